Context: an optimization exercise on an open-source flow, tuned for small area and a short achievable clock period. The choices shown serve that exercise and are no tape-out recipe. At most, simulation tests tie the RTL to the original design; equivalence was not proved. Order is by start time. A run may have started before the one above it ended, and the first run may already hold edits. Some runs may be left out. An edit can pass the tests and still lose a function that they never use. Function not checked in runs 5, 8, 11, 13, 14, 16, 24, 25, 27 and 42: the RTL went through the layout flow alone.

### flow/run.sh
#!/bin/bash
# synth_recipe.tcl (not shown) runs the flow's synth.tcl, then flattens the netlist and writes it again
# the make line also repeats each setting of config.mk as NAME=value (left out here)
make -C /OpenROAD-flow-scripts/flow DESIGN_CONFIG=/design/flow/config.mk WORK_HOME=/design/flow/orfs CLKGATE_MAP_FILE= SYNTH_SCRIPT=/design/flow/synth_recipe.tcl finish
### flow/config.mk
export PLATFORM = sky130hd
export DESIGN_NAME = alu
export DESIGN_NICKNAME = alu
export VERILOG_FILES = /design/flow/design.v
export SDC_FILE = /design/flow/constraint.sdc
export NUM_CORES = 4
export LEC_CHECK = 0
export CAP_MARGIN = 20
export CORE_MARGIN = 2
export CORE_UTILIZATION = 40
export SLEW_MARGIN = 20
### flow/constraint.sdc
create_clock -name core_clock -period 9.0 [get_ports {clk}]
set_input_delay 1.8000 -clock core_clock [delete_from_list [all_inputs] [get_ports {clk}]]
set_output_delay 1.8000 -clock core_clock [all_outputs]
set_load 0.01 [all_outputs]
### flow/design.v
module alu # ( parameter WIDTH = 16, CMD_WIDTH = 4 ) (
	input clk, rst,
	input CE,
	input CIN,
	input mode,
	input [1:0] INP_INVALID,
	input [ CMD_WIDTH-1 :0] CMD,
	input [ WIDTH-1 :0] opa,
	input [ WIDTH-1 :0] opb,
	output reg ERR, OFLOW, g , l, e, cout,
	output reg [ 2 * WIDTH :0] RES
);
    localparam ADD = 4'd0,		 
	             SUB = 4'd1,
	             ADD_CIN = 4'd2,
	             SUB_CIN = 4'd3,
	             INC_A = 4'd4,
	             INC_B = 4'd5,
      	       DEC_A = 4'd6,
	             DEC_B = 4'd7,
      	       CMP = 4'd8,
	             ADD_MUL = 4'd9,
	             SHFTL_MUL = 4'd10,
	             ADD_SIG = 4'd11,
	             SUB_SIG = 4'd12;
    localparam AND = 4'd0,		 
               NAND = 4'd1,
               OR = 4'd2,
               NOR = 4'd3,
               XOR = 4'd4,
               XNOR = 4'd5,
               NOT_A = 4'd6,
               NOT_B = 4'd7,
               SHR1_A = 4'd8,
               SHL1_A = 4'd9,
               SHR1_B = 4'd10,
               SHL1_B = 4'd11,
	             ROL_A_B = 4'd12,
	             ROR_A_B = 4'd13;
    reg [ 2 * WIDTH :0] res;
    reg oflow,G,L,E,COUT,err;
    localparam POW_2_N = $clog2(WIDTH);  
    wire [POW_2_N - 1:0] SH_AMT = opb[POW_2_N - 1:0];
    wire [ 2 * WIDTH :0] sum      = opa + opb;
    wire [ 2 * WIDTH :0] sum_cin  = opa + opb + CIN;
    wire [ 2 * WIDTH :0] diff_cin = opa - opb - CIN;
    wire [ 2 * WIDTH :0] inc_a    = opa + 1;
    wire [ 2 * WIDTH :0] dec_a    = opa - 1;
    wire [ 2 * WIDTH :0] inc_b    = opb + 1;
    wire [ 2 * WIDTH :0] dec_b    = opb - 1;
    wire [ 2 * WIDTH :0] sum_sig  = $signed(opa) + $signed(opb);
    wire [ 2 * WIDTH :0] diff_sig = $signed(opa) - $signed(opb);
    wire sig_zero = ~|sum_sig;
    wire dif_zero = ~|diff_sig;
    wire sum_ovf  = (opa[WIDTH-1] == opb[WIDTH-1]) && (sum_sig[WIDTH-1] != opa[WIDTH-1]);
    wire dif_ovf  = (opa[WIDTH-1] != opb[WIDTH-1]) && (diff_sig[WIDTH-1] != opa[WIDTH-1]);
    wire [ WIDTH-1 :0] rot_l = (opa << SH_AMT) | (opa >> (WIDTH - SH_AMT));
    wire [ WIDTH-1 :0] rot_r = (opa >> SH_AMT) | (opa << (WIDTH - SH_AMT));
    wire rot_err = |opb[WIDTH - 1 : POW_2_N];
    always@( posedge clk or posedge rst ) begin
      if(rst) begin
            res <= {(2*WIDTH+1){1'b0}};
            {G, L, E, err, COUT, oflow} <= 6'b0;
      end
      else if( CE ) begin
		    if( mode ) begin  
		      if( INP_INVALID == 2'b11 ) begin
		          case( CMD )
		              ADD       : begin
		                              res   <= sum;
		                              {G, L, E, err, COUT, oflow} <= {5'b0, 1'b0};
		                              COUT  <= sum[WIDTH];
		                          end
		              SUB       : begin 
		                              res   <= opa - opb;
		                              {G, L, E, err, COUT, oflow} <= 6'b0;
		                              COUT  <= ( opa < opb ) ? 1'b1 : 1'b0;
		                          end
		              ADD_CIN   : begin
		                              res   <= sum_cin;
		                              {G, L, E, err} <= 4'b0;
		                              COUT  <= sum_cin[WIDTH];
		                              oflow <= sum_cin[WIDTH];
		                          end
		              SUB_CIN   : begin
		                              res   <= diff_cin;
		                              {G, L, E, err} <= 4'b0;
		                              COUT  <= diff_cin[WIDTH];
		                              oflow <= diff_cin[WIDTH];
		                          end
		              ADD_MUL   : begin
		                              res   <= ({{WIDTH{1'b0}},opa} + 1 ) * ({{WIDTH{1'b0}},opb} + 1 );
		                              {G, L, E, err, COUT, oflow} <= 6'b0;
		                          end
		              CMP       : begin
		                              res   <= 0;
		                              {err, COUT, oflow} <= 3'b0;
		                              {G,L,E} <= (opa > opb) ? 3'b100 : (opa < opb) ? 3'b010 : 3'b001;
		                          end
		              SHFTL_MUL : begin
		                              res   <= {{WIDTH{1'b0}},opa << 1} * opb;
		                              {G, L, E, err, COUT, oflow} <= 6'b0;
		                          end
		              ADD_SIG   : begin
		                              res   <= sum_sig;
		                              err   <= 1'b0;
		                              COUT  <= sum_sig[WIDTH];
		                              oflow <= sum_ovf;
		                              {G,L,E} <= sig_zero ? 3'b001 : sum_sig[2*WIDTH] ? 3'b010 : 3'b100;
		                          end
		              SUB_SIG   : begin
		                              res   <= diff_sig;
		                              err   <= 1'b0;
		                              COUT  <= diff_sig[WIDTH];
		                              oflow <= dif_ovf;
		                              {G,L,E} <= dif_zero ? 3'b001 : diff_sig[2*WIDTH] ? 3'b010 : 3'b100;
		                          end
		              default   : begin
		                              res <= {(2*WIDTH+1){1'b0}};
                                  {G, L, E, err, COUT, oflow} <= 6'b000100;
		                          end
		          endcase
		      end
		      else if( INP_INVALID == 2'b10 ) begin
		          case( CMD )
		              INC_A     : begin
		                              res   <= inc_a;
		                              {G, L, E, err} <= 4'b0;
		                              COUT  <= inc_a[WIDTH];
		                              oflow <= inc_a[WIDTH];
		                          end
		              DEC_A     : begin
		                              res   <= dec_a;
		                              {G, L, E, err, oflow} <= 5'b0;
		                              COUT  <= dec_a[WIDTH];
		                          end
		              default   : begin
		                              res <= {(2*WIDTH+1){1'b0}};
                                  {G, L, E, err, COUT, oflow} <= 6'b000100;
		                          end
		          endcase
		      end
		      else if( INP_INVALID == 2'b01 ) begin
		          case( CMD )
		              INC_B     : begin
		                              res   <= inc_b;
		                              {G, L, E, err} <= 4'b0;
		                              COUT  <= inc_b[WIDTH];
		                              oflow <= inc_b[WIDTH];
		                          end
		              DEC_B     : begin
		                              res   <= dec_b;
		                              {G, L, E, err, oflow} <= 5'b0;
		                              COUT  <= dec_b[WIDTH];
		                          end
		              default   : begin
		                              res <= {(2*WIDTH+1){1'b0}};
                                  {G, L, E, err, COUT, oflow} <= 6'b000100;
		                          end
		          endcase
		      end
		      else 
                res <= {(2*WIDTH+1){1'b0}};             
          end  
          else begin  
              if( INP_INVALID == 2'b11 ) begin
                  {G, L, E, err, COUT, oflow} <= 6'b0;
		          case( CMD )
		              AND       : res <= {{(WIDTH+1){1'b0}},(opa & opb)};
		              OR        : res <= {{(WIDTH+1){1'b0}},(opa | opb)};
		              NAND      : res <= {{(WIDTH+1){1'b0}},(~(opa & opb))};
		              XOR       : res <= {{(WIDTH+1){1'b0}},(opa ^ opb)};
		              NOR       : res <= {{(WIDTH+1){1'b0}},(~(opa | opb))};
		              XNOR      : res <= {{(WIDTH+1){1'b0}},(~(opa ^ opb))};
		              ROL_A_B   : begin
		                              res <= {{(WIDTH+1){1'b0}},rot_l};
		                              err <= rot_err;
		                          end 
		              ROR_A_B   : begin
		                              res <= {{(WIDTH+1){1'b0}},rot_r};
		                              err <= rot_err;
		                          end
		              default   : begin
		                              res <= {(2*WIDTH+1){1'b0}};
                                  {G, L, E, err, COUT, oflow} <= 6'b000100;
		                          end
		          endcase
		      end
		      else if( INP_INVALID == 2'b10 ) begin                    
		          {G, L, E, err, COUT, oflow} <= 6'b0;
		          case( CMD )
		              NOT_A     : res <= {{(WIDTH+1){1'b0}},(~opa)};
		              SHR1_A    : res <= {{(WIDTH+1){1'b0}},(opa >> 1)};
		              SHL1_A    : res <= {{(WIDTH+1){1'b0}},(opa << 1)};
		              default   : begin
		                              res <= {(2*WIDTH+1){1'b0}};
                                  {G, L, E, err, COUT, oflow} <= 6'b000100;
		                          end
		          endcase
		      end
		      else if( INP_INVALID == 2'b01 ) begin
		          {G, L, E, err, COUT, oflow} <= 6'b0;
		          case( CMD )
		              NOT_B     : res <= {{(WIDTH+1){1'b0}},(~opb)};
		              SHR1_B    : res <= {{(WIDTH+1){1'b0}},(opb >> 1)};
		              SHL1_B    : res <= {{(WIDTH+1){1'b0}},(opb << 1)};
		              default   : begin
		                              res <= {(2*WIDTH+1){1'b0}};
                                  {G, L, E, err, COUT, oflow} <= 6'b000100;
		                          end
		          endcase
		      end
		      else begin
                res <= {(2*WIDTH+1){1'b0}};
                {G, L, E, err, COUT, oflow} <= 6'b000100;
              end  
          end
       end
       end
       always@( * ) begin
          RES = res;
		      cout = COUT;
	        {g,l,e} = {G,L,E};
		      OFLOW = oflow;
		      ERR = err;
       end
endmodule
==> impl_metrics.toml, run 1 <==
[clock_tree]
clock_sinks = 39
root_buffer = "clkbuf_16"
cts_tree = "yes"
htreeDepth = 2
hold_buffers = 0
cts.path.max_buffers = 2
clk_pin_slew_ns = 0.07
clkLatencyLatePin_ns = 0.30
cts_buffers = 5

[synthesis]
synth_cell_type_count = 85
netlist_instances = 3580
avgSynthCellArea_um2 = 7.705
yosysSeqAreaShare = 0.03538
synth_edf_count = 0
synthArstFlopShare = 1.000
synth_flop_cell = "dfrtp_1"
synth_fp_nets = 4285
ys_warn_count = 1
syn_area_um2 = 27590
synth_seq_cells = 39

[grt]
track_usage = 0.3559
first_global_vias = 28370
grt_max_degree = 57
grt_pass1_wl_um = 186700
gr-total-overflow = 0
grt_antenna_before_repair = 2

[timing]
skew_ns = 0
fin_crit_sh = 0.9661
fin_ws_ns = 0.3051
final-setup-viol-count = 0
hold_ws_ns = 0.4887
final_hold_viol_count = 0
fmax_mhz = 115.0
finalSetupTns_ns = 0
maxSlewViolCount = 0
slew_headroom = 0.2333
period_needed_ns = 8.695
worst_pin_slew_ns = 1.147

[final_layout]
drive_gt1_frac = 0.1352
fin_nets = 4558
layout_common_cells = "inv_1, nand2_1, fa_1"
area_growth_pct = 16.72
final_common_cell = "inv_1"
fin_cells = 4739
fill_cells = 7017

[drt]
first_iter_violations = 3133
drt_pass1_iterations = 8
vias_per_cell = 5.987
wl_um = 125800
wire_per_inst_um = 26.55
drc = 0
final_antenna_net_count = 0
vias = 28370

[floorplanning]
die_x_um = 266.6
die_h_um = 266.6
core_area_um2 = 68470
ios = 82
dieArea_um2 = 71080
start_util = 0.4029
rows = 96

[worst_setup_path]
critical_path.top_delay_family = "adder cells"
crit_required_ns = 9.17
cp_common_cell = "fa_1"
slowest_stage = "fa_1"
cp_max_fo = 3
end_kind = "flop"
worst-path-buf-inv = 8
arrival_ns = 8.86
crit_type = "in2reg"
worst_setup_path_start_kind = "input pin"
cp_slowest_stage_delay_ns = 0.55

[place]
dp.cells = 4718
globalplace.congestion = 1.027
dpl.hpwl_um = 102600
preCtsSetupSlack_ns = -0.6662
port-buffer-count = 81

[hold_path]
min_path_type = "reg2reg"

[job]
maxCapViolCount = 0

[status]
status = "complete, no violations"
-- path summary, 6_finish.rpt --
check	from	to	slack, ns	cells after the start
max reg2reg	res[14]	res[14]	6.81	6
max	opa[12]	res[27]	0.31	25
min	res[22]	res[22]	0.49	1
min reg2reg	res[22]	res[22]	0.49	1
min in group asynchronous	rst	res[24]	2.04	2
max in group asynchronous	rst	res[6]	6.30	2
-- Yosys cell counts (40+ instances only) --
master | count | share of area
xor2_1 | 47 | 0.015
mux2i_1 | 43 | 0.016
fa_1 | 405 | 0.29
o21ai_0 | 108 | 0.020
buf_1 | 40 | 0.0054
o22ai_1 | 73 | 0.017
clkbuf_1 | 159 | 0.022
a21oi_1 | 149 | 0.027
nand3_1 | 53 | 0.0096
xnor2_1 | 152 | 0.048
ha_1 | 257 | 0.12
inv_1 | 505 | 0.069
nor3_1 | 58 | 0.011
nand2_1 | 475 | 0.065
nor2_1 | 379 | 0.052
-- worst reg2reg max path: cells and delay by family, from the launching register on --
family	cells	cell delay (ns)
AO/OA/AOI/OAI	4	1.37
AND/OR/NAND/NOR	2	0.24
flip-flops	1	0.47
-- layer usage --
metal / global-route usage / wire length, um / vias up
li1: - / - / 12420
met3: 0.08811 / 14290 / 407
met2: 0.5349 / 52690 / 1632
met4: 0.1918 / 8863 / 4
met5: 0 / 28 / -
met1: 0.4702 / 49930 / 13900
-- through the flow --
step	util	cell area (um^2)
floorplan	-	27610
global placement	0.4626	31680
detailed placement	0.4627	31680
CTS	0.4667	31950
global route	0.4702	32190
finish	0.4703	32200
-- layout make-up --
class                           count  area [um^2]  area share
Multi-Input combinational cell   2802        24090      0.7483
Timing Repair Buffer              477         3866      0.1201
Inverter                          528         1982     0.06155
Tap cell                          882         1104     0.03427
Sequential cell                    39        975.9     0.03031
Clock buffer                        5        125.1    0.003886
Clock inverter                      3        43.79    0.001360
Antenna cell                        3        7.507   0.0002332
-- kinds of logic after synthesis --
| family | share of synthesized area |
|---|---|
| AO/OA/AOI/OAI | 0.1776 |
| multiplexers | 0.02662 |
| AND/OR/NAND/NOR | 0.1852 |
| flip-flops | 0.03538 |
| adder cells (fa/ha/maj) | 0.4105 |
| buffers and inverters | 0.1016 |
| XOR/XNOR | 0.06318 |
-- what timing repair did --
item                       CTS  global route
setup buffers                4             6
resized for setup           25            60
setup endpoints to repair   16            16
pin swaps                    6            22
-- state kept, by name, summed over array words and instances (netlist names) --
signal	flops
G	1
E	1
L	1
COUT	1
res	33
err	1
oflow	1
Power of run 1 is not shown: the default activity estimate is doubtful for this run.
--- run 2: outline of the changes from run 1 ---
flow/design.v: 227 -> 823 lines; modules unchanged: 0
  alu: edited, 227 -> 823 lines, shown in part
==> module alu as of run 2, first 47 of 823 lines <==
module alu # ( parameter WIDTH = 16, CMD_WIDTH = 4 ) (
	input clk, rst,
	input CE,
	input CIN,
	input mode,
	input [1:0] INP_INVALID,
	input [ CMD_WIDTH-1 :0] CMD,
	input [ WIDTH-1 :0] opa,
	input [ WIDTH-1 :0] opb,
	output reg ERR, OFLOW, g , l, e, cout,
	output reg [ 2 * WIDTH :0] RES
);
    wire [15:0] a = opa;
    wire [15:0] b = opb;
    wire v11 = INP_INVALID == 2'b11;
    wire v10 = INP_INVALID == 2'b10;
    wire v01 = INP_INVALID == 2'b01;
    wire v00 = INP_INVALID == 2'b00;
    wire ar  = mode;
    wire lo  = ~mode;
    wire op_add  = ar & v11 & (CMD == 4'd0);
    wire op_sub  = ar & v11 & (CMD == 4'd1);
    wire op_addc = ar & v11 & (CMD == 4'd2);
    wire op_subc = ar & v11 & (CMD == 4'd3);
    wire op_cmp  = ar & v11 & (CMD == 4'd8);
    wire op_amul = ar & v11 & (CMD == 4'd9);
    wire op_smul = ar & v11 & (CMD == 4'd10);
    wire op_adds = ar & v11 & (CMD == 4'd11);
    wire op_subs = ar & v11 & (CMD == 4'd12);
    wire op_inca = ar & v10 & (CMD == 4'd4);
    wire op_deca = ar & v10 & (CMD == 4'd6);
    wire op_incb = ar & v01 & (CMD == 4'd5);
    wire op_decb = ar & v01 & (CMD == 4'd7);
    wire op_nop  = ar & v00;                
    wire op_and  = lo & v11 & (CMD == 4'd0);
    wire op_nand = lo & v11 & (CMD == 4'd1);
    wire op_or   = lo & v11 & (CMD == 4'd2);
    wire op_nor  = lo & v11 & (CMD == 4'd3);
    wire op_xor  = lo & v11 & (CMD == 4'd4);
    wire op_xnor = lo & v11 & (CMD == 4'd5);
    wire op_rol  = lo & v11 & (CMD == 4'd12);
    wire op_ror  = lo & v11 & (CMD == 4'd13);
    wire op_nota = lo & v10 & (CMD == 4'd6);
    wire op_shra = lo & v10 & (CMD == 4'd8);
    wire op_shla = lo & v10 & (CMD == 4'd9);
    wire op_notb = lo & v01 & (CMD == 4'd7);
    wire op_shrb = lo & v01 & (CMD == 4'd10);
==> run 2 against run 1 <==
Setup slack got worse by 0.14 ns. Non-clock buffer count fell by 37. Register-to-register slack improved by 1.4 ns. Worst hold slack got worse by 0.0084 ns. First-iteration DRC count fell by 52%. Critical path depth rose by 8. Die area fell by 50%. Sequential share of layout area rose by 2.5 points. Sequential cell count did not move. Maximum frequency fell by 1.6%. Critical endpoint is now RES[27]. Highest routed layer is now met4. Global-route usage fell by 6.3 points. Critical path type unchanged. Largest cell class unchanged.
==> impl_metrics.toml, run 2 <==
[worst_setup_path]
cp_max_fo = 6
critical_path.top_delay_family = "adder cells"
end_kind = "flop"
worst_setup_path_start_kind = "input pin"
crit_required_ns = 9.17
slowest_stage = "fa_1"
crit_type = "in2reg"
arrival_ns = 9.00
cp_slowest_stage_delay_ns = 0.55
cp_common_cell = "buf_4"
worst-path-buf-inv = 10

[synthesis]
netlist_instances = 1806
synthArstFlopShare = 1.000
synth.largest_area_cell = "fa_1"
synthTopCellsByArea = "fa_1, ha_1, dfrtp_1, inv_1, o21ai_0"
syn_area_um2 = 13690
synth_flop_cell = "dfrtp_1"
synth_cell_type_count = 90
synth_seq_cells = 39
yosys-top-cells-count = "inv_1, nor2_1, nand2_1"
yosysMostFrequentCell = "inv_1"
synth_top_cell_area_share = 0.2106
avgSynthCellArea_um2 = 7.580
yosysSeqAreaShare = 0.07129
synth_fp_nets = 2073
ys_warn_count = 1
synth_edf_count = 0

[grt]
grt_pass1_wl_um = 81610
first_global_vias = 14100
grt_antenna_before_repair = 3
grt_busiest_layer = "met2"
use_met2 = 0.4749
grt_max_degree = 40
track_usage = 0.2927
gr-total-overflow = 0
met3_usage = 0.04096
gr-usage-met1 = 0.3934

[clock_tree]
cts.path.max_buffers = 2
cts_buffers = 5
clock_sinks = 39
root_buffer = "clkbuf_16"
clk_pin_slew_ns = 0.06
clkLatencyLatePin_ns = 0.28
hold_buffers = 0
htreeDepth = 2
cts_tree = "yes"

[floorplanning]
rows = 67
start_util = 0.4072
dieArea_um2 = 35720
core_area_um2 = 33620
die_h_um = 189.0
die_x_um = 189.0
ios = 82

[timing]
period_needed_ns = 8.835
fin_crit_sh = 0.9817
final_hold_viol_count = 0
finalSetupTns_ns = 0
slew_headroom = 0.2525
skew_ns = 0
fmax_mhz = 113.2
final-setup-viol-count = 0
maxSlewViolCount = 0
hold_ws_ns = 0.4803
fin_ws_ns = 0.1646
worst_pin_slew_ns = 1.117

[job]
maxCapViolCount = 0

[final_layout]
utilization = 0.5219
regMostFlops = "RES"
drive_gt1_frac = 0.2310
area_growth_pct = 28.15
largest_reg_flops = 33
layout_common_cells = "buf_4, inv_1, nor2_1"
fin_nets = 2344
final_common_cell = "buf_4"

[drt]
drt_pass1_iterations = 7
wl_um = 53600
drc = 0
final_antenna_net_count = 0
wire_per_inst_um = 21.19
vias = 14540
first_iter_violations = 1512
vias_per_cell = 5.749

[hold_path]
min_path_type = "reg2reg"

[place]
preCtsSetupSlack_ns = -0.3448
globalplace.congestion = 0.9444
dpl.hpwl_um = 43530
port-buffer-count = 81

[status]
status = "complete, no violations"
==> run 2: through the flow <==
stage,instances,cell area [um^2]
floorplan,1806,13690
global placement,2507,16970
detailed placement,2507,16970
CTS,2515,17140
global route,2526,17540
finish,2529,17540
==> run 2: repair_timing <==
action,4_1_cts,5_1_grt
gates resized for setup,2,60
setup buffers,0,11
endpoints found under the setup margin,5,36
pin swaps,0,23
==> run 2: final cells by class <==
| cell class | instances | area [um^2] |
|---|---|---|
| fillers | 3247 | 16070 |
| multi-input cells | 1399 | 11490 |
| repair buffers | 440 | 3621 |
| flip-flops and latches | 39 | 975.9 |
| inverters | 192 | 720.7 |
| well taps | 448 | 560.5 |
| clock buffers | 5 | 125.1 |
| clock inverters | 3 | 43.79 |
| diodes | 3 | 7.507 |
==> run 2: final timing paths <==
| kind | from | endpoint | slack [ns] | cells after the start |
|---|---|---|---|---|
| min in group asynchronous | rst | RES[16] | 1.95 | 3 |
| min reg2reg | e | e | 0.48 | 2 |
| max reg2reg | RES[32] | RES[32] | 8.20 | 2 |
| max | opb[0] | RES[27] | 0.16 | 33 |
| max in group asynchronous | rst | RES[4] | 6.69 | 3 |
| min | e | e | 0.48 | 2 |
==> run 2: kinds of logic (layout without fill, tap and decap cells) <==
group | Yosys count | in the layout | synth area share
buf+inv | 368 | 640 | 0.1109
flops | 39 | 39 | 0.07129
simple gates | 472 | 472 | 0.1560
xor+xnor | 75 | 75 | 0.04853
compound gates | 588 | 588 | 0.2977
fa+ha+maj | 224 | 224 | 0.2837
other cells | 0 | 3 | 0
mux | 40 | 40 | 0.03190
==> run 2: worst min-delay path: cells and delay by family (launching register included) <==
| family | cells | cell delay [ns] |
|---|---|---|
| AO/OA/AOI/OAI | 1 | 0.06 |
| AND/OR/NAND/NOR | 1 | 0.05 |
| flip-flops | 1 | 0.34 |
==> run 2: per-layer routing <==
layer | up-vias | share of wire
li1 | 6775 | -
met1 | 7064 | 0.43
met2 | 597 | 0.46
met3 | 103 | 0.075
met4 | 0 | 0.043
met5 | - | 0
Power of run 2 is not shown: the default activity estimate is doubtful for this run.
--- run 3: outline of the changes from run 2 ---
flow/design.v: 823 -> 1077 lines; modules unchanged: 0
  alu: edited, 823 -> 1077 lines, shown in part
==> module alu as of run 3, first 47 of 1077 lines <==
module alu # ( parameter WIDTH = 16, CMD_WIDTH = 4 ) (
	input clk, rst,
	input CE,
	input CIN,
	input mode,
	input [1:0] INP_INVALID,
	input [ CMD_WIDTH-1 :0] CMD,
	input [ WIDTH-1 :0] opa,
	input [ WIDTH-1 :0] opb,
	output reg ERR, OFLOW, g , l, e, cout,
	output reg [ 2 * WIDTH :0] RES
);
    wire [15:0] a = opa;
    wire [15:0] b = opb;
    wire v11 = INP_INVALID == 2'b11;
    wire v10 = INP_INVALID == 2'b10;
    wire v01 = INP_INVALID == 2'b01;
    wire v00 = INP_INVALID == 2'b00;
    wire ar  = mode;
    wire lo  = ~mode;
    wire op_add  = ar & v11 & (CMD == 4'd0);
    wire op_sub  = ar & v11 & (CMD == 4'd1);
    wire op_addc = ar & v11 & (CMD == 4'd2);
    wire op_subc = ar & v11 & (CMD == 4'd3);
    wire op_cmp  = ar & v11 & (CMD == 4'd8);
    wire op_amul = ar & v11 & (CMD == 4'd9);
    wire op_smul = ar & v11 & (CMD == 4'd10);
    wire op_adds = ar & v11 & (CMD == 4'd11);
    wire op_subs = ar & v11 & (CMD == 4'd12);
    wire op_inca = ar & v10 & (CMD == 4'd4);
    wire op_deca = ar & v10 & (CMD == 4'd6);
    wire op_incb = ar & v01 & (CMD == 4'd5);
    wire op_decb = ar & v01 & (CMD == 4'd7);
    wire op_nop  = ar & v00;                
    wire op_and  = lo & v11 & (CMD == 4'd0);
    wire op_nand = lo & v11 & (CMD == 4'd1);
    wire op_or   = lo & v11 & (CMD == 4'd2);
    wire op_nor  = lo & v11 & (CMD == 4'd3);
    wire op_xor  = lo & v11 & (CMD == 4'd4);
    wire op_xnor = lo & v11 & (CMD == 4'd5);
    wire op_rol  = lo & v11 & (CMD == 4'd12);
    wire op_ror  = lo & v11 & (CMD == 4'd13);
    wire op_nota = lo & v10 & (CMD == 4'd6);
    wire op_shra = lo & v10 & (CMD == 4'd8);
    wire op_shla = lo & v10 & (CMD == 4'd9);
    wire op_notb = lo & v01 & (CMD == 4'd7);
    wire op_shrb = lo & v01 & (CMD == 4'd10);
==> run 3 against run 2 <==
Non-clock buffer count down 124. Worst hold slack worse by 0.00067 ns. Die area is 3.3% lower. Synthesized cell count is 13% lower. Register-to-register slack gained 0.04 ns. Clock-buffer cell count rose by 1. Setup slack better by 0.027 ns. Largest cell class unchanged. Cell count down 12%. Design area fell by 4.7%. Still clean on timing, DRC and antenna.
==> impl_metrics.toml, run 3 <==
[floorplanning]
start_util = 0.4065
die_h_um = 185.8
rows = 66
dieArea_um2 = 34530
die_x_um = 185.8
core_area_um2 = 32540
ios = 82

[synthesis]
ys_warn_count = 1
synthTopCellsByArea = "fa_1, ha_1, inv_1, and2_1, dfrtp_1"
synth_cell_type_count = 79
synth.largest_area_cell = "fa_1"
yosys-top-cells-count = "inv_1, fa_1, nand2_1"
synth_flop_cell = "dfrtp_1"
yosysSeqAreaShare = 0.07379
syn_area_um2 = 13230
synth_top_cell_area_share = 0.3482
synth_fp_nets = 1925
synth_seq_cells = 39
avgSynthCellArea_um2 = 8.445
yosysMostFrequentCell = "inv_1"
netlist_instances = 1566
synthArstFlopShare = 1.000
synth_edf_count = 0

[place]
dp.cells = 2208
dpl.hpwl_um = 36170
globalplace.congestion = 0.9609
port-buffer-count = 81

[worst_setup_path]
crit_required_ns = 9.16
arrival_ns = 8.97
end_kind = "flop"
worst_setup_path_start_kind = "input pin"
cp_max_fo = 8
crit_type = "in2reg"

[drt]
drc = 0
wire_per_inst_um = 20.04
final_antenna_net_count = 0
wl_um = 44650
vias_per_cell = 5.254
drt_pass1_iterations = 5
vias = 11710
first_iter_violations = 739

[clock_tree]
clock_sinks = 39
cts_tree = "yes"
htreeDepth = 2
clk_pin_slew_ns = 0.05
root_buffer = "clkbuf_16"
cts_buffers = 5
cts.path.max_buffers = 2
clkLatencyLatePin_ns = 0.28

[grt]
track_usage = 0.2663
grt_antenna_before_repair = 0
first_global_vias = 12270
grt_max_degree = 53
grt_pass1_wl_um = 69570
gr-total-overflow = 0

[final_layout]
utilization = 0.5137
fin_cells = 2228
fin_nets = 2144
antenna_cells = 0
layout_common_cells = "inv_1, fa_1, buf_4"
drive_gt1_frac = 0.2004
regMostFlops = "RES"
largest_reg_flops = 33
final_common_cell = "inv_1"
area_growth_pct = 26.38

[timing]
final-setup-viol-count = 0
final_hold_viol_count = 0
fmax_mhz = 113.5
hold_ws_ns = 0.4796
fin_crit_sh = 0.9787
worst_pin_slew_ns = 1.239
skew_ns = 0
period_needed_ns = 8.809
slew_headroom = 0.1709
finalSetupTns_ns = 0
maxSlewViolCount = 0

[job]
maxCapViolCount = 0

[status]
status = "complete, no violations"

[hold_path]
min_path_type = "reg2reg"
[run 3: cell types whose count changed after synthesis, sizes merged, moves of 47 or more]
cell	previous run	this run
a21oi	132	68
a221oi	68	21
a22oi	76	3
and2	17	163
fa	144	230
inv	192	275
nor2	196	82
o21ai	159	56
[run 3: path summary, 6_finish.rpt]
check / from / end / slack [ns] / cells past startpoint
max in group asynchronous: rst / RES[12] / 6.70 / 3
hold / removal: RES[9] / RES[9] / 0.48 / 1
setup / recovery: opb[2] / RES[21] / 0.19 / 28
min in group asynchronous: rst / RES[4] / 1.94 / 3
hold reg to reg: RES[9] / RES[9] / 0.48 / 1
setup reg to reg: RES[1] / RES[1] / 8.24 / 1
[run 3: cells by family after synthesis]
family          share of synthesized area
simple gates                       0.1927
buf+inv                            0.1116
fa+ha+maj                          0.4295
compound gates                     0.1389
xor+xnor                          0.03974
flops                             0.07379
mux                               0.01372
[run 3: worst max-delay path, stage by stage]
cell	delay [ns]
clkdlybuf4s50_1	0.47
o31ai_2	0.28
xnor2_1	0.12
a21oi_2	0.23
or2_4	0.22
nor2_2	0.05
a22o_1	0.23
and2_1	0.19
fa_1	0.53
inv_1	0.05
fa_1	0.49
inv_2	0.05
fa_1	0.53
inv_2	0.05
fa_2	0.37
inv_2	0.06
fa_1	0.40
fa_1	0.49
ha_1	0.32
and4_4	0.16
a221oi_2	0.26
nand2_1	0.13
fa_1	0.48
buf_6	0.16
nand3b_1	0.14
o211ai_4	0.15
buf_12	0.20
o32a_1	0.34
[run 3: final cells by class]
type,instances,area (um^2)
tap,442,553.0
clock inverter,2,35.03
clock buffer,6,138.9
multi-input combinational,1148,11280
sequential,39,975.9
inverter,275,1032
fill,3135,15820
timing repair buffer,316,2701
[run 3: routing by layer]
layer	wire length, um	track usage	vias up
li1	-	-	5355
met1	18580	0.3487	5924
met2	21610	0.4470	340
met3	2230	0.02504	88
met4	2228	0.1216	0
met5	0	0	-
[run 3: repair_timing]
item,4_1_cts,5_1_grt
buffers inserted,7,5
gates cloned,1,0
hold buffers,0,0
setup endpoints to repair,31,38
pin swaps,15,59
resized for setup,30,89
[run 3: metrics by stage]
| step | instance area, um^2 | setup WS (ns) |
|---|---|---|
| after global routing | 16710 | -0.06568 |
| final | 16710 | 0.1914 |
| after detailed placement | 15870 | -0.4699 |
| after floorplan | 13240 | 0.02785 |
| after CTS | 16250 | -0.02403 |
| after global placement | 15870 | -0.3833 |
Power of run 3 is not shown: the default activity estimate is doubtful for this run.
==> run 4: changes to the inputs <==
--- a/flow/config.mk
+++ b/flow/config.mk
@@ -8,4 +8,5 @@
 export CAP_MARGIN = 20
 export CORE_MARGIN = 2
 export CORE_UTILIZATION = 40
+export SETUP_SLACK_MARGIN = 2.0
 export SLEW_MARGIN = 20
==> run 4 against run 3 <==
Sequential share of layout area shrank 0.27 points. Synthesized cell count is the same. Cell count grew 1.2%. Critical path type unchanged.
==> impl_metrics.toml, run 4 <==
[status]
status = "complete, no violations"

[final_layout]
drive_gt1_frac = 0.2599
layout_common_cells = "inv_1, buf_4, fa_1"
fin_nets = 2170
area_growth_pct = 32.50
fin_cells = 2254
final_common_cell = "inv_1"
utilization = 0.5386
antenna_cells = 0
regMostFlops = "RES"
fin_area_um2 = 17520
largest_reg_flops = 33

[timing]
period_needed_ns = 8.507
rsz0062_at_grt = "true"
worst_pin_slew_ns = 1.258
skew_ns = 0
slew_headroom = 0.1584
maxSlewViolCount = 0
final_hold_viol_count = 0
final-setup-viol-count = 0
fin_crit_sh = 0.9452
fmax_mhz = 117.5
hold_ws_ns = 0.4808

[worst_setup_path]
cp_slowest_stage_delay_ns = 0.52
slowest_stage = "fa_1"
arrival_ns = 8.67
worst_setup_path_start_kind = "input pin"
crit_required_ns = 9.16
cp_max_fo = 7
crit_type = "in2reg"
end_kind = "flop"
reg2reg_depth = 1
cp_common_cell = "fa_1"

[place]
port-buffer-count = 81
dp.cells = 2198
place_area_um2 = 16110
globalplace.congestion = 0.9807
dpl.hpwl_um = 36450

[grt]
grt_pass1_wl_um = 69820
first_global_vias = 12380
grt_max_degree = 54
gr-total-overflow = 0
track_usage = 0.2660
grt_antenna_before_repair = 0

[synthesis]
synth_edf_count = 0
yosys-top-cells-count = "inv_1, fa_1, nand2_1"
synth_top_cell_area_share = 0.3482
netlist_instances = 1566
yosysSeqAreaShare = 0.07379
avgSynthCellArea_um2 = 8.445
synth.largest_area_cell = "fa_1"
synth_seq_cells = 39
synthTopCellsByArea = "fa_1, ha_1, inv_1, and2_1, dfrtp_1"
synth_cell_type_count = 79
synth_fp_nets = 1925
yosysMostFrequentCell = "inv_1"
synth_flop_cell = "dfrtp_1"
ys_warn_count = 1
syn_area_um2 = 13230
synthArstFlopShare = 1.000

[clock_tree]
clk_pin_slew_ns = 0.06
clkLatencyLatePin_ns = 0.28
root_buffer = "clkbuf_16"
cts_buffers = 5
clock_sinks = 39
htreeDepth = 2
cts_tree = "yes"
cts.path.max_buffers = 2

[drt]
vias_per_cell = 5.268
wl_um = 44720
final_antenna_net_count = 0
drc = 0
drt_pass1_iterations = 7
wire_per_inst_um = 19.84
first_iter_violations = 729
vias = 11870

[floorplanning]
rows = 66
die_h_um = 185.8
die_x_um = 185.8
start_util = 0.4065
core_area_um2 = 32540
ios = 82
dieArea_um2 = 34530

[hold_path]
hold_path_depth = 1
min_path_type = "reg2reg"

[job]
maxCapViolCount = 0
[run 4: metal layers]
layer | track usage | up-vias | part of all wire | routed length [um]
li1 | - | 5404 | - | -
met1 | 0.3579 | 5952 | 0.42 | 18940
met2 | 0.4459 | 435 | 0.48 | 21300
met5 | 0 | - | 0 | 0
met4 | 0.09953 | 0 | 0.042 | 1890
met3 | 0.02387 | 83 | 0.058 | 2591
[run 4: worst paths after layout]
kind / start / end / slack, ns
min in group asynchronous: rst / l / 1.95
hold / removal: RES[14] / RES[14] / 0.48
hold reg to reg: RES[14] / RES[14] / 0.48
max in group asynchronous: rst / RES[30] / 6.70
setup / recovery: INP_INVALID[0] / RES[29] / 0.49
setup reg to reg: l / l / 8.24
[run 4: area by class of cell]
| class | instances | area, um^2 |
|---|---|---|
| Clock inverter | 1 | 5.005 |
| Clock buffer | 7 | 132.6 |
| Sequential cell | 39 | 975.9 |
| Timing Repair Buffer | 341 | 2948 |
| Multi-Input combinational cell | 1149 | 11870 |
| Tap cell | 442 | 553.0 |
| Inverter | 275 | 1042 |
| Fill cell | 3004 | 15010 |
[run 4: timing repair]
action                                  CTS  global route
pin swaps                                71            76
resized for setup                       146            71
endpoints found under the setup margin   38            38
cloned                                    1             0
hold endpoints to repair                  0             0
hold buffers                              0             0
setup buffers                            34            13
[run 4: cell families (layout without fill, tap and decap cells)]
kind of cell / Yosys count / after routing / synth area share
buf+inv: 379 / 624 / 0.1116
compound gates: 257 / 258 / 0.1389
xor+xnor: 60 / 60 / 0.03974
simple gates: 497 / 497 / 0.1927
mux: 18 / 18 / 0.01372
fa+ha+maj: 316 / 316 / 0.4295
flops: 39 / 39 / 0.07379
[run 4: critical path, delay by kind of cell]
| family | cells | cell delay [ns] |
|---|---|---|
| compound gates | 4 | 0.55 |
| fa+ha+maj | 8 | 3.48 |
| buf+inv | 11 | 1.16 |
| simple gates | 9 | 1.67 |
[run 4: metrics by stage]
step	setup slack (ns)	setup TNS, ns
floorplan	0.6573	0
global placement	-0.2963	-4.306
detailed placement	-0.3491	-5.274
CTS	0.5296	0
global route	0.2502	0
finish	0.4929	0
Power of run 4 is not shown: the default activity estimate is doubtful for this run.
--- run 5: outline of the changes from run 4 ---
flow/design.v: 1077 -> 825 lines; modules unchanged: 0
  alu: edited, 1077 -> 825 lines, shown in part
==> module alu, changes in run 5, first 27 of 1757 lines <==
@@ -55,1014 +55,762 @@
     wire op_lut  = op_and | op_nand | op_or | op_nor | op_xor | op_xnor | op_nota | op_notb;
     wire op_ok   = op_addt | op_cmp | op_mul | op_nop | op_lut | op_shq | op_shrb | op_shlb;
     wire op_err  = ~op_ok;
-    wire [3:0] sh   = b[3:0];
-    wire [3:0] kk   = ({4{op_rol}} & sh) | ({4{op_ror}} & (4'd0 - sh)) |
-                      ({4{op_shla}} & 4'd1) | ({4{op_shra}} & 4'd15);
-    wire [15:0] onehot = {15'd0, op_shq} << kk;
-    wire [15:0] m  = {a[15] & ~op_smul, a[14:0]};
-    wire [15:0] q  = ({16{op_mul}} & b) | onehot;
-    wire ena  = op_add | op_sub | op_addc | op_subc | op_cmp | op_amul | op_sig | op_inca | op_deca;
-    wire enb1 = op_incb | op_decb;
-    wire enb2 = op_add | op_sub | op_addc | op_subc | op_cmp | op_amul | op_sig;
-    wire inv  = op_sub | op_subc | op_cmp | op_subs | op_deca | op_decb;
-    wire [15:0] r1 = ({16{ena}} & a) | ({16{enb1}} & b);
-    wire [15:0] r2 = ({16{enb2}} & b) ^ {16{inv}};
+    wire [15:0] m  = (op_smul ? {a[14:0], 1'b0} : a) | {16{op_decb}};
+    wire [15:0] q  = b;
+    wire ben   = op_mul;
+    wire ym1   = op_amul;
+    wire one0f = (op_addt & ~op_incb) | op_cmp;
+    wire enb  = op_add | op_sub | op_addc | op_subc | op_cmp | op_amul | op_sig | op_incb | op_decb;
+    wire inv  = op_sub | op_subc | op_cmp | op_subs | op_deca;
+    wire [15:0] r1 = ({16{enb}} & b) ^ {16{inv}};
     wire cin = op_sub | op_cmp | op_subs | op_amul | op_inca | op_incb |
                (op_addc & CIN) | (op_subc & ~CIN);
+    wire op_neg = op_sub | op_subc | op_cmp | op_deca | op_decb;
--- a/flow/config.mk
+++ b/flow/config.mk
@@ -8,5 +8,4 @@
 export CAP_MARGIN = 20
 export CORE_MARGIN = 2
 export CORE_UTILIZATION = 40
-export SETUP_SLACK_MARGIN = 2.0
 export SLEW_MARGIN = 20
==> run 5 against run 4 <==
Wire length up 39%. First-iteration DRC count increased to 2.8 times the previous value. Largest cell class unchanged. Sequential cell count unchanged. Worst hold slack worse by 0.0062 ns. Still clean on timing, DRC and antenna. Maximum frequency down 0.80%. Register-to-register slack got worse by 0.30 ns. Sequential share of layout area is 0.13 points higher. Critical path type unchanged.
==> impl_metrics.toml, run 5 <==
[clock_tree]
cts_resized = 0
cts_buffers = 5
clk_pin_slew_ns = 0.06
clock_sinks = 39
htreeDepth = 2
cts_tree = "yes"
clkLatencyLatePin_ns = 0.29
root_buffer = "clkbuf_16"
cts.path.max_buffers = 2
hold_buffers = 0
cts_setup_buffers = 0

[floorplanning]
die_h_um = 198.8
ios = 82
core_area_um2 = 37490
start_util = 0.4050
rows = 71
dieArea_um2 = 39530
die_x_um = 198.8

[timing]
rsz0062_at_grt = "false"
worst_pin_slew_ns = 1.079
maxSlewViolCount = 0
fin_crit_sh = 0.9528
slew_headroom = 0.2765
period_needed_ns = 8.575
final_hold_viol_count = 0
skew_ns = 0
hold_ws_ns = 0.4746
fmax_mhz = 116.6
final-setup-viol-count = 0

[final_layout]
regMostFlops = "RES"
fin_nets = 2296
largest_reg_flops = 33
fin_cells = 2555
drive_gt1_frac = 0.1228
final_common_cell = "nand2_1"
layout_common_cells = "nand2_1, inv_1, buf_4"
antenna_cells = 0
fill_cells = 3794
area_growth_pct = 12.76

[synthesis]
synth_flop_cell = "dfrtp_1"
ys_warn_count = 1
synth_cell_type_count = 78
synth.largest_area_cell = "fa_1"
netlist_instances = 2017
synth_fp_nets = 2270
yosysMostFrequentCell = "nand2_1"
synth_top_cell_area_share = 0.1806
synthArstFlopShare = 1.000
synth_edf_count = 0
avgSynthCellArea_um2 = 7.528
yosys-top-cells-count = "nand2_1, inv_1, clkbuf_1"
synth_seq_cells = 39
yosysSeqAreaShare = 0.06428
syn_area_um2 = 15180
synthTopCellsByArea = "fa_1, dfrtp_1, ha_1, nand2_1, o21ai_0"

[grt]
grt_antenna_before_repair = 0
grt_max_degree = 55
gr-total-overflow = 0
track_usage = 0.3169
first_global_vias = 15190
grt_pass1_wl_um = 96010

[drt]
vias = 16010
wl_um = 62200
wl_met3_um = 5743
wire_per_inst_um = 24.34
m1WireLength_um = 27070
drt_pass1_iterations = 10
wl_met2_um = 27340
final_antenna_net_count = 0
drc = 0
top_layer = "met4"
vias_per_cell = 6.266
first_iter_violations = 2037

[worst_setup_path]
crit_required_ns = 9.18
r2r_start = "RES[13]"
end_kind = "flop"
cp_max_fo = 18
crit_type = "in2reg"
reg2reg_to = "RES[13]"
worst_setup_path_start_kind = "input pin"
reg2reg_setup_slack_ns = 7.94
reg2reg_depth = 3
arrival_ns = 8.76
cp_common_cell = "fa_1"
slowest_stage = "fa_1"
cp_slowest_stage_delay_ns = 0.55

[place]
dp.cells = 2547
dpl.hpwl_um = 48010
globalplace.congestion = 0.9655
port-buffer-count = 81

[status]
status = "complete, no violations"

[hold_path]
hp-start = "RES[5]"
hold_path_depth = 1
min_path_type = "reg2reg"
min_to = "RES[5]"

[job]
maxCapViolCount = 0
## run 5: cell type report
class                      count  area, um^2  area share
multi-input combinational   1580       12630      0.7378
timing repair buffer         238        2021      0.1180
sequential                    39       975.9     0.05700
inverter                     179       684.4     0.03998
tap                          511       639.4     0.03735
clock buffer                   5       125.1    0.007308
clock inverter                 3       43.79    0.002558
## run 5: routing by layer
layer	GRT usage	vias to the layer above
li1	-	7214
met1	0.4544	7745
met2	0.4982	931
met3	0.03662	120
met4	0.09701	0
met5	0	-
## run 5: stage by stage
step / utilization / cell area (um^2) / TNS (ns) / worst slack (ns)
final: 0.4567 / 17120 / 0 / 0.4245
after global routing: 0.4567 / 17120 / 0 / 0.06090
after CTS: 0.4556 / 17080 / 0 / 0.2121
after detailed placement: 0.4511 / 16910 / -0.1166 / -0.08085
after global placement: 0.4511 / 16910 / -0.007432 / -0.007432
after floorplan: - / 15190 / 0 / 0.1785
## run 5: cell families after synthesis
logic type | after synthesis | synth area share
flops | 39 | 0.06428
fa+ha+maj | 255 | 0.2705
buf+inv | 398 | 0.1079
mux | 75 | 0.06757
simple gates | 476 | 0.1405
compound gates | 678 | 0.2915
xor+xnor | 96 | 0.05785
## run 5: worst max-delay path by stage
| stage | startpoint | endpoint | cells past startpoint |
|---|---|---|---|
| floorplan | CMD[2] | RES[30] | 31 |
| global placement | mode | OFLOW | 26 |
| detailed placement | mode | e | 25 |
| CTS | mode | e | 25 |
| global route | CMD[2] | OFLOW | 29 |
| finish | CMD[3] | e | 25 |
## run 5: worst max-delay path, delay by kind of cell
kind,cells,cell delay [ns]
compound gates,6,1.39
simple gates,5,1.19
buf+inv,8,1.47
fa+ha+maj,6,2.88
Power of run 5 is not shown: the default activity estimate is doubtful for this run.
==> run 6: changes to the inputs <==
==> flow/design.v: back to that of run 3 <==
--- a/flow/config.mk
+++ b/flow/config.mk
@@ -8,4 +8,5 @@
 export CAP_MARGIN = 20
 export CORE_MARGIN = 2
 export CORE_UTILIZATION = 40
+export GPL_TIMING_DRIVEN = 0
 export SLEW_MARGIN = 20
==> run 6 against run 5 <==
Worst hold slack better by 0.0040 ns. Synthesized cell count is 22% lower. Critical path depth is 8 higher. Cell count is 17% lower. Highest routed layer unchanged. Still clean. Critical path type unchanged.
==> impl_metrics.toml, run 6 <==
[synthesis]
yosys-top-cells-count = "inv_1, fa_1, nand2_1"
yosysSeqAreaShare = 0.07379
avgSynthCellArea_um2 = 8.445
synth_cell_type_count = 79
synth_seq_cells = 39
synth_edf_count = 0
synth.largest_area_cell = "fa_1"
synth_flop_cell = "dfrtp_1"
netlist_instances = 1566
synth_fp_nets = 1925
synthArstFlopShare = 1.000
ys_warn_count = 1
yosysMostFrequentCell = "inv_1"
syn_area_um2 = 13230
synth_top_cell_area_share = 0.3482
synthTopCellsByArea = "fa_1, ha_1, inv_1, and2_1, dfrtp_1"

[floorplanning]
ios = 82
dieArea_um2 = 34530
die_x_um = 185.8
rows = 66
start_util = 0.4065
die_h_um = 185.8
core_area_um2 = 32540

[final_layout]
final_common_cell = "inv_1"
largest_reg_flops = 33
area_growth_pct = 19.74
fin_area_um2 = 15840
layout_common_cells = "inv_1, fa_1, nand2_1"
fin_nets = 2044
fill_cells = 3131
regMostFlops = "RES"
drive_gt1_frac = 0.1489

[status]
status = "complete, no violations"

[worst_setup_path]
crit_end = "RES[23]"
reg2reg_to = "l"
setup.worst_path.start = "opb[1]"
cp_slowest_stage_delay_ns = 0.61
reg2reg_setup_slack_ns = 8.25
arrival_ns = 8.99
r2r_start = "l"
cp_max_fo = 7
cp_common_cell = "fa_1"
end_kind = "flop"
reg2reg_depth = 1
crit_type = "in2reg"
slowest_stage = "fa_1"
worst_setup_path_start_kind = "input pin"
crit_required_ns = 9.16

[timing]
final_hold_viol_count = 0
maxSlewViolCount = 0
rsz0062_at_grt = "true"
final-setup-viol-count = 0
period_needed_ns = 8.835
worst_pin_slew_ns = 1.077
slew_headroom = 0.2819
fin_crit_sh = 0.9816
fmax_mhz = 113.2
skew_ns = 0

[place]
place_area_um2 = 14330
globalplace.congestion = 0.9388
port-buffer-count = 52
dpl.hpwl_um = 36370

[clock_tree]
clock_sinks = 39
root_buffer = "clkbuf_16"
clk_pin_slew_ns = 0.06
hold_buffers = 0
clkLatencyLatePin_ns = 0.28
cts_tree = "yes"
cts.path.max_buffers = 2
htreeDepth = 2
cts_buffers = 5

[grt]
grt_pass1_wl_um = 71910
grt_max_degree = 34
grt_antenna_before_repair = 3
gr-total-overflow = 0
track_usage = 0.2803
first_global_vias = 11980

[drt]
wl_um = 47100
vias_per_cell = 5.531
wire_per_inst_um = 22.11
final_antenna_net_count = 0
drc = 0
first_iter_violations = 996
vias = 11780
drt_pass1_iterations = 6

[job]
maxCapViolCount = 0

[hold_path]
min_path_type = "reg2reg"
## run 6: cell types whose count changed in the layout (fill, tap and decap cells not counted), sizes merged, moves of 66 or more
cell,change
clkbuf,+69
a22oi,-66
inv,+98
and2,+155
nand2,-83
o21ai,-136
o22ai,-81
fa,+93
## run 6: repair_timing
item                       CTS  global route
resized for setup          157            92
pin swaps                   34            53
setup endpoints to repair   38            38
buffers inserted            32            29
cloned                       1             1
## run 6: final cells by class
class	instances	area (um^2)	area share
multi-input combinational	1148	11430	0.7217
inverter	275	1032	0.06519
timing repair buffer	116	1025	0.06471
sequential	39	975.9	0.06163
buffer	100	626.9	0.03959
tap	442	553.0	0.03492
clock buffer	6	128.9	0.008138
clock inverter	2	60.06	0.003793
antenna	2	5.005	0.0003161
## run 6: logic make-up after synthesis
group / after synthesis / share of synthesized area
mux: 18 / 0.01372
simple gates: 497 / 0.1927
flops: 39 / 0.07379
buf+inv: 379 / 0.1116
xor+xnor: 60 / 0.03974
compound gates: 257 / 0.1389
fa+ha+maj: 316 / 0.4295
## run 6: worst min path at each step
stage               startpoint       to  slack, ns  cells past startpoint
CTS                    RES[27]  RES[27]       0.48                      1
detailed placement     RES[27]  RES[27]       0.47                      1
global route           RES[14]  RES[14]       0.50                      1
global placement         OFLOW    OFLOW       0.47                      2
floorplan                  ERR      ERR       0.52                      2
finish                     ERR      ERR       0.48                      2
## run 6: layer usage
metal | GRT usage | share of wire | up-vias
met3 | 0.03444 | 0.079 | 121
met2 | 0.4614 | 0.46 | 565
met1 | 0.3746 | 0.41 | 5929
met4 | 0.1146 | 0.051 | 0
li1 | - | - | 5165
met5 | 0 | 0 | -
## run 6: stage by stage
stage / setup slack, ns / utilization / setup TNS (ns) / hold WS, ns / cells
2_1_floorplan: 0.02785 / - / 0 / 0.5162 / 1566
3_3_place_gp: -1.981 / 0.4399 / -63.83 / 0.4701 / 2060
3_5_place_dp: -2.045 / 0.4405 / -65.49 / 0.4703 / 2061
4_1_cts: 0.002516 / 0.4714 / 0 / 0.4833 / 2099
5_1_grt: -0.03658 / 0.4867 / -0.1713 / 0.5011 / 2130
6_report: 0.1654 / 0.4867 / 0 / 0.4786 / 2130
## run 6: critical path: cells and delay by family
family | cells | cell delay, ns
AO/OA/AOI/OAI | 5 | 0.94
buffers and inverters | 11 | 1.15
AND/OR/NAND/NOR | 8 | 1.25
adder cells (fa/ha/maj) | 9 | 3.85
Power of run 6 is not shown: the default activity estimate is doubtful for this run.
==> run 7: changes to the inputs <==
--- a/flow/config.mk
+++ b/flow/config.mk
@@ -5,8 +5,8 @@
 export SDC_FILE = /design/flow/constraint.sdc
 export NUM_CORES = 4
 export LEC_CHECK = 0
-export CAP_MARGIN = 20
+export CAP_MARGIN = 0
 export CORE_MARGIN = 2
 export CORE_UTILIZATION = 40
 export GPL_TIMING_DRIVEN = 0
-export SLEW_MARGIN = 20
+export SLEW_MARGIN = 0
==> run 7 against run 6 <==
Synthesized cell count is the same. Die area stayed put. Global-route usage rose by 0.30 points. Sequential share of layout area about the same. Sequential cell count unchanged. Design area is 0.62% higher. Worst hold slack about the same. First-iteration DRC count rose by 12%. Synthesized area stayed put. Wire length up 0.94%. Highest routed layer unchanged.
==> impl_metrics.toml, run 7 <==
[status]
status = "complete, no violations"

[floorplanning]
die_x_um = 185.8
dieArea_um2 = 34530
ios = 82
rows = 66
die_h_um = 185.8
start_util = 0.4065
core_area_um2 = 32540

[final_layout]
final_common_cell = "inv_1"
drive_gt1_frac = 0.1555
largest_reg_flops = 33
fin_nets = 2043
fin_area_um2 = 15930
area_growth_pct = 20.47
fin_cells = 2131
layout_common_cells = "inv_1, fa_1, nand2_1"
regMostFlops = "RES"

[drt]
drc = 0
drt_pass1_iterations = 5
vias_per_cell = 5.554
vias = 11840
first_iter_violations = 1114
final_antenna_net_count = 0
wl_um = 47540
wire_per_inst_um = 22.31

[hold_path]
hold_path_depth = 2
min_path_type = "reg2reg"

[synthesis]
synth_edf_count = 0
avgSynthCellArea_um2 = 8.445
yosys-top-cells-count = "inv_1, fa_1, nand2_1"
ys_warn_count = 1
syn_area_um2 = 13230
synth_seq_cells = 39
synth.largest_area_cell = "fa_1"
synthTopCellsByArea = "fa_1, ha_1, inv_1, and2_1, dfrtp_1"
synth_fp_nets = 1925
synthArstFlopShare = 1.000
synth_flop_cell = "dfrtp_1"
netlist_instances = 1566
synth_cell_type_count = 79
yosysMostFrequentCell = "inv_1"
yosysSeqAreaShare = 0.07379
synth_top_cell_area_share = 0.3482

[timing]
skew_ns = 0
maxSlewViolCount = 0
final-setup-viol-count = 0
fin_ws_ns = 0.1060
slew_headroom = 0.2598
fmax_mhz = 112.4
worst_pin_slew_ns = 1.102
period_needed_ns = 8.894
final_hold_viol_count = 0
rsz0062_at_grt = "true"
fin_crit_sh = 0.9882

[clock_tree]
cts.path.max_buffers = 2
clkLatencyLatePin_ns = 0.28
htreeDepth = 2
cts_tree = "yes"
clk_pin_slew_ns = 0.06
cts_buffers = 5
clock_sinks = 39
root_buffer = "clkbuf_16"

[place]
globalplace.congestion = 0.9388
dp.cells = 2060
place_area_um2 = 14310
dpl.hpwl_um = 36340
port-buffer-count = 52
preCtsSetupSlack_ns = -2.017

[grt]
grt_pass1_wl_um = 72550
first_global_vias = 11970
track_usage = 0.2833
grt_antenna_before_repair = 4
gr-total-overflow = 0
grt_max_degree = 40

[worst_setup_path]
crit_type = "in2reg"
end_kind = "flop"
arrival_ns = 9.03
cp_slowest_stage_delay_ns = 0.61
worst_setup_path_start_kind = "input pin"
reg2reg_depth = 1
cp_common_cell = "fa_1"
cp_max_fo = 6
crit_required_ns = 9.14
slowest_stage = "fa_1"

[job]
maxCapViolCount = 0
## run 7: cell count changes in the layout (fill, tap and decap cells not counted), moves of 2 or more
cell and change:
a21oi_4 +3, a221oi_2 +2, nand3_4 +2, buf_6 +5
ha_1 -2, diode_2 +2, a21oi_1 -2, clkbuf_4 -2
a221oi_1 -2, buf_8 -3
## run 7: final cells by class
cell class | count | area (um^2)
fillers | 3205 | 16600
multi-input cells | 1148 | 11540
inverters | 275 | 1032
repair buffers | 115 | 992.2
flip-flops and latches | 39 | 975.9
plain buffers | 100 | 643.1
well taps | 442 | 553.0
clock buffers | 6 | 128.9
clock inverters | 2 | 60.06
diodes | 4 | 10.01
## run 7: layer usage
| layer | share of wire | global-route usage |
|---|---|---|
| met3 | 0.087 | 0.04148 |
| met4 | 0.048 | 0.1228 |
| met2 | 0.47 | 0.4578 |
| met1 | 0.40 | 0.3789 |
| met5 | 0 | 0 |
## run 7: kinds of logic after synthesis
family | count (synthesis) | synth area share
compound gates | 257 | 0.1389
xor+xnor | 60 | 0.03974
fa+ha+maj | 316 | 0.4295
buf+inv | 379 | 0.1116
flops | 39 | 0.07379
mux | 18 | 0.01372
simple gates | 497 | 0.1927
## run 7: timing repair
action,in CTS,in global routing
buffers inserted,33,30
pin swaps,32,57
hold buffers,0,0
gates resized for setup,152,117
gates cloned,1,0
endpoints found under the setup margin,38,38
## run 7: worst paths after layout
kind / startpoint / endpoint / slack [ns]
max in group asynchronous: rst / RES[27] / 6.47
worst min-delay path: ERR / ERR / 0.48
min in group asynchronous: rst / e / 2.01
worst max register to register: l / l / 8.25
worst min register to register: ERR / ERR / 0.48
worst max-delay path: opb[0] / RES[16] / 0.11
## run 7: critical path: cells and delay by family
kind	cells	cell delay, ns
adder cells (fa/ha/maj)	8	3.52
AND/OR/NAND/NOR	7	1.27
AO/OA/AOI/OAI	5	1.24
buffers and inverters	8	0.92
XOR/XNOR	1	0.26
## run 7: per-stage QoR
step	hold WS, ns	TNS (ns)	utilization
after global routing	0.5007	-0.5921	0.4895
final	0.4784	0	0.4897
after global placement	0.4701	-63.83	0.4399
after floorplan	0.5162	0	-
after CTS	0.4865	0	0.4699
after detailed placement	0.4703	-64.14	0.4399
Power of run 7 is not shown: the default activity estimate is doubtful for this run.
==> run 8: too many edits to list; what changed since run 7 <==
flow/design.v: 1077 -> 1085 lines; modules unchanged: 0
  alu: edited, 1077 -> 1085 lines, shown in part
==> module alu, changes in run 8, first 26 of 930 lines <==
@@ -55,20 +55,28 @@
     wire op_lut  = op_and | op_nand | op_or | op_nor | op_xor | op_xnor | op_nota | op_notb;
     wire op_ok   = op_addt | op_cmp | op_mul | op_nop | op_lut | op_shq | op_shrb | op_shlb;
     wire op_err  = ~op_ok;
-    wire [3:0] sh   = b[3:0];
-    wire [3:0] kk   = ({4{op_rol}} & sh) | ({4{op_ror}} & (4'd0 - sh)) |
-                      ({4{op_shla}} & 4'd1) | ({4{op_shra}} & 4'd15);
-    wire [15:0] onehot = {15'd0, op_shq} << kk;
     wire [15:0] m  = {a[15] & ~op_smul, a[14:0]};
-    wire [15:0] q  = ({16{op_mul}} & b) | onehot;
-    wire ena  = op_add | op_sub | op_addc | op_subc | op_cmp | op_amul | op_sig | op_inca | op_deca;
-    wire enb1 = op_incb | op_decb;
-    wire enb2 = op_add | op_sub | op_addc | op_subc | op_cmp | op_amul | op_sig;
-    wire inv  = op_sub | op_subc | op_cmp | op_subs | op_deca | op_decb;
-    wire [15:0] r1 = ({16{ena}} & a) | ({16{enb1}} & b);
-    wire [15:0] r2 = ({16{enb2}} & b) ^ {16{inv}};
-    wire cin = op_sub | op_cmp | op_subs | op_amul | op_inca | op_incb |
-               (op_addc & CIN) | (op_subc & ~CIN);
+    wire [15:0] q  = b;
+    wire [15:0] r1 = {16{op_amul}} & a;
+    wire [15:0] r2 = {16{op_amul}} & b;
+    wire cin = op_amul;
+    wire sel_xb = op_incb | op_decb;
+    wire eny = op_add | op_sub | op_addc | op_subc | op_cmp | op_sig;
+    wire inv = op_sub | op_subc | op_cmp | op_subs | op_deca | op_decb;
+    wire [15:0] x = sel_xb ? b : a;
--- a/flow/config.mk
+++ b/flow/config.mk
@@ -5,8 +5,8 @@
 export SDC_FILE = /design/flow/constraint.sdc
 export NUM_CORES = 4
 export LEC_CHECK = 0
-export CAP_MARGIN = 0
+export CAP_MARGIN = 20
 export CORE_MARGIN = 2
 export CORE_UTILIZATION = 40
 export GPL_TIMING_DRIVEN = 0
-export SLEW_MARGIN = 0
+export SLEW_MARGIN = 20
==> run 8 against run 7 <==
Still clean. Register-to-register slack lost 0.38 ns. Clock-buffer cell count is the same. First-iteration DRC count grew 15%. Cell count grew 6.7%. Setup slack gained 0.054 ns. Design area grew 1.9%. Critical path depth shrank 9. Critical endpoint is now RES[30]. Largest cell class unchanged. Highest routed layer unchanged.
==> impl_metrics.toml, run 8 <==
[final_layout]
antenna_cells = 0
fin_nets = 2164
final_common_cell = "inv_1"
regMostFlops = "RES"
drive_gt1_frac = 0.07064
fin_area_um2 = 16240
fin_cells = 2273
largest_reg_flops = 33
layout_common_cells = "inv_1, fa_1, and2_1"
area_growth_pct = 11.44

[clock_tree]
cts.path.max_buffers = 2
htreeDepth = 2
root_buffer = "clkbuf_16"
clock_sinks = 39
cts_buffers = 5
cts_tree = "yes"
hold_buffers = 0
clkLatencyLatePin_ns = 0.31
clk_pin_slew_ns = 0.06

[synthesis]
yosys-top-cells-count = "inv_1, fa_1, and2_1"
synth_fp_nets = 2077
yosysSeqAreaShare = 0.06698
synthTopCellsByArea = "fa_1, and2_1, dfrtp_1, ha_1, inv_1"
yosysMostFrequentCell = "inv_1"
ys_warn_count = 1
synthArstFlopShare = 1.000
synth_flop_cell = "dfrtp_1"
synth_seq_cells = 39
synth_top_cell_area_share = 0.3201
synth_cell_type_count = 93
synth.largest_area_cell = "fa_1"
synth_edf_count = 0
avgSynthCellArea_um2 = 8.447
netlist_instances = 1725
syn_area_um2 = 14570

[place]
dpl.hpwl_um = 42570
dp.cells = 2265
globalplace.congestion = 0.9578
place_area_um2 = 15950
port-buffer-count = 78

[worst_setup_path]
worst_setup_path_start_kind = "input pin"
r2r_start = "RES[32]"
reg2reg_to = "RES[32]"
reg2reg_setup_slack_ns = 7.87
crit_type = "in2reg"
end_kind = "flop"
crit_required_ns = 9.22
reg2reg_depth = 5
arrival_ns = 9.06
cp_max_fo = 10

[drt]
first_iter_violations = 1276
vias_per_cell = 5.885
vias = 13380
final_antenna_net_count = 0
wire_per_inst_um = 23.53
drc = 0
drt_pass1_iterations = 11
wl_um = 53480

[floorplanning]
rows = 69
dieArea_um2 = 37970
core_area_um2 = 35740
ios = 82
die_h_um = 194.9
die_x_um = 194.9
start_util = 0.4077

[timing]
final-setup-viol-count = 0
skew_ns = 0
period_needed_ns = 8.840
worst_pin_slew_ns = 0.9469
hold_ws_ns = 0.4862
final_hold_viol_count = 0
fin_crit_sh = 0.9823
maxSlewViolCount = 0
slew_headroom = 0.3687
rsz0062_at_grt = "false"
fmax_mhz = 113.1

[hold_path]
hp-start = "cout"
hold_path_depth = 2
min_to = "cout"
min_path_type = "reg2reg"

[job]
maxCapViolCount = 0

[grt]
grt_max_degree = 26
first_global_vias = 13620
grt_pass1_wl_um = 82850
track_usage = 0.2887
gr-total-overflow = 0
grt_antenna_before_repair = 0

[status]
status = "complete, no violations"
==> run 8: changes by cell type in the layout (fill, tap and decap cells not counted), moves of 20 or more <==
cell | before | now
clkdlybuf4s50_1 | 44 | 78
mux2_2 | 1 | 22
inv_1 | 263 | 239
nor2_1 | 69 | 96
xor2_1 | 35 | 15
and2_1 | 159 | 199
buf_4 | 67 | 6
xnor2_1 | 18 | 40
==> run 8: per-stage QoR <==
| stage | util | TNS, ns | worst slack [ns] |
|---|---|---|---|
| final | 0.4543 | 0 | 0.1595 |
| after global routing | 0.4543 | 0 | 0.008389 |
| after CTS | 0.4523 | 0 | 0.03224 |
| after detailed placement | 0.4462 | -28.65 | -1.582 |
| after global placement | 0.4457 | -27.59 | -1.514 |
| after floorplan | - | 0 | 1.154 |
==> run 8: logic make-up after synthesis <==
logic type / Yosys count / synth area share
compound gates: 281 / 0.1332
xor+xnor: 58 / 0.03667
fa+ha+maj: 309 / 0.3854
buf+inv: 359 / 0.09574
flops: 39 / 0.06698
mux: 58 / 0.06054
simple gates: 621 / 0.2215
==> run 8: how the worst max path moves through the flow <==
| stage | from | to | slack, ns |
|---|---|---|---|
| 6_report | opa[5] | RES[30] | 0.16 |
| 5_1_grt | INP_INVALID[0] | RES[26] | 0.008 |
| 3_5_place_dp | INP_INVALID[0] | RES[30] | -1.58 |
| 3_3_place_gp | INP_INVALID[0] | RES[30] | -1.51 |
| 2_1_floorplan | INP_INVALID[1] | RES[21] | 1.15 |
| 4_1_cts | opa[5] | RES[30] | 0.03 |
==> run 8: layout make-up <==
cell class	count	area (um^2)
fill	3580	19500
multi-input combinational	1327	12270
sequential	39	975.9
inverter	241	907.1
timing repair buffer	81	815.8
tap	461	576.8
buffer	117	534.3
clock buffer	6	128.9
clock inverter	1	30.03
==> run 8: critical path, cell delays in order <==
cell	delay [ns]
clkdlybuf4s50_1	0.61
clkbuf_2	0.42
clkbuf_1	0.54
and2_1	0.24
fa_1	0.44
fa_1	0.53
inv_1	0.06
fa_1	0.53
fa_1	0.45
inv_1	0.09
fa_1	0.41
fa_1	0.50
ha_1	0.37
and4_1	0.29
nand3_1	0.20
o31ai_4	0.54
a21oi_1	0.19
o21ba_2	0.26
or4_1	0.47
o211ai_1	0.10
==> run 8: repair_timing <==
item	in CTS	in global routing
endpoints found under the setup margin	25	23
buffers inserted	2	0
gates resized for setup	18	49
pin swaps	1	1
==> run 8: per-layer routing <==
metal | global-route usage | routed length (um) | up-vias
li1 | - | - | 5843
met1 | 0.3911 | 22270 | 6683
met2 | 0.4559 | 24110 | 706
met3 | 0.05691 | 4666 | 144
met4 | 0.1134 | 2440 | 0
met5 | 0 | 0 | -
Power of run 8 is not shown: the default activity estimate is doubtful for this run.
==> run 9: changes to the inputs <==
==> flow/design.v: back to that of run 3 <==
--- a/flow/config.mk
+++ b/flow/config.mk
@@ -5,6 +5,7 @@
 export SDC_FILE = /design/flow/constraint.sdc
 export NUM_CORES = 4
 export LEC_CHECK = 0
+export ABC_AREA = 1
 export CAP_MARGIN = 20
 export CORE_MARGIN = 2
 export CORE_UTILIZATION = 40
==> run 9 against run 8 <==
Synthesized cell count is 9.3% higher. Maximum frequency decreased by 0.14%. Global-route usage is 0.49 points higher. Setup slack got worse by 0.013 ns. Synthesized area shrank 7.6%. Register-to-register slack better by 0.26 ns. Critical path type unchanged.
==> impl_metrics.toml, run 9 <==
[clock_tree]
cts_buffers = 5
cts.path.max_buffers = 2
clkLatencyLatePin_ns = 0.29
clock_sinks = 39
cts_tree = "yes"
clk_pin_slew_ns = 0.06
htreeDepth = 2
root_buffer = "clkbuf_16"

[final_layout]
regMostFlops = "RES"
utilization = 0.4709
final_common_cell = "inv_1"
area_growth_pct = 16.63
drive_gt1_frac = 0.1124
fin_nets = 2369
antenna_cells = 0
layout_common_cells = "inv_1, nand2_1, fa_1"
largest_reg_flops = 33

[status]
status = "complete, no violations"

[floorplanning]
core_area_um2 = 33360
die_h_um = 187.5
ios = 82
rows = 67
dieArea_um2 = 35160
die_x_um = 187.5
start_util = 0.4037

[synthesis]
synth_fp_nets = 2244
synth_cell_type_count = 46
syn_area_um2 = 13470
synth_seq_cells = 39
yosys-top-cells-count = "inv_1, nand2_1, nor2_1"
netlist_instances = 1885
yosysMostFrequentCell = "inv_1"
synth_top_cell_area_share = 0.3418
synth.largest_area_cell = "fa_1"
yosysSeqAreaShare = 0.07245
synth_edf_count = 0
ys_warn_count = 1
avgSynthCellArea_um2 = 7.146
synthArstFlopShare = 1.000
synth_flop_cell = "dfrtp_1"
synthTopCellsByArea = "fa_1, inv_1, nand2_1, ha_1, dfrtp_1"

[grt]
gr-total-overflow = 0
grt_max_degree = 22
track_usage = 0.2936
grt_pass1_wl_um = 77710
grt_antenna_before_repair = 1
first_global_vias = 13490

[worst_setup_path]
r2r_start = "RES[30]"
crit_end = "RES[20]"
arrival_ns = 9.03
cp_max_fo = 6
crit_cells = 37
end_kind = "flop"
worst_setup_path_start_kind = "input pin"
slowest_stage = "fa_2"
crit_required_ns = 9.18
critical_path.top_delay_family = "adder cells"
worst-path-buf-inv = 11
reg2reg_setup_slack_ns = 8.13
cp_slowest_stage_delay_ns = 0.67
crit_type = "in2reg"
reg2reg_depth = 3
reg2reg_to = "RES[30]"
setup.worst_path.start = "mode"

[drt]
drt_pass1_iterations = 6
final_antenna_net_count = 0
drc = 0
wl_um = 50810
vias_per_cell = 5.346
wire_per_inst_um = 20.66
first_iter_violations = 1154
vias = 13150

[timing]
maxSlewViolCount = 0
fin_crit_sh = 0.9837
final-setup-viol-count = 0
worst_pin_slew_ns = 0.9991
slew_headroom = 0.3340
final_hold_viol_count = 0
skew_ns = 0
period_needed_ns = 8.853
fmax_mhz = 113.0

[hold_path]
min_path_type = "reg2reg"

[place]
dpl.hpwl_um = 40620
globalplace.congestion = 0.9689
port-buffer-count = 70

[job]
maxCapViolCount = 0
[run 9: cell count changes after synthesis, sizes merged, moves of 16 or more]
cell / change
nor2: +147
nand3: +107
xnor2: -34
mux2: -23
mux4: -20
nand2: +206
a221oi: -16
a21oi: +25
inv: +160
clkbuf: -55
and2: -177
[run 9: worst min path at each step]
stage	start	end	slack, ns	cells past startpoint
2_1_floorplan	g	g	0.51	2
3_3_place_gp	e	e	0.48	2
3_5_place_dp	e	e	0.48	2
4_1_cts	e	e	0.50	2
5_1_grt	e	e	0.52	2
6_report	e	e	0.49	2
[run 9: logic make-up after synthesis]
family / after synthesis / share of synthesized area
adder cells (fa/ha/maj): 316 / 0.4217
buffers and inverters: 469 / 0.1342
flip-flops: 39 / 0.07245
AO/OA/AOI/OAI: 196 / 0.08387
XOR/XNOR: 33 / 0.02146
AND/OR/NAND/NOR: 832 / 0.2663
[run 9: worst reg2reg max path, cell delays in order (launching register included)]
cell	delay [ns]
dfrtp_1	0.38
or2_2	0.28
nand2_1	0.07
inv_1	0.04
[run 9: repair_timing]
action	in CTS	in global routing
hold buffers	0	0
endpoints found under the setup margin	38	30
pin swaps	23	35
gates cloned	0	1
resized for setup	87	58
setup buffers	32	19
[run 9: metal layers]
metal / vias up / routed length, um / track usage
li1: 5963 / - / -
met1: 6378 / 19990 / 0.3686
met2: 667 / 22950 / 0.4725
met3: 137 / 5148 / 0.08235
met4: 2 / 2712 / 0.1320
met5: - / 10 / 0
[run 9: cell type report]
| class | count | area [um^2] |
|---|---|---|
| clock buffer | 6 | 128.9 |
| clock inverter | 2 | 60.06 |
| buffer | 59 | 296.5 |
| fill | 3510 | 17650 |
| inverter | 405 | 1548 |
| sequential | 39 | 975.9 |
| timing repair buffer | 123 | 1095 |
| tap | 448 | 560.5 |
| multi-input combinational | 1377 | 11050 |
[run 9: per-stage QoR]
step	setup TNS, ns	hold WS [ns]	std cells	instance area, um^2	worst slack, ns
floorplan	0	0.5149	1885	13470	0.3266
global placement	-48.02	0.4778	2403	14730	-1.827
detailed placement	-48.67	0.4816	2404	14760	-1.857
CTS	0	0.4992	2439	15430	0.004325
global route	-0.5145	0.5162	2459	15710	-0.06693
finish	0	0.4940	2459	15710	0.1469
Power of run 9 is not shown: the default activity estimate is doubtful for this run.
==> run 10: changes to the inputs <==
==> flow/flow/run.sh (new file) <==
#!/bin/bash
# The standard layout, with the port buffers made of sky130_fd_sc_hd__buf_4
# instead of the delay cell buffer_ports picks by default.
bash standard.sh BUFFER_PORTS_ARGS="-buffer_cell sky130_fd_sc_hd__buf_4" finish > standard.log 2>&1
==> flow/standard.sh (new file) <==
#!/bin/bash
# synth_recipe.tcl (not shown) runs the flow's synth.tcl, then flattens the netlist and writes it again
# the make line also repeats each setting of config.mk as NAME=value (left out here)
make -C /OpenROAD-flow-scripts/flow DESIGN_CONFIG=/design/flow/config.mk WORK_HOME=/design/flow/orfs CLKGATE_MAP_FILE= SYNTH_SCRIPT=/design/flow/synth_recipe.tcl "${@:-finish}"
--- a/flow/config.mk
+++ b/flow/config.mk
@@ -5,7 +5,6 @@
 export SDC_FILE = /design/flow/constraint.sdc
 export NUM_CORES = 4
 export LEC_CHECK = 0
-export ABC_AREA = 1
 export CAP_MARGIN = 20
 export CORE_MARGIN = 2
 export CORE_UTILIZATION = 40
removed: flow/run.sh
==> run 10 against run 9 <==
Synthesized cell count decreased by 17%. Clock skew is the same. Design area is 0.49% higher. Sequential share of layout area about the same. Via count shrank 10%. Wire length is 5.9% lower. Cell count is 13% lower. Die area decreased by 1.8%.
==> impl_metrics.toml, run 10 <==
[status]
status = "complete, no violations"

[clock_tree]
cts_tree = "yes"
hold_buffers = 0
cts_buffers = 5
cts.path.max_buffers = 2
root_buffer = "clkbuf_16"
clkLatencyLatePin_ns = 0.28
htreeDepth = 2
clk_pin_slew_ns = 0.06
clock_sinks = 39

[job]
maxCapViolCount = 0

[synthesis]
yosysMostFrequentCell = "inv_1"
synth_fp_nets = 1925
synthArstFlopShare = 1.000
synth_cell_type_count = 79
netlist_instances = 1566
synth_xor_area_frac = 0.03974
synth_flop_cell = "dfrtp_1"
synth_top_family_by_area = "adder cells"
synth_seq_cells = 39
synth_top_cell_area_share = 0.3482
yosysSeqAreaShare = 0.07379
synth.largest_area_cell = "fa_1"
synth_fa_ha_area_frac = 0.4295
yosys-top-cells-count = "inv_1, fa_1, nand2_1"
syn_area_um2 = 13230
avgSynthCellArea_um2 = 8.445
synthTopCellsByArea = "fa_1, ha_1, inv_1, and2_1, dfrtp_1"
synth_compound_area_frac = 0.1389
yosys.area_share.simple = 0.1927
ys_warn_count = 1
synth_mux_area_frac = 0.01372
synth_edf_count = 0

[floorplanning]
die_h_um = 185.8
dieArea_um2 = 34530
die_x_um = 185.8
start_util = 0.4065
core_area_um2 = 32540
ios = 82
rows = 66

[timing]
final-setup-viol-count = 0
skew_ns = 0
fin_ws_ns = 0.09871
fmax_mhz = 112.3
maxSlewViolCount = 0
slew_headroom = 0.2627
period_needed_ns = 8.901
worst_pin_slew_ns = 1.106
fin_crit_sh = 0.9890
final_hold_viol_count = 0

[worst_setup_path]
cp_slowest_stage_delay_ns = 0.55
cp_common_cell = "fa_1"
arrival_ns = 9.08
worst_setup_path_start_kind = "input pin"
cp_max_fo = 7
end_kind = "flop"
crit_required_ns = 9.18
slowest_stage = "fa_1"
crit_type = "in2reg"

[grt]
grt_antenna_before_repair = 5
first_global_vias = 12000
gr-total-overflow = 0
track_usage = 0.2817
grt_max_degree = 34
grt_pass1_wl_um = 72350

[drt]
drc = 0
vias_per_cell = 5.529
wire_per_inst_um = 22.40
final_antenna_net_count = 0
wl_um = 47820
drt_pass1_iterations = 12
vias = 11810
first_iter_violations = 1008

[final_layout]
fill_cells = 3232
drive_gt1_frac = 0.1763
area_growth_pct = 19.38
layout_common_cells = "inv_1, fa_1, nand2_1"
fin_nets = 2048
largest_reg_flops = 33
regMostFlops = "RES"
final_common_cell = "inv_1"

[place]
preCtsSetupSlack_ns = -1.547
port-buffer-count = 52
dpl.hpwl_um = 36260
globalplace.congestion = 0.9468

[hold_path]
min_path_type = "reg2reg"
==> run 10: cells by family after synthesis <==
logic type | Yosys count
mux | 18
buf+inv | 379
flops | 39
compound gates | 257
xor+xnor | 60
simple gates | 497
fa+ha+maj | 316
==> run 10: final cells by class <==
type	count	area, um^2	share of cell area
timing repair buffer	117	940.9	0.05960
tap	442	553.0	0.03503
clock inverter	1	5.005	0.0003170
clock buffer	7	132.6	0.008401
inverter	275	1032	0.06538
multi-input combinational	1148	11530	0.7305
antenna	3	7.507	0.0004755
buffer	103	606.8	0.03844
sequential	39	975.9	0.06182
==> run 10: worst max-delay path, delay by kind of cell <==
family / cells / cell delay, ns
buffers and inverters: 8 / 1.06
AO/OA/AOI/OAI: 6 / 1.43
adder cells (fa/ha/maj): 8 / 3.37
AND/OR/NAND/NOR: 7 / 1.40
==> run 10: metal layers <==
metal,vias up,track usage,part of all wire
li1,5159,-,-
met1,5960,0.3785,0.41
met2,559,0.4638,0.46
met3,127,0.03111,0.075
met4,0,0.1159,0.050
met5,-,0,0
==> run 10: through the flow <==
step | hold WS [ns] | cells | area [um^2] | setup TNS [ns] | utilization
finish | 0.4731 | 2135 | 15790 | 0 | 0.4852
detailed placement | 0.4680 | 2061 | 14200 | -46.86 | 0.4365
global route | 0.5079 | 2135 | 15790 | -0.4635 | 0.4852
CTS | 0.4804 | 2086 | 14990 | -0.002999 | 0.4606
global placement | 0.4704 | 2060 | 14180 | -43.86 | 0.4359
floorplan | 0.5162 | 1566 | 13240 | 0 | -
==> run 10: final timing paths <==
check,start,to,slack [ns],cells after the start
setup / recovery,opb[0],RES[27],0.1,29
hold / removal,cout,cout,0.47,2
setup reg to reg,l,l,8.25,1
hold reg to reg,cout,cout,0.47,2
max in group asynchronous,rst,RES[24],7.18,3
min in group asynchronous,rst,OFLOW,1.41,2
==> run 10: repair_timing <==
| action | CTS | global route |
|---|---|---|
| pin swaps | 23 | 67 |
| gates resized for setup | 108 | 102 |
| gates cloned | 1 | 0 |
| buffers inserted | 17 | 46 |
| endpoints found under the setup margin | 38 | 38 |
Power of run 10 is not shown: the default activity estimate is doubtful for this run.
==> run 11: too many edits to list; what changed since run 10 <==
flow/design.v: 1077 -> 1083 lines; modules unchanged: 0
  alu: edited, 1077 -> 1083 lines, shown in part
==> module alu, changes in run 11, first 25 of 928 lines <==
@@ -55,20 +55,25 @@
     wire op_lut  = op_and | op_nand | op_or | op_nor | op_xor | op_xnor | op_nota | op_notb;
     wire op_ok   = op_addt | op_cmp | op_mul | op_nop | op_lut | op_shq | op_shrb | op_shlb;
     wire op_err  = ~op_ok;
-    wire [3:0] sh   = b[3:0];
-    wire [3:0] kk   = ({4{op_rol}} & sh) | ({4{op_ror}} & (4'd0 - sh)) |
-                      ({4{op_shla}} & 4'd1) | ({4{op_shra}} & 4'd15);
-    wire [15:0] onehot = {15'd0, op_shq} << kk;
+    wire [15:0] dec = 16'd1 << b[3:0];
+    wire [15:0] dec_r = {dec[1], dec[2], dec[3], dec[4], dec[5], dec[6], dec[7], dec[8],
+                         dec[9], dec[10], dec[11], dec[12], dec[13], dec[14], dec[15], dec[0]};
     wire [15:0] m  = {a[15] & ~op_smul, a[14:0]};
-    wire [15:0] q  = ({16{op_mul}} & b) | onehot;
-    wire ena  = op_add | op_sub | op_addc | op_subc | op_cmp | op_amul | op_sig | op_inca | op_deca;
-    wire enb1 = op_incb | op_decb;
-    wire enb2 = op_add | op_sub | op_addc | op_subc | op_cmp | op_amul | op_sig;
-    wire inv  = op_sub | op_subc | op_cmp | op_subs | op_deca | op_decb;
-    wire [15:0] r1 = ({16{ena}} & a) | ({16{enb1}} & b);
-    wire [15:0] r2 = ({16{enb2}} & b) ^ {16{inv}};
-    wire cin = op_sub | op_cmp | op_subs | op_amul | op_inca | op_incb |
-               (op_addc & CIN) | (op_subc & ~CIN);
+    wire [15:0] q  = mode ? b : (CMD[0] ? dec_r : dec);
+    wire [15:0] r1 = {16{op_amul}} & a;
+    wire [15:0] r2 = {16{op_amul}} & b;
+    wire cin = op_amul;
removed: flow/flow/run.sh
removed: flow/standard.sh
==> flow/run.sh (new file) <==
#!/bin/bash
# synth_recipe.tcl (not shown) runs the flow's synth.tcl, then flattens the netlist and writes it again
# the make line also repeats each setting of config.mk as NAME=value (left out here)
make -C /OpenROAD-flow-scripts/flow DESIGN_CONFIG=/design/flow/config.mk WORK_HOME=/design/flow/orfs CLKGATE_MAP_FILE= SYNTH_SCRIPT=/design/flow/synth_recipe.tcl finish
==> run 11 against run 10 <==
Critical endpoint is now RES[5]. Via count is 7.6% higher. Register-to-register slack got worse by 0.03 ns. Still clean. Synthesized area is 3.8% higher. Maximum frequency rose by 0.85%. Clock skew is the same. Critical path type unchanged. First-iteration DRC count is 40% higher. Die area up 3.7%. Utilization decreased by 1.1 points.
==> impl_metrics.toml, run 11 <==
[drt]
drc = 0
vias = 12710
wl_um = 52520
final_antenna_net_count = 0
drt_pass1_iterations = 5
wire_per_inst_um = 23.86
first_iter_violations = 1410
vias_per_cell = 5.772

[synthesis]
syn_area_um2 = 13730
avgSynthCellArea_um2 = 8.299
yosysMostFrequentCell = "inv_1"
netlist_instances = 1654
yosysSeqAreaShare = 0.07110
synth_cell_type_count = 80
synth_edf_count = 0
yosys-top-cells-count = "inv_1, fa_1, nand2_1"
synthArstFlopShare = 1.000
synth_fp_nets = 2006
synthTopCellsByArea = "fa_1, and2_1, dfrtp_1, ha_1, inv_1"
synth_top_cell_area_share = 0.3398
ys_warn_count = 1
synth_seq_cells = 39
synth.largest_area_cell = "fa_1"
synth_flop_cell = "dfrtp_1"

[grt]
first_global_vias = 12970
grt_antenna_before_repair = 2
grt_max_degree = 33
gr-total-overflow = 0
track_usage = 0.2972
grt_pass1_wl_um = 79180

[job]
maxCapViolCount = 0

[worst_setup_path]
crit_required_ns = 9.18
slowest_stage = "fa_2"
arrival_ns = 9.00
critical_path.top_delay_family = "adder cells"
worst_setup_path_start_kind = "input pin"
cp_common_cell = "fa_1"
end_kind = "flop"
crit_type = "in2reg"
crit_cells = 28
worst-path-buf-inv = 8
reg2reg_depth = 2
cp_slowest_stage_delay_ns = 0.58
cp_max_fo = 10

[floorplanning]
core_area_um2 = 33700
die_h_um = 189.3
dieArea_um2 = 35820
ios = 82
start_util = 0.4073
die_x_um = 189.3
rows = 67

[place]
port-buffer-count = 74
dpl.hpwl_um = 42570
globalplace.congestion = 0.9998

[timing]
maxSlewViolCount = 0
finalSetupTns_ns = 0
rsz0062_at_grt = "false"
final-setup-viol-count = 0
fmax_mhz = 113.3
period_needed_ns = 8.826
skew_ns = 0
slew_headroom = 0.2831
final_hold_viol_count = 0
worst_pin_slew_ns = 1.061
fin_crit_sh = 0.9807

[clock_tree]
hold_buffers = 0
htreeDepth = 2
cts_tree = "yes"
clk_pin_slew_ns = 0.06
clkLatencyLatePin_ns = 0.28
root_buffer = "clkbuf_16"
clock_sinks = 39
cts_buffers = 5
cts.path.max_buffers = 2

[final_layout]
regMostFlops = "RES"
fin_nets = 2104
layout_common_cells = "inv_1, fa_1, nand2_1"
final_common_cell = "inv_1"
drive_gt1_frac = 0.1005
area_growth_pct = 16.50
largest_reg_flops = 33

[hold_path]
min_path_type = "reg2reg"
hold_path_depth = 1

[status]
status = "complete, no violations"
run 11: cell count changes after synthesis, moves of 16 or more:
cell / previous run / this run
and2_1: 163 / 182
buf_2: 28 / 10
clkbuf_1: 68 / 91
inv_1: 272 / 238
mux2_2: 1 / 18
nand2_1: 169 / 185
nor2b_1: 9 / 31
o21ai_0: 37 / 66
run 11: what timing repair did:
action,in CTS,in global routing
endpoints found under the hold margin,0,0
pin swaps,11,17
gates resized for setup,116,49
buffers inserted,8,8
endpoints found under the setup margin,33,33
run 11: stage by stage:
step	instance area (um^2)	worst slack (ns)	hold slack [ns]	utilization	instances
after floorplan	13730	0.7113	0.5162	-	1654
after global placement	15030	-2.254	0.4661	0.4459	2176
after detailed placement	15090	-2.317	0.4745	0.4478	2179
after CTS	15730	-0.002078	0.4872	0.4669	2193
after global routing	15990	0.00006573	0.4981	0.4745	2200
final	15990	0.1740	0.4822	0.4745	2201
run 11: final timing paths:
kind,from,to,slack (ns)
max in group asynchronous,rst,l,6.84
min in group asynchronous,rst,RES[0],1.73
min reg2reg,RES[5],RES[5],0.48
min,RES[5],RES[5],0.48
max reg2reg,RES[6],RES[6],8.22
max,opb[3],RES[5],0.17
run 11: cell type report:
class | count | area [um^2]
fillers | 3363 | 17710
multi-input cells | 1266 | 11940
flip-flops and latches | 39 | 975.9
inverters | 239 | 905.9
repair buffers | 93 | 903.4
well taps | 448 | 560.5
plain buffers | 108 | 558.0
clock buffers | 6 | 138.9
clock inverters | 1 | 5.005
diodes | 1 | 2.502
run 11: logic make-up (layout without fill, tap and decap cells):
family / count (synthesis) / after routing / synth area share
compound gates: 305 / 305 / 0.1516
xor+xnor: 60 / 60 / 0.03883
fa+ha+maj: 309 / 309 / 0.4091
buf+inv: 349 / 447 / 0.09671
flops: 39 / 39 / 0.07110
mux: 25 / 25 / 0.01987
other cells: 0 / 1 / 0
simple gates: 567 / 567 / 0.2128
run 11: worst reg2reg max path, cell delays in order (launching register included):
cell     delay (ns)
dfrtp_1        0.37
nor2_1         0.17
a31oi_1        0.09
run 11: metal layers:
layer	vias up	part of all wire	track usage	routed length, um
li1	5555	-	-	-
met4	2	0.045	0.1196	2338
met2	610	0.43	0.4438	22700
met3	107	0.10	0.07192	5290
met1	6431	0.42	0.4143	22180
met5	-	0.00025	0	13
Power of run 11 is not shown: the default activity estimate is doubtful for this run.
--- run 12: outline of the changes from run 11 ---
flow/design.v: 1083 -> 1080 lines; modules unchanged: 0
  alu: edited, 1083 -> 1080 lines, shown in part
==> module alu, changes in run 12, first 27 of 933 lines <==
@@ -58,22 +58,21 @@
     wire [15:0] dec = 16'd1 << b[3:0];
     wire [15:0] dec_r = {dec[1], dec[2], dec[3], dec[4], dec[5], dec[6], dec[7], dec[8],
                          dec[9], dec[10], dec[11], dec[12], dec[13], dec[14], dec[15], dec[0]};
-    wire [15:0] m  = {a[15] & ~op_smul, a[14:0]};
-    wire [15:0] q  = mode ? b : (CMD[0] ? dec_r : dec);
-    wire [15:0] r1 = {16{op_amul}} & a;
-    wire [15:0] r2 = {16{op_amul}} & b;
-    wire cin = op_amul;
-    wire sel_xb = op_incb | op_decb;
-    wire eny = op_add | op_sub | op_addc | op_subc | op_cmp | op_sig;
-    wire inv = op_sub | op_subc | op_cmp | op_subs | op_deca | op_decb;
-    wire [15:0] x = sel_xb ? b : a;
-    wire [15:0] y = ({16{eny}} & b) ^ {16{inv}};
-    wire ci = op_sub | op_cmp | op_subs | op_inca | op_incb |
-              (op_addc & CIN) | (op_subc & ~CIN);
-    wire [16:0] s = {1'b0, x} + {1'b0, y} + {16'd0, ci};
-    wire kinv = op_sub | op_subc | op_cmp | op_deca | op_decb | (op_sig & (x[15] ^ y[15]));
-    wire hb = s[16] ^ kinv;
-    wire z = ~|s[15:0];
+    wire [15:0] onehot = ({16{op_rol}} & dec) | ({16{op_ror}} & dec_r) |
+                         {op_shra, 13'd0, op_shla, 1'b0};
+    wire [15:0] m  = op_smul ? {a[14:0], 1'b0} : a;
+    wire [15:0] q  = ({16{op_mul}} & b) | onehot;
+    wire ena  = op_add | op_sub | op_addc | op_subc | op_cmp | op_amul | op_sig | op_inca | op_deca;
+    wire enb1 = op_incb | op_decb;
+    wire enb2 = op_add | op_sub | op_addc | op_subc | op_cmp | op_amul | op_sig;
--- a/flow/config.mk
+++ b/flow/config.mk
@@ -5,6 +5,7 @@
 export SDC_FILE = /design/flow/constraint.sdc
 export NUM_CORES = 4
 export LEC_CHECK = 0
+export ABC_AREA = 1
 export CAP_MARGIN = 20
 export CORE_MARGIN = 2
 export CORE_UTILIZATION = 40
==> run 12 against run 11 <==
Still clean. Register-to-register slack improved by 0.03 ns. Worst hold slack better by 0.0032 ns. Setup slack gained 0.011 ns. Clock skew unchanged. Largest cell class unchanged. Synthesized area is 2.0% lower. Highest routed layer is now met4. Utilization shrank 1.5 points.
==> impl_metrics.toml, run 12 <==
[status]
status = "complete, no violations"

[floorplanning]
die_x_um = 187.4
start_util = 0.4041
dieArea_um2 = 35110
rows = 67
die_h_um = 187.4
ios = 82
core_area_um2 = 33280

[synthesis]
ys_warn_count = 1
synth_mux_area_frac = 0
synth_xor_area_frac = 0.02019
yosysSeqAreaShare = 0.07256
synth_compound_area_frac = 0.09759
synth_fa_ha_area_frac = 0.4317
synth_flop_cell = "dfrtp_1"
synth_seq_cells = 39
netlist_instances = 1806
synth_edf_count = 0
yosys-top-cells-count = "nand2_1, inv_1, nor2_1"
synth.largest_area_cell = "fa_1"
synthTopCellsByArea = "fa_1, nand2_1, inv_1, dfrtp_1, nor2_1"
synth_fp_nets = 2166
synth_cell_type_count = 53
syn_area_um2 = 13450
synth_top_family_by_area = "adder cells"
yosysMostFrequentCell = "nand2_1"
avgSynthCellArea_um2 = 7.447
synthArstFlopShare = 1.000
synth_top_cell_area_share = 0.3647
yosys.area_share.simple = 0.2467

[final_layout]
final_common_cell = "nand2_1"
fin_nets = 2268
area_growth_pct = 13.61
drive_gt1_frac = 0.09534
fin_area_um2 = 15280
fin_cells = 2358
layout_common_cells = "nand2_1, inv_1, nor2_1"
regMostFlops = "RES"
largest_reg_flops = 33

[grt]
track_usage = 0.2725
grt_max_degree = 27
grt_pass1_wl_um = 72590
gr-total-overflow = 0
grt_antenna_before_repair = 1
first_global_vias = 12650

[timing]
fmax_mhz = 113.4
maxSlewViolCount = 0
worst_pin_slew_ns = 0.5858
final-setup-viol-count = 0
skew_ns = 0
period_needed_ns = 8.815
final_hold_viol_count = 0
rsz0062_at_grt = "true"
fin_crit_sh = 0.9794
slew_headroom = 0.6054

[drt]
vias_per_cell = 5.364
drt_pass1_iterations = 6
vias = 12650
drc = 0
first_iter_violations = 1103
wl_um = 47040
final_antenna_net_count = 0
wire_per_inst_um = 19.95

[clock_tree]
htreeDepth = 2
clk_pin_slew_ns = 0.06
cts_buffers = 5
clock_sinks = 39
clkLatencyLatePin_ns = 0.29
cts_tree = "yes"
hold_buffers = 0
cts.path.max_buffers = 2
root_buffer = "clkbuf_16"

[place]
globalplace.congestion = 0.9230
dpl.hpwl_um = 38680
port-buffer-count = 77
dp.cells = 2332
place_area_um2 = 14800

[worst_setup_path]
reg2reg_setup_slack_ns = 8.25
crit_required_ns = 9.17
cp_max_fo = 10
reg2reg_to = "OFLOW"
crit_type = "in2reg"
arrival_ns = 8.98
slowest_stage = "fa_1"
cp_slowest_stage_delay_ns = 0.58
setup.worst_path.start = "opb[2]"
r2r_start = "OFLOW"
end_kind = "flop"
worst_setup_path_start_kind = "input pin"
cp_common_cell = "fa_1"
reg2reg_depth = 2

[job]
maxCapViolCount = 0

[hold_path]
min_to = "RES[31]"
hold_path_depth = 2
min_path_type = "reg2reg"
hp-start = "RES[31]"
[run 12: cell families (layout without fill, tap and decap cells)]
logic type	Yosys count	count (layout)
and+or+nand+nor	786	786
adders and majority gates	317	317
other	0	1
AOI/OAI and AO/OA	184	184
xor gates and xnor gates	31	31
buffers and inverters	449	552
DFF	39	39
[run 12: worst max path at each step]
stage / endpoint / slack [ns]
after detailed placement: RES[1] / -1.20
final: RES[1] / 0.19
after CTS: RES[1] / -0.12
after global routing: RES[1] / -0.11
after floorplan: RES[1] / 0.73
after global placement: RES[1] / -1.16
[run 12: metal layers]
layer | up-vias | global-route usage | part of all wire
met5 | - | 0 | 0
met4 | 0 | 0.1435 | 0.063
met3 | 134 | 0.04803 | 0.086
met2 | 606 | 0.4291 | 0.45
met1 | 6233 | 0.3595 | 0.40
li1 | 5675 | - | -
[run 12: per-stage QoR]
stage / hold slack [ns] / utilization / TNS [ns] / worst slack [ns]
after floorplan: 0.5155 / - / 0 / 0.7274
after global placement: 0.4690 / 0.4441 / -15.88 / -1.163
after detailed placement: 0.4725 / 0.4447 / -16.13 / -1.201
after CTS: 0.4889 / 0.4548 / -0.1220 / -0.1220
after global routing: 0.5029 / 0.4591 / -0.1117 / -0.1117
final: 0.4854 / 0.4591 / 0 / 0.1850
[run 12: timing repair]
action / in CTS / in global routing
endpoints found under the setup margin: 28 / 27
buffers inserted: 10 / 10
resized for setup: 44 / 45
pin swaps: 6 / 8
[run 12: critical path: cells and delay by family]
family | cells | cell delay, ns
AOI/OAI and AO/OA | 3 | 0.51
adders and majority gates | 8 | 3.79
buffers and inverters | 10 | 1.42
and+or+nand+nor | 11 | 1.28
xor gates and xnor gates | 1 | 0.20
[run 12: layout make-up]
class | instances | area, um^2
Tap cell | 448 | 560.5
Sequential cell | 39 | 975.9
Timing Repair Buffer | 98 | 915.9
Clock buffer | 6 | 128.9
Clock inverter | 2 | 12.51
Antenna cell | 1 | 2.502
Multi-Input combinational cell | 1318 | 10860
Buffer | 47 | 294.0
Fill cell | 3433 | 18000
Inverter | 399 | 1534
Power of run 12 is not shown: the default activity estimate is doubtful for this run.
==> run 13: too many edits to list; what changed since run 12 <==
flow/design.v: 1080 -> 1080 lines; modules unchanged: 0
  alu: edited, 1080 -> 1080 lines, shown in part
==> module alu as of run 13, first 42 of 1080 lines <==
module alu # ( parameter WIDTH = 16, CMD_WIDTH = 4 ) (
	input clk, rst,
	input CE,
	input CIN,
	input mode,
	input [1:0] INP_INVALID,
	input [ CMD_WIDTH-1 :0] CMD,
	input [ WIDTH-1 :0] opa,
	input [ WIDTH-1 :0] opb,
	output reg ERR, OFLOW, g , l, e, cout,
	output reg [ 2 * WIDTH :0] RES
);
    wire [15:0] a = opa;
    wire [15:0] b = opb;
    wire v11 = INP_INVALID == 2'b11;
    wire v10 = INP_INVALID == 2'b10;
    wire v01 = INP_INVALID == 2'b01;
    wire v00 = INP_INVALID == 2'b00;
    wire ar  = mode;
    wire lo  = ~mode;
    wire op_add  = ar & v11 & (CMD == 4'd0);
    wire op_sub  = ar & v11 & (CMD == 4'd1);
    wire op_addc = ar & v11 & (CMD == 4'd2);
    wire op_subc = ar & v11 & (CMD == 4'd3);
    wire op_cmp  = ar & v11 & (CMD == 4'd8);
    wire op_amul = ar & v11 & (CMD == 4'd9);
    wire op_smul = ar & v11 & (CMD == 4'd10);
    wire op_adds = ar & v11 & (CMD == 4'd11);
    wire op_subs = ar & v11 & (CMD == 4'd12);
    wire op_inca = ar & v10 & (CMD == 4'd4);
    wire op_deca = ar & v10 & (CMD == 4'd6);
    wire op_incb = ar & v01 & (CMD == 4'd5);
    wire op_decb = ar & v01 & (CMD == 4'd7);
    wire op_nop  = ar & v00;                
    wire op_and  = lo & v11 & (CMD == 4'd0);
    wire op_nand = lo & v11 & (CMD == 4'd1);
    wire op_or   = lo & v11 & (CMD == 4'd2);
    wire op_nor  = lo & v11 & (CMD == 4'd3);
    wire op_xor  = lo & v11 & (CMD == 4'd4);
    wire op_xnor = lo & v11 & (CMD == 4'd5);
    wire op_rol  = lo & v11 & (CMD == 4'd12);
    wire op_ror  = lo & v11 & (CMD == 4'd13);
--- a/flow/config.mk
+++ b/flow/config.mk
@@ -5,7 +5,6 @@
 export SDC_FILE = /design/flow/constraint.sdc
 export NUM_CORES = 4
 export LEC_CHECK = 0
-export ABC_AREA = 1
 export CAP_MARGIN = 20
 export CORE_MARGIN = 2
 export CORE_UTILIZATION = 40
==> run 13 against run 12 <==
Setup slack worse by 0.048 ns. Register-to-register slack worse by 0.05 ns. Cell count is 10% lower. Non-clock buffer count is 74 higher. Die area is 1.1% lower. Sequential share of layout area is 0.33 points lower. Maximum frequency is 0.54% lower. Synthesized cell count is 15% lower. Global-route usage is 2.2 points higher. Sequential cell count stayed put. Critical path depth is 9 lower. Utilization is 3.5 points higher. Highest routed layer unchanged.
==> impl_metrics.toml, run 13 <==
[clock_tree]
cts_tree = "yes"
root_buffer = "clkbuf_16"
htreeDepth = 2
hold_buffers = 0
clk_pin_slew_ns = 0.07
clkLatencyLatePin_ns = 0.28
clock_sinks = 39
cts.path.max_buffers = 2
cts_buffers = 5

[timing]
skew_ns = 0
fmax_mhz = 112.8
fin_crit_sh = 0.9848
final_hold_viol_count = 0
worst_pin_slew_ns = 0.8979
final-setup-viol-count = 0
fin_ws_ns = 0.1369
maxSlewViolCount = 0
period_needed_ns = 8.863
slew_headroom = 0.3960

[place]
globalplace.congestion = 0.9657
place_area_um2 = 14680
dp.cells = 2050
dpl.hpwl_um = 39360
preCtsSetupSlack_ns = -1.983
port-buffer-count = 65

[worst_setup_path]
end_kind = "flop"
worst_setup_path_start_kind = "input pin"
crit_required_ns = 9.17
crit_type = "in2reg"
cp_max_fo = 10
arrival_ns = 9.03
reg2reg_depth = 2

[hold_path]
hold_path_depth = 2
min_path_type = "reg2reg"

[synthesis]
synth.largest_area_cell = "fa_1"
syn_area_um2 = 13300
synth_top_cell_area_share = 0.3537
synth_edf_count = 0
synth_cell_type_count = 82
synthTopCellsByArea = "fa_1, ha_1, inv_1, dfrtp_1, nor2_1"
yosys.area_share.simple = 0.1766
synth_compound_area_frac = 0.1330
netlist_instances = 1540
synth_seq_cells = 39
yosys-top-cells-count = "inv_1, fa_1, nor2_1"
yosysSeqAreaShare = 0.07338
synth_fa_ha_area_frac = 0.4324
synth_top_family_by_area = "adder cells"
synth_mux_area_frac = 0.04234
synth_xor_area_frac = 0.03951
ys_warn_count = 1
avgSynthCellArea_um2 = 8.636
synth_flop_cell = "dfrtp_1"
synthArstFlopShare = 1.000
yosysMostFrequentCell = "inv_1"
synth_fp_nets = 1900

[final_layout]
area_growth_pct = 21.24
fin_nets = 2034
utilization = 0.4943
seq_area_um2 = 975.9
largest_reg_flops = 33
drive_gt1_frac = 0.1899
fin_area_um2 = 16120
fill_cells = 3150
layout_common_cells = "inv_1, fa_1, nor2_1"
final_common_cell = "inv_1"
regMostFlops = "RES"
fin_cells = 2118
multi_input_comb_area_um2 = 11590

[drt]
first_iter_violations = 1029
wl_um = 51100
vias = 12250
vias_per_cell = 5.782
drc = 0
final_antenna_net_count = 0
drt_pass1_iterations = 5
wire_per_inst_um = 24.12

[floorplanning]
ios = 82
start_util = 0.4077
die_x_um = 186.3
rows = 66
die_h_um = 186.3
dieArea_um2 = 34720
core_area_um2 = 32620

[grt]
gr-total-overflow = 0
grt_max_degree = 31
first_global_vias = 12720
grt_pass1_wl_um = 76980
track_usage = 0.2944
grt_antenna_before_repair = 1

[job]
maxCapViolCount = 0

[status]
status = "complete, no violations"
==> run 13: cells by family (layout without fill, tap and decap cells) <==
logic type | Yosys count | count (layout)
and+or+nand+nor | 491 | 491
DFF | 39 | 39
buffers and inverters | 355 | 490
adders and majority gates | 319 | 319
AOI/OAI and AO/OA | 240 | 240
muxes | 36 | 36
xor gates and xnor gates | 60 | 60
other | 0 | 1
==> run 13: final timing paths <==
path	from	end	slack, ns
setup / recovery	opb[2]	RES[12]	0.14
hold / removal	RES[27]	RES[27]	0.48
setup reg to reg	RES[32]	RES[32]	8.20
hold reg to reg	RES[27]	RES[27]	0.48
max in group asynchronous	rst	RES[0]	6.81
min in group asynchronous	rst	RES[10]	1.75
==> run 13: timing repair <==
action	4_1_cts	5_1_grt
setup endpoints to repair	38	26
setup buffers	39	23
gates cloned	1	1
resized for setup	134	101
pin swaps	39	42
==> run 13: final cells by class <==
type	count	share of cell area
diodes	1	0.0001552
plain buffers	87	0.03849
clock buffers	5	0.007760
clock inverters	3	0.002949
inverters	263	0.06200
multi-input cells	1146	0.7190
flip-flops and latches	39	0.06053
well taps	442	0.03430
repair buffers	132	0.07480
==> run 13: through the flow <==
stage	hold slack, ns	setup TNS [ns]
after floorplan	0.5115	0
after global placement	0.4688	-58.82
after detailed placement	0.4690	-58.17
after CTS	0.4908	0
after global routing	0.5081	-0.008218
final	0.4806	0
==> run 13: metal layers <==
metal | vias up | share of wire | global-route usage
met5 | - | 0 | 0
met4 | 0 | 0.040 | 0.1052
met3 | 138 | 0.099 | 0.07391
met2 | 618 | 0.46 | 0.4601
met1 | 6220 | 0.40 | 0.3971
li1 | 5271 | - | -
==> run 13: worst max-delay path, cell delays in order <==
cell             delay [ns]
clkdlybuf4s50_1        0.54
buf_6                  0.17
nand2b_1               0.22
o22ai_2                0.09
a22oi_2                0.35
clkbuf_8               0.28
nor2_1                 0.07
fa_2                   0.36
fa_1                   0.56
inv_2                  0.04
fa_1                   0.49
fa_1                   0.56
inv_2                  0.04
fa_1                   0.50
fa_2                   0.58
ha_4                   0.22
and2_1                 0.14
a311o_1                0.32
a21o_1                 0.21
a221oi_4               0.40
a211oi_2               0.15
or3_1                  0.38
and3_4                 0.19
o32a_1                 0.33
Power of run 13 is not shown: the default activity estimate is doubtful for this run.
==> run 14: changes to the inputs <==
--- a/flow/config.mk
+++ b/flow/config.mk
@@ -5,6 +5,7 @@
 export SDC_FILE = /design/flow/constraint.sdc
 export NUM_CORES = 4
 export LEC_CHECK = 0
+export ABC_AREA = 1
 export CAP_MARGIN = 20
 export CORE_MARGIN = 2
 export CORE_UTILIZATION = 40
==> run 14 against run 13 <==
Still clean on timing, DRC and antenna. Via count rose by 7.1%. Clock skew did not move. Clock-buffer cell count rose by 1. Synthesized cell count rose by 22%. Maximum frequency rose by 0.26%. Critical endpoint is now RES[0].
==> impl_metrics.toml, run 14 <==
[final_layout]
fill_cells = 3501
regMostFlops = "RES"
area_growth_pct = 13.57
multi_input_comb_area_um2 = 10960
largest_reg_flops = 33
drive_gt1_frac = 0.06939
layout_common_cells = "inv_1, nand2_1, nor2_1"
final_common_cell = "inv_1"
seq_area_um2 = 975.9
fin_nets = 2321
utilization = 0.4583
fin_cells = 2409
fin_area_um2 = 15290

[drt]
first_iter_violations = 1349
drc = 0
final_antenna_net_count = 0
drt_pass1_iterations = 6
vias_per_cell = 5.447
vias = 13120
wire_per_inst_um = 21.61
wl_um = 52060

[timing]
rsz0062_at_grt = "true"
final-setup-viol-count = 0
maxSlewViolCount = 0
fin_ws_ns = 0.1601
final_hold_viol_count = 0
skew_ns = 0
fin_crit_sh = 0.9822
slew_headroom = 0.2447
period_needed_ns = 8.840
fmax_mhz = 113.1
worst_pin_slew_ns = 1.123

[floorplanning]
die_x_um = 187.5
rows = 67
start_util = 0.4035
core_area_um2 = 33360
dieArea_um2 = 35140
die_h_um = 187.5
ios = 82

[hold_path]
min_path_type = "reg2reg"
hp-start = "cout"
min_to = "cout"
hold_path_depth = 2

[place]
globalplace.congestion = 1.042
preCtsSetupSlack_ns = -2.537
dp.cells = 2398
dpl.hpwl_um = 43380
port-buffer-count = 76
place_area_um2 = 14810

[grt]
gr-total-overflow = 0
grt_pass1_wl_um = 79540
grt_antenna_before_repair = 1
track_usage = 0.2998
grt_max_degree = 33
first_global_vias = 13260

[clock_tree]
cts_buffers = 5
htreeDepth = 2
clkLatencyLatePin_ns = 0.28
clock_sinks = 39
cts_tree = "yes"
clk_pin_slew_ns = 0.05
cts.path.max_buffers = 2
hold_buffers = 0
root_buffer = "clkbuf_16"

[synthesis]
synth_edf_count = 0
synthTopCellsByArea = "fa_1, inv_1, nand2_1, ha_1, nor2_1"
synth_xor_area_frac = 0.02900
synth.largest_area_cell = "fa_1"
synth_fp_nets = 2233
ys_warn_count = 1
synth_seq_cells = 39
synth_flop_cell = "dfrtp_1"
synthArstFlopShare = 1.000
yosys.area_share.simple = 0.2401
synth_fa_ha_area_frac = 0.4257
synth_compound_area_frac = 0.1046
yosysSeqAreaShare = 0.07249
yosysMostFrequentCell = "inv_1"
synth_mux_area_frac = 0
synth_cell_type_count = 50
avgSynthCellArea_um2 = 7.188
syn_area_um2 = 13460
yosys-top-cells-count = "inv_1, nand2_1, nor2_1"
synth_top_cell_area_share = 0.3494
synth_top_family_by_area = "adder cells"
netlist_instances = 1873

[worst_setup_path]
crit_required_ns = 9.14
crit_type = "in2reg"
r2r_start = "RES[6]"
end_kind = "flop"
cp_max_fo = 11
reg2reg_to = "RES[6]"
worst_setup_path_start_kind = "input pin"
arrival_ns = 8.98
reg2reg_depth = 3
reg2reg_setup_slack_ns = 8.15

[status]
status = "complete, no violations"

[job]
maxCapViolCount = 0
==> run 14: worst max-delay path by stage <==
stage                         to    from  cells after the start  slack [ns]
after floorplan           RES[0]  CMD[1]                     34        0.12
after global placement    RES[0]  CMD[1]                     35       -2.38
after detailed placement  RES[0]  CMD[1]                     35       -2.54
after CTS                 RES[0]  opb[1]                     30       0.004
after global routing      RES[0]  CMD[1]                     35       -0.02
final                     RES[0]  opa[9]                     26        0.16
==> run 14: kinds of logic after synthesis <==
logic type / count (synthesis)
and+or+nand+nor: 780
buffers and inverters: 454
adders and majority gates: 317
AOI/OAI and AO/OA: 241
xor gates and xnor gates: 42
DFF: 39
==> run 14: worst max-delay path, cell delays in order <==
cell             delay [ns]
clkdlybuf4s50_1        0.62
inv_1                  0.19
o21ai_1                0.76
inv_1                  0.49
nor2_1                 0.24
ha_1                   0.28
fa_1                   0.49
fa_1                   0.51
inv_1                  0.05
fa_1                   0.40
inv_1                  0.08
fa_1                   0.41
fa_2                   0.48
ha_4                   0.31
inv_1                  0.07
nor3_4                 0.20
and2_1                 0.14
nand2_1                0.08
nand2_4                0.14
fa_2                   0.50
inv_2                  0.13
o22ai_1                0.09
a21oi_1                0.13
nand3_1                0.10
a21oi_1                0.16
o21ai_0                0.09
==> run 14: repair_timing <==
| action | 4_1_cts | 5_1_grt |
|---|---|---|
| resized for setup | 86 | 47 |
| pin swaps | 4 | 5 |
| cloned | 1 | 0 |
| setup endpoints to repair | 38 | 28 |
| setup buffers | 7 | 4 |
==> run 14: final cells by class <==
type / instances / area share
Multi-Input combinational cell: 1380 / 0.7166
Inverter: 391 / 0.09705
Sequential cell: 39 / 0.06383
Timing Repair Buffer: 88 / 0.05638
Tap cell: 448 / 0.03666
Buffer: 55 / 0.02054
Clock buffer: 6 / 0.008429
Timing Repair inverter: 1 / 0.0003273
Antenna cell: 1 / 0.0001637
==> run 14: routing by layer <==
metal  vias to the layer above  track usage  part of all wire
met5                         -            0                 0
met4                         0       0.1266             0.048
li1                       5917            -                 -
met2                       637       0.4847              0.46
met1                      6459       0.4032              0.42
met3                       109      0.04390             0.080
==> run 14: stage by stage <==
step / setup TNS, ns / hold slack (ns)
4_1_cts: 0 / 0.4813
5_1_grt: -0.01859 / 0.5195
6_report: 0 / 0.4742
3_5_place_dp: -68.32 / 0.4665
3_3_place_gp: -62.67 / 0.4658
2_1_floorplan: 0 / 0.5155
Power of run 14 is not shown: the default activity estimate is doubtful for this run.
--- run 15: outline of the changes from run 14 ---
flow/design.v: 1080 -> 1076 lines; modules unchanged: 0
  alu: edited, 1080 -> 1076 lines, not shown
==> run 15 against run 14 <==
Still clean. Via count fell by 5.0%. Die area shrank 5.0%. Register-to-register slack barely moved. Synthesized cell count fell by 6.9%. Critical path depth is 2 higher. Wire length shrank 11%. Design area decreased by 2.7%. Clock skew unchanged. Maximum frequency is 2.0% higher. Critical path type unchanged.
==> impl_metrics.toml, run 15 <==
[status]
status = "complete, no violations"

[clock_tree]
clk_pin_slew_ns = 0.06
cts_buffers = 5
clkLatencyLatePin_ns = 0.28
root_buffer = "clkbuf_16"
htreeDepth = 2
clock_sinks = 39
hold_buffers = 0
cts.path.max_buffers = 2
cts_tree = "yes"

[final_layout]
layout_common_cells = "inv_1, nand2_1, nor2_1"
fin_cells = 2271
fill_cells = 3211
multi_input_comb_area_um2 = 10410
fin_nets = 2203
drive_gt1_frac = 0.09898
regMostFlops = "RES"
area_growth_pct = 16.54
largest_reg_flops = 33
antenna_cells = 0
seq_area_um2 = 975.9

[floorplanning]
ios = 82
die_x_um = 182.7
start_util = 0.4058
die_h_um = 182.7
core_area_um2 = 31470
dieArea_um2 = 33370
rows = 65

[worst_setup_path]
end_kind = "flop"
crit_type = "in2reg"
cp_slowest_stage_delay_ns = 0.50
r2r_start = "OFLOW"
cp_common_cell = "fa_1"
worst_setup_path_start_kind = "input pin"
reg2reg_setup_slack_ns = 8.14
crit_end = "OFLOW"
reg2reg_to = "OFLOW"
setup.worst_path.start = "INP_INVALID[0]"
cp_max_fo = 10
reg2reg_depth = 2
arrival_ns = 8.81
crit_required_ns = 9.15
slowest_stage = "fa_1"

[place]
globalplace.congestion = 0.9724
dpl.hpwl_um = 37730
port-buffer-count = 79
dp.cells = 2226

[drt]
wire_per_inst_um = 20.36
wl_um = 46250
final_antenna_net_count = 0
drt_pass1_iterations = 5
drc = 0
vias = 12460
first_iter_violations = 1241
vias_per_cell = 5.488

[synthesis]
avgSynthCellArea_um2 = 7.323
synth.largest_area_cell = "fa_1"
synthTopCellsByArea = "fa_1, nand2_1, inv_1, nor2_1, dfrtp_1"
synth_edf_count = 0
netlist_instances = 1744
yosys-top-cells-count = "nand2_1, inv_1, nor2_1"
yosysSeqAreaShare = 0.07642
synth_cell_type_count = 44
synth_fp_nets = 2079
synth_top_cell_area_share = 0.3841
synth_seq_cells = 39
ys_warn_count = 1
syn_area_um2 = 12770
yosysMostFrequentCell = "nand2_1"
synth_flop_cell = "dfrtp_1"
synthArstFlopShare = 1.000

[timing]
fin_crit_sh = 0.9626
hold_ws_ns = 0.4769
final-setup-viol-count = 0
skew_ns = 0
period_needed_ns = 8.663
fmax_mhz = 115.4
rsz0062_at_grt = "true"
worst_pin_slew_ns = 0.8064
finalSetupTns_ns = 0
slew_headroom = 0.4623
maxSlewViolCount = 0
final_hold_viol_count = 0

[job]
maxCapViolCount = 0

[hold_path]
min_path_type = "reg2reg"
hold_path_depth = 2

[grt]
gr-total-overflow = 0
track_usage = 0.2818
grt_max_degree = 24
grt_antenna_before_repair = 0
grt_pass1_wl_um = 70880
first_global_vias = 12550
run 15: cell count changes after synthesis, sizes merged, moves of 20 or more:
cell | previous run | this run
clkbuf | 53 | 14
ha | 82 | 47
o211ai | 28 | 6
o22ai | 27 | 7
xor2 | 36 | 3
run 15: how the worst min path moves through the flow:
stage,from,slack [ns],endpoint
after global placement,RES[26],0.47,RES[26]
after global routing,RES[24],0.51,RES[24]
after detailed placement,RES[26],0.47,RES[26]
final,RES[26],0.48,RES[26]
after floorplan,g,0.52,g
after CTS,RES[26],0.48,RES[26]
run 15: stage by stage:
| step | instance area (um^2) | util | setup slack, ns |
|---|---|---|---|
| after floorplan | 12770 | - | 0.8993 |
| after global placement | 14060 | 0.4469 | -1.146 |
| after detailed placement | 14090 | 0.4477 | -1.142 |
| after CTS | 14480 | 0.4601 | 0.004502 |
| after global routing | 14880 | 0.4729 | -0.02571 |
| final | 14880 | 0.4729 | 0.3368 |
run 15: area by class of cell:
| class | instances | area share |
|---|---|---|
| multi-input cells | 1285 | 0.6993 |
| inverters | 381 | 0.09836 |
| repair buffers | 119 | 0.07558 |
| flip-flops and latches | 39 | 0.06557 |
| well taps | 402 | 0.03380 |
| plain buffers | 37 | 0.01606 |
| clock buffers | 5 | 0.008407 |
| clock inverters | 3 | 0.002942 |
run 15: cell families (layout without fill, tap and decap cells):
family,after synthesis,in the layout,share of synthesized area
AOI/OAI and AO/OA,212,212,0.1046
xor gates and xnor gates,22,22,0.01568
adders and majority gates,292,292,0.4301
buffers and inverters,421,545,0.1272
DFF,39,39,0.07642
and+or+nand+nor,758,759,0.2460
run 15: layer usage:
layer / GRT usage / routed length (um) / vias up / share of wire
met5: 0 / 0 / - / 0
met1: 0.3671 / 17600 / 6199 / 0.38
met3: 0.04271 / 4439 / 115 / 0.096
met2: 0.4713 / 21860 / 608 / 0.47
met4: 0.1139 / 2346 / 0 / 0.051
li1: - / - / 5542 / -
run 15: repair_timing:
| item | 4_1_cts | 5_1_grt |
|---|---|---|
| gates cloned | 0 | 1 |
| pin swaps | 7 | 11 |
| endpoints found under the setup margin | 31 | 27 |
| resized for setup | 37 | 67 |
| buffers inserted | 15 | 24 |
run 15: critical path, delay by kind of cell:
kind / cells / cell delay, ns
AND/OR/NAND/NOR: 10 / 1.54
buffers and inverters: 8 / 1.61
adder cells (fa/ha/maj): 7 / 3.08
AO/OA/AOI/OAI: 3 / 0.76
Power of run 15 is not shown: the default activity estimate is doubtful for this run.
--- run 16: outline of the changes from run 15 ---
flow/design.v: 1076 -> 1074 lines; modules unchanged: 0
  alu: edited, 1076 -> 1074 lines, shown in part
==> module alu as of run 16, first 47 of 1074 lines <==
module alu # ( parameter WIDTH = 16, CMD_WIDTH = 4 ) (
	input clk, rst,
	input CE,
	input CIN,
	input mode,
	input [1:0] INP_INVALID,
	input [ CMD_WIDTH-1 :0] CMD,
	input [ WIDTH-1 :0] opa,
	input [ WIDTH-1 :0] opb,
	output reg ERR, OFLOW, g , l, e, cout,
	output reg [ 2 * WIDTH :0] RES
);
    wire [15:0] a = opa;
    wire [15:0] b = opb;
    wire v11 = INP_INVALID == 2'b11;
    wire v10 = INP_INVALID == 2'b10;
    wire v01 = INP_INVALID == 2'b01;
    wire v00 = INP_INVALID == 2'b00;
    wire ar  = mode;
    wire lo  = ~mode;
    wire op_add  = ar & v11 & (CMD == 4'd0);
    wire op_sub  = ar & v11 & (CMD == 4'd1);
    wire op_addc = ar & v11 & (CMD == 4'd2);
    wire op_subc = ar & v11 & (CMD == 4'd3);
    wire op_cmp  = ar & v11 & (CMD == 4'd8);
    wire op_amul = ar & v11 & (CMD == 4'd9);
    wire op_smul = ar & v11 & (CMD == 4'd10);
    wire op_adds = ar & v11 & (CMD == 4'd11);
    wire op_subs = ar & v11 & (CMD == 4'd12);
    wire op_inca = ar & v10 & (CMD == 4'd4);
    wire op_deca = ar & v10 & (CMD == 4'd6);
    wire op_incb = ar & v01 & (CMD == 4'd5);
    wire op_decb = ar & v01 & (CMD == 4'd7);
    wire op_nop  = ar & v00;                
    wire op_and  = lo & v11 & (CMD == 4'd0);
    wire op_nand = lo & v11 & (CMD == 4'd1);
    wire op_or   = lo & v11 & (CMD == 4'd2);
    wire op_nor  = lo & v11 & (CMD == 4'd3);
    wire op_xor  = lo & v11 & (CMD == 4'd4);
    wire op_xnor = lo & v11 & (CMD == 4'd5);
    wire op_rol  = lo & v11 & (CMD == 4'd12);
    wire op_ror  = lo & v11 & (CMD == 4'd13);
    wire op_nota = lo & v10 & (CMD == 4'd6);
    wire op_shra = lo & v10 & (CMD == 4'd8);
    wire op_shla = lo & v10 & (CMD == 4'd9);
    wire op_notb = lo & v01 & (CMD == 4'd7);
    wire op_shrb = lo & v01 & (CMD == 4'd10);
==> run 16 against run 15 <==
Wire length up 3.1%. Non-clock buffer count fell by 4. Maximum frequency is 2.0% lower. Critical path depth increased by 2. Via count up 0.43%. Worst hold slack better by 0.0017 ns. Cell count up 0.18%. Highest routed layer unchanged. Register-to-register slack better by 0.06 ns. Global-route usage rose by 1.2 points. Still clean. Sequential share of layout area barely moved.
==> impl_metrics.toml, run 16 <==
[worst_setup_path]
worst-path-buf-inv = 10
cp_max_fo = 10
cp_slowest_stage_delay_ns = 0.66
r2r_start = "RES[0]"
slowest_stage = "fa_2"
arrival_ns = 9.06
crit_type = "in2reg"
reg2reg_depth = 2
end_kind = "flop"
worst_setup_path_start_kind = "input pin"
cp_common_cell = "fa_1"
crit_required_ns = 9.22
critical_path.top_delay_family = "adder cells"
reg2reg_to = "RES[0]"
reg2reg_setup_slack_ns = 8.20

[timing]
slew_headroom = 0.5007
hold_ws_ns = 0.4785
fin_crit_sh = 0.9826
skew_ns = 0
maxSlewViolCount = 0
period_needed_ns = 8.844
final-setup-viol-count = 0
fmax_mhz = 113.1
final_hold_viol_count = 0
worst_pin_slew_ns = 0.7489

[synthesis]
synth_top_cell_area_share = 0.3856
synth_compound_area_frac = 0.1026
synth_mux_area_frac = 0
yosysSeqAreaShare = 0.07673
synth_edf_count = 0
synth_xor_area_frac = 0.01308
synth_fa_ha_area_frac = 0.4308
avgSynthCellArea_um2 = 7.277
synth.largest_area_cell = "fa_1"
synth_cell_type_count = 47
yosys.area_share.simple = 0.2429
netlist_instances = 1748
synth_top_family_by_area = "adder cells"
yosys-top-cells-count = "inv_1, nand2_1, nor2_1"
synth_fp_nets = 2082
yosysMostFrequentCell = "inv_1"
syn_area_um2 = 12720
synthTopCellsByArea = "fa_1, inv_1, nand2_1, dfrtp_1, nor2_1"
ys_warn_count = 1
synth_flop_cell = "dfrtp_1"
synth_seq_cells = 39
synthArstFlopShare = 1.000

[drt]
drt_pass1_iterations = 6
drc = 0
first_iter_violations = 1151
vias_per_cell = 5.502
vias = 12520
final_antenna_net_count = 0
wire_per_inst_um = 20.97
wl_um = 47700

[floorplanning]
start_util = 0.4041
die_h_um = 182.3
core_area_um2 = 31470
die_x_um = 182.3
ios = 82
rows = 65
dieArea_um2 = 33240

[status]
status = "complete, no violations"

[grt]
first_global_vias = 12930
gr-total-overflow = 0
track_usage = 0.2942
grt_pass1_wl_um = 73760
grt_antenna_before_repair = 0
grt_max_degree = 32

[place]
globalplace.congestion = 0.9778
port-buffer-count = 80
dpl.hpwl_um = 37610

[hold_path]
hold_path_depth = 2
min_to = "RES[28]"
hp-start = "RES[28]"
min_path_type = "reg2reg"

[final_layout]
antenna_cells = 0
multi_input_comb_area_um2 = 10370
seq_area_um2 = 975.9
fill_cells = 3172
layout_common_cells = "inv_1, nand2_1, fa_1"
drive_gt1_frac = 0.09717
regMostFlops = "RES"
area_growth_pct = 17.65
fin_nets = 2206
final_common_cell = "inv_1"
largest_reg_flops = 33

[clock_tree]
root_buffer = "clkbuf_16"
clk_pin_slew_ns = 0.06
clock_sinks = 39
cts_tree = "yes"
clkLatencyLatePin_ns = 0.28
htreeDepth = 2
cts_buffers = 5
cts.path.max_buffers = 2

[job]
maxCapViolCount = 0
run 16: changes by cell type after synthesis, moves of 5 or more:
cell      previous run  this run
xor2_1               3        18
xnor2_1             18         1
nand4_1             10        17
nand2_1            349       372
o21ai_0             50        43
nor2_1             275       249
clkinv_1             2        12
a221oi_1             0        13
a31oi_1             19         5
nand2_2              7         2
inv_2               33        18
buf_2               23        12
inv_1              346       379
clkbuf_1            14        20
run 16: area by class of cell:
class                   count  area share
multi-input cells        1264      0.6929
inverters                 410      0.1070
well taps                 402     0.03361
flip-flops and latches     39     0.06522
clock buffers               6    0.009281
clock inverters             2    0.002341
plain buffers              32     0.01338
repair buffers            120     0.07625
run 16: worst register-to-register path: stages, from the launching register on:
cell and delay [ns]:
dfrtp_1 0.38, nor2_1 0.07, a31oi_1 0.25
run 16: kinds of logic after synthesis:
kind of cell / count (synthesis)
buf+inv: 445
compound gates: 200
simple gates: 754
xor+xnor: 19
fa+ha+maj: 291
flops: 39
run 16: stage by stage:
stage / instances / area (um^2) / util / setup WS (ns) / TNS, ns
3_3_place_gp: 2230 / 14020 / 0.4456 / -1.669 / -32.15
6_report: 2275 / 14960 / 0.4755 / 0.1563 / 0
5_1_grt: 2275 / 14960 / 0.4755 / -0.03072 / -0.04641
4_1_cts: 2271 / 14830 / 0.4710 / -0.007976 / -0.007976
2_1_floorplan: 1748 / 12720 / - / 0.7235 / 0
3_5_place_dp: 2231 / 14040 / 0.4462 / -1.661 / -34.19
run 16: worst max-delay path by stage:
stage                         from  to  slack, ns  cells past startpoint
floorplan                   CMD[0]   e       0.72                     31
global placement            CMD[1]   e      -1.67                     32
detailed placement          CMD[1]   e      -1.66                     32
CTS                           mode   e     -0.008                     29
global route                CMD[3]   e      -0.03                     35
finish              INP_INVALID[1]   e       0.16                     30
run 16: layer usage:
metal	GRT usage	routed length, um
met1	0.3727	18330
met2	0.4994	22630
met3	0.04889	4157
met4	0.1245	2574
met5	0	0
run 16: what timing repair did:
| action | in CTS | in global routing |
|---|---|---|
| endpoints found under the setup margin | 38 | 32 |
| pin swaps | 20 | 5 |
| setup buffers | 34 | 5 |
| hold buffers | 0 | 0 |
| gates resized for setup | 90 | 58 |
Power of run 16 is not shown: the default activity estimate is doubtful for this run.
==> run 17: changes to the inputs <==
==> flow/design.v: back to that of run 12 <==
==> flow/flow/run.sh (new file) <==
#!/bin/bash
# The standard layout (standard.sh, all of its steps), except that the
# port buffers that buffer_ports inserts at placement are sky130_fd_sc_hd__buf_1
# instead of the delay cell it picks by default.  Every input and output port
# still gets its own buffer.  The make output is kept in standard.log.
bash standard.sh BUFFER_PORTS_ARGS="-buffer_cell sky130_fd_sc_hd__buf_1" finish > standard.log 2>&1
==> flow/standard.sh (new file) <==
#!/bin/bash
# synth_recipe.tcl (not shown) runs the flow's synth.tcl, then flattens the netlist and writes it again
# the make line also repeats each setting of config.mk as NAME=value (left out here)
make -C /OpenROAD-flow-scripts/flow DESIGN_CONFIG=/design/flow/config.mk WORK_HOME=/design/flow/orfs CLKGATE_MAP_FILE= SYNTH_SCRIPT=/design/flow/synth_recipe.tcl "${@:-finish}"
removed: flow/run.sh
==> run 17 against run 16 <==
Via count rose by 0.79%. Critical path depth increased by 1. Wire length decreased by 2.1%. Global-route usage is 2.1 points lower. Register-to-register slack gained 0.05 ns. Sequential share of layout area grew 0.087 points. Non-clock buffer count down 17. Die area up 5.6%. First-iteration DRC count down 12%. Synthesized cell count grew 3.3%. Clock-buffer cell count fell by 1. Synthesized area increased by 5.7%.
==> impl_metrics.toml, run 17 <==
[drt]
wire_per_inst_um = 19.89
drt_pass1_iterations = 5
final_antenna_net_count = 0
drc = 0
wl_um = 46690
vias_per_cell = 5.374
first_iter_violations = 1009
vias = 12620

[place]
preCtsSetupSlack_ns = -0.9193
place_area_um2 = 14320
port-buffer-count = 77
globalplace.congestion = 0.9253
dpl.hpwl_um = 38790

[synthesis]
synthArstFlopShare = 1.000
yosysSeqAreaShare = 0.07256
netlist_instances = 1806
ys_warn_count = 1
synth_seq_cells = 39
synth_top_cell_area_share = 0.3647
yosys-top-cells-count = "nand2_1, inv_1, nor2_1"
synth_edf_count = 0
synth.largest_area_cell = "fa_1"
synth_cell_type_count = 53
synth_flop_cell = "dfrtp_1"
avgSynthCellArea_um2 = 7.447
synth_fp_nets = 2166
yosysMostFrequentCell = "nand2_1"
synthTopCellsByArea = "fa_1, nand2_1, inv_1, dfrtp_1, nor2_1"
syn_area_um2 = 13450

[worst_setup_path]
end_kind = "flop"
cp_common_cell = "fa_1"
crit_required_ns = 9.18
slowest_stage = "fa_1"
cp_slowest_stage_delay_ns = 0.60
cp_max_fo = 10
arrival_ns = 8.95
worst_setup_path_start_kind = "input pin"
crit_type = "in2reg"

[clock_tree]
clock_sinks = 39
cts_buffers = 5
clk_pin_slew_ns = 0.07
cts.path.max_buffers = 2
htreeDepth = 2
cts_tree = "yes"
hold_buffers = 0
clkLatencyLatePin_ns = 0.29
root_buffer = "clkbuf_16"

[floorplanning]
ios = 82
die_x_um = 187.4
rows = 67
die_h_um = 187.4
core_area_um2 = 33280
start_util = 0.4041
dieArea_um2 = 35110

[timing]
slew_headroom = 0.4141
worst_pin_slew_ns = 0.8730
finalSetupTns_ns = 0
fin_ws_ns = 0.2267
final-setup-viol-count = 0
fmax_mhz = 114.0
final_hold_viol_count = 0
fin_crit_sh = 0.9748
skew_ns = 0
maxSlewViolCount = 0
period_needed_ns = 8.773

[hold_path]
min_path_type = "reg2reg"

[grt]
first_global_vias = 12830
grt_max_degree = 29
grt_antenna_before_repair = 0
gr-total-overflow = 0
track_usage = 0.2735
grt_pass1_wl_um = 73320

[final_layout]
area_growth_pct = 9.797
regMostFlops = "RES"
layout_common_cells = "nand2_1, inv_1, nor2_1"
fill_cells = 3494
utilization = 0.4437
drive_gt1_frac = 0.09005
final_common_cell = "nand2_1"
fin_area_um2 = 14770
fin_nets = 2258
largest_reg_flops = 33

[job]
maxCapViolCount = 0

[status]
status = "complete, no violations"
[run 17: cell families (layout without fill, tap and decap cells)]
| group | Yosys count | count (layout) | synth area share |
|---|---|---|---|
| compound gates | 184 | 184 | 0.09759 |
| xor+xnor | 31 | 31 | 0.02019 |
| fa+ha+maj | 317 | 317 | 0.4317 |
| buf+inv | 449 | 542 | 0.1313 |
| flops | 39 | 39 | 0.07257 |
| other cells | 0 | 1 | 0 |
| simple gates | 786 | 786 | 0.2467 |
[run 17: stage by stage]
stage,hold slack (ns),cells
2_1_floorplan,0.5155,1806
3_3_place_gp,0.4659,2331
3_5_place_dp,0.4651,2332
4_1_cts,0.4811,2347
5_1_grt,0.4978,2347
6_report,0.4783,2348
[run 17: final timing paths]
path | startpoint | end | slack, ns | cells after the start
hold / removal | RES[31] | RES[31] | 0.48 | 2
setup reg to reg | OFLOW | OFLOW | 8.25 | 2
max in group asynchronous | rst | RES[9] | 7.13 | 3
min in group asynchronous | rst | RES[24] | 1.42 | 2
setup / recovery | opb[3] | RES[1] | 0.23 | 31
hold reg to reg | RES[31] | RES[31] | 0.48 | 2
[run 17: per-layer routing]
metal / wire length (um) / share of wire / track usage
met4: 2210 / 0.047 / 0.1129
met1: 18890 / 0.40 / 0.3693
met5: 0 / 0 / 0
met3: 3791 / 0.081 / 0.03340
met2: 21810 / 0.47 / 0.4467
[run 17: worst max-delay path, delay by kind of cell]
| kind | cells | cell delay, ns |
|---|---|---|
| fa+ha+maj | 8 | 3.63 |
| compound gates | 4 | 0.80 |
| buf+inv | 7 | 1.31 |
| simple gates | 11 | 1.23 |
| xor+xnor | 1 | 0.19 |
[run 17: timing repair]
action | in CTS | in global routing
setup endpoints to repair | 9 | 27
hold endpoints to repair | 0 | 0
pin swaps | 5 | 5
buffers inserted | 11 | 0
gates resized for setup | 19 | 57
[run 17: layout make-up]
type                    instances  area (um^2)  area share
flip-flops and latches         39        975.9     0.06609
plain buffers                  46        282.8     0.01915
multi-input cells            1318        10850      0.7346
clock inverters                 3        43.79    0.002966
diodes                          1        2.502   0.0001695
well taps                     448        560.5     0.03796
clock buffers                   5        125.1    0.008473
repair buffers                 89        400.4     0.02711
inverters                     399         1528      0.1035
Power of run 17 is not shown: the default activity estimate is doubtful for this run.
==> run 18: changes to the inputs <==
--- a/flow/design.v
+++ b/flow/design.v
@@ -1043,17 +1043,13 @@
   assign p[30] = pp0[30] ^ g669;
   assign p[31] = pp0[31] ^ g671;
   assign p[32] = pp0[32] ^ g673;
-    wire [15:0] zt = {r1[14:0] | r2[14:0], cin};
-    wire z = &(~(r1 ^ r2 ^ zt));
+    wire z = ~|p[15:0];
     wire t00 = op_nand | op_nor | op_xnor | op_nota | op_notb;
     wire t01 = op_nand | op_or  | op_xor  | op_nota;
     wire t10 = op_nand | op_or  | op_xor  | op_notb;
     wire t11 = op_and  | op_or  | op_xnor;
-    wire [15:0] lut;
-    genvar gi;
-    generate for (gi = 0; gi < 16; gi = gi + 1) begin : g_lut
-        assign lut[gi] = a[gi] ? (b[gi] ? t11 : t10) : (b[gi] ? t01 : t00);
-    end endgenerate
+    wire [15:0] lut = ({16{t00}} & ~a & ~b) | ({16{t01}} & ~a & b) |
+                      ({16{t10}} & a & ~b) | ({16{t11}} & a & b);
     wire sel_p  = op_addt | op_mul;
     wire sel_lo = sel_p | op_rol | op_ror | op_shla;
     wire sel_hi = op_rol | op_ror | op_shra;
==> flow/flow/run.sh (replaced) <==
#!/bin/bash
# The standard layout (standard.sh, all of its steps), with one change
# to synthesis: Yosys's synth command is run with -noabc as well, so its quick
# generic ABC pass does not rewrite the full adders before extract_fa maps them
# (that pass leaves an inverter between most pairs of adder cells).  The rest
# of the synthesis script is synth_recipe.tcl unchanged (-nofsm -noshare,
# flatten, renames), and ORFS's own ABC mapping still runs afterwards.
set -euo pipefail
{
  echo 'proc synth {args} { yosys synth -nofsm -noshare -noabc {*}$args }'
  tail -n +2 synth_recipe.tcl
} > synth_noabc.tcl
head -1 synth_recipe.tcl > synth_noabc.orig_first_line.txt
bash standard.sh SYNTH_SCRIPT="$PWD/synth_noabc.tcl" finish > standard.log 2>&1
==> run 18 against run 17 <==
Via count decreased by 9.2%. Worst hold slack worse by 0.0040 ns. First-iteration DRC count increased by 0.99%. Register-to-register slack got worse by 0.02 ns. Sequential cell count unchanged. Wire length is 6.2% lower. Cell count fell by 13%. Utilization up 2.4 points. Global-route usage grew 1.1 points. Maximum frequency about the same. Clock skew did not move. Critical path depth is 2 lower. Critical path type unchanged. Critical endpoint is now e. Largest cell class unchanged.
==> impl_metrics.toml, run 18 <==
[status]
status = "complete, no violations"

[drt]
vias_per_cell = 5.635
first_iter_violations = 1019
wl_um = 43790
drc = 0
drt_pass1_iterations = 5
final_antenna_net_count = 0
wire_per_inst_um = 21.54
vias = 11460

[final_layout]
largest_reg_flops = 33
seq_area_um2 = 975.9
multi_input_comb_area_um2 = 10430
fill_cells = 2958
drive_gt1_frac = 0.09982
layout_common_cells = "nor2_1, nand2_1, fa_1"
antenna_cells = 0
area_growth_pct = 14.63
final_common_cell = "nor2_1"
regMostFlops = "RES"
fin_nets = 1979

[synthesis]
synth_seq_cells = 39
yosys-top-cells-count = "nor2_1, nand2_1, fa_1"
synth_flop_cell = "dfrtp_1"
yosysSeqAreaShare = 0.08032
netlist_instances = 1543
yosysMostFrequentCell = "nor2_1"
syn_area_um2 = 12150
synth_fp_nets = 1880
ys_warn_count = 1
synth_cell_type_count = 50
synth_top_cell_area_share = 0.4053
synth.largest_area_cell = "fa_1"
synthArstFlopShare = 1.000
synth_edf_count = 0
synthTopCellsByArea = "fa_1, nor2_1, nand2_1, dfrtp_1, ha_1"
avgSynthCellArea_um2 = 7.875

[hold_path]
hp-start = "g"
min_to = "g"
min_path_type = "reg2reg"
hold_path_depth = 2

[worst_setup_path]
crit_type = "in2reg"
cp_common_cell = "fa_1"
reg2reg_setup_slack_ns = 8.23
cp_max_fo = 10
arrival_ns = 8.98
reg2reg_depth = 3
slowest_stage = "fa_1"
end_kind = "flop"
cp_slowest_stage_delay_ns = 0.56
worst_setup_path_start_kind = "input pin"
crit_required_ns = 9.22
reg2reg_to = "RES[0]"
r2r_start = "RES[0]"

[place]
port-buffer-count = 76
dpl.hpwl_um = 35710
globalplace.congestion = 0.9932

[clock_tree]
clk_pin_slew_ns = 0.06
cts_tree = "yes"
clkLatencyLatePin_ns = 0.27
cts_buffers = 5
htreeDepth = 2
cts.path.max_buffers = 2
clock_sinks = 39
root_buffer = "clkbuf_16"
hold_buffers = 0

[job]
maxCapViolCount = 0

[timing]
slew_headroom = 0.3962
worst_pin_slew_ns = 0.9057
final-setup-viol-count = 0
hold_ws_ns = 0.4743
fin_crit_sh = 0.9742
fmax_mhz = 114.1
finalSetupTns_ns = 0
maxSlewViolCount = 0
skew_ns = 0
period_needed_ns = 8.767
final_hold_viol_count = 0

[floorplanning]
core_area_um2 = 29800
rows = 63
dieArea_um2 = 31790
start_util = 0.4078
ios = 82
die_x_um = 178.3
die_h_um = 178.3

[grt]
grt_antenna_before_repair = 0
grt_pass1_wl_um = 67880
gr-total-overflow = 0
track_usage = 0.2850
first_global_vias = 11770
grt_max_degree = 30
==> run 18: cell families after synthesis <==
family	Yosys count	share of synthesized area
xor gates and xnor gates	18	0.01297
and+or+nand+nor	811	0.2799
AOI/OAI and AO/OA	174	0.09906
adders and majority gates	294	0.4547
buffers and inverters	207	0.07301
DFF	39	0.08032
==> run 18: how the worst max path moves through the flow <==
stage                              start  cells past startpoint      end
final                             CMD[1]                     29        e
after global routing              CMD[1]                     31   RES[1]
after CTS                         CMD[1]                     30   RES[1]
after detailed placement          CMD[1]                     30   RES[1]
after global placement            CMD[2]                     31  RES[11]
after floorplan           INP_INVALID[0]                     28  RES[10]
==> run 18: area by class of cell <==
cell class / instances / share of cell area
multi-input cells: 1297 / 0.7488
flip-flops and latches: 39 / 0.07007
repair buffers: 94 / 0.06719
inverters: 149 / 0.04042
well taps: 390 / 0.03503
plain buffers: 56 / 0.02632
clock buffers: 5 / 0.008983
clock inverters: 3 / 0.003144
==> run 18: stage by stage <==
| step | utilization | setup WS, ns | cell area (um^2) | instances |
|---|---|---|---|---|
| after floorplan | - | 0.09457 | 12150 | 1543 |
| after global placement | 0.4497 | -2.063 | 13400 | 2009 |
| final | 0.4675 | 0.2326 | 13930 | 2033 |
| after CTS | 0.4601 | 0.0008322 | 13710 | 2023 |
| after detailed placement | 0.4517 | -0.7205 | 13460 | 2011 |
| after global routing | 0.4675 | -0.01440 | 13930 | 2033 |
==> run 18: repair_timing <==
action | 4_1_cts | 5_1_grt
endpoints found under the setup margin | 19 | 26
endpoints found under the hold margin | 0 | 0
buffers inserted | 4 | 12
pin swaps | 2 | 8
gates resized for setup | 14 | 32
==> run 18: per-layer routing <==
layer / part of all wire / global-route usage / vias to the layer above
met5: 0 / 0 / -
met4: 0.042 / 0.1043 / 0
met3: 0.085 / 0.05861 / 114
met2: 0.48 / 0.4677 / 578
met1: 0.39 / 0.3735 / 5667
li1: - / - / 5096
==> run 18: critical path: cells and delay by family <==
kind,cells,cell delay [ns]
compound gates,1,0.39
fa+ha+maj,8,3.62
simple gates,13,1.50
buf+inv,7,1.65
Power of run 18 is not shown: the default activity estimate is doubtful for this run.
==> run 19: changes to the inputs <==
==> flow/flow/run.sh (replaced) <==
#!/bin/bash
# The standard layout (standard.sh, all of its steps), with two changes:
#  - synthesis: Yosys's synth command also gets -noabc, so its quick generic
#    ABC pass does not rewrite the full adders before extract_fa maps them (that
#    pass leaves an inverter between most pairs of adder cells).  The rest of
#    the synthesis script is synth_recipe.tcl unchanged (-nofsm -noshare,
#    flatten, renames), and ORFS's own ABC mapping still runs afterwards.
#  - placement: buffer_ports uses sky130_fd_sc_hd__buf_1 for the port buffers
#    instead of the delay cell it picks by default; every input and output port
#    still gets its own buffer.
# The make output is kept in standard.log.
set -euo pipefail
{
  echo 'proc synth {args} { yosys synth -nofsm -noshare -noabc {*}$args }'
  tail -n +2 synth_recipe.tcl
} > synth_noabc.tcl
bash standard.sh SYNTH_SCRIPT="$PWD/synth_noabc.tcl" \
  BUFFER_PORTS_ARGS="-buffer_cell sky130_fd_sc_hd__buf_1" finish > standard.log 2>&1
==> run 19 against run 18 <==
Sequential share of layout area up 0.36 points. Clock skew unchanged. Setup slack gained 0.060 ns. Maximum frequency increased by 0.68%. Register-to-register slack about the same. Utilization shrank 2.3 points.
==> impl_metrics.toml, run 19 <==
[status]
status = "complete, no violations"

[drt]
vias = 11380
wire_per_inst_um = 21.55
final_antenna_net_count = 0
wl_um = 43570
drt_pass1_iterations = 6
first_iter_violations = 1047
vias_per_cell = 5.628
drc = 0

[synthesis]
synth_seq_cells = 39
synthArstFlopShare = 1.000
yosys-top-cells-count = "nor2_1, nand2_1, fa_1"
synthTopCellsByArea = "fa_1, nor2_1, nand2_1, dfrtp_1, ha_1"
yosysMostFrequentCell = "nor2_1"
synth_fp_nets = 1880
synth.largest_area_cell = "fa_1"
avgSynthCellArea_um2 = 7.875
synth_top_cell_area_share = 0.4053
syn_area_um2 = 12150
yosysSeqAreaShare = 0.08032
ys_warn_count = 1
synth_edf_count = 0
synth_cell_type_count = 50
netlist_instances = 1543
synth_flop_cell = "dfrtp_1"

[worst_setup_path]
cp_max_fo = 10
end_kind = "flop"
reg2reg_setup_slack_ns = 8.23
crit_required_ns = 9.17
r2r_start = "RES[0]"
reg2reg_depth = 3
reg2reg_to = "RES[0]"
crit_type = "in2reg"
cp_common_cell = "fa_1"
cp_slowest_stage_delay_ns = 0.55
arrival_ns = 8.88
worst_setup_path_start_kind = "input pin"
slowest_stage = "fa_1"

[hold_path]
hp-start = "RES[30]"
min_to = "RES[30]"
min_path_type = "reg2reg"
hold_path_depth = 2

[grt]
grt_antenna_before_repair = 1
grt_max_degree = 30
track_usage = 0.2809
first_global_vias = 11700
grt_pass1_wl_um = 66790
gr-total-overflow = 0

[final_layout]
area_growth_pct = 9.042
largest_reg_flops = 33
fin_cells = 2022
multi_input_comb_area_um2 = 10340
antenna_cells = 0
final_common_cell = "nor2_1"
regMostFlops = "RES"
seq_area_um2 = 975.9
fin_nets = 1968
layout_common_cells = "nor2_1, nand2_1, fa_1"
drive_gt1_frac = 0.08701
fill_cells = 3060

[timing]
slew_headroom = 0.3483
period_needed_ns = 8.708
maxSlewViolCount = 0
skew_ns = 0
fin_crit_sh = 0.9675
fmax_mhz = 114.8
final-setup-viol-count = 0
worst_pin_slew_ns = 0.9710
final_hold_viol_count = 0
fin_ws_ns = 0.2922
rsz0062_at_grt = "false"
hold_ws_ns = 0.4783

[place]
dp.cells = 2011
port-buffer-count = 76
globalplace.congestion = 0.9902
dpl.hpwl_um = 35710
preCtsSetupSlack_ns = -0.4348

[clock_tree]
hold_buffers = 0
root_buffer = "clkbuf_16"
cts_tree = "yes"
cts.path.max_buffers = 2
clock_sinks = 39
htreeDepth = 2
clk_pin_slew_ns = 0.06
clkLatencyLatePin_ns = 0.28
cts_buffers = 5

[floorplanning]
start_util = 0.4078
dieArea_um2 = 31790
core_area_um2 = 29800
rows = 63
ios = 82
die_x_um = 178.3
die_h_um = 178.3

[job]
maxCapViolCount = 0
## run 19: cell count changes in the layout (fill, tap and decap cells not counted), moves of 3 or more
| cell | before | now |
|---|---|---|
| buf_4 | 31 | 18 |
| nand2_1 | 289 | 293 |
| nand2_2 | 12 | 8 |
| clkdlybuf4s50_1 | 73 | 0 |
| o21ai_4 | 6 | 3 |
| dlymetal6s2s_1 | 3 | 0 |
| buf_2 | 23 | 26 |
| a21oi_1 | 56 | 59 |
| buf_1 | 1 | 75 |
## run 19: what timing repair did
item / in CTS / in global routing
gates cloned: 0 / 0
endpoints found under the setup margin: 1 / 7
pin swaps: 1 / 2
hold endpoints to repair: 0 / 0
buffers inserted: 2 / 1
resized for setup: 4 / 15
## run 19: per-stage QoR
stage	util	cell area, um^2	setup TNS (ns)
after global routing	0.4447	13250	0
after detailed placement	0.4357	12980	-1.481
after CTS	0.4424	13180	0
after global placement	0.4337	12920	-42.21
after floorplan	-	12150	0
final	0.4447	13250	0
## run 19: routing by layer
layer	up-vias	wire length (um)	global-route usage
li1	5068	-	-
met1	5650	17230	0.3622
met2	536	20240	0.4559
met3	123	3600	0.05797
met4	2	2487	0.1277
met5	-	11	0
## run 19: worst max-delay path by stage
stage	from	endpoint	slack (ns)	cells past startpoint
final	CMD[1]	RES[1]	0.29	31
after global routing	CMD[1]	RES[1]	0.01	30
after CTS	CMD[1]	RES[1]	0.06	30
after detailed placement	CMD[1]	RES[1]	-0.43	30
after global placement	CMD[2]	RES[11]	-1.69	31
after floorplan	INP_INVALID[0]	RES[10]	0.09	28
## run 19: worst max-delay path, delay by kind of cell
| kind | cells | cell delay (ns) |
|---|---|---|
| AOI/OAI and AO/OA | 6 | 1.16 |
| buffers and inverters | 7 | 1.08 |
| adders and majority gates | 8 | 3.44 |
| xor gates and xnor gates | 1 | 0.19 |
| and+or+nand+nor | 9 | 1.18 |
## run 19: final cells by class
class	count	area share
multi-input combinational	1297	0.7803
inverter	149	0.04250
buffer	58	0.02654
clock buffer	6	0.01048
clock inverter	2	0.002644
tap	390	0.03683
timing repair buffer	81	0.02701
sequential	39	0.07366
## run 19: cells by family (layout without fill, tap and decap cells)
family,after synthesis,after routing,share of synthesized area
simple gates,811,811,0.2799
fa+ha+maj,294,294,0.4547
buf+inv,207,296,0.07301
compound gates,174,174,0.09906
flops,39,39,0.08032
xor+xnor,18,18,0.01297
Power of run 19 is not shown: the default activity estimate is doubtful for this run.
==> run 20: changes to the inputs <==
--- a/flow/config.mk
+++ b/flow/config.mk
@@ -8,6 +8,7 @@
 export ABC_AREA = 1
 export CAP_MARGIN = 20
 export CORE_MARGIN = 2
-export CORE_UTILIZATION = 40
+export CORE_UTILIZATION = 55
+export CTS_BUF_LIST = sky130_fd_sc_hd__clkbuf_4 sky130_fd_sc_hd__clkbuf_8
 export GPL_TIMING_DRIVEN = 0
 export SLEW_MARGIN = 20
==> run 20 against run 19 <==
Non-clock buffer count rose by 6. Largest cell class unchanged. Synthesized cell count unchanged. Wire length decreased by 2.9%. Cell count is 5.1% lower. Sequential share of layout area increased by 0.064 points. Setup slack improved by 0.012 ns.
==> impl_metrics.toml, run 20 <==
[timing]
skew_ns = 0
worst_pin_slew_ns = 0.8870
final_hold_viol_count = 0
period_needed_ns = 8.696
slew_headroom = 0.4047
hold_ws_ns = 0.4767
final-setup-viol-count = 0
maxSlewViolCount = 0
fin_crit_sh = 0.9662
fmax_mhz = 115.0

[worst_setup_path]
cp_max_fo = 10
worst_setup_path_start_kind = "input pin"
crit_type = "in2reg"
crit_required_ns = 9.19
end_kind = "flop"
reg2reg_depth = 3
arrival_ns = 8.88

[floorplanning]
core_area_um2 = 21760
rows = 54
die_x_um = 152.6
ios = 82
die_h_um = 152.6
start_util = 0.5585
dieArea_um2 = 23300

[drt]
wl_um = 42320
vias = 11370
final_antenna_net_count = 0
first_iter_violations = 1006
vias_per_cell = 5.926
wire_per_inst_um = 22.06
drc = 0
drt_pass1_iterations = 6

[final_layout]
drive_gt1_frac = 0.08852
largest_reg_flops = 33
final_common_cell = "nor2_1"
seq_area_um2 = 975.9
regMostFlops = "RES"
multi_input_comb_area_um2 = 10330
fin_cells = 1918
layout_common_cells = "nor2_1, nand2_1, fa_1"
antenna_cells = 0
area_growth_pct = 8.104
fin_nets = 1974
fill_cells = 2100

[grt]
track_usage = 0.3746
grt_pass1_wl_um = 66990
grt_max_degree = 23
gr-total-overflow = 0
met3_usage = 0.06115
grt_antenna_before_repair = 1
first_global_vias = 11780
grt_busiest_layer = "met2"
use_met2 = 0.6272
gr-usage-met1 = 0.4919

[clock_tree]
cts_buffers = 5
clock_sinks = 39
root_buffer = "clkbuf_8"
hold_buffers = 0
clkLatencyLatePin_ns = 0.29
clk_pin_slew_ns = 0.07
cts_tree = "yes"
htreeDepth = 2
cts.path.max_buffers = 2

[hold_path]
hold_path_depth = 2
min_path_type = "reg2reg"

[synthesis]
synth_edf_count = 0
yosys-top-cells-count = "nor2_1, nand2_1, fa_1"
synth_flop_cell = "dfrtp_1"
syn_area_um2 = 12150
ys_warn_count = 1
avgSynthCellArea_um2 = 7.875
synthTopCellsByArea = "fa_1, nor2_1, nand2_1, dfrtp_1, ha_1"
synth_cell_type_count = 50
synthArstFlopShare = 1.000
synth_top_cell_area_share = 0.4053
synth_seq_cells = 39
yosysSeqAreaShare = 0.08032
synth.largest_area_cell = "fa_1"
yosysMostFrequentCell = "nor2_1"
netlist_instances = 1543
synth_fp_nets = 1880

[status]
status = "complete, no violations"

[place]
globalplace.congestion = 1.018
dp.cells = 1901
port-buffer-count = 76
dpl.hpwl_um = 34660

[job]
maxCapViolCount = 0
## run 20: routing by layer
metal  vias up  share of wire
li1       5083              -
met1      5624           0.38
met2       542           0.48
met3       116          0.084
met4         2          0.050
met5         -        0.00031
## run 20: cells by family (layout without fill, tap and decap cells)
family	after synthesis	after routing	synth area share
flip-flops	39	39	0.08032
XOR/XNOR	18	18	0.01297
AND/OR/NAND/NOR	811	811	0.2799
adder cells (fa/ha/maj)	294	294	0.4547
buffers and inverters	207	302	0.07301
AO/OA/AOI/OAI	174	174	0.09906
## run 20: worst max-delay path: stages
cell and delay (ns):
buf_1 0.29, inv_1 0.14, clkbuf_1 0.27, nand4_1 0.19, o22ai_1 0.16, a21oi_4 0.33
clkbuf_4 0.33, nor2_1 0.09, fa_1 0.56, fa_1 0.44, fa_1 0.52, fa_1 0.41
fa_1 0.54, fa_1 0.42, ha_1 0.37, a21oi_1 0.15, o21ai_0 0.10, a21oi_1 0.15
nand2_2 0.12, buf_4 0.20, fa_1 0.39, xor2_1 0.19, nand2_1 0.16, nand3_1 0.11
a21oi_1 0.12, nand3_1 0.13, o21ai_1 0.11, inv_1 0.06
## run 20: what timing repair did
| action | CTS | global route |
|---|---|---|
| endpoints found under the setup margin | 0 | 24 |
| buffers inserted | 0 | 9 |
| gates resized for setup | 0 | 19 |
## run 20: final timing paths
| kind | start | endpoint | slack, ns |
|---|---|---|---|
| worst max-delay path | opb[0] | RES[1] | 0.30 |
| worst min-delay path | g | g | 0.48 |
| worst max register to register | RES[0] | RES[0] | 8.27 |
| worst min register to register | g | g | 0.48 |
| max in group asynchronous | rst | RES[27] | 7.09 |
| min in group asynchronous | rst | RES[16] | 1.47 |
## run 20: through the flow
| step | cell area, um^2 | setup slack [ns] | setup TNS [ns] | util |
|---|---|---|---|---|
| after floorplan | 12150 | 0.09457 | 0 | - |
| after global placement | 12790 | -1.533 | -38.36 | 0.5877 |
| after detailed placement | 12850 | -0.2920 | -0.8385 | 0.5908 |
| after CTS | 12990 | 0.001456 | 0 | 0.5970 |
| after global routing | 13140 | -0.004345 | -0.004345 | 0.6038 |
| final | 13140 | 0.3040 | 0 | 0.6038 |
## run 20: cell type report
| class | instances | area share |
|---|---|---|
| clock buffer | 5 | 0.005239 |
| clock inverter | 3 | 0.005144 |
| timing repair buffer | 87 | 0.03201 |
| multi-input combinational | 1297 | 0.7867 |
| buffer | 58 | 0.02705 |
| tap | 280 | 0.02667 |
| inverter | 149 | 0.04287 |
| sequential | 39 | 0.07430 |
Power of run 20 is not shown: the default activity estimate is doubtful for this run.
==> run 21: changes to the inputs <==
--- a/flow/design.v
+++ b/flow/design.v
@@ -70,9 +70,6 @@
     wire [15:0] r2 = ({16{enb2}} & b) ^ {16{inv}};
     wire cin = op_sub | op_cmp | op_subs | op_amul | op_inca | op_incb |
                (op_addc & CIN) | (op_subc & ~CIN);
-    wire op_neg = op_sub | op_subc | op_cmp | op_deca | op_decb;
-    wire ext16 = op_neg | (op_sig & (r1[15] ^ r2[15]));
-    wire exthi = op_neg | (op_sig & (r1[15] | r2[15]));
     wire [32:0] p;
   wire pp0_0 = q[0] & m[0];
   wire pp0_1 = q[0] & m[1];
@@ -360,26 +357,26 @@
   wire c28 = (pp1_14 & pp2_13) | (pp1_14 & pp3_12) | (pp2_13 & pp3_12);
   wire s29 = pp4_11 ^ pp5_10;
   wire c30 = pp4_11 & pp5_10;
-  wire s31 = ext16 ^ pp10_6 ^ pp11_5;
-  wire c32 = (ext16 & pp10_6) | (ext16 & pp11_5) | (pp10_6 & pp11_5);
-  wire s33 = pp12_4 ^ pp13_3 ^ pp14_2;
-  wire c34 = (pp12_4 & pp13_3) | (pp12_4 & pp14_2) | (pp13_3 & pp14_2);
-  wire s35 = pp15_1 ^ pp1_15 ^ pp2_14;
-  wire c36 = (pp15_1 & pp1_15) | (pp15_1 & pp2_14) | (pp1_15 & pp2_14);
-  wire s37 = pp3_13 ^ pp4_12 ^ pp5_11;
-  wire c38 = (pp3_13 & pp4_12) | (pp3_13 & pp5_11) | (pp4_12 & pp5_11);
-  wire s39 = exthi ^ pp10_7 ^ pp11_6;
-  wire c40 = (exthi & pp10_7) | (exthi & pp11_6) | (pp10_7 & pp11_6);
-  wire s41 = pp12_5 ^ pp13_4 ^ pp14_3;
-  wire c42 = (pp12_5 & pp13_4) | (pp12_5 & pp14_3) | (pp13_4 & pp14_3);
-  wire s43 = pp15_2 ^ pp2_15 ^ pp3_14;
-  wire c44 = (pp15_2 & pp2_15) | (pp15_2 & pp3_14) | (pp2_15 & pp3_14);
-  wire s45 = exthi ^ pp10_8 ^ pp11_7;
-  wire c46 = (exthi & pp10_8) | (exthi & pp11_7) | (pp10_8 & pp11_7);
-  wire s47 = pp12_6 ^ pp13_5 ^ pp14_4;
-  wire c48 = (pp12_6 & pp13_5) | (pp12_6 & pp14_4) | (pp13_5 & pp14_4);
-  wire s49 = exthi ^ pp10_9 ^ pp11_8;
-  wire c50 = (exthi & pp10_9) | (exthi & pp11_8) | (pp10_9 & pp11_8);
+  wire s31 = pp10_6 ^ pp11_5 ^ pp12_4;
+  wire c32 = (pp10_6 & pp11_5) | (pp10_6 & pp12_4) | (pp11_5 & pp12_4);
+  wire s33 = pp13_3 ^ pp14_2 ^ pp15_1;
+  wire c34 = (pp13_3 & pp14_2) | (pp13_3 & pp15_1) | (pp14_2 & pp15_1);
+  wire s35 = pp1_15 ^ pp2_14 ^ pp3_13;
+  wire c36 = (pp1_15 & pp2_14) | (pp1_15 & pp3_13) | (pp2_14 & pp3_13);
+  wire s37 = pp4_12 ^ pp5_11;
+  wire c38 = pp4_12 & pp5_11;
+  wire s39 = pp10_7 ^ pp11_6 ^ pp12_5;
+  wire c40 = (pp10_7 & pp11_6) | (pp10_7 & pp12_5) | (pp11_6 & pp12_5);
+  wire s41 = pp13_4 ^ pp14_3 ^ pp15_2;
+  wire c42 = (pp13_4 & pp14_3) | (pp13_4 & pp15_2) | (pp14_3 & pp15_2);
+  wire s43 = pp2_15 ^ pp3_14;
+  wire c44 = pp2_15 & pp3_14;
+  wire s45 = pp10_8 ^ pp11_7 ^ pp12_6;
+  wire c46 = (pp10_8 & pp11_7) | (pp10_8 & pp12_6) | (pp11_7 & pp12_6);
+  wire s47 = pp13_5 ^ pp14_4;
+  wire c48 = pp13_5 & pp14_4;
+  wire s49 = pp10_9 ^ pp11_8;
+  wire c50 = pp10_9 & pp11_8;
   wire s51 = r1[7] ^ r2[7];
   wire c52 = r1[7] & r2[7];
   wire s53 = r1[8] ^ r2[8] ^ pp0_8;
@@ -442,56 +439,56 @@
   wire c110 = (s21 & s23) | (s21 & s25) | (s23 & s25);
   wire s111 = pp6_10 ^ pp7_9 ^ pp8_8;
   wire c112 = (pp6_10 & pp7_9) | (pp6_10 & pp8_8) | (pp7_9 & pp8_8);
-  wire s113 = pp9_7 ^ c30 ^ c22;
-  wire c114 = (pp9_7 & c30) | (pp9_7 & c22) | (c30 & c22);
-  wire s115 = c24 ^ c26 ^ c28;
-  wire c116 = (c24 & c26) | (c24 & c28) | (c26 & c28);
-  wire s117 = s31 ^ s33 ^ s35;
-  wire c118 = (s31 & s33) | (s31 & s35) | (s33 & s35);
+  wire s113 = pp9_7 ^ c30 ^ s37;
+  wire c114 = (pp9_7 & c30) | (pp9_7 & s37) | (c30 & s37);
+  wire s115 = c22 ^ c24 ^ c26;
+  wire c116 = (c22 & c24) | (c22 & c26) | (c24 & c26);
+  wire s117 = c28 ^ s31 ^ s33;
+  wire c118 = (c28 & s31) | (c28 & s33) | (s31 & s33);
   wire s119 = pp4_13 ^ pp5_12 ^ pp6_11;
   wire c120 = (pp4_13 & pp5_12) | (pp4_13 & pp6_11) | (pp5_12 & pp6_11);
   wire s121 = pp7_10 ^ pp8_9 ^ pp9_8;
   wire c122 = (pp7_10 & pp8_9) | (pp7_10 & pp9_8) | (pp8_9 & pp9_8);
-  wire s123 = c32 ^ c34 ^ c36;
-  wire c124 = (c32 & c34) | (c32 & c36) | (c34 & c36);
-  wire s125 = c38 ^ s39 ^ s41;
-  wire c126 = (c38 & s39) | (c38 & s41) | (s39 & s41);
+  wire s123 = c38 ^ s43 ^ c32;
+  wire c124 = (c38 & s43) | (c38 & c32) | (s43 & c32);
+  wire s125 = c34 ^ c36 ^ s39;
+  wire c126 = (c34 & c36) | (c34 & s39) | (c36 & s39);
   wire s127 = pp15_3 ^ pp3_15 ^ pp4_14;
   wire c128 = (pp15_3 & pp3_15) | (pp15_3 & pp4_14) | (pp3_15 & pp4_14);
   wire s129 = pp5_13 ^ pp6_12 ^ pp7_11;
   wire c130 = (pp5_13 & pp6_12) | (pp5_13 & pp7_11) | (pp6_12 & pp7_11);
-  wire s131 = pp8_10 ^ pp9_9 ^ c40;
-  wire c132 = (pp8_10 & pp9_9) | (pp8_10 & c40) | (pp9_9 & c40);
-  wire s133 = c42 ^ c44 ^ s45;
-  wire c134 = (c42 & c44) | (c42 & s45) | (c44 & s45);
+  wire s131 = pp8_10 ^ pp9_9 ^ c44;
+  wire c132 = (pp8_10 & pp9_9) | (pp8_10 & c44) | (pp9_9 & c44);
+  wire s133 = s47 ^ c40 ^ c42;
+  wire c134 = (s47 & c40) | (s47 & c42) | (c40 & c42);
   wire s135 = pp12_7 ^ pp13_6 ^ pp14_5;
   wire c136 = (pp12_7 & pp13_6) | (pp12_7 & pp14_5) | (pp13_6 & pp14_5);
   wire s137 = pp15_4 ^ pp4_15 ^ pp5_14;
   wire c138 = (pp15_4 & pp4_15) | (pp15_4 & pp5_14) | (pp4_15 & pp5_14);
   wire s139 = pp6_13 ^ pp7_12 ^ pp8_11;
   wire c140 = (pp6_13 & pp7_12) | (pp6_13 & pp8_11) | (pp7_12 & pp8_11);
-  wire s141 = pp9_10 ^ c46 ^ c48;
-  wire c142 = (pp9_10 & c46) | (pp9_10 & c48) | (c46 & c48);
-  wire s143 = exthi ^ pp10_10 ^ pp11_9;
-  wire c144 = (exthi & pp10_10) | (exthi & pp11_9) | (pp10_10 & pp11_9);
-  wire s145 = pp12_8 ^ pp13_7 ^ pp14_6;
-  wire c146 = (pp12_8 & pp13_7) | (pp12_8 & pp14_6) | (pp13_7 & pp14_6);
-  wire s147 = pp15_5 ^ pp5_15 ^ pp6_14;
-  wire c148 = (pp15_5 & pp5_15) | (pp15_5 & pp6_14) | (pp5_15 & pp6_14);
-  wire s149 = pp7_13 ^ pp8_12 ^ pp9_11;
-  wire c150 = (pp7_13 & pp8_12) | (pp7_13 & pp9_11) | (pp8_12 & pp9_11);
-  wire s151 = exthi ^ pp10_11 ^ pp11_10;
-  wire c152 = (exthi & pp10_11) | (exthi & pp11_10) | (pp10_11 & pp11_10);
-  wire s153 = pp12_9 ^ pp13_8 ^ pp14_7;
-  wire c154 = (pp12_9 & pp13_8) | (pp12_9 & pp14_7) | (pp13_8 & pp14_7);
-  wire s155 = pp15_6 ^ pp6_15 ^ pp7_14;
-  wire c156 = (pp15_6 & pp6_15) | (pp15_6 & pp7_14) | (pp6_15 & pp7_14);
-  wire s157 = exthi ^ pp10_12 ^ pp11_11;
-  wire c158 = (exthi & pp10_12) | (exthi & pp11_11) | (pp10_12 & pp11_11);
-  wire s159 = pp12_10 ^ pp13_9 ^ pp14_8;
-  wire c160 = (pp12_10 & pp13_9) | (pp12_10 & pp14_8) | (pp13_9 & pp14_8);
-  wire s161 = exthi ^ pp10_13 ^ pp11_12;
-  wire c162 = (exthi & pp10_13) | (exthi & pp11_12) | (pp10_13 & pp11_12);
+  wire s141 = pp9_10 ^ c48 ^ s49;
+  wire c142 = (pp9_10 & c48) | (pp9_10 & s49) | (c48 & s49);
+  wire s143 = pp10_10 ^ pp11_9 ^ pp12_8;
+  wire c144 = (pp10_10 & pp11_9) | (pp10_10 & pp12_8) | (pp11_9 & pp12_8);
+  wire s145 = pp13_7 ^ pp14_6 ^ pp15_5;
+  wire c146 = (pp13_7 & pp14_6) | (pp13_7 & pp15_5) | (pp14_6 & pp15_5);
+  wire s147 = pp5_15 ^ pp6_14 ^ pp7_13;
+  wire c148 = (pp5_15 & pp6_14) | (pp5_15 & pp7_13) | (pp6_14 & pp7_13);
+  wire s149 = pp8_12 ^ pp9_11;
+  wire c150 = pp8_12 & pp9_11;
+  wire s151 = pp10_11 ^ pp11_10 ^ pp12_9;
+  wire c152 = (pp10_11 & pp11_10) | (pp10_11 & pp12_9) | (pp11_10 & pp12_9);
+  wire s153 = pp13_8 ^ pp14_7 ^ pp15_6;
+  wire c154 = (pp13_8 & pp14_7) | (pp13_8 & pp15_6) | (pp14_7 & pp15_6);
+  wire s155 = pp6_15 ^ pp7_14;
+  wire c156 = pp6_15 & pp7_14;
+  wire s157 = pp10_12 ^ pp11_11 ^ pp12_10;
+  wire c158 = (pp10_12 & pp11_11) | (pp10_12 & pp12_10) | (pp11_11 & pp12_10);
+  wire s159 = pp13_9 ^ pp14_8;
+  wire c160 = pp13_9 & pp14_8;
+  wire s161 = pp10_13 ^ pp11_12;
+  wire c162 = pp10_13 & pp11_12;
   wire s163 = r1[4] ^ r2[4];
   wire c164 = r1[4] & r2[4];
   wire s165 = r1[5] ^ r2[5] ^ pp0_5;
@@ -558,66 +555,66 @@
   wire c226 = (s27 & s105) | (s27 & c100) | (s105 & c100);
   wire s227 = c102 ^ s107 ^ s109;
   wire c228 = (c102 & s107) | (c102 & s109) | (s107 & s109);
-  wire s229 = c104 ^ s111 ^ s37;
-  wire c230 = (c104 & s111) | (c104 & s37) | (s111 & s37);
-  wire s231 = c106 ^ c108 ^ c110;
-  wire c232 = (c106 & c108) | (c106 & c110) | (c108 & c110);
-  wire s233 = s113 ^ s115 ^ s117;
-  wire c234 = (s113 & s115) | (s113 & s117) | (s115 & s117);
+  wire s229 = c104 ^ s111 ^ s35;
+  wire c230 = (c104 & s111) | (c104 & s35) | (s111 & s35);
+  wire s231 = c106 ^ s113 ^ c108;
+  wire c232 = (c106 & s113) | (c106 & c108) | (s113 & c108);
+  wire s233 = c110 ^ s115 ^ s117;
+  wire c234 = (c110 & s115) | (c110 & s117) | (s115 & s117);
   wire s235 = c112 ^ s119 ^ s121;
   wire c236 = (c112 & s119) | (c112 & s121) | (s119 & s121);
-  wire s237 = s43 ^ c114 ^ c116;
-  wire c238 = (s43 & c114) | (s43 & c116) | (c114 & c116);
+  wire s237 = s41 ^ c114 ^ c116;
+  wire c238 = (s41 & c114) | (s41 & c116) | (c114 & c116);
   wire s239 = c118 ^ s123 ^ s125;
   wire c240 = (c118 & s123) | (c118 & s125) | (s123 & s125);
   wire s241 = c120 ^ c122 ^ s127;
   wire c242 = (c120 & c122) | (c120 & s127) | (c122 & s127);
-  wire s243 = s129 ^ s47 ^ c124;
-  wire c244 = (s129 & s47) | (s129 & c124) | (s47 & c124);
-  wire s245 = c126 ^ s131 ^ s133;
-  wire c246 = (c126 & s131) | (c126 & s133) | (s131 & s133);
-  wire s247 = c128 ^ c130 ^ s135;
-  wire c248 = (c128 & c130) | (c128 & s135) | (c130 & s135);
-  wire s249 = s137 ^ s139 ^ s49;
-  wire c250 = (s137 & s139) | (s137 & s49) | (s139 & s49);
-  wire s251 = c132 ^ c134 ^ s141;
-  wire c252 = (c132 & c134) | (c132 & s141) | (c134 & s141);
-  wire s253 = c136 ^ c138 ^ c140;
-  wire c254 = (c136 & c138) | (c136 & c140) | (c138 & c140);
-  wire s255 = c50 ^ s143 ^ s145;
-  wire c256 = (c50 & s143) | (c50 & s145) | (s143 & s145);
-  wire s257 = s147 ^ s149 ^ c142;
-  wire c258 = (s147 & s149) | (s147 & c142) | (s149 & c142);
-  wire s259 = pp8_13 ^ pp9_12 ^ c144;
-  wire c260 = (pp8_13 & pp9_12) | (pp8_13 & c144) | (pp9_12 & c144);
-  wire s261 = c146 ^ c148 ^ c150;
-  wire c262 = (c146 & c148) | (c146 & c150) | (c148 & c150);
-  wire s263 = s151 ^ s153 ^ s155;
-  wire c264 = (s151 & s153) | (s151 & s155) | (s153 & s155);
+  wire s243 = s129 ^ s45 ^ s131;
+  wire c244 = (s129 & s45) | (s129 & s131) | (s45 & s131);
+  wire s245 = c124 ^ c126 ^ s133;
+  wire c246 = (c124 & c126) | (c124 & s133) | (c126 & s133);
+  wire s247 = c128 ^ c130 ^ c46;
+  wire c248 = (c128 & c130) | (c128 & c46) | (c130 & c46);
+  wire s249 = s135 ^ s137 ^ s139;
+  wire c250 = (s135 & s137) | (s135 & s139) | (s137 & s139);
+  wire s251 = c132 ^ s141 ^ c134;
+  wire c252 = (c132 & s141) | (c132 & c134) | (s141 & c134);
+  wire s253 = c50 ^ s149 ^ c136;
+  wire c254 = (c50 & s149) | (c50 & c136) | (s149 & c136);
+  wire s255 = c138 ^ c140 ^ s143;
+  wire c256 = (c138 & c140) | (c138 & s143) | (c140 & s143);
+  wire s257 = s145 ^ s147 ^ c142;
+  wire c258 = (s145 & s147) | (s145 & c142) | (s147 & c142);
+  wire s259 = pp8_13 ^ pp9_12 ^ c150;
+  wire c260 = (pp8_13 & pp9_12) | (pp8_13 & c150) | (pp9_12 & c150);
+  wire s261 = s155 ^ c144 ^ c146;
+  wire c262 = (s155 & c144) | (s155 & c146) | (c144 & c146);
+  wire s263 = c148 ^ s151 ^ s153;
+  wire c264 = (c148 & s151) | (c148 & s153) | (s151 & s153);
   wire s265 = pp15_7 ^ pp7_15 ^ pp8_14;
   wire c266 = (pp15_7 & pp7_15) | (pp15_7 & pp8_14) | (pp7_15 & pp8_14);
-  wire s267 = pp9_13 ^ c152 ^ c154;
-  wire c268 = (pp9_13 & c152) | (pp9_13 & c154) | (c152 & c154);
-  wire s269 = c156 ^ s157 ^ s159;
-  wire c270 = (c156 & s157) | (c156 & s159) | (s157 & s159);
+  wire s267 = pp9_13 ^ c156 ^ s159;
+  wire c268 = (pp9_13 & c156) | (pp9_13 & s159) | (c156 & s159);
+  wire s269 = c152 ^ c154 ^ s157;
+  wire c270 = (c152 & c154) | (c152 & s157) | (c154 & s157);
   wire s271 = pp12_11 ^ pp13_10 ^ pp14_9;
   wire c272 = (pp12_11 & pp13_10) | (pp12_11 & pp14_9) | (pp13_10 & pp14_9);
   wire s273 = pp15_8 ^ pp8_15 ^ pp9_14;
   wire c274 = (pp15_8 & pp8_15) | (pp15_8 & pp9_14) | (pp8_15 & pp9_14);
-  wire s275 = c158 ^ c160 ^ s161;
-  wire c276 = (c158 & c160) | (c158 & s161) | (c160 & s161);
-  wire s277 = exthi ^ pp10_14 ^ pp11_13;
-  wire c278 = (exthi & pp10_14) | (exthi & pp11_13) | (pp10_14 & pp11_13);
-  wire s279 = pp12_12 ^ pp13_11 ^ pp14_10;
-  wire c280 = (pp12_12 & pp13_11) | (pp12_12 & pp14_10) | (pp13_11 & pp14_10);
-  wire s281 = pp15_9 ^ pp9_15 ^ c162;
-  wire c282 = (pp15_9 & pp9_15) | (pp15_9 & c162) | (pp9_15 & c162);
-  wire s283 = exthi ^ pp10_15 ^ pp11_14;
-  wire c284 = (exthi & pp10_15) | (exthi & pp11_14) | (pp10_15 & pp11_14);
-  wire s285 = pp12_13 ^ pp13_12 ^ pp14_11;
-  wire c286 = (pp12_13 & pp13_12) | (pp12_13 & pp14_11) | (pp13_12 & pp14_11);
-  wire s287 = exthi ^ pp11_15 ^ pp12_14;
-  wire c288 = (exthi & pp11_15) | (exthi & pp12_14) | (pp11_15 & pp12_14);
+  wire s275 = c160 ^ s161 ^ c158;
+  wire c276 = (c160 & s161) | (c160 & c158) | (s161 & c158);
+  wire s277 = pp10_14 ^ pp11_13 ^ pp12_12;
+  wire c278 = (pp10_14 & pp11_13) | (pp10_14 & pp12_12) | (pp11_13 & pp12_12);
+  wire s279 = pp13_11 ^ pp14_10 ^ pp15_9;
+  wire c280 = (pp13_11 & pp14_10) | (pp13_11 & pp15_9) | (pp14_10 & pp15_9);
+  wire s281 = pp9_15 ^ c162;
+  wire c282 = pp9_15 & c162;
+  wire s283 = pp10_15 ^ pp11_14 ^ pp12_13;
+  wire c284 = (pp10_15 & pp11_14) | (pp10_15 & pp12_13) | (pp11_14 & pp12_13);
+  wire s285 = pp13_12 ^ pp14_11;
+  wire c286 = pp13_12 & pp14_11;
+  wire s287 = pp11_15 ^ pp12_14;
+  wire c288 = pp11_15 & pp12_14;
   wire s289 = r1[2] ^ r2[2];
   wire c290 = r1[2] & r2[2];
   wire s291 = r1[3] ^ r2[3] ^ pp0_3;
@@ -674,54 +671,54 @@
   wire c342 = (s225 & c222) | (s225 & s227) | (c222 & s227);
   wire s343 = c224 ^ s229 ^ c226;
   wire c344 = (c224 & s229) | (c224 & c226) | (s229 & c226);
-  wire s345 = c228 ^ s231 ^ s233;
-  wire c346 = (c228 & s231) | (c228 & s233) | (s231 & s233);
-  wire s347 = c230 ^ s235 ^ s237;
-  wire c348 = (c230 & s235) | (c230 & s237) | (s235 & s237);
-  wire s349 = c232 ^ c234 ^ s239;
-  wire c350 = (c232 & c234) | (c232 & s239) | (c234 & s239);
-  wire s351 = c236 ^ s241 ^ c238;
-  wire c352 = (c236 & s241) | (c236 & c238) | (s241 & c238);
-  wire s353 = s243 ^ c240 ^ s245;
-  wire c354 = (s243 & c240) | (s243 & s245) | (c240 & s245);
+  wire s345 = s231 ^ c228 ^ s233;
+  wire c346 = (s231 & c228) | (s231 & s233) | (c228 & s233);
+  wire s347 = c230 ^ s235 ^ c232;
+  wire c348 = (c230 & s235) | (c230 & c232) | (s235 & c232);
+  wire s349 = s237 ^ c234 ^ s239;
+  wire c350 = (s237 & c234) | (s237 & s239) | (c234 & s239);
+  wire s351 = c236 ^ s241 ^ s243;
+  wire c352 = (c236 & s241) | (c236 & s243) | (s241 & s243);
+  wire s353 = c238 ^ c240 ^ s245;
+  wire c354 = (c238 & c240) | (c238 & s245) | (c240 & s245);
   wire s355 = c242 ^ s247 ^ s249;
   wire c356 = (c242 & s247) | (c242 & s249) | (s247 & s249);
-  wire s357 = c244 ^ c246 ^ s251;
-  wire c358 = (c244 & c246) | (c244 & s251) | (c246 & s251);
+  wire s357 = c244 ^ s251 ^ c246;
+  wire c358 = (c244 & s251) | (c244 & c246) | (s251 & c246);
   wire s359 = c248 ^ c250 ^ s253;
   wire c360 = (c248 & c250) | (c248 & s253) | (c250 & s253);
   wire s361 = s255 ^ s257 ^ c252;
   wire c362 = (s255 & s257) | (s255 & c252) | (s257 & c252);
-  wire s363 = c254 ^ c256 ^ s259;
-  wire c364 = (c254 & c256) | (c254 & s259) | (c256 & s259);
+  wire s363 = s259 ^ c254 ^ c256;
+  wire c364 = (s259 & c254) | (s259 & c256) | (c254 & c256);
   wire s365 = s261 ^ s263 ^ c258;
   wire c366 = (s261 & s263) | (s261 & c258) | (s263 & c258);
-  wire s367 = s265 ^ c260 ^ c262;
-  wire c368 = (s265 & c260) | (s265 & c262) | (c260 & c262);
-  wire s369 = c264 ^ s267 ^ s269;
-  wire c370 = (c264 & s267) | (c264 & s269) | (s267 & s269);
+  wire s367 = s265 ^ c260 ^ s267;
+  wire c368 = (s265 & c260) | (s265 & s267) | (c260 & s267);
+  wire s369 = c262 ^ c264 ^ s269;
+  wire c370 = (c262 & c264) | (c262 & s269) | (c264 & s269);
   wire s371 = c266 ^ s271 ^ s273;
   wire c372 = (c266 & s271) | (c266 & s273) | (s271 & s273);
   wire s373 = c268 ^ c270 ^ s275;
   wire c374 = (c268 & c270) | (c268 & s275) | (c270 & s275);
   wire s375 = c272 ^ c274 ^ s277;
   wire c376 = (c272 & c274) | (c272 & s277) | (c274 & s277);
-  wire s377 = s279 ^ c276 ^ s281;
-  wire c378 = (s279 & c276) | (s279 & s281) | (c276 & s281);
-  wire s379 = pp15_10 ^ c278 ^ c280;
-  wire c380 = (pp15_10 & c278) | (pp15_10 & c280) | (c278 & c280);
-  wire s381 = s283 ^ s285 ^ c282;
-  wire c382 = (s283 & s285) | (s283 & c282) | (s285 & c282);
+  wire s377 = s279 ^ s281 ^ c276;
+  wire c378 = (s279 & s281) | (s279 & c276) | (s281 & c276);
+  wire s379 = pp15_10 ^ s285 ^ c278;
+  wire c380 = (pp15_10 & s285) | (pp15_10 & c278) | (s285 & c278);
+  wire s381 = c280 ^ c282 ^ s283;
+  wire c382 = (c280 & c282) | (c280 & s283) | (c282 & s283);
   wire s383 = pp13_13 ^ pp14_12 ^ pp15_11;
   wire c384 = (pp13_13 & pp14_12) | (pp13_13 & pp15_11) | (pp14_12 & pp15_11);
-  wire s385 = c284 ^ c286 ^ s287;
-  wire c386 = (c284 & c286) | (c284 & s287) | (c286 & s287);
-  wire s387 = exthi ^ pp12_15 ^ pp13_14;
-  wire c388 = (exthi & pp12_15) | (exthi & pp13_14) | (pp12_15 & pp13_14);
-  wire s389 = pp14_13 ^ pp15_12 ^ c288;
-  wire c390 = (pp14_13 & pp15_12) | (pp14_13 & c288) | (pp15_12 & c288);
-  wire s391 = exthi ^ pp13_15 ^ pp14_14;
-  wire c392 = (exthi & pp13_15) | (exthi & pp14_14) | (pp13_15 & pp14_14);
+  wire s385 = c286 ^ s287 ^ c284;
+  wire c386 = (c286 & s287) | (c286 & c284) | (s287 & c284);
+  wire s387 = pp12_15 ^ pp13_14 ^ pp14_13;
+  wire c388 = (pp12_15 & pp13_14) | (pp12_15 & pp14_13) | (pp13_14 & pp14_13);
+  wire s389 = pp15_12 ^ c288;
+  wire c390 = pp15_12 & c288;
+  wire s391 = pp13_15 ^ pp14_14;
+  wire c392 = pp13_15 & pp14_14;
   wire s393 = cin ^ r1[0];
   wire c394 = cin & r1[0];
   wire s395 = r1[1] ^ r2[1] ^ pp0_1;
@@ -758,30 +755,30 @@
   wire c426 = (c340 & s343) | (c340 & c342) | (s343 & c342);
   wire s427 = c344 ^ s347 ^ c346;
   wire c428 = (c344 & s347) | (c344 & c346) | (s347 & c346);
-  wire s429 = c348 ^ s351 ^ c350;
-  wire c430 = (c348 & s351) | (c348 & c350) | (s351 & c350);
-  wire s431 = s355 ^ c352 ^ s357;
-  wire c432 = (s355 & c352) | (s355 & s357) | (c352 & s357);
-  wire s433 = c356 ^ s359 ^ c358;
-  wire c434 = (c356 & s359) | (c356 & c358) | (s359 & c358);
+  wire s429 = s351 ^ c348 ^ s353;
+  wire c430 = (s351 & c348) | (s351 & s353) | (c348 & s353);
+  wire s431 = s355 ^ c352 ^ c354;
+  wire c432 = (s355 & c352) | (s355 & c354) | (c352 & c354);
+  wire s433 = c356 ^ s359 ^ s361;
+  wire c434 = (c356 & s359) | (c356 & s361) | (s359 & s361);
   wire s435 = c360 ^ s363 ^ s365;
   wire c436 = (c360 & s363) | (c360 & s365) | (s363 & s365);
   wire s437 = s367 ^ c364 ^ s369;
   wire c438 = (s367 & c364) | (s367 & s369) | (c364 & s369);
   wire s439 = s371 ^ c368 ^ c370;
   wire c440 = (s371 & c368) | (s371 & c370) | (c368 & c370);
-  wire s441 = c372 ^ s375 ^ c374;
-  wire c442 = (c372 & s375) | (c372 & c374) | (s375 & c374);
+  wire s441 = c372 ^ s375 ^ s377;
+  wire c442 = (c372 & s375) | (c372 & s377) | (s375 & s377);
   wire s443 = c376 ^ s379 ^ s381;
   wire c444 = (c376 & s379) | (c376 & s381) | (s379 & s381);
-  wire s445 = s383 ^ c380 ^ s385;
-  wire c446 = (s383 & c380) | (s383 & s385) | (c380 & s385);
-  wire s447 = c384 ^ s387 ^ c386;
-  wire c448 = (c384 & s387) | (c384 & c386) | (s387 & c386);
-  wire s449 = pp15_13 ^ c388 ^ s391;
-  wire c450 = (pp15_13 & c388) | (pp15_13 & s391) | (c388 & s391);
-  wire s451 = exthi ^ pp14_15 ^ pp15_14;
-  wire c452 = (exthi & pp14_15) | (exthi & pp15_14) | (pp14_15 & pp15_14);
+  wire s445 = s383 ^ c380 ^ c382;
+  wire c446 = (s383 & c380) | (s383 & c382) | (c380 & c382);
+  wire s447 = c384 ^ s387 ^ s389;
+  wire c448 = (c384 & s387) | (c384 & s389) | (s387 & s389);
+  wire s449 = pp15_13 ^ s391 ^ c388;
+  wire c450 = (pp15_13 & s391) | (pp15_13 & c388) | (s391 & c388);
+  wire s451 = pp14_15 ^ pp15_14;
+  wire c452 = pp14_15 & pp15_14;
   wire s453 = r2[0] ^ pp0_0;
   wire c454 = r2[0] & pp0_0;
   wire s455 = pp1_0 ^ c394 ^ s395;
@@ -818,34 +815,34 @@
   wire c486 = (s345 & c424) | (s345 & s425) | (c424 & s425);
   wire s487 = s349 ^ c426 ^ s427;
   wire c488 = (s349 & c426) | (s349 & s427) | (c426 & s427);
-  wire s489 = s353 ^ c428 ^ s429;
-  wire c490 = (s353 & c428) | (s353 & s429) | (c428 & s429);
-  wire s491 = c354 ^ c430 ^ s431;
-  wire c492 = (c354 & c430) | (c354 & s431) | (c430 & s431);
-  wire s493 = s361 ^ c432 ^ s433;
-  wire c494 = (s361 & c432) | (s361 & s433) | (c432 & s433);
+  wire s489 = c350 ^ c428 ^ s429;
+  wire c490 = (c350 & c428) | (c350 & s429) | (c428 & s429);
+  wire s491 = s357 ^ c430 ^ s431;
+  wire c492 = (s357 & c430) | (s357 & s431) | (c430 & s431);
+  wire s493 = c358 ^ s433 ^ c432;
+  wire c494 = (c358 & s433) | (c358 & c432) | (s433 & c432);
   wire s495 = c362 ^ s435 ^ c434;
   wire c496 = (c362 & s435) | (c362 & c434) | (s435 & c434);
   wire s497 = c366 ^ s437 ^ c436;
   wire c498 = (c366 & s437) | (c366 & c436) | (s437 & c436);
   wire s499 = s373 ^ s439 ^ c438;
   wire c500 = (s373 & s439) | (s373 & c438) | (s439 & c438);
-  wire s501 = s377 ^ c440 ^ s441;
-  wire c502 = (s377 & c440) | (s377 & s441) | (c440 & s441);
+  wire s501 = c374 ^ s441 ^ c440;
+  wire c502 = (c374 & s441) | (c374 & c440) | (s441 & c440);
   wire s503 = c378 ^ s443 ^ c442;
   wire c504 = (c378 & s443) | (c378 & c442) | (s443 & c442);
-  wire s505 = c382 ^ s445 ^ c444;
-  wire c506 = (c382 & s445) | (c382 & c444) | (s445 & c444);
-  wire s507 = s389 ^ c446 ^ s447;
-  wire c508 = (s389 & c446) | (s389 & s447) | (c446 & s447);
+  wire s505 = s385 ^ c444 ^ s445;
+  wire c506 = (s385 & c444) | (s385 & s445) | (c444 & s445);
+  wire s507 = c386 ^ s447 ^ c446;
+  wire c508 = (c386 & s447) | (c386 & c446) | (s447 & c446);
   wire s509 = c390 ^ s449 ^ c448;
   wire c510 = (c390 & s449) | (c390 & c448) | (s449 & c448);
   wire s511 = c392 ^ s451 ^ c450;
   wire c512 = (c392 & s451) | (c392 & c450) | (s451 & c450);
-  wire s513 = exthi ^ pp15_15 ^ c452;
-  wire c514 = (exthi & pp15_15) | (exthi & c452) | (pp15_15 & c452);
-  wire [32:0] fa_x = {exthi, c514, c512, c510, c508, c506, c504, c502, c500, c498, c496, c494, c492, c490, c488, c486, c484, c482, c480, c478, c476, c474, c472, c470, c468, c466, c464, c462, c460, c458, c456, c454, s453};
-  wire [32:0] fa_y = {1'b0, exthi, s513, s511, s509, s507, s505, s503, s501, s499, s497, s495, s493, s491, s489, s487, s485, s483, s481, s479, s477, s475, s473, s471, s469, s467, s465, s463, s461, s459, s457, s455, s393};
+  wire s513 = pp15_15 ^ c452;
+  wire c514 = pp15_15 & c452;
+  wire [32:0] fa_x = {1'b0, c514, c512, c510, c508, c506, c504, c502, c500, c498, c496, c494, c492, c490, c488, c486, c484, c482, c480, c478, c476, c474, c472, c470, c468, c466, c464, c462, c460, c458, c456, c454, s453};
+  wire [32:0] fa_y = {1'b0, 1'b0, s513, s511, s509, s507, s505, s503, s501, s499, s497, s495, s493, s491, s489, s487, s485, s483, s481, s479, s477, s475, s473, s471, s469, s467, s465, s463, s461, s459, s457, s455, s393};
   wire [32:0] gg0 = fa_x & fa_y;
   wire [32:0] pp0 = fa_x ^ fa_y;
   wire g515 = gg0[1] | (pp0[1] & gg0[0]);
@@ -1044,6 +1041,8 @@
   assign p[31] = pp0[31] ^ g671;
   assign p[32] = pp0[32] ^ g673;
     wire z = ~|p[15:0];
+    wire kinv = op_sub | op_subc | op_cmp | op_deca | op_decb | (op_sig & (r1[15] ^ r2[15]));
+    wire hb   = p[16] ^ kinv;
     wire t00 = op_nand | op_nor | op_xnor | op_nota | op_notb;
     wire t01 = op_nand | op_or  | op_xor  | op_nota;
     wire t10 = op_nand | op_or  | op_xor  | op_notb;
@@ -1055,13 +1054,15 @@
     wire sel_hi = op_rol | op_ror | op_shra;
     wire [15:0] res_lo = ({16{sel_lo}} & p[15:0]) | ({16{sel_hi}} & p[31:16]) | lut |
                          ({16{op_shlb}} & {b[14:0], 1'b0}) | ({16{op_shrb}} & {1'b0, b[15:1]});
-    wire [32:0] res_n = {{17{sel_p}} & p[32:16], res_lo};
+    wire res_16 = (op_mul & p[16]) | (op_addt & hb);
+    wire [15:0] res_hi = ({16{op_mul}} & p[32:17]) | {16{op_ext & hb}};
+    wire [32:0] res_n = {res_hi, res_16, res_lo};
     wire op_fl   = op_cmp | op_sig;
-    wire cout_n  = op_addt & p[16];
-    wire oflow_n = ((op_addc | op_subc | op_inca | op_incb) & p[16]) | (op_sig & (p[16] ^ p[15]));
-    wire g_n     = op_fl & ~p[16] & ~z;
-    wire l_n     = op_fl & p[16];
-    wire e_n     = op_fl & ~p[16] & z;
+    wire cout_n  = op_addt & hb;
+    wire oflow_n = ((op_addc | op_subc | op_inca | op_incb) & hb) | (op_sig & (hb ^ p[15]));
+    wire g_n     = op_fl & ~hb & ~z;
+    wire l_n     = op_fl & hb;
+    wire e_n     = op_fl & ~hb & z;
     wire err_n   = op_err | ((op_rol | op_ror) & (|b[15:4]));
     always @(posedge clk or posedge rst) begin
         if (rst) begin
--- a/flow/config.mk
+++ b/flow/config.mk
@@ -8,7 +8,6 @@
 export ABC_AREA = 1
 export CAP_MARGIN = 20
 export CORE_MARGIN = 2
-export CORE_UTILIZATION = 55
-export CTS_BUF_LIST = sky130_fd_sc_hd__clkbuf_4 sky130_fd_sc_hd__clkbuf_8
+export CORE_UTILIZATION = 40
 export GPL_TIMING_DRIVEN = 0
 export SLEW_MARGIN = 20
==> run 21 against run 20 <==
Sequential cell count stayed put. Design area up 1.1%. Sequential share of layout area decreased by 0.080 points. Cell count is 6.1% higher. Largest cell class unchanged.
==> impl_metrics.toml, run 21 <==
[synthesis]
netlist_instances = 1538
synth_edf_count = 0
yosys-top-cells-count = "nor2_1, nand2_1, fa_1"
synth_top_family_by_area = "adder cells"
avgSynthCellArea_um2 = 7.749
synth_flop_cell = "dfrtp_1"
synth.largest_area_cell = "fa_1"
yosysMostFrequentCell = "nor2_1"
ys_warn_count = 1
synth_seq_cells = 39
synth_fa_ha_area_frac = 0.4531
yosys.area_share.simple = 0.2782
synth_compound_area_frac = 0.09995
synth_xor_area_frac = 0.01396
yosysSeqAreaShare = 0.08189
synth_cell_type_count = 52
synth_mux_area_frac = 0
synth_fp_nets = 1874
synth_top_cell_area_share = 0.3880
synthArstFlopShare = 1.000
synthTopCellsByArea = "fa_1, nor2_1, nand2_1, dfrtp_1, ha_1"
syn_area_um2 = 11920

[final_layout]
regMostFlops = "RES"
fin_nets = 1980
layout_common_cells = "nor2_1, nand2_1, fa_1"
largest_reg_flops = 33
fin_cells = 2035
final_common_cell = "nor2_1"
drive_gt1_frac = 0.09848
antenna_cells = 0
area_growth_pct = 11.41

[floorplanning]
die_h_um = 176.6
start_util = 0.4043
core_area_um2 = 29480
rows = 63
die_x_um = 176.6
ios = 82
dieArea_um2 = 31190

[drt]
final_antenna_net_count = 0
drc = 0
wire_per_inst_um = 20.95
wl_um = 42620
vias = 11370
vias_per_cell = 5.588
drt_pass1_iterations = 5
first_iter_violations = 978

[worst_setup_path]
cp_max_fo = 10
arrival_ns = 8.81
crit_required_ns = 9.17
reg2reg_depth = 2
worst_setup_path_start_kind = "input pin"
crit_type = "in2reg"
r2r_start = "RES[3]"
cp_slowest_stage_delay_ns = 0.63
end_kind = "flop"
reg2reg_setup_slack_ns = 8.30
cp_common_cell = "fa_1"
reg2reg_to = "RES[3]"
slowest_stage = "fa_2"

[grt]
first_global_vias = 11550
track_usage = 0.2779
grt_max_degree = 34
grt_pass1_wl_um = 66000
gr-total-overflow = 0
grt_antenna_before_repair = 0

[clock_tree]
clk_pin_slew_ns = 0.06
cts.path.max_buffers = 2
cts_buffers = 5
root_buffer = "clkbuf_16"
hold_buffers = 0
cts_tree = "yes"
clock_sinks = 39
htreeDepth = 2
clkLatencyLatePin_ns = 0.28

[timing]
fin_crit_sh = 0.9599
skew_ns = 0
fmax_mhz = 115.7
rsz0062_at_grt = "false"
period_needed_ns = 8.639
maxSlewViolCount = 0
slew_headroom = 0.3665
final-setup-viol-count = 0
final_hold_viol_count = 0
worst_pin_slew_ns = 0.9468

[hold_path]
hold_path_depth = 2
hp-start = "g"
min_path_type = "reg2reg"
min_to = "g"

[place]
dpl.hpwl_um = 34840
port-buffer-count = 79
dp.cells = 2008
globalplace.congestion = 0.9688

[job]
maxCapViolCount = 0

[status]
status = "complete, no violations"
run 21: routing by layer:
layer / vias to the layer above / part of all wire / GRT usage
li1: 5113 / - / -
met5: - / 0 / 0
met2: 448 / 0.48 / 0.4554
met3: 77 / 0.060 / 0.03308
met4: 0 / 0.044 / 0.1006
met1: 5733 / 0.42 / 0.3806
run 21: worst max-delay path, delay by kind of cell:
family | cells | cell delay (ns)
AO/OA/AOI/OAI | 3 | 0.52
AND/OR/NAND/NOR | 12 | 1.24
buffers and inverters | 9 | 1.38
adder cells (fa/ha/maj) | 8 | 3.84
run 21: logic make-up (layout without fill, tap and decap cells):
kind of cell / Yosys count / in the layout
and+or+nand+nor: 802 / 802
adders and majority gates: 293 / 293
AOI/OAI and AO/OA: 196 / 196
buffers and inverters: 189 / 296
DFF: 39 / 39
xor gates and xnor gates: 19 / 19
run 21: cell type report:
type	count	area, um^2
repair buffers	99	466.7
plain buffers	63	420.4
clock buffers	6	128.9
flip-flops and latches	39	975.9
clock inverters	2	60.06
multi-input cells	1310	10250
inverters	126	483.0
fillers	3024	16200
well taps	390	488.0
run 21: timing repair:
| item | in CTS | in global routing |
|---|---|---|
| pin swaps | 1 | 8 |
| setup buffers | 2 | 17 |
| endpoints found under the hold margin | 0 | 0 |
| endpoints found under the setup margin | 24 | 24 |
| gates resized for setup | 12 | 44 |
run 21: worst max path at each step:
stage / startpoint / endpoint / slack (ns)
2_1_floorplan: CMD[3] / RES[19] / 1.02
3_3_place_gp: CMD[3] / RES[21] / -0.81
3_5_place_dp: CMD[1] / RES[19] / -0.81
4_1_cts: CMD[3] / RES[19] / 0.004
5_1_grt: CMD[1] / RES[25] / 0.08
6_report: CMD[2] / RES[20] / 0.36
run 21: through the flow:
step                      hold slack [ns]  worst slack, ns  area, um^2  utilization  setup TNS [ns]
after CTS                          0.4890         0.004023       12980       0.4403               0
after detailed placement           0.4677          -0.8089       12720       0.4315          -16.64
after global placement             0.4692          -0.8133       12700       0.4309          -16.86
after floorplan                    0.5155            1.016       11920            -               0
final                              0.4860           0.3606       13280       0.4504               0
after global routing               0.5100          0.08352       13280       0.4504               0
Power of run 21 is not shown: the default activity estimate is doubtful for this run.
==> run 22: changes to the inputs <==
==> flow/design.v: back to that of run 15 <==
==> flow/flow/run.sh (replaced) <==
#!/bin/bash
# The standard layout (standard.sh, all of its steps), with these changes:
#  - synthesis: Yosys's synth command also gets -noabc, so its quick generic
#    ABC pass does not rewrite the full adders before extract_fa maps them (that
#    pass leaves an inverter between most pairs of adder cells); and ORFS's
#    technology-mapping ABC call runs flow/abc_map.script instead of
#    abc_area.script (same mapping, without ABC's own buffering).  Everything
#    else in the synthesis is ORFS's synth.tcl and synth_recipe.tcl unchanged
#    (-nofsm -noshare, flatten, renames).
#  - placement: buffer_ports uses sky130_fd_sc_hd__buf_1 for the port buffers
#    instead of the delay cell it picks by default; every input and output port
#    still gets its own buffer.
# The make output is kept in standard.log.
set -euo pipefail
here="$PWD"
grep -q 'log_cmd abc {\*}\$abc_args' "$FLOW_HOME/scripts/synth.tcl"
sed "s|log_cmd abc {\*}\$abc_args|log_cmd abc -script $here/flow/abc_map.script {*}[lrange \$abc_args 2 end]|" \
  "$FLOW_HOME/scripts/synth.tcl" > synth_body.tcl
{
  echo 'proc synth {args} { yosys synth -nofsm -noshare -noabc {*}$args }'
  echo "source $here/synth_body.tcl"
  tail -n +3 synth_recipe.tcl
} > synth_own.tcl
bash standard.sh SYNTH_SCRIPT="$here/synth_own.tcl" \
  BUFFER_PORTS_ARGS="-buffer_cell sky130_fd_sc_hd__buf_1" finish > standard.log 2>&1
==> flow/flow/abc_map.script (new file) <==
strash
dch
map
topo
stime -c
upsize -c
dnsize -c
==> run 22 against run 21 <==
Still clean on timing, DRC and antenna. Wire length increased by 7.1%. Clock-buffer cell count is the same. Synthesized cell count shrank 13%. Die area down 2.0%. First-iteration DRC count rose by 26%. Synthesized area decreased by 2.0%. Critical path type unchanged.
==> impl_metrics.toml, run 22 <==
[drt]
drc = 0
first_iter_violations = 1234
wl_um = 45670
drt_pass1_iterations = 5
vias_per_cell = 6.186
wire_per_inst_um = 24.32
final_antenna_net_count = 0
vias = 11620

[floorplanning]
ios = 82
die_h_um = 174.9
core_area_um2 = 28700
start_util = 0.4068
rows = 62
die_x_um = 174.9
dieArea_um2 = 30570

[final_layout]
fin_nets = 1830
drive_gt1_frac = 0.1191
final_common_cell = "nor2_1"
utilization = 0.4778
fin_area_um2 = 13710
seq_area_um2 = 975.9
regMostFlops = "RES"
area_growth_pct = 17.45
layout_common_cells = "nor2_1, fa_1, nand2_1"
antenna_cells = 0
largest_reg_flops = 33
fin_cells = 1878
multi_input_comb_area_um2 = 10700
fill_cells = 2831

[worst_setup_path]
worst-path-buf-inv = 3
reg2reg_depth = 1
slowest_stage = "fa_1"
reg2reg_setup_slack_ns = 8.23
arrival_ns = 8.92
cp_common_cell = "fa_1"
worst_setup_path_start_kind = "input pin"
reg2reg_to = "RES[18]"
critical_path.top_delay_family = "adder cells"
crit_required_ns = 9.19
cp_max_fo = 10
end_kind = "flop"
crit_type = "in2reg"
cp_slowest_stage_delay_ns = 0.57
r2r_start = "RES[18]"

[place]
dpl.hpwl_um = 33630
port-buffer-count = 81
globalplace.congestion = 0.9374
place_area_um2 = 12780
dp.cells = 1813

[hold_path]
min_to = "RES[30]"
hp-start = "RES[30]"
hold_path_depth = 1
min_path_type = "reg2reg"

[timing]
rsz0062_at_grt = "true"
final-setup-viol-count = 0
slew_headroom = 0.3175
worst_pin_slew_ns = 1.018
maxSlewViolCount = 0
skew_ns = 0
fmax_mhz = 114.5
final_hold_viol_count = 0
period_needed_ns = 8.733
fin_crit_sh = 0.9703

[job]
maxCapViolCount = 0

[synthesis]
synth_edf_count = 0
ys_warn_count = 1
netlist_instances = 1334
synth_top_cell_area_share = 0.4218
yosysMostFrequentCell = "nor2_1"
synth_seq_cells = 39
avgSynthCellArea_um2 = 8.753
yosysSeqAreaShare = 0.08358
synth_flop_cell = "dfrtp_1"
synth_fp_nets = 1671
yosys-top-cells-count = "nor2_1, fa_1, nand2_1"
syn_area_um2 = 11680
synth_cell_type_count = 54
synth.largest_area_cell = "fa_1"
synthTopCellsByArea = "fa_1, nor2_1, dfrtp_1, ha_1, nand2_1"
synthArstFlopShare = 1.000

[clock_tree]
root_buffer = "clkbuf_16"
clock_sinks = 39
clk_pin_slew_ns = 0.07
cts_tree = "yes"
cts.path.max_buffers = 2
cts_buffers = 5
htreeDepth = 2
clkLatencyLatePin_ns = 0.30

[grt]
first_global_vias = 11910
track_usage = 0.3062
grt_max_degree = 33
gr-total-overflow = 0
grt_antenna_before_repair = 1
grt_pass1_wl_um = 71150

[status]
status = "complete, no violations"
==> run 22: how the worst max path moves through the flow <==
stage                     startpoint       to  slack, ns  depth (start not counted)
after global placement        CMD[2]  RES[26]      -2.18                         23
after CTS                     CMD[3]  RES[26]       0.01                         26
after global routing          CMD[3]  RES[13]      -0.08                         26
after floorplan               CMD[2]  RES[27]       0.09                         23
after detailed placement      CMD[2]  RES[26]      -1.84                         23
final                         CMD[3]  RES[26]       0.27                         26
==> run 22: per-layer routing <==
metal | global-route usage | routed length, um | part of all wire | vias to the layer above
met3 | 0.06332 | 4364 | 0.096 | 145
met2 | 0.4997 | 21540 | 0.47 | 640
li1 | - | - | - | 4950
met5 | 0 | 13 | 0.00028 | -
met1 | 0.4065 | 17840 | 0.39 | 5880
met4 | 0.1059 | 1914 | 0.042 | 2
==> run 22: metrics by stage <==
step / TNS [ns] / hold WS, ns / setup slack (ns)
5_1_grt: -0.1569 / 0.5222 / -0.08296
3_3_place_gp: -62.09 / 0.4633 / -2.176
4_1_cts: 0 / 0.4922 / 0.01376
2_1_floorplan: 0 / 0.5156 / 0.08967
3_5_place_dp: -50.38 / 0.4758 / -1.843
6_report: 0 / 0.4908 / 0.2669
==> run 22: timing repair <==
action | in CTS | in global routing
hold buffers | 0 | 0
resized for setup | 23 | 28
gates cloned | 1 | 0
pin swaps | 16 | 7
endpoints found under the setup margin | 38 | 24
setup buffers | 44 | 12
==> run 22: logic make-up (layout without fill, tap and decap cells) <==
family	Yosys count	in the layout	share of synthesized area
AO/OA/AOI/OAI	263	263	0.1675
AND/OR/NAND/NOR	630	631	0.2319
XOR/XNOR	21	21	0.01575
buffers and inverters	87	246	0.02808
flip-flops	39	39	0.08358
adder cells (fa/ha/maj)	294	294	0.4732
==> run 22: final cells by class <==
cell class / count / share of cell area
Clock inverter: 2 / 0.002828
Tap cell: 384 / 0.03504
Timing Repair Buffer: 151 / 0.07536
Clock buffer: 6 / 0.01013
Inverter: 87 / 0.02500
Multi-Input combinational cell: 1209 / 0.7805
Sequential cell: 39 / 0.07117
Power of run 22 is not shown: the default activity estimate is doubtful for this run.
==> run 23: changes to the inputs <==
==> flow/flow/run.sh (replaced) <==
#!/bin/bash
# The standard layout (standard.sh, all of its steps), with two changes:
#  - synthesis: Yosys's synth command also gets -noabc, so its quick generic
#    ABC pass does not rewrite the full adders before extract_fa maps them (that
#    pass leaves an inverter between most pairs of adder cells).  The rest of
#    the synthesis script is synth_recipe.tcl unchanged (-nofsm -noshare,
#    flatten, renames), and ORFS's own ABC mapping still runs afterwards.
#  - placement: buffer_ports uses sky130_fd_sc_hd__buf_1 for the port buffers
#    instead of the delay cell it picks by default; every input and output port
#    still gets its own buffer.
# The make output is kept in standard.log.
set -euo pipefail
{
  echo 'proc synth {args} { yosys synth -nofsm -noshare -noabc {*}$args }'
  tail -n +2 synth_recipe.tcl
} > synth_noabc.tcl
bash standard.sh SYNTH_SCRIPT="$PWD/synth_noabc.tcl" \
  BUFFER_PORTS_ARGS="-buffer_cell sky130_fd_sc_hd__buf_1" finish > standard.log 2>&1
--- a/flow/config.mk
+++ b/flow/config.mk
@@ -10,4 +10,5 @@
 export CORE_MARGIN = 2
 export CORE_UTILIZATION = 40
 export GPL_TIMING_DRIVEN = 0
+export SETUP_SLACK_MARGIN = 0.5
 export SLEW_MARGIN = 20
removed: flow/flow/abc_map.script
==> run 23 against run 22 <==
Maximum frequency rose by 5.5%. Wire length fell by 3.7%. Synthesized cell count rose by 16%. First-iteration DRC count rose by 1.9%. Synthesized area rose by 4.1%. Utilization fell by 1.3 points. Non-clock buffer count rose by 22. Cell count rose by 9.5%. Worst hold slack got worse by 0.015 ns. Die area rose by 4.0%. Clock-buffer cell count did not move. Design area rose by 1.1%. Critical path type unchanged. Critical endpoint is now RES[1]. Largest cell class unchanged. Highest routed layer is now met4.
==> impl_metrics.toml, run 23 <==
[clock_tree]
cts_tree = "yes"
clk_pin_slew_ns = 0.06
htreeDepth = 2
clock_sinks = 39
root_buffer = "clkbuf_16"
clkLatencyLatePin_ns = 0.28
cts.path.max_buffers = 2
cts_buffers = 5

[timing]
fin_crit_sh = 0.9198
maxSlewViolCount = 0
fmax_mhz = 120.8
rsz0062_at_grt = "false"
worst_pin_slew_ns = 0.7259
skew_ns = 0
slew_headroom = 0.5145
final-setup-viol-count = 0
final_hold_viol_count = 0
period_needed_ns = 8.279

[grt]
grt_pass1_wl_um = 66360
grt_antenna_before_repair = 0
grt_max_degree = 30
first_global_vias = 11460
track_usage = 0.2793
gr-total-overflow = 0

[worst_setup_path]
reg2reg_setup_slack_ns = 8.28
cp_max_fo = 10
setup.worst_path.start = "CMD[0]"
crit_required_ns = 9.17
cp_slowest_stage_delay_ns = 0.64
end_kind = "flop"
r2r_start = "RES[0]"
crit_type = "in2reg"
arrival_ns = 8.45
reg2reg_to = "RES[0]"
crit_end = "RES[1]"
slowest_stage = "fa_2"
worst_setup_path_start_kind = "input pin"
reg2reg_depth = 3

[drt]
drc = 0
first_iter_violations = 1258
wire_per_inst_um = 21.39
vias = 11640
final_antenna_net_count = 0
drt_pass1_iterations = 6
vias_per_cell = 5.661
wl_um = 43990

[status]
status = "complete, no violations"

[floorplanning]
core_area_um2 = 29800
die_h_um = 178.3
dieArea_um2 = 31790
die_x_um = 178.3
ios = 82
start_util = 0.4078
rows = 63

[place]
dpl.hpwl_um = 35540
place_area_um2 = 12980
globalplace.congestion = 0.9888
port-buffer-count = 76

[synthesis]
synth_seq_cells = 39
synth_cell_type_count = 50
avgSynthCellArea_um2 = 7.875
yosys-top-cells-count = "nor2_1, nand2_1, fa_1"
yosysSeqAreaShare = 0.08032
synth_edf_count = 0
synth_fp_nets = 1880
synthArstFlopShare = 1.000
netlist_instances = 1543
synth_flop_cell = "dfrtp_1"
synthTopCellsByArea = "fa_1, nor2_1, nand2_1, dfrtp_1, ha_1"
synth_top_cell_area_share = 0.4053
ys_warn_count = 1
yosysMostFrequentCell = "nor2_1"
syn_area_um2 = 12150
synth.largest_area_cell = "fa_1"

[final_layout]
antenna_cells = 0
regMostFlops = "RES"
largest_reg_flops = 33
area_growth_pct = 14.06
final_common_cell = "nor2_1"
multi_input_comb_area_um2 = 10540
fin_area_um2 = 13860
drive_gt1_frac = 0.1236
layout_common_cells = "nor2_1, nand2_1, fa_1"
fin_nets = 2003
fill_cells = 3018
seq_area_um2 = 975.9

[hold_path]
hold_path_depth = 2
hp-start = "RES[26]"
min_path_type = "reg2reg"

[job]
maxCapViolCount = 0
[run 23: through the flow]
step	instances	setup slack [ns]	utilization	hold slack (ns)	setup TNS [ns]
final	2057	0.7215	0.4651	0.4760	0
after floorplan	1543	0.6829	-	0.5081	0
after global placement	2009	-0.8051	0.4339	0.4611	-16.01
after detailed placement	2011	-0.3513	0.4357	0.4683	-1.468
after global routing	2057	0.4656	0.4651	0.5007	0
after CTS	2022	0.5015	0.4444	0.4837	0
[run 23: routing by layer]
| metal | vias to the layer above | wire length (um) | track usage | part of all wire |
|---|---|---|---|---|
| met3 | 125 | 3552 | 0.03645 | 0.081 |
| met4 | 0 | 2132 | 0.08943 | 0.048 |
| li1 | 5146 | - | - | - |
| met1 | 5779 | 17430 | 0.3769 | 0.40 |
| met5 | - | 0 | 0 | 0 |
| met2 | 594 | 20880 | 0.4674 | 0.47 |
[run 23: how the worst min path moves through the flow]
| stage | endpoint |
|---|---|
| floorplan | RES[1] |
| global placement | RES[1] |
| detailed placement | RES[25] |
| CTS | RES[25] |
| global route | RES[26] |
| finish | RES[26] |
[run 23: repair_timing]
| item | in CTS | in global routing |
|---|---|---|
| endpoints found under the setup margin | 22 | 29 |
| hold endpoints to repair | 0 | 0 |
| gates cloned | 0 | 1 |
| hold buffers | 0 | 0 |
| gates resized for setup | 14 | 84 |
| setup buffers | 3 | 34 |
| pin swaps | 2 | 15 |
[run 23: layout make-up]
type / instances / share of cell area
Multi-Input combinational cell: 1298 / 0.7608
Buffer: 58 / 0.03106
Clock inverter: 2 / 0.004334
Sequential cell: 39 / 0.07042
Clock buffer: 6 / 0.009299
Tap cell: 390 / 0.03521
Timing Repair Buffer: 115 / 0.04758
Inverter: 149 / 0.04126
[run 23: logic make-up (layout without fill, tap and decap cells)]
group | count (synthesis) | after routing | synth area share
xor gates and xnor gates | 18 | 18 | 0.01297
adders and majority gates | 294 | 294 | 0.4547
buffers and inverters | 207 | 330 | 0.07301
AOI/OAI and AO/OA | 174 | 174 | 0.09906
and+or+nand+nor | 811 | 812 | 0.2799
DFF | 39 | 39 | 0.08032
[run 23: critical path, delay by kind of cell]
| kind | cells | cell delay (ns) |
|---|---|---|
| AOI/OAI and AO/OA | 5 | 0.57 |
| xor gates and xnor gates | 1 | 0.18 |
| adders and majority gates | 8 | 3.58 |
| buffers and inverters | 6 | 0.76 |
| and+or+nand+nor | 12 | 1.53 |
Power of run 23 is not shown: the default activity estimate is doubtful for this run.
==> run 24: too many edits to list; what changed since run 23 <==
flow/design.v: 1076 -> 1076 lines; modules unchanged: 0
  alu: edited, 1076 -> 1076 lines, shown in part
==> module alu as of run 24, first 43 of 1076 lines <==
module alu # ( parameter WIDTH = 16, CMD_WIDTH = 4 ) (
	input clk, rst,
	input CE,
	input CIN,
	input mode,
	input [1:0] INP_INVALID,
	input [ CMD_WIDTH-1 :0] CMD,
	input [ WIDTH-1 :0] opa,
	input [ WIDTH-1 :0] opb,
	output reg ERR, OFLOW, g , l, e, cout,
	output reg [ 2 * WIDTH :0] RES
);
    wire [15:0] a = opa;
    wire [15:0] b = opb;
    wire v11 = INP_INVALID == 2'b11;
    wire v10 = INP_INVALID == 2'b10;
    wire v01 = INP_INVALID == 2'b01;
    wire v00 = INP_INVALID == 2'b00;
    wire ar  = mode;
    wire lo  = ~mode;
    wire op_add  = ar & v11 & (CMD == 4'd0);
    wire op_sub  = ar & v11 & (CMD == 4'd1);
    wire op_addc = ar & v11 & (CMD == 4'd2);
    wire op_subc = ar & v11 & (CMD == 4'd3);
    wire op_cmp  = ar & v11 & (CMD == 4'd8);
    wire op_amul = ar & v11 & (CMD == 4'd9);
    wire op_smul = ar & v11 & (CMD == 4'd10);
    wire op_adds = ar & v11 & (CMD == 4'd11);
    wire op_subs = ar & v11 & (CMD == 4'd12);
    wire op_inca = ar & v10 & (CMD == 4'd4);
    wire op_deca = ar & v10 & (CMD == 4'd6);
    wire op_incb = ar & v01 & (CMD == 4'd5);
    wire op_decb = ar & v01 & (CMD == 4'd7);
    wire op_nop  = ar & v00;                
    wire op_and  = lo & v11 & (CMD == 4'd0);
    wire op_nand = lo & v11 & (CMD == 4'd1);
    wire op_or   = lo & v11 & (CMD == 4'd2);
    wire op_nor  = lo & v11 & (CMD == 4'd3);
    wire op_xor  = lo & v11 & (CMD == 4'd4);
    wire op_xnor = lo & v11 & (CMD == 4'd5);
    wire op_rol  = lo & v11 & (CMD == 4'd12);
    wire op_ror  = lo & v11 & (CMD == 4'd13);
    wire op_nota = lo & v10 & (CMD == 4'd6);
--- a/flow/config.mk
+++ b/flow/config.mk
@@ -10,5 +10,4 @@
 export CORE_MARGIN = 2
 export CORE_UTILIZATION = 40
 export GPL_TIMING_DRIVEN = 0
-export SETUP_SLACK_MARGIN = 0.5
 export SLEW_MARGIN = 20
==> run 24 against run 23 <==
Still clean. Global-route usage rose by 2.2 points. Setup slack worse by 0.46 ns. First-iteration DRC count fell by 13%. Critical path depth decreased by 6. Wire length is 7.1% higher. Maximum frequency down 5.2%. Synthesized cell count increased by 3.8%. Design area decreased by 2.4%. Synthesized area up 0.73%. Cell count up 2.4%.
==> impl_metrics.toml, run 24 <==
[final_layout]
fin_area_um2 = 13520
drive_gt1_frac = 0.07364
multi_input_comb_area_um2 = 10500
fin_nets = 2051
seq_area_um2 = 975.9
regMostFlops = "RES"
area_growth_pct = 10.49
antenna_cells = 0
final_common_cell = "nor2_1"
layout_common_cells = "nor2_1, nand2_1, fa_1"
fill_cells = 3141
largest_reg_flops = 33

[timing]
skew_ns = 0
period_needed_ns = 8.736
fin_crit_sh = 0.9707
final-setup-viol-count = 0
worst_pin_slew_ns = 1.067
rsz0062_at_grt = "false"
hold_ws_ns = 0.4872
slew_headroom = 0.2836
maxSlewViolCount = 0
fmax_mhz = 114.5
final_hold_viol_count = 0

[worst_setup_path]
r2r_start = "RES[10]"
worst_setup_path_start_kind = "input pin"
reg2reg_depth = 3
reg2reg_setup_slack_ns = 8.16
crit_type = "in2reg"
reg2reg_to = "RES[10]"
cp_max_fo = 10
arrival_ns = 8.93
setup.worst_path.start = "CMD[1]"
end_kind = "flop"
crit_required_ns = 9.20

[place]
dpl.hpwl_um = 37300
place_area_um2 = 13050
globalplace.congestion = 0.9885
port-buffer-count = 78

[clock_tree]
clkLatencyLatePin_ns = 0.30
cts_tree = "yes"
cts.path.max_buffers = 2
htreeDepth = 2
hold_buffers = 0
clock_sinks = 39
cts_buffers = 5
root_buffer = "clkbuf_16"
clk_pin_slew_ns = 0.07

[synthesis]
avgSynthCellArea_um2 = 7.645
synth.largest_area_cell = "fa_1"
yosysMostFrequentCell = "nor2_1"
synth_edf_count = 0
synthArstFlopShare = 1.000
synth_cell_type_count = 49
yosys-top-cells-count = "nor2_1, nand2_1, fa_1"
synth_seq_cells = 39
yosysSeqAreaShare = 0.07974
synth_flop_cell = "dfrtp_1"
syn_area_um2 = 12240
synth_top_cell_area_share = 0.4024
synthTopCellsByArea = "fa_1, nor2_1, nand2_1, dfrtp_1, ha_1"
ys_warn_count = 1
synth_fp_nets = 1942
netlist_instances = 1601

[floorplanning]
start_util = 0.4033
rows = 64
die_x_um = 178.9
ios = 82
dieArea_um2 = 32010
core_area_um2 = 30350
die_h_um = 178.9

[hold_path]
hp-start = "RES[26]"
min_to = "RES[26]"
min_path_type = "reg2reg"
hold_path_depth = 2

[drt]
drt_pass1_iterations = 6
final_antenna_net_count = 0
drc = 0
wl_um = 47110
wire_per_inst_um = 22.36
first_iter_violations = 1092
vias_per_cell = 5.736
vias = 12090

[grt]
grt_antenna_before_repair = 0
gr-total-overflow = 0
grt_max_degree = 27
grt_pass1_wl_um = 71540
first_global_vias = 12220
track_usage = 0.3011

[status]
status = "complete, no violations"

[job]
maxCapViolCount = 0
## run 24: changes by cell type after synthesis, moves of 9 or more
| cell | delta |
|---|---|
| nor2_1 | -19 |
| o21ai_1 | +11 |
| o21ai_0 | +10 |
| xor2_1 | +15 |
| xnor2_1 | -13 |
| nand3_1 | +18 |
| nand2_1 | +39 |
| buf_2 | -14 |
| a22oi_2 | +10 |
| clkbuf_1 | +26 |
| nand4_1 | +14 |
| buf_4 | -9 |
| o21ai_2 | -14 |
## run 24: timing repair
item                       in CTS  in global routing
setup buffers                  13                 12
setup endpoints to repair      28                 32
gates resized for setup         7                 27
pin swaps                       7                  5
## run 24: final cells by class
type	instances	share of cell area
multi-input cells	1355	0.7766
repair buffers	104	0.03812
well taps	396	0.03664
inverters	142	0.04025
clock buffers	5	0.009252
plain buffers	63	0.02350
flip-flops and latches	39	0.07217
clock inverters	3	0.003423
## run 24: how the worst max path moves through the flow
stage	slack (ns)	end
6_report	0.26	RES[1]
2_1_floorplan	0.68	RES[0]
3_5_place_dp	-1.25	RES[0]
5_1_grt	0.01	RES[0]
4_1_cts	0.003	RES[0]
3_3_place_gp	-1.21	RES[1]
## run 24: critical path, stage by stage
cell      delay, ns
buf_2          0.18
buf_1          0.46
nand2_1        0.10
o21ai_1        0.52
clkbuf_1       0.68
nor2_1         0.16
fa_1           0.60
fa_1           0.45
fa_1           0.41
fa_1           0.53
fa_1           0.43
ha_1           0.33
nand2_1        0.13
nand2_1        0.08
nand2_1        0.06
nand2_1        0.14
a21oi_1        0.20
nand2_2        0.13
buf_4          0.21
fa_2           0.35
xor2_1         0.15
inv_1          0.19
o22ai_1        0.14
nor3_2         0.19
nand4_1        0.14
nor2b_1        0.15
## run 24: kinds of logic after synthesis
logic type	synth area share
flip-flops	0.07974
buffers and inverters	0.06941
XOR/XNOR	0.01431
AO/OA/AOI/OAI	0.08577
adder cells (fa/ha/maj)	0.4555
AND/OR/NAND/NOR	0.2952
## run 24: through the flow
| stage | cells | setup slack, ns | utilization | TNS (ns) |
|---|---|---|---|---|
| floorplan | 1601 | 0.6807 | - | 0 |
| global placement | 2075 | -1.209 | 0.4293 | -32.55 |
| detailed placement | 2076 | -1.247 | 0.4299 | -21.14 |
| CTS | 2095 | 0.003405 | 0.4394 | 0 |
| global route | 2107 | 0.009597 | 0.4456 | 0 |
| finish | 2107 | 0.2640 | 0.4456 | 0 |
## run 24: metal layers
metal	GRT usage	vias to the layer above	wire length, um
met5	0	-	0
met4	0.1159	0	2122
met3	0.05789	139	4254
met2	0.4901	610	21920
met1	0.3969	6015	18820
li1	-	5321	-
Power of run 24 is not shown: the default activity estimate is doubtful for this run.
==> run 25: changes to the inputs <==
--- a/flow/design.v
+++ b/flow/design.v
@@ -58,9 +58,9 @@
     wire [15:0] dec = 16'd1 << b[3:0];
     wire [15:0] dec_r = {dec[1], dec[2], dec[3], dec[4], dec[5], dec[6], dec[7], dec[8],
                          dec[9], dec[10], dec[11], dec[12], dec[13], dec[14], dec[15], dec[0]};
-    wire gmul = CMD[3] & ~CMD[2] & (CMD[1] ^ CMD[0]);
-    wire [15:0] m  = CMD[1] ? {a[14:0], 1'b0} : a;
-    wire [15:0] q  = mode ? ({16{gmul}} & b) : (CMD[0] ? dec_r : dec);
+    wire gm = ~mode | (CMD[3] & ~CMD[2] & (CMD[1] ^ CMD[0]));
+    wire [15:0] m  = (CMD[1] ? {a[14:0], 1'b0} : a) & {16{gm}};
+    wire [15:0] q  = mode ? b : (CMD[0] ? dec_r : dec);
     wire ena  = op_add | op_sub | op_addc | op_subc | op_cmp | op_amul | op_sig | op_inca | op_deca;
     wire enb1 = op_incb | op_decb;
     wire enb2 = op_add | op_sub | op_addc | op_subc | op_cmp | op_amul | op_sig;
==> run 25 against run 24 <==
Non-clock buffer count down 11. Utilization about the same. Still clean on timing, DRC and antenna. First-iteration DRC count up 3.6%. Largest cell class unchanged.
==> impl_metrics.toml, run 25 <==
[status]
status = "complete, no violations"

[final_layout]
fin_nets = 2100
seq_area_um2 = 975.9
regMostFlops = "RES"
utilization = 0.4455
multi_input_comb_area_um2 = 10620
largest_reg_flops = 33
final_common_cell = "nand2_1"
drive_gt1_frac = 0.08016
layout_common_cells = "nand2_1, nor2_1, fa_1"
area_growth_pct = 10.04
fill_cells = 3170
antenna_cells = 0

[grt]
track_usage = 0.2898
grt_max_degree = 27
grt_pass1_wl_um = 72220
first_global_vias = 12700
gr-total-overflow = 0
grt_antenna_before_repair = 0

[drt]
wl_um = 46280
first_iter_violations = 1131
drt_pass1_iterations = 5
final_antenna_net_count = 0
wire_per_inst_um = 21.48
vias_per_cell = 5.677
drc = 0
vias = 12230

[clock_tree]
htreeDepth = 2
clkLatencyLatePin_ns = 0.28
clk_pin_slew_ns = 0.05
cts.path.max_buffers = 2
root_buffer = "clkbuf_16"
clock_sinks = 39
cts_buffers = 5
cts_tree = "yes"
hold_buffers = 0

[timing]
hold_ws_ns = 0.4779
worst_pin_slew_ns = 0.8996
fin_crit_sh = 0.9739
final-setup-viol-count = 0
fmax_mhz = 114.1
finalSetupTns_ns = 0
slew_headroom = 0.3988
skew_ns = 0
rsz0062_at_grt = "false"
maxSlewViolCount = 0
final_hold_viol_count = 0
period_needed_ns = 8.765

[synthesis]
synth.largest_area_cell = "fa_1"
avgSynthCellArea_um2 = 7.436
syn_area_um2 = 12350
synth_fp_nets = 2002
synth_edf_count = 0
ys_warn_count = 1
synthArstFlopShare = 1.000
synth_seq_cells = 39
synthTopCellsByArea = "fa_1, nand2_1, nor2_1, dfrtp_1, ha_1"
yosysMostFrequentCell = "nand2_1"
synth_top_cell_area_share = 0.3987
yosysSeqAreaShare = 0.07902
synth_cell_type_count = 46
yosys-top-cells-count = "nand2_1, nor2_1, fa_1"
synth_flop_cell = "dfrtp_1"
netlist_instances = 1661

[floorplanning]
ios = 82
dieArea_um2 = 32300
core_area_um2 = 30510
start_util = 0.4048
die_h_um = 179.7
rows = 64
die_x_um = 179.7

[worst_setup_path]
arrival_ns = 8.93
worst_setup_path_start_kind = "input pin"
cp_max_fo = 11
cp_slowest_stage_delay_ns = 0.65
cp_common_cell = "fa_1"
crit_type = "in2reg"
end_kind = "flop"
critical_path.top_delay_family = "adder cells"
worst-path-buf-inv = 8
slowest_stage = "fa_1"
crit_required_ns = 9.16

[hold_path]
min_path_type = "reg2reg"

[place]
globalplace.congestion = 0.9808
dpl.hpwl_um = 37480
port-buffer-count = 78

[job]
maxCapViolCount = 0
run 25: cell types whose count changed in the layout (fill, tap and decap cells not counted), moves of 9 or more:
cell      before  now
nand2_1      334  373
nor2_1       345  368
clkbuf_1      32   15
nand4_1       23    8
o21ai_0       31   43
a21oi_1       59   49
a22oi_2       11    1
buf_2         18   28
inv_1        132  141
run 25: through the flow:
stage | area [um^2] | worst slack (ns) | instances
4_1_cts | 13370 | -0.03065 | 2143
6_report | 13590 | 0.2350 | 2155
2_1_floorplan | 12350 | 0.1657 | 1661
3_3_place_gp | 13140 | -2.005 | 2135
3_5_place_dp | 13190 | -0.8745 | 2137
5_1_grt | 13590 | 0.01380 | 2155
run 25: cell type report:
cell class | count | area share
Timing Repair Buffer | 94 | 0.03296
Multi-Input combinational cell | 1408 | 0.7811
Buffer | 62 | 0.02587
Inverter | 149 | 0.04124
Clock buffer | 6 | 0.01022
Tap cell | 396 | 0.03646
Clock inverter | 1 | 0.0003683
Sequential cell | 39 | 0.07181
run 25: final timing paths:
path,depth (start not counted),start,slack [ns],to
worst max-delay path,30,CMD[0],0.24,RES[0]
worst min-delay path,2,RES[32],0.48,RES[32]
worst max register to register,1,RES[17],8.28,RES[17]
worst min register to register,2,RES[32],0.48,RES[32]
max in group asynchronous,3,rst,7.12,e
min in group asynchronous,2,rst,1.44,RES[18]
run 25: tightest hold or removal path: stages (launching register included):
cell and delay, ns:
dfrtp_1 0.34, nand2_1 0.05, nand2_1 0.05
run 25: timing repair:
item	CTS	global route
endpoints found under the setup margin	26	27
pin swaps	2	4
resized for setup	13	37
buffers inserted	2	12
run 25: cell families (layout without fill, tap and decap cells):
family / after synthesis / in the layout / synth area share
simple gates: 936 / 936 / 0.3132
fa+ha+maj: 298 / 298 / 0.4514
buf+inv: 214 / 312 / 0.07223
compound gates: 156 / 156 / 0.07132
flops: 39 / 39 / 0.07902
xor+xnor: 18 / 18 / 0.01276
run 25: metal layers:
metal / vias to the layer above / GRT usage / share of wire
met5: - / 0 / 0
met4: 0 / 0.1376 / 0.053
met3: 139 / 0.05612 / 0.080
met2: 565 / 0.4736 / 0.47
met1: 6109 / 0.3712 / 0.40
li1: 5421 / - / -
Power of run 25 is not shown: the default activity estimate is doubtful for this run.
==> run 26: changes to the inputs <==
==> flow/design.v: back to that of run 21 <==
--- a/flow/config.mk
+++ b/flow/config.mk
@@ -5,7 +5,6 @@
 export SDC_FILE = /design/flow/constraint.sdc
 export NUM_CORES = 4
 export LEC_CHECK = 0
-export ABC_AREA = 1
 export CAP_MARGIN = 20
 export CORE_MARGIN = 2
 export CORE_UTILIZATION = 40
==> run 26 against run 25 <==
Wire length is 10% lower. Non-clock buffer count grew 25. Worst hold slack improved by 0.0078 ns. Critical endpoint is now RES[22]. Critical path depth decreased by 5. First-iteration DRC count down 7.0%. Critical path type unchanged. Die area decreased by 8.2%. Sequential share of layout area increased by 0.31 points.
==> impl_metrics.toml, run 26 <==
[floorplanning]
ios = 82
die_x_um = 172.2
die_h_um = 172.2
rows = 61
dieArea_um2 = 29660
start_util = 0.4063
core_area_um2 = 27860

[clock_tree]
cts_resized = 82
hold_buffers = 0
clkLatencyLatePin_ns = 0.28
htreeDepth = 2
cts_buffers = 5
root_buffer = "clkbuf_16"
cts.path.max_buffers = 2
cts_setup_buffers = 6
clock_sinks = 39
clk_pin_slew_ns = 0.06
cts_tree = "yes"

[timing]
hold_ws_ns = 0.4857
worst_pin_slew_ns = 1.059
final_hold_viol_count = 0
slew_headroom = 0.2883
maxSlewViolCount = 0
skew_ns = 0
period_needed_ns = 8.815
fmax_mhz = 113.4
fin_crit_sh = 0.9794
final-setup-viol-count = 0

[synthesis]
synth_fp_nets = 1541
synth_fa_ha_area_frac = 0.4771
netlist_instances = 1205
synth_top_cell_area_share = 0.4085
synth_top_family_by_area = "adder cells"
avgSynthCellArea_um2 = 9.394
ys_warn_count = 1
synth_cell_type_count = 75
synth_edf_count = 0
yosys.area_share.simple = 0.1818
synthArstFlopShare = 1.000
synth_flop_cell = "dfrtp_1"
synthTopCellsByArea = "fa_1, nor2_1, dfrtp_1, ha_1, mux4_2"
synth_mux_area_frac = 0.04742
yosysMostFrequentCell = "nor2_1"
synth_compound_area_frac = 0.1460
yosys-top-cells-count = "nor2_1, fa_1, nand2_1"
synth_seq_cells = 39
synth.largest_area_cell = "fa_1"
syn_area_um2 = 11320
yosysSeqAreaShare = 0.08622
synth_xor_area_frac = 0.02774

[worst_setup_path]
reg2reg_depth = 3
arrival_ns = 8.97
reg2reg_to = "RES[15]"
crit_required_ns = 9.15
cp_max_fo = 10
worst_setup_path_start_kind = "input pin"
r2r_start = "RES[15]"
end_kind = "flop"
reg2reg_setup_slack_ns = 7.91
crit_type = "in2reg"

[final_layout]
layout_common_cells = "nor2_1, fa_1, buf_1"
fin_nets = 1651
drive_gt1_frac = 0.1330
final_common_cell = "nor2_1"
antenna_cells = 0
largest_reg_flops = 33
area_growth_pct = 15.04
fin_area_um2 = 13020
regMostFlops = "RES"

[grt]
grt_max_degree = 33
grt_antenna_before_repair = 0
grt_busiest_layer = "met2"
grt_pass1_wl_um = 63640
gr-total-overflow = 0
first_global_vias = 10780
use_met2 = 0.4584
track_usage = 0.2897
gr-usage-met1 = 0.3886
met3_usage = 0.06798

[drt]
final_antenna_net_count = 0
wire_per_inst_um = 24.54
vias_per_cell = 6.012
wl_um = 41570
drt_pass1_iterations = 5
vias = 10190
first_iter_violations = 1052
drc = 0

[hold_path]
min_path_type = "reg2reg"
min_to = "l"
hp-start = "l"
hold_path_depth = 1

[job]
maxCapViolCount = 0

[place]
dpl.hpwl_um = 33470
port-buffer-count = 78
globalplace.congestion = 0.9933
place_area_um2 = 12120

[status]
status = "complete, no violations"
[run 26: cell types whose count changed in the layout (fill, tap and decap cells not counted), sizes merged, moves of 11 or more]
cell	change
a22o	+16
fa	-15
nand2	-326
xor2	-11
xnor2	+28
a211oi	+16
nor2	-58
o21ai	-19
mux2i	+21
nand3	-119
clkbuf	+31
mux4	+14
inv	-131
[run 26: metrics by stage]
step,cells,worst slack (ns),util,setup TNS (ns)
final,1694,0.1854,0.4675,0
after global routing,1694,-0.01431,0.4675,-0.02575
after CTS,1676,0.006312,0.4538,0
after detailed placement,1663,-1.911,0.4350,-50.48
after global placement,1661,-1.840,0.4338,-50.25
after floorplan,1205,0.1929,-,0
[run 26: layer usage]
| layer | share of wire | up-vias |
|---|---|---|
| met3 | 0.089 | 99 |
| met5 | 0 | - |
| met4 | 0.037 | 0 |
| li1 | - | 4372 |
| met1 | 0.41 | 5201 |
| met2 | 0.47 | 513 |
[run 26: cells by family (layout without fill, tap and decap cells)]
| logic type | count (synthesis) | in the layout |
|---|---|---|
| mux | 36 | 36 |
| buf+inv | 93 | 204 |
| fa+ha+maj | 293 | 293 |
| simple gates | 481 | 481 |
| xor+xnor | 35 | 35 |
| compound gates | 228 | 228 |
| flops | 39 | 39 |
[run 26: cell type report]
| type | count | area (um^2) |
|---|---|---|
| fill | 2679 | 14840 |
| sequential | 39 | 975.9 |
| tap | 378 | 473.0 |
| inverter | 15 | 56.30 |
| multi-input combinational | 1073 | 10430 |
| timing repair buffer | 105 | 530.5 |
| clock inverter | 3 | 23.77 |
| buffer | 76 | 411.6 |
| clock buffer | 5 | 125.1 |
[run 26: worst max-delay path by stage]
stage / startpoint / to / slack (ns) / cells after the start
2_1_floorplan: CMD[2] / RES[22] / 0.19 / 25
3_3_place_gp: mode / RES[22] / -1.84 / 26
3_5_place_dp: mode / RES[22] / -1.91 / 26
4_1_cts: CMD[0] / RES[22] / 0.006 / 24
5_1_grt: CMD[2] / RES[27] / -0.01 / 24
6_report: CMD[0] / RES[22] / 0.19 / 25
[run 26: critical path, cell delays in order]
cell and delay (ns):
buf_1 0.18, buf_4 0.23, and3b_1 0.20, o211a_1 0.26, a311o_2 0.42, o21bai_4 0.25
buf_4 0.23, a22o_1 0.27, fa_1 0.53, fa_1 0.51, fa_1 0.40, fa_1 0.54
fa_1 0.45, ha_4 0.34, nand2_1 0.10, a211oi_2 0.23, a21oi_1 0.14, o21a_1 0.23
o21ai_2 0.19, fa_2 0.55, xnor2_4 0.26, o221ai_4 0.19, buf_6 0.22, nor3_2 0.17
a211oi_2 0.05
Power of run 26 is not shown: the default activity estimate is doubtful for this run.
--- run 27: outline of the changes from run 26 ---
flow/design.v: 1077 -> 823 lines; modules unchanged: 0
  alu: edited, 1077 -> 823 lines, shown in part
==> module alu, changes in run 27, first 28 of 1734 lines <==
@@ -60,989 +60,737 @@
                          dec[9], dec[10], dec[11], dec[12], dec[13], dec[14], dec[15], dec[0]};
     wire [15:0] onehot = ({16{op_rol}} & dec) | ({16{op_ror}} & dec_r) |
                          {op_shra, 13'd0, op_shla, 1'b0};
-    wire [15:0] m  = op_smul ? {a[14:0], 1'b0} : a;
+    wire [15:0] m  = (op_smul ? {a[14:0], 1'b0} : a) | {16{op_decb}};
     wire [15:0] q  = ({16{op_mul}} & b) | onehot;
-    wire ena  = op_add | op_sub | op_addc | op_subc | op_cmp | op_amul | op_sig | op_inca | op_deca;
-    wire enb1 = op_incb | op_decb;
-    wire enb2 = op_add | op_sub | op_addc | op_subc | op_cmp | op_amul | op_sig;
-    wire inv  = op_sub | op_subc | op_cmp | op_subs | op_deca | op_decb;
-    wire [15:0] r1 = ({16{ena}} & a) | ({16{enb1}} & b);
-    wire [15:0] r2 = ({16{enb2}} & b) ^ {16{inv}};
+    wire ben   = 1'b1;
+    wire ym1   = op_amul;
+    wire one0f = (op_addt & ~op_incb) | op_cmp;
+    wire enb  = op_add | op_sub | op_addc | op_subc | op_cmp | op_amul | op_sig | op_incb | op_decb;
+    wire inv  = op_sub | op_subc | op_cmp | op_subs | op_deca;
+    wire [15:0] r1 = ({16{enb}} & b) ^ {16{inv}};
     wire cin = op_sub | op_cmp | op_subs | op_amul | op_inca | op_incb |
                (op_addc & CIN) | (op_subc & ~CIN);
+    wire op_neg = op_sub | op_subc | op_cmp | op_deca | op_decb;
+    wire ext16 = op_neg | (op_sig & (m[15] ^ r1[15]));
+    wire exthi = op_neg | (op_sig & (m[15] | r1[15]));
     wire [32:0] p;
-  wire pp0_0 = q[0] & m[0];
-  wire pp0_1 = q[0] & m[1];
-  wire pp0_2 = q[0] & m[2];
--- a/flow/config.mk
+++ b/flow/config.mk
@@ -5,6 +5,7 @@
 export SDC_FILE = /design/flow/constraint.sdc
 export NUM_CORES = 4
 export LEC_CHECK = 0
+export ABC_AREA = 1
 export CAP_MARGIN = 20
 export CORE_MARGIN = 2
 export CORE_UTILIZATION = 40
==> run 27 against run 26 <==
Register-to-register slack better by 0.31 ns. Critical path type unchanged. Largest cell class unchanged. Critical endpoint is now RES[1]. Via count is 47% higher. Worst hold slack worse by 0.00084 ns. Still clean on timing, DRC and antenna.
==> impl_metrics.toml, run 27 <==
[status]
status = "complete, no violations"

[floorplanning]
start_util = 0.4043
rows = 66
die_h_um = 185.1
dieArea_um2 = 34270
ios = 82
die_x_um = 185.1
core_area_um2 = 32450

[synthesis]
synth_xor_area_frac = 0.03013
synth_fp_nets = 2382
synthArstFlopShare = 1.000
synth_fa_ha_area_frac = 0.2735
netlist_instances = 2138
ys_warn_count = 1
synthTopCellsByArea = "nand2_1, fa_1, nand3_1, dfrtp_1, ha_1"
synth_flop_cell = "dfrtp_1"
synth_compound_area_frac = 0.06532
syn_area_um2 = 13120
synth_top_family_by_area = "simple AND/OR/NAND/NOR gates"
synth_seq_cells = 39
synth.largest_area_cell = "nand2_1"
synth_top_cell_area_share = 0.2606
synth_edf_count = 0
yosys-top-cells-count = "nand2_1, nand3_1, inv_1"
synth_mux_area_frac = 0
yosys.area_share.simple = 0.4690
synth_cell_type_count = 47
yosysMostFrequentCell = "nand2_1"
yosysSeqAreaShare = 0.07438
avgSynthCellArea_um2 = 6.137

[timing]
rsz0062_at_grt = "false"
worst_pin_slew_ns = 0.8744
maxSlewViolCount = 0
final-setup-viol-count = 0
period_needed_ns = 8.635
skew_ns = 0
fin_crit_sh = 0.9594
slew_headroom = 0.4170
final_hold_viol_count = 0
fmax_mhz = 115.8

[final_layout]
final_common_cell = "nand2_1"
drive_gt1_frac = 0.06476
layout_common_cells = "nand2_1, nand3_1, inv_1"
fin_nets = 2482
area_growth_pct = 9.059
fill_cells = 3575
largest_reg_flops = 33
utilization = 0.4409
antenna_cells = 0
regMostFlops = "RES"

[worst_setup_path]
cp_common_cell = "nand2_1"
cp_slowest_stage_delay_ns = 0.57
crit_type = "in2reg"
worst-path-buf-inv = 8
reg2reg_setup_slack_ns = 8.22
critical_path.top_delay_family = "adder cells"
r2r_start = "RES[0]"
worst_setup_path_start_kind = "input pin"
crit_required_ns = 9.19
reg2reg_depth = 3
reg2reg_to = "RES[0]"
end_kind = "flop"
slowest_stage = "fa_1"
arrival_ns = 8.82
cp_max_fo = 10

[grt]
grt_max_degree = 25
first_global_vias = 14150
track_usage = 0.3299
gr-total-overflow = 0
grt_antenna_before_repair = 0
grt_pass1_wl_um = 84790

[place]
dpl.hpwl_um = 45540
port-buffer-count = 78
globalplace.congestion = 1.048

[hold_path]
hp-start = "l"
min_path_type = "reg2reg"
min_to = "l"
hold_path_depth = 2

[clock_tree]
clkLatencyLatePin_ns = 0.29
clock_sinks = 39
root_buffer = "clkbuf_16"
cts_buffers = 5
htreeDepth = 2
cts.path.max_buffers = 2
clk_pin_slew_ns = 0.07
cts_tree = "yes"

[drt]
vias = 14940
drc = 0
first_iter_violations = 1463
drt_pass1_iterations = 6
final_antenna_net_count = 0
vias_per_cell = 5.573
wl_um = 56010
wire_per_inst_um = 20.89

[job]
maxCapViolCount = 0
-- run 27: cell count changes after synthesis, moves of 21 or more --
cell,change
nand2_1,+848
nand3_1,+228
nor2_1,-196
inv_1,+158
nand4_1,+99
fa_1,-88
clkbuf_1,-28
buf_2,+21
mux2i_1,-21
-- run 27: worst max-delay path by stage --
stage / start / end / slack (ns) / cells after the start
floorplan: CMD[0] / RES[11] / 1.35 / 29
global placement: CMD[1] / RES[11] / -0.64 / 30
detailed placement: CMD[1] / RES[11] / -0.66 / 30
CTS: CMD[1] / OFLOW / 0.07 / 25
global route: CMD[2] / RES[11] / 0.02 / 35
finish: CMD[1] / RES[1] / 0.37 / 31
-- run 27: final cells by class --
| class | count | area, um^2 | area share |
|---|---|---|---|
| multi-input combinational | 1825 | 11040 | 0.7717 |
| inverter | 182 | 686.9 | 0.04800 |
| buffer | 91 | 469.2 | 0.03279 |
| sequential | 39 | 975.9 | 0.06820 |
| timing repair buffer | 94 | 432.9 | 0.03025 |
| tap | 442 | 553.0 | 0.03865 |
| clock inverter | 3 | 23.77 | 0.001661 |
| clock buffer | 5 | 125.1 | 0.008744 |
-- run 27: per-layer routing --
metal,global-route usage,wire length [um],vias up
met3,0.04286,4603,110
met5,0,0,-
met1,0.4568,24800,7041
met2,0.5173,24100,686
li1,-,-,7104
met4,0.1394,2501,0
-- run 27: per-stage QoR --
stage | cells | hold slack [ns] | instance area (um^2) | setup slack (ns) | TNS (ns)
floorplan | 2138 | 0.5155 | 13120 | 1.348 | 0
global placement | 2658 | 0.4655 | 13970 | -0.6397 | -12.72
detailed placement | 2665 | 0.4667 | 14040 | -0.6570 | -12.68
CTS | 2678 | 0.4852 | 14240 | 0.07410 | 0
global route | 2681 | 0.5034 | 14310 | 0.02212 | 0
finish | 2681 | 0.4849 | 14310 | 0.3652 | 0
-- run 27: worst reg2reg max path, stage by stage, from the launching register on --
cell      delay (ns)
dfrtp_1         0.41
nor2_1          0.10
o21bai_1        0.11
inv_1           0.05
-- run 27: kinds of logic (layout without fill, tap and decap cells) --
family,count (synthesis),count (layout)
XOR/XNOR,40,40
buffers and inverters,274,375
adder cells (fa/ha/maj),201,201
flip-flops,39,39
AND/OR/NAND/NOR,1434,1434
AO/OA/AOI/OAI,150,150
-- run 27: what timing repair did --
item / in CTS / in global routing
pin swaps: 2 / 2
setup endpoints to repair: 24 / 28
buffers inserted: 6 / 3
gates resized for setup: 2 / 19
cloned: 0 / 0
hold buffers: 0 / 0
Power of run 27 is not shown: the default activity estimate is doubtful for this run.
==> run 28: changes to the inputs <==
==> flow/design.v: back to that of run 21 <==
--- a/flow/config.mk
+++ b/flow/config.mk
@@ -5,9 +5,11 @@
 export SDC_FILE = /design/flow/constraint.sdc
 export NUM_CORES = 4
 export LEC_CHECK = 0
-export ABC_AREA = 1
 export CAP_MARGIN = 20
 export CORE_MARGIN = 2
 export CORE_UTILIZATION = 40
+export CTS_BUF_LIST = sky130_fd_sc_hd__clkbuf_8 sky130_fd_sc_hd__clkbuf_16
+export CTS_CLUSTER_DIAMETER = 300
+export CTS_CLUSTER_SIZE = 50
 export GPL_TIMING_DRIVEN = 0
 export SLEW_MARGIN = 20
==> run 28 against run 27 <==
Still clean. Synthesized area shrank 14%. Clock skew is the same. Die area shrank 13%. Cell count shrank 37%. Maximum frequency shrank 2.0%. First-iteration DRC count shrank 28%. Critical endpoint is now RES[22]. Highest routed layer unchanged.
==> impl_metrics.toml, run 28 <==
[grt]
grt_max_degree = 33
met3_usage = 0.06798
grt_antenna_before_repair = 0
track_usage = 0.2897
gr-usage-met1 = 0.3886
gr-total-overflow = 0
grt_busiest_layer = "met2"
first_global_vias = 10780
use_met2 = 0.4584
grt_pass1_wl_um = 63640

[place]
port-buffer-count = 78
globalplace.congestion = 0.9933
dpl.hpwl_um = 33470

[worst_setup_path]
reg2reg_to = "RES[15]"
crit_required_ns = 9.15
setup.worst_path.start = "CMD[0]"
reg2reg_setup_slack_ns = 7.91
worst_setup_path_start_kind = "input pin"
reg2reg_depth = 3
r2r_start = "RES[15]"
cp_max_fo = 10
crit_end = "RES[22]"
crit_type = "in2reg"
arrival_ns = 8.97
end_kind = "flop"

[synthesis]
synth_cell_type_count = 75
yosysSeqAreaShare = 0.08622
netlist_instances = 1205
yosysMostFrequentCell = "nor2_1"
avgSynthCellArea_um2 = 9.394
ys_warn_count = 1
syn_area_um2 = 11320
synth.largest_area_cell = "fa_1"
synthArstFlopShare = 1.000
synth_flop_cell = "dfrtp_1"
synth_seq_cells = 39
synth_fp_nets = 1541
synth_top_cell_area_share = 0.4085
yosys-top-cells-count = "nor2_1, fa_1, nand2_1"
synth_edf_count = 0
synthTopCellsByArea = "fa_1, nor2_1, dfrtp_1, ha_1, mux4_2"

[drt]
drt_pass1_iterations = 5
first_iter_violations = 1052
final_antenna_net_count = 0
wl_um = 41570
wire_per_inst_um = 24.54
vias_per_cell = 6.012
vias = 10190
drc = 0

[clock_tree]
cts_tree = "yes"
root_buffer = "clkbuf_16"
clock_sinks = 39
cts.path.max_buffers = 2
hold_buffers = 0
htreeDepth = 2
clkLatencyLatePin_ns = 0.28
clk_pin_slew_ns = 0.06
cts_buffers = 5

[final_layout]
largest_reg_flops = 33
antenna_cells = 0
fin_nets = 1651
layout_common_cells = "nor2_1, fa_1, buf_1"
area_growth_pct = 15.04
drive_gt1_frac = 0.1330
fill_cells = 2679
regMostFlops = "RES"
final_common_cell = "nor2_1"

[floorplanning]
start_util = 0.4063
ios = 82
die_h_um = 172.2
core_area_um2 = 27860
die_x_um = 172.2
dieArea_um2 = 29660
rows = 61

[timing]
fmax_mhz = 113.4
final_hold_viol_count = 0
maxSlewViolCount = 0
period_needed_ns = 8.815
slew_headroom = 0.2883
hold_ws_ns = 0.4857
worst_pin_slew_ns = 1.059
skew_ns = 0
fin_crit_sh = 0.9794
final-setup-viol-count = 0

[status]
status = "complete, no violations"

[job]
maxCapViolCount = 0

[hold_path]
min_path_type = "reg2reg"
[run 28: cells by family (layout without fill, tap and decap cells)]
logic type | after synthesis | in the layout | synth area share
flops | 39 | 39 | 0.08622
compound gates | 228 | 228 | 0.1460
buf+inv | 93 | 204 | 0.03371
mux | 36 | 36 | 0.04742
fa+ha+maj | 293 | 293 | 0.4771
simple gates | 481 | 481 | 0.1818
xor+xnor | 35 | 35 | 0.02774
[run 28: metal layers]
metal / up-vias / wire, um
met2: 513 / 19350
met5: - / 0
met1: 5201 / 17000
met4: 0 / 1537
li1: 4372 / -
met3: 99 / 3684
[run 28: worst max-delay path, stage by stage]
cell and delay, ns:
buf_1 0.18, buf_4 0.23, and3b_1 0.20, o211a_1 0.26, a311o_2 0.42, o21bai_4 0.25
buf_4 0.23, a22o_1 0.27, fa_1 0.53, fa_1 0.51, fa_1 0.40, fa_1 0.54
fa_1 0.45, ha_4 0.34, nand2_1 0.10, a211oi_2 0.23, a21oi_1 0.14, o21a_1 0.23
o21ai_2 0.19, fa_2 0.55, xnor2_4 0.26, o221ai_4 0.19, buf_6 0.22, nor3_2 0.17
a211oi_2 0.05
[run 28: worst min path at each step]
stage	depth (start not counted)	slack (ns)	to	startpoint
after floorplan	2	0.52	cout	cout
after global placement	1	0.47	l	l
after detailed placement	2	0.47	cout	cout
after CTS	2	0.49	cout	cout
after global routing	1	0.51	l	l
final	1	0.49	l	l
[run 28: cell type report]
cell class              instances  area (um^2)  area share
clock buffers                   5        125.1    0.009608
plain buffers                  76        411.6     0.03161
inverters                      15        56.30    0.004324
repair buffers                105        530.5     0.04074
clock inverters                 3        23.77    0.001826
multi-input cells            1073        10430      0.8006
flip-flops and latches         39        975.9     0.07494
well taps                     378        473.0     0.03632
[run 28: timing repair]
item,CTS,global route
resized for setup,82,72
gates cloned,0,1
pin swaps,3,10
buffers inserted,6,18
setup endpoints to repair,38,36
[run 28: stage by stage]
step | setup WS [ns] | instances | utilization | TNS (ns) | instance area [um^2]
floorplan | 0.1929 | 1205 | - | 0 | 11320
global placement | -1.840 | 1661 | 0.4338 | -50.25 | 12090
detailed placement | -1.911 | 1663 | 0.4350 | -50.48 | 12120
CTS | 0.006312 | 1676 | 0.4538 | 0 | 12640
global route | -0.01431 | 1694 | 0.4675 | -0.02575 | 13020
finish | 0.1854 | 1694 | 0.4675 | 0 | 13020
Power of run 28 is not shown: the default activity estimate is doubtful for this run.
==> run 29: changes to the inputs <==
==> flow/config.mk (replaced) <==
export PLATFORM = sky130hd
export DESIGN_NAME = alu
export DESIGN_NICKNAME = alu
export VERILOG_FILES = /design/flow/design.v
export SDC_FILE = /design/flow/constraint.sdc
export NUM_CORES = 4
export LEC_CHECK = 0
export CAP_MARGIN = 20
export CORE_MARGIN = 2
export CORE_UTILIZATION = 40
export SLEW_MARGIN = 20
==> run 29 against run 28 <==
Still clean. Non-clock buffer count decreased by 14. Die area did not move. Clock-buffer cell count unchanged. Worst hold slack worse by 0.0039 ns. Sequential share of layout area grew 0.19 points. Via count down 1.0%. Register-to-register slack is essentially flat. Maximum frequency up 1.7%. Critical path depth did not move. Critical path type unchanged. Highest routed layer is now met5.
==> impl_metrics.toml, run 29 <==
[status]
status = "complete, no violations"

[worst_setup_path]
crit_type = "in2reg"
slowest_stage = "fa_1"
cp_common_cell = "fa_1"
cp_max_fo = 16
end_kind = "flop"
arrival_ns = 8.83
r2r_start = "RES[15]"
crit_required_ns = 9.16
reg2reg_setup_slack_ns = 7.90
reg2reg_depth = 3
worst_setup_path_start_kind = "input pin"
reg2reg_to = "RES[15]"
cp_slowest_stage_delay_ns = 0.58

[drt]
first_iter_violations = 1036
final_antenna_net_count = 0
wl_um = 38770
vias_per_cell = 5.998
vias = 10080
wire_per_inst_um = 23.06
drc = 0
drt_pass1_iterations = 8

[final_layout]
fill_cells = 2732
seq_area_um2 = 975.9
largest_reg_flops = 33
multi_input_comb_area_um2 = 9996
drive_gt1_frac = 0.1083
area_growth_pct = 12.22
regMostFlops = "RES"
utilization = 0.4560
fin_cells = 1681
fin_nets = 1637
layout_common_cells = "nor2_1, fa_1, buf_1"
final_common_cell = "nor2_1"

[synthesis]
synth_top_cell_area_share = 0.4085
yosysMostFrequentCell = "nor2_1"
synth_compound_area_frac = 0.1460
syn_area_um2 = 11320
synth_edf_count = 0
synthArstFlopShare = 1.000
synth_mux_area_frac = 0.04742
synth_flop_cell = "dfrtp_1"
synth_xor_area_frac = 0.02774
synth.largest_area_cell = "fa_1"
yosys-top-cells-count = "nor2_1, fa_1, nand2_1"
synth_top_family_by_area = "adder cells"
netlist_instances = 1205
synthTopCellsByArea = "fa_1, nor2_1, dfrtp_1, ha_1, mux4_2"
yosysSeqAreaShare = 0.08622
yosys.area_share.simple = 0.1818
synth_cell_type_count = 75
ys_warn_count = 1
synth_fp_nets = 1541
avgSynthCellArea_um2 = 9.394
synth_fa_ha_area_frac = 0.4771
synth_seq_cells = 39

[timing]
finalSetupTns_ns = 0
final-setup-viol-count = 0
fin_crit_sh = 0.9631
final_hold_viol_count = 0
rsz0062_at_grt = "false"
fin_ws_ns = 0.3321
maxSlewViolCount = 0
period_needed_ns = 8.668
fmax_mhz = 115.4
slew_headroom = 0.2485
worst_pin_slew_ns = 1.127
skew_ns = 0

[grt]
grt_max_degree = 48
track_usage = 0.2700
grt_antenna_before_repair = 1
first_global_vias = 10350
gr-total-overflow = 0
grt_pass1_wl_um = 59950

[place]
preCtsSetupSlack_ns = -0.04001
dpl.hpwl_um = 30810
dp.cells = 1672
globalplace.congestion = 0.9489
port-buffer-count = 81

[hold_path]
hp-start = "cout"
min_path_type = "reg2reg"
hold_path_depth = 2
min_to = "cout"

[clock_tree]
hold_buffers = 0
clock_sinks = 39
clkLatencyLatePin_ns = 0.28
htreeDepth = 2
cts.path.max_buffers = 2
cts_buffers = 5
cts_tree = "yes"
cts_setup_buffers = 0
clk_pin_slew_ns = 0.06
cts_resized = 0
root_buffer = "clkbuf_16"

[floorplanning]
die_h_um = 172.2
dieArea_um2 = 29660
die_x_um = 172.2
start_util = 0.4063
core_area_um2 = 27860
ios = 82
rows = 61

[job]
maxCapViolCount = 0
==> run 29: changes by cell type in the layout (fill, tap and decap cells not counted), moves of 7 or more <==
cell / previous run / this run
mux2i_1: 6 / 21
a22oi_2: 7 / 0
mux2i_4: 15 / 0
clkbuf_4: 10 / 0
clkbuf_2: 16 / 1
buf_2: 14 / 0
clkbuf_1: 27 / 0
buf_4: 30 / 78
a22oi_1: 1 / 8
==> run 29: layer usage <==
metal,up-vias,GRT usage,part of all wire
met5,-,0,0.0014
li1,4338,-,-
met4,4,0.06613,0.026
met1,5151,0.3590,0.40
met2,503,0.4486,0.48
met3,86,0.06180,0.091
==> run 29: worst max path at each step <==
| stage | startpoint | endpoint | slack (ns) | cells after the start |
|---|---|---|---|---|
| 2_1_floorplan | CMD[2] | RES[22] | 0.19 | 25 |
| 3_3_place_gp | CMD[1] | RES[29] | 0.07 | 25 |
| 3_5_place_dp | CMD[0] | RES[29] | -0.04 | 25 |
| 4_1_cts | CMD[0] | RES[29] | 0.23 | 25 |
| 5_1_grt | INP_INVALID[0] | RES[13] | 0.02 | 24 |
| 6_report | INP_INVALID[0] | RES[29] | 0.33 | 25 |
==> run 29: kinds of logic after synthesis <==
group / count (synthesis)
AO/OA/AOI/OAI: 228
buffers and inverters: 93
multiplexers: 36
AND/OR/NAND/NOR: 481
adder cells (fa/ha/maj): 293
flip-flops: 39
XOR/XNOR: 35
==> run 29: final cells by class <==
cell class / instances / share of cell area
Multi-Input combinational cell: 1073 / 0.7869
Timing Repair Buffer: 167 / 0.08273
Sequential cell: 39 / 0.07682
Tap cell: 378 / 0.03723
Clock buffer: 5 / 0.009849
Inverter: 15 / 0.004432
Clock inverter: 3 / 0.001871
Antenna cell: 1 / 0.0001970
==> run 29: worst max-delay path: cells and delay by family <==
family	cells	cell delay, ns
compound gates	6	1.13
xor+xnor	1	0.31
fa+ha+maj	7	3.24
buf+inv	3	0.66
simple gates	8	1.69
==> run 29: stage by stage <==
| step | hold slack, ns | instance area [um^2] |
|---|---|---|
| 3_3_place_gp | 0.4702 | 12520 |
| 6_report | 0.4818 | 12700 |
| 5_1_grt | 0.5210 | 12700 |
| 4_1_cts | 0.4834 | 12680 |
| 3_5_place_dp | 0.4689 | 12530 |
| 2_1_floorplan | 0.5168 | 11320 |
Power of run 29 is not shown: the default activity estimate is doubtful for this run.
==> run 30: changes to the inputs <==
==> flow/design.v: back to that of run 15 <==
--- a/flow/config.mk
+++ b/flow/config.mk
@@ -5,6 +5,7 @@
 export SDC_FILE = /design/flow/constraint.sdc
 export NUM_CORES = 4
 export LEC_CHECK = 0
+export ABC_AREA = 1
 export CAP_MARGIN = 20
 export CORE_MARGIN = 2
 export CORE_UTILIZATION = 40
==> run 30 against run 29 <==
Global-route usage about the same. Sequential share of layout area down 0.25 points. Maximum frequency up 4.1%. Utilization down 1.5 points. Cell count up 19%. Synthesized area up 7.3%. Via count up 12%. Non-clock buffer count down 43. Design area up 3.3%.
==> impl_metrics.toml, run 30 <==
[final_layout]
fill_cells = 3085
fin_nets = 1953
area_growth_pct = 8.052
largest_reg_flops = 33
multi_input_comb_area_um2 = 10290
regMostFlops = "RES"
seq_area_um2 = 975.9
fin_area_um2 = 13130
drive_gt1_frac = 0.07730
layout_common_cells = "nor2_1, nand2_1, fa_1"
final_common_cell = "nor2_1"

[timing]
final_hold_viol_count = 0
period_needed_ns = 8.325
finalSetupTns_ns = 0
final-setup-viol-count = 0
skew_ns = 0
rsz0062_at_grt = "false"
fin_crit_sh = 0.9250
fin_ws_ns = 0.6751
hold_ws_ns = 0.4777
worst_pin_slew_ns = 1.125
slew_headroom = 0.2497
maxSlewViolCount = 0
fmax_mhz = 120.1

[grt]
grt_antenna_before_repair = 0
first_global_vias = 11750
track_usage = 0.2699
gr-total-overflow = 0
grt_pass1_wl_um = 65120
grt_max_degree = 40

[worst_setup_path]
crit_required_ns = 9.22
reg2reg_setup_slack_ns = 8.20
arrival_ns = 8.55
cp_slowest_stage_delay_ns = 0.56
reg2reg_to = "RES[17]"
end_kind = "flop"
r2r_start = "RES[17]"
setup.worst_path.start = "INP_INVALID[0]"
crit_end = "RES[10]"
cp_common_cell = "nand2_1"
cp_max_fo = 15
crit_type = "in2reg"
worst-path-buf-inv = 5
crit_cells = 28
critical_path.top_delay_family = "adder cells"
reg2reg_depth = 1
slowest_stage = "fa_1"
worst_setup_path_start_kind = "input pin"

[clock_tree]
cts_setup_buffers = 0
cts.path.max_buffers = 2
cts_resized = 0
root_buffer = "clkbuf_16"
clkLatencyLatePin_ns = 0.29
clk_pin_slew_ns = 0.06
hold_buffers = 0
htreeDepth = 2
cts_tree = "yes"
cts_buffers = 5
clock_sinks = 39

[synthesis]
synthArstFlopShare = 1.000
synth_fa_ha_area_frac = 0.4547
syn_area_um2 = 12150
synthTopCellsByArea = "fa_1, nor2_1, nand2_1, dfrtp_1, ha_1"
synth_edf_count = 0
yosysMostFrequentCell = "nor2_1"
yosysSeqAreaShare = 0.08032
synth_top_family_by_area = "adder cells"
synth_seq_cells = 39
synth_flop_cell = "dfrtp_1"
ys_warn_count = 1
synth_compound_area_frac = 0.09906
avgSynthCellArea_um2 = 7.875
netlist_instances = 1543
synth_xor_area_frac = 0.01297
yosys-top-cells-count = "nor2_1, nand2_1, fa_1"
synth_cell_type_count = 50
yosys.area_share.simple = 0.2799
synth_mux_area_frac = 0
synth.largest_area_cell = "fa_1"
synth_top_cell_area_share = 0.4053
synth_fp_nets = 1880

[drt]
vias = 11260
final_antenna_net_count = 0
wl_um = 41240
vias_per_cell = 5.607
drt_pass1_iterations = 6
wire_per_inst_um = 20.54
first_iter_violations = 960
drc = 0

[floorplanning]
rows = 63
start_util = 0.4078
die_h_um = 178.3
die_x_um = 178.3
ios = 82
core_area_um2 = 29800
dieArea_um2 = 31790

[place]
preCtsSetupSlack_ns = 0.4034
port-buffer-count = 81
place_area_um2 = 12960
dpl.hpwl_um = 32830
globalplace.congestion = 0.9710

[status]
status = "complete, no violations"

[job]
maxCapViolCount = 0

[hold_path]
min_path_type = "reg2reg"
run 30: area by class of cell:
cell class | count | share of cell area
multi-input combinational | 1297 | 0.7839
tap | 390 | 0.03717
clock inverter | 3 | 0.003336
timing repair buffer | 124 | 0.04870
clock buffer | 5 | 0.009530
antenna | 1 | 0.0001906
inverter | 149 | 0.04289
sequential | 39 | 0.07434
run 30: worst min-delay path by stage:
| stage | cells past startpoint | startpoint | endpoint |
|---|---|---|---|
| floorplan | 2 | RES[1] | RES[1] |
| global placement | 2 | RES[28] | RES[28] |
| finish | 2 | e | e |
| CTS | 2 | e | e |
| global route | 2 | e | e |
| detailed placement | 2 | e | e |
run 30: worst min-delay path, delay by kind of cell (launching register included):
kind             cells  cell delay, ns
and+or+nand+nor      2            0.11
DFF                  1            0.34
run 30: logic make-up after synthesis:
kind of cell / after synthesis
AOI/OAI and AO/OA: 174
buffers and inverters: 207
DFF: 39
and+or+nand+nor: 811
adders and majority gates: 294
xor gates and xnor gates: 18
run 30: stage by stage:
step / util / std cells
CTS: 0.4405 / 2007
floorplan: - / 1543
global placement: 0.4349 / 1999
global route: 0.4405 / 2007
finish: 0.4406 / 2008
detailed placement: 0.4349 / 1999
run 30: metal layers:
layer / wire [um] / GRT usage
met1: 16620 / 0.3519
met5: 0 / 0
met4: 1908 / 0.1114
met2: 19670 / 0.4482
met3: 3051 / 0.04305
Power of run 30 is not shown: the default activity estimate is doubtful for this run.
==> run 31: changes to the inputs <==
==> flow/design.v: back to that of run 21 <==
==> flow/flow/run.sh (replaced) <==
#!/bin/bash
# The standard layout (standard.sh, all of its steps), with these changes:
#  - synthesis: Yosys's synth command also gets -noabc, so its quick generic
#    ABC pass does not rewrite the full adders before extract_fa maps them (that
#    pass leaves an inverter between most pairs of adder cells); and ORFS's
#    technology-mapping ABC call runs flow/abc_map.script instead of
#    abc_area.script (same mapping, without ABC's own buffering).  Everything
#    else in the synthesis is ORFS's synth.tcl and synth_recipe.tcl unchanged
#    (-nofsm -noshare, flatten, renames).
#  - placement: buffer_ports uses sky130_fd_sc_hd__buf_1 for the port buffers
#    instead of the delay cell it picks by default; every input and output port
#    still gets its own buffer.
# The make output is kept in standard.log.
set -euo pipefail
here="$PWD"
grep -q 'log_cmd abc {\*}\$abc_args' "$FLOW_HOME/scripts/synth.tcl"
sed "s|log_cmd abc {\*}\$abc_args|log_cmd abc -script $here/flow/abc_map.script {*}[lrange \$abc_args 2 end]|" \
  "$FLOW_HOME/scripts/synth.tcl" > synth_body.tcl
{
  echo 'proc synth {args} { yosys synth -nofsm -noshare -noabc {*}$args }'
  echo "source $here/synth_body.tcl"
  tail -n +3 synth_recipe.tcl
} > synth_own.tcl
bash standard.sh SYNTH_SCRIPT="$here/synth_own.tcl" \
  BUFFER_PORTS_ARGS="-buffer_cell sky130_fd_sc_hd__buf_1" finish > standard.log 2>&1
==> flow/flow/abc_map.script (new file) <==
strash
dch
map
topo
stime -c
upsize -c
dnsize -c
==> run 31 against run 30 <==
Still clean. Register-to-register slack improved by 0.08 ns. Global-route usage increased by 3.5 points. Setup slack worse by 0.32 ns. Worst hold slack better by 0.012 ns. Non-clock buffer count is 35 higher. First-iteration DRC count grew 4.1%. Critical path type unchanged. Largest cell class unchanged.
==> impl_metrics.toml, run 31 <==
[clock_tree]
cts_buffers = 5
root_buffer = "clkbuf_16"
clkLatencyLatePin_ns = 0.29
cts_tree = "yes"
clk_pin_slew_ns = 0.07
htreeDepth = 2
clock_sinks = 39
cts.path.max_buffers = 2

[synthesis]
synth_cell_type_count = 55
synth_top_family_by_area = "adder cells"
synth.largest_area_cell = "fa_1"
netlist_instances = 1342
synth_top_cell_area_share = 0.4037
synthTopCellsByArea = "fa_1, nor2_1, dfrtp_1, ha_1, nand2_1"
ys_warn_count = 1
synth_edf_count = 0
synth_fp_nets = 1678
synth_fa_ha_area_frac = 0.4714
yosysSeqAreaShare = 0.08519
syn_area_um2 = 11460
synthArstFlopShare = 1.000
synth_compound_area_frac = 0.1611
synth_seq_cells = 39
synth_flop_cell = "dfrtp_1"
yosysMostFrequentCell = "nor2_1"
avgSynthCellArea_um2 = 8.537
yosys-top-cells-count = "nor2_1, fa_1, nand2_1"
yosys.area_share.simple = 0.2395
synth_mux_area_frac = 0
synth_xor_area_frac = 0.01606

[drt]
drt_pass1_iterations = 5
wl_um = 44870
vias = 11540
first_iter_violations = 999
wire_per_inst_um = 23.76
drc = 0
final_antenna_net_count = 0
vias_per_cell = 6.110

[grt]
first_global_vias = 11970
track_usage = 0.3048
gr-total-overflow = 0
grt_pass1_wl_um = 70240
grt_max_degree = 45
grt_antenna_before_repair = 0

[timing]
final-setup-viol-count = 0
fmax_mhz = 115.6
hold_ws_ns = 0.4901
maxSlewViolCount = 0
fin_crit_sh = 0.9609
period_needed_ns = 8.648
worst_pin_slew_ns = 1.064
skew_ns = 0
slew_headroom = 0.2910
final_hold_viol_count = 0

[final_layout]
drive_gt1_frac = 0.08549
layout_common_cells = "nor2_1, fa_1, nand2_1"
largest_reg_flops = 33
area_growth_pct = 13.99
multi_input_comb_area_um2 = 10190
final_common_cell = "nor2_1"
fin_nets = 1844
regMostFlops = "RES"
utilization = 0.4662
seq_area_um2 = 975.9
fin_area_um2 = 13060
fill_cells = 2842

[worst_setup_path]
worst-path-buf-inv = 3
setup.worst_path.start = "CMD[1]"
cp_common_cell = "fa_1"
slowest_stage = "o21ai_2"
worst_setup_path_start_kind = "input pin"
crit_type = "in2reg"
r2r_start = "RES[15]"
crit_required_ns = 9.17
end_kind = "flop"
arrival_ns = 8.82
cp_max_fo = 16
critical_path.top_delay_family = "adder cells"
reg2reg_setup_slack_ns = 8.28
cp_slowest_stage_delay_ns = 0.62
crit_chain = "buf_1 -> inv_2 -> nor2_2 -> nand3_4 -> o21ai_2 -> nor2_1 -> fa_1 -> fa_1 -> fa_1 -> fa_1 -> fa_1 -> fa_1 -> ha_1 -> a21oi_1 -> o21ai_0 -> a21oi_1 -> nand2_1 -> fa_1 -> o21ai_0 -> a31oi_4 -> buf_12 -> a21oi_1"

[floorplanning]
rows = 61
start_util = 0.4090
core_area_um2 = 28010
die_h_um = 173.2
ios = 82
dieArea_um2 = 30010
die_x_um = 173.2

[place]
dpl.hpwl_um = 35790
globalplace.congestion = 1.037
port-buffer-count = 81
place_area_um2 = 12850

[hold_path]
min_path_type = "reg2reg"
hp-start = "g"

[status]
status = "complete, no violations"

[job]
maxCapViolCount = 0
==> run 31: changes by cell type in the layout (fill, tap and decap cells not counted), moves of 16 or more <==
cell / delta
nand2_1: -159
inv_1: -136
clkinv_1: +73
nor2_1: -33
a21oi_1: +32
buf_4: +32
o21ai_0: +18
xor2_1: +18
nand4_1: +16
==> run 31: logic make-up (layout without fill, tap and decap cells) <==
logic type,after synthesis,count (layout)
AND/OR/NAND/NOR,637,637
adder cells (fa/ha/maj),293,293
AO/OA/AOI/OAI,271,271
buffers and inverters,81,248
flip-flops,39,39
XOR/XNOR,21,21
other,0,1
==> run 31: metal layers <==
layer  track usage  share of wire
met1        0.4053           0.41
met2        0.5195           0.49
met3       0.03531          0.064
met4        0.1010          0.037
met5             0              0
==> run 31: through the flow <==
step / setup slack, ns / cells / TNS [ns]
after floorplan: 0.1631 / 1342 / 0
after global placement: 0.1114 / 1878 / 0
after detailed placement: -0.01182 / 1878 / -0.05726
after CTS: 0.2355 / 1886 / 0
after global routing: -0.01976 / 1887 / -0.07296
final: 0.3521 / 1888 / 0
==> run 31: path summary, 6_finish.rpt <==
path / to / depth (start not counted)
max: RES[27] / 22
min: g / 2
max reg2reg: RES[15] / 2
min reg2reg: g / 2
max in group asynchronous: l / 3
min in group asynchronous: RES[24] / 3
==> run 31: repair_timing <==
item | in CTS | in global routing
buffers inserted | 0 | 1
resized for setup | 0 | 3
endpoints found under the setup margin | 0 | 19
hold buffers | 0 | 0
==> run 31: worst reg2reg max path: cells and delay by family, from the launching register on <==
| family | cells | cell delay (ns) |
|---|---|---|
| DFF | 1 | 0.40 |
| AOI/OAI and AO/OA | 1 | 0.06 |
| and+or+nand+nor | 1 | 0.10 |
==> run 31: layout make-up <==
| class | instances | share of cell area |
|---|---|---|
| inverter | 81 | 0.02347 |
| tap | 378 | 0.03622 |
| timing repair buffer | 159 | 0.07205 |
| sequential | 39 | 0.07473 |
| clock inverter | 3 | 0.003545 |
| antenna | 1 | 0.0001916 |
| clock buffer | 5 | 0.009581 |
| multi-input combinational | 1222 | 0.7802 |
Power of run 31 is not shown: the default activity estimate is doubtful for this run.
==> run 32: changes to the inputs <==
==> flow/flow/run.sh (replaced) <==
#!/bin/bash
# The standard layout (standard.sh, all of its steps), with two changes:
#  - synthesis: Yosys's synth command also gets -noabc, so its quick generic
#    ABC pass does not rewrite the full adders before extract_fa maps them (that
#    pass leaves an inverter between most pairs of adder cells).  The rest of
#    the synthesis script is synth_recipe.tcl unchanged (-nofsm -noshare,
#    flatten, renames), and ORFS's own ABC mapping still runs afterwards.
#  - placement: buffer_ports uses sky130_fd_sc_hd__buf_1 for the port buffers
#    instead of the delay cell it picks by default; every input and output port
#    still gets its own buffer.
# The make output is kept in standard.log.
set -euo pipefail
{
  echo 'proc synth {args} { yosys synth -nofsm -noshare -noabc {*}$args }'
  tail -n +2 synth_recipe.tcl
} > synth_noabc.tcl
bash standard.sh SYNTH_SCRIPT="$PWD/synth_noabc.tcl" \
  BUFFER_PORTS_ARGS="-buffer_cell sky130_fd_sc_hd__buf_1" finish > standard.log 2>&1
removed: flow/flow/abc_map.script
==> run 32 against run 31 <==
Still clean on timing, DRC and antenna. Clock-buffer cell count did not move. Sequential cell count did not move. Maximum frequency is 3.8% higher. Register-to-register slack better by 0.02 ns. Wire length decreased by 7.0%. Via count is 2.6% lower. First-iteration DRC count increased by 0.40%. Setup slack better by 0.31 ns. Worst hold slack hardly changed. Global-route usage is 3.0 points lower. Design area shrank 1.2%.
==> impl_metrics.toml, run 32 <==
[status]
status = "complete, no violations"

[drt]
drt_pass1_iterations = 5
vias_per_cell = 5.590
drc = 0
wl_um = 41740
final_antenna_net_count = 0
wire_per_inst_um = 20.77
first_iter_violations = 1003
vias = 11240

[synthesis]
netlist_instances = 1538
synth_top_cell_area_share = 0.3880
syn_area_um2 = 11920
synth_fp_nets = 1874
synth_cell_type_count = 52
synth_xor_area_frac = 0.01396
synth_top_family_by_area = "adder cells"
synth_mux_area_frac = 0
synthArstFlopShare = 1.000
synth_fa_ha_area_frac = 0.4531
synth_seq_cells = 39
synth_flop_cell = "dfrtp_1"
ys_warn_count = 1
synth_compound_area_frac = 0.09995
yosysSeqAreaShare = 0.08189
avgSynthCellArea_um2 = 7.749
synthTopCellsByArea = "fa_1, nor2_1, nand2_1, dfrtp_1, ha_1"
yosys-top-cells-count = "nor2_1, nand2_1, fa_1"
yosys.area_share.simple = 0.2782
synth.largest_area_cell = "fa_1"
synth_edf_count = 0
yosysMostFrequentCell = "nor2_1"

[clock_tree]
cts.path.max_buffers = 2
htreeDepth = 2
clock_sinks = 39
clkLatencyLatePin_ns = 0.28
cts_setup_buffers = 0
cts_resized = 0
hold_buffers = 0
root_buffer = "clkbuf_16"
cts_buffers = 5
clk_pin_slew_ns = 0.06
cts_tree = "yes"

[floorplanning]
rows = 63
start_util = 0.4043
die_x_um = 176.6
core_area_um2 = 29480
ios = 82
dieArea_um2 = 31190
die_h_um = 176.6

[place]
port-buffer-count = 81
dp.cells = 2001
globalplace.congestion = 0.9634
dpl.hpwl_um = 33760

[worst_setup_path]
end_kind = "flop"
arrival_ns = 8.55
cp_common_cell = "nand2_1"
setup.worst_path.start = "opb[2]"
crit_type = "in2reg"
worst_setup_path_start_kind = "input pin"
slowest_stage = "fa_1"
reg2reg_depth = 2
reg2reg_setup_slack_ns = 8.30
reg2reg_to = "RES[6]"
crit_end = "RES[15]"
cp_max_fo = 11
r2r_start = "RES[6]"
crit_required_ns = 9.22
cp_slowest_stage_delay_ns = 0.59

[final_layout]
fin_nets = 1954
largest_reg_flops = 33
drive_gt1_frac = 0.07227
layout_common_cells = "nor2_1, nand2_1, fa_1"
area_growth_pct = 8.305
final_common_cell = "nor2_1"
fin_cells = 2010
fill_cells = 3025
regMostFlops = "RES"

[grt]
gr-total-overflow = 0
track_usage = 0.2752
grt_antenna_before_repair = 2
grt_pass1_wl_um = 65460
grt_max_degree = 52
first_global_vias = 11470

[job]
maxCapViolCount = 0

[timing]
fin_crit_sh = 0.9260
final_hold_viol_count = 0
final-setup-viol-count = 0
finalSetupTns_ns = 0
slew_headroom = 0.4122
skew_ns = 0
fmax_mhz = 120.0
hold_ws_ns = 0.4902
rsz0062_at_grt = "false"
period_needed_ns = 8.334
worst_pin_slew_ns = 0.8785
maxSlewViolCount = 0

[hold_path]
min_path_type = "reg2reg"
-- run 32: critical path: cells and delay by family --
family | cells | cell delay, ns
adder cells (fa/ha/maj) | 7 | 3.16
AND/OR/NAND/NOR | 14 | 1.66
AO/OA/AOI/OAI | 3 | 0.78
buffers and inverters | 5 | 1.13
-- run 32: metal layers --
metal | track usage | routed length, um | part of all wire | up-vias
met5 | 0 | 8 | 0.00019 | -
met2 | 0.4642 | 20120 | 0.48 | 450
met3 | 0.03651 | 2840 | 0.068 | 112
met4 | 0.1033 | 1853 | 0.044 | 2
met1 | 0.3614 | 16920 | 0.41 | 5616
li1 | - | - | - | 5055
-- run 32: cell families (layout without fill, tap and decap cells) --
logic type | after synthesis | after routing
AND/OR/NAND/NOR | 802 | 802
adder cells (fa/ha/maj) | 293 | 293
flip-flops | 39 | 39
buffers and inverters | 189 | 270
XOR/XNOR | 19 | 19
AO/OA/AOI/OAI | 196 | 196
other | 0 | 1
-- run 32: worst min path at each step --
stage	depth (start not counted)	end	from	slack (ns)
CTS	2	e	e	0.49
global placement	2	e	e	0.47
global route	2	g	g	0.51
finish	2	e	e	0.49
floorplan	2	g	g	0.52
detailed placement	2	e	e	0.48
-- run 32: metrics by stage --
stage | setup WS [ns] | utilization | cell area [um^2]
floorplan | 1.016 | - | 11920
global placement | 0.4517 | 0.4320 | 12740
detailed placement | 0.4526 | 0.4320 | 12740
CTS | 0.7337 | 0.4377 | 12900
global route | 0.2815 | 0.4377 | 12900
finish | 0.6661 | 0.4378 | 12910
-- run 32: layout make-up --
cell class	instances	area (um^2)	area share
well taps	390	488.0	0.03781
clock buffers	5	125.1	0.009694
inverters	126	475.5	0.03684
diodes	1	2.502	0.0001939
clock inverters	3	43.79	0.003393
flip-flops and latches	39	975.9	0.07561
multi-input cells	1310	10080	0.7808
repair buffers	136	718.2	0.05564
Power of run 32 is not shown: the default activity estimate is doubtful for this run.
==> run 33: changes to the inputs <==
--- a/flow/config.mk
+++ b/flow/config.mk
@@ -9,4 +9,5 @@
 export CAP_MARGIN = 20
 export CORE_MARGIN = 2
 export CORE_UTILIZATION = 40
+export SETUP_SLACK_MARGIN = 1.0
 export SLEW_MARGIN = 20
==> run 33 against run 32 <==
Cell count increased by 1.7%. Maximum frequency increased by 7.6%. Sequential share of layout area decreased by 0.36 points. Clock-buffer cell count unchanged. Register-to-register slack about the same. Synthesized area unchanged. Clock skew unchanged. First-iteration DRC count increased by 2.1%. Critical path depth decreased by 4. Via count increased by 2.0%. Sequential cell count unchanged. Highest routed layer unchanged.
==> impl_metrics.toml, run 33 <==
[status]
status = "complete, no violations"

[timing]
finalSetupTns_ns = 0
skew_ns = 0
worst_pin_slew_ns = 0.8564
maxSlewViolCount = 0
period_needed_ns = 7.747
final_hold_viol_count = 0
slew_headroom = 0.4270
fmax_mhz = 129.1
rsz0062_at_grt = "true"
fin_crit_sh = 0.8608
final-setup-viol-count = 0

[synthesis]
yosysSeqAreaShare = 0.08189
synthTopCellsByArea = "fa_1, nor2_1, nand2_1, dfrtp_1, ha_1"
synth_fp_nets = 1874
ys_warn_count = 1
synthArstFlopShare = 1.000
synth_edf_count = 0
synth_seq_cells = 39
netlist_instances = 1538
syn_area_um2 = 11920
avgSynthCellArea_um2 = 7.749
synth.largest_area_cell = "fa_1"
synth_cell_type_count = 52
synth_flop_cell = "dfrtp_1"
yosysMostFrequentCell = "nor2_1"
yosys-top-cells-count = "nor2_1, nand2_1, fa_1"
synth_top_cell_area_share = 0.3880

[final_layout]
area_growth_pct = 13.77
drive_gt1_frac = 0.1276
fin_nets = 1989
seq_area_um2 = 975.9
multi_input_comb_area_um2 = 10350
final_common_cell = "nor2_1"
fill_cells = 2989
regMostFlops = "RES"
largest_reg_flops = 33
layout_common_cells = "nor2_1, nand2_1, fa_1"

[grt]
first_global_vias = 11480
gr-total-overflow = 0
grt_antenna_before_repair = 2
met3_usage = 0.03802
grt_pass1_wl_um = 65430
gr-usage-met1 = 0.3597
track_usage = 0.2749
grt_max_degree = 52
use_met2 = 0.4624
grt_busiest_layer = "met2"

[clock_tree]
clock_sinks = 39
clk_pin_slew_ns = 0.06
root_buffer = "clkbuf_16"
cts.path.max_buffers = 2
cts_buffers = 5
clkLatencyLatePin_ns = 0.28
cts_tree = "yes"
htreeDepth = 2
hold_buffers = 0

[worst_setup_path]
crit_required_ns = 9.20
critical_path.top_delay_family = "adder cells"
worst-path-buf-inv = 5
end_kind = "flop"
cp_slowest_stage_delay_ns = 0.64
arrival_ns = 7.95
cp_max_fo = 15
crit_type = "in2reg"
worst_setup_path_start_kind = "input pin"
reg2reg_setup_slack_ns = 8.29
slowest_stage = "fa_2"
cp_common_cell = "fa_1"

[drt]
drc = 0
final_antenna_net_count = 0
vias_per_cell = 5.602
first_iter_violations = 1024
vias = 11460
wl_um = 42460
wire_per_inst_um = 20.76
drt_pass1_iterations = 5

[floorplanning]
die_h_um = 176.6
dieArea_um2 = 31190
ios = 82
die_x_um = 176.6
rows = 63
core_area_um2 = 29480
start_util = 0.4043

[place]
dpl.hpwl_um = 33760
globalplace.congestion = 0.9634
port-buffer-count = 81

[hold_path]
min_path_type = "reg2reg"

[job]
maxCapViolCount = 0
==> run 33: changes by cell type in the layout (fill, tap and decap cells not counted), sizes merged <==
| cell | previous run | this run |
|---|---|---|
| clkinvlp | 0 | 5 |
| clkinv | 4 | 3 |
| inv | 124 | 120 |
| buf | 135 | 164 |
| clkbuf | 6 | 12 |
==> run 33: final timing paths <==
kind                       endpoint  startpoint  cells after the start
max                         RES[22]      opb[2]                     25
min                               e           e                      2
max reg2reg                  RES[6]      RES[6]                      2
min reg2reg                       e           e                      2
max in group asynchronous    RES[0]         rst                      3
min in group asynchronous   RES[29]         rst                      3
==> run 33: stage by stage <==
| step | util | hold WS (ns) | instances | worst slack (ns) | area [um^2] |
|---|---|---|---|---|---|
| floorplan | - | 0.5155 | 1538 | 1.016 | 11920 |
| global placement | 0.4320 | 0.4662 | 2001 | 0.4517 | 12740 |
| detailed placement | 0.4320 | 0.4793 | 2001 | 0.4526 | 12740 |
| CTS | 0.4388 | 0.4945 | 2009 | 1.005 | 12940 |
| global route | 0.4599 | 0.5128 | 2044 | 0.9715 | 13560 |
| finish | 0.4599 | 0.4943 | 2045 | 1.253 | 13560 |
==> run 33: what timing repair did <==
item | in CTS | in global routing
resized for setup | 12 | 84
setup endpoints to repair | 27 | 32
buffers inserted | 0 | 35
pin swaps | 1 | 16
==> run 33: worst reg2reg max path: stages (launching register included) <==
cell and delay [ns]:
dfrtp_1 0.40, nor2_1 0.10, a21oi_1 0.06
==> run 33: metal layers <==
metal  vias up  wire length (um)
met1      5744             16920
met4         2              1921
li1       5120                 -
met5         -                 8
met3       113              3006
met2       478             20600
==> run 33: cell type report <==
class	count	share of cell area
sequential	39	0.07198
tap	390	0.03599
antenna	1	0.0001846
clock inverter	3	0.003230
multi-input combinational	1310	0.7632
clock buffer	5	0.009228
inverter	126	0.03737
timing repair buffer	171	0.07880
==> run 33: kinds of logic after synthesis <==
kind of cell             Yosys count  share of synthesized area
adder cells (fa/ha/maj)          293                     0.4531
flip-flops                        39                    0.08189
XOR/XNOR                          19                    0.01396
AO/OA/AOI/OAI                    196                    0.09995
buffers and inverters            189                    0.07286
AND/OR/NAND/NOR                  802                     0.2782
Power of run 33 is not shown: the default activity estimate is doubtful for this run.
==> run 34: changes to the inputs <==
--- a/flow/config.mk
+++ b/flow/config.mk
@@ -9,5 +9,5 @@
 export CAP_MARGIN = 20
 export CORE_MARGIN = 2
 export CORE_UTILIZATION = 40
-export SETUP_SLACK_MARGIN = 1.0
+export SETUP_SLACK_MARGIN = 2.0
 export SLEW_MARGIN = 20
==> run 34 against run 33 <==
Register-to-register slack got worse by 0.04 ns. Wire length increased by 4.7%. Critical path depth increased by 5. Synthesized cell count unchanged. Die area unchanged. Clock-buffer cell count unchanged. Synthesized area unchanged. Setup slack improved by 0.23 ns. Global-route usage increased by 0.94 points. Critical path type unchanged. Largest cell class unchanged. Highest routed layer is now met4.
==> impl_metrics.toml, run 34 <==
[final_layout]
area_growth_pct = 29.12
largest_reg_flops = 33
final_common_cell = "nor2_1"
fin_area_um2 = 15390
fin_nets = 2046
regMostFlops = "RES"
drive_gt1_frac = 0.2525
antenna_cells = 0
layout_common_cells = "nor2_1, nand2_1, fa_1"
fin_cells = 2101

[synthesis]
synth_edf_count = 0
netlist_instances = 1538
yosysMostFrequentCell = "nor2_1"
yosysSeqAreaShare = 0.08189
avgSynthCellArea_um2 = 7.749
syn_area_um2 = 11920
yosys-top-cells-count = "nor2_1, nand2_1, fa_1"
synthArstFlopShare = 1.000
synthTopCellsByArea = "fa_1, nor2_1, nand2_1, dfrtp_1, ha_1"
synth_cell_type_count = 52
synth_top_cell_area_share = 0.3880
synth_flop_cell = "dfrtp_1"
synth.largest_area_cell = "fa_1"
synth_fp_nets = 1874
synth_seq_cells = 39
ys_warn_count = 1

[timing]
fin_crit_sh = 0.8357
worst_pin_slew_ns = 1.032
finalSetupTns_ns = 0
maxSlewViolCount = 0
slew_headroom = 0.3119
final_hold_viol_count = 0
fmax_mhz = 133.0
skew_ns = 0
final-setup-viol-count = 0
rsz0062_at_grt = "true"
period_needed_ns = 7.521

[drt]
first_iter_violations = 1262
vias = 11920
drt_pass1_iterations = 7
final_antenna_net_count = 0
drc = 0
wire_per_inst_um = 21.15
vias_per_cell = 5.673
wl_um = 44440

[hold_path]
hold_path_depth = 2
hp-start = "e"
min_to = "e"
min_path_type = "reg2reg"

[worst_setup_path]
worst_setup_path_start_kind = "input pin"
reg2reg_setup_slack_ns = 8.25
arrival_ns = 7.74
crit_required_ns = 9.22
end_kind = "flop"
cp_slowest_stage_delay_ns = 0.60
cp_max_fo = 8
reg2reg_to = "RES[4]"
r2r_start = "RES[4]"
crit_type = "in2reg"
slowest_stage = "fa_2"
cp_common_cell = "fa_1"
reg2reg_depth = 2

[grt]
grt_pass1_wl_um = 68230
grt_max_degree = 52
first_global_vias = 12230
track_usage = 0.2844
gr-total-overflow = 0
grt_antenna_before_repair = 0

[clock_tree]
cts_tree = "yes"
root_buffer = "clkbuf_16"
clkLatencyLatePin_ns = 0.28
htreeDepth = 2
cts_buffers = 5
clk_pin_slew_ns = 0.07
clock_sinks = 39
cts.path.max_buffers = 2
hold_buffers = 0

[floorplanning]
die_x_um = 176.6
ios = 82
core_area_um2 = 29480
start_util = 0.4043
rows = 63
dieArea_um2 = 31190
die_h_um = 176.6

[place]
globalplace.congestion = 1.034
port-buffer-count = 81
place_area_um2 = 12910
dpl.hpwl_um = 32460
dp.cells = 1979

[job]
maxCapViolCount = 0

[status]
status = "complete, no violations"
-- run 34: routing by layer --
layer / up-vias / wire length (um) / track usage
met4: 0 / 1747 / 0.1006
met1: 6011 / 17870 / 0.3721
li1: 5241 / - / -
met5: - / 0 / 0
met3: 120 / 2894 / 0.03780
met2: 546 / 21930 / 0.4844
-- run 34: per-stage QoR --
stage / setup WS (ns) / utilization / hold slack (ns)
2_1_floorplan: 1.446 / - / 0.5155
3_3_place_gp: 0.4172 / 0.4379 / 0.4722
3_5_place_dp: 0.3770 / 0.4379 / 0.4687
4_1_cts: 1.477 / 0.4938 / 0.4844
5_1_grt: 1.292 / 0.5220 / 0.5345
6_report: 1.479 / 0.5220 / 0.4894
-- run 34: critical path: cells and delay by family --
family / cells / cell delay, ns
AND/OR/NAND/NOR: 12 / 1.06
AO/OA/AOI/OAI: 3 / 0.42
adder cells (fa/ha/maj): 8 / 3.65
XOR/XNOR: 1 / 0.17
buffers and inverters: 6 / 0.61
-- run 34: worst max path at each step --
stage	startpoint	end
floorplan	CMD[3]	RES[19]
global placement	CMD[0]	RES[22]
detailed placement	CMD[2]	RES[22]
CTS	INP_INVALID[1]	RES[27]
global route	INP_INVALID[1]	OFLOW
finish	INP_INVALID[1]	RES[23]
-- run 34: final cells by class --
cell class	count	area (um^2)
repair buffers	226	1792
flip-flops and latches	39	975.9
fillers	2788	14090
repair inverters	1	16.27
multi-input cells	1311	11420
inverters	126	523.0
well taps	390	488.0
clock inverters	3	46.29
clock buffers	5	125.1
-- run 34: cell families (layout without fill, tap and decap cells) --
| logic type | Yosys count | after routing | share of synthesized area |
|---|---|---|---|
| compound gates | 196 | 196 | 0.09995 |
| xor+xnor | 19 | 19 | 0.01396 |
| fa+ha+maj | 293 | 293 | 0.4531 |
| buf+inv | 189 | 361 | 0.07286 |
| flops | 39 | 39 | 0.08189 |
| simple gates | 802 | 803 | 0.2782 |
-- run 34: repair_timing --
| item | CTS | global route |
|---|---|---|
| gates resized for setup | 160 | 147 |
| setup buffers | 89 | 22 |
| endpoints found under the hold margin | 0 | 0 |
| gates cloned | 1 | 2 |
| setup endpoints to repair | 38 | 38 |
| pin swaps | 74 | 65 |
Power of run 34 is not shown: the default activity estimate is doubtful for this run.
==> run 35: changes to the inputs <==
--- a/flow/config.mk
+++ b/flow/config.mk
@@ -9,5 +9,5 @@
 export CAP_MARGIN = 20
 export CORE_MARGIN = 2
 export CORE_UTILIZATION = 40
-export SETUP_SLACK_MARGIN = 2.0
+export SETUP_SLACK_MARGIN = 1.5
 export SLEW_MARGIN = 20
==> run 35 against run 34 <==
Still clean. Synthesized cell count stayed put. Register-to-register slack better by 0.03 ns. Non-clock buffer count is 20 lower. Worst hold slack better by 0.0018 ns. Wire length is 0.84% lower.
==> impl_metrics.toml, run 35 <==
[final_layout]
largest_reg_flops = 33
layout_common_cells = "nor2_1, nand2_1, fa_1"
regMostFlops = "RES"
drive_gt1_frac = 0.2021
area_growth_pct = 23.94
final_common_cell = "nor2_1"
fin_nets = 2027

[drt]
wire_per_inst_um = 21.16
vias = 11830
wl_um = 44070
drc = 0
first_iter_violations = 1271
final_antenna_net_count = 0
vias_per_cell = 5.680
drt_pass1_iterations = 6

[synthesis]
netlist_instances = 1538
syn_area_um2 = 11920
yosysMostFrequentCell = "nor2_1"
yosysSeqAreaShare = 0.08189
synth_cell_type_count = 52
synth_edf_count = 0
synth_flop_cell = "dfrtp_1"
synthArstFlopShare = 1.000
ys_warn_count = 1
synth_seq_cells = 39
synth_top_cell_area_share = 0.3880
synth_fp_nets = 1874
synth.largest_area_cell = "fa_1"
synthTopCellsByArea = "fa_1, nor2_1, nand2_1, dfrtp_1, ha_1"
avgSynthCellArea_um2 = 7.749
yosys-top-cells-count = "nor2_1, nand2_1, fa_1"

[worst_setup_path]
crit_end = "RES[26]"
end_kind = "flop"
arrival_ns = 7.72
cp_slowest_stage_delay_ns = 0.63
r2r_start = "RES[4]"
setup.worst_path.start = "opb[2]"
crit_type = "in2reg"
reg2reg_setup_slack_ns = 8.28
reg2reg_depth = 2
slowest_stage = "fa_2"
crit_required_ns = 9.17
worst_setup_path_start_kind = "input pin"
cp_max_fo = 11
reg2reg_to = "RES[4]"

[timing]
fmax_mhz = 132.4
final-setup-viol-count = 0
skew_ns = 0
period_needed_ns = 7.552
worst_pin_slew_ns = 1.011
slew_headroom = 0.3238
rsz0062_at_grt = "true"
maxSlewViolCount = 0
final_hold_viol_count = 0
fin_ws_ns = 1.448
finalSetupTns_ns = 0
fin_crit_sh = 0.8392

[place]
preCtsSetupSlack_ns = 0.2893
dpl.hpwl_um = 32730
port-buffer-count = 81
globalplace.congestion = 0.9735

[grt]
grt_max_degree = 52
grt_antenna_before_repair = 0
first_global_vias = 12080
gr-total-overflow = 0
track_usage = 0.2815
grt_pass1_wl_um = 67300

[clock_tree]
clkLatencyLatePin_ns = 0.28
clock_sinks = 39
root_buffer = "clkbuf_16"
cts.path.max_buffers = 2
cts_buffers = 5
htreeDepth = 2
clk_pin_slew_ns = 0.06
cts_tree = "yes"

[floorplanning]
core_area_um2 = 29480
ios = 82
rows = 63
die_x_um = 176.6
start_util = 0.4043
dieArea_um2 = 31190
die_h_um = 176.6

[status]
status = "complete, no violations"

[job]
maxCapViolCount = 0

[hold_path]
min_path_type = "reg2reg"
run 35: cell types whose count changed in the layout (fill, tap and decap cells not counted), moves of 7 or more:
cell     change
a21oi_1     +14
a21oi_2     -11
nand2_1     +23
fa_1         +7
nand3_2     -14
nand2_2     -16
buf_4        -7
nand3_1     +16
nand2_4      -7
fa_2         -7
run 35: routing by layer:
layer / wire, um / GRT usage / vias up
met3: 3595 / 0.02942 / 143
li1: - / - / 5211
met5: 0 / 0 / -
met2: 21240 / 0.4738 / 642
met1: 17350 / 0.3815 / 5836
met4: 1877 / 0.09125 / 0
run 35: through the flow:
| step | hold WS [ns] | instances | utilization | instance area, um^2 |
|---|---|---|---|---|
| finish | 0.4913 | 2083 | 0.5010 | 14770 |
| global route | 0.5189 | 2082 | 0.5009 | 14770 |
| CTS | 0.4920 | 2044 | 0.4698 | 13850 |
| detailed placement | 0.4663 | 1988 | 0.4379 | 12910 |
| global placement | 0.4722 | 1988 | 0.4379 | 12910 |
| floorplan | 0.5155 | 1538 | - | 12260 |
run 35: area by class of cell:
class                      count  area [um^2]
clock inverter                 2        60.06
sequential                    39        975.9
antenna                        1        2.502
inverter                     126        525.5
timing repair buffer         206         1534
multi-input combinational   1311        11040
tap                          390        488.0
fill                        2789        14710
timing repair inverter         2        17.52
clock buffer                   6        128.9
run 35: worst min-delay path by stage:
stage | from | endpoint | slack [ns] | cells past startpoint
2_1_floorplan | g | g | 0.52 | 2
3_3_place_gp | g | g | 0.47 | 2
3_5_place_dp | g | g | 0.47 | 2
4_1_cts | g | g | 0.49 | 2
5_1_grt | g | g | 0.52 | 2
6_report | g | g | 0.49 | 2
run 35: repair_timing:
item,CTS,global route
gates cloned,2,2
hold buffers,0,0
gates resized for setup,98,123
pin swaps,23,31
setup buffers,46,36
endpoints found under the setup margin,38,35
run 35: logic make-up (layout without fill, tap and decap cells):
| group | Yosys count | in the layout | synth area share |
|---|---|---|---|
| compound gates | 196 | 196 | 0.09995 |
| xor+xnor | 19 | 19 | 0.01396 |
| fa+ha+maj | 293 | 293 | 0.4531 |
| buf+inv | 189 | 342 | 0.07286 |
| flops | 39 | 39 | 0.08189 |
| other cells | 0 | 1 | 0 |
| simple gates | 802 | 803 | 0.2782 |
run 35: critical path, delay by kind of cell:
family | cells | cell delay [ns]
adder cells (fa/ha/maj) | 8 | 3.43
AND/OR/NAND/NOR | 10 | 0.92
buffers and inverters | 7 | 0.95
AO/OA/AOI/OAI | 4 | 0.60
Power of run 35 is not shown: the default activity estimate is doubtful for this run.
==> run 36: changes to the inputs <==
--- a/flow/config.mk
+++ b/flow/config.mk
@@ -9,5 +9,5 @@
 export CAP_MARGIN = 20
 export CORE_MARGIN = 2
 export CORE_UTILIZATION = 40
-export SETUP_SLACK_MARGIN = 1.5
+export SETUP_SLACK_MARGIN = 1.2
 export SLEW_MARGIN = 20
==> run 36 against run 35 <==
Synthesized cell count unchanged. Utilization shrank 2.6 points. Non-clock buffer count is 27 lower. Cell count down 1.4%. Sequential cell count did not move. Clock-buffer cell count fell by 1. Worst hold slack better by 0.0049 ns. Design area fell by 5.2%. Critical endpoint is now RES[24]. Largest cell class unchanged.
==> impl_metrics.toml, run 36 <==
[drt]
final_antenna_net_count = 0
vias = 11680
vias_per_cell = 5.686
first_iter_violations = 923
drt_pass1_iterations = 5
wl_um = 42720
wire_per_inst_um = 20.80
drc = 0

[final_layout]
regMostFlops = "RES"
final_common_cell = "nor2_1"
drive_gt1_frac = 0.1521
fin_cells = 2054
area_growth_pct = 17.47
fin_area_um2 = 14000
largest_reg_flops = 33
fin_nets = 1998
layout_common_cells = "nor2_1, nand2_1, fa_1"

[synthesis]
yosysMostFrequentCell = "nor2_1"
synth_cell_type_count = 52
ys_warn_count = 1
synth_top_cell_area_share = 0.3880
synth_flop_cell = "dfrtp_1"
yosys-top-cells-count = "nor2_1, nand2_1, fa_1"
netlist_instances = 1538
avgSynthCellArea_um2 = 7.749
synthTopCellsByArea = "fa_1, nor2_1, nand2_1, dfrtp_1, ha_1"
synth_seq_cells = 39
synth_fp_nets = 1874
synth_edf_count = 0
synthArstFlopShare = 1.000
yosysSeqAreaShare = 0.08189
synth.largest_area_cell = "fa_1"
syn_area_um2 = 11920

[clock_tree]
clock_sinks = 39
root_buffer = "clkbuf_16"
cts.path.max_buffers = 2
cts_tree = "yes"
htreeDepth = 2
clk_pin_slew_ns = 0.06
cts_buffers = 5
hold_buffers = 0
clkLatencyLatePin_ns = 0.28

[worst_setup_path]
cp_slowest_stage_delay_ns = 0.61
worst_setup_path_start_kind = "input pin"
cp_max_fo = 8
slowest_stage = "fa_2"
end_kind = "flop"
crit_type = "in2reg"
worst-path-buf-inv = 6
critical_path.top_delay_family = "adder cells"
arrival_ns = 7.79
crit_required_ns = 9.17

[timing]
final-setup-viol-count = 0
slew_headroom = 0.3888
finalSetupTns_ns = 0
fin_crit_sh = 0.8462
skew_ns = 0
final_hold_viol_count = 0
period_needed_ns = 7.616
worst_pin_slew_ns = 0.9134
fmax_mhz = 131.3
rsz0062_at_grt = "false"
maxSlewViolCount = 0

[floorplanning]
die_h_um = 176.6
core_area_um2 = 29480
dieArea_um2 = 31190
rows = 63
start_util = 0.4043
die_x_um = 176.6
ios = 82

[job]
maxCapViolCount = 0

[place]
place_area_um2 = 12730
globalplace.congestion = 0.9643
dpl.hpwl_um = 32540
port-buffer-count = 81
dp.cells = 1990

[grt]
grt_antenna_before_repair = 0
track_usage = 0.2762
first_global_vias = 11930
grt_max_degree = 52
gr-total-overflow = 0
grt_pass1_wl_um = 66280

[hold_path]
min_path_type = "reg2reg"

[status]
status = "complete, no violations"
run 36: final timing paths:
kind                         from      end  slack (ns)  cells after the start
max in group asynchronous     rst   RES[1]        7.05                      3
hold / removal                  e        e        0.50                      2
min in group asynchronous     rst  RES[28]        1.59                      3
setup / recovery           CMD[0]  RES[24]        1.38                     30
hold reg to reg                 e        e        0.50                      2
setup reg to reg           RES[6]   RES[6]        8.29                      2
run 36: layout make-up:
type                            count  area (um^2)
Fill cell                        2928        15480
Clock buffer                        5        125.1
Tap cell                          390        488.0
Sequential cell                    39        975.9
Timing Repair inverter              1        11.26
Multi-Input combinational cell   1310        10610
Inverter                          126        499.2
Timing Repair Buffer              179         1240
Antenna cell                        1        2.502
Clock inverter                      3        46.29
run 36: cells by family after synthesis:
family,Yosys count,synth area share
flip-flops,39,0.08189
AND/OR/NAND/NOR,802,0.2782
adder cells (fa/ha/maj),293,0.4531
buffers and inverters,189,0.07286
AO/OA/AOI/OAI,196,0.09995
XOR/XNOR,19,0.01396
run 36: worst reg2reg max path, delay by kind of cell (launching register included):
kind / cells / cell delay [ns]
flip-flops: 1 / 0.41
AO/OA/AOI/OAI: 1 / 0.05
AND/OR/NAND/NOR: 1 / 0.10
run 36: per-layer routing:
metal,up-vias,part of all wire,routed length [um],global-route usage
met4,0,0.044,1889,0.1006
met2,553,0.49,21100,0.4744
li1,5145,-,-,-
met5,-,0,0,0
met3,117,0.064,2742,0.03179
met1,5864,0.40,16990,0.3595
run 36: repair_timing:
action / 4_1_cts / 5_1_grt
buffers inserted: 24 / 29
pin swaps: 9 / 33
setup endpoints to repair: 33 / 33
cloned: 1 / 1
endpoints found under the hold margin: 0 / 0
resized for setup: 49 / 125
run 36: per-stage QoR:
step	setup slack [ns]	util	hold WS (ns)
after floorplan	1.200	-	0.5155
after global placement	0.3810	0.4317	0.4772
after detailed placement	0.3290	0.4317	0.4797
after CTS	1.206	0.4512	0.4941
after global routing	1.188	0.4748	0.5264
final	1.384	0.4749	0.4962
Power of run 36 is not shown: the default activity estimate is doubtful for this run.
==> run 37: changes to the inputs <==
--- a/flow/config.mk
+++ b/flow/config.mk
@@ -9,5 +9,5 @@
 export CAP_MARGIN = 20
 export CORE_MARGIN = 2
 export CORE_UTILIZATION = 40
-export SETUP_SLACK_MARGIN = 1.2
+export SETUP_SLACK_MARGIN = 0.8
 export SLEW_MARGIN = 20
==> run 37 against run 36 <==
Utilization fell by 2.9 points. Design area is 6.1% lower. Sequential share of layout area up 0.45 points. Clock skew stayed put. Highest routed layer is now met5. Global-route usage shrank 0.098 points. Clock-buffer cell count stayed put. Sequential cell count unchanged. First-iteration DRC count up 9.4%. Setup slack got worse by 0.28 ns. Die area unchanged.
==> impl_metrics.toml, run 37 <==
[floorplanning]
die_h_um = 176.6
start_util = 0.4043
ios = 82
die_x_um = 176.6
rows = 63
dieArea_um2 = 31190
core_area_um2 = 29480

[clock_tree]
cts.path.max_buffers = 2
clock_sinks = 39
hold_buffers = 0
htreeDepth = 2
clkLatencyLatePin_ns = 0.28
clk_pin_slew_ns = 0.06
root_buffer = "clkbuf_16"
cts_buffers = 5
cts_tree = "yes"

[synthesis]
synth_seq_cells = 39
yosysSeqAreaShare = 0.08189
avgSynthCellArea_um2 = 7.749
synth_flop_cell = "dfrtp_1"
synth_edf_count = 0
yosysMostFrequentCell = "nor2_1"
synth_cell_type_count = 52
yosys-top-cells-count = "nor2_1, nand2_1, fa_1"
ys_warn_count = 1
synth_fp_nets = 1874
netlist_instances = 1538
synth.largest_area_cell = "fa_1"
synthArstFlopShare = 1.000
synth_top_cell_area_share = 0.3880
syn_area_um2 = 11920
synthTopCellsByArea = "fa_1, nor2_1, nand2_1, dfrtp_1, ha_1"

[worst_setup_path]
cp_slowest_stage_delay_ns = 0.63
setup.worst_path.start = "mode"
crit_required_ns = 9.17
worst_setup_path_start_kind = "input pin"
cp_max_fo = 16
arrival_ns = 8.06
crit_type = "in2reg"
slowest_stage = "fa_1"
r2r_start = "RES[6]"
end_kind = "flop"

[final_layout]
regMostFlops = "RES"
fin_nets = 1972
layout_common_cells = "nor2_1, nand2_1, fa_1"
fill_cells = 3025
final_common_cell = "nor2_1"
largest_reg_flops = 33
fin_area_um2 = 13150
drive_gt1_frac = 0.09346
area_growth_pct = 10.31

[timing]
rsz0062_at_grt = "false"
fin_crit_sh = 0.8774
worst_pin_slew_ns = 0.8780
period_needed_ns = 7.897
final_hold_viol_count = 0
skew_ns = 0
maxSlewViolCount = 0
final-setup-viol-count = 0
fmax_mhz = 126.6
slew_headroom = 0.4125
finalSetupTns_ns = 0

[grt]
grt_antenna_before_repair = 2
grt_max_degree = 52
grt_pass1_wl_um = 65460
gr-total-overflow = 0
first_global_vias = 11470
track_usage = 0.2752

[drt]
final_antenna_net_count = 0
vias_per_cell = 5.561
wl_met3_um = 2894
first_iter_violations = 1010
wl_um = 42070
wl_met2_um = 20310
vias = 11280
drt_pass1_iterations = 8
drc = 0
top_layer = "met5"
wire_per_inst_um = 20.74
m1WireLength_um = 17050

[hold_path]
hp-start = "e"
min_path_type = "reg2reg"

[place]
port-buffer-count = 81
dpl.hpwl_um = 33760
globalplace.congestion = 0.9634
place_area_um2 = 12740

[status]
status = "complete, no violations"

[job]
maxCapViolCount = 0
[run 37: cell counts after synthesis]
Identical to the previous run, type by type.
[run 37: metal layers]
metal,GRT usage,vias to the layer above
li1,-,5093
met1,0.3614,5624
met2,0.4642,452
met3,0.03651,107
met4,0.1033,2
met5,0,-
[run 37: cell families (layout without fill, tap and decap cells)]
family	Yosys count	in the layout	synth area share
XOR/XNOR	19	19	0.01396
AND/OR/NAND/NOR	802	802	0.2782
flip-flops	39	39	0.08189
adder cells (fa/ha/maj)	293	293	0.4531
AO/OA/AOI/OAI	196	196	0.09995
other	0	1	0
buffers and inverters	189	288	0.07286
[run 37: final cells by class]
class                           instances  area (um^2)  share of cell area
Sequential cell                        39        975.9             0.07424
Timing Repair Buffer                  154        898.4             0.06834
Clock buffer                            5        125.1            0.009517
Inverter                              126        486.7             0.03702
Tap cell                              390        488.0             0.03712
Antenna cell                            1        2.502           0.0001903
Clock inverter                          3        43.79            0.003331
Multi-Input combinational cell       1310        10130              0.7702
[run 37: stage by stage]
step                      cells  setup slack, ns    util  hold slack, ns
after global routing       2027           0.7965  0.4458          0.5128
final                      2028            1.103  0.4459          0.4932
after floorplan            1538            1.016       -          0.5155
after detailed placement   2001           0.4526  0.4320          0.4793
after CTS                  2009           0.8056  0.4378          0.4945
after global placement     2001           0.4517  0.4320          0.4662
[run 37: worst max-delay path: cells and delay by family]
kind / cells / cell delay [ns]
simple gates: 14 / 1.38
fa+ha+maj: 7 / 3.36
buf+inv: 6 / 1.20
compound gates: 3 / 0.28
[run 37: what timing repair did]
item                                    CTS  global route
hold endpoints to repair                  0             0
setup buffers                             0            18
pin swaps                                 0             4
endpoints found under the setup margin   16            31
resized for setup                         1            31
[run 37: path summary, 6_finish.rpt]
kind	endpoint	slack, ns	cells after the start
worst max register to register	RES[6]	8.30	2
max in group asynchronous	RES[0]	7.05	3
worst max-delay path	RES[22]	1.10	30
min in group asynchronous	RES[31]	1.60	3
worst min-delay path	e	0.49	2
worst min register to register	e	0.49	2
Power of run 37 is not shown: the default activity estimate is doubtful for this run.
==> run 38: changes to the inputs <==
--- a/flow/config.mk
+++ b/flow/config.mk
@@ -9,5 +9,5 @@
 export CAP_MARGIN = 20
 export CORE_MARGIN = 2
 export CORE_UTILIZATION = 40
-export SETUP_SLACK_MARGIN = 0.8
+export SETUP_SLACK_MARGIN = 0.6
 export SLEW_MARGIN = 20
==> run 38 against run 37 <==
Critical endpoint unchanged. Non-clock buffer count down 18. Clock skew unchanged. Clock-buffer cell count unchanged. Via count down 0.13%. Critical path type unchanged.
==> impl_metrics.toml, run 38 <==
[place]
dpl.hpwl_um = 33760
globalplace.congestion = 0.9634
port-buffer-count = 81
place_area_um2 = 12740

[timing]
slew_headroom = 0.4224
period_needed_ns = 8.015
final_hold_viol_count = 0
hold_ws_ns = 0.4945
worst_pin_slew_ns = 0.8631
rsz0062_at_grt = "false"
finalSetupTns_ns = 0
fmax_mhz = 124.8
maxSlewViolCount = 0
skew_ns = 0
final-setup-viol-count = 0
fin_crit_sh = 0.8906

[status]
status = "complete, no violations"

[synthesis]
ys_warn_count = 1
synth_edf_count = 0
yosysSeqAreaShare = 0.08189
synth_flop_cell = "dfrtp_1"
synth_top_cell_area_share = 0.3880
synthArstFlopShare = 1.000
synthTopCellsByArea = "fa_1, nor2_1, nand2_1, dfrtp_1, ha_1"
yosys-top-cells-count = "nor2_1, nand2_1, fa_1"
netlist_instances = 1538
synth.largest_area_cell = "fa_1"
synth_cell_type_count = 52
synth_seq_cells = 39
yosysMostFrequentCell = "nor2_1"
avgSynthCellArea_um2 = 7.749
syn_area_um2 = 11920
synth_fp_nets = 1874

[worst_setup_path]
critical_path.top_delay_family = "adder cells"
r2r_start = "RES[6]"
worst_setup_path_start_kind = "input pin"
reg2reg_to = "RES[6]"
reg2reg_depth = 2
crit_required_ns = 9.17
cp_slowest_stage_delay_ns = 0.63
end_kind = "flop"
reg2reg_setup_slack_ns = 8.30
cp_max_fo = 16
arrival_ns = 8.18
worst-path-buf-inv = 7
crit_type = "in2reg"
cp_common_cell = "nand2_1"
slowest_stage = "fa_1"

[final_layout]
area_growth_pct = 8.640
layout_common_cells = "nor2_1, nand2_1, fa_1"
largest_reg_flops = 33
utilization = 0.4392
fin_nets = 1954
regMostFlops = "RES"
fin_area_um2 = 12950
drive_gt1_frac = 0.07721
final_common_cell = "nor2_1"

[drt]
wl_um = 41800
drt_pass1_iterations = 5
drc = 0
final_antenna_net_count = 0
vias_per_cell = 5.603
wire_per_inst_um = 20.79
first_iter_violations = 1008
vias = 11260

[floorplanning]
dieArea_um2 = 31190
start_util = 0.4043
die_x_um = 176.6
ios = 82
rows = 63
core_area_um2 = 29480
die_h_um = 176.6

[clock_tree]
clock_sinks = 39
hold_buffers = 0
root_buffer = "clkbuf_16"
clk_pin_slew_ns = 0.06
clkLatencyLatePin_ns = 0.28
cts_setup_buffers = 0
cts.path.max_buffers = 2
htreeDepth = 2
cts_tree = "yes"
cts_buffers = 5
cts_resized = 0

[hold_path]
min_to = "e"
hold_path_depth = 2
min_path_type = "reg2reg"
hp-start = "e"

[grt]
gr-total-overflow = 0
grt_antenna_before_repair = 2
grt_max_degree = 52
grt_pass1_wl_um = 65460
track_usage = 0.2752
first_global_vias = 11470

[job]
maxCapViolCount = 0
-- run 38: metrics by stage --
stage                     instances  setup slack, ns
after floorplan                1538            1.016
after global placement         2001           0.4517
after detailed placement       2001           0.4526
after CTS                      2009           0.7337
after global routing           2009           0.6160
final                          2010           0.9847
-- run 38: cell families after synthesis --
kind of cell	Yosys count	share of synthesized area
fa+ha+maj	293	0.4531
simple gates	802	0.2782
compound gates	196	0.09995
xor+xnor	19	0.01396
buf+inv	189	0.07286
flops	39	0.08189
-- run 38: how the worst max path moves through the flow --
stage	from	to	slack [ns]	cells after the start
global placement	opb[2]	RES[15]	0.45	27
finish	mode	RES[22]	0.98	30
detailed placement	opb[2]	RES[22]	0.45	27
global route	CMD[2]	RES[27]	0.62	32
CTS	opb[2]	RES[22]	0.73	27
floorplan	CMD[3]	RES[19]	1.02	32
-- run 38: cell type report --
| type | instances | area [um^2] |
|---|---|---|
| Fill cell | 3024 | 16530 |
| Multi-Input combinational cell | 1310 | 10100 |
| Sequential cell | 39 | 975.9 |
| Timing Repair Buffer | 136 | 730.7 |
| Tap cell | 390 | 488.0 |
| Inverter | 126 | 480.5 |
| Clock buffer | 5 | 125.1 |
| Clock inverter | 3 | 43.79 |
| Antenna cell | 1 | 2.502 |
-- run 38: layer usage --
| metal | track usage | vias up | share of wire |
|---|---|---|---|
| li1 | - | 5057 | - |
| met1 | 0.3614 | 5640 | 0.41 |
| met2 | 0.4642 | 459 | 0.48 |
| met3 | 0.03651 | 105 | 0.065 |
| met4 | 0.1033 | 2 | 0.043 |
| met5 | 0 | - | 0.00019 |
-- run 38: worst min-delay path: cells and delay by family, from the launching register on --
family,cells,cell delay [ns]
and+or+nand+nor,2,0.12
DFF,1,0.35
Power of run 38 is not shown: the default activity estimate is doubtful for this run.
==> run 39: changes to the inputs <==
--- a/flow/config.mk
+++ b/flow/config.mk
@@ -8,6 +8,7 @@
 export ABC_AREA = 1
 export CAP_MARGIN = 20
 export CORE_MARGIN = 2
-export CORE_UTILIZATION = 40
-export SETUP_SLACK_MARGIN = 0.6
+export CORE_UTILIZATION = 55
+export PLACE_DENSITY = 0.7
+export SETUP_SLACK_MARGIN = 0.8
 export SLEW_MARGIN = 20
==> run 39 against run 38 <==
Utilization grew 18 points. Via count is 1.2% higher. Maximum frequency rose by 0.86%. Critical path depth shrank 2. Sequential share of layout area fell by 0.11 points. Die area decreased by 27%. Wire length decreased by 3.5%. Worst hold slack improved by 0.0011 ns. First-iteration DRC count increased by 6.1%. Register-to-register slack about the same. Global-route usage is 8.4 points higher. Sequential cell count stayed put. Critical endpoint is now RES[23].
==> impl_metrics.toml, run 39 <==
[synthesis]
synth.largest_area_cell = "fa_1"
yosys-top-cells-count = "nor2_1, nand2_1, fa_1"
synthArstFlopShare = 1.000
yosysSeqAreaShare = 0.08189
synth_edf_count = 0
yosysMostFrequentCell = "nor2_1"
ys_warn_count = 1
syn_area_um2 = 11920
avgSynthCellArea_um2 = 7.749
netlist_instances = 1538
synth_flop_cell = "dfrtp_1"
synth_seq_cells = 39
synthTopCellsByArea = "fa_1, nor2_1, nand2_1, dfrtp_1, ha_1"
synth_fp_nets = 1874
synth_top_cell_area_share = 0.3880
synth_cell_type_count = 52

[clock_tree]
cts_buffers = 5
clk_pin_slew_ns = 0.06
root_buffer = "clkbuf_16"
clkLatencyLatePin_ns = 0.28
clock_sinks = 39
cts.path.max_buffers = 2
hold_buffers = 0
cts_tree = "yes"
htreeDepth = 2

[place]
port-buffer-count = 81
globalplace.congestion = 1.017
dpl.hpwl_um = 31340

[status]
status = "complete, no violations"

[final_layout]
largest_reg_flops = 33
drive_gt1_frac = 0.1059
area_growth_pct = 10.31
regMostFlops = "RES"
final_common_cell = "nor2_1"
fin_nets = 1968
antenna_cells = 0
layout_common_cells = "nor2_1, nand2_1, fa_1"

[timing]
slew_headroom = 0.2917
fin_crit_sh = 0.8830
skew_ns = 0
rsz0062_at_grt = "false"
final-setup-viol-count = 0
final_hold_viol_count = 0
finalSetupTns_ns = 0
maxSlewViolCount = 0
fmax_mhz = 125.8
worst_pin_slew_ns = 1.062
period_needed_ns = 7.947

[worst_setup_path]
crit_type = "in2reg"
reg2reg_depth = 2
reg2reg_setup_slack_ns = 8.29
crit_required_ns = 9.21
r2r_start = "RES[6]"
arrival_ns = 8.16
cp_max_fo = 8
crit_end = "RES[23]"
reg2reg_to = "RES[6]"
worst_setup_path_start_kind = "input pin"
setup.worst_path.start = "CMD[3]"
end_kind = "flop"

[grt]
grt_max_degree = 52
first_global_vias = 11370
grt_antenna_before_repair = 1
grt_pass1_wl_um = 61980
gr-total-overflow = 0
track_usage = 0.3589

[floorplanning]
die_h_um = 151.2
dieArea_um2 = 22860
start_util = 0.5634
die_x_um = 151.2
core_area_um2 = 21150
ios = 82
rows = 53

[drt]
wire_per_inst_um = 21.15
vias_per_cell = 5.971
final_antenna_net_count = 0
vias = 11390
drc = 0
drt_pass1_iterations = 6
first_iter_violations = 1069
wl_um = 40350

[hold_path]
min_path_type = "reg2reg"
hold_path_depth = 2

[job]
maxCapViolCount = 0
run 39: repair_timing:
| item | 4_1_cts | 5_1_grt |
|---|---|---|
| pin swaps | 0 | 7 |
| hold endpoints to repair | 0 | 0 |
| cloned | 0 | 1 |
| setup endpoints to repair | 22 | 33 |
| gates resized for setup | 13 | 57 |
| setup buffers | 0 | 22 |
run 39: worst min-delay path by stage:
stage | startpoint | to | slack [ns]
after floorplan | g | g | 0.52
after global placement | e | e | 0.46
after detailed placement | g | g | 0.48
after CTS | e | e | 0.50
after global routing | e | e | 0.53
final | e | e | 0.50
run 39: area by class of cell:
type | count | area [um^2]
fill | 1997 | 8008
multi-input combinational | 1310 | 10270
tap | 275 | 344.1
clock inverter | 2 | 38.79
sequential | 39 | 975.9
inverter | 126 | 498.0
clock buffer | 6 | 138.9
timing repair buffer | 149 | 872.1
timing repair inverter | 1 | 8.758
run 39: metrics by stage:
stage / hold WS (ns) / worst slack, ns / cell area [um^2] / instances / util
2_1_floorplan: 0.5155 / 1.016 / 11920 / 1538 / -
3_3_place_gp: 0.4647 / 0.3440 / 12520 / 1877 / 0.5921
3_5_place_dp: 0.4810 / 0.2933 / 12520 / 1877 / 0.5921
4_1_cts: 0.4977 / 0.8199 / 12750 / 1885 / 0.6028
5_1_grt: 0.5338 / 0.7809 / 13150 / 1908 / 0.6215
6_report: 0.4956 / 1.053 / 13150 / 1908 / 0.6215
run 39: logic make-up (layout without fill, tap and decap cells):
| kind of cell | after synthesis | after routing | share of synthesized area |
|---|---|---|---|
| DFF | 39 | 39 | 0.08189 |
| xor gates and xnor gates | 19 | 19 | 0.01396 |
| buffers and inverters | 189 | 284 | 0.07286 |
| adders and majority gates | 293 | 293 | 0.4531 |
| AOI/OAI and AO/OA | 196 | 196 | 0.09995 |
| and+or+nand+nor | 802 | 802 | 0.2782 |
run 39: layer usage:
metal	part of all wire	GRT usage
met1	0.38	0.4737
met2	0.49	0.6023
met3	0.083	0.04940
met4	0.046	0.1407
met5	0.00020	0
run 39: worst max-delay path, cell delays in order:
cell and delay [ns]:
clkbuf_2 0.16, inv_1 0.12, nor2_4 0.16, nand2_1 0.08, nand2_1 0.10, nand2_2 0.11, nand4_4 0.13, nor3b_2 0.06
buf_6 0.14, buf_2 0.18, o22ai_1 0.38, fa_1 0.50, fa_1 0.50, fa_1 0.40, fa_1 0.53, fa_1 0.42
ha_1 0.33, a21oi_1 0.24, nand2_1 0.15, a21oi_1 0.16, nand2_1 0.14, fa_2 0.66, nand3_1 0.10, nand2_2 0.12
nand2_2 0.07, nand2_4 0.13, clkinv_8 0.11, a21oi_1 0.16
Power of run 39 is not shown: the default activity estimate is doubtful for this run.
==> run 40: changes to the inputs <==
==> flow/config.mk (replaced) <==
export PLATFORM = sky130hd
export DESIGN_NAME = alu
export DESIGN_NICKNAME = alu
export VERILOG_FILES = /design/flow/design.v
export SDC_FILE = /design/flow/constraint.sdc
export NUM_CORES = 4
export LEC_CHECK = 0
export CAP_MARGIN = 20
export CORE_MARGIN = 2
export CORE_UTILIZATION = 40
export SETUP_SLACK_MARGIN = 0.8
export SLEW_MARGIN = 20
==> run 40 against run 39 <==
Sequential cell count did not move. Global-route usage fell by 8.6 points. Die area rose by 30%. Highest routed layer is now met4.
==> impl_metrics.toml, run 40 <==
[status]
status = "complete, no violations"

[timing]
slew_headroom = 0.4530
final-setup-viol-count = 0
fin_crit_sh = 0.9027
final_hold_viol_count = 0
rsz0062_at_grt = "true"
worst_pin_slew_ns = 0.8175
fmax_mhz = 123.1
maxSlewViolCount = 0
period_needed_ns = 8.124
finalSetupTns_ns = 0
skew_ns = 0

[worst_setup_path]
slowest_stage = "fa_1"
end_kind = "flop"
arrival_ns = 8.35
worst-path-buf-inv = 4
worst_setup_path_start_kind = "input pin"
crit_cells = 24
crit_type = "in2reg"
reg2reg_setup_slack_ns = 7.80
r2r_start = "RES[15]"
crit_chain = "buf_4 -> buf_6 -> and3_4 -> o211a_1 -> a311o_1 -> o21bai_4 -> buf_8 -> a22o_4 -> fa_2 -> fa_1 -> fa_1 -> fa_2 -> fa_1 -> fa_2 -> ha_4 -> nand3_2 -> nor2_4 -> a22oi_2 -> buf_6 -> a211oi_4 -> o21ai_2 -> a211o_1 -> a2111oi_4 -> a211o_1"
setup.worst_path.start = "INP_INVALID[0]"
reg2reg_to = "RES[15]"
crit_required_ns = 9.22
cp_max_fo = 8
reg2reg_depth = 3
cp_slowest_stage_delay_ns = 0.57
crit_end = "RES[15]"
critical_path.top_delay_family = "adder cells"

[final_layout]
largest_reg_flops = 33
area_growth_pct = 22.22
regMostFlops = "RES"
final_common_cell = "nor2_1"
fill_cells = 2582
layout_common_cells = "nor2_1, fa_1, buf_4"
fin_nets = 1678
antenna_cells = 0
drive_gt1_frac = 0.2152

[grt]
grt_pass1_wl_um = 60560
grt_max_degree = 48
track_usage = 0.2725
gr-total-overflow = 0
grt_antenna_before_repair = 0
first_global_vias = 10530

[synthesis]
synth_edf_count = 0
yosys-top-cells-count = "nor2_1, fa_1, nand2_1"
synth_fp_nets = 1541
ys_warn_count = 1
synth_top_cell_area_share = 0.4085
yosysSeqAreaShare = 0.08622
avgSynthCellArea_um2 = 9.394
yosysMostFrequentCell = "nor2_1"
synth.largest_area_cell = "fa_1"
synth_cell_type_count = 75
synth_seq_cells = 39
synthTopCellsByArea = "fa_1, nor2_1, dfrtp_1, ha_1, mux4_2"
netlist_instances = 1205
synth_flop_cell = "dfrtp_1"
syn_area_um2 = 11320
synthArstFlopShare = 1.000

[job]
maxCapViolCount = 0

[clock_tree]
root_buffer = "clkbuf_16"
cts_tree = "yes"
clkLatencyLatePin_ns = 0.28
clk_pin_slew_ns = 0.06
cts.path.max_buffers = 2
clock_sinks = 39
htreeDepth = 2
hold_buffers = 0
cts_buffers = 5

[drt]
first_iter_violations = 862
vias = 10310
m1WireLength_um = 15720
top_layer = "met4"
wl_met2_um = 19410
final_antenna_net_count = 0
vias_per_cell = 5.993
wire_per_inst_um = 23.37
wl_met3_um = 3594
wl_um = 40220
drc = 0
drt_pass1_iterations = 7

[floorplanning]
core_area_um2 = 27860
die_x_um = 172.2
dieArea_um2 = 29660
die_h_um = 172.2
rows = 61
start_util = 0.4063
ios = 82

[place]
dpl.hpwl_um = 31190
port-buffer-count = 81
globalplace.congestion = 0.9742

[hold_path]
min_path_type = "reg2reg"
run 40: changes by cell type after synthesis, sizes merged, moves of 16 or more:
cell,before,now
clkbuf,10,59
nor2,400,321
mux2i,0,21
xnor2,2,29
nand3,86,15
buf,53,19
nand2,275,64
o22ai,26,10
inv,124,15
a22o,0,17
a21oi,94,53
run 40: per-layer routing:
metal  up-vias  track usage
met2       531       0.4444
met3       118      0.07073
met4         0      0.09134
met5         -            0
met1      5248       0.3538
li1       4417            -
run 40: cell families (layout without fill, tap and decap cells):
kind of cell / after synthesis / count (layout) / share of synthesized area
flip-flops: 39 / 39 / 0.08622
XOR/XNOR: 35 / 35 / 0.02774
AO/OA/AOI/OAI: 228 / 228 / 0.1460
buffers and inverters: 93 / 231 / 0.03371
multiplexers: 36 / 36 / 0.04742
AND/OR/NAND/NOR: 481 / 481 / 0.1818
adder cells (fa/ha/maj): 293 / 293 / 0.4771
run 40: worst min-delay path: stages, from the launching register on:
cell,delay [ns]
dfrtp_1,0.35
nand2_1,0.05
o31ai_1,0.06
run 40: how the worst min path moves through the flow:
stage	startpoint	endpoint	slack, ns	cells after the start
final	g	g	0.49	2
after floorplan	cout	cout	0.52	2
after global routing	RES[3]	RES[3]	0.52	2
after detailed placement	g	g	0.48	2
after global placement	g	g	0.47	2
after CTS	g	g	0.49	2
run 40: area by class of cell:
class                      instances  area [um^2]  area share
clock inverter                     3        23.77    0.001718
timing repair buffer             208         1475      0.1066
multi-input combinational       1073        10710      0.7738
tap                              378        473.0     0.03419
clock buffer                       5        125.1    0.009044
inverter                          15        56.30    0.004070
sequential                        39        975.9     0.07054
run 40: what timing repair did:
item | CTS | global route
setup buffers | 8 | 39
gates cloned | 0 | 1
pin swaps | 10 | 45
endpoints found under the setup margin | 36 | 36
gates resized for setup | 37 | 119
run 40: through the flow:
step | setup slack (ns) | hold slack, ns | cell area, um^2 | utilization | std cells
floorplan | 0.7832 | 0.5168 | 11530 | - | 1205
global placement | 0.1322 | 0.4718 | 12570 | 0.4512 | 1665
detailed placement | 0.02554 | 0.4802 | 12570 | 0.4512 | 1665
CTS | 0.8078 | 0.4933 | 12960 | 0.4651 | 1681
global route | 0.7021 | 0.5171 | 13830 | 0.4966 | 1721
finish | 0.8760 | 0.4906 | 13830 | 0.4966 | 1721
Power of run 40 is not shown: the default activity estimate is doubtful for this run.
==> run 41: changes to the inputs <==
==> flow/design.v: back to that of run 15 <==
--- a/flow/config.mk
+++ b/flow/config.mk
@@ -5,6 +5,7 @@
 export SDC_FILE = /design/flow/constraint.sdc
 export NUM_CORES = 4
 export LEC_CHECK = 0
+export ABC_AREA = 1
 export CAP_MARGIN = 20
 export CORE_MARGIN = 2
 export CORE_UTILIZATION = 40
==> run 41 against run 40 <==
Synthesized cell count up 28%. Via count grew 10%. Clock skew is the same. Maximum frequency is 2.9% higher. Sequential share of layout area grew 0.18 points. Setup slack better by 0.23 ns. Critical path depth increased by 6. Wire length up 4.1%. Die area grew 7.2%. Utilization decreased by 4.4 points. Clock-buffer cell count did not move.
==> impl_metrics.toml, run 41 <==
[worst_setup_path]
cp_max_fo = 6
worst_setup_path_start_kind = "input pin"
slowest_stage = "fa_1"
cp_slowest_stage_delay_ns = 0.55
crit_type = "in2reg"
arrival_ns = 8.07
crit_required_ns = 9.17
cp_common_cell = "fa_1"
end_kind = "flop"

[synthesis]
yosysSeqAreaShare = 0.08032
synth_flop_cell = "dfrtp_1"
yosysMostFrequentCell = "nor2_1"
synthTopCellsByArea = "fa_1, nor2_1, nand2_1, dfrtp_1, ha_1"
synth_seq_cells = 39
synth_cell_type_count = 50
netlist_instances = 1543
synth_top_cell_area_share = 0.4053
ys_warn_count = 1
synth_edf_count = 0
avgSynthCellArea_um2 = 7.875
yosys-top-cells-count = "nor2_1, nand2_1, fa_1"
synthArstFlopShare = 1.000
synth_fp_nets = 1880
syn_area_um2 = 12150
synth.largest_area_cell = "fa_1"

[clock_tree]
clkLatencyLatePin_ns = 0.28
cts_tree = "yes"
htreeDepth = 2
clk_pin_slew_ns = 0.06
clock_sinks = 39
cts.path.max_buffers = 2
hold_buffers = 0
cts_buffers = 5
root_buffer = "clkbuf_16"

[drt]
drc = 0
vias_per_cell = 5.617
wl_um = 41860
final_antenna_net_count = 0
vias = 11380
wire_per_inst_um = 20.67
first_iter_violations = 1122
drt_pass1_iterations = 6

[timing]
skew_ns = 0
fin_crit_sh = 0.8776
final_hold_viol_count = 0
worst_pin_slew_ns = 1.112
maxSlewViolCount = 0
hold_ws_ns = 0.4748
period_needed_ns = 7.898
fmax_mhz = 126.6
final-setup-viol-count = 0
finalSetupTns_ns = 0
rsz0062_at_grt = "false"
slew_headroom = 0.2584

[floorplanning]
dieArea_um2 = 31790
die_x_um = 178.3
start_util = 0.4078
ios = 82
die_h_um = 178.3
core_area_um2 = 29800
rows = 63

[grt]
grt_pass1_wl_um = 64810
gr-total-overflow = 0
grt_max_degree = 40
first_global_vias = 11470
grt_antenna_before_repair = 0
track_usage = 0.2682

[final_layout]
fin_nets = 1971
largest_reg_flops = 33
drive_gt1_frac = 0.1095
layout_common_cells = "nor2_1, nand2_1, fa_1"
final_common_cell = "nor2_1"
area_growth_pct = 10.97
regMostFlops = "RES"
antenna_cells = 0

[hold_path]
min_path_type = "reg2reg"

[place]
dpl.hpwl_um = 33090
globalplace.congestion = 0.9885
port-buffer-count = 81

[status]
status = "complete, no violations"

[job]
maxCapViolCount = 0
## run 41: final timing paths
kind                               from  slack [ns]      end  depth (start not counted)
worst max-delay path             CMD[1]        1.10   RES[1]                         30
worst min-delay path            RES[30]        0.47  RES[30]                          2
worst max register to register  RES[17]        8.25  RES[17]                          1
worst min register to register  RES[30]        0.47  RES[30]                          2
max in group asynchronous           rst        7.03   RES[0]                          3
min in group asynchronous           rst        1.61  RES[30]                          3
## run 41: stage by stage
step	std cells	utilization	instance area, um^2	setup slack (ns)
finish	2025	0.4525	13480	1.102
CTS	2008	0.4409	13140	0.8235
global route	2025	0.4525	13480	0.7143
global placement	2000	0.4350	12960	0.6056
detailed placement	2000	0.4350	12960	0.4811
floorplan	1543	-	12160	0.9363
## run 41: logic make-up (layout without fill, tap and decap cells)
group           count (synthesis)  count (layout)  synth area share
flops                          39              39           0.08032
simple gates                  811             811            0.2799
compound gates                174             174           0.09906
buf+inv                       207             299           0.07301
fa+ha+maj                     294             294            0.4547
xor+xnor                       18              18           0.01297
## run 41: final cells by class
type                       instances  area (um^2)
fill                            3068        16310
multi-input combinational       1297        10460
sequential                        39        975.9
timing repair buffer             142        819.5
inverter                         149        566.8
tap                              390        488.0
clock buffer                       5        125.1
clock inverter                     3        43.79
## run 41: per-layer routing
layer  share of wire  global-route usage
met5               0                   0
met4           0.037             0.08435
met3           0.060             0.02813
met2            0.49              0.4603
met1            0.42              0.3570
## run 41: worst max-delay path, delay by kind of cell
kind            cells  cell delay [ns]
compound gates      5             0.62
xor+xnor            1             0.17
fa+ha+maj           8             3.50
buf+inv             6             0.70
simple gates       10             1.26
## run 41: timing repair
item	4_1_cts	5_1_grt
setup buffers	0	16
resized for setup	1	55
cloned	0	0
endpoints found under the setup margin	2	28
pin swaps	0	9
Power of run 41 is not shown: the default activity estimate is doubtful for this run.
## Run 42: large edit since run 41, in outline
flow/design.v: 1076 -> 1075 lines; modules unchanged: 0
  alu: edited, 1076 -> 1075 lines, shown in part
==> module alu as of run 42, first 47 of 1075 lines <==
module alu # ( parameter WIDTH = 16, CMD_WIDTH = 4 ) (
	input clk, rst,
	input CE,
	input CIN,
	input mode,
	input [1:0] INP_INVALID,
	input [ CMD_WIDTH-1 :0] CMD,
	input [ WIDTH-1 :0] opa,
	input [ WIDTH-1 :0] opb,
	output reg ERR, OFLOW, g , l, e, cout,
	output reg [ 2 * WIDTH :0] RES
);
    wire [15:0] a = opa;
    wire [15:0] b = opb;
    wire v11 = INP_INVALID == 2'b11;
    wire v10 = INP_INVALID == 2'b10;
    wire v01 = INP_INVALID == 2'b01;
    wire v00 = INP_INVALID == 2'b00;
    wire ar  = mode;
    wire lo  = ~mode;
    wire op_add  = ar & v11 & (CMD == 4'd0);
    wire op_sub  = ar & v11 & (CMD == 4'd1);
    wire op_addc = ar & v11 & (CMD == 4'd2);
    wire op_subc = ar & v11 & (CMD == 4'd3);
    wire op_cmp  = ar & v11 & (CMD == 4'd8);
    wire op_amul = ar & v11 & (CMD == 4'd9);
    wire op_smul = ar & v11 & (CMD == 4'd10);
    wire op_adds = ar & v11 & (CMD == 4'd11);
    wire op_subs = ar & v11 & (CMD == 4'd12);
    wire op_inca = ar & v10 & (CMD == 4'd4);
    wire op_deca = ar & v10 & (CMD == 4'd6);
    wire op_incb = ar & v01 & (CMD == 4'd5);
    wire op_decb = ar & v01 & (CMD == 4'd7);
    wire op_nop  = ar & v00;                
    wire op_and  = lo & v11 & (CMD == 4'd0);
    wire op_nand = lo & v11 & (CMD == 4'd1);
    wire op_or   = lo & v11 & (CMD == 4'd2);
    wire op_nor  = lo & v11 & (CMD == 4'd3);
    wire op_xor  = lo & v11 & (CMD == 4'd4);
    wire op_xnor = lo & v11 & (CMD == 4'd5);
    wire op_rol  = lo & v11 & (CMD == 4'd12);
    wire op_ror  = lo & v11 & (CMD == 4'd13);
    wire op_nota = lo & v10 & (CMD == 4'd6);
    wire op_shra = lo & v10 & (CMD == 4'd8);
    wire op_shla = lo & v10 & (CMD == 4'd9);
    wire op_notb = lo & v01 & (CMD == 4'd7);
    wire op_shrb = lo & v01 & (CMD == 4'd10);
==> run 42 against run 41 <==
Still clean on timing, DRC and antenna. Global-route usage up 1.0 points. Clock skew unchanged. Utilization up 3.5 points. Setup slack worse by 0.097 ns. Maximum frequency down 1.2%. First-iteration DRC count down 8.1%. Design area up 6.7%.
==> impl_metrics.toml, run 42 <==
[status]
status = "complete, no violations"

[timing]
slew_headroom = 0.2609
final_hold_viol_count = 0
final-setup-viol-count = 0
finalSetupTns_ns = 0
rsz0062_at_grt = "false"
fin_crit_sh = 0.8884
fmax_mhz = 125.1
skew_ns = 0
worst_pin_slew_ns = 1.109
fin_ws_ns = 1.005
period_needed_ns = 7.995
maxSlewViolCount = 0

[final_layout]
antenna_cells = 0
fin_nets = 2028
fin_cells = 2084
area_growth_pct = 21.08
largest_reg_flops = 33
regMostFlops = "RES"
drive_gt1_frac = 0.1871
multi_input_comb_area_um2 = 10760
final_common_cell = "nor2_1"
fill_cells = 2927
layout_common_cells = "nor2_1, nand2_1, fa_1"
seq_area_um2 = 975.9

[synthesis]
synth_fp_nets = 1875
ys_warn_count = 1
synth_edf_count = 0
synth_top_cell_area_share = 0.3892
synthTopCellsByArea = "fa_1, nor2_1, nand2_1, dfrtp_1, ha_1"
synth_seq_cells = 39
synth_flop_cell = "dfrtp_1"
netlist_instances = 1540
synthArstFlopShare = 1.000
yosys-top-cells-count = "nor2_1, nand2_1, fa_1"
yosysMostFrequentCell = "nor2_1"
synth_cell_type_count = 51
syn_area_um2 = 11880
synth.largest_area_cell = "fa_1"
yosysSeqAreaShare = 0.08214
avgSynthCellArea_um2 = 7.715

[drt]
drt_pass1_iterations = 6
wire_per_inst_um = 20.82
vias_per_cell = 5.624
first_iter_violations = 1031
drc = 0
vias = 11720
final_antenna_net_count = 0
wl_um = 43380

[worst_setup_path]
reg2reg_setup_slack_ns = 8.29
slowest_stage = "fa_1"
worst_setup_path_start_kind = "input pin"
arrival_ns = 8.21
crit_type = "in2reg"
cp_max_fo = 7
cp_common_cell = "fa_1"
end_kind = "flop"
crit_required_ns = 9.21
cp_slowest_stage_delay_ns = 0.59

[grt]
grt_antenna_before_repair = 1
gr-total-overflow = 0
grt_max_degree = 48
grt_pass1_wl_um = 66510
track_usage = 0.2783
first_global_vias = 11790

[place]
globalplace.congestion = 0.9719
port-buffer-count = 81
dp.cells = 2008
preCtsSetupSlack_ns = 0.1539
dpl.hpwl_um = 33460

[floorplanning]
core_area_um2 = 29480
start_util = 0.4030
die_h_um = 176.3
dieArea_um2 = 31100
die_x_um = 176.3
ios = 82
rows = 63

[hold_path]
min_path_type = "reg2reg"

[clock_tree]
cts_buffers = 5
root_buffer = "clkbuf_16"
clock_sinks = 39
clkLatencyLatePin_ns = 0.28
cts_tree = "yes"
cts.path.max_buffers = 2
clk_pin_slew_ns = 0.06
htreeDepth = 2
hold_buffers = 0

[job]
maxCapViolCount = 0
-- run 42: routing by layer --
metal | wire length, um | track usage
met1 | 17120 | 0.3620
met2 | 21440 | 0.4859
met3 | 3134 | 0.03467
met4 | 1671 | 0.08333
met5 | 15 | 0
-- run 42: repair_timing --
action	in CTS	in global routing
endpoints found under the setup margin	32	31
gates cloned	1	2
pin swaps	7	42
gates resized for setup	57	146
setup buffers	16	49
-- run 42: critical path, delay by kind of cell --
kind                       cells  cell delay, ns
buffers and inverters          7            0.99
adders and majority gates      8            3.67
AOI/OAI and AO/OA              6            1.10
and+or+nand+nor                8            0.64
-- run 42: logic make-up after synthesis --
| kind of cell | count (synthesis) | share of synthesized area |
|---|---|---|
| AND/OR/NAND/NOR | 802 | 0.2741 |
| AO/OA/AOI/OAI | 196 | 0.09888 |
| adder cells (fa/ha/maj) | 292 | 0.4535 |
| XOR/XNOR | 19 | 0.02033 |
| flip-flops | 39 | 0.08214 |
| buffers and inverters | 192 | 0.07108 |
-- run 42: path summary, 6_finish.rpt --
check,start,endpoint,cells after the start
min in group asynchronous,rst,RES[24],3
max reg2reg,RES[6],RES[6],2
min reg2reg,e,e,2
max,CMD[0],RES[18],29
max in group asynchronous,rst,RES[0],3
min,e,e,2
-- run 42: area by class of cell --
class / instances / share of cell area
clock buffer: 5 / 0.008697
clock inverter: 3 / 0.003218
inverter: 128 / 0.03540
multi-input combinational: 1310 / 0.7479
sequential: 39 / 0.06784
tap: 390 / 0.03392
timing repair buffer: 208 / 0.1025
timing repair inverter: 1 / 0.0005218
-- run 42: stage by stage --
stage,utilization,cell area [um^2],hold WS (ns)
final,0.4880,14390,0.4996
after global routing,0.4880,14390,0.5175
after CTS,0.4543,13390,0.4942
after detailed placement,0.4359,12850,0.4784
after global placement,0.4357,12840,0.4729
after floorplan,-,11940,0.5155
Power of run 42 is not shown: the default activity estimate is doubtful for this run.
==> run 43: changes to the inputs <==
==> flow/design.v: back to that of run 21 <==
--- a/flow/config.mk
+++ b/flow/config.mk
@@ -9,5 +9,6 @@
 export CAP_MARGIN = 20
 export CORE_MARGIN = 2
 export CORE_UTILIZATION = 40
-export SETUP_SLACK_MARGIN = 0.8
+export SETUP_SLACK_MARGIN = 1.0
 export SLEW_MARGIN = 20
+export TNS_END_PERCENT = 30
==> run 43 against run 42 <==
Design area is 5.9% lower. Clock skew stayed put. Utilization is 2.9 points lower. Wire length is 2.3% lower. Synthesized cell count is 0.13% lower. Largest cell class unchanged. Critical path depth is 4 lower. Die area is 0.30% higher. Critical endpoint is now RES[22]. Register-to-register slack hardly changed.
==> impl_metrics.toml, run 43 <==
[status]
status = "complete, no violations"

[synthesis]
synthArstFlopShare = 1.000
yosysSeqAreaShare = 0.08189
synth_xor_area_frac = 0.01396
syn_area_um2 = 11920
synth.largest_area_cell = "fa_1"
synth_cell_type_count = 52
synth_compound_area_frac = 0.09995
synth_top_cell_area_share = 0.3880
yosys.area_share.simple = 0.2782
synth_fp_nets = 1874
synth_fa_ha_area_frac = 0.4531
yosysMostFrequentCell = "nor2_1"
synth_top_family_by_area = "adder cells"
ys_warn_count = 1
netlist_instances = 1538
synth_seq_cells = 39
yosys-top-cells-count = "nor2_1, nand2_1, fa_1"
synth_edf_count = 0
synthTopCellsByArea = "fa_1, nor2_1, nand2_1, dfrtp_1, ha_1"
synth_flop_cell = "dfrtp_1"
synth_mux_area_frac = 0
avgSynthCellArea_um2 = 7.749

[timing]
final_hold_viol_count = 0
worst_pin_slew_ns = 0.8664
rsz0062_at_grt = "true"
maxSlewViolCount = 0
final-setup-viol-count = 0
skew_ns = 0
fmax_mhz = 128.7
fin_crit_sh = 0.8635
period_needed_ns = 7.771
slew_headroom = 0.4203
finalSetupTns_ns = 0

[clock_tree]
clk_pin_slew_ns = 0.06
clkLatencyLatePin_ns = 0.28
root_buffer = "clkbuf_16"
cts.path.max_buffers = 2
cts_tree = "yes"
clock_sinks = 39
htreeDepth = 2
cts_buffers = 5

[grt]
track_usage = 0.2749
gr-total-overflow = 0
grt_antenna_before_repair = 2
first_global_vias = 11480
grt_max_degree = 52
grt_pass1_wl_um = 65430

[final_layout]
area_growth_pct = 13.65
final_common_cell = "nor2_1"
drive_gt1_frac = 0.1276
fin_area_um2 = 13540
largest_reg_flops = 33
layout_common_cells = "nor2_1, nand2_1, fa_1"
regMostFlops = "RES"
fin_cells = 2045
fin_nets = 1989

[drt]
drc = 0
wire_per_inst_um = 20.72
m1WireLength_um = 16710
wl_met3_um = 3222
vias = 11450
vias_per_cell = 5.599
wl_um = 42380
final_antenna_net_count = 0
wl_met2_um = 20540
first_iter_violations = 1048
drt_pass1_iterations = 5
top_layer = "met5"

[place]
dpl.hpwl_um = 33760
port-buffer-count = 81
place_area_um2 = 12740
dp.cells = 2001
globalplace.congestion = 0.9634

[floorplanning]
die_h_um = 176.6
die_x_um = 176.6
start_util = 0.4043
dieArea_um2 = 31190
ios = 82
rows = 63
core_area_um2 = 29480

[worst_setup_path]
end_kind = "flop"
crit_required_ns = 9.20
worst_setup_path_start_kind = "input pin"
cp_max_fo = 15
crit_type = "in2reg"
arrival_ns = 7.98
reg2reg_depth = 2

[hold_path]
hold_path_depth = 2
min_path_type = "reg2reg"

[job]
maxCapViolCount = 0
[run 43: cell types whose count changed in the layout (fill, tap and decap cells not counted), sizes merged, moves of 4 or more]
cell | before | now
buf | 202 | 164
o21ai | 43 | 57
nand2 | 287 | 275
a21oi | 102 | 94
nor2 | 393 | 400
inv | 126 | 120
nand3 | 81 | 86
o211ai | 6 | 1
a221oi | 6 | 2
nand3b | 3 | 7
nand4 | 15 | 11
[run 43: stage by stage]
step	utilization	worst slack, ns	hold slack, ns
6_report	0.4594	1.229	0.4909
5_1_grt	0.4593	0.9563	0.5128
4_1_cts	0.4388	1.005	0.4945
3_5_place_dp	0.4320	0.4526	0.4793
3_3_place_gp	0.4320	0.4517	0.4662
2_1_floorplan	-	1.016	0.5155
[run 43: timing repair]
| item | CTS | global route |
|---|---|---|
| gates resized for setup | 12 | 82 |
| hold buffers | 0 | 0 |
| pin swaps | 1 | 16 |
| endpoints found under the hold margin | 0 | 0 |
| setup endpoints to repair | 27 | 32 |
| setup buffers | 0 | 35 |
[run 43: final timing paths]
| check | startpoint | to | slack, ns |
|---|---|---|---|
| min in group asynchronous | rst | RES[29] | 1.60 |
| worst max-delay path | opb[2] | RES[22] | 1.23 |
| worst min-delay path | e | e | 0.49 |
| worst max register to register | RES[6] | RES[6] | 8.29 |
| worst min register to register | e | e | 0.49 |
| max in group asynchronous | rst | RES[0] | 7.05 |
[run 43: metal layers]
layer,GRT usage,up-vias
met4,0.1071,2
li1,-,5126
met5,0,-
met1,0.3597,5708
met2,0.4624,499
met3,0.03802,115
[run 43: worst max-delay path: stages]
cell and delay (ns):
clkbuf_4 0.21, clkinvlp_4 0.21, clkbuf_2 0.21, nand4_1 0.12, o22ai_1 0.10, a21oi_2 0.41, buf_4 0.24, nor2_1 0.07
fa_1 0.50, fa_1 0.52, fa_1 0.43, fa_1 0.54, fa_1 0.41, ha_1 0.37, nand2_1 0.18, nor2_1 0.06
a21oi_1 0.14, nand2_1 0.11, fa_2 0.64, nand3_1 0.10, nand2_2 0.11, nand2_2 0.08, nand2_4 0.10, clkinv_8 0.11
a21oi_1 0.17
[run 43: logic make-up (layout without fill, tap and decap cells)]
kind of cell    Yosys count  in the layout
buf+inv                 189            305
simple gates            802            802
xor+xnor                 19             19
fa+ha+maj               293            293
other cells               0              1
compound gates          196            196
flops                    39             39
[run 43: area by class of cell]
type	instances	area [um^2]
clock inverter	3	43.79
timing repair buffer	171	1069
multi-input combinational	1310	10330
clock buffer	5	125.1
antenna	1	2.502
fill	2995	15940
inverter	126	506.7
tap	390	488.0
sequential	39	975.9
Power of run 43 is not shown: the default activity estimate is doubtful for this run.
==> run 44: changes to the inputs <==
--- a/flow/config.mk
+++ b/flow/config.mk
@@ -9,6 +9,6 @@
 export CAP_MARGIN = 20
 export CORE_MARGIN = 2
 export CORE_UTILIZATION = 40
-export SETUP_SLACK_MARGIN = 1.0
+export SETUP_SLACK_MARGIN = 1.2
 export SLEW_MARGIN = 20
-export TNS_END_PERCENT = 30
+export TNS_END_PERCENT = 0
==> run 44 against run 43 <==
Synthesized area did not move. Synthesized cell count unchanged. Utilization increased by 1.5 points. Highest routed layer is now met4. Wire length rose by 0.71%. Maximum frequency rose by 2.1%. Design area grew 3.3%. Setup slack better by 0.16 ns.
==> impl_metrics.toml, run 44 <==
[status]
status = "complete, no violations"

[synthesis]
yosysMostFrequentCell = "nor2_1"
synth_fp_nets = 1874
synth_cell_type_count = 52
yosys-top-cells-count = "nor2_1, nand2_1, fa_1"
synth.largest_area_cell = "fa_1"
syn_area_um2 = 11920
synthTopCellsByArea = "fa_1, nor2_1, nand2_1, dfrtp_1, ha_1"
yosysSeqAreaShare = 0.08189
avgSynthCellArea_um2 = 7.749
ys_warn_count = 1
synth_top_cell_area_share = 0.3880
netlist_instances = 1538
synth_edf_count = 0
synth_flop_cell = "dfrtp_1"
synthArstFlopShare = 1.000
synth_seq_cells = 39

[timing]
period_needed_ns = 7.608
fmax_mhz = 131.4
slew_headroom = 0.3867
final_hold_viol_count = 0
worst_pin_slew_ns = 0.9166
finalSetupTns_ns = 0
final-setup-viol-count = 0
rsz0062_at_grt = "true"
skew_ns = 0
maxSlewViolCount = 0
fin_crit_sh = 0.8454

[clock_tree]
clkLatencyLatePin_ns = 0.28
root_buffer = "clkbuf_16"
htreeDepth = 2
cts_buffers = 5
cts.path.max_buffers = 2
clock_sinks = 39
cts_tree = "yes"
clk_pin_slew_ns = 0.06

[floorplanning]
dieArea_um2 = 31190
rows = 63
ios = 82
die_h_um = 176.6
start_util = 0.4043
die_x_um = 176.6
core_area_um2 = 29480

[drt]
first_iter_violations = 959
drt_pass1_iterations = 5
final_antenna_net_count = 0
wire_per_inst_um = 20.78
vias = 11620
wl_um = 42680
drc = 0
vias_per_cell = 5.656

[hold_path]
min_path_type = "reg2reg"
hp-start = "e"
hold_path_depth = 2
min_to = "e"

[worst_setup_path]
reg2reg_setup_slack_ns = 8.29
end_kind = "flop"
cp_common_cell = "nand2_2"
crit_type = "in2reg"
reg2reg_to = "RES[6]"
r2r_start = "RES[6]"
cp_max_fo = 8
slowest_stage = "fa_2"
worst_setup_path_start_kind = "input pin"
crit_required_ns = 9.17
reg2reg_depth = 2
cp_slowest_stage_delay_ns = 0.61
arrival_ns = 7.78

[job]
maxCapViolCount = 0

[grt]
track_usage = 0.2762
grt_antenna_before_repair = 0
gr-total-overflow = 0
first_global_vias = 11930
grt_max_degree = 52
grt_pass1_wl_um = 66280

[place]
port-buffer-count = 81
globalplace.congestion = 0.9643
dpl.hpwl_um = 32540
dp.cells = 1990

[final_layout]
fin_nets = 1998
area_growth_pct = 17.41
regMostFlops = "RES"
utilization = 0.4746
largest_reg_flops = 33
final_common_cell = "nor2_1"
layout_common_cells = "nor2_1, nand2_1, fa_1"
drive_gt1_frac = 0.1515
fin_cells = 2054
[run 44: cell counts after synthesis]
No cell type changed its count.
[run 44: kinds of logic (layout without fill, tap and decap cells)]
kind of cell,after synthesis,after routing,synth area share
AOI/OAI and AO/OA,196,196,0.09995
xor gates and xnor gates,19,19,0.01396
adders and majority gates,293,293,0.4531
buffers and inverters,189,314,0.07286
DFF,39,39,0.08189
other,0,1,0
and+or+nand+nor,802,802,0.2782
[run 44: worst max-delay path, delay by kind of cell]
family / cells / cell delay [ns]
buffers and inverters: 6 / 0.52
AOI/OAI and AO/OA: 2 / 0.19
xor gates and xnor gates: 1 / 0.18
and+or+nand+nor: 14 / 1.25
adders and majority gates: 8 / 3.81
[run 44: layout make-up]
type,instances,area (um^2)
inverters,126,499.2
clock inverters,3,46.29
repair inverters,1,11.26
clock buffers,5,125.1
flip-flops and latches,39,975.9
diodes,1,2.502
well taps,390,488.0
multi-input cells,1310,10600
repair buffers,179,1240
fillers,2927,15490
[run 44: timing repair]
action                     4_1_cts  5_1_grt
pin swaps                        9       33
hold endpoints to repair         0        0
hold buffers                     0        0
setup buffers                   24       29
setup endpoints to repair       33       33
gates resized for setup         49      124
cloned                           1        1
[run 44: worst max-delay path by stage]
stage                         end  slack (ns)   start  cells past startpoint
final                     RES[24]        1.39  CMD[3]                     31
after global routing         cout        1.19    mode                     26
after CTS                 RES[24]        1.21    mode                     29
after detailed placement  RES[24]        0.33  CMD[1]                     29
after global placement    RES[26]        0.38  CMD[1]                     30
after floorplan           RES[19]        1.20  CMD[0]                     31
[run 44: per-layer routing]
| metal | GRT usage | routed length, um | vias to the layer above |
|---|---|---|---|
| met5 | 0 | 0 | - |
| met4 | 0.1006 | 1940 | 0 |
| met3 | 0.03179 | 2875 | 125 |
| met2 | 0.4744 | 20930 | 542 |
| met1 | 0.3595 | 16940 | 5802 |
| li1 | - | - | 5148 |
[run 44: through the flow]
step	setup WS, ns	area (um^2)	hold slack (ns)
2_1_floorplan	1.200	12000	0.5155
3_3_place_gp	0.3810	12730	0.4772
3_5_place_dp	0.3290	12730	0.4797
4_1_cts	1.206	13300	0.4941
5_1_grt	1.188	13990	0.5264
6_report	1.392	13990	0.4963
Power of run 44 is not shown: the default activity estimate is doubtful for this run.
==> run 45: changes to the inputs <==
--- a/flow/config.mk
+++ b/flow/config.mk
@@ -9,6 +9,6 @@
 export CAP_MARGIN = 20
 export CORE_MARGIN = 2
 export CORE_UTILIZATION = 40
-export SETUP_SLACK_MARGIN = 1.2
+export GPL_ROUTABILITY_DRIVEN = 0
+export SETUP_SLACK_MARGIN = 0.8
 export SLEW_MARGIN = 20
-export TNS_END_PERCENT = 0
==> run 45 against run 44 <==
Synthesized area did not move. Global-route usage is 0.67 points lower. Setup slack worse by 0.29 ns. Utilization shrank 2.1 points. Via count is 1.2% lower. Maximum frequency is 3.6% lower. Clock skew stayed put. Critical endpoint unchanged.
==> impl_metrics.toml, run 45 <==
[status]
status = "complete, no violations"

[timing]
skew_ns = 0
final-setup-viol-count = 0
rsz0062_at_grt = "false"
maxSlewViolCount = 0
fin_ws_ns = 1.105
slew_headroom = 0.2754
fmax_mhz = 126.7
period_needed_ns = 7.895
worst_pin_slew_ns = 1.087
fin_crit_sh = 0.8772
final_hold_viol_count = 0
finalSetupTns_ns = 0

[worst_setup_path]
critical_path.top_delay_family = "adder cells"
cp_slowest_stage_delay_ns = 0.62
slowest_stage = "fa_2"
cp_max_fo = 11
cp_common_cell = "fa_1"
worst_setup_path_start_kind = "input pin"
crit_type = "in2reg"
end_kind = "flop"
worst-path-buf-inv = 4
crit_required_ns = 9.20
arrival_ns = 8.09

[floorplanning]
dieArea_um2 = 31190
start_util = 0.4043
die_x_um = 176.6
ios = 82
rows = 63
core_area_um2 = 29480
die_h_um = 176.6

[place]
preCtsSetupSlack_ns = 0.1545
port-buffer-count = 81
dpl.hpwl_um = 32450

[synthesis]
avgSynthCellArea_um2 = 7.749
synth_fp_nets = 1874
syn_area_um2 = 11920
netlist_instances = 1538
synth_top_cell_area_share = 0.3880
yosys-top-cells-count = "nor2_1, nand2_1, fa_1"
synth_flop_cell = "dfrtp_1"
synth_edf_count = 0
synthArstFlopShare = 1.000
synthTopCellsByArea = "fa_1, nor2_1, nand2_1, dfrtp_1, ha_1"
synth.largest_area_cell = "fa_1"
synth_cell_type_count = 52
yosysMostFrequentCell = "nor2_1"
ys_warn_count = 1
yosysSeqAreaShare = 0.08189
synth_seq_cells = 39

[hold_path]
min_path_type = "reg2reg"

[final_layout]
final_common_cell = "nor2_1"
fill_cells = 3030
seq_area_um2 = 975.9
largest_reg_flops = 33
fin_nets = 1976
layout_common_cells = "nor2_1, nand2_1, fa_1"
drive_gt1_frac = 0.1091
antenna_cells = 0
multi_input_comb_area_um2 = 10320
regMostFlops = "RES"
area_growth_pct = 12.29

[drt]
wl_um = 41550
first_iter_violations = 1217
wire_per_inst_um = 20.46
drt_pass1_iterations = 6
final_antenna_net_count = 0
vias_per_cell = 5.654
vias = 11480
drc = 0

[grt]
grt_pass1_wl_um = 64730
first_global_vias = 11590
grt_max_degree = 52
grt_antenna_before_repair = 0
track_usage = 0.2694
gr-total-overflow = 0

[job]
maxCapViolCount = 0

[clock_tree]
root_buffer = "clkbuf_16"
cts.path.max_buffers = 2
cts_buffers = 5
clk_pin_slew_ns = 0.06
clock_sinks = 39
cts_tree = "yes"
hold_buffers = 0
htreeDepth = 2
clkLatencyLatePin_ns = 0.28
## run 45: cell counts after synthesis
No cell type changed its count.
## run 45: worst min-delay path: cells and delay by family (launching register included)
| kind | cells | cell delay, ns |
|---|---|---|
| simple gates | 2 | 0.11 |
| flops | 1 | 0.35 |
## run 45: area by class of cell
| class | instances | area share |
|---|---|---|
| Clock buffer | 7 | 0.009910 |
| Clock inverter | 1 | 0.0003740 |
| Inverter | 126 | 0.03730 |
| Multi-Input combinational cell | 1310 | 0.7713 |
| Sequential cell | 39 | 0.07292 |
| Tap cell | 390 | 0.03646 |
| Timing Repair Buffer | 157 | 0.07105 |
| Timing Repair inverter | 1 | 0.0006545 |
## run 45: final timing paths
path                        start      end  slack, ns  depth (start not counted)
max in group asynchronous     rst   RES[7]       7.04                          3
min in group asynchronous     rst  RES[22]       1.60                          3
setup reg to reg           RES[5]   RES[5]       8.28                          2
hold / removal                  e        e       0.49                          2
setup / recovery           opb[2]  RES[24]       1.11                         26
hold reg to reg                 e        e       0.49                          2
## run 45: cell families (layout without fill, tap and decap cells)
group | count (synthesis) | count (layout) | share of synthesized area
flip-flops | 39 | 39 | 0.08189
adder cells (fa/ha/maj) | 293 | 293 | 0.4531
AND/OR/NAND/NOR | 802 | 802 | 0.2782
XOR/XNOR | 19 | 19 | 0.01396
AO/OA/AOI/OAI | 196 | 196 | 0.09995
buffers and inverters | 189 | 292 | 0.07286
## run 45: layer usage
| layer | up-vias | share of wire | global-route usage |
|---|---|---|---|
| met1 | 5705 | 0.40 | 0.3596 |
| met5 | - | 0 | 0 |
| li1 | 5102 | - | - |
| met2 | 562 | 0.48 | 0.4539 |
| met4 | 0 | 0.040 | 0.08402 |
| met3 | 114 | 0.075 | 0.03823 |
## run 45: per-stage QoR
stage / cells / cell area [um^2] / util / hold WS [ns]
2_1_floorplan: 1538 / 11920 / - / 0.5155
3_3_place_gp: 1991 / 12660 / 0.4295 / 0.4727
3_5_place_dp: 1991 / 12660 / 0.4295 / 0.4807
4_1_cts: 1999 / 12840 / 0.4355 / 0.4942
5_1_grt: 2031 / 13380 / 0.4540 / 0.5335
6_report: 2031 / 13380 / 0.4540 / 0.4901
## run 45: what timing repair did
action / CTS / global route
gates cloned: 0 / 1
setup buffers: 0 / 31
endpoints found under the setup margin: 27 / 33
resized for setup: 10 / 67
endpoints found under the hold margin: 0 / 0
pin swaps: 0 / 15
Power of run 45 is not shown: the default activity estimate is doubtful for this run.
==> run 46: changes to the inputs <==
--- a/flow/config.mk
+++ b/flow/config.mk
@@ -9,6 +9,5 @@
 export CAP_MARGIN = 20
 export CORE_MARGIN = 2
 export CORE_UTILIZATION = 40
-export GPL_ROUTABILITY_DRIVEN = 0
-export SETUP_SLACK_MARGIN = 0.8
+export SETUP_SLACK_MARGIN = 0.7
 export SLEW_MARGIN = 20
==> run 46 against run 45 <==
Critical path depth grew 5. Design area fell by 3.2%. Clock skew unchanged. Critical path type unchanged. Critical endpoint is now RES[22]. First-iteration DRC count shrank 13%. Setup slack worse by 0.060 ns.
==> impl_metrics.toml, run 46 <==
[grt]
met3_usage = 0.03651
use_met2 = 0.4642
grt_max_degree = 52
grt_antenna_before_repair = 2
track_usage = 0.2752
gr-usage-met1 = 0.3614
grt_busiest_layer = "met2"
first_global_vias = 11470
gr-total-overflow = 0
grt_pass1_wl_um = 65460

[timing]
period_needed_ns = 7.955
finalSetupTns_ns = 0
skew_ns = 0
final-setup-viol-count = 0
fin_crit_sh = 0.8839
worst_pin_slew_ns = 0.8698
rsz0062_at_grt = "false"
slew_headroom = 0.4180
final_hold_viol_count = 0
fmax_mhz = 125.7
fin_ws_ns = 1.045
maxSlewViolCount = 0

[synthesis]
ys_warn_count = 1
synthTopCellsByArea = "fa_1, nor2_1, nand2_1, dfrtp_1, ha_1"
avgSynthCellArea_um2 = 7.749
yosys-top-cells-count = "nor2_1, nand2_1, fa_1"
synth_seq_cells = 39
yosysMostFrequentCell = "nor2_1"
netlist_instances = 1538
yosysSeqAreaShare = 0.08189
synth_edf_count = 0
synth_top_cell_area_share = 0.3880
synth.largest_area_cell = "fa_1"
synth_cell_type_count = 52
synthArstFlopShare = 1.000
synth_flop_cell = "dfrtp_1"
syn_area_um2 = 11920
synth_fp_nets = 1874

[worst_setup_path]
reg2reg_setup_slack_ns = 8.30
slowest_stage = "fa_2"
worst-path-buf-inv = 6
crit_type = "in2reg"
crit_required_ns = 9.17
end_kind = "flop"
arrival_ns = 8.12
cp_max_fo = 16
worst_setup_path_start_kind = "input pin"
cp_slowest_stage_delay_ns = 0.60
cp_common_cell = "nand2_1"
critical_path.top_delay_family = "adder cells"

[clock_tree]
cts.path.max_buffers = 2
clock_sinks = 39
clkLatencyLatePin_ns = 0.28
cts_tree = "yes"
clk_pin_slew_ns = 0.06
hold_buffers = 0
cts_buffers = 5
htreeDepth = 2
root_buffer = "clkbuf_16"

[floorplanning]
dieArea_um2 = 31190
die_x_um = 176.6
rows = 63
core_area_um2 = 29480
start_util = 0.4043
ios = 82
die_h_um = 176.6

[final_layout]
layout_common_cells = "nor2_1, nand2_1, fa_1"
fin_area_um2 = 12960
largest_reg_flops = 33
fin_nets = 1954
fill_cells = 3022
final_common_cell = "nor2_1"
drive_gt1_frac = 0.08030
area_growth_pct = 8.756
regMostFlops = "RES"

[place]
place_area_um2 = 12740
dpl.hpwl_um = 33760
globalplace.congestion = 0.9634
preCtsSetupSlack_ns = 0.4526
port-buffer-count = 81

[hold_path]
min_path_type = "reg2reg"

[job]
maxCapViolCount = 0

[drt]
final_antenna_net_count = 0
vias = 11190
first_iter_violations = 1055
drc = 0
drt_pass1_iterations = 5
wl_um = 41760
wire_per_inst_um = 20.78
vias_per_cell = 5.569

[status]
status = "complete, no violations"
-- run 46: cell counts after synthesis --
No cell type changed its count.
-- run 46: metrics by stage --
| stage | cells | utilization | hold slack (ns) |
|---|---|---|---|
| after detailed placement | 2001 | 0.4320 | 0.4793 |
| after floorplan | 1538 | - | 0.5155 |
| after CTS | 2009 | 0.4377 | 0.4945 |
| final | 2010 | 0.4396 | 0.4934 |
| after global placement | 2001 | 0.4320 | 0.4662 |
| after global routing | 2009 | 0.4396 | 0.5128 |
-- run 46: worst paths after layout --
check                        from      end  depth (start not counted)
max                        CMD[0]  RES[22]                         31
min                             e        e                          2
max reg2reg                RES[6]   RES[6]                          2
min reg2reg                     e        e                          2
max in group asynchronous     rst   RES[0]                          3
min in group asynchronous     rst  RES[31]                          3
-- run 46: per-layer routing --
layer	vias up	wire (um)
met4	2	1755
met3	99	2716
met1	5608	17080
met2	428	20190
met5	-	8
li1	5057	-
-- run 46: timing repair --
| item | 4_1_cts | 5_1_grt |
|---|---|---|
| resized for setup | 0 | 21 |
| setup buffers | 0 | 0 |
| endpoints found under the setup margin | 0 | 33 |
| hold endpoints to repair | 0 | 0 |
-- run 46: worst reg2reg max path, stage by stage (launching register included) --
cell and delay, ns:
dfrtp_1 0.40, nor2_1 0.10, a21oi_1 0.06
-- run 46: cell type report --
class	count	area, um^2	area share
clock inverters	3	43.79	0.003379
diodes	1	2.502	0.0001931
repair buffers	136	735.7	0.05676
clock buffers	5	125.1	0.009653
flip-flops and latches	39	975.9	0.07530
inverters	126	480.5	0.03707
well taps	390	488.0	0.03765
multi-input cells	1310	10110	0.7800
-- run 46: kinds of logic (layout without fill, tap and decap cells) --
| group | Yosys count | count (layout) | synth area share |
|---|---|---|---|
| AND/OR/NAND/NOR | 802 | 802 | 0.2782 |
| adder cells (fa/ha/maj) | 293 | 293 | 0.4531 |
| AO/OA/AOI/OAI | 196 | 196 | 0.09995 |
| buffers and inverters | 189 | 270 | 0.07286 |
| flip-flops | 39 | 39 | 0.08189 |
| XOR/XNOR | 19 | 19 | 0.01396 |
| other | 0 | 1 | 0 |
Power of run 46 is not shown: the default activity estimate is doubtful for this run.
==> run 47: changes to the inputs <==
--- a/flow/config.mk
+++ b/flow/config.mk
@@ -8,6 +8,6 @@
 export ABC_AREA = 1
 export CAP_MARGIN = 20
 export CORE_MARGIN = 2
-export CORE_UTILIZATION = 40
+export CORE_UTILIZATION = 30
 export SETUP_SLACK_MARGIN = 0.7
 export SLEW_MARGIN = 20
==> run 47 against run 46 <==
Still clean. Worst hold slack worse by 0.0080 ns. Sequential share of layout area is 0.15 points lower. Setup slack lost 0.060 ns. Synthesized area unchanged. Clock-buffer cell count did not move. Critical endpoint is now RES[26]. Highest routed layer unchanged.
==> impl_metrics.toml, run 47 <==
[status]
status = "complete, no violations"

[drt]
wl_um = 43370
wire_per_inst_um = 20.20
drt_pass1_iterations = 6
vias_per_cell = 5.258
drc = 0
final_antenna_net_count = 0
vias = 11290
first_iter_violations = 1052

[timing]
rsz0062_at_grt = "false"
final-setup-viol-count = 0
period_needed_ns = 8.014
finalSetupTns_ns = 0
final_hold_viol_count = 0
worst_pin_slew_ns = 1.025
hold_ws_ns = 0.4854
fin_ws_ns = 0.9856
maxSlewViolCount = 0
skew_ns = 0
slew_headroom = 0.3142
fmax_mhz = 124.8
fin_crit_sh = 0.8905

[final_layout]
layout_common_cells = "nor2_1, nand2_1, fa_1"
drive_gt1_frac = 0.08385
fin_nets = 1957
final_common_cell = "nor2_1"
largest_reg_flops = 33
area_growth_pct = 10.93
regMostFlops = "RES"
antenna_cells = 0
fin_area_um2 = 13220

[synthesis]
synth_edf_count = 0
yosysSeqAreaShare = 0.08189
avgSynthCellArea_um2 = 7.749
ys_warn_count = 1
synth_cell_type_count = 52
yosysMostFrequentCell = "nor2_1"
yosys.area_share.simple = 0.2782
synth_flop_cell = "dfrtp_1"
synth_mux_area_frac = 0
synth_fa_ha_area_frac = 0.4531
synthTopCellsByArea = "fa_1, nor2_1, nand2_1, dfrtp_1, ha_1"
yosys-top-cells-count = "nor2_1, nand2_1, fa_1"
synth_top_cell_area_share = 0.3880
syn_area_um2 = 11920
synth_top_family_by_area = "adder cells"
synth.largest_area_cell = "fa_1"
synth_xor_area_frac = 0.01396
synth_seq_cells = 39
synth_compound_area_frac = 0.09995
synthArstFlopShare = 1.000
synth_fp_nets = 1874
netlist_instances = 1538

[grt]
track_usage = 0.2132
grt_antenna_before_repair = 2
grt_pass1_wl_um = 67610
grt_max_degree = 52
gr-total-overflow = 0
first_global_vias = 11540

[worst_setup_path]
worst_setup_path_start_kind = "input pin"
setup.worst_path.start = "mode"
slowest_stage = "fa_2"
arrival_ns = 8.19
reg2reg_setup_slack_ns = 8.29
end_kind = "flop"
reg2reg_to = "RES[5]"
crit_type = "in2reg"
cp_common_cell = "fa_1"
cp_slowest_stage_delay_ns = 0.61
r2r_start = "RES[5]"
cp_max_fo = 16
reg2reg_depth = 2
crit_required_ns = 9.18

[place]
globalplace.congestion = 0.9604
dpl.hpwl_um = 34170
preCtsSetupSlack_ns = 0.3819
port-buffer-count = 81
place_area_um2 = 12890

[floorplanning]
die_h_um = 203.3
core_area_um2 = 39460
dieArea_um2 = 41340
rows = 73
die_x_um = 203.3
start_util = 0.3020
ios = 82

[clock_tree]
clock_sinks = 39
clkLatencyLatePin_ns = 0.29
clk_pin_slew_ns = 0.06
hold_buffers = 0
cts.path.max_buffers = 2
htreeDepth = 2
cts_tree = "yes"
cts_buffers = 5
root_buffer = "clkbuf_16"

[hold_path]
hold_path_depth = 2
hp-start = "g"
min_to = "g"
min_path_type = "reg2reg"

[job]
maxCapViolCount = 0
## run 47: cell counts after synthesis
Identical to the previous run, type by type.
## run 47: worst max-delay path, delay by kind of cell
kind | cells | cell delay [ns]
compound gates | 2 | 0.22
xor+xnor | 1 | 0.21
buf+inv | 6 | 0.81
fa+ha+maj | 8 | 3.84
simple gates | 12 | 1.29
## run 47: per-stage QoR
step,util,instances
finish,0.3350,2147
global route,0.3350,2147
CTS,0.3311,2140
detailed placement,0.3266,2132
global placement,0.3266,2132
floorplan,-,1538
## run 47: how the worst max path moves through the flow
stage               to  slack [ns]
2_1_floorplan  RES[19]        1.02
3_3_place_gp   RES[32]        0.43
3_5_place_dp   RES[22]        0.38
4_1_cts        RES[26]        0.70
5_1_grt        RES[23]        0.70
6_report       RES[26]        0.99
## run 47: per-layer routing
metal	vias to the layer above	wire, um	GRT usage
met5	-	27	0
met4	4	1203	0.05683
met3	76	3501	0.03899
met2	528	20380	0.3476
met1	5622	18250	0.2911
li1	5058	-	-
## run 47: area by class of cell
type / count / area [um^2]
inverter: 126 / 486.7
clock buffer: 5 / 125.1
clock inverter: 3 / 43.79
timing repair buffer: 139 / 782.0
fill: 4262 / 26240
sequential: 39 / 975.9
tap: 525 / 656.9
multi-input combinational: 1310 / 10150
## run 47: cell families after synthesis
group	after synthesis
AO/OA/AOI/OAI	196
XOR/XNOR	19
adder cells (fa/ha/maj)	293
buffers and inverters	189
flip-flops	39
AND/OR/NAND/NOR	802
## run 47: timing repair
action	4_1_cts	5_1_grt
pin swaps	0	4
setup buffers	0	6
resized for setup	1	30
endpoints found under the setup margin	2	32
Power of run 47 is not shown: the default activity estimate is doubtful for this run.
==> run 48: changes to the inputs <==
--- a/flow/flow/run.sh
+++ b/flow/flow/run.sh
@@ -5,7 +5,7 @@
 #    pass leaves an inverter between most pairs of adder cells).  The rest of
 #    the synthesis script is synth_recipe.tcl unchanged (-nofsm -noshare,
 #    flatten, renames), and ORFS's own ABC mapping still runs afterwards.
-#  - placement: buffer_ports uses sky130_fd_sc_hd__buf_1 for the port buffers
+#  - placement: buffer_ports uses sky130_fd_sc_hd__buf_2 for the port buffers
 #    instead of the delay cell it picks by default; every input and output port
 #    still gets its own buffer.
 # The make output is kept in standard.log.
@@ -15,4 +15,4 @@
   tail -n +2 synth_recipe.tcl
 } > synth_noabc.tcl
 bash standard.sh SYNTH_SCRIPT="$PWD/synth_noabc.tcl" \
-  BUFFER_PORTS_ARGS="-buffer_cell sky130_fd_sc_hd__buf_1" finish > standard.log 2>&1
+  BUFFER_PORTS_ARGS="-buffer_cell sky130_fd_sc_hd__buf_2" finish > standard.log 2>&1
--- a/flow/config.mk
+++ b/flow/config.mk
@@ -8,6 +8,6 @@
 export ABC_AREA = 1
 export CAP_MARGIN = 20
 export CORE_MARGIN = 2
-export CORE_UTILIZATION = 30
+export CORE_UTILIZATION = 40
 export SETUP_SLACK_MARGIN = 0.7
 export SLEW_MARGIN = 20
==> run 48 against run 47 <==
Maximum frequency shrank 0.19%. First-iteration DRC count grew 14%. Register-to-register slack is essentially flat. Sequential share of layout area grew 0.10 points. Still clean. Critical endpoint is now RES[27]. Utilization grew 11 points. Highest routed layer is now met4. Sequential cell count is the same. Clock-buffer cell count is the same. Setup slack lost 0.016 ns. Global-route usage grew 5.6 points. Clock skew is the same.
==> impl_metrics.toml, run 48 <==
[drt]
drt_pass1_iterations = 6
drc = 0
vias_per_cell = 5.635
final_antenna_net_count = 0
vias = 11270
wire_per_inst_um = 20.60
first_iter_violations = 1203
wl_um = 41210

[worst_setup_path]
reg2reg_setup_slack_ns = 8.30
arrival_ns = 8.24
slowest_stage = "fa_2"
end_kind = "flop"
crit_type = "in2reg"
worst_setup_path_start_kind = "input pin"
cp_slowest_stage_delay_ns = 0.60
reg2reg_depth = 2
cp_common_cell = "fa_1"
r2r_start = "RES[5]"
crit_required_ns = 9.21
reg2reg_to = "RES[5]"
cp_max_fo = 15

[synthesis]
synthTopCellsByArea = "fa_1, nor2_1, nand2_1, dfrtp_1, ha_1"
yosys.area_share.simple = 0.2782
synth_mux_area_frac = 0
ys_warn_count = 1
avgSynthCellArea_um2 = 7.749
yosys-top-cells-count = "nor2_1, nand2_1, fa_1"
synth_compound_area_frac = 0.09995
netlist_instances = 1538
yosysSeqAreaShare = 0.08189
syn_area_um2 = 11920
synth_flop_cell = "dfrtp_1"
synth_top_family_by_area = "adder cells"
synthArstFlopShare = 1.000
synth_xor_area_frac = 0.01396
synth_edf_count = 0
synth_seq_cells = 39
synth_top_cell_area_share = 0.3880
synth_fa_ha_area_frac = 0.4531
synth_cell_type_count = 52
synth_fp_nets = 1874
synth.largest_area_cell = "fa_1"
yosysMostFrequentCell = "nor2_1"

[clock_tree]
clk_pin_slew_ns = 0.06
clkLatencyLatePin_ns = 0.28
cts_buffers = 5
cts.path.max_buffers = 2
htreeDepth = 2
cts_tree = "yes"
hold_buffers = 0
clock_sinks = 39
root_buffer = "clkbuf_16"

[timing]
slew_headroom = 0.3598
skew_ns = 0
fin_crit_sh = 0.8922
final-setup-viol-count = 0
maxSlewViolCount = 0
worst_pin_slew_ns = 0.9603
final_hold_viol_count = 0
finalSetupTns_ns = 0
hold_ws_ns = 0.4896
fmax_mhz = 124.5
rsz0062_at_grt = "true"
period_needed_ns = 8.030

[final_layout]
layout_common_cells = "nor2_1, nand2_1, fa_1"
area_growth_pct = 9.386
fill_cells = 3067
largest_reg_flops = 33
drive_gt1_frac = 0.1218
fin_nets = 1944
seq_area_um2 = 975.9
final_common_cell = "nor2_1"
fin_area_um2 = 13040
regMostFlops = "RES"
multi_input_comb_area_um2 = 10150
fin_cells = 2000

[grt]
grt_max_degree = 52
grt_pass1_wl_um = 64430
first_global_vias = 11670
track_usage = 0.2687
gr-total-overflow = 0
grt_antenna_before_repair = 1

[floorplanning]
dieArea_um2 = 31190
die_h_um = 176.6
die_x_um = 176.6
rows = 63
ios = 82
start_util = 0.4043
core_area_um2 = 29480

[hold_path]
min_to = "e"
min_path_type = "reg2reg"
hold_path_depth = 2
hp-start = "e"

[place]
dp.cells = 1990
port-buffer-count = 81
place_area_um2 = 12750
globalplace.congestion = 0.9656
dpl.hpwl_um = 32360

[status]
status = "complete, no violations"

[job]
maxCapViolCount = 0
[run 48: cell counts after synthesis]
Identical to the previous run, type by type.
[run 48: logic make-up after synthesis]
| logic type | after synthesis |
|---|---|
| buf+inv | 189 |
| xor+xnor | 19 |
| flops | 39 |
| simple gates | 802 |
| compound gates | 196 |
| fa+ha+maj | 293 |
[run 48: layer usage]
layer / wire length [um] / up-vias / GRT usage / part of all wire
met5: 0 / - / 0 / 0
met4: 1474 / 0 / 0.09366 / 0.036
li1: - / 5026 / - / -
met3: 3145 / 113 / 0.03329 / 0.076
met2: 19860 / 537 / 0.4528 / 0.48
met1: 16720 / 5594 / 0.3577 / 0.41
[run 48: how the worst max path moves through the flow]
stage	from	end	slack [ns]
floorplan	CMD[3]	RES[19]	1.02
CTS	CMD[0]	RES[27]	0.90
finish	opb[3]	RES[27]	0.97
detailed placement	opb[3]	RES[27]	0.61
global placement	CMD[1]	RES[26]	0.60
global route	CMD[3]	RES[27]	0.67
[run 48: stage by stage]
step	utilization	setup WS (ns)
detailed placement	0.4326	0.6124
CTS	0.4384	0.9029
global route	0.4422	0.6663
global placement	0.4326	0.5990
finish	0.4422	0.9701
floorplan	-	1.016
[run 48: final cells by class]
| cell class | count | area share |
|---|---|---|
| Timing Repair Buffer | 126 | 0.05787 |
| Antenna cell | 1 | 0.0001920 |
| Multi-Input combinational cell | 1310 | 0.7788 |
| Clock inverter | 3 | 0.003551 |
| Sequential cell | 39 | 0.07486 |
| Tap cell | 390 | 0.03743 |
| Inverter | 126 | 0.03772 |
| Clock buffer | 5 | 0.009598 |
[run 48: timing repair]
item	CTS	global route
endpoints found under the setup margin	0	22
hold endpoints to repair	0	0
buffers inserted	0	1
resized for setup	0	22
[run 48: critical path, delay by kind of cell]
family | cells | cell delay [ns]
adders and majority gates | 8 | 3.79
and+or+nand+nor | 10 | 1.07
buffers and inverters | 4 | 0.80
AOI/OAI and AO/OA | 4 | 0.76
Power of run 48 is not shown: the default activity estimate is doubtful for this run.

==> what the ideal ports hide <==
The flow's constraints put no driver on any port. The routed layouts listed below were extracted and timed again, unchanged, in two steps.
Step 1 sets driving cells, clkbuf_16 on the clock port and buf_2 on the other inputs (assumed; they add their load-dependent delay and slew).
Step 2, shift: input delay + t, output delay - t, t = (earliest + latest rising clock arrival at the registers) / 2. This alone moves slack from input paths to output paths.
Three values: ideal, step 1, step 2; two values: the first two.
| run | shift t [ns] | setup WS [ns] | latest minus earliest clock arrival (ns) | slew at the worst register clock pin (ns) | worst data-port slew with drivers (ns) |
|---|---|---|---|---|---|
| run 1 | 0.350 | 0.305 / 0.318 / -0.032 | 0.013 / 0.013 | 0.08 / 0.08 | 0.05 |
| run 2 | 0.316 | 0.165 / 0.172 / -0.144 | 0.007 / 0.006 | 0.06 / 0.06 | 0.14 |
| run 3 | 0.312 | 0.191 / 0.198 / -0.114 | 0.007 / 0.006 | 0.06 / 0.06 | 0.06 |
| run 4 | 0.310 | 0.493 / 0.484 / 0.174 | 0.012 / 0.011 | 0.06 / 0.06 | 0.07 |
| run 5 | 0.330 | 0.425 / 0.440 / 0.110 | 0.003 / 0.002 | 0.06 / 0.06 | 0.05 |
| run 6 | 0.316 | 0.165 / 0.160 / -0.156 | 0.004 / 0.004 | 0.06 / 0.06 | 0.09 |
| run 7 | 0.318 | 0.106 / 0.115 / -0.203 | 0.003 / 0.003 | 0.06 / 0.06 | 0.09 |
| run 8 | 0.356 | 0.160 / 0.176 / -0.180 | 0.010 / 0.010 | 0.07 / 0.07 | 0.04 |
| run 9 | 0.319 | 0.147 / 0.162 / -0.157 | 0.009 / 0.008 | 0.06 / 0.06 | 0.06 |
| run 10 | 0.315 | 0.099 / 0.089 / -0.225 | 0.005 / 0.005 | 0.06 / 0.06 | 0.09 |
| run 11 | 0.319 | 0.174 / 0.175 / -0.144 | 0.003 / 0.004 | 0.06 / 0.06 | 0.09 |
| run 12 | 0.325 | 0.185 / 0.202 / -0.123 | 0.003 / 0.003 | 0.06 / 0.06 | 0.08 |
| run 13 | 0.321 | 0.137 / 0.146 / -0.175 | 0.013 / 0.014 | 0.07 / 0.07 | 0.07 |
| run 14 | 0.312 | 0.160 / 0.166 / -0.146 | 0.005 / 0.005 | 0.06 / 0.06 | 0.07 |
| run 15 | 0.316 | 0.337 / 0.345 / 0.029 | 0.003 / 0.002 | 0.06 / 0.06 | 0.06 |
| run 16 | 0.315 | 0.156 / 0.157 / -0.158 | 0.005 / 0.005 | 0.06 / 0.06 | 0.06 |
| run 17 | 0.330 | 0.227 / 0.245 / -0.085 | 0.012 / 0.012 | 0.07 / 0.07 | 0.07 |
| run 18 | 0.306 | 0.233 / 0.239 / -0.068 | 0.005 / 0.005 | 0.06 / 0.06 | 0.06 |
| run 19 | 0.315 | 0.292 / 0.303 / -0.011 | 0.005 / 0.005 | 0.06 / 0.06 | 0.06 |
| run 20 | 0.324 | 0.304 / 0.309 / -0.015 | 0.006 / 0.006 | 0.08 / 0.08 | 0.07 |
| run 21 | 0.308 | 0.361 / 0.371 / 0.063 | 0.006 / 0.006 | 0.06 / 0.06 | 0.07 |
| run 22 | 0.341 | 0.267 / 0.288 / -0.053 | 0.008 / 0.007 | 0.07 / 0.07 | 0.06 |
| run 23 | 0.313 | 0.721 / 0.733 / 0.420 | 0.008 / 0.008 | 0.06 / 0.06 | 0.07 |
| run 24 | 0.337 | 0.264 / 0.284 / -0.052 | 0.011 / 0.011 | 0.07 / 0.07 | 0.06 |
| run 25 | 0.321 | 0.235 / 0.248 / -0.073 | 0.002 / 0.003 | 0.06 / 0.06 | 0.04 |
| run 26 | 0.314 | 0.185 / 0.192 / -0.122 | 0.004 / 0.004 | 0.06 / 0.06 | 0.06 |
| run 27 | 0.331 | 0.365 / 0.378 / 0.047 | 0.009 / 0.009 | 0.07 / 0.07 | 0.06 |
| run 28 | 0.314 | 0.185 / 0.192 / -0.122 | 0.004 / 0.004 | 0.06 / 0.06 | 0.06 |
| run 29 | 0.312 | 0.332 / 0.343 / 0.031 | 0.004 / 0.004 | 0.06 / 0.06 | 0.08 |
| run 30 | 0.321 | 0.675 / 0.681 / 0.360 | 0.007 / 0.008 | 0.06 / 0.06 | 0.10 |
| run 31 | 0.332 | 0.352 / 0.362 / 0.030 | 0.006 / 0.006 | 0.07 / 0.07 | 0.09 |
| run 32 | 0.313 | 0.666 / 0.671 / 0.358 | 0.006 / 0.006 | 0.06 / 0.06 | 0.07 |
| run 33 | 0.310 | 1.253 / 1.260 / 0.950 | 0.006 / 0.006 | 0.06 / 0.06 | 0.08 |
| run 34 | 0.310 | 1.479 / 1.443 / 1.133 | 0.007 / 0.008 | 0.07 / 0.07 | 0.06 |
| run 35 | 0.308 | 1.448 / 1.434 / 1.126 | 0.008 / 0.007 | 0.06 / 0.06 | 0.08 |
| run 36 | 0.312 | 1.384 / 1.356 / 1.044 | 0.005 / 0.004 | 0.06 / 0.06 | 0.07 |
| run 37 | 0.310 | 1.103 / 1.112 / 0.802 | 0.005 / 0.006 | 0.06 / 0.06 | 0.08 |
| run 38 | 0.310 | 0.985 / 0.994 / 0.684 | 0.005 / 0.006 | 0.06 / 0.06 | 0.08 |
| run 39 | 0.307 | 1.053 / 1.056 / 0.749 | 0.007 / 0.006 | 0.06 / 0.06 | 0.06 |
| run 40 | 0.319 | 0.876 / 0.883 / 0.564 | 0.004 / 0.005 | 0.06 / 0.06 | 0.06 |
| run 41 | 0.314 | 1.102 / 1.111 / 0.798 | 0.005 / 0.005 | 0.06 / 0.06 | 0.07 |
| run 42 | 0.310 | 1.005 / 1.011 / 0.701 | 0.005 / 0.005 | 0.06 / 0.06 | 0.04 |
| run 43 | 0.310 | 1.229 / 1.235 / 0.924 | 0.007 / 0.007 | 0.06 / 0.06 | 0.07 |
| run 44 | 0.312 | 1.392 / 1.356 / 1.044 | 0.003 / 0.004 | 0.06 / 0.06 | 0.08 |
| run 45 | 0.302 | 1.105 / 1.106 / 0.804 | 0.005 / 0.006 | 0.06 / 0.06 | 0.07 |
| run 46 | 0.309 | 1.045 / 1.055 / 0.745 | 0.005 / 0.005 | 0.06 / 0.06 | 0.08 |
| run 47 | 0.328 | 0.986 / 0.998 / 0.671 | 0.005 / 0.005 | 0.06 / 0.06 | 0.05 |
| run 48 | 0.312 | 0.970 / 0.974 / 0.662 | 0.009 / 0.008 | 0.06 / 0.06 | 0.07 |
Met with ideal ports but missed after step 2: setup timing in 22 of these runs. For run 44, which loses most, drivers alone change the setup slack by -0.036 ns; drivers and shift together by -0.348 ns.
